Background: an optimization exercise with open tools, aiming at small area, a short achievable clock period and few clock cycles. Do not read the settings as production practice. Only simulation tests tie the RTL to the original design; equivalence was not proved. The runs stand in the order in which they began. Some may have run side by side, so a run need not build on the results above it, and the first need not be the original design. Some runs may be left out. An edit can pass the tests and still lose a function that they never use.

`run.sh`:
```
#!/bin/bash
# synth_recipe.tcl (not shown) runs the flow's synth.tcl, then flattens the netlist and writes it again
# the make line also repeats each setting of config.mk as NAME=value (left out here)
make -C /OpenROAD-flow-scripts/flow DESIGN_CONFIG=/design/flow/config.mk WORK_HOME=/design/flow/orfs CLKGATE_MAP_FILE= SYNTH_SCRIPT=/design/flow/synth_recipe.tcl finish
```
`design.v`:
```
module milestone1 (
	input logic CLOCK_50_I,                    
	input logic resetn,
	input  logic            M1_en,
	output  logic            M1_end,
	output logic   [17:0]   SRAM_address,
	input  logic   [15:0]   SRAM_read_data,
	output logic   [15:0]   SRAM_write_data,
	output logic            SRAM_we_n
);
typedef enum logic [6:0] {
  S_DELAY1,
	S_IDLE,
	IN_S_0,
	IN_S_1,
	IN_S_2,
	IN_S_3,
	IN_S_4,
	IN_S_5,
	IN_S_6,
	IN_S_7,
	IN_S_8,
	IN_S_9,
	IN_S_10,
	IN_S_11,
	IN_S_12,
	IN_S_13,
	IN_S_14,
	IN_S_15,
	IN_S_16,
	IN_S_17,
	IN_S_18,
	IN_S_19,
	IN_S_20,
	IN_S_21,
	CC_S0_0,
	CC_S0_1,
	CC_S0_2,
	CC_S0_3,
	CC_S0_4,
	CC_S0_5,
	CC_S1_0,
	CC_S1_1,
	CC_S1_2,
	CC_S1_3,
	CC_S1_4,
	CC_S1_5,
	EN_S_0,
	EN_S_1,
	EN_S_2,
	EN_S_3,
	EN_S_4,
	EN_S_5,
	EN_S_6,
	EN_S_7,
	EN_S_8,
	EN_S_9,
	EN_S_10,
	EN_S_11,
	EN_S_12,
	EN_S_13,
	EN_S_14,
	EN_S_15,
	EN_S_16,
	EN_S_17,
	EN_S_18,
	EN_S_19,
	EN_S_20,
	EN_S_21,
	EN_S_22,
	EN_S_23,
	EN_S_24,
	EN_S_25,
	EN_S_26,
	EN_S_27
} M1_state;
M1_state state;
parameter Yaddress = 18'd0,
Uaddress = 18'd38400,
Vaddress = 18'd57600,
RGBaddress = 18'd146944;
logic [17:0] data_counter;
logic [17:0] Y_counter;
logic [17:0] RGB_counter;
logic [17:0] U_counter; 
logic [9:0] Vert_count;
logic [9:0] Hori_count;
logic [15:0] Y;
logic [7:0] U [5:0];
logic [7:0] V [5:0];
logic [7:0] Ytest;
logic [7:0] Utest;
logic [7:0] Vtest;
logic [15:0] UPrime;
logic [15:0] VPrime;
logic [32:0] U_Even;
logic [32:0] U_Odd;
logic [32:0] V_Even;
logic [32:0] V_Odd;
logic [15:0] STORY;
logic [15:0] STORU;
logic [15:0] STORV;
logic [31:0] ans1;
logic [31:0] ans2;
logic [15:0] R;
logic [15:0] G;
logic [15:0] B;
logic [31:0] R0;
logic [31:0] G0;
logic [31:0] B0;
logic [31:0] R1;
logic [31:0] G1;
logic [31:0] B1;
logic [31:0] Mult_op_1, Mult_op_2, Mult_op_3, Mult_op_4, Mult_op_5, Mult_op_6, Mult_op_7, Mult_op_8;
logic [31:0] Mult_result1, Mult_result2, Mult_result3, Mult_result4;
logic [63:0] Mult_result_long1, Mult_result_long2, Mult_result_long3, Mult_result_long4;
assign Mult_result_long1 = Mult_op_1 * Mult_op_2;
assign Mult_result1 = Mult_result_long1[31:0];
assign Mult_result_long2 = Mult_op_3 * Mult_op_4;
assign Mult_result2 = Mult_result_long2[31:0];
assign Mult_result_long3 = Mult_op_5 * Mult_op_6;
assign Mult_result3 = Mult_result_long3[31:0];
assign Mult_result_long4 = Mult_op_7 * Mult_op_8;
assign Mult_result4 = Mult_result_long4[31:0];
always_comb begin
  			Mult_op_1 = 32'd0;
			Mult_op_2 = 32'd0;
			Mult_op_3 = 32'd0;
			Mult_op_4 = 32'd0;
			Mult_op_5 = 32'd0;
			Mult_op_6 = 32'd0;
			Mult_op_7 = 32'd0;
			Mult_op_8 = 32'd0;
	case(state)
		IN_S_5: begin
			Mult_op_1 = {24'd0,U[0]};
			Mult_op_2 = 32'd21;
			Mult_op_3 = {24'd0,V[0]};
			Mult_op_4 = 32'd21;
		end
		IN_S_6: begin
			Mult_op_1 = {24'd0,U[0]};
			Mult_op_2 = 32'd52;
			Mult_op_3 = {24'd0,V[0]};
			Mult_op_4 = 32'd52;
		end
		IN_S_7: begin
			Mult_op_1 = {24'd0,U[0]};
			Mult_op_2 = 32'd159;
			Mult_op_3 = {24'd0,V[0]};
			Mult_op_4 = 32'd159;
		end
		IN_S_8: begin
			Mult_op_1 = {24'd0,U[1]};
			Mult_op_2 = 32'd159;
			Mult_op_3 = {24'd0,V[1]};
			Mult_op_4 = 32'd159;
		end
		IN_S_9: begin
			Mult_op_1 = {24'd0,U[2]};
			Mult_op_2 = 32'd52;
			Mult_op_3 = {24'd0,V[2]};
			Mult_op_4 = 32'd52;
		end
		IN_S_10: begin
			Mult_op_1 = {24'd0,U[3]};
			Mult_op_2 = 32'd21;
			Mult_op_3 = {24'd0,V[3]};
			Mult_op_4 = 32'd21;
			Mult_op_5 = {24'd0,Y[15:8]}-32'd16;
			Mult_op_6 = 32'd76284;
			Mult_op_7 = {24'd0,Y[7:0]}-32'd16;
			Mult_op_8 = 32'd76284;
		end
		IN_S_11: begin
			Mult_op_1 = {24'd0,U[0]};
			Mult_op_2 = 32'd21;
			Mult_op_3 = {24'd0,V[0]};
			Mult_op_4 = 32'd21;
			Mult_op_5 = {24'd0,VPrime[15:8]}-32'd128;
			Mult_op_6 = 32'd104595;
			Mult_op_7 = {24'd0,VPrime[7:0]}-32'd128;
			Mult_op_8 = 32'd104595;
		end
		IN_S_12: begin
			Mult_op_1 = {24'd0,U[0]};
			Mult_op_2 = 32'd52;
			Mult_op_3 = {24'd0,V[0]};
			Mult_op_4 = 32'd52;
			Mult_op_5 = {24'd0,UPrime[15:8]}-32'd128;
			Mult_op_6 = 32'd25624;
			Mult_op_7 = {24'd0,UPrime[7:0]}-32'd128;
			Mult_op_8 = 32'd25624;
		end
		IN_S_13: begin
			Mult_op_1 = {24'd0,U[1]};
			Mult_op_2 = 32'd159;
			Mult_op_3 = {24'd0,V[1]};
			Mult_op_4 = 32'd159;
			Mult_op_5 = {24'd0,VPrime[15:8]}-32'd128;
			Mult_op_6 = 32'd53281;
			Mult_op_7 = {24'd0,VPrime[7:0]}-32'd128;
			Mult_op_8 = 32'd53281;
		end
		IN_S_14: begin
			Mult_op_1 = {24'd0,U[2]};
			Mult_op_2 = 32'd159;
			Mult_op_3 = {24'd0,V[2]};
			Mult_op_4 = 32'd159;
			Mult_op_5 = {24'd0,UPrime[15:8]}-32'd128;
			Mult_op_6 = 32'd132251;
			Mult_op_7 = {24'd0,UPrime[7:0]}-32'd128;
			Mult_op_8 = 32'd132251;;
		end
		IN_S_15: begin
			Mult_op_1 = {24'd0,U[3]};
			Mult_op_2 = 32'd52;
			Mult_op_3 = {24'd0,V[3]};
			Mult_op_4 = 32'd52;
		end
		IN_S_16: begin
			Mult_op_1 = {24'd0,U[4]};
			Mult_op_2 = 32'd21;
			Mult_op_3 = {24'd0,V[4]};
			Mult_op_4 = 32'd21;
			Mult_op_5 = {24'd0,Y[15:8]}-32'd16;
			Mult_op_6 = 32'd76284;
			Mult_op_7 = {24'd0,Y[7:0]}-32'd16;
			Mult_op_8 = 32'd76284;
		end
		IN_S_17: begin
			Mult_op_1 = {24'd0,U[0]};
			Mult_op_2 = 32'd21;
			Mult_op_3 = {24'd0,V[0]};
			Mult_op_4 = 32'd21;
			Mult_op_5 = {24'd0,VPrime[15:8]}-32'd128;
			Mult_op_6 = 32'd104595;
			Mult_op_7 = {24'd0,VPrime[7:0]}-32'd128;
			Mult_op_8 = 32'd104595;
		end
		IN_S_18: begin
			Mult_op_1 = {24'd0,U[1]};
			Mult_op_2 = 32'd52;
			Mult_op_3 = {24'd0,V[1]};
			Mult_op_4 = 32'd52;
			Mult_op_5 = {24'd0,UPrime[15:8]}-32'd128;
			Mult_op_6 = 32'd25624;
			Mult_op_7 = {24'd0,UPrime[7:0]}-32'd128;
			Mult_op_8 = 32'd25624;
		end
		IN_S_19: begin
			Mult_op_1 = {24'd0,U[2]};
			Mult_op_2 = 32'd159;
			Mult_op_3 = {24'd0,V[2]};
			Mult_op_4 = 32'd159;
			Mult_op_5 = {24'd0,VPrime[15:8]}-32'd128;
			Mult_op_6 = 32'd53281;
			Mult_op_7 = {24'd0,VPrime[7:0]}-32'd128;
			Mult_op_8 = 32'd53281;
		end
		IN_S_20: begin
			Mult_op_1 = {24'd0,U[3]};
			Mult_op_2 = 32'd159;
			Mult_op_3 = {24'd0,V[3]};
			Mult_op_4 = 32'd159;
			Mult_op_5 = {24'd0,UPrime[15:8]}-32'd128;
			Mult_op_6 = 32'd132251;
			Mult_op_7 = {24'd0,UPrime[7:0]}-32'd128;
			Mult_op_8 = 32'd132251;
		end
		IN_S_21: begin
			Mult_op_1 = {24'd0,U[4]};
			Mult_op_2 = 32'd52;
			Mult_op_3 = {24'd0,V[4]};
			Mult_op_4 = 32'd52;
		end
		CC_S0_0: begin
			Mult_op_1 = {24'd0,U[5]};
			Mult_op_2 = 32'd21;
			Mult_op_3 = {24'd0,V[5]};
			Mult_op_4 = 32'd21;
			Mult_op_5 = {24'd0,Y[15:8]}-32'd16;
			Mult_op_6 = 32'd76284;
			Mult_op_7 = {24'd0,Y[7:0]}-32'd16;
			Mult_op_8 = 32'd76284;
		end
		CC_S0_1: begin
			Mult_op_1 = {24'd0,U[0]};
			Mult_op_2 = 32'd21;
			Mult_op_3 = {24'd0,V[0]};
			Mult_op_4 = 32'd21;
			Mult_op_5 = {24'd0,VPrime[15:8]}-32'd128;
			Mult_op_6 = 32'd104595;
			Mult_op_7 = {24'd0,VPrime[7:0]}-32'd128;
			Mult_op_8 = 32'd104595;
		end
		CC_S0_2: begin
			Mult_op_1 = {24'd0,U[1]};
			Mult_op_2 = 32'd52;
			Mult_op_3 = {24'd0,V[1]};
			Mult_op_4 = 32'd52;
			Mult_op_5 = {24'd0,UPrime[15:8]}-32'd128;
			Mult_op_6 = 32'd25624;
			Mult_op_7 = {24'd0,UPrime[7:0]}-32'd128;
			Mult_op_8 = 32'd25624;
		end
		CC_S0_3: begin
			Mult_op_1 = {24'd0,U[2]};
			Mult_op_2 = 32'd159;
			Mult_op_3 = {24'd0,V[2]};
			Mult_op_4 = 32'd159;
			Mult_op_5 = {24'd0,VPrime[15:8]}-32'd128;
			Mult_op_6 = 32'd53281;
			Mult_op_7 = {24'd0,VPrime[7:0]}-32'd128;
			Mult_op_8 = 32'd53281;	
		end
		CC_S0_4: begin
			Mult_op_1 = {24'd0,U[3]};
			Mult_op_2 = 32'd159;
			Mult_op_3 = {24'd0,V[3]};
			Mult_op_4 = 32'd159;
			Mult_op_5 = {24'd0,UPrime[15:8]}-32'd128;
			Mult_op_6 = 32'd132251;
			Mult_op_7 = {24'd0,UPrime[7:0]}-32'd128;
			Mult_op_8 = 32'd132251;
		end
		CC_S0_5: begin
			Mult_op_1 = {24'd0,U[4]};
			Mult_op_2 = 32'd52;
			Mult_op_3 = {24'd0,V[4]};
			Mult_op_4 = 32'd52;
		end
		CC_S1_0: begin
			Mult_op_1 = {24'd0,U[5]};
			Mult_op_2 = 32'd21;
			Mult_op_3 = {24'd0,V[5]};
			Mult_op_4 = 32'd21;
			Mult_op_5 = {24'd0,Y[15:8]}-32'd16;
			Mult_op_6 = 32'd76284;
			Mult_op_7 = {24'd0,Y[7:0]}-32'd16;
			Mult_op_8 = 32'd76284;
		end
		CC_S1_1: begin
			Mult_op_1 = {24'd0,U[0]};
			Mult_op_2 = 32'd21;
			Mult_op_3 = {24'd0,V[0]};
			Mult_op_4 = 32'd21;
			Mult_op_5 = {24'd0,VPrime[15:8]}-32'd128;
			Mult_op_6 = 32'd104595;
			Mult_op_7 = {24'd0,VPrime[7:0]}-32'd128;
			Mult_op_8 = 32'd104595;
		end
		CC_S1_2: begin
			Mult_op_1 = {24'd0,U[1]};
			Mult_op_2 = 32'd52;
			Mult_op_3 = {24'd0,V[1]};
			Mult_op_4 = 32'd52;
			Mult_op_5 = {24'd0,UPrime[15:8]}-32'd128;
			Mult_op_6 = 32'd25624;
			Mult_op_7 = {24'd0,UPrime[7:0]}-32'd128;
			Mult_op_8 = 32'd25624;
		end
		CC_S1_3: begin
			Mult_op_1 = {24'd0,U[2]};
			Mult_op_2 = 32'd159;
			Mult_op_3 = {24'd0,V[2]};
			Mult_op_4 = 32'd159;
			Mult_op_5 = {24'd0,VPrime[15:8]}-32'd128;
			Mult_op_6 = 32'd53281;
			Mult_op_7 = {24'd0,VPrime[7:0]}-32'd128;
			Mult_op_8 = 32'd53281;
		end
		CC_S1_4: begin
			Mult_op_1 = {24'd0,U[3]};
			Mult_op_2 = 32'd159;
			Mult_op_3 = {24'd0,V[3]};
			Mult_op_4 = 32'd159;
			Mult_op_5 = {24'd0,UPrime[15:8]}-32'd128;
			Mult_op_6 = 32'd132251;
			Mult_op_7 = {24'd0,UPrime[7:0]}-32'd128;
			Mult_op_8 = 32'd132251;
		end
		CC_S1_5: begin
			Mult_op_1 = {24'd0,U[4]};
			Mult_op_2 = 32'd52;
			Mult_op_3 = {24'd0,V[4]};
			Mult_op_4 = 32'd52;
		end
		EN_S_0: begin
			Mult_op_1 = {24'd0,U[5]};
			Mult_op_2 = 32'd21;
			Mult_op_3 = {24'd0,V[5]};
			Mult_op_4 = 32'd21;
			Mult_op_5 = {24'd0,Y[15:8]}-32'd16;
			Mult_op_6 = 32'd76284;
			Mult_op_7 = {24'd0,Y[7:0]}-32'd16;
			Mult_op_8 = 32'd76284;
		end
		EN_S_1: begin
			Mult_op_1 = {24'd0,U[1]};
			Mult_op_2 = 32'd21;
			Mult_op_3 = {24'd0,V[1]};
			Mult_op_4 = 32'd21;
			Mult_op_5 = {24'd0,VPrime[15:8]}-32'd128;
			Mult_op_6 = 32'd104595;
			Mult_op_7 = {24'd0,VPrime[7:0]}-32'd128;
			Mult_op_8 = 32'd104595;
		end
		EN_S_2: begin
			Mult_op_1 = {24'd0,U[2]};
			Mult_op_2 = 32'd52;
			Mult_op_3 = {24'd0,V[2]};
			Mult_op_4 = 32'd52;
			Mult_op_5 = {24'd0,UPrime[15:8]}-32'd128;
			Mult_op_6 = 32'd25624;
			Mult_op_7 = {24'd0,UPrime[7:0]}-32'd128;
			Mult_op_8 = 32'd25624;
		end
		EN_S_3: begin
			Mult_op_1 = {24'd0,U[3]};
			Mult_op_2 = 32'd159;
			Mult_op_3 = {24'd0,V[3]};
			Mult_op_4 = 32'd159;
			Mult_op_5 = {24'd0,VPrime[15:8]}-32'd128;
			Mult_op_6 = 32'd53281;
			Mult_op_7 = {24'd0,VPrime[7:0]}-32'd128;
			Mult_op_8 = 32'd53281;	
		end
		EN_S_4: begin
			Mult_op_1 = {24'd0,U[4]};
			Mult_op_2 = 32'd159;
			Mult_op_3 = {24'd0,V[4]};
			Mult_op_4 = 32'd159;
			Mult_op_5 = {24'd0,UPrime[15:8]}-32'd128;
			Mult_op_6 = 32'd132251;
			Mult_op_7 = {24'd0,UPrime[7:0]}-32'd128;
			Mult_op_8 = 32'd132251;
		end
		EN_S_5: begin
			Mult_op_1 = {24'd0,U[5]};
			Mult_op_2 = 32'd52;
			Mult_op_3 = {24'd0,V[5]};
			Mult_op_4 = 32'd52;
		end
		EN_S_6: begin
			Mult_op_1 = {24'd0,U[5]};
			Mult_op_2 = 32'd21;
			Mult_op_3 = {24'd0,V[5]};
			Mult_op_4 = 32'd21;
			Mult_op_5 = {24'd0,Y[15:8]}-32'd16;
			Mult_op_6 = 32'd76284;
			Mult_op_7 = {24'd0,Y[7:0]}-32'd16;
			Mult_op_8 = 32'd76284;
		end
		EN_S_7: begin
			Mult_op_1 = {24'd0,U[2]};
			Mult_op_2 = 32'd21;
			Mult_op_3 = {24'd0,V[2]};
			Mult_op_4 = 32'd21;
			Mult_op_5 = {24'd0,VPrime[15:8]}-32'd128;
			Mult_op_6 = 32'd104595;
			Mult_op_7 = {24'd0,VPrime[7:0]}-32'd128;
			Mult_op_8 = 32'd104595;
		end
		EN_S_8: begin
			Mult_op_1 = {24'd0,U[3]};
			Mult_op_2 = 32'd52;
			Mult_op_3 = {24'd0,V[3]};
			Mult_op_4 = 32'd52;
			Mult_op_5 = {24'd0,UPrime[15:8]}-32'd128;
			Mult_op_6 = 32'd25624;
			Mult_op_7 = {24'd0,UPrime[7:0]}-32'd128;
			Mult_op_8 = 32'd25624;
		end
		EN_S_9: begin
			Mult_op_1 = {24'd0,U[4]};
			Mult_op_2 = 32'd159;
			Mult_op_3 = {24'd0,V[4]};
			Mult_op_4 = 32'd159;
			Mult_op_5 = {24'd0,VPrime[15:8]}-32'd128;
			Mult_op_6 = 32'd53281;
			Mult_op_7 = {24'd0,VPrime[7:0]}-32'd128;
			Mult_op_8 = 32'd53281;
		end
		EN_S_10: begin
			Mult_op_1 = {24'd0,U[5]};
			Mult_op_2 = 32'd159;
			Mult_op_3 = {24'd0,V[5]};
			Mult_op_4 = 32'd159;
			Mult_op_5 = {24'd0,UPrime[15:8]}-32'd128;
			Mult_op_6 = 32'd132251;
			Mult_op_7 = {24'd0,UPrime[7:0]}-32'd128;
			Mult_op_8 = 32'd132251;
		end
		EN_S_11: begin
			Mult_op_1 = {24'd0,U[5]};
			Mult_op_2 = 32'd52;
			Mult_op_3 = {24'd0,V[5]};
			Mult_op_4 = 32'd52;
		end
		EN_S_12: begin
			Mult_op_1 = {24'd0,U[5]};
			Mult_op_2 = 32'd21;
			Mult_op_3 = {24'd0,V[5]};
			Mult_op_4 = 32'd21;
			Mult_op_5 = {24'd0,Y[15:8]}-32'd16;
			Mult_op_6 = 32'd76284;
			Mult_op_7 = {24'd0,Y[7:0]}-32'd16;
			Mult_op_8 = 32'd76284;
		end
		EN_S_13: begin
			Mult_op_1 = {24'd0,U[3]};
			Mult_op_2 = 32'd21;
			Mult_op_3 = {24'd0,V[3]};
			Mult_op_4 = 32'd21;
			Mult_op_5 = {24'd0,VPrime[15:8]}-32'd128;
			Mult_op_6 = 32'd104595;
			Mult_op_7 = {24'd0,VPrime[7:0]}-32'd128;
			Mult_op_8 = 32'd104595;
		end
		EN_S_14: begin
			Mult_op_1 = {24'd0,U[4]};
			Mult_op_2 = 32'd52;
			Mult_op_3 = {24'd0,V[4]};
			Mult_op_4 = 32'd52;
			Mult_op_5 = {24'd0,UPrime[15:8]}-32'd128;
			Mult_op_6 = 32'd25624;
			Mult_op_7 = {24'd0,UPrime[7:0]}-32'd128;
			Mult_op_8 = 32'd25624;
		end
		EN_S_15: begin
			Mult_op_1 = {24'd0,U[5]};
			Mult_op_2 = 32'd159;
			Mult_op_3 = {24'd0,V[5]};
			Mult_op_4 = 32'd159;
			Mult_op_5 = {24'd0,VPrime[15:8]}-32'd128;
			Mult_op_6 = 32'd53281;
			Mult_op_7 = {24'd0,VPrime[7:0]}-32'd128;
			Mult_op_8 = 32'd53281;	
			end
		EN_S_16: begin
			Mult_op_1 = {24'd0,U[5]};
			Mult_op_2 = 32'd159;
			Mult_op_3 = {24'd0,V[5]};
			Mult_op_4 = 32'd159;
			Mult_op_5 = {24'd0,UPrime[15:8]}-32'd128;
			Mult_op_6 = 32'd132251;
			Mult_op_7 = {24'd0,UPrime[7:0]}-32'd128;
			Mult_op_8 = 32'd132251;
		end
		EN_S_17: begin
			Mult_op_1 = {24'd0,U[5]};
			Mult_op_2 = 32'd52;
			Mult_op_3 = {24'd0,V[5]};
			Mult_op_4 = 32'd52;
		end
		EN_S_18: begin
			Mult_op_1 = {24'd0,U[5]};
			Mult_op_2 = 32'd21;
			Mult_op_3 = {24'd0,V[5]};
			Mult_op_4 = 32'd21;
			Mult_op_5 = {24'd0,Y[15:8]}-32'd16;
			Mult_op_6 = 32'd76284;
			Mult_op_7 = {24'd0,Y[7:0]}-32'd16;
			Mult_op_8 = 32'd76284;
		end
		EN_S_19: begin
			Mult_op_5 = {24'd0,VPrime[15:8]}-32'd128;
			Mult_op_6 = 32'd104595;
			Mult_op_7 = {24'd0,VPrime[7:0]}-32'd128;
			Mult_op_8 = 32'd104595;
		end
		EN_S_20: begin
			Mult_op_5 = {24'd0,UPrime[15:8]}-32'd128;
			Mult_op_6 = 32'd25624;
			Mult_op_7 = {24'd0,UPrime[7:0]}-32'd128;
			Mult_op_8 = 32'd25624;
		end
		EN_S_21: begin
			Mult_op_5 = {24'd0,VPrime[15:8]}-32'd128;
			Mult_op_6 = 32'd53281;
			Mult_op_7 = {24'd0,VPrime[7:0]}-32'd128;
			Mult_op_8 = 32'd53281;
		end
		EN_S_22: begin
			Mult_op_5 = {24'd0,UPrime[15:8]}-32'd128;
			Mult_op_6 = 32'd132251;
			Mult_op_7 = {24'd0,UPrime[7:0]}-32'd128;
			Mult_op_8 = 32'd132251;
		end
		endcase
	end
	always_ff @ (posedge CLOCK_50_I or negedge resetn) begin
		if (resetn == 1'b0) begin	
			state <= S_IDLE;
			SRAM_we_n <= 1'b1;
			SRAM_write_data <= 16'd0;
			SRAM_address <= 18'd0;
			data_counter <= 18'd0;
			Y_counter <= 18'd0;
			RGB_counter <= 18'd0;
			Vert_count <= 10'd0;
			Hori_count <= 10'd0;
			M1_end <= 1'b0;
			Y <= 16'd0;
			UPrime <= 16'd0; 
			VPrime <= 16'd0;
			STORU <= 16'd0;
			STORV <= 16'd0;
			R <= 16'd0;
			G <= 16'd0;
			B <= 16'd0;
			R0 <= 32'd0;
			G0 <= 32'd0;
			B0 <= 32'd0;
			R1 <= 32'd0;
			G1 <= 32'd0;
			B1 <= 32'd0;
			{U[5], U[4], U[3], U[2], U[1], U[0]} <= 48'd0;
			{V[5], V[4], V[3], V[2], V[1], V[0]} <= 48'd0;
			ans1 <= 32'd0;
			ans2 <= 32'd0;
			end else begin
			case (state)
				S_IDLE: begin		
					if (Hori_count == 10'd319) begin
						Vert_count <= Vert_count + 10'd1;
						Hori_count <= 10'd0;
						data_counter <= data_counter - 18'd1;
					end
					if (Vert_count == 10'd239 && Hori_count == 10'd319) begin
						M1_end <= 1'b1;
					end
					if (M1_en == 1'b1 && M1_end!=1'b1 && !(Vert_count == 10'd239 && Hori_count == 10'd319))
					state <= IN_S_0;	
				end
				S_DELAY1: begin
				  state <= IN_S_0;	
				end
				IN_S_0: begin
				  SRAM_address <= Uaddress + data_counter;
					SRAM_we_n <= 1'b1;
					state <= IN_S_1;
				end
				IN_S_1: begin
				  SRAM_address <= Vaddress + data_counter;
					data_counter <= data_counter +18'd1;
					SRAM_we_n <= 1'b1;
					state <= IN_S_2;
				end
				IN_S_2: begin
				  SRAM_address <= Uaddress + data_counter;
					SRAM_we_n <= 1'b1;
					state <= IN_S_3;
				end
				IN_S_3: begin
				  SRAM_address <= Vaddress + data_counter;
				  data_counter <= data_counter +18'd1;
					SRAM_we_n <= 1'b1;
					U[0] <= SRAM_read_data[15:8];
					U[1] <= SRAM_read_data[7:0];
					state <= IN_S_4;
				end
				IN_S_4: begin
				  SRAM_address <= Yaddress + Y_counter;
					Y_counter <= Y_counter + 18'd1;
					SRAM_we_n <= 1'b1;
					V[0] <= SRAM_read_data[15:8];
					V[1] <= SRAM_read_data[7:0];
					state <= IN_S_5;
				end
				IN_S_5: begin
				  SRAM_address <= Uaddress + data_counter;
					SRAM_we_n <= 1'b1;
					ans1 <= $signed(Mult_result1);
					ans2 <= $signed(Mult_result2);
					U[2] <= SRAM_read_data[15:8];
					U[3] <= SRAM_read_data[7:0];
					state <= IN_S_6;
				end
				IN_S_6: begin
					SRAM_address <= Vaddress + data_counter;
					data_counter <= data_counter +18'd1;
					SRAM_we_n <= 1'b1;
					ans1 <= $signed(ans1-Mult_result1);
					ans2 <= $signed(ans2-Mult_result2);
					V[2] <= SRAM_read_data[15:8];
					V[3] <= SRAM_read_data[7:0];
					state <= IN_S_7;
				end
				IN_S_7: begin
					SRAM_we_n <= 1'b1;
					Y <= SRAM_read_data;
					Ytest <= SRAM_read_data[15:8];
					ans1 <= $signed(ans1+Mult_result1);
					ans2 <= $signed(ans2+Mult_result2);
					state <= IN_S_8;
				end
				IN_S_8: begin
					SRAM_we_n <= 1'b1;
					ans1 <= $signed(ans1+Mult_result1);
					ans2 <= $signed(ans2+Mult_result2);
					U[4] <= SRAM_read_data[15:8];
					U[5] <= SRAM_read_data[7:0];
					state <= IN_S_9;
				end
				IN_S_9: begin
					ans1 <= $signed(ans1-Mult_result1);
					ans2 <= $signed(ans2-Mult_result2);
					V[4] <= SRAM_read_data[15:8];
					V[5] <= SRAM_read_data[7:0];
					state <= IN_S_10;
				end
				IN_S_10: begin
					UPrime[15:8] <= U[0];
					UPrime[7:0] <= $signed(ans1+Mult_result1+8'd128) >>8;
					ans1 <= $signed(ans1+Mult_result1+8'd128) >> 8;
					Utest <= $signed(ans1+Mult_result1+8'd128) >> 8;
					VPrime[15:8] <= V[0];
					VPrime[7:0] <= $signed(ans2+Mult_result2+8'd128) >> 8;			
					ans2 <= $signed(ans2+Mult_result2+8'd128) >> 8;
					Vtest <= $signed(ans2+Mult_result2+8'd128) >> 8;
					R0 <= $signed(Mult_result3);
					G0 <= $signed(Mult_result3);
					B0 <= $signed(Mult_result3);
					R1 <= $signed(Mult_result4);
					G1 <= $signed(Mult_result4);
					B1 <= $signed(Mult_result4);
					state <= IN_S_11;
				end
				IN_S_11: begin
					ans1 <= $signed(Mult_result1);
					ans2 <= $signed(Mult_result2);
					R0 <= $signed(R0 + Mult_result3);
					R1 <= $signed(R1 + Mult_result4);
					state <= IN_S_12;
				end
				IN_S_12: begin
				  SRAM_address <= Yaddress + Y_counter;
					Y_counter <= Y_counter + 18'd1;
					SRAM_we_n <= 1'b1;
					ans1 <= $signed(ans1-Mult_result1);
					ans2 <= $signed(ans2-Mult_result2);
					G0 <= $signed(G0 - Mult_result3);
					G1 <= $signed(G1 - Mult_result4);
					state <= IN_S_13;
				end
				IN_S_13: begin
					SRAM_address <= Yaddress + Y_counter;
					Y_counter <= Y_counter + 18'd1;
					SRAM_we_n <= 1'b1;
					ans1 <= $signed(ans1+Mult_result1);
					ans2 <= $signed(ans2+Mult_result2);
					G0 <= $signed(G0 - Mult_result3);
					G1 <= $signed(G1 - Mult_result4);
					state <= IN_S_14;
				end
				IN_S_14: begin
				  SRAM_address <= Uaddress + data_counter;
					SRAM_we_n <= 1'b1;
					Hori_count <= Hori_count + 10'd1;
					ans1 <= $signed(ans1+Mult_result1);
					ans2 <= $signed(ans2+Mult_result2);
					B0 <= $signed(B0 + Mult_result3);
					B1 <= $signed(B1 + Mult_result4);
					state <= IN_S_15;
				end
				IN_S_15: begin
					SRAM_address <= Vaddress + data_counter;
					data_counter <= data_counter + 18'd1;
					SRAM_we_n <= 1'b1;
					Y <= SRAM_read_data;
					ans1 <= $signed(ans1-Mult_result1);
					ans2 <= $signed(ans2-Mult_result2);
					R[15:8] <= R0[31] ? 8'd0 : |R0[30:24] ? 8'd255 : R0[23:16];
					G[15:8] <= G0[31] ? 8'd0 : |G0[30:24] ? 8'd255 : G0[23:16];
					B[15:8] <= B0[31] ? 8'd0 : |B0[30:24] ? 8'd255 : B0[23:16];
					R[7:0] <= R1[31] ? 8'd0 : |R1[30:24] ? 8'd255 : R1[23:16];
					G[7:0] <= G1[31] ? 8'd0 : |G1[30:24] ? 8'd255 : G1[23:16];
					B[7:0] <= B1[31] ? 8'd0 : |B1[30:24] ? 8'd255 : B1[23:16];
					SRAM_we_n <= 1'b1;
					state <= IN_S_16;
				end
				IN_S_16: begin
					SRAM_address <= RGBaddress + RGB_counter;
					SRAM_write_data <= {R[15:8],G[15:8]};
					RGB_counter <= RGB_counter + 18'd1;
					STORY <= SRAM_read_data;
					UPrime[15:8] <= U[1];
					UPrime[7:0] <= $signed(ans1+Mult_result1+8'd128) >> 8;
					VPrime[15:8] <= V[1];
					VPrime[7:0] <= $signed(ans2+Mult_result2+8'd128) >> 8;			
					R0 <= $signed(Mult_result3);
					G0 <= $signed(Mult_result3);
					B0 <= $signed(Mult_result3);
					R1 <= $signed(Mult_result4);
					G1 <= $signed(Mult_result4);
					B1 <= $signed(Mult_result4);
					SRAM_we_n <= 1'b0;
					state <= IN_S_17;
				end
				IN_S_17: begin
					STORU <= SRAM_read_data;
					SRAM_address <= RGBaddress + RGB_counter;
					SRAM_write_data <= {B[15:8],R[7:0]};
					RGB_counter <= RGB_counter + 18'd1;
					ans1 <= $signed(Mult_result1);
					ans2 <= $signed(Mult_result2);
					R0 <= $signed(R0 + Mult_result3);
					R1 <= $signed(R1 + Mult_result4);
					SRAM_we_n <= 1'b0;
					state <= IN_S_18;
				end
				IN_S_18: begin
					STORV <= SRAM_read_data;
					SRAM_address <= RGBaddress + RGB_counter;
					SRAM_write_data <= {G[7:0],B[7:0]};
					RGB_counter <= RGB_counter + 18'd1;
					ans1 <= $signed(ans1-Mult_result1);
					ans2 <= $signed(ans2-Mult_result2);
					G0 <= $signed(G0 - Mult_result3);
					G1 <= $signed(G1 - Mult_result4);
					SRAM_we_n <= 1'b0;
					state <= IN_S_19;
				end
				IN_S_19: begin
					SRAM_address <= Yaddress + Y_counter;
					Y_counter <= Y_counter + 18'd1;
					SRAM_we_n <= 1'b1;
					Y <= STORY;
					ans1 <= $signed(ans1+Mult_result1);
					ans2 <= $signed(ans2+Mult_result2);
					G0 <= $signed(G0 - Mult_result3);
					G1 <= $signed(G1 - Mult_result4);
					state <= IN_S_20;
				end
				IN_S_20: begin
					SRAM_we_n <= 1'b1;
					ans1 <= $signed(ans1+Mult_result1);
					ans2 <= $signed(ans2+Mult_result2);
					B0 <= $signed(B0 + Mult_result3);
					B1 <= $signed(B1 + Mult_result4);
					state <= IN_S_21;
				end
				IN_S_21: begin
					SRAM_we_n <= 1'b1;
					Hori_count <= Hori_count + 10'd2;
					ans1 <= $signed(ans1-Mult_result1);
					ans2 <= $signed(ans2-Mult_result2);
					R[15:8] <= R0[31] ? 8'd0 : |R0[30:24] ? 8'd255 : R0[23:16];
					G[15:8] <= G0[31] ? 8'd0 : |G0[30:24] ? 8'd255 : G0[23:16];
					B[15:8] <= B0[31] ? 8'd0 : |B0[30:24] ? 8'd255 : B0[23:16];
					R[7:0] <= R1[31] ? 8'd0 : |R1[30:24] ? 8'd255 : R1[23:16];
					G[7:0] <= G1[31] ? 8'd0 : |G1[30:24] ? 8'd255 : G1[23:16];
					B[7:0] <= B1[31] ? 8'd0 : |B1[30:24] ? 8'd255 : B1[23:16];
					Hori_count <= Hori_count + 10'd2;
					state <= CC_S0_0;
					U_counter <= 18'd5;
				end
				CC_S0_0: begin	
					SRAM_address <= RGBaddress + RGB_counter;
					SRAM_write_data <= {R[15:8],G[15:8]};
					RGB_counter <= RGB_counter + 18'd1;
					STORY <= SRAM_read_data;
					UPrime[15:8] <= U[2];
					UPrime[7:0] <= $signed(ans1+Mult_result1+8'd128) >> 8;
					VPrime[15:8] <= V[2];
					VPrime[7:0] <= $signed(ans2+Mult_result2+8'd128) >> 8;			
					R0 <= Mult_result3;
					G0 <= Mult_result3;
					B0 <= Mult_result3;
					R1 <= Mult_result4;
					G1 <= Mult_result4;
					B1 <= Mult_result4;
					U[0] <= U[1];
					U[1] <= U[2];
					U[2] <= U[3];
					U[3] <= U[4];
					U[4] <= U[5];	
					U[5] <= STORU[15:8];
					V[0] <= V[1];
					V[1] <= V[2];
					V[2] <= V[3];
					V[3] <= V[4];
					V[4] <= V[5];	
					V[5] <= STORV[15:8];
					SRAM_we_n <= 1'b0;
					state <= CC_S0_1;	
				end
				CC_S0_1: begin
					Hori_count <= Hori_count + 10'd2;
					SRAM_address <= RGBaddress + RGB_counter;
					SRAM_write_data <= {B[15:8],R[7:0]};
					RGB_counter <= RGB_counter + 18'd1;
					ans1 <= $signed(Mult_result1);
					ans2 <= $signed(Mult_result2);
					R0 <= $signed(R0 + Mult_result3);
					R1 <= $signed(R1 + Mult_result4);
					SRAM_we_n <= 1'b0;
					state <= CC_S0_2;	
				end
				CC_S0_2: begin
					SRAM_address <= RGBaddress + RGB_counter;
					SRAM_write_data <= {G[7:0],B[7:0]};
					RGB_counter <= RGB_counter + 18'd1;
					ans1 <= $signed(ans1-Mult_result1);
					ans2 <= $signed(ans2-Mult_result2);
					G0 <= $signed(G0 - Mult_result3);
					G1 <= $signed(G1 - Mult_result4);
					SRAM_we_n <= 1'b0;
					state <= CC_S0_3;	
				end
				CC_S0_3: begin
					SRAM_address <= Yaddress + Y_counter;
					Y_counter <= Y_counter + 18'd1;
					Y <= STORY;
					SRAM_we_n <= 1'b1;
					ans1 <= $signed(ans1+Mult_result1);
					ans2 <= $signed(ans2+Mult_result2);
					G0 <= $signed(G0 - Mult_result3);
					G1 <= $signed(G1 - Mult_result4);
					state <= CC_S0_4;	
				end
				CC_S0_4: begin
					SRAM_address <= Uaddress + data_counter;
					SRAM_we_n <= 1'b1;
					ans1 <= $signed(ans1+Mult_result1);
					ans2 <= $signed(ans2+Mult_result2);
					B0 <= $signed(B0 + Mult_result3);
					B1 <= $signed(B1 + Mult_result4);
					state <= CC_S0_5;	
				end
				CC_S0_5: begin
					SRAM_address <= Vaddress + data_counter;
					data_counter <= data_counter + 18'd1;
					U_counter <= U_counter + 18'd1;
					SRAM_we_n <= 1'b1;
					ans1 <= $signed(ans1-Mult_result1);
					ans2 <= $signed(ans2-Mult_result2);
					R[15:8] <= R0[31] ? 8'd0 : |R0[30:24] ? 8'd255 : R0[23:16];
					G[15:8] <= G0[31] ? 8'd0 : |G0[30:24] ? 8'd255 : G0[23:16];
					B[15:8] <= B0[31] ? 8'd0 : |B0[30:24] ? 8'd255 : B0[23:16];
					R[7:0] <= R1[31] ? 8'd0 : |R1[30:24] ? 8'd255 : R1[23:16];
					G[7:0] <= G1[31] ? 8'd0 : |G1[30:24] ? 8'd255 : G1[23:16];
					B[7:0] <= B1[31] ? 8'd0 : |B1[30:24] ? 8'd255 : B1[23:16];
					state <= CC_S1_0;	
				end
				CC_S1_0: begin	
					Hori_count <= Hori_count + 10'd2;
					SRAM_address <= RGBaddress + RGB_counter;
					SRAM_write_data <= {R[15:8],G[15:8]};
					RGB_counter <= RGB_counter + 18'd1;
					STORY <= SRAM_read_data;
					UPrime[15:8] <= U[2];
					UPrime[7:0] <= $signed(ans1+Mult_result1+8'd128) >> 8;
					VPrime[15:8] <= V[2];
					VPrime[7:0] <= $signed(ans2+Mult_result2+8'd128) >> 8;			
					R0 <= $signed(Mult_result3);
					G0 <= $signed(Mult_result3);
					B0 <= $signed(Mult_result3);
					R1 <= $signed(Mult_result4);
					G1 <= $signed(Mult_result4);
					B1 <= $signed(Mult_result4);
					U[0] <= U[1];
					U[1] <= U[2];
					U[2] <= U[3];
					U[3] <= U[4];
					U[4] <= U[5];	
					U[5] <= STORU[7:0];
					V[0] <= V[1];
					V[1] <= V[2];
					V[2] <= V[3];
					V[3] <= V[4];
					V[4] <= V[5];	
					V[5] <= STORV[7:0];
					SRAM_we_n <= 1'b0;
					state <= CC_S1_1;	
				end
				CC_S1_1: begin
					STORU <= SRAM_read_data;
					SRAM_address <= RGBaddress + RGB_counter;
					SRAM_write_data <= {B[15:8],R[7:0]};
					RGB_counter <= RGB_counter + 18'd1;
					ans1 <= $signed(Mult_result1);
					ans2 <= $signed(Mult_result2);
					R0 <= $signed(R0 + Mult_result3);
					R1 <= $signed(R1 + Mult_result4);
					SRAM_we_n <= 1'b0;
					state <= CC_S1_2;	
				end
				CC_S1_2: begin
					STORV <= SRAM_read_data;
					SRAM_address <= RGBaddress + RGB_counter;
					SRAM_write_data <= {G[7:0],B[7:0]};
					RGB_counter <= RGB_counter + 18'd1;
					ans1 <= $signed(ans1-Mult_result1);
					ans2 <= $signed(ans2-Mult_result2);
					G0 <= $signed(G0 - Mult_result3);
					G1 <= $signed(G1 - Mult_result4);
					SRAM_we_n <= 1'b0;
					state <= CC_S1_3;	
				end
				CC_S1_3: begin
					SRAM_address <= Yaddress + Y_counter;
					Y_counter <= Y_counter + 18'd1;
					Y <= STORY;
					SRAM_we_n <= 1'b1;
					ans1 <= $signed(ans1+Mult_result1);
					ans2 <= $signed(ans2+Mult_result2);
					G0 <= $signed(G0 - Mult_result3);
					G1 <= $signed(G1 - Mult_result4);
					state <= CC_S1_4;	
				end
				CC_S1_4: begin
					SRAM_we_n <= 1'b1;
					ans1 <= $signed(ans1+Mult_result1);
					ans2 <= $signed(ans2+Mult_result2);
					B0 <= $signed(B0 + Mult_result3);
					B1 <= $signed(B1 + Mult_result4);
					state <= CC_S1_5;	
				end
				CC_S1_5: begin
					ans1 <= $signed(ans1-Mult_result1);
					ans2 <= $signed(ans2-Mult_result2);
					R[15:8] <= R0[31] ? 8'd0 : |R0[30:24] ? 8'd255 : R0[23:16];
					G[15:8] <= G0[31] ? 8'd0 : |G0[30:24] ? 8'd255 : G0[23:16];
					B[15:8] <= B0[31] ? 8'd0 : |B0[30:24] ? 8'd255 : B0[23:16];
					R[7:0] <= R1[31] ? 8'd0 : |R1[30:24] ? 8'd255 : R1[23:16];
					G[7:0] <= G1[31] ? 8'd0 : |G1[30:24] ? 8'd255 : G1[23:16];
					B[7:0] <= B1[31] ? 8'd0 : |B1[30:24] ? 8'd255 : B1[23:16];
					SRAM_we_n <= 1'b1;
					if (Hori_count == 10'd311) 
					   state <= EN_S_0;
					else 
					   state <= CC_S0_0;	
				end
				EN_S_0: begin	
					SRAM_address <= RGBaddress + RGB_counter;
					SRAM_write_data <= {R[15:8],G[15:8]};
					RGB_counter <= RGB_counter + 18'd1;
					STORY <= SRAM_read_data;
					UPrime[15:8] <= U[2];
					UPrime[7:0] <= $signed(ans1+Mult_result1+8'd128) >> 8;
					VPrime[15:8] <= V[2];
					VPrime[7:0] <= $signed(ans2+Mult_result2+8'd128) >> 8;			
					R0 <= $signed(Mult_result3);
					G0 <= $signed(Mult_result3);
					B0 <= $signed(Mult_result3);
					R1 <= $signed(Mult_result4);
					G1 <= $signed(Mult_result4);
					B1 <= $signed(Mult_result4);
					SRAM_we_n <= 1'b0;
					state <= EN_S_1;	
				end
				EN_S_1: begin
					SRAM_address <= RGBaddress + RGB_counter;
					SRAM_write_data <= {B[15:8],R[7:0]};
					RGB_counter <= RGB_counter + 18'd1;
					ans1 <= $signed(Mult_result1);
					ans2 <= $signed(Mult_result2);
					R0 <= $signed(R0 + Mult_result3);
					R1 <= $signed(R1 + Mult_result4);
					SRAM_we_n <= 1'b0;
					state <= EN_S_2;	
				end
				EN_S_2: begin
					SRAM_address <= RGBaddress + RGB_counter;
					SRAM_write_data <= {G[7:0],B[7:0]};
					RGB_counter <= RGB_counter + 18'd1;
					ans1 <= $signed(ans1-Mult_result1);
					ans2 <= $signed(ans2-Mult_result2);
					G0 <= $signed(G0 - Mult_result3);
					G1 <= $signed(G1 - Mult_result4);
					SRAM_we_n <= 1'b0;
					state <= EN_S_3;	
				end
				EN_S_3: begin
					SRAM_address <= Yaddress + Y_counter;
					Y_counter <= Y_counter + 18'd1;
					SRAM_we_n <= 1'b1;
					Y <= STORY;
					ans1 <= $signed(ans1+Mult_result1);
					ans2 <= $signed(ans2+Mult_result2);
					G0 <= $signed(G0 - Mult_result3);
					G1 <= $signed(G1 - Mult_result4);
					state <= EN_S_4;	
				end
				EN_S_4: begin
					SRAM_we_n <= 1'b1;
					ans1 <= $signed(ans1+Mult_result1);
					ans2 <= $signed(ans2+Mult_result2);
					B0 <= $signed(B0 + Mult_result3);
					B1 <= $signed(B1 + Mult_result4);
					state <= EN_S_5;	
				end
				EN_S_5: begin
					Hori_count <= Hori_count + 10'd2;
					SRAM_we_n <= 1'b1;
					ans1 <= $signed(ans1-Mult_result1);
					ans2 <= $signed(ans2-Mult_result2);
					R[15:8] <= R0[31] ? 8'd0 : |R0[30:24] ? 8'd255 : R0[23:16];
					G[15:8] <= G0[31] ? 8'd0 : |G0[30:24] ? 8'd255 : G0[23:16];
					B[15:8] <= B0[31] ? 8'd0 : |B0[30:24] ? 8'd255 : B0[23:16];
					R[7:0] <= R1[31] ? 8'd0 : |R1[30:24] ? 8'd255 : R1[23:16];
					G[7:0] <= G1[31] ? 8'd0 : |G1[30:24] ? 8'd255 : G1[23:16];
					B[7:0] <= B1[31] ? 8'd0 : |B1[30:24] ? 8'd255 : B1[23:16];
					SRAM_we_n <= 1'b1;
					state <= EN_S_6;	
				end
				EN_S_6: begin
					SRAM_address <= RGBaddress + RGB_counter;
					SRAM_write_data <= {R[15:8],G[15:8]};
					RGB_counter <= RGB_counter + 18'd1;
					STORY <= SRAM_read_data;
					UPrime[15:8] <= U[3];
					UPrime[7:0] <= $signed(ans1+Mult_result1+8'd128) >> 8;
					VPrime[15:8] <= V[3];
					VPrime[7:0] <= $signed(ans2+Mult_result2+8'd128) >> 8;			
					R0 <= $signed(Mult_result3);
					G0 <= $signed(Mult_result3);
					B0 <= $signed(Mult_result3);
					R1 <= $signed(Mult_result4);
					G1 <= $signed(Mult_result4);
					B1 <= $signed(Mult_result4);
					SRAM_we_n <= 1'b0;
					state <= EN_S_7;
				end
				EN_S_7: begin
					SRAM_address <= RGBaddress + RGB_counter;
					SRAM_write_data <= {B[15:8],R[7:0]};
					RGB_counter <= RGB_counter + 18'd1;
					ans1 <= $signed(Mult_result1);
					ans2 <= $signed(Mult_result2);
					R0 <= $signed(R0 + Mult_result3);
					R1 <= $signed(R1 + Mult_result4);
					SRAM_we_n <= 1'b0;	
					state <= EN_S_8;
				end
				EN_S_8: begin
					SRAM_address <= RGBaddress + RGB_counter;
					SRAM_write_data <= {G[7:0],B[7:0]};
					RGB_counter <= RGB_counter + 18'd1;
					ans1 <= $signed(ans1-Mult_result1);
					ans2 <= $signed(ans2-Mult_result2);
					G0 <= $signed(G0 - Mult_result3);
					G1 <= $signed(G1 - Mult_result4);
					SRAM_we_n <= 1'b0;	
					state <= EN_S_9;
				end
				EN_S_9: begin
					SRAM_address <= Yaddress + Y_counter;
					Y_counter <= Y_counter + 18'd1;
					SRAM_we_n <= 1'b1;
					Y <= STORY;
					ans1 <= $signed(ans1+Mult_result1);
					ans2 <= $signed(ans2+Mult_result2);
					G0 <= $signed(G0 - Mult_result3);
					G1 <= $signed(G1 - Mult_result4);
					state <= EN_S_10;
				end
				EN_S_10: begin
					SRAM_we_n <= 1'b1;
					ans1 <= $signed(ans1+Mult_result1);
					ans2 <= $signed(ans2+Mult_result2);
					B0 <= $signed(B0 + Mult_result3);
					B1 <= $signed(B1 + Mult_result4);
					state <= EN_S_11;
				end
				EN_S_11: begin
					SRAM_we_n <= 1'b1;
					Hori_count <= Hori_count + 10'd2;
					ans1 <= $signed(ans1-Mult_result1);
					ans2 <= $signed(ans2-Mult_result2);
					R[15:8] <= R0[31] ? 8'd0 : |R0[30:24] ? 8'd255 : R0[23:16];
					G[15:8] <= G0[31] ? 8'd0 : |G0[30:24] ? 8'd255 : G0[23:16];
					B[15:8] <= B0[31] ? 8'd0 : |B0[30:24] ? 8'd255 : B0[23:16];
					R[7:0] <= R1[31] ? 8'd0 : |R1[30:24] ? 8'd255 : R1[23:16];
					G[7:0] <= G1[31] ? 8'd0 : |G1[30:24] ? 8'd255 : G1[23:16];
					B[7:0] <= B1[31] ? 8'd0 : |B1[30:24] ? 8'd255 : B1[23:16];
					state <= EN_S_12;
				end
				EN_S_12: begin
					SRAM_address <= RGBaddress + RGB_counter;
					SRAM_write_data <= {R[15:8],G[15:8]};
					RGB_counter <= RGB_counter + 18'd1;
					STORY <= SRAM_read_data;
					UPrime[15:8] <= U[4];
					UPrime[7:0] <= $signed(ans1+Mult_result1+8'd128) >> 8;
					VPrime[15:8] <= V[4];
					VPrime[7:0] <= $signed(ans2+Mult_result2+8'd128) >> 8;			
					R0 <= $signed(Mult_result3);
					G0 <= $signed(Mult_result3);
					B0 <= $signed(Mult_result3);
					R1 <= $signed(Mult_result4);
					G1 <= $signed(Mult_result4);
					B1 <= $signed(Mult_result4);
					SRAM_we_n <= 1'b0;
					state <= EN_S_13;
				end
				EN_S_13: begin
					SRAM_address <= RGBaddress + RGB_counter;
					SRAM_write_data <= {B[15:8],R[7:0]};
					RGB_counter <= RGB_counter + 18'd1;
					ans1 <= $signed(Mult_result1);
					ans2 <= $signed(Mult_result2);
					R0 <= $signed(R0 + Mult_result3);
					R1 <= $signed(R1 + Mult_result4);
					SRAM_we_n <= 1'b0;
					state <= EN_S_14;
				end
				EN_S_14: begin
					SRAM_address <= RGBaddress + RGB_counter;
					SRAM_write_data <= {G[7:0],B[7:0]};
					RGB_counter <= RGB_counter + 18'd1;
					ans1 <= $signed(ans1-Mult_result1);
					ans2 <= $signed(ans2-Mult_result2);
					G0 <= $signed(G0 - Mult_result3);
					G1 <= $signed(G1 - Mult_result4);
					SRAM_we_n <= 1'b0;
					state <= EN_S_15;
				end
				EN_S_15: begin
					SRAM_we_n <= 1'b1;
					Y <= STORY;
					ans1 <= $signed(ans1+Mult_result1);
					ans2 <= $signed(ans2+Mult_result2);
					G0 <= $signed(G0 - Mult_result3);
					G1 <= $signed(G1 - Mult_result4);
					state <= EN_S_16;
				end
				EN_S_16: begin
					SRAM_we_n <= 1'b1;
					ans1 <= $signed(ans1+Mult_result1);
					ans2 <= $signed(ans2+Mult_result2);
					B0 <= $signed(B0 + Mult_result3);
					B1 <= $signed(B1 + Mult_result4);
					state <= EN_S_17;
				end
				EN_S_17: begin
					SRAM_we_n <= 1'b1;
					ans1 <= $signed(ans1-Mult_result1);
					ans2 <= $signed(ans2-Mult_result2);
					R[15:8] <= R0[31] ? 8'd0 : |R0[30:24] ? 8'd255 : R0[23:16];
					G[15:8] <= G0[31] ? 8'd0 : |G0[30:24] ? 8'd255 : G0[23:16];
					B[15:8] <= B0[31] ? 8'd0 : |B0[30:24] ? 8'd255 : B0[23:16];
					R[7:0] <= R1[31] ? 8'd0 : |R1[30:24] ? 8'd255 : R1[23:16];
					G[7:0] <= G1[31] ? 8'd0 : |G1[30:24] ? 8'd255 : G1[23:16];
					B[7:0] <= B1[31] ? 8'd0 : |B1[30:24] ? 8'd255 : B1[23:16];
					SRAM_we_n <= 1'b1;
					state <= EN_S_18;
				end
				EN_S_18: begin
					SRAM_address <= RGBaddress + RGB_counter;
					SRAM_write_data <= {R[15:8],G[15:8]};
					RGB_counter <= RGB_counter + 18'd1;
					Hori_count <= Hori_count + 10'd2;
					UPrime[15:8] <= U[5];
					UPrime[7:0] <= $signed(ans1+Mult_result1+8'd128) >> 8;
					VPrime[15:8] <= V[5];
					VPrime[7:0] <= $signed(ans2+Mult_result2+8'd128) >> 8;			
					R0 <= $signed(Mult_result3);
					G0 <= $signed(Mult_result3);
					B0 <= $signed(Mult_result3);
					R1 <= $signed(Mult_result4);
					G1 <= $signed(Mult_result4);
					B1 <= $signed(Mult_result4);
					SRAM_we_n <= 1'b0;
					state <= EN_S_19;
				end
				EN_S_19: begin
					SRAM_address <= RGBaddress + RGB_counter;
					SRAM_write_data <= {B[15:8],R[7:0]};
					RGB_counter <= RGB_counter + 18'd1;
					R0 <= $signed(R0 + Mult_result3);
					R1 <= $signed(R1 + Mult_result4);
					SRAM_we_n <= 1'b0;
					state <= EN_S_20;
				end
				EN_S_20: begin
					SRAM_address <= RGBaddress + RGB_counter;
					SRAM_write_data <= {G[7:0],B[7:0]};
					RGB_counter <= RGB_counter + 18'd1;
					G0 <= $signed(G0 - Mult_result3);
					G1 <= $signed(G1 - Mult_result4);
					SRAM_we_n <= 1'b0;
					state <= EN_S_21;
				end
				EN_S_21: begin
					SRAM_we_n <= 1'b1;
					G0 <= $signed(G0 - Mult_result3);
					G1 <= $signed(G1 - Mult_result4);
					state <= EN_S_22;
				end
				EN_S_22: begin
					SRAM_we_n <= 1'b1;
					B0 <= $signed(B0 + Mult_result3);
					B1 <= $signed(B1 + Mult_result4);
					state <= EN_S_23;
				end
				EN_S_23: begin
					Hori_count <= Hori_count + 10'd2;
					SRAM_we_n <= 1'b1;
					R[15:8] <= R0[31] ? 8'd0 : |R0[30:24] ? 8'd255 : R0[23:16];
					G[15:8] <= G0[31] ? 8'd0 : |G0[30:24] ? 8'd255 : G0[23:16];
					B[15:8] <= B0[31] ? 8'd0 : |B0[30:24] ? 8'd255 : B0[23:16];
					R[7:0] <= R1[31] ? 8'd0 : |R1[30:24] ? 8'd255 : R1[23:16];
					G[7:0] <= G1[31] ? 8'd0 : |G1[30:24] ? 8'd255 : G1[23:16];
					B[7:0] <= B1[31] ? 8'd0 : |B1[30:24] ? 8'd255 : B1[23:16];
					SRAM_we_n <= 1'b1;
					state <= EN_S_24;
				end
				EN_S_24: begin
					SRAM_address <= RGBaddress + RGB_counter;
					SRAM_write_data <= {R[15:8],G[15:8]};
					RGB_counter <= RGB_counter + 18'd1;
					SRAM_we_n <= 1'b0;
					state <= EN_S_25;
				end
				EN_S_25: begin
					SRAM_address <= RGBaddress + RGB_counter;
					SRAM_write_data <= {B[15:8],R[7:0]};
					RGB_counter <= RGB_counter + 18'd1;
					SRAM_we_n <= 1'b0;
					state <= EN_S_26;
				end
				EN_S_26: begin
					SRAM_address <= RGBaddress + RGB_counter;
					SRAM_write_data <= {G[7:0],B[7:0]};
					RGB_counter <= RGB_counter + 18'd1;
					SRAM_we_n <= 1'b0;
					state <= EN_S_27;
				end
				EN_S_27: begin
				  SRAM_we_n <= 1'b1;
				  state <= S_IDLE;
				end
				default: state <= S_IDLE;
			endcase
		end
	end
	endmodule
```
`constraint.sdc`:
```
create_clock -name core_clock -period 13.0 [get_ports {CLOCK_50_I}]
set_input_delay 2.6000 -clock core_clock [delete_from_list [all_inputs] [get_ports {CLOCK_50_I}]]
set_output_delay 2.6000 -clock core_clock [all_outputs]
set_load 0.01 [all_outputs]
```
`config.mk`:
```
export PLATFORM = sky130hd
export DESIGN_NAME = milestone1
export DESIGN_NICKNAME = milestone1
export VERILOG_FILES = /design/flow/design.v
export SDC_FILE = /design/flow/constraint.sdc
export NUM_CORES = 4
export LEC_CHECK = 0
export CAP_MARGIN = 20
export CORE_MARGIN = 2
export CORE_UTILIZATION = 40
export SLEW_MARGIN = 20
```
==> results of run 1 <==
## layer usage
metal	up-vias	global-route usage, %
met5	-	0
met4	0	6.48
met3	277	2.61
met2	1631	37.3
met1	26100	33.6
li1	25500	-
## through the flow
step,hold WS (ps),worst slack (ps),cells,cell area [um2],util (%)
floorplan,437,2040,7467,62800,-
global placement,451,977,9347,65700,42.1
detailed placement,457,762,9347,65700,42.1
CTS,469,681,9484,68400,43.9
global route,480,158,9485,68500,43.9
finish,471,829,9485,68500,43.9
## synth_stat cells (104+ instances only)
library cell  count
nor3_1          108
clkbuf_1        293
xor2_1          113
nand2_1         654
mux2i_1         104
xnor2_1         273
a21oi_1         626
ha_1            526
a22oi_1         106
nand3_1         130
nor2_1          755
o21ai_0         412
fa_1            442
a21o_1          144
inv_1           897
dfrtp_1         594
## worst min path at each step
stage	to	start	slack, ps
2_1_floorplan	VPrime[0]	VPrime[0]	440
5_1_grt	RGB_counter[2]	RGB_counter[2]	480
3_5_place_dp	RGB_counter[2]	RGB_counter[2]	460
6_report	RGB_counter[2]	RGB_counter[2]	470
3_3_place_gp	UPrime[0]	UPrime[0]	450
4_1_cts	RGB_counter[2]	RGB_counter[2]	470
## sequential cells by signal, summed over array words and instances, names as in the netlist, 32 cells and up
| signal | count |
|---|---|
| ans2 | 32 |
| V | 48 |
| U | 48 |
| R0 | 32 |
| G0 | 32 |
| ans1 | 32 |
| B0 | 32 |
| G1 | 32 |
| R1 | 32 |
| B1 | 32 |
## kinds of logic after synthesis
family	after synthesis	share of synthesized area, %
AOI/OAI and AO/OA	2040	20.8
xor gates and xnor gates	387	5.41
adders and majority gates	986	24.9
buffers and inverters	1245	7.45
DFF	612	24.5
muxes	144	2.37
other	1	0.00597
and+or+nand+nor	2051	14.5
## worst max-delay path, delay by kind of cell, from the launching register on
family / cells / cell delay, ps
xor+xnor: 1 / 470
fa+ha+maj: 11 / 4850
buf+inv: 7 / 710
compound gates: 15 / 3780
flops: 1 / 450
simple gates: 8 / 1810
## final cells by class
type / count / share of cell area (%)
Sequential cell: 612 / 22.5
Timing Repair Buffer: 168 / 2.11
Tap cell: 2058 / 3.76
Multi-Input combinational cell: 5610 / 62.7
Inverter: 900 / 4.95
Clock buffer: 103 / 3.25
Clock inverter: 34 / 0.709
## repair_timing
item | in CTS | in global routing
resized for setup | 0 | 5
endpoints found under the setup margin | 0 | 7
hold buffers | 0 | 0
setup buffers | 0 | 0
==> summary.md, run 1 <==
| Metric | Value |
|---|---|
| Clk_skew | 57.3 ps |
| FF-to-FF path depth | 42 |
| Post-route ant nets | 0 |
| Post-Syn Instances | about 7500 |
| DR top layer | met4 |
| Fin. Hold Viols | 0 |
| Clock buffer depth | 3 |
| Syn Area/Cell | about 8.4 um2 |
| WL met3 | around 11000 um |
| Vias per cell | 5.64 |
| Initial core utilization | 40.3% |
| RSZ-0062 raised after global routing | false |
| Slew at the pin closest to its max-slew limit | between 1000 and 1500 ps |
| Setup Viol. Count Final | 0 |
| Layout cells sized above 1 | ~5.4% |
| GPL Wtd Cong | 0.939 |
| Drt wl/cell | roughly 20 um |
| WP data arrival | 12790 ps |
| Metal1 wirelength | 88100 um |
| CTS tree | done |
| Yosys warns | 3 |
| CP Capture Type | flip-flop |
| Max-slew violation count | 0 |
| Max stage delay on crit path | 610 ps |
| Cell taking the most area after synthesis | dfrtp_1 |
| Top cell type's share of synthesized area | between 20% and 30% |
| Die ar. | 160000 um2 |
| Number of flops mapped to enable cells by yosys | 16 |
| Htree depth | 3 |
| Root Buffer | clkbuf_16 |
| Post-Route WL | about 190000 um |
| Total Neg Setup Slack | 0 ps |
| Core area | 156000 um2 |
| # port buffers | between 50 and 60 |
| Min-Delay Path Class | reg2reg |
| Run status | finished clean |
| Syn-to-layout area delta | 9.02% |
| Overall routing resource usage | a little under a quarter |
| Synth unique cells | between 100 and 150 |
| Vias | roughly 53000 |
| Sequential fraction of the synthesis area | around 25% |
| DRC errors left | 0 |
| Setup crit end | G1[31] |
| Most used DFF post-synth | dfrtp_1 |
| Reg2Reg Setup Slack | 830 ps |
| Total of max-cap violations | 0 |
| Synth Register Bits | 612 |
| CP Launch Type | flip-flop |
| Filler cells | 15500 |
| # rows | ~150 |
| Antenna violations before repair | 1 |
| Commonest non-fill, non-tap cell in the layout | inv_1 |
| R2r startpoint | state[4] |
| CTS buffer count | 77 |
| Final nets | about 8400 |
| Post-synthesis async set-or-reset flop share | a little over nine tenths |
| I/O pins | between 50 and 60 |
| Clock sinks | between 600 and 700 |
| Worst-path maximum fanout | 31 |
| Worst slew margin | between 20% and 30% |
| WHS Path Cells | 1 |
| Placed wire-length estimate | roughly 140000 um |
| F_max | 82.2 MHz |
| Clock-pin slew on the worst setup and hold paths | around 70 ps |
| Final Critical Period | 12170 ps |
| Grt total ovfl | 0 |
| Die Height | roughly 400 um |
| First-pass GRT wire length | ~300000 um |
| Critical path required time | ~14000 ps |
| Synth top area cells | dfrtp_1 24%, fa_1 14%, ha_1 10% |
| Final period util | 93.6% |
| Area of the multi-input gates | 42900 um2 |
| R2R Path End | G1[31] |
| Vias in the first global route | roughly 53000 |
| Die width | around 400 um |
| WS Path Type | reg2reg |
| Skew-Pair Late Insertion Delay | slightly above 700 ps |
| Slowest-stage cell, CP | fa_1 |
| Largest net degree at the start of global routing | approximately 180 |
| Crit path launch | state[4] |
| Register area | approximately 15000 um2 |
| Mapped Area | between 60000 and 70000 um2 |
| N_diodes | 0 |
| Met2 Routed Length | ~86000 um |
| Number of DRC markers in iteration 0 | between 4000 and 5000 |
| Most frequent cells in the layout | 895 x inv_1, 748 x nor2_1, 651 x nand2_1, 624 x a21oi_1, 592 x dfrtp_1 |
| 1st-pass router iterations | 8 |
Testbench counts, summed over its fixed seeds: cycles 1,404,006.
Power of run 1 is not shown: default switching activity piles up to over one toggle a cycle in this logic, so the estimate is an artifact.
==> inputs of run 2 (changes only) <==
==> design.v (replaced) <==
module milestone1 (
	input  logic        CLOCK_50_I,
	input  logic        resetn,
	input  logic        M1_en,
	output logic        M1_end,
	output logic [17:0] SRAM_address,
	input  logic [15:0] SRAM_read_data,
	output logic [15:0] SRAM_write_data,
	output logic        SRAM_we_n
);
localparam logic [17:0] UBASE = 18'd38400;
localparam logic [17:0] VOFS  = 18'd19200;
localparam logic [17:0] RGBBASE = 18'd146944;
logic [3:0]  ph;
logic        run;
logic [6:0]  gcnt;      
logic [15:0] ya;        
logic [17:0] ca;        
logic [17:0] ra;        
logic [7:0] UW [0:5];
logic [7:0] VW [0:5];
logic [7:0] SU, SV;
logic [7:0] PY, PU, PV;     
logic [7:0] YL;             
logic [7:0] INT;            
logic [7:0] EB;             
wire [7:0] rh = SRAM_read_data[15:8];
wire [7:0] rl = SRAM_read_data[7:0];
wire active = run | M1_en;
wire clamp  = (gcnt >= 7'd78);
wire last_g = (gcnt == 7'd79);
wire isel_v = (ph == 4'd0) || (ph == 4'd3);
wire [7:0] t0 = isel_v ? VW[0] : UW[0];
wire [7:0] t1 = isel_v ? VW[1] : UW[1];
wire [7:0] t2 = isel_v ? VW[2] : UW[2];
wire [7:0] t3 = isel_v ? VW[3] : UW[3];
wire [7:0] t4 = isel_v ? VW[4] : UW[4];
wire [7:0] t5 = isel_v ? VW[5] : UW[5];
wire [8:0] s1 = t0 + t5;
wire [8:0] s2 = t1 + t4;
wire [8:0] s3 = t2 + t3;
wire [15:0] S1 = {7'd0,s1}, S2 = {7'd0,s2}, S3 = {7'd0,s3};
wire [15:0] isum = (S1<<4) + (S1<<2) + S1 - (S2<<6) + (S2<<4) - (S2<<2) + (S3<<7) + (S3<<5) - S3 + 16'd128;
wire [7:0] ip = isum[15:8];
wire [27:0] Y28 = {20'd0, PY};
wire [27:0] U28 = {20'd0, PU};
wire [27:0] V28 = {20'd0, PV};
wire [27:0] Rs = (Y28<<16) + (Y28<<13) + (Y28<<11) + (Y28<<9) - (Y28<<2)
               + (V28<<17) - (V28<<15) + (V28<<13) - (V28<<11) + (V28<<7) + (V28<<4) + (V28<<2) - V28
               - 28'd14608704;
wire [27:0] Gs = (Y28<<16) + (Y28<<13) + (Y28<<11) + (Y28<<9) - (Y28<<2)
               - (U28<<15) + (U28<<13) - (U28<<10) - (U28<<5) + (U28<<3)
               - (V28<<16) + (V28<<14) - (V28<<12) - (V28<<5) - V28
               + 28'd8879296;
wire [27:0] Bs = (Y28<<16) + (Y28<<13) + (Y28<<11) + (Y28<<9) - (Y28<<2)
               + (U28<<17) + (U28<<10) + (U28<<7) + (U28<<5) - (U28<<2) - U28
               - 28'd18148672;
function automatic [7:0] clip(input logic [27:0] x);
	clip = x[27] ? 8'd0 : (|x[26:24]) ? 8'd255 : x[23:16];
endfunction
wire [7:0] Ro = clip(Rs);
wire [7:0] Go = clip(Gs);
wire [7:0] Bo = clip(Bs);
logic [3:0] nph;
always_comb begin
	case (ph)
		4'd6:  nph = last_g ? 4'd10 : 4'd7;
		4'd9:  nph = 4'd0;
		4'd13: nph = 4'd14;
		4'd15: nph = 4'd9;
		default: nph = ph + 4'd1;
	endcase
end
wire frame_done = (ph == 4'd6) && last_g && (&SRAM_address);
always_ff @(posedge CLOCK_50_I or negedge resetn) begin
	if (!resetn) begin
		ph <= 4'd10;
		run <= 1'b0;
		M1_end <= 1'b0;
		gcnt <= 7'd0;
		ya <= 16'd0;
		ca <= UBASE;
		ra <= RGBBASE;
		SRAM_address <= UBASE;
		SRAM_we_n <= 1'b1;
	end else if (active && !M1_end) begin
		run <= 1'b1;
		if (frame_done) begin
			M1_end <= 1'b1;
			SRAM_we_n <= 1'b1;
		end else begin
			ph <= nph;
			if (ph == 4'd6) gcnt <= last_g ? 7'd0 : gcnt + 7'd1;
			SRAM_we_n <= 1'b1;
			case (nph)
				4'd0, 4'd7, 4'd14: begin
					SRAM_address <= {2'b0, ya};
					ya <= ya + 16'd1;
				end
				4'd1, 4'd2, 4'd3, 4'd4, 4'd5, 4'd6: begin
					SRAM_address <= ra;
					ra <= ra + 18'd1;
					SRAM_we_n <= 1'b0;
				end
				4'd8, 4'd10, 4'd12, 4'd15: begin
					SRAM_address <= ca;
				end
				default: begin  
					SRAM_address <= ca + VOFS;
					if (nph != 4'd9 || !clamp) ca <= ca + 18'd1;
				end
			endcase
		end
	end
end
always_ff @(posedge CLOCK_50_I) begin
	case (ph)
		4'd0, 4'd3: SRAM_write_data <= {Ro, Go};
		4'd1, 4'd4: SRAM_write_data <= {EB, Ro};
		default:    SRAM_write_data <= {Go, Bo};
	endcase
	if (ph == 4'd0 || ph == 4'd3) EB <= Bo;
	if (ph == 4'd9 || ph == 4'd2) begin
		PY <= rh; YL <= rl;
		PU <= UW[2]; PV <= VW[2];
		INT <= ip;
	end else if (ph == 4'd0 || ph == 4'd3) begin
		PY <= YL; PU <= INT; PV <= ip;
	end
	if (ph == 4'd0 || ph == 4'd3) begin
		UW[0] <= UW[1]; UW[1] <= UW[2]; UW[2] <= UW[3]; UW[3] <= UW[4]; UW[4] <= UW[5];
		if (!clamp) UW[5] <= (ph == 4'd0) ? rh : SU;
		if (ph == 4'd0) SU <= rl;
	end else if (ph == 4'd12) begin
		UW[0] <= rh; UW[1] <= rh; UW[2] <= rh; UW[3] <= rl;
	end else if (ph == 4'd14) begin
		UW[4] <= rh; UW[5] <= rl;
	end
	if (ph == 4'd1 || ph == 4'd4) begin
		VW[0] <= VW[1]; VW[1] <= VW[2]; VW[2] <= VW[3]; VW[3] <= VW[4]; VW[4] <= VW[5];
		if (!clamp) VW[5] <= (ph == 4'd1) ? rh : SV;
		if (ph == 4'd1) SV <= rl;
	end else if (ph == 4'd13) begin
		VW[0] <= rh; VW[1] <= rh; VW[2] <= rh; VW[3] <= rl;
	end else if (ph == 4'd15) begin
		VW[4] <= rh; VW[5] <= rl;
	end
end
endmodule
==> run 2 against run 1 <==
Against the previous run:
- maximum frequency rose by 40%
- critical path type unchanged
- register-to-register slack improved by 3500 ps
- still clean
- largest cell class unchanged
- highest routed layer unchanged
- hold slack got worse by 11 ps
==> summary.md, run 2 <==
| Metric | Value |
|---|---|
| Skew-Pair Late Insertion Delay | 590 ps (-120 ps) |
| Final period util | 67.1% (-27 points) |
| R2r startpoint | PY[3] |
| 1st-pass router iterations | 8 (unchanged) |
| Antenna violations before repair | 0 (-1) |
| WP data arrival | 9170 ps (-3620 ps) |
| Combinational family with the most area after synthesis | adder cells |
| Number of DRC markers in iteration 0 | 1177 (-74%) |
| Die Height | 253 um (-37%) |
| Vias per cell | 5.23 (-7.2%) |
| Post-CTS resize count | 0 (unchanged) |
| WL met3 | 2360 um (-78%) |
| DR top layer | met4 |
| Yosys warns | 3 (unchanged) |
| Synth Area in Compound Gates | 9.88% (-11 points) |
| Core area | 61500 um2 (-61%) |
| Hold Crit Start | run |
| Post-cts hold buffer count | 0 (unchanged) |
| Post-Synth XOR/XNOR Area | 4.72% (-0.69 points) |
| I/O pins | 55 (unchanged) |
| Area of the multi-input gates | 15800 um2 (-63%) |
| RSZ-0062 raised after global routing | false |
| Setup WS post-layout | 4280 ps (+3450 ps) |
| Cell Count Post-Placement | 3398 (-64%) |
| Htree depth | 1 (-2) |
| Mapped Area | 24800 um2 (-60%) |
| Mux contribution to synthesized area | 1.95% (-0.43 points) |
| Simple-gate share of the synthesized area | 12.7% (-1.8 points) |
| Metal1 wirelength | 29600 um (-66%) |
| Slew at the pin closest to its max-slew limit | 1030 ps (-84.6 ps) |
| Post-Syn Instances | 2584 (-65%) |
| Vias | 18100 (-66%) |
| Most used DFF post-synth | edfxtp_1 |
| Max stage delay on crit path | 510 ps (-100 ps) |
| Die ar. | 64000 um2 (-60%) |
| Slowest-stage cell, CP | fa_1 |
| Fin. Hold Viols | 0 (unchanged) |
| # rows | 91 (-37%) |
| Commonest non-fill, non-tap cell in the layout | inv_1 |
| Initial core utilization | 40.4% (+0.099 points) |
| Filler cells | 5933 (-62%) |
| Clock-pin slew on the worst setup and hold paths | 60 ps (about the same) |
| Run status | finished clean |
| Largest net degree at the start of global routing | 85 (-53%) |
| Post-Route WL | 62900 um (-67%) |
| Synth unique cells | 73 (-32%) |
| Crit path launch | PY[3] |
| Layout cells sized above 1 | 5.11% (-0.31 points) |
| Vias in the first global route | 18600 (-65%) |
| Pre-CTS setup slack | 4390 ps (+3630 ps) |
| Worst slew margin | 31.4% (+5.7 points) |
| Cell taking the most area after synthesis | ha_1 |
| Syn-to-layout area delta | 10.3% |
| CP Capture Type | flip-flop |
| Regs by FF count | UW: 48 flops, VW: 48 flops |
| Syn Area/Cell | 9.60 um2 (+14%) |
| DRC errors left | 0 (unchanged) |
| Critical path required time | 13460 ps (-160 ps) |
| Synth top area cells | ha_1 19%, edfxtp_1 19%, fa_1 15% |
| Most frequent cells in the layout | 446 x inv_1, 430 x nand2_1, 386 x ha_1, 180 x fa_1, 160 x edfxtp_1 |
| Cell Count, Final, Fillers Out | 3454 (-64%) |
| Max-slew violation count | 0 (unchanged) |
| First-pass GRT wire length | 101000 um (-66%) |
| # port buffers | 54 (unchanged) |
| N_diodes | 0 (unchanged) |
| Synth top cells by count | 446 x inv_1, 430 x nand2_1, 386 x ha_1, 180 x fa_1, 160 x edfxtp_1 |
| Worst-path maximum fanout | 7 (-77%) |
| Post-synthesis async set-or-reset flop share | 32.3% (-65 points) |
| Top cell type's share of synthesized area | 19.5% (-4.2 points) |
| Die width | 253 um (-37%) |
| Sequential fraction of the synthesis area | 29.2% (+4.7 points) |
| F_max | 115 MHz (+40%) |
| Clock sinks | 260 (-58%) |
| Grt total ovfl | 0 (unchanged) |
| CTS tree | done |
| Overall routing resource usage | 20.0% (-3.4 points) |
| Drt wl/cell | 18.2 um (-9.1%) |
| Synth Register Bits | 260 (-58%) |
| GPL Wtd Cong | 0.929 (-1.1%) |
| Met2 Routed Length | 30000 um (-65%) |
| Root Buffer | clkbuf_16 |
| Hold slack | 461 ps (-10.5 ps) |
| Min-Delay Path Class | reg2reg |
| Total Neg Setup Slack | 0 ps (unchanged) |
| Final nets | 3225 (-61%) |
| Placed wire-length estimate | 50100 um (-64%) |
| Count leader, synth | inv_1 |
| Clk_skew | 30.7 ps (-26.6 ps) |
| CTS buffer count | 30 (-61%) |
| CP Launch Type | flip-flop |
| Adder-cell share of the synthesized area | 34.0% (+9.1 points) |
| Final Critical Period | 8720 ps (-3450 ps) |
| Register area | 7250 um2 (-53%) |
| Setup Viol. Count Final | 0 (unchanged) |
| Post-route ant nets | 0 (unchanged) |
| Post-CTS Setup Bufs | 0 (unchanged) |
| Number of flops mapped to enable cells by yosys | 160 (+144) |
| Total of max-cap violations | 0 (unchanged) |
| Clock buffer depth | 3 (unchanged) |
| WS Path Type | reg2reg |
-- run 2: cell count changes in the layout (fill, tap and decap cells not counted), moves of 96 or more --
cell and change:
nand3_1 -96, fa_1 -262, nand2_1 -221, dfrtp_1 -525, nor2_1 -637, xnor2_1 -188
edfxtp_1 +144, a21o_1 -111, inv_1 -449, ha_1 -140, a21oi_1 -534, o21ai_0 -339
-- run 2: layout make-up --
class	instances	area share [%]
clock inverters	13	0.544
inverters	447	6.14
well taps	790	3.61
clock buffers	43	3.14
repair buffers	73	2.50
flip-flops and latches	260	26.5
multi-input cells	1828	57.6
-- run 2: final timing paths --
check,slack [ps],depth (start not counted),endpoint
max in group asynchronous,10410,1,SRAM_address[4]
min in group asynchronous,2060,1,SRAM_address[17]
worst min-delay path,460,1,run
worst min register to register,460,1,run
worst max register to register,4280,31,SRAM_write_data[3]
worst max-delay path,4280,31,SRAM_write_data[3]
-- run 2: per-stage QoR --
step / cell area (um2) / util [%]
floorplan: 24800 / -
global placement: 26300 / 42.9
detailed placement: 26300 / 42.9
CTS: 27400 / 44.5
global route: 27400 / 44.5
finish: 27400 / 44.5
-- run 2: critical path: cells and delay by family, from the launching register on --
kind	cells	cell delay [ps]
flip-flops	1	470
adder cells (fa/ha/maj)	9	3640
AO/OA/AOI/OAI	12	2720
AND/OR/NAND/NOR	3	800
buffers and inverters	5	350
XOR/XNOR	2	640
-- run 2: cell families (layout without fill, tap and decap cells) --
group / after synthesis / after routing
compound gates: 369 / 369
fa+ha+maj: 566 / 566
simple gates: 721 / 721
buf+inv: 496 / 576
flops: 260 / 260
xor+xnor: 127 / 127
mux: 45 / 45
-- run 2: per-layer routing --
metal | GRT usage, % | vias up
li1 | - | 8777
met1 | 27.7 | 8877
met2 | 34.1 | 357
met3 | 1.98 | 62
met4 | 3.65 | 0
met5 | 0 | -
Testbench counts for the RTL of run 2, summed over its fixed seeds: cycles 1,157,760.
Power of run 2 is left out for the same reason.
==> inputs of run 3 (changes only) <==
--- a/design.v
+++ b/design.v
@@ -30,5 +30,5 @@
 wire clamp  = (gcnt >= 7'd78);
 wire last_g = (gcnt == 7'd79);
-wire isel_v = (ph == 4'd0) || (ph == 4'd3);
+logic isel_v;    
 wire [7:0] t0 = isel_v ? VW[0] : UW[0];
 wire [7:0] t1 = isel_v ? VW[1] : UW[1];
@@ -37,25 +37,775 @@
 wire [7:0] t4 = isel_v ? VW[4] : UW[4];
 wire [7:0] t5 = isel_v ? VW[5] : UW[5];
-wire [8:0] s1 = t0 + t5;
-wire [8:0] s2 = t1 + t4;
-wire [8:0] s3 = t2 + t3;
-wire [15:0] S1 = {7'd0,s1}, S2 = {7'd0,s2}, S3 = {7'd0,s3};
-wire [15:0] isum = (S1<<4) + (S1<<2) + S1 - (S2<<6) + (S2<<4) - (S2<<2) + (S3<<7) + (S3<<5) - S3 + 16'd128;
+wire q_1 = t0[5] ^ t0[3];
+wire q_2 = t0[5] & t0[3];
+wire q_3 = t0[6] ^ t0[4] ^ t0[2];
+wire q_4 = (t0[6] & t0[4]) | (t0[6] & t0[2]) | (t0[4] & t0[2]);
+wire q_5 = t5[6] ^ t5[4] ^ t5[2];
+wire q_6 = (t5[6] & t5[4]) | (t5[6] & t5[2]) | (t5[4] & t5[2]);
+wire q_7 = t0[7] ^ t0[5] ^ t0[3];
+wire q_8 = (t0[7] & t0[5]) | (t0[7] & t0[3]) | (t0[5] & t0[3]);
+wire q_9 = t5[7] ^ t5[5] ^ t5[3];
+wire q_10 = (t5[7] & t5[5]) | (t5[7] & t5[3]) | (t5[5] & t5[3]);
+wire q_11 = t1[3] ^ t4[3] ^ t2[2];
+wire q_12 = (t1[3] & t4[3]) | (t1[3] & t2[2]) | (t4[3] & t2[2]);
+wire q_13 = t2[0] ^ t3[2];
+wire q_14 = t2[0] & t3[2];
+wire q_15 = t0[6] ^ t0[4] ^ t5[6];
+wire q_16 = (t0[6] & t0[4]) | (t0[6] & t5[6]) | (t0[4] & t5[6]);
+wire q_17 = t5[4] ^ t1[4] ^ t4[4];
+wire q_18 = (t5[4] & t1[4]) | (t5[4] & t4[4]) | (t1[4] & t4[4]);
+wire q_19 = t2[3] ^ t2[1] ^ t3[3];
+wire q_20 = (t2[3] & t2[1]) | (t2[3] & t3[3]) | (t2[1] & t3[3]);
+wire q_21 = t0[7] ^ t0[5] ^ t5[7];
+wire q_22 = (t0[7] & t0[5]) | (t0[7] & t5[7]) | (t0[5] & t5[7]);
+wire q_23 = t5[5] ^ t1[5] ^ t4[5];
+wire q_24 = (t5[5] & t1[5]) | (t5[5] & t4[5]) | (t1[5] & t4[5]);
+wire q_25 = t2[4] ^ t2[2];
+wire q_26 = t2[4] & t2[2];
+wire q_27 = t0[6] ^ t5[6];
+wire q_28 = t0[6] & t5[6];
+wire q_29 = t0[4] ^ t0[2] ^ t0[0];
+wire q_30 = (t0[4] & t0[2]) | (t0[4] & t0[0]) | (t0[2] & t0[0]);
+wire q_31 = t5[4] ^ t5[2];
+wire q_32 = t5[4] & t5[2];
+wire q_33 = q_1 ^ t0[1] ^ t5[5];
+wire q_34 = (q_1 & t0[1]) | (q_1 & t5[5]) | (t0[1] & t5[5]);
+wire q_35 = t5[3] ^ t5[1] ^ t1[1];
+wire q_36 = (t5[3] & t5[1]) | (t5[3] & t1[1]) | (t5[1] & t1[1]);
+wire q_37 = t4[1] ^ t2[0] ^ t3[0];
+wire q_38 = (t4[1] & t2[0]) | (t4[1] & t3[0]) | (t2[0] & t3[0]);
+wire q_39 = q_3 ^ q_5 ^ t1[2];
+wire q_40 = (q_3 & q_5) | (q_3 & t1[2]) | (q_5 & t1[2]);
+wire q_41 = t4[2] ^ t2[1] ^ t3[1];
+wire q_42 = (t4[2] & t2[1]) | (t4[2] & t3[1]) | (t2[1] & t3[1]);
+wire q_43 = q_2 ^ ~t1[4] ^ ~t1[0];
+wire q_44 = (q_2 & ~t1[4]) | (q_2 & ~t1[0]) | (~t1[4] & ~t1[0]);
+wire q_45 = t4[4] ^ t4[0];
+wire q_46 = ~(t4[4] | t4[0]);
+wire q_47 = q_7 ^ q_9 ^ q_11;
+wire q_48 = (q_7 & q_9) | (q_7 & q_11) | (q_9 & q_11);
+wire q_49 = q_13 ^ t3[0] ^ q_4;
+wire q_50 = (q_13 & t3[0]) | (q_13 & q_4) | (t3[0] & q_4);
+wire q_51 = q_6 ^ ~t1[5] ^ ~t1[1];
+wire q_52 = (q_6 & ~t1[5]) | (q_6 & ~t1[1]) | (~t1[5] & ~t1[1]);
+wire q_53 = t4[5] ^ t4[1] ^ t2[7];
+wire q_54 = (t4[5] & t4[1]) | (t4[5] & t2[7]) | (t4[1] & t2[7]);
+wire q_55 = q_15 ^ q_17 ^ q_19;
+wire q_56 = (q_15 & q_17) | (q_15 & q_19) | (q_17 & q_19);
+wire q_57 = t3[1] ^ q_8 ^ q_10;
+wire q_58 = (t3[1] & q_8) | (t3[1] & q_10) | (q_8 & q_10);
+wire q_59 = q_12 ^ q_14 ^ ~t1[6];
+wire q_60 = (q_12 & q_14) | (q_12 & ~t1[6]) | (q_14 & ~t1[6]);
+wire q_61 = t1[2] ^ t4[6] ^ t4[2];
+wire q_62 = (t1[2] & t4[6]) | (t1[2] & t4[2]) | (t4[6] & t4[2]);
+wire q_63 = q_21 ^ q_23 ^ q_25;
+wire q_64 = (q_21 & q_23) | (q_21 & q_25) | (q_23 & q_25);
+wire q_65 = t3[4] ^ t3[2] ^ q_16;
+wire q_66 = (t3[4] & t3[2]) | (t3[4] & q_16) | (t3[2] & q_16);
+wire q_67 = q_18 ^ q_20 ^ ~t1[7];
+wire q_68 = (q_18 & q_20) | (q_18 & ~t1[7]) | (q_20 & ~t1[7]);
+wire q_69 = t1[3] ^ t4[7] ^ t4[3];
+wire q_70 = (t1[3] & t4[7]) | (t1[3] & t4[3]) | (t4[7] & t4[3]);
+wire q_71 = q_27 ^ t1[6] ^ t4[6];
+wire q_72 = (q_27 & t1[6]) | (q_27 & t4[6]) | (t1[6] & t4[6]);
+wire q_73 = t2[5] ^ t2[3] ^ t3[5];
+wire q_74 = (t2[5] & t2[3]) | (t2[5] & t3[5]) | (t2[3] & t3[5]);
+wire q_75 = t3[3] ^ q_22 ^ q_24;
+wire q_76 = (t3[3] & q_22) | (t3[3] & q_24) | (q_22 & q_24);
+wire q_77 = q_26 ^ ~t1[4] ^ ~t4[4];
+wire q_78 = (q_26 & ~t1[4]) | (q_26 & ~t4[4]) | (~t1[4] & ~t4[4]);
+wire q_79 = t0[7] ^ t5[7] ^ t1[7];
+wire q_80 = (t0[7] & t5[7]) | (t0[7] & t1[7]) | (t5[7] & t1[7]);
+wire q_81 = t4[7] ^ t2[6] ^ t2[4];
+wire q_82 = (t4[7] & t2[6]) | (t4[7] & t2[4]) | (t2[6] & t2[4]);
+wire q_83 = t3[6] ^ t3[4] ^ q_28;
+wire q_84 = (t3[6] & t3[4]) | (t3[6] & q_28) | (t3[4] & q_28);
+wire q_85 = t2[7] ^ t2[5];
+wire q_86 = t2[7] & t2[5];
+wire q_87 = t0[2] ^ t0[0] ^ t5[2];
+wire q_88 = (t0[2] & t0[0]) | (t0[2] & t5[2]) | (t0[0] & t5[2]);
+wire q_89 = t0[3] ^ t0[1] ^ t5[3];
+wire q_90 = (t0[3] & t0[1]) | (t0[3] & t5[3]) | (t0[1] & t5[3]);
+wire q_91 = t5[1] ^ ~t1[1] ^ ~t4[1];
+wire q_92 = (t5[1] & ~t1[1]) | (t5[1] & ~t4[1]) | (~t1[1] & ~t4[1]);
+wire q_93 = q_29 ^ q_31 ^ t5[0];
+wire q_94 = (q_29 & q_31) | (q_29 & t5[0]) | (q_31 & t5[0]);
+wire q_95 = t1[0] ^ t4[0] ^ ~t1[2];
+wire q_96 = (t1[0] & t4[0]) | (t1[0] & ~t1[2]) | (t4[0] & ~t1[2]);
+wire q_97 = t4[2] ^ t2[4];
+wire q_98 = ~(t4[2] | t2[4]);
+wire q_99 = q_33 ^ q_35 ^ q_37;
+wire q_100 = (q_33 & q_35) | (q_33 & q_37) | (q_35 & q_37);
+wire q_101 = q_30 ^ q_32 ^ ~t1[3];
+wire q_102 = (q_30 & q_32) | (q_30 & ~t1[3]) | (q_32 & ~t1[3]);
+wire q_103 = t4[3] ^ t2[5] ^ t3[5];
+wire q_104 = (t4[3] & t2[5]) | (t4[3] & t3[5]) | (t2[5] & t3[5]);
+wire q_105 = q_39 ^ q_41 ^ q_43;
+wire q_106 = (q_39 & q_41) | (q_39 & q_43) | (q_41 & q_43);
+wire q_107 = q_45 ^ q_34 ^ q_36;
+wire q_108 = (q_45 & q_34) | (q_45 & q_36) | (q_34 & q_36);
+wire q_109 = q_38 ^ ~t2[6] ^ ~t3[6];
+wire q_110 = (q_38 & ~t2[6]) | (q_38 & ~t3[6]) | (~t2[6] & ~t3[6]);
+wire q_111 = q_47 ^ q_49 ^ q_51;
+wire q_112 = (q_47 & q_49) | (q_47 & q_51) | (q_49 & q_51);
+wire q_113 = q_40 ^ q_42 ^ q_44;
+wire q_114 = (q_40 & q_42) | (q_40 & q_44) | (q_42 & q_44);
+wire q_115 = q_46 ^ ~q_53 ^ ~t3[7];
+wire q_116 = (q_46 & ~q_53) | (q_46 & ~t3[7]) | (~q_53 & ~t3[7]);
+wire q_117 = q_55 ^ q_57 ^ q_59;
+wire q_118 = (q_55 & q_57) | (q_55 & q_59) | (q_57 & q_59);
+wire q_119 = q_48 ^ q_50 ^ q_52;
+wire q_120 = (q_48 & q_50) | (q_48 & q_52) | (q_50 & q_52);
+wire q_121 = ~q_61 ^ ~q_54 ^ 1'b1;
+wire q_122 = (~q_61 & ~q_54) | (~q_61 & 1'b1) | (~q_54 & 1'b1);
+wire q_123 = q_63 ^ q_65 ^ q_67;
+wire q_124 = (q_63 & q_65) | (q_63 & q_67) | (q_65 & q_67);
+wire q_125 = q_56 ^ q_58 ^ q_60;
+wire q_126 = (q_56 & q_58) | (q_56 & q_60) | (q_58 & q_60);
+wire q_127 = ~q_69 ^ ~q_62 ^ 1'b1;
+wire q_128 = (~q_69 & ~q_62) | (~q_69 & 1'b1) | (~q_62 & 1'b1);
+wire q_129 = q_71 ^ q_73 ^ q_75;
+wire q_130 = (q_71 & q_73) | (q_71 & q_75) | (q_73 & q_75);
+wire q_131 = q_77 ^ q_64 ^ q_66;
+wire q_132 = (q_77 & q_64) | (q_77 & q_66) | (q_64 & q_66);
+wire q_133 = q_68 ^ ~q_70 ^ 1'b1;
+wire q_134 = (q_68 & ~q_70) | (q_68 & 1'b1) | (~q_70 & 1'b1);
+wire q_135 = q_79 ^ q_81 ^ q_83;
+wire q_136 = (q_79 & q_81) | (q_79 & q_83) | (q_81 & q_83);
+wire q_137 = q_72 ^ q_74 ^ q_76;
+wire q_138 = (q_72 & q_74) | (q_72 & q_76) | (q_74 & q_76);
+wire q_139 = q_78 ^ ~t1[5] ^ ~t4[5];
+wire q_140 = (q_78 & ~t1[5]) | (q_78 & ~t4[5]) | (~t1[5] & ~t4[5]);
+wire q_141 = q_85 ^ t3[7] ^ t3[5];
+wire q_142 = (q_85 & t3[7]) | (q_85 & t3[5]) | (t3[7] & t3[5]);
+wire q_143 = q_80 ^ q_82 ^ q_84;
+wire q_144 = (q_80 & q_82) | (q_80 & q_84) | (q_82 & q_84);
+wire q_145 = ~t1[6] ^ ~t4[6] ^ 1'b1;
+wire q_146 = (~t1[6] & ~t4[6]) | (~t1[6] & 1'b1) | (~t4[6] & 1'b1);
+wire q_147 = t2[6] ^ t3[6] ^ q_86;
+wire q_148 = (t2[6] & t3[6]) | (t2[6] & q_86) | (t3[6] & q_86);
+wire q_149 = t1[7] ^ t4[7];
+wire q_150 = ~(t1[7] | t4[7]);
+wire q_151 = t0[1] ^ t5[1];
+wire q_152 = t0[1] & t5[1];
+wire q_153 = q_87 ^ t5[0] ^ ~t1[0];
+wire q_154 = (q_87 & t5[0]) | (q_87 & ~t1[0]) | (t5[0] & ~t1[0]);
+wire q_155 = t4[0] ^ t2[2];
+wire q_156 = ~(t4[0] | t2[2]);
+wire q_157 = q_89 ^ q_91 ^ q_88;
+wire q_158 = (q_89 & q_91) | (q_89 & q_88) | (q_91 & q_88);
+wire q_159 = ~t2[3] ^ ~t3[3] ^ 1'b1;
+wire q_160 = (~t2[3] & ~t3[3]) | (~t2[3] & 1'b1) | (~t3[3] & 1'b1);
+wire q_161 = q_93 ^ q_95 ^ q_97;
+wire q_162 = (q_93 & q_95) | (q_93 & q_97) | (q_95 & q_97);
+wire q_163 = q_90 ^ q_92 ^ ~t3[4];
+wire q_164 = (q_90 & q_92) | (q_90 & ~t3[4]) | (q_92 & ~t3[4]);
+wire q_165 = q_99 ^ q_101 ^ q_94;
+wire q_166 = (q_99 & q_101) | (q_99 & q_94) | (q_101 & q_94);
+wire q_167 = q_96 ^ q_98 ^ ~q_103;
+wire q_168 = (q_96 & q_98) | (q_96 & ~q_103) | (q_98 & ~q_103);
+wire q_169 = q_105 ^ q_107 ^ q_109;
+wire q_170 = (q_105 & q_107) | (q_105 & q_109) | (q_107 & q_109);
+wire q_171 = q_100 ^ q_102 ^ ~q_104;
+wire q_172 = (q_100 & q_102) | (q_100 & ~q_104) | (q_102 & ~q_104);
+wire q_173 = q_111 ^ q_113 ^ q_115;
+wire q_174 = (q_111 & q_113) | (q_111 & q_115) | (q_113 & q_115);
+wire q_175 = q_106 ^ q_108 ^ q_110;
+wire q_176 = (q_106 & q_108) | (q_106 & q_110) | (q_108 & q_110);
+wire q_177 = q_117 ^ q_119 ^ q_121;
+wire q_178 = (q_117 & q_119) | (q_117 & q_121) | (q_119 & q_121);
+wire q_179 = q_112 ^ q_114 ^ q_116;
+wire q_180 = (q_112 & q_114) | (q_112 & q_116) | (q_114 & q_116);
+wire q_181 = q_123 ^ q_125 ^ q_127;
+wire q_182 = (q_123 & q_125) | (q_123 & q_127) | (q_125 & q_127);
+wire q_183 = q_118 ^ q_120 ^ q_122;
+wire q_184 = (q_118 & q_120) | (q_118 & q_122) | (q_120 & q_122);
+wire q_185 = q_129 ^ q_131 ^ q_133;
+wire q_186 = (q_129 & q_131) | (q_129 & q_133) | (q_131 & q_133);
+wire q_187 = q_124 ^ q_126 ^ q_128;
+wire q_188 = (q_124 & q_126) | (q_124 & q_128) | (q_126 & q_128);
+wire q_189 = q_135 ^ q_137 ^ q_139;
+wire q_190 = (q_135 & q_137) | (q_135 & q_139) | (q_137 & q_139);
+wire q_191 = q_130 ^ q_132 ^ q_134;
+wire q_192 = (q_130 & q_132) | (q_130 & q_134) | (q_132 & q_134);
+wire q_193 = q_141 ^ q_143 ^ q_145;
+wire q_194 = (q_141 & q_143) | (q_141 & q_145) | (q_143 & q_145);
+wire q_195 = q_136 ^ q_138 ^ q_140;
+wire q_196 = (q_136 & q_138) | (q_136 & q_140) | (q_138 & q_140);
+wire q_197 = q_147 ^ q_149 ^ q_142;
+wire q_198 = (q_147 & q_149) | (q_147 & q_142) | (q_149 & q_142);
+wire q_199 = q_144 ^ q_146 ^ 1'b1;
+wire q_200 = (q_144 & q_146) | (q_144 & 1'b1) | (q_146 & 1'b1);
+wire q_201 = t2[7] ^ t3[7] ^ q_148;
+wire q_202 = (t2[7] & t3[7]) | (t2[7] & q_148) | (t3[7] & q_148);
+wire q_203 = q_150 ^ 1'b1;
+wire q_204 = q_150 & 1'b1;
+wire q_205 = t0[0] ^ t5[0];
+wire q_206 = t0[0] & t5[0];
+wire q_207 = q_151 ^ ~t2[1] ^ ~t3[1];
+wire q_208 = (q_151 & ~t2[1]) | (q_151 & ~t3[1]) | (~t2[1] & ~t3[1]);
+wire q_209 = q_153 ^ q_155 ^ q_152;
+wire q_210 = (q_153 & q_155) | (q_153 & q_152) | (q_155 & q_152);
+wire q_211 = q_157 ^ q_159 ^ q_154;
+wire q_212 = (q_157 & q_159) | (q_157 & q_154) | (q_159 & q_154);
+wire q_213 = q_161 ^ q_163 ^ q_158;
+wire q_214 = (q_161 & q_163) | (q_161 & q_158) | (q_163 & q_158);
+wire q_215 = q_165 ^ q_167 ^ q_162;
+wire q_216 = (q_165 & q_167) | (q_165 & q_162) | (q_167 & q_162);
+wire q_217 = q_169 ^ q_171 ^ q_166;
+wire q_218 = (q_169 & q_171) | (q_169 & q_166) | (q_171 & q_166);
+wire q_219 = q_173 ^ q_175 ^ q_170;
+wire q_220 = (q_173 & q_175) | (q_173 & q_170) | (q_175 & q_170);
+wire q_221 = q_177 ^ q_179 ^ q_174;
+wire q_222 = (q_177 & q_179) | (q_177 & q_174) | (q_179 & q_174);
+wire q_223 = q_181 ^ q_183 ^ q_178;
+wire q_224 = (q_181 & q_183) | (q_181 & q_178) | (q_183 & q_178);
+wire q_225 = q_185 ^ q_187 ^ q_182;
+wire q_226 = (q_185 & q_187) | (q_185 & q_182) | (q_187 & q_182);
+wire q_227 = q_189 ^ q_191 ^ q_186;
+wire q_228 = (q_189 & q_191) | (q_189 & q_186) | (q_191 & q_186);
+wire q_229 = q_193 ^ q_195 ^ q_190;
+wire q_230 = (q_193 & q_195) | (q_193 & q_190) | (q_195 & q_190);
+wire q_231 = q_197 ^ q_199 ^ q_194;
+wire q_232 = (q_197 & q_199) | (q_197 & q_194) | (q_199 & q_194);
+wire q_233 = q_201 ^ q_203 ^ q_198;
+wire q_234 = (q_201 & q_203) | (q_201 & q_198) | (q_203 & q_198);
+wire q_235 = q_205 ^ ~t2[0];
+wire q_236 = q_205 & ~t2[0];
+wire q_237 = q_207 ^ q_206 ^ 1'b1;
+wire q_238 = (q_207 & q_206) | (q_207 & 1'b1) | (q_206 & 1'b1);
+wire q_239 = q_209 ^ q_208 ^ ~t3[2];
+wire q_240 = (q_209 & q_208) | (q_209 & ~t3[2]) | (q_208 & ~t3[2]);
+wire q_241 = q_211 ^ q_156 ^ q_210;
+wire q_242 = (q_211 & q_156) | (q_211 & q_210) | (q_156 & q_210);
+wire q_243 = q_213 ^ q_160 ^ q_212;
+wire q_244 = (q_213 & q_160) | (q_213 & q_212) | (q_160 & q_212);
+wire q_245 = q_215 ^ q_164 ^ q_214;
+wire q_246 = (q_215 & q_164) | (q_215 & q_214) | (q_164 & q_214);
+wire q_247 = q_217 ^ q_168 ^ q_216;
+wire q_248 = (q_217 & q_168) | (q_217 & q_216) | (q_168 & q_216);
+wire q_249 = q_219 ^ q_172 ^ q_218;
+wire q_250 = (q_219 & q_172) | (q_219 & q_218) | (q_172 & q_218);
+wire q_251 = q_221 ^ q_176 ^ q_220;
+wire q_252 = (q_221 & q_176) | (q_221 & q_220) | (q_176 & q_220);
+wire q_253 = q_223 ^ q_180 ^ q_222;
+wire q_254 = (q_223 & q_180) | (q_223 & q_222) | (q_180 & q_222);
+wire q_255 = q_225 ^ q_184 ^ q_224;
+wire q_256 = (q_225 & q_184) | (q_225 & q_224) | (q_184 & q_224);
+wire q_257 = q_227 ^ q_188 ^ q_226;
+wire q_258 = (q_227 & q_188) | (q_227 & q_226) | (q_188 & q_226);
+wire q_259 = q_229 ^ q_192 ^ q_228;
+wire q_260 = (q_229 & q_192) | (q_229 & q_228) | (q_192 & q_228);
+wire q_261 = q_231 ^ q_196 ^ q_230;
+wire q_262 = (q_231 & q_196) | (q_231 & q_230) | (q_196 & q_230);
+wire q_263 = q_233 ^ q_200 ^ q_232;
+wire q_264 = (q_233 & q_200) | (q_233 & q_232) | (q_200 & q_232);
+wire q_265 = q_202 ^ q_204 ^ q_234;
+wire q_266 = (q_202 & q_204) | (q_202 & q_234) | (q_204 & q_234);
+wire [15:0] q_a = {q_265, q_263, q_261, q_259, q_257, q_255, q_253, q_251, q_249, q_247, q_245, q_243, q_241, q_239, q_237, q_235};
+wire [15:0] q_b = {q_264, q_262, q_260, q_258, q_256, q_254, q_252, q_250, q_248, q_246, q_244, q_242, q_240, q_238, q_236, ~t3[0]};
+wire [15:0] isum = q_a + q_b;
 wire [7:0] ip = isum[15:8];
-wire [27:0] Y28 = {20'd0, PY};
-wire [27:0] U28 = {20'd0, PU};
-wire [27:0] V28 = {20'd0, PV};
-wire [27:0] Rs = (Y28<<16) + (Y28<<13) + (Y28<<11) + (Y28<<9) - (Y28<<2)
-               + (V28<<17) - (V28<<15) + (V28<<13) - (V28<<11) + (V28<<7) + (V28<<4) + (V28<<2) - V28
-               - 28'd14608704;
-wire [27:0] Gs = (Y28<<16) + (Y28<<13) + (Y28<<11) + (Y28<<9) - (Y28<<2)
-               - (U28<<15) + (U28<<13) - (U28<<10) - (U28<<5) + (U28<<3)
-               - (V28<<16) + (V28<<14) - (V28<<12) - (V28<<5) - V28
-               + 28'd8879296;
-wire [27:0] Bs = (Y28<<16) + (Y28<<13) + (Y28<<11) + (Y28<<9) - (Y28<<2)
-               + (U28<<17) + (U28<<10) + (U28<<7) + (U28<<5) - (U28<<2) - U28
-               - 28'd18148672;
-function automatic [7:0] clip(input logic [27:0] x);
-	clip = x[27] ? 8'd0 : (|x[26:24]) ? 8'd255 : x[23:16];
+wire r_1 = PY[6] ^ PY[4];
+wire r_2 = PY[6] & PY[4];
+wire r_3 = PY[7] ^ PY[5] ^ PY[3];
+wire r_4 = (PY[7] & PY[5]) | (PY[7] & PY[3]) | (PY[5] & PY[3]);
+wire r_5 = PY[0] ^ PV[3];
+wire r_6 = PY[0] & PV[3];
+wire r_7 = PY[6] ^ PY[4] ^ PY[1];
+wire r_8 = (PY[6] & PY[4]) | (PY[6] & PY[1]) | (PY[4] & PY[1]);
+wire r_9 = PV[4] ^ PV[0];
+wire r_10 = PV[4] & PV[0];
+wire r_11 = PY[7] ^ PY[5] ^ PY[2];
+wire r_12 = (PY[7] & PY[5]) | (PY[7] & PY[2]) | (PY[5] & PY[2]);
+wire r_13 = PV[5] ^ PV[1];
+wire r_14 = PV[5] & PV[1];
+wire r_15 = PY[6] ^ PY[3] ^ PV[6];
+wire r_16 = (PY[6] & PY[3]) | (PY[6] & PV[6]) | (PY[3] & PV[6]);
+wire r_17 = PY[7] ^ PY[4];
+wire r_18 = PY[7] & PY[4];
+wire r_19 = PV[4] ^ PV[2];
+wire r_20 = PV[4] & PV[2];
+wire r_21 = PV[5] ^ PV[3] ^ PV[0];
+wire r_22 = (PV[5] & PV[3]) | (PV[5] & PV[0]) | (PV[3] & PV[0]);
+wire r_23 = PY[5] ^ PV[7];
+wire r_24 = ~(PY[5] | PV[7]);
+wire r_25 = PV[6] ^ PV[4] ^ PV[1];
+wire r_26 = (PV[6] & PV[4]) | (PV[6] & PV[1]) | (PV[4] & PV[1]);
+wire r_27 = ~PY[6] ^ 1'b1;
+wire r_28 = ~PY[6] & 1'b1;
+wire r_29 = PY[0] ^ PV[7] ^ PV[5];
+wire r_30 = (PY[0] & PV[7]) | (PY[0] & PV[5]) | (PV[7] & PV[5]);
+wire r_31 = PV[2] ^ ~PY[7];
+wire r_32 = PV[2] & ~PY[7];
+wire r_33 = PY[1] ^ PV[6];
+wire r_34 = PY[1] & PV[6];
+wire r_35 = PY[2] ^ PY[0] ^ PV[7];
+wire r_36 = (PY[2] & PY[0]) | (PY[2] & PV[7]) | (PY[0] & PV[7]);
+wire r_37 = PV[4] ^ ~PV[0];
+wire r_38 = PV[4] & ~PV[0];
+wire r_39 = PY[3] ^ PY[1] ^ PV[5];
+wire r_40 = (PY[3] & PY[1]) | (PY[3] & PV[5]) | (PY[1] & PV[5]);
+wire r_41 = ~PV[1] ^ 1'b1;
+wire r_42 = ~PV[1] & 1'b1;
+wire r_43 = PY[4] ^ PY[2] ^ PY[0];
+wire r_44 = (PY[4] & PY[2]) | (PY[4] & PY[0]) | (PY[2] & PY[0]);
+wire r_45 = PV[6] ^ PV[0] ^ ~PV[2];
+wire r_46 = (PV[6] & PV[0]) | (PV[6] & ~PV[2]) | (PV[0] & ~PV[2]);
+wire r_47 = PY[5] ^ PY[3] ^ PY[1];
+wire r_48 = (PY[5] & PY[3]) | (PY[5] & PY[1]) | (PY[3] & PY[1]);
+wire r_49 = PV[7] ^ PV[1] ^ ~PV[3];
+wire r_50 = (PV[7] & PV[1]) | (PV[7] & ~PV[3]) | (PV[1] & ~PV[3]);
+wire r_51 = r_1 ^ PY[2] ^ PV[2];
+wire r_52 = (r_1 & PY[2]) | (r_1 & PV[2]) | (PY[2] & PV[2]);
+wire r_53 = ~PV[4] ^ ~PV[0] ^ 1'b1;
+wire r_54 = (~PV[4] & ~PV[0]) | (~PV[4] & 1'b1) | (~PV[0] & 1'b1);
+wire r_55 = r_3 ^ r_5 ^ r_2;
+wire r_56 = (r_3 & r_5) | (r_3 & r_2) | (r_5 & r_2);
+wire r_57 = ~PV[5] ^ ~PV[1] ^ 1'b1;
+wire r_58 = (~PV[5] & ~PV[1]) | (~PV[5] & 1'b1) | (~PV[1] & 1'b1);
+wire r_59 = r_7 ^ r_9 ^ r_4;
+wire r_60 = (r_7 & r_9) | (r_7 & r_4) | (r_9 & r_4);
+wire r_61 = r_6 ^ ~PV[6] ^ ~PV[2];
+wire r_62 = (r_6 & ~PV[6]) | (r_6 & ~PV[2]) | (~PV[6] & ~PV[2]);
+wire r_63 = r_11 ^ r_13 ^ r_8;
+wire r_64 = (r_11 & r_13) | (r_11 & r_8) | (r_13 & r_8);
+wire r_65 = r_10 ^ ~PV[7] ^ ~PV[3];
+wire r_66 = (r_10 & ~PV[7]) | (r_10 & ~PV[3]) | (~PV[7] & ~PV[3]);
+wire r_67 = r_15 ^ PV[2] ^ r_12;
+wire r_68 = (r_15 & PV[2]) | (r_15 & r_12) | (PV[2] & r_12);
+wire r_69 = r_14 ^ ~PV[4] ^ 1'b1;
+wire r_70 = (r_14 & ~PV[4]) | (r_14 & 1'b1) | (~PV[4] & 1'b1);
+wire r_71 = r_17 ^ PV[7] ^ PV[3];
+wire r_72 = (r_17 & PV[7]) | (r_17 & PV[3]) | (PV[7] & PV[3]);
+wire r_73 = r_16 ^ ~PV[5] ^ 1'b1;
+wire r_74 = (r_16 & ~PV[5]) | (r_16 & 1'b1) | (~PV[5] & 1'b1);
+wire r_75 = PY[5] ^ PV[4] ^ r_18;
+wire r_76 = (PY[5] & PV[4]) | (PY[5] & r_18) | (PV[4] & r_18);
+wire r_77 = PV[0] ^ ~PY[0];
+wire r_78 = PV[0] & ~PY[0];
+wire r_79 = PV[1] ^ ~PY[1];
+wire r_80 = PV[1] & ~PY[1];
+wire r_81 = PV[2] ^ PV[0] ^ ~PY[2];
+wire r_82 = (PV[2] & PV[0]) | (PV[2] & ~PY[2]) | (PV[0] & ~PY[2]);
+wire r_83 = PV[3] ^ PV[1] ^ ~PY[3];
+wire r_84 = (PV[3] & PV[1]) | (PV[3] & ~PY[3]) | (PV[1] & ~PY[3]);
+wire r_85 = r_19 ^ ~PY[4] ^ ~PV[6];
+wire r_86 = (r_19 & ~PY[4]) | (r_19 & ~PV[6]) | (~PY[4] & ~PV[6]);
+wire r_87 = r_21 ^ r_23 ^ r_20;
+wire r_88 = (r_21 & r_23) | (r_21 & r_20) | (r_23 & r_20);
+wire r_89 = r_25 ^ r_27 ^ r_22;
+wire r_90 = (r_25 & r_27) | (r_25 & r_22) | (r_27 & r_22);
+wire r_91 = r_29 ^ r_31 ^ r_26;
+wire r_92 = (r_29 & r_31) | (r_29 & r_26) | (r_31 & r_26);
+wire r_93 = r_33 ^ PV[3] ^ r_30;
+wire r_94 = (r_33 & PV[3]) | (r_33 & r_30) | (PV[3] & r_30);
+wire r_95 = r_35 ^ r_37 ^ r_34;
+wire r_96 = (r_35 & r_37) | (r_35 & r_34) | (r_37 & r_34);
+wire r_97 = r_39 ^ r_41 ^ r_36;
+wire r_98 = (r_39 & r_41) | (r_39 & r_36) | (r_41 & r_36);
+wire r_99 = r_43 ^ r_45 ^ r_40;
+wire r_100 = (r_43 & r_45) | (r_43 & r_40) | (r_45 & r_40);
+wire r_101 = r_47 ^ r_49 ^ r_44;
+wire r_102 = (r_47 & r_49) | (r_47 & r_44) | (r_49 & r_44);
+wire r_103 = r_51 ^ r_53 ^ r_48;
+wire r_104 = (r_51 & r_53) | (r_51 & r_48) | (r_53 & r_48);
+wire r_105 = r_55 ^ r_57 ^ r_52;
+wire r_106 = (r_55 & r_57) | (r_55 & r_52) | (r_57 & r_52);
+wire r_107 = r_59 ^ r_61 ^ r_56;
+wire r_108 = (r_59 & r_61) | (r_59 & r_56) | (r_61 & r_56);
+wire r_109 = r_63 ^ r_65 ^ r_60;
+wire r_110 = (r_63 & r_65) | (r_63 & r_60) | (r_65 & r_60);
+wire r_111 = r_67 ^ r_69 ^ r_64;
+wire r_112 = (r_67 & r_69) | (r_67 & r_64) | (r_69 & r_64);
+wire r_113 = r_71 ^ r_73 ^ r_68;
+wire r_114 = (r_71 & r_73) | (r_71 & r_68) | (r_73 & r_68);
+wire r_115 = r_75 ^ r_72 ^ r_74;
+wire r_116 = (r_75 & r_72) | (r_75 & r_74) | (r_72 & r_74);
+wire r_117 = PY[6] ^ PV[5] ^ r_76;
+wire r_118 = (PY[6] & PV[5]) | (PY[6] & r_76) | (PV[5] & r_76);
+wire r_119 = PY[7] ^ PV[6];
+wire r_120 = PY[7] & PV[6];
+wire r_121 = r_77 ^ ~PV[2];
+wire r_122 = r_77 & ~PV[2];
+wire r_123 = r_79 ^ r_78 ^ ~PV[3];
+wire r_124 = (r_79 & r_78) | (r_79 & ~PV[3]) | (r_78 & ~PV[3]);
+wire r_125 = r_81 ^ r_80 ^ ~PV[4];
+wire r_126 = (r_81 & r_80) | (r_81 & ~PV[4]) | (r_80 & ~PV[4]);
+wire r_127 = r_83 ^ r_82 ^ ~PV[5];
+wire r_128 = (r_83 & r_82) | (r_83 & ~PV[5]) | (r_82 & ~PV[5]);
+wire r_129 = r_85 ^ r_84 ^ 1'b1;
+wire r_130 = (r_85 & r_84) | (r_85 & 1'b1) | (r_84 & 1'b1);
+wire r_131 = r_87 ^ r_86 ^ 1'b1;
+wire r_132 = (r_87 & r_86) | (r_87 & 1'b1) | (r_86 & 1'b1);
+wire r_133 = r_89 ^ r_24 ^ r_88;
+wire r_134 = (r_89 & r_24) | (r_89 & r_88) | (r_24 & r_88);
+wire r_135 = r_91 ^ r_28 ^ r_90;
+wire r_136 = (r_91 & r_28) | (r_91 & r_90) | (r_28 & r_90);
+wire r_137 = r_93 ^ r_32 ^ r_92;
+wire r_138 = (r_93 & r_32) | (r_93 & r_92) | (r_32 & r_92);
+wire r_139 = r_95 ^ r_94 ^ 1'b1;
+wire r_140 = (r_95 & r_94) | (r_95 & 1'b1) | (r_94 & 1'b1);
+wire r_141 = r_97 ^ r_38 ^ r_96;
+wire r_142 = (r_97 & r_38) | (r_97 & r_96) | (r_38 & r_96);
+wire r_143 = r_99 ^ r_42 ^ r_98;
+wire r_144 = (r_99 & r_42) | (r_99 & r_98) | (r_42 & r_98);
+wire r_145 = r_101 ^ r_46 ^ r_100;
+wire r_146 = (r_101 & r_46) | (r_101 & r_100) | (r_46 & r_100);
+wire r_147 = r_103 ^ r_50 ^ r_102;
+wire r_148 = (r_103 & r_50) | (r_103 & r_102) | (r_50 & r_102);
+wire r_149 = r_105 ^ r_54 ^ r_104;
+wire r_150 = (r_105 & r_54) | (r_105 & r_104) | (r_54 & r_104);
+wire r_151 = r_107 ^ r_58 ^ r_106;
+wire r_152 = (r_107 & r_58) | (r_107 & r_106) | (r_58 & r_106);
+wire r_153 = r_109 ^ r_62 ^ r_108;
+wire r_154 = (r_109 & r_62) | (r_109 & r_108) | (r_62 & r_108);
+wire r_155 = r_111 ^ r_66 ^ r_110;
+wire r_156 = (r_111 & r_66) | (r_111 & r_110) | (r_66 & r_110);
+wire r_157 = r_113 ^ r_70 ^ r_112;
+wire r_158 = (r_113 & r_70) | (r_113 & r_112) | (r_70 & r_112);
+wire r_159 = r_115 ^ r_114 ^ ~PV[6];
+wire r_160 = (r_115 & r_114) | (r_115 & ~PV[6]) | (r_114 & ~PV[6]);
+wire r_161 = r_117 ^ r_116 ^ ~PV[7];
+wire r_162 = (r_117 & r_116) | (r_117 & ~PV[7]) | (r_116 & ~PV[7]);
+wire r_163 = r_119 ^ r_118 ^ 1'b1;
+wire r_164 = (r_119 & r_118) | (r_119 & 1'b1) | (r_118 & 1'b1);
+wire r_165 = PV[7] ^ r_120;
+wire r_166 = PV[7] & r_120;
+wire [26:0] r_a = {1'b1, 1'b1, r_165, r_163, r_161, r_159, r_157, r_155, r_153, r_151, r_149, r_147, r_145, r_143, r_141, r_139, r_137, r_135, r_133, r_131, r_129, r_127, r_125, r_123, r_121, ~PV[1], ~PV[0]};
+wire [26:0] r_b = {1'b0, r_166, r_164, r_162, r_160, r_158, r_156, r_154, r_152, r_150, r_148, r_146, r_144, r_142, r_140, r_138, r_136, r_134, r_132, r_130, r_128, r_126, r_124, r_122, 1'b1, 1'b0, 1'b1};
+wire [26:0] Rs = r_a + r_b;
+wire g_1 = PY[7] ^ PY[5];
+wire g_2 = PY[7] & PY[5];
+wire g_3 = PY[6] ^ PY[4];
+wire g_4 = PY[6] & PY[4];
+wire g_5 = PY[7] ^ PY[5];
+wire g_6 = PY[7] & PY[5];
+wire g_7 = PY[5] ^ PY[3] ^ PY[1];
+wire g_8 = (PY[5] & PY[3]) | (PY[5] & PY[1]) | (PY[3] & PY[1]);
+wire g_9 = PY[6] ^ PY[4] ^ PY[2];
+wire g_10 = (PY[6] & PY[4]) | (PY[6] & PY[2]) | (PY[4] & PY[2]);
+wire g_11 = PU[2] ^ PV[1] ^ ~PU[5];
+wire g_12 = (PU[2] & PV[1]) | (PU[2] & ~PU[5]) | (PV[1] & ~PU[5]);
+wire g_13 = g_1 ^ PY[3] ^ PY[0];
+wire g_14 = (g_1 & PY[3]) | (g_1 & PY[0]) | (PY[3] & PY[0]);
+wire g_15 = PU[3] ^ PV[2] ^ ~PU[6];
+wire g_16 = (PU[3] & PV[2]) | (PU[3] & ~PU[6]) | (PV[2] & ~PU[6]);
+wire g_17 = PU[1] ^ PV[4];
+wire g_18 = ~(PU[1] | PV[4]);
+wire g_19 = g_3 ^ PY[1] ^ PU[4];
+wire g_20 = (g_3 & PY[1]) | (g_3 & PU[4]) | (PY[1] & PU[4]);
+wire g_21 = PV[3] ^ g_2 ^ ~PU[7];
+wire g_22 = (PV[3] & g_2) | (PV[3] & ~PU[7]) | (g_2 & ~PU[7]);
+wire g_23 = PU[2] ^ PV[5] ^ PV[1];
+wire g_24 = (PU[2] & PV[5]) | (PU[2] & PV[1]) | (PV[5] & PV[1]);
+wire g_25 = g_5 ^ PY[2] ^ PU[5];
+wire g_26 = (g_5 & PY[2]) | (g_5 & PU[5]) | (PY[2] & PU[5]);
+wire g_27 = PV[4] ^ g_4 ^ ~PU[3];
+wire g_28 = (PV[4] & g_4) | (PV[4] & ~PU[3]) | (g_4 & ~PU[3]);
+wire g_29 = ~PV[6] ^ ~PV[2] ^ 1'b1;
+wire g_30 = (~PV[6] & ~PV[2]) | (~PV[6] & 1'b1) | (~PV[2] & 1'b1);
+wire g_31 = PY[6] ^ PY[3] ^ PU[6];
+wire g_32 = (PY[6] & PY[3]) | (PY[6] & PU[6]) | (PY[3] & PU[6]);
+wire g_33 = PV[5] ^ g_6 ^ ~PU[4];
+wire g_34 = (PV[5] & g_6) | (PV[5] & ~PU[4]) | (g_6 & ~PU[4]);
+wire g_35 = PV[7] ^ PV[3];
+wire g_36 = ~(PV[7] | PV[3]);
+wire g_37 = PY[7] ^ PY[4] ^ PU[7];
+wire g_38 = (PY[7] & PY[4]) | (PY[7] & PU[7]) | (PY[4] & PU[7]);
+wire g_39 = PV[6] ^ ~PU[5] ^ ~PV[4];
+wire g_40 = (PV[6] & ~PU[5]) | (PV[6] & ~PV[4]) | (~PU[5] & ~PV[4]);
+wire g_41 = PY[5] ^ PV[7];
+wire g_42 = PY[5] & PV[7];
+wire g_43 = PU[2] ^ ~PY[3];
+wire g_44 = PU[2] & ~PY[3];
+wire g_45 = PU[3] ^ ~PY[4] ^ ~PU[1];
+wire g_46 = (PU[3] & ~PY[4]) | (PU[3] & ~PU[1]) | (~PY[4] & ~PU[1]);
+wire g_47 = PU[4] ^ ~PY[5] ^ ~PU[2];
+wire g_48 = (PU[4] & ~PY[5]) | (PU[4] & ~PU[2]) | (~PY[5] & ~PU[2]);
+wire g_49 = PU[5] ^ ~PY[6];
+wire g_50 = PU[5] & ~PY[6];
+wire g_51 = PY[0] ^ PU[6] ^ ~PY[7];
+wire g_52 = (PY[0] & PU[6]) | (PY[0] & ~PY[7]) | (PU[6] & ~PY[7]);
+wire g_53 = PY[1] ^ PU[7] ^ ~PU[5];
+wire g_54 = (PY[1] & PU[7]) | (PY[1] & ~PU[5]) | (PU[7] & ~PU[5]);
+wire g_55 = PU[0] ^ PV[5];
+wire g_56 = ~(PU[0] | PV[5]);
+wire g_57 = PY[2] ^ PY[0] ^ ~PU[6];
+wire g_58 = (PY[2] & PY[0]) | (PY[2] & ~PU[6]) | (PY[0] & ~PU[6]);
+wire g_59 = ~PU[1] ^ ~PV[6] ^ 1'b1;
+wire g_60 = (~PU[1] & ~PV[6]) | (~PU[1] & 1'b1) | (~PV[6] & 1'b1);
+wire g_61 = PY[3] ^ PY[1] ^ ~PU[7];
+wire g_62 = (PY[3] & PY[1]) | (PY[3] & ~PU[7]) | (PY[1] & ~PU[7]);
+wire g_63 = PU[2] ^ PV[7] ^ PV[0];
+wire g_64 = (PU[2] & PV[7]) | (PU[2] & PV[0]) | (PV[7] & PV[0]);
+wire g_65 = PY[4] ^ PY[2] ^ PY[0];
+wire g_66 = (PY[4] & PY[2]) | (PY[4] & PY[0]) | (PY[2] & PY[0]);
+wire g_67 = PU[0] ^ ~PU[3] ^ ~PV[1];
+wire g_68 = (PU[0] & ~PU[3]) | (PU[0] & ~PV[1]) | (~PU[3] & ~PV[1]);
+wire g_69 = g_7 ^ PU[1] ^ PV[0];
+wire g_70 = (g_7 & PU[1]) | (g_7 & PV[0]) | (PU[1] & PV[0]);
+wire g_71 = ~PU[4] ^ ~PV[2] ^ 1'b1;
+wire g_72 = (~PU[4] & ~PV[2]) | (~PU[4] & 1'b1) | (~PV[2] & 1'b1);
+wire g_73 = g_9 ^ g_11 ^ g_8;
+wire g_74 = (g_9 & g_11) | (g_9 & g_8) | (g_11 & g_8);
+wire g_75 = ~PU[0] ^ ~PV[3] ^ 1'b1;
+wire g_76 = (~PU[0] & ~PV[3]) | (~PU[0] & 1'b1) | (~PV[3] & 1'b1);
+wire g_77 = g_13 ^ g_15 ^ g_17;
+wire g_78 = (g_13 & g_15) | (g_13 & g_17) | (g_15 & g_17);
+wire g_79 = g_10 ^ g_12 ^ ~PV[0];
+wire g_80 = (g_10 & g_12) | (g_10 & ~PV[0]) | (g_12 & ~PV[0]);
+wire g_81 = g_19 ^ g_21 ^ g_14;
+wire g_82 = (g_19 & g_21) | (g_19 & g_14) | (g_21 & g_14);
+wire g_83 = g_16 ^ g_18 ^ ~g_23;
+wire g_84 = (g_16 & g_18) | (g_16 & ~g_23) | (g_18 & ~g_23);
+wire g_85 = g_25 ^ g_27 ^ g_29;
+wire g_86 = (g_25 & g_27) | (g_25 & g_29) | (g_27 & g_29);
+wire g_87 = g_20 ^ g_22 ^ ~g_24;
+wire g_88 = (g_20 & g_22) | (g_20 & ~g_24) | (g_22 & ~g_24);
+wire g_89 = g_31 ^ g_33 ^ g_35;
+wire g_90 = (g_31 & g_33) | (g_31 & g_35) | (g_33 & g_35);
+wire g_91 = g_26 ^ g_28 ^ g_30;
+wire g_92 = (g_26 & g_28) | (g_26 & g_30) | (g_28 & g_30);
+wire g_93 = g_37 ^ g_39 ^ g_32;
+wire g_94 = (g_37 & g_39) | (g_37 & g_32) | (g_39 & g_32);
+wire g_95 = g_34 ^ g_36 ^ 1'b1;
+wire g_96 = (g_34 & g_36) | (g_34 & 1'b1) | (g_36 & 1'b1);
+wire g_97 = g_41 ^ g_38 ^ g_40;
+wire g_98 = (g_41 & g_38) | (g_41 & g_40) | (g_38 & g_40);
+wire g_99 = ~PU[6] ^ ~PV[5] ^ 1'b1;
+wire g_100 = (~PU[6] & ~PV[5]) | (~PU[6] & 1'b1) | (~PV[5] & 1'b1);
+wire g_101 = PY[6] ^ g_42 ^ ~PU[7];
+wire g_102 = (PY[6] & g_42) | (PY[6] & ~PU[7]) | (g_42 & ~PU[7]);
+wire g_103 = ~PV[6] ^ 1'b1;
+wire g_104 = ~PV[6] & 1'b1;
+wire g_105 = PY[7] ^ ~PV[7];
+wire g_106 = PY[7] & ~PV[7];
+wire g_107 = g_43 ^ ~PU[0];
+wire g_108 = g_43 & ~PU[0];
+wire g_109 = g_45 ^ g_44 ^ ~PV[6];
+wire g_110 = (g_45 & g_44) | (g_45 & ~PV[6]) | (g_44 & ~PV[6]);
+wire g_111 = g_47 ^ g_46 ^ ~PV[7];
+wire g_112 = (g_47 & g_46) | (g_47 & ~PV[7]) | (g_46 & ~PV[7]);
+wire g_113 = g_49 ^ g_48 ^ ~PU[3];
+wire g_114 = (g_49 & g_48) | (g_49 & ~PU[3]) | (g_48 & ~PU[3]);
+wire g_115 = g_51 ^ g_50 ^ ~PU[4];
+wire g_116 = (g_51 & g_50) | (g_51 & ~PU[4]) | (g_50 & ~PU[4]);
+wire g_117 = g_53 ^ g_55 ^ g_52;
+wire g_118 = (g_53 & g_55) | (g_53 & g_52) | (g_55 & g_52);
+wire g_119 = g_57 ^ g_59 ^ g_54;
+wire g_120 = (g_57 & g_59) | (g_57 & g_54) | (g_59 & g_54);
+wire g_121 = g_61 ^ g_58 ^ g_60;
+wire g_122 = (g_61 & g_58) | (g_61 & g_60) | (g_58 & g_60);
+wire g_123 = g_65 ^ g_67 ^ g_62;
+wire g_124 = (g_65 & g_67) | (g_65 & g_62) | (g_67 & g_62);
+wire g_125 = g_69 ^ g_71 ^ g_66;
+wire g_126 = (g_69 & g_71) | (g_69 & g_66) | (g_71 & g_66);
+wire g_127 = g_73 ^ g_75 ^ g_70;
+wire g_128 = (g_73 & g_75) | (g_73 & g_70) | (g_75 & g_70);
+wire g_129 = g_77 ^ g_79 ^ g_74;
+wire g_130 = (g_77 & g_79) | (g_77 & g_74) | (g_79 & g_74);
+wire g_131 = g_81 ^ g_83 ^ g_78;
+wire g_132 = (g_81 & g_83) | (g_81 & g_78) | (g_83 & g_78);
+wire g_133 = g_85 ^ g_87 ^ g_82;
+wire g_134 = (g_85 & g_87) | (g_85 & g_82) | (g_87 & g_82);
+wire g_135 = g_89 ^ g_91 ^ g_86;
+wire g_136 = (g_89 & g_91) | (g_89 & g_86) | (g_91 & g_86);
+wire g_137 = g_93 ^ g_95 ^ g_90;
+wire g_138 = (g_93 & g_95) | (g_93 & g_90) | (g_95 & g_90);
+wire g_139 = g_97 ^ g_99 ^ g_94;
+wire g_140 = (g_97 & g_99) | (g_97 & g_94) | (g_99 & g_94);
+wire g_141 = g_101 ^ g_103 ^ g_98;
+wire g_142 = (g_101 & g_103) | (g_101 & g_98) | (g_103 & g_98);
+wire g_143 = g_105 ^ g_102 ^ g_104;
+wire g_144 = (g_105 & g_102) | (g_105 & g_104) | (g_102 & g_104);
+wire g_145 = PY[0] ^ PV[2];
+wire g_146 = ~(PY[0] | PV[2]);
+wire g_147 = PU[0] ^ ~PY[1] ^ ~PV[3];
+wire g_148 = (PU[0] & ~PY[1]) | (PU[0] & ~PV[3]) | (~PY[1] & ~PV[3]);
+wire g_149 = PU[1] ^ ~PY[2] ^ ~PV[4];
+wire g_150 = (PU[1] & ~PY[2]) | (PU[1] & ~PV[4]) | (~PY[2] & ~PV[4]);
+wire g_151 = g_107 ^ ~PV[5] ^ ~PV[0];
+wire g_152 = (g_107 & ~PV[5]) | (g_107 & ~PV[0]) | (~PV[5] & ~PV[0]);
+wire g_153 = g_109 ^ g_108 ^ ~PV[1];
+wire g_154 = (g_109 & g_108) | (g_109 & ~PV[1]) | (g_108 & ~PV[1]);
+wire g_155 = g_111 ^ g_110 ^ ~PV[2];
+wire g_156 = (g_111 & g_110) | (g_111 & ~PV[2]) | (g_110 & ~PV[2]);
+wire g_157 = g_113 ^ g_112 ^ ~PV[3];
+wire g_158 = (g_113 & g_112) | (g_113 & ~PV[3]) | (g_112 & ~PV[3]);
+wire g_159 = g_115 ^ g_114 ^ ~PV[4];
+wire g_160 = (g_115 & g_114) | (g_115 & ~PV[4]) | (g_114 & ~PV[4]);
+wire g_161 = g_117 ^ g_116 ^ 1'b1;
+wire g_162 = (g_117 & g_116) | (g_117 & 1'b1) | (g_116 & 1'b1);
+wire g_163 = g_119 ^ g_56 ^ g_118;
+wire g_164 = (g_119 & g_56) | (g_119 & g_118) | (g_56 & g_118);
+wire g_165 = g_121 ^ g_120 ^ ~g_63;
+wire g_166 = (g_121 & g_120) | (g_121 & ~g_63) | (g_120 & ~g_63);
+wire g_167 = g_123 ^ g_122 ^ ~g_64;
+wire g_168 = (g_123 & g_122) | (g_123 & ~g_64) | (g_122 & ~g_64);
+wire g_169 = g_125 ^ g_68 ^ g_124;
+wire g_170 = (g_125 & g_68) | (g_125 & g_124) | (g_68 & g_124);
+wire g_171 = g_127 ^ g_72 ^ g_126;
+wire g_172 = (g_127 & g_72) | (g_127 & g_126) | (g_72 & g_126);
+wire g_173 = g_129 ^ g_76 ^ g_128;
+wire g_174 = (g_129 & g_76) | (g_129 & g_128) | (g_76 & g_128);
+wire g_175 = g_131 ^ g_80 ^ g_130;
+wire g_176 = (g_131 & g_80) | (g_131 & g_130) | (g_80 & g_130);
+wire g_177 = g_133 ^ g_84 ^ g_132;
+wire g_178 = (g_133 & g_84) | (g_133 & g_132) | (g_84 & g_132);
+wire g_179 = g_135 ^ g_88 ^ g_134;
+wire g_180 = (g_135 & g_88) | (g_135 & g_134) | (g_88 & g_134);
+wire g_181 = g_137 ^ g_92 ^ g_136;
+wire g_182 = (g_137 & g_92) | (g_137 & g_136) | (g_92 & g_136);
+wire g_183 = g_139 ^ g_96 ^ g_138;
+wire g_184 = (g_139 & g_96) | (g_139 & g_138) | (g_96 & g_138);
+wire g_185 = g_141 ^ g_100 ^ g_140;
+wire g_186 = (g_141 & g_100) | (g_141 & g_140) | (g_100 & g_140);
+wire g_187 = g_143 ^ g_142 ^ 1'b1;
+wire g_188 = (g_143 & g_142) | (g_143 & 1'b1) | (g_142 & 1'b1);
+wire g_189 = g_106 ^ g_144;
+wire g_190 = g_106 & g_144;
+wire [26:0] g_a = {1'b1, 1'b1, g_189, g_187, g_185, g_183, g_181, g_179, g_177, g_175, g_173, g_171, g_169, g_167, g_165, g_163, g_161, g_159, g_157, g_155, g_153, g_151, g_149, g_147, g_145, ~PV[1], ~PV[0]};
+wire [26:0] g_b = {1'b0, g_190, g_188, g_186, g_184, g_182, g_180, g_178, g_176, g_174, g_172, g_170, g_168, g_166, g_164, g_162, g_160, g_158, g_156, g_154, g_152, g_150, g_148, g_146, 1'b1, 1'b0, 1'b1};
+wire [26:0] Gs = g_a + g_b;
+wire b_1 = PU[1] ^ ~PY[4];
+wire b_2 = PU[1] & ~PY[4];
+wire b_3 = PU[2] ^ PU[0] ^ ~PY[5];
+wire b_4 = (PU[2] & PU[0]) | (PU[2] & ~PY[5]) | (PU[0] & ~PY[5]);
+wire b_5 = PU[7] ^ PU[5];
+wire b_6 = ~(PU[7] | PU[5]);
+wire b_7 = PU[3] ^ PU[1] ^ ~PY[6];
+wire b_8 = (PU[3] & PU[1]) | (PU[3] & ~PY[6]) | (PU[1] & ~PY[6]);
+wire b_9 = ~PU[6] ^ 1'b1;
+wire b_10 = ~PU[6] & 1'b1;
+wire b_11 = PY[0] ^ PU[4] ^ PU[2];
+wire b_12 = (PY[0] & PU[4]) | (PY[0] & PU[2]) | (PU[4] & PU[2]);
+wire b_13 = PY[7] ^ PU[7];
+wire b_14 = ~(PY[7] | PU[7]);
+wire b_15 = PY[1] ^ PU[5] ^ PU[3];
+wire b_16 = (PY[1] & PU[5]) | (PY[1] & PU[3]) | (PU[5] & PU[3]);
+wire b_17 = PY[2] ^ PY[0] ^ PU[6];
+wire b_18 = (PY[2] & PY[0]) | (PY[2] & PU[6]) | (PY[0] & PU[6]);
+wire b_19 = PU[4] ^ PU[1];
+wire b_20 = PU[4] & PU[1];
+wire b_21 = PY[3] ^ PY[1] ^ PU[7];
+wire b_22 = (PY[3] & PY[1]) | (PY[3] & PU[7]) | (PY[1] & PU[7]);
+wire b_23 = PU[5] ^ PU[2];
+wire b_24 = PU[5] & PU[2];
+wire b_25 = PY[4] ^ PY[2] ^ PY[0];
+wire b_26 = (PY[4] & PY[2]) | (PY[4] & PY[0]) | (PY[2] & PY[0]);
+wire b_27 = PU[6] ^ PU[3];
+wire b_28 = PU[6] & PU[3];
+wire b_29 = PY[5] ^ PY[3] ^ PY[1];
+wire b_30 = (PY[5] & PY[3]) | (PY[5] & PY[1]) | (PY[3] & PY[1]);
+wire b_31 = PU[7] ^ PU[4];
+wire b_32 = PU[7] & PU[4];
+wire b_33 = PY[6] ^ PY[4] ^ PY[2];
+wire b_34 = (PY[6] & PY[4]) | (PY[6] & PY[2]) | (PY[4] & PY[2]);
+wire b_35 = PY[7] ^ PY[5] ^ PY[3];
+wire b_36 = (PY[7] & PY[5]) | (PY[7] & PY[3]) | (PY[5] & PY[3]);
+wire b_37 = PY[0] ^ PU[6];
+wire b_38 = PY[0] & PU[6];
+wire b_39 = PY[6] ^ PY[4] ^ PY[1];
+wire b_40 = (PY[6] & PY[4]) | (PY[6] & PY[1]) | (PY[4] & PY[1]);
+wire b_41 = PU[7] ^ PU[0] ^ 1'b1;
+wire b_42 = (PU[7] & PU[0]) | (PU[7] & 1'b1) | (PU[0] & 1'b1);
+wire b_43 = PY[7] ^ PY[5] ^ PY[2];
+wire b_44 = (PY[7] & PY[5]) | (PY[7] & PY[2]) | (PY[5] & PY[2]);
+wire b_45 = PY[6] ^ PY[3];
+wire b_46 = PY[6] & PY[3];
+wire b_47 = PY[1] ^ PU[3];
+wire b_48 = ~(PY[1] | PU[3]);
+wire b_49 = PY[2] ^ PU[4];
+wire b_50 = ~(PY[2] | PU[4]);
+wire b_51 = PU[0] ^ ~PY[3] ^ ~PU[5];
+wire b_52 = (PU[0] & ~PY[3]) | (PU[0] & ~PU[5]) | (~PY[3] & ~PU[5]);
+wire b_53 = b_1 ^ ~PU[6] ^ ~PU[4];
+wire b_54 = (b_1 & ~PU[6]) | (b_1 & ~PU[4]) | (~PU[6] & ~PU[4]);
+wire b_55 = b_3 ^ b_5 ^ b_2;
+wire b_56 = (b_3 & b_5) | (b_3 & b_2) | (b_5 & b_2);
+wire b_57 = b_7 ^ b_9 ^ b_4;
+wire b_58 = (b_7 & b_9) | (b_7 & b_4) | (b_9 & b_4);
+wire b_59 = b_11 ^ b_13 ^ b_8;
+wire b_60 = (b_11 & b_13) | (b_11 & b_8) | (b_13 & b_8);
+wire b_61 = b_15 ^ PU[0] ^ b_12;
+wire b_62 = (b_15 & PU[0]) | (b_15 & b_12) | (PU[0] & b_12);
+wire b_63 = b_17 ^ b_19 ^ b_16;
+wire b_64 = (b_17 & b_19) | (b_17 & b_16) | (b_19 & b_16);
+wire b_65 = b_21 ^ b_23 ^ b_18;
+wire b_66 = (b_21 & b_23) | (b_21 & b_18) | (b_23 & b_18);
+wire b_67 = b_25 ^ b_27 ^ b_22;
+wire b_68 = (b_25 & b_27) | (b_25 & b_22) | (b_27 & b_22);
+wire b_69 = b_29 ^ b_31 ^ b_26;
+wire b_70 = (b_29 & b_31) | (b_29 & b_26) | (b_31 & b_26);
+wire b_71 = b_33 ^ PU[5] ^ b_30;
+wire b_72 = (b_33 & PU[5]) | (b_33 & b_30) | (PU[5] & b_30);
+wire b_73 = b_35 ^ b_37 ^ b_34;
+wire b_74 = (b_35 & b_37) | (b_35 & b_34) | (b_37 & b_34);
+wire b_75 = b_39 ^ b_41 ^ b_36;
+wire b_76 = (b_39 & b_41) | (b_39 & b_36) | (b_41 & b_36);
+wire b_77 = b_43 ^ PU[1] ^ b_40;
+wire b_78 = (b_43 & PU[1]) | (b_43 & b_40) | (PU[1] & b_40);
+wire b_79 = b_45 ^ PU[2] ^ b_44;
+wire b_80 = (b_45 & PU[2]) | (b_45 & b_44) | (PU[2] & b_44);
+wire b_81 = PY[7] ^ PY[4] ^ PU[3];
+wire b_82 = (PY[7] & PY[4]) | (PY[7] & PU[3]) | (PY[4] & PU[3]);
+wire b_83 = PY[5] ^ PU[4];
+wire b_84 = PY[5] & PU[4];
+wire b_85 = PY[6] ^ PU[5];
+wire b_86 = PY[6] & PU[5];
+wire b_87 = PY[7] ^ PU[6];
+wire b_88 = PY[7] & PU[6];
+wire b_89 = PY[0] ^ PU[2];
+wire b_90 = ~(PY[0] | PU[2]);
+wire b_91 = b_47 ^ ~PU[1] ^ 1'b1;
+wire b_92 = (b_47 & ~PU[1]) | (b_47 & 1'b1) | (~PU[1] & 1'b1);
+wire b_93 = b_49 ^ b_48 ^ ~PU[2];
+wire b_94 = (b_49 & b_48) | (b_49 & ~PU[2]) | (b_48 & ~PU[2]);
+wire b_95 = b_51 ^ b_50 ^ ~PU[3];
+wire b_96 = (b_51 & b_50) | (b_51 & ~PU[3]) | (b_50 & ~PU[3]);
+wire b_97 = b_53 ^ b_52 ^ 1'b1;
+wire b_98 = (b_53 & b_52) | (b_53 & 1'b1) | (b_52 & 1'b1);
+wire b_99 = b_55 ^ b_54 ^ 1'b1;
+wire b_100 = (b_55 & b_54) | (b_55 & 1'b1) | (b_54 & 1'b1);
+wire b_101 = b_57 ^ b_6 ^ b_56;
+wire b_102 = (b_57 & b_6) | (b_57 & b_56) | (b_6 & b_56);
+wire b_103 = b_59 ^ b_10 ^ b_58;
+wire b_104 = (b_59 & b_10) | (b_59 & b_58) | (b_10 & b_58);
+wire b_105 = b_61 ^ b_14 ^ b_60;
+wire b_106 = (b_61 & b_14) | (b_61 & b_60) | (b_14 & b_60);
+wire b_107 = b_63 ^ b_62 ^ 1'b1;
+wire b_108 = (b_63 & b_62) | (b_63 & 1'b1) | (b_62 & 1'b1);
+wire b_109 = b_65 ^ b_20 ^ b_64;
+wire b_110 = (b_65 & b_20) | (b_65 & b_64) | (b_20 & b_64);
+wire b_111 = b_67 ^ b_24 ^ b_66;
+wire b_112 = (b_67 & b_24) | (b_67 & b_66) | (b_24 & b_66);
+wire b_113 = b_69 ^ b_28 ^ b_68;
+wire b_114 = (b_69 & b_28) | (b_69 & b_68) | (b_28 & b_68);
+wire b_115 = b_71 ^ b_32 ^ b_70;
+wire b_116 = (b_71 & b_32) | (b_71 & b_70) | (b_32 & b_70);
+wire b_117 = b_73 ^ b_72 ^ 1'b1;
+wire b_118 = (b_73 & b_72) | (b_73 & 1'b1) | (b_72 & 1'b1);
+wire b_119 = b_75 ^ b_38 ^ b_74;
+wire b_120 = (b_75 & b_38) | (b_75 & b_74) | (b_38 & b_74);
+wire b_121 = b_77 ^ b_42 ^ b_76;
+wire b_122 = (b_77 & b_42) | (b_77 & b_76) | (b_42 & b_76);
+wire b_123 = b_79 ^ b_78 ^ 1'b1;
+wire b_124 = (b_79 & b_78) | (b_79 & 1'b1) | (b_78 & 1'b1);
+wire b_125 = b_81 ^ b_46 ^ b_80;
+wire b_126 = (b_81 & b_46) | (b_81 & b_80) | (b_46 & b_80);
+wire b_127 = b_83 ^ b_82 ^ 1'b1;
+wire b_128 = (b_83 & b_82) | (b_83 & 1'b1) | (b_82 & 1'b1);
+wire b_129 = b_85 ^ b_84 ^ 1'b1;
+wire b_130 = (b_85 & b_84) | (b_85 & 1'b1) | (b_84 & 1'b1);
+wire b_131 = b_87 ^ b_86 ^ 1'b1;
+wire b_132 = (b_87 & b_86) | (b_87 & 1'b1) | (b_86 & 1'b1);
+wire b_133 = PU[7] ^ b_88;
+wire b_134 = PU[7] & b_88;
+wire [26:0] b_a = {1'b1, 1'b1, b_133, b_131, b_129, b_127, b_125, b_123, b_121, b_119, b_117, b_115, b_113, b_111, b_109, b_107, b_105, b_103, b_101, b_99, b_97, b_95, b_93, b_91, b_89, ~PU[1], ~PU[0]};
+wire [26:0] b_b = {1'b0, b_134, b_132, b_130, b_128, b_126, b_124, b_122, b_120, b_118, b_116, b_114, b_112, b_110, b_108, b_106, b_104, b_102, b_100, b_98, b_96, b_94, b_92, b_90, ~PU[0], 1'b0, 1'b1};
+wire [26:0] Bs = b_a + b_b;
+function automatic [7:0] clip(input logic [26:0] x);
+	clip = x[26] ? 8'd0 : (|x[25:24]) ? 8'd255 : x[23:16];
 endfunction
 wire [7:0] Ro = clip(Rs);
@@ -84,6 +834,8 @@
 		SRAM_address <= UBASE;
 		SRAM_we_n <= 1'b1;
+		isel_v <= 1'b0;
 	end else if (active && !M1_end) begin
 		run <= 1'b1;
+		isel_v <= (nph == 4'd0) || (nph == 4'd3);
 		if (frame_done) begin
 			M1_end <= 1'b1;
==> run 3 against run 2 <==
Against the previous run:
- core utilization increased by 0.22 points
- maximum frequency increased by 30%
- synthesized cell count down 14%
- non-clock buffer count shrank 4
- die area fell by 7.0%
- design area fell by 7.3%
- area after synthesis fell by 7.1%
- cell count decreased by 12%
- sequential cell count increased by 1
- via count is 14% lower
- sequential share of layout area increased by 2.2 points
- global-route usage increased by 0.052 points
==> summary.md, run 3 <==
| Metric | Value |
|---|---|
| CP top delay family | adder cells |
| Post-Route WL | 58500 um (-7.0%) |
| Total Neg Setup Slack | 0 ps (unchanged) |
| Synth unique cells | 81 (+11%) |
| RSZ-0062 raised after global routing | false |
| Drt wl/cell | 19.3 um (+5.7%) |
| DRC errors left | 0 (unchanged) |
| CTS buffer count | 29 (-3.3%) |
| Die ar. | 59600 um2 (-7.0%) |
| Register area | 7270 um2 (+0.36%) |
| CTS tree | done |
| 1st-pass router iterations | 5 (-3) |
| GPL Wtd Cong | 0.918 (-1.2%) |
| Count leader, synth | inv_1 |
| Post-CTS resize count | 0 (unchanged) |
| # port buffers | 54 (unchanged) |
| Synth top area cells | fa_1 24%, edfxtp_1 21%, ha_1 10% |
| Sequential fraction of the synthesis area | 31.6% (+2.3 points) |
| Commonest non-fill, non-tap cell in the layout | inv_1 |
| Final Critical Period | 6710 ps (-2010 ps) |
| Top cell type's share of synthesized area | 23.5% (+4.1 points) |
| N_diodes | 0 (unchanged) |
| Clk_skew | 37.8 ps (+7.13 ps) |
| Antenna violations before repair | 3 (+3) |
| WS Path Type | reg2reg |
| Final nets | 2739 (-15%) |
| Post-route ant nets | 0 (unchanged) |
| Placed wire-length estimate | 46700 um (-6.9%) |
| Skew-Pair Late Insertion Delay | 580 ps (about the same) |
| Vias in the first global route | 16300 (-12%) |
| Clock buffer depth | 3 (unchanged) |
| Post-Syn Instances | 2210 (-14%) |
| Buf/Inv on CP | 5 (unchanged) |
| Cell Count Post-Placement | 2984 (-12%) |
| Worst-path maximum fanout | 49 (+42) |
| Post-CTS Setup Bufs | 0 (unchanged) |
| Min-Delay Path Class | reg2reg |
| Critical path required time | 13330 ps (-130 ps) |
| Cell Count, Final, Fillers Out | 3038 (-12%) |
| Max stage delay on crit path | 630 ps (+120 ps) |
| Final Core Density | 44.7% (+0.22 points) |
| Syn-to-layout area delta | 10.0% |
| First-pass GRT wire length | 93500 um (-7.6%) |
| Grt total ovfl | 0 (unchanged) |
| Worst path most repeated cell | fa_1 |
| Max-slew violation count | 0 (unchanged) |
| Clock-pin slew on the worst setup and hold paths | 70 ps (about the same) |
| I/O pins | 55 (unchanged) |
| Layout cells sized above 1 | 6.18% (+1.1 points) |
| Largest net degree at the start of global routing | 86 (+1.2%) |
| Fin. Hold Viols | 0 (unchanged) |
| Most frequent cells in the layout | 416 x inv_1, 285 x nand2_1, 271 x fa_1, 190 x ha_1, 160 x edfxtp_1 |
| Die Height | 244 um (-3.6%) |
| Vias per cell | 5.12 (-2.1%) |
| Slew at the pin closest to its max-slew limit | 1050 ps (+26.8 ps) |
| Slowest-stage cell, CP | buf_4 |
| Post-cts hold buffer count | 0 (unchanged) |
| Regs by FF count | UW: 48 flops, VW: 48 flops |
| Initial core utilization | 40.6% (+0.29 points) |
| Worst slew margin | 29.8% (-1.6 points) |
| Most used DFF post-synth | edfxtp_1 |
| F_max | 149 MHz (+30%) |
| Total of max-cap violations | 0 (unchanged) |
| Synth top cells by count | 417 x inv_1, 285 x nand2_1, 271 x fa_1, 190 x ha_1, 160 x edfxtp_1 |
| Syn Area/Cell | 10.4 um2 (+8.6%) |
| Run status | finished clean |
| CP Capture Type | flip-flop |
| WP data arrival | 7040 ps (-2130 ps) |
| Core area | 56700 um2 (-7.8%) |
| # rows | 87 (-4.4%) |
| Vias | 15600 (-14%) |
| Setup Viol. Count Final | 0 (unchanged) |
| Number of DRC markers in iteration 0 | 1044 (-11%) |
| Mapped Area | 23000 um2 (-7.1%) |
| Cell taking the most area after synthesis | fa_1 |
| Clock sinks | 261 (+0.38%) |
| CP Launch Type | flip-flop |
| Area of the multi-input gates | 14000 um2 (-11%) |
| Overall routing resource usage | 20.1% (+0.052 points) |
| Synth Register Bits | 261 (+0.38%) |
| Htree depth | 1 (unchanged) |
| Yosys warns | 3 (unchanged) |
| Final period util | 51.6% (-15 points) |
| Number of flops mapped to enable cells by yosys | 160 (unchanged) |
| Reg2Reg Setup Slack | 6290 ps (+2010 ps) |
| Die width | 244 um (-3.6%) |
| Post-synthesis async set-or-reset flop share | 32.6% (+0.26 points) |
| Critical path cell sequence | buf_4 > mux2_2 > fa_1 > inv_1 > fa_1 > inv_1 > fa_1 > fa_1 > inv_1 > fa_1 > inv_1 > fa_1 > ha_1 > a21o_1 > a21oi_1 > o211ai_1 > nand2_1 > o21ai_1 > o41ai_1 > xnor2_1 > mux2_2 |
| Root Buffer | clkbuf_16 |
| Filler cells | 5315 (-10%) |
==> run 3: cell types whose count changed after synthesis, sizes merged, moves of 19 or more <==
cell	change
a21oi	-34
fa	+91
ha	-196
inv	-30
mux2i	+40
nand2	-145
nor2	-21
o21bai	-19
==> run 3: through the flow <==
step                      hold slack [ps]  setup WS, ps  cell area [um2]
after CTS                             444          6310            25400
after detailed placement              433          6270            24500
after global routing                  466          5920            25400
final                                 440          6290            25400
after global placement                429          6380            24500
after floorplan                       418          6530            23000
==> run 3: worst paths after layout <==
check	from	endpoint	cells past startpoint
hold / removal	EB[0]	SRAM_write_data[8]	2
max in group asynchronous	resetn	ca[5]	1
setup reg to reg	isel_v	PV[7]	21
setup / recovery	isel_v	PV[7]	21
min in group asynchronous	resetn	ca[16]	1
hold reg to reg	EB[0]	SRAM_write_data[8]	2
==> run 3: area by class of cell <==
type,count,area share (%)
multi-input cells,1481,55.3
repair buffers,69,2.58
flip-flops and latches,261,28.7
clock inverters,12,0.360
inverters,417,6.17
well taps,756,3.73
clock buffers,42,3.13
==> run 3: routing by layer <==
metal / track usage, % / routed length [um]
met2: 33.0 / 27400
met5: 0 / 0
met3: 2.00 / 2450
met1: 28.3 / 27000
met4: 5.38 / 1590
==> run 3: worst register-to-register path, cell delays in order (launching register included) <==
cell,delay [ps]
dfrtp_2,340
buf_4,630
mux2_2,530
fa_1,550
inv_1,50
fa_1,530
inv_1,50
fa_1,450
fa_1,490
inv_1,60
fa_1,470
inv_1,50
fa_1,430
ha_1,300
a21o_1,170
a21oi_1,160
o211ai_1,160
nand2_1,170
o21ai_1,130
o41ai_1,360
xnor2_1,130
mux2_2,270
==> run 3: kinds of logic (layout without fill, tap and decap cells) <==
family                     Yosys count  in the layout  synth area share (%)
muxes                               95             95                  4.32
AOI/OAI and AO/OA                  287            287                  8.28
and+or+nand+nor                    533            533                  10.3
buffers and inverters              468            540                  7.66
xor gates and xnor gates           102            102                  3.88
DFF                                261            261                  31.6
adders and majority gates          464            464                  34.0
Testbench counts for the RTL of run 3, summed over its fixed seeds: cycles 1,157,760.
Power of run 3 is left out for the same reason.
==> inputs of run 4 (changes only) <==
==> design.v (replaced) <==
module milestone1 (
	input  logic        CLOCK_50_I,
	input  logic        resetn,
	input  logic        M1_en,
	output logic        M1_end,
	output logic [17:0] SRAM_address,
	input  logic [15:0] SRAM_read_data,
	output logic [15:0] SRAM_write_data,
	output logic        SRAM_we_n
);
localparam logic [17:0] UBASE = 18'd38400;
localparam logic [17:0] VOFS  = 18'd19200;
localparam logic [17:0] RGBBASE = 18'd146944;
logic [3:0]  ph;
logic        run, first, rs;
logic        isel_v, selR;
logic [6:0]  gcnt;      
logic [15:0] ya;        
logic [17:0] ca;        
logic [17:0] ra;        
logic [7:0] UW [0:5];
logic [7:0] VW [0:5];
logic [7:0] SU, SV;
logic [7:0] YH, YL;         
logic [7:0] PY, PX;         
logic [7:0] PGU, PGV;       
logic [7:0] EB;             
wire [7:0] rh = SRAM_read_data[15:8];
wire [7:0] rl = SRAM_read_data[7:0];
wire active = run | M1_en;
wire clamp  = (gcnt >= 7'd78);
wire last_g = (gcnt == 7'd79);
wire [7:0] t0 = isel_v ? VW[0] : UW[0];
wire [7:0] t1 = isel_v ? VW[1] : UW[1];
wire [7:0] t2 = isel_v ? VW[2] : UW[2];
wire [7:0] t3 = isel_v ? VW[3] : UW[3];
wire [7:0] t4 = isel_v ? VW[4] : UW[4];
wire [7:0] t5 = isel_v ? VW[5] : UW[5];
logic [8:0] S1, S2, S3;
always_ff @(posedge CLOCK_50_I) begin
	S1 <= t0 + t5;
	S2 <= t1 + t4;
	S3 <= t2 + t3;
end
wire q_1 = S1[7] ^ S1[5];
wire q_2 = S1[7] & S1[5];
wire q_3 = S1[8] ^ S1[6];
wire q_4 = S1[8] & S1[6];
wire q_5 = S1[5] ^ S1[3];
wire q_6 = S1[5] & S1[3];
wire q_7 = S1[6] ^ S1[4] ^ S1[2];
wire q_8 = (S1[6] & S1[4]) | (S1[6] & S1[2]) | (S1[4] & S1[2]);
wire q_9 = S2[2] ^ S3[1] ^ ~S2[4];
wire q_10 = (S2[2] & S3[1]) | (S2[2] & ~S2[4]) | (S3[1] & ~S2[4]);
wire q_11 = q_1 ^ S1[3] ^ S2[3];
wire q_12 = (q_1 & S1[3]) | (q_1 & S2[3]) | (S1[3] & S2[3]);
wire q_13 = S3[2] ^ S3[0] ^ ~S2[5];
wire q_14 = (S3[2] & S3[0]) | (S3[2] & ~S2[5]) | (S3[0] & ~S2[5]);
wire q_15 = S2[1] ^ S3[7];
wire q_16 = ~(S2[1] | S3[7]);
wire q_17 = q_3 ^ S1[4] ^ S2[4];
wire q_18 = (q_3 & S1[4]) | (q_3 & S2[4]) | (S1[4] & S2[4]);
wire q_19 = S3[3] ^ S3[1] ^ q_2;
wire q_20 = (S3[3] & S3[1]) | (S3[3] & q_2) | (S3[1] & q_2);
wire q_21 = S2[6] ^ S2[2] ^ S3[8];
wire q_22 = (S2[6] & S2[2]) | (S2[6] & S3[8]) | (S2[2] & S3[8]);
wire q_23 = S1[7] ^ S1[5] ^ S2[5];
wire q_24 = (S1[7] & S1[5]) | (S1[7] & S2[5]) | (S1[5] & S2[5]);
wire q_25 = S3[4] ^ S3[2] ^ q_4;
wire q_26 = (S3[4] & S3[2]) | (S3[4] & q_4) | (S3[2] & q_4);
wire q_27 = ~S2[7] ^ ~S2[3] ^ 1'b1;
wire q_28 = (~S2[7] & ~S2[3]) | (~S2[7] & 1'b1) | (~S2[3] & 1'b1);
wire q_29 = S1[8] ^ S1[6] ^ S2[6];
wire q_30 = (S1[8] & S1[6]) | (S1[8] & S2[6]) | (S1[6] & S2[6]);
wire q_31 = S3[5] ^ S3[3] ^ ~S2[8];
wire q_32 = (S3[5] & S3[3]) | (S3[5] & ~S2[8]) | (S3[3] & ~S2[8]);
wire q_33 = ~S2[4] ^ 1'b1;
wire q_34 = ~S2[4] & 1'b1;
wire q_35 = S1[7] ^ S2[7] ^ S3[6];
wire q_36 = (S1[7] & S2[7]) | (S1[7] & S3[6]) | (S2[7] & S3[6]);
wire q_37 = S1[8] ^ S2[8];
wire q_38 = S1[8] & S2[8];
wire q_39 = S1[2] ^ S1[0];
wire q_40 = S1[2] & S1[0];
wire q_41 = S1[3] ^ S1[1];
wire q_42 = S1[3] & S1[1];
wire q_43 = S1[4] ^ S1[2] ^ S1[0];
wire q_44 = (S1[4] & S1[2]) | (S1[4] & S1[0]) | (S1[2] & S1[0]);
wire q_45 = S2[0] ^ ~S2[2];
wire q_46 = S2[0] & ~S2[2];
wire q_47 = q_5 ^ S1[1] ^ S2[1];
wire q_48 = (q_5 & S1[1]) | (q_5 & S2[1]) | (S1[1] & S2[1]);
wire q_49 = S3[0] ^ ~S2[3] ^ ~S3[5];
wire q_50 = (S3[0] & ~S2[3]) | (S3[0] & ~S3[5]) | (~S2[3] & ~S3[5]);
wire q_51 = q_7 ^ q_9 ^ q_6;
wire q_52 = (q_7 & q_9) | (q_7 & q_6) | (q_9 & q_6);
wire q_53 = ~S2[0] ^ ~S3[6] ^ 1'b1;
wire q_54 = (~S2[0] & ~S3[6]) | (~S2[0] & 1'b1) | (~S3[6] & 1'b1);
wire q_55 = q_11 ^ q_13 ^ q_15;
wire q_56 = (q_11 & q_13) | (q_11 & q_15) | (q_13 & q_15);
wire q_57 = q_8 ^ q_10 ^ 1'b1;
wire q_58 = (q_8 & q_10) | (q_8 & 1'b1) | (q_10 & 1'b1);
wire q_59 = q_17 ^ q_19 ^ q_12;
wire q_60 = (q_17 & q_19) | (q_17 & q_12) | (q_19 & q_12);
wire q_61 = q_14 ^ q_16 ^ ~q_21;
wire q_62 = (q_14 & q_16) | (q_14 & ~q_21) | (q_16 & ~q_21);
wire q_63 = q_23 ^ q_25 ^ q_27;
wire q_64 = (q_23 & q_25) | (q_23 & q_27) | (q_25 & q_27);
wire q_65 = q_18 ^ q_20 ^ ~q_22;
wire q_66 = (q_18 & q_20) | (q_18 & ~q_22) | (q_20 & ~q_22);
wire q_67 = q_29 ^ q_31 ^ q_33;
wire q_68 = (q_29 & q_31) | (q_29 & q_33) | (q_31 & q_33);
wire q_69 = q_24 ^ q_26 ^ q_28;
wire q_70 = (q_24 & q_26) | (q_24 & q_28) | (q_26 & q_28);
wire q_71 = q_35 ^ S3[4] ^ q_30;
wire q_72 = (q_35 & S3[4]) | (q_35 & q_30) | (S3[4] & q_30);
wire q_73 = q_32 ^ q_34 ^ ~S2[5];
wire q_74 = (q_32 & q_34) | (q_32 & ~S2[5]) | (q_34 & ~S2[5]);
wire q_75 = q_37 ^ S3[7] ^ S3[5];
wire q_76 = (q_37 & S3[7]) | (q_37 & S3[5]) | (S3[7] & S3[5]);
wire q_77 = q_36 ^ ~S2[6] ^ 1'b1;
wire q_78 = (q_36 & ~S2[6]) | (q_36 & 1'b1) | (~S2[6] & 1'b1);
wire q_79 = S3[8] ^ S3[6] ^ q_38;
wire q_80 = (S3[8] & S3[6]) | (S3[8] & q_38) | (S3[6] & q_38);
wire q_81 = ~S2[7] ^ 1'b1;
wire q_82 = ~S2[7] & 1'b1;
wire q_83 = S3[7] ^ ~S2[8];
wire q_84 = S3[7] & ~S2[8];
wire q_85 = q_39 ^ ~S2[0];
wire q_86 = q_39 & ~S2[0];
wire q_87 = q_41 ^ q_40 ^ ~S2[1];
wire q_88 = (q_41 & q_40) | (q_41 & ~S2[1]) | (q_40 & ~S2[1]);
wire q_89 = q_43 ^ q_45 ^ q_42;
wire q_90 = (q_43 & q_45) | (q_43 & q_42) | (q_45 & q_42);
wire q_91 = q_47 ^ q_49 ^ q_44;
wire q_92 = (q_47 & q_49) | (q_47 & q_44) | (q_49 & q_44);
wire q_93 = q_51 ^ q_53 ^ q_48;
wire q_94 = (q_51 & q_53) | (q_51 & q_48) | (q_53 & q_48);
wire q_95 = q_55 ^ q_57 ^ q_52;
wire q_96 = (q_55 & q_57) | (q_55 & q_52) | (q_57 & q_52);
wire q_97 = q_59 ^ q_61 ^ q_56;
wire q_98 = (q_59 & q_61) | (q_59 & q_56) | (q_61 & q_56);
wire q_99 = q_63 ^ q_65 ^ q_60;
wire q_100 = (q_63 & q_65) | (q_63 & q_60) | (q_65 & q_60);
wire q_101 = q_67 ^ q_69 ^ q_64;
wire q_102 = (q_67 & q_69) | (q_67 & q_64) | (q_69 & q_64);
wire q_103 = q_71 ^ q_73 ^ q_68;
wire q_104 = (q_71 & q_73) | (q_71 & q_68) | (q_73 & q_68);
wire q_105 = q_75 ^ q_77 ^ q_72;
wire q_106 = (q_75 & q_77) | (q_75 & q_72) | (q_77 & q_72);
wire q_107 = q_79 ^ q_81 ^ q_76;
wire q_108 = (q_79 & q_81) | (q_79 & q_76) | (q_81 & q_76);
wire q_109 = q_83 ^ q_80 ^ q_82;
wire q_110 = (q_83 & q_80) | (q_83 & q_82) | (q_80 & q_82);
wire q_111 = S1[0] ^ ~S3[0];
wire q_112 = S1[0] & ~S3[0];
wire q_113 = S1[1] ^ ~S3[1];
wire q_114 = S1[1] & ~S3[1];
wire q_115 = q_85 ^ ~S3[2] ^ 1'b1;
wire q_116 = (q_85 & ~S3[2]) | (q_85 & 1'b1) | (~S3[2] & 1'b1);
wire q_117 = q_87 ^ q_86 ^ ~S3[3];
wire q_118 = (q_87 & q_86) | (q_87 & ~S3[3]) | (q_86 & ~S3[3]);
wire q_119 = q_89 ^ q_88 ^ ~S3[4];
wire q_120 = (q_89 & q_88) | (q_89 & ~S3[4]) | (q_88 & ~S3[4]);
wire q_121 = q_91 ^ q_46 ^ q_90;
wire q_122 = (q_91 & q_46) | (q_91 & q_90) | (q_46 & q_90);
wire q_123 = q_93 ^ q_50 ^ q_92;
wire q_124 = (q_93 & q_50) | (q_93 & q_92) | (q_50 & q_92);
wire q_125 = q_95 ^ q_54 ^ q_94;
wire q_126 = (q_95 & q_54) | (q_95 & q_94) | (q_54 & q_94);
wire q_127 = q_97 ^ q_58 ^ q_96;
wire q_128 = (q_97 & q_58) | (q_97 & q_96) | (q_58 & q_96);
wire q_129 = q_99 ^ q_62 ^ q_98;
wire q_130 = (q_99 & q_62) | (q_99 & q_98) | (q_62 & q_98);
wire q_131 = q_101 ^ q_66 ^ q_100;
wire q_132 = (q_101 & q_66) | (q_101 & q_100) | (q_66 & q_100);
wire q_133 = q_103 ^ q_70 ^ q_102;
wire q_134 = (q_103 & q_70) | (q_103 & q_102) | (q_70 & q_102);
wire q_135 = q_105 ^ q_74 ^ q_104;
wire q_136 = (q_105 & q_74) | (q_105 & q_104) | (q_74 & q_104);
wire q_137 = q_107 ^ q_78 ^ q_106;
wire q_138 = (q_107 & q_78) | (q_107 & q_106) | (q_78 & q_106);
wire q_139 = q_109 ^ q_108 ^ 1'b1;
wire q_140 = (q_109 & q_108) | (q_109 & 1'b1) | (q_108 & 1'b1);
wire q_141 = S3[8] ^ q_84 ^ q_110;
wire q_142 = (S3[8] & q_84) | (S3[8] & q_110) | (q_84 & q_110);
wire [15:0] q_a = {q_141, q_139, q_137, q_135, q_133, q_131, q_129, q_127, q_125, q_123, q_121, q_119, q_117, q_115, q_113, q_111};
wire [15:0] q_b = {q_140, q_138, q_136, q_134, q_132, q_130, q_128, q_126, q_124, q_122, q_120, q_118, q_116, q_114, q_112, 1'b1};
wire [15:0] isum = q_a + q_b;
wire [7:0] ip = isum[15:8];
wire [7:0] XR = PX & {8{selR}};
wire [7:0] XB = PX & {8{~selR}};
wire rb_1 = PX[7] ^ PX[6];
wire rb_2 = PX[7] & PX[6];
wire rb_3 = PY[2] ^ PY[0];
wire rb_4 = PY[2] & PY[0];
wire rb_5 = PY[3] ^ PY[1] ^ PX[5];
wire rb_6 = (PY[3] & PY[1]) | (PY[3] & PX[5]) | (PY[1] & PX[5]);
wire rb_7 = PY[4] ^ PY[2] ^ PY[0];
wire rb_8 = (PY[4] & PY[2]) | (PY[4] & PY[0]) | (PY[2] & PY[0]);
wire rb_9 = PY[5] ^ PY[3] ^ PY[1];
wire rb_10 = (PY[5] & PY[3]) | (PY[5] & PY[1]) | (PY[3] & PY[1]);
wire rb_11 = PY[6] ^ PY[4] ^ PY[2];
wire rb_12 = (PY[6] & PY[4]) | (PY[6] & PY[2]) | (PY[4] & PY[2]);
wire rb_13 = XR[4] ^ XR[3];
wire rb_14 = XR[4] & XR[3];
wire rb_15 = PY[7] ^ PY[5] ^ PY[3];
wire rb_16 = (PY[7] & PY[5]) | (PY[7] & PY[3]) | (PY[5] & PY[3]);
wire rb_17 = PY[0] ^ XR[5] ^ XR[4];
wire rb_18 = (PY[0] & XR[5]) | (PY[0] & XR[4]) | (XR[5] & XR[4]);
wire rb_19 = XB[6] ^ ~XR[1];
wire rb_20 = XB[6] & ~XR[1];
wire rb_21 = PY[6] ^ PY[4] ^ PY[1];
wire rb_22 = (PY[6] & PY[4]) | (PY[6] & PY[1]) | (PY[4] & PY[1]);
wire rb_23 = PX[0] ^ XR[6] ^ XR[5];
wire rb_24 = (PX[0] & XR[6]) | (PX[0] & XR[5]) | (XR[6] & XR[5]);
wire rb_25 = XB[7] ^ ~XR[2] ^ ~selR;
wire rb_26 = (XB[7] & ~XR[2]) | (XB[7] & ~selR) | (~XR[2] & ~selR);
wire rb_27 = PY[7] ^ PY[5] ^ PY[2];
wire rb_28 = (PY[7] & PY[5]) | (PY[7] & PY[2]) | (PY[5] & PY[2]);
wire rb_29 = PX[1] ^ XR[7] ^ XR[6];
wire rb_30 = (PX[1] & XR[7]) | (PX[1] & XR[6]) | (XR[7] & XR[6]);
wire rb_31 = PY[6] ^ PY[3] ^ PX[2];
wire rb_32 = (PY[6] & PY[3]) | (PY[6] & PX[2]) | (PY[3] & PX[2]);
wire rb_33 = PX[4] ^ PX[3];
wire rb_34 = PX[4] & PX[3];
wire rb_35 = PX[5] ^ PX[4] ^ PX[1];
wire rb_36 = (PX[5] & PX[4]) | (PX[5] & PX[1]) | (PX[4] & PX[1]);
wire rb_37 = PX[6] ^ PX[5] ^ PX[2];
wire rb_38 = (PX[6] & PX[5]) | (PX[6] & PX[2]) | (PX[5] & PX[2]);
wire rb_39 = XB[3] ^ ~PY[4];
wire rb_40 = XB[3] & ~PY[4];
wire rb_41 = rb_1 ^ PX[3] ^ PX[0];
wire rb_42 = (rb_1 & PX[3]) | (rb_1 & PX[0]) | (PX[3] & PX[0]);
wire rb_43 = XB[4] ^ ~PY[5] ^ 1'b1;
wire rb_44 = (XB[4] & ~PY[5]) | (XB[4] & 1'b1) | (~PY[5] & 1'b1);
wire rb_45 = PX[7] ^ PX[4] ^ PX[1];
wire rb_46 = (PX[7] & PX[4]) | (PX[7] & PX[1]) | (PX[4] & PX[1]);
wire rb_47 = XB[5] ^ rb_2 ^ ~PY[6];
wire rb_48 = (XB[5] & rb_2) | (XB[5] & ~PY[6]) | (rb_2 & ~PY[6]);
wire rb_49 = PY[0] ^ PX[5] ^ PX[2];
wire rb_50 = (PY[0] & PX[5]) | (PY[0] & PX[2]) | (PX[5] & PX[2]);
wire rb_51 = XB[6] ^ ~PY[7] ^ 1'b1;
wire rb_52 = (XB[6] & ~PY[7]) | (XB[6] & 1'b1) | (~PY[7] & 1'b1);
wire rb_53 = PY[1] ^ PX[6] ^ PX[3];
wire rb_54 = (PY[1] & PX[6]) | (PY[1] & PX[3]) | (PX[6] & PX[3]);
wire rb_55 = XB[7] ^ XB[0] ^ ~selR;
wire rb_56 = (XB[7] & XB[0]) | (XB[7] & ~selR) | (XB[0] & ~selR);
wire rb_57 = rb_3 ^ PX[7] ^ PX[4];
wire rb_58 = (rb_3 & PX[7]) | (rb_3 & PX[4]) | (PX[7] & PX[4]);
wire rb_59 = XR[0] ^ XB[1] ^ ~selR;
wire rb_60 = (XR[0] & XB[1]) | (XR[0] & ~selR) | (XB[1] & ~selR);
wire rb_61 = rb_5 ^ XR[1] ^ XR[0];
wire rb_62 = (rb_5 & XR[1]) | (rb_5 & XR[0]) | (XR[1] & XR[0]);
wire rb_63 = XB[2] ^ selR ^ rb_4;
wire rb_64 = (XB[2] & selR) | (XB[2] & rb_4) | (selR & rb_4);
wire rb_65 = rb_7 ^ PX[6] ^ XR[2];
wire rb_66 = (rb_7 & PX[6]) | (rb_7 & XR[2]) | (PX[6] & XR[2]);
wire rb_67 = XR[1] ^ XB[3] ^ rb_6;
wire rb_68 = (XR[1] & XB[3]) | (XR[1] & rb_6) | (XB[3] & rb_6);
wire rb_69 = rb_9 ^ PX[7] ^ XR[3];
wire rb_70 = (rb_9 & PX[7]) | (rb_9 & XR[3]) | (PX[7] & XR[3]);
wire rb_71 = XR[2] ^ XB[4] ^ rb_8;
wire rb_72 = (XR[2] & XB[4]) | (XR[2] & rb_8) | (XB[4] & rb_8);
wire rb_73 = rb_11 ^ rb_13 ^ XB[5];
wire rb_74 = (rb_11 & rb_13) | (rb_11 & XB[5]) | (rb_13 & XB[5]);
wire rb_75 = rb_10 ^ ~XR[0] ^ 1'b1;
wire rb_76 = (rb_10 & ~XR[0]) | (rb_10 & 1'b1) | (~XR[0] & 1'b1);
wire rb_77 = rb_15 ^ rb_17 ^ rb_19;
wire rb_78 = (rb_15 & rb_17) | (rb_15 & rb_19) | (rb_17 & rb_19);
wire rb_79 = rb_12 ^ rb_14 ^ 1'b1;
wire rb_80 = (rb_12 & rb_14) | (rb_12 & 1'b1) | (rb_14 & 1'b1);
wire rb_81 = rb_21 ^ rb_23 ^ rb_25;
wire rb_82 = (rb_21 & rb_23) | (rb_21 & rb_25) | (rb_23 & rb_25);
wire rb_83 = rb_16 ^ rb_18 ^ rb_20;
wire rb_84 = (rb_16 & rb_18) | (rb_16 & rb_20) | (rb_18 & rb_20);
wire rb_85 = rb_27 ^ rb_29 ^ rb_22;
wire rb_86 = (rb_27 & rb_29) | (rb_27 & rb_22) | (rb_29 & rb_22);
wire rb_87 = rb_24 ^ rb_26 ^ ~XR[3];
wire rb_88 = (rb_24 & rb_26) | (rb_24 & ~XR[3]) | (rb_26 & ~XR[3]);
wire rb_89 = rb_31 ^ XR[7] ^ rb_28;
wire rb_90 = (rb_31 & XR[7]) | (rb_31 & rb_28) | (XR[7] & rb_28);
wire rb_91 = rb_30 ^ ~XR[4] ^ ~selR;
wire rb_92 = (rb_30 & ~XR[4]) | (rb_30 & ~selR) | (~XR[4] & ~selR);
wire rb_93 = PY[7] ^ PY[4] ^ PX[3];
wire rb_94 = (PY[7] & PY[4]) | (PY[7] & PX[3]) | (PY[4] & PX[3]);
wire rb_95 = rb_32 ^ ~XR[5];
wire rb_96 = rb_32 & ~XR[5];
wire rb_97 = PY[5] ^ PX[4] ^ ~XR[6];
wire rb_98 = (PY[5] & PX[4]) | (PY[5] & ~XR[6]) | (PX[4] & ~XR[6]);
wire rb_99 = PY[6] ^ PX[5];
wire rb_100 = PY[6] & PX[5];
wire rb_101 = PX[2] ^ PX[1];
wire rb_102 = PX[2] & PX[1];
wire rb_103 = PX[3] ^ PX[2] ^ XB[0];
wire rb_104 = (PX[3] & PX[2]) | (PX[3] & XB[0]) | (PX[2] & XB[0]);
wire rb_105 = rb_33 ^ PX[0] ^ XB[1];
wire rb_106 = (rb_33 & PX[0]) | (rb_33 & XB[1]) | (PX[0] & XB[1]);
wire rb_107 = rb_35 ^ XB[2] ^ rb_34;
wire rb_108 = (rb_35 & XB[2]) | (rb_35 & rb_34) | (XB[2] & rb_34);
wire rb_109 = rb_37 ^ rb_39 ^ rb_36;
wire rb_110 = (rb_37 & rb_39) | (rb_37 & rb_36) | (rb_39 & rb_36);
wire rb_111 = rb_41 ^ rb_43 ^ rb_38;
wire rb_112 = (rb_41 & rb_43) | (rb_41 & rb_38) | (rb_43 & rb_38);
wire rb_113 = rb_45 ^ rb_47 ^ rb_42;
wire rb_114 = (rb_45 & rb_47) | (rb_45 & rb_42) | (rb_47 & rb_42);
wire rb_115 = rb_49 ^ rb_51 ^ rb_46;
wire rb_116 = (rb_49 & rb_51) | (rb_49 & rb_46) | (rb_51 & rb_46);
wire rb_117 = rb_53 ^ rb_55 ^ rb_50;
wire rb_118 = (rb_53 & rb_55) | (rb_53 & rb_50) | (rb_55 & rb_50);
wire rb_119 = rb_57 ^ rb_59 ^ rb_54;
wire rb_120 = (rb_57 & rb_59) | (rb_57 & rb_54) | (rb_59 & rb_54);
wire rb_121 = rb_61 ^ rb_63 ^ rb_58;
wire rb_122 = (rb_61 & rb_63) | (rb_61 & rb_58) | (rb_63 & rb_58);
wire rb_123 = rb_65 ^ rb_67 ^ rb_62;
wire rb_124 = (rb_65 & rb_67) | (rb_65 & rb_62) | (rb_67 & rb_62);
wire rb_125 = rb_69 ^ rb_71 ^ rb_66;
wire rb_126 = (rb_69 & rb_71) | (rb_69 & rb_66) | (rb_71 & rb_66);
wire rb_127 = rb_73 ^ rb_75 ^ rb_70;
wire rb_128 = (rb_73 & rb_75) | (rb_73 & rb_70) | (rb_75 & rb_70);
wire rb_129 = rb_77 ^ rb_79 ^ rb_74;
wire rb_130 = (rb_77 & rb_79) | (rb_77 & rb_74) | (rb_79 & rb_74);
wire rb_131 = rb_81 ^ rb_83 ^ rb_78;
wire rb_132 = (rb_81 & rb_83) | (rb_81 & rb_78) | (rb_83 & rb_78);
wire rb_133 = rb_85 ^ rb_87 ^ rb_82;
wire rb_134 = (rb_85 & rb_87) | (rb_85 & rb_82) | (rb_87 & rb_82);
wire rb_135 = rb_89 ^ rb_91 ^ rb_86;
wire rb_136 = (rb_89 & rb_91) | (rb_89 & rb_86) | (rb_91 & rb_86);
wire rb_137 = rb_93 ^ rb_95 ^ rb_90;
wire rb_138 = (rb_93 & rb_95) | (rb_93 & rb_90) | (rb_95 & rb_90);
wire rb_139 = rb_97 ^ rb_94 ^ rb_96;
wire rb_140 = (rb_97 & rb_94) | (rb_97 & rb_96) | (rb_94 & rb_96);
wire rb_141 = rb_99 ^ rb_98 ^ ~XR[7];
wire rb_142 = (rb_99 & rb_98) | (rb_99 & ~XR[7]) | (rb_98 & ~XR[7]);
wire rb_143 = PY[7] ^ PX[6] ^ selR;
wire rb_144 = (PY[7] & PX[6]) | (PY[7] & selR) | (PX[6] & selR);
wire rb_145 = rb_101 ^ ~PY[0];
wire rb_146 = rb_101 & ~PY[0];
wire rb_147 = rb_103 ^ rb_102 ^ ~PY[1];
wire rb_148 = (rb_103 & rb_102) | (rb_103 & ~PY[1]) | (rb_102 & ~PY[1]);
wire rb_149 = rb_105 ^ rb_104 ^ ~PY[2];
wire rb_150 = (rb_105 & rb_104) | (rb_105 & ~PY[2]) | (rb_104 & ~PY[2]);
wire rb_151 = rb_107 ^ rb_106 ^ ~PY[3];
wire rb_152 = (rb_107 & rb_106) | (rb_107 & ~PY[3]) | (rb_106 & ~PY[3]);
wire rb_153 = rb_109 ^ rb_108 ^ 1'b1;
wire rb_154 = (rb_109 & rb_108) | (rb_109 & 1'b1) | (rb_108 & 1'b1);
wire rb_155 = rb_111 ^ rb_40 ^ rb_110;
wire rb_156 = (rb_111 & rb_40) | (rb_111 & rb_110) | (rb_40 & rb_110);
wire rb_157 = rb_113 ^ rb_44 ^ rb_112;
wire rb_158 = (rb_113 & rb_44) | (rb_113 & rb_112) | (rb_44 & rb_112);
wire rb_159 = rb_115 ^ rb_48 ^ rb_114;
wire rb_160 = (rb_115 & rb_48) | (rb_115 & rb_114) | (rb_48 & rb_114);
wire rb_161 = rb_117 ^ rb_52 ^ rb_116;
wire rb_162 = (rb_117 & rb_52) | (rb_117 & rb_116) | (rb_52 & rb_116);
wire rb_163 = rb_119 ^ rb_56 ^ rb_118;
wire rb_164 = (rb_119 & rb_56) | (rb_119 & rb_118) | (rb_56 & rb_118);
wire rb_165 = rb_121 ^ rb_60 ^ rb_120;
wire rb_166 = (rb_121 & rb_60) | (rb_121 & rb_120) | (rb_60 & rb_120);
wire rb_167 = rb_123 ^ rb_64 ^ rb_122;
wire rb_168 = (rb_123 & rb_64) | (rb_123 & rb_122) | (rb_64 & rb_122);
wire rb_169 = rb_125 ^ rb_68 ^ rb_124;
wire rb_170 = (rb_125 & rb_68) | (rb_125 & rb_124) | (rb_68 & rb_124);
wire rb_171 = rb_127 ^ rb_72 ^ rb_126;
wire rb_172 = (rb_127 & rb_72) | (rb_127 & rb_126) | (rb_72 & rb_126);
wire rb_173 = rb_129 ^ rb_76 ^ rb_128;
wire rb_174 = (rb_129 & rb_76) | (rb_129 & rb_128) | (rb_76 & rb_128);
wire rb_175 = rb_131 ^ rb_80 ^ rb_130;
wire rb_176 = (rb_131 & rb_80) | (rb_131 & rb_130) | (rb_80 & rb_130);
wire rb_177 = rb_133 ^ rb_84 ^ rb_132;
wire rb_178 = (rb_133 & rb_84) | (rb_133 & rb_132) | (rb_84 & rb_132);
wire rb_179 = rb_135 ^ rb_88 ^ rb_134;
wire rb_180 = (rb_135 & rb_88) | (rb_135 & rb_134) | (rb_88 & rb_134);
wire rb_181 = rb_137 ^ rb_92 ^ rb_136;
wire rb_182 = (rb_137 & rb_92) | (rb_137 & rb_136) | (rb_92 & rb_136);
wire rb_183 = rb_139 ^ rb_138 ^ 1'b1;
wire rb_184 = (rb_139 & rb_138) | (rb_139 & 1'b1) | (rb_138 & 1'b1);
wire rb_185 = rb_141 ^ rb_140 ^ ~selR;
wire rb_186 = (rb_141 & rb_140) | (rb_141 & ~selR) | (rb_140 & ~selR);
wire rb_187 = rb_143 ^ rb_100 ^ rb_142;
wire rb_188 = (rb_143 & rb_100) | (rb_143 & rb_142) | (rb_100 & rb_142);
wire rb_189 = PX[7] ^ rb_144;
wire rb_190 = PX[7] & rb_144;
wire [26:0] rb_a = {1'b1, 1'b1, rb_189, rb_187, rb_185, rb_183, rb_181, rb_179, rb_177, rb_175, rb_173, rb_171, rb_169, rb_167, rb_165, rb_163, rb_161, rb_159, rb_157, rb_155, rb_153, rb_151, rb_149, rb_147, rb_145, PX[1], PX[0]};
wire [26:0] rb_b = {1'b0, rb_190, rb_188, rb_186, rb_184, rb_182, rb_180, rb_178, rb_176, rb_174, rb_172, rb_170, rb_168, rb_166, rb_164, rb_162, rb_160, rb_158, rb_156, rb_154, rb_152, rb_150, rb_148, rb_146, 1'b1, PX[0], 1'b0};
wire [26:0] RBs = rb_a + rb_b;
wire g_1 = PY[7] ^ PY[5];
wire g_2 = PY[7] & PY[5];
wire g_3 = PY[6] ^ PY[4];
wire g_4 = PY[6] & PY[4];
wire g_5 = PY[7] ^ PY[5];
wire g_6 = PY[7] & PY[5];
wire g_7 = PY[5] ^ PY[3] ^ PY[1];
wire g_8 = (PY[5] & PY[3]) | (PY[5] & PY[1]) | (PY[3] & PY[1]);
wire g_9 = PY[6] ^ PY[4] ^ PY[2];
wire g_10 = (PY[6] & PY[4]) | (PY[6] & PY[2]) | (PY[4] & PY[2]);
wire g_11 = PGU[2] ^ PGV[1] ^ ~PGU[5];
wire g_12 = (PGU[2] & PGV[1]) | (PGU[2] & ~PGU[5]) | (PGV[1] & ~PGU[5]);
wire g_13 = g_1 ^ PY[3] ^ PY[0];
wire g_14 = (g_1 & PY[3]) | (g_1 & PY[0]) | (PY[3] & PY[0]);
wire g_15 = PGU[3] ^ PGV[2] ^ ~PGU[6];
wire g_16 = (PGU[3] & PGV[2]) | (PGU[3] & ~PGU[6]) | (PGV[2] & ~PGU[6]);
wire g_17 = PGU[1] ^ PGV[4];
wire g_18 = ~(PGU[1] | PGV[4]);
wire g_19 = g_3 ^ PY[1] ^ PGU[4];
wire g_20 = (g_3 & PY[1]) | (g_3 & PGU[4]) | (PY[1] & PGU[4]);
wire g_21 = PGV[3] ^ g_2 ^ ~PGU[7];
wire g_22 = (PGV[3] & g_2) | (PGV[3] & ~PGU[7]) | (g_2 & ~PGU[7]);
wire g_23 = PGU[2] ^ PGV[5] ^ PGV[1];
wire g_24 = (PGU[2] & PGV[5]) | (PGU[2] & PGV[1]) | (PGV[5] & PGV[1]);
wire g_25 = g_5 ^ PY[2] ^ PGU[5];
wire g_26 = (g_5 & PY[2]) | (g_5 & PGU[5]) | (PY[2] & PGU[5]);
wire g_27 = PGV[4] ^ g_4 ^ ~PGU[3];
wire g_28 = (PGV[4] & g_4) | (PGV[4] & ~PGU[3]) | (g_4 & ~PGU[3]);
wire g_29 = ~PGV[6] ^ ~PGV[2] ^ 1'b1;
wire g_30 = (~PGV[6] & ~PGV[2]) | (~PGV[6] & 1'b1) | (~PGV[2] & 1'b1);
wire g_31 = PY[6] ^ PY[3] ^ PGU[6];
wire g_32 = (PY[6] & PY[3]) | (PY[6] & PGU[6]) | (PY[3] & PGU[6]);
wire g_33 = PGV[5] ^ g_6 ^ ~PGU[4];
wire g_34 = (PGV[5] & g_6) | (PGV[5] & ~PGU[4]) | (g_6 & ~PGU[4]);
wire g_35 = PGV[7] ^ PGV[3];
wire g_36 = ~(PGV[7] | PGV[3]);
wire g_37 = PY[7] ^ PY[4] ^ PGU[7];
wire g_38 = (PY[7] & PY[4]) | (PY[7] & PGU[7]) | (PY[4] & PGU[7]);
wire g_39 = PGV[6] ^ ~PGU[5] ^ ~PGV[4];
wire g_40 = (PGV[6] & ~PGU[5]) | (PGV[6] & ~PGV[4]) | (~PGU[5] & ~PGV[4]);
wire g_41 = PY[5] ^ PGV[7];
wire g_42 = PY[5] & PGV[7];
wire g_43 = PGU[2] ^ ~PY[3];
wire g_44 = PGU[2] & ~PY[3];
wire g_45 = PGU[3] ^ ~PY[4] ^ ~PGU[1];
wire g_46 = (PGU[3] & ~PY[4]) | (PGU[3] & ~PGU[1]) | (~PY[4] & ~PGU[1]);
wire g_47 = PGU[4] ^ ~PY[5] ^ ~PGU[2];
wire g_48 = (PGU[4] & ~PY[5]) | (PGU[4] & ~PGU[2]) | (~PY[5] & ~PGU[2]);
wire g_49 = PGU[5] ^ ~PY[6];
wire g_50 = PGU[5] & ~PY[6];
wire g_51 = PY[0] ^ PGU[6] ^ ~PY[7];
wire g_52 = (PY[0] & PGU[6]) | (PY[0] & ~PY[7]) | (PGU[6] & ~PY[7]);
wire g_53 = PY[1] ^ PGU[7] ^ ~PGU[5];
wire g_54 = (PY[1] & PGU[7]) | (PY[1] & ~PGU[5]) | (PGU[7] & ~PGU[5]);
wire g_55 = PGU[0] ^ PGV[5];
wire g_56 = ~(PGU[0] | PGV[5]);
wire g_57 = PY[2] ^ PY[0] ^ ~PGU[6];
wire g_58 = (PY[2] & PY[0]) | (PY[2] & ~PGU[6]) | (PY[0] & ~PGU[6]);
wire g_59 = ~PGU[1] ^ ~PGV[6] ^ 1'b1;
wire g_60 = (~PGU[1] & ~PGV[6]) | (~PGU[1] & 1'b1) | (~PGV[6] & 1'b1);
wire g_61 = PY[3] ^ PY[1] ^ ~PGU[7];
wire g_62 = (PY[3] & PY[1]) | (PY[3] & ~PGU[7]) | (PY[1] & ~PGU[7]);
wire g_63 = PGU[2] ^ PGV[7] ^ PGV[0];
wire g_64 = (PGU[2] & PGV[7]) | (PGU[2] & PGV[0]) | (PGV[7] & PGV[0]);
wire g_65 = PY[4] ^ PY[2] ^ PY[0];
wire g_66 = (PY[4] & PY[2]) | (PY[4] & PY[0]) | (PY[2] & PY[0]);
wire g_67 = PGU[0] ^ ~PGU[3] ^ ~PGV[1];
wire g_68 = (PGU[0] & ~PGU[3]) | (PGU[0] & ~PGV[1]) | (~PGU[3] & ~PGV[1]);
wire g_69 = g_7 ^ PGU[1] ^ PGV[0];
wire g_70 = (g_7 & PGU[1]) | (g_7 & PGV[0]) | (PGU[1] & PGV[0]);
wire g_71 = ~PGU[4] ^ ~PGV[2] ^ 1'b1;
wire g_72 = (~PGU[4] & ~PGV[2]) | (~PGU[4] & 1'b1) | (~PGV[2] & 1'b1);
wire g_73 = g_9 ^ g_11 ^ g_8;
wire g_74 = (g_9 & g_11) | (g_9 & g_8) | (g_11 & g_8);
wire g_75 = ~PGU[0] ^ ~PGV[3] ^ 1'b1;
wire g_76 = (~PGU[0] & ~PGV[3]) | (~PGU[0] & 1'b1) | (~PGV[3] & 1'b1);
wire g_77 = g_13 ^ g_15 ^ g_17;
wire g_78 = (g_13 & g_15) | (g_13 & g_17) | (g_15 & g_17);
wire g_79 = g_10 ^ g_12 ^ ~PGV[0];
wire g_80 = (g_10 & g_12) | (g_10 & ~PGV[0]) | (g_12 & ~PGV[0]);
wire g_81 = g_19 ^ g_21 ^ g_14;
wire g_82 = (g_19 & g_21) | (g_19 & g_14) | (g_21 & g_14);
wire g_83 = g_16 ^ g_18 ^ ~g_23;
wire g_84 = (g_16 & g_18) | (g_16 & ~g_23) | (g_18 & ~g_23);
wire g_85 = g_25 ^ g_27 ^ g_29;
wire g_86 = (g_25 & g_27) | (g_25 & g_29) | (g_27 & g_29);
wire g_87 = g_20 ^ g_22 ^ ~g_24;
wire g_88 = (g_20 & g_22) | (g_20 & ~g_24) | (g_22 & ~g_24);
wire g_89 = g_31 ^ g_33 ^ g_35;
wire g_90 = (g_31 & g_33) | (g_31 & g_35) | (g_33 & g_35);
wire g_91 = g_26 ^ g_28 ^ g_30;
wire g_92 = (g_26 & g_28) | (g_26 & g_30) | (g_28 & g_30);
wire g_93 = g_37 ^ g_39 ^ g_32;
wire g_94 = (g_37 & g_39) | (g_37 & g_32) | (g_39 & g_32);
wire g_95 = g_34 ^ g_36 ^ 1'b1;
wire g_96 = (g_34 & g_36) | (g_34 & 1'b1) | (g_36 & 1'b1);
wire g_97 = g_41 ^ g_38 ^ g_40;
wire g_98 = (g_41 & g_38) | (g_41 & g_40) | (g_38 & g_40);
wire g_99 = ~PGU[6] ^ ~PGV[5] ^ 1'b1;
wire g_100 = (~PGU[6] & ~PGV[5]) | (~PGU[6] & 1'b1) | (~PGV[5] & 1'b1);
wire g_101 = PY[6] ^ g_42 ^ ~PGU[7];
wire g_102 = (PY[6] & g_42) | (PY[6] & ~PGU[7]) | (g_42 & ~PGU[7]);
wire g_103 = ~PGV[6] ^ 1'b1;
wire g_104 = ~PGV[6] & 1'b1;
wire g_105 = PY[7] ^ ~PGV[7];
wire g_106 = PY[7] & ~PGV[7];
wire g_107 = g_43 ^ ~PGU[0];
wire g_108 = g_43 & ~PGU[0];
wire g_109 = g_45 ^ g_44 ^ ~PGV[6];
wire g_110 = (g_45 & g_44) | (g_45 & ~PGV[6]) | (g_44 & ~PGV[6]);
wire g_111 = g_47 ^ g_46 ^ ~PGV[7];
wire g_112 = (g_47 & g_46) | (g_47 & ~PGV[7]) | (g_46 & ~PGV[7]);
wire g_113 = g_49 ^ g_48 ^ ~PGU[3];
wire g_114 = (g_49 & g_48) | (g_49 & ~PGU[3]) | (g_48 & ~PGU[3]);
wire g_115 = g_51 ^ g_50 ^ ~PGU[4];
wire g_116 = (g_51 & g_50) | (g_51 & ~PGU[4]) | (g_50 & ~PGU[4]);
wire g_117 = g_53 ^ g_55 ^ g_52;
wire g_118 = (g_53 & g_55) | (g_53 & g_52) | (g_55 & g_52);
wire g_119 = g_57 ^ g_59 ^ g_54;
wire g_120 = (g_57 & g_59) | (g_57 & g_54) | (g_59 & g_54);
wire g_121 = g_61 ^ g_58 ^ g_60;
wire g_122 = (g_61 & g_58) | (g_61 & g_60) | (g_58 & g_60);
wire g_123 = g_65 ^ g_67 ^ g_62;
wire g_124 = (g_65 & g_67) | (g_65 & g_62) | (g_67 & g_62);
wire g_125 = g_69 ^ g_71 ^ g_66;
wire g_126 = (g_69 & g_71) | (g_69 & g_66) | (g_71 & g_66);
wire g_127 = g_73 ^ g_75 ^ g_70;
wire g_128 = (g_73 & g_75) | (g_73 & g_70) | (g_75 & g_70);
wire g_129 = g_77 ^ g_79 ^ g_74;
wire g_130 = (g_77 & g_79) | (g_77 & g_74) | (g_79 & g_74);
wire g_131 = g_81 ^ g_83 ^ g_78;
wire g_132 = (g_81 & g_83) | (g_81 & g_78) | (g_83 & g_78);
wire g_133 = g_85 ^ g_87 ^ g_82;
wire g_134 = (g_85 & g_87) | (g_85 & g_82) | (g_87 & g_82);
wire g_135 = g_89 ^ g_91 ^ g_86;
wire g_136 = (g_89 & g_91) | (g_89 & g_86) | (g_91 & g_86);
wire g_137 = g_93 ^ g_95 ^ g_90;
wire g_138 = (g_93 & g_95) | (g_93 & g_90) | (g_95 & g_90);
wire g_139 = g_97 ^ g_99 ^ g_94;
wire g_140 = (g_97 & g_99) | (g_97 & g_94) | (g_99 & g_94);
wire g_141 = g_101 ^ g_103 ^ g_98;
wire g_142 = (g_101 & g_103) | (g_101 & g_98) | (g_103 & g_98);
wire g_143 = g_105 ^ g_102 ^ g_104;
wire g_144 = (g_105 & g_102) | (g_105 & g_104) | (g_102 & g_104);
wire g_145 = PY[0] ^ PGV[2];
wire g_146 = ~(PY[0] | PGV[2]);
wire g_147 = PGU[0] ^ ~PY[1] ^ ~PGV[3];
wire g_148 = (PGU[0] & ~PY[1]) | (PGU[0] & ~PGV[3]) | (~PY[1] & ~PGV[3]);
wire g_149 = PGU[1] ^ ~PY[2] ^ ~PGV[4];
wire g_150 = (PGU[1] & ~PY[2]) | (PGU[1] & ~PGV[4]) | (~PY[2] & ~PGV[4]);
wire g_151 = g_107 ^ ~PGV[5] ^ ~PGV[0];
wire g_152 = (g_107 & ~PGV[5]) | (g_107 & ~PGV[0]) | (~PGV[5] & ~PGV[0]);
wire g_153 = g_109 ^ g_108 ^ ~PGV[1];
wire g_154 = (g_109 & g_108) | (g_109 & ~PGV[1]) | (g_108 & ~PGV[1]);
wire g_155 = g_111 ^ g_110 ^ ~PGV[2];
wire g_156 = (g_111 & g_110) | (g_111 & ~PGV[2]) | (g_110 & ~PGV[2]);
wire g_157 = g_113 ^ g_112 ^ ~PGV[3];
wire g_158 = (g_113 & g_112) | (g_113 & ~PGV[3]) | (g_112 & ~PGV[3]);
wire g_159 = g_115 ^ g_114 ^ ~PGV[4];
wire g_160 = (g_115 & g_114) | (g_115 & ~PGV[4]) | (g_114 & ~PGV[4]);
wire g_161 = g_117 ^ g_116 ^ 1'b1;
wire g_162 = (g_117 & g_116) | (g_117 & 1'b1) | (g_116 & 1'b1);
wire g_163 = g_119 ^ g_56 ^ g_118;
wire g_164 = (g_119 & g_56) | (g_119 & g_118) | (g_56 & g_118);
wire g_165 = g_121 ^ g_120 ^ ~g_63;
wire g_166 = (g_121 & g_120) | (g_121 & ~g_63) | (g_120 & ~g_63);
wire g_167 = g_123 ^ g_122 ^ ~g_64;
wire g_168 = (g_123 & g_122) | (g_123 & ~g_64) | (g_122 & ~g_64);
wire g_169 = g_125 ^ g_68 ^ g_124;
wire g_170 = (g_125 & g_68) | (g_125 & g_124) | (g_68 & g_124);
wire g_171 = g_127 ^ g_72 ^ g_126;
wire g_172 = (g_127 & g_72) | (g_127 & g_126) | (g_72 & g_126);
wire g_173 = g_129 ^ g_76 ^ g_128;
wire g_174 = (g_129 & g_76) | (g_129 & g_128) | (g_76 & g_128);
wire g_175 = g_131 ^ g_80 ^ g_130;
wire g_176 = (g_131 & g_80) | (g_131 & g_130) | (g_80 & g_130);
wire g_177 = g_133 ^ g_84 ^ g_132;
wire g_178 = (g_133 & g_84) | (g_133 & g_132) | (g_84 & g_132);
wire g_179 = g_135 ^ g_88 ^ g_134;
wire g_180 = (g_135 & g_88) | (g_135 & g_134) | (g_88 & g_134);
wire g_181 = g_137 ^ g_92 ^ g_136;
wire g_182 = (g_137 & g_92) | (g_137 & g_136) | (g_92 & g_136);
wire g_183 = g_139 ^ g_96 ^ g_138;
wire g_184 = (g_139 & g_96) | (g_139 & g_138) | (g_96 & g_138);
wire g_185 = g_141 ^ g_100 ^ g_140;
wire g_186 = (g_141 & g_100) | (g_141 & g_140) | (g_100 & g_140);
wire g_187 = g_143 ^ g_142 ^ 1'b1;
wire g_188 = (g_143 & g_142) | (g_143 & 1'b1) | (g_142 & 1'b1);
wire g_189 = g_106 ^ g_144;
wire g_190 = g_106 & g_144;
wire [26:0] g_a = {1'b1, 1'b1, g_189, g_187, g_185, g_183, g_181, g_179, g_177, g_175, g_173, g_171, g_169, g_167, g_165, g_163, g_161, g_159, g_157, g_155, g_153, g_151, g_149, g_147, g_145, ~PGV[1], ~PGV[0]};
wire [26:0] g_b = {1'b0, g_190, g_188, g_186, g_184, g_182, g_180, g_178, g_176, g_174, g_172, g_170, g_168, g_166, g_164, g_162, g_160, g_158, g_156, g_154, g_152, g_150, g_148, g_146, 1'b1, 1'b0, 1'b1};
wire [26:0] Gs = g_a + g_b;
function automatic [7:0] clip(input logic [26:0] x);
	clip = x[26] ? 8'd0 : (|x[25:24]) ? 8'd255 : x[23:16];
endfunction
wire [7:0] cRB = clip(RBs);
wire [7:0] cG  = clip(Gs);
logic [3:0] nph;
always_comb begin
	case (ph)
		4'd8:  nph = last_g ? 4'd10 : 4'd9;
		4'd9:  nph = 4'd0;
		4'd13: nph = 4'd9;
		4'd14: nph = 4'd10;
		default: nph = ph + 4'd1;
	endcase
end
wire frame_done = (ph == 4'd8) && last_g && (&SRAM_address);
always_ff @(posedge CLOCK_50_I or negedge resetn) begin
	if (!resetn) begin
		ph <= 4'd14;
		run <= 1'b0;
		first <= 1'b1;
		rs <= 1'b0;
		isel_v <= 1'b0;
		selR <= 1'b0;
		M1_end <= 1'b0;
		gcnt <= 7'd0;
		ya <= 16'd1;
		ca <= UBASE;
		ra <= RGBBASE;
		SRAM_address <= 18'd0;
		SRAM_we_n <= 1'b1;
	end else if (active && !M1_end) begin
		run <= 1'b1;
		isel_v <= (nph == 4'd0) || (nph == 4'd4);
		selR <= (nph == 4'd1) || (nph == 4'd2) || (nph == 4'd5) || (nph == 4'd6);
		if (ph == 4'd11) first <= 1'b0;
		if (ph == 4'd13) rs <= 1'b1;
		else if (ph == 4'd0) rs <= 1'b0;
		if (frame_done) begin
			M1_end <= 1'b1;
			SRAM_we_n <= 1'b1;
		end else begin
			ph <= nph;
			if (ph == 4'd8) gcnt <= last_g ? 7'd0 : gcnt + 7'd1;
			SRAM_we_n <= 1'b1;
			case (nph)
				4'd5, 4'd9: begin
					SRAM_address <= {2'b0, ya};
					ya <= ya + 16'd1;
				end
				4'd2, 4'd3, 4'd4, 4'd6, 4'd7, 4'd8: begin
					SRAM_address <= ra;
					ra <= ra + 18'd1;
					SRAM_we_n <= 1'b0;
				end
				4'd0: begin
					SRAM_address <= ca;
				end
				4'd11, 4'd13: begin
					SRAM_address <= ca;
					ca <= ca + 18'd1;
				end
				default: begin  
					SRAM_address <= ca + VOFS;
					if (nph == 4'd1 && !clamp) ca <= ca + 18'd1;
				end
			endcase
		end
	end
end
always_ff @(posedge CLOCK_50_I) begin
	if (ph == 4'd1 || ph == 4'd7 || (ph == 4'd11 && first)) begin
		YH <= rh; YL <= rl;
	end
	case (ph)
		4'd1, 4'd5: SRAM_write_data <= {cRB, cG};
		4'd2, 4'd6: SRAM_write_data <= {EB, cRB};
		default:    SRAM_write_data <= {cG, cRB};
	endcase
	if (ph == 4'd0 || ph == 4'd4) EB <= cRB;
	case (ph)
		4'd9, 4'd3: begin PY <= YH; PX <= UW[2]; end
		4'd0, 4'd4: begin PX <= VW[2]; PGU <= UW[2]; PGV <= VW[2]; end
		4'd1, 4'd5: begin PY <= YL; PX <= ip; PGV <= ip; end
		4'd2, 4'd6: begin PX <= ip; PGU <= ip; end
		default: ;
	endcase
	if (ph == 4'd2 || ph == 4'd6) begin
		UW[0] <= UW[1]; UW[1] <= UW[2]; UW[2] <= UW[3]; UW[3] <= UW[4]; UW[4] <= UW[5];
		if (!clamp) UW[5] <= (ph == 4'd2) ? rh : SU;
		if (ph == 4'd2) SU <= rl;
	end else if (ph == 4'd13) begin
		UW[0] <= rh; UW[1] <= rh; UW[2] <= rh; UW[3] <= rl;
	end else if (ph == 4'd0 && rs) begin
		UW[4] <= rh; UW[5] <= rl;
	end
	if (ph == 4'd3 || ph == 4'd7) begin
		VW[0] <= VW[1]; VW[1] <= VW[2]; VW[2] <= VW[3]; VW[3] <= VW[4]; VW[4] <= VW[5];
		if (!clamp) VW[5] <= (ph == 4'd3) ? rh : SV;
		if (ph == 4'd3) SV <= rl;
	end else if (ph == 4'd12) begin
		VW[0] <= rh; VW[1] <= rh; VW[2] <= rh; VW[3] <= rl;
	end else if (ph == 4'd9 && rs) begin
		VW[4] <= rh; VW[5] <= rl;
	end
end
endmodule
==> run 4 against run 3 <==
Against the previous run:
- still clean on timing, DRC and antenna
- first-iteration DRC count up 15%
- non-clock buffer count down 2
- global-route usage fell by 0.73 points
- die area fell by 5.9%
- largest cell class unchanged
- highest routed layer unchanged
==> summary.md, run 4 <==
| Metric | Value |
|---|---|
| Run status | finished clean |
| Final Core Density | 45.1% (+0.38 points) |
| DRC errors left | 0 (unchanged) |
| # port buffers | 54 (unchanged) |
| Post-route ant nets | 0 (unchanged) |
| FF-to-FF path depth | 16 (-24%) |
| Syn-to-layout area delta | 11.8% |
| Core area | 53700 um2 (-5.3%) |
| Reg2Reg Setup Slack | 6960 ps (+670 ps) |
| Die width | 237 um (-3.0%) |
| Clock-pin slew on the worst setup and hold paths | 60 ps (about the same) |
| Cell Count, Final, Fillers Out | 2866 (-5.7%) |
| Cell Count Post-Placement | 2799 (-6.2%) |
| 1st-pass router iterations | 7 (+2) |
| Synth unique cells | 82 (+1.2%) |
| Vias in the first global route | 15400 (-5.2%) |
| Placed wire-length estimate | 41500 um (-11%) |
| Layout cells sized above 1 | 7.79% (+1.6 points) |
| Most frequent cells in the layout | 325 x nand2_1, 311 x inv_1, 187 x fa_1, 168 x edfxtp_1, 150 x ha_1 |
| Skew-Pair Late Insertion Delay | 550 ps (-30 ps) |
| Largest net degree at the start of global routing | 63 (-27%) |
| Area of the multi-input gates | 12200 um2 (-13%) |
| First-pass GRT wire length | 85300 um (-8.9%) |
| Post-CTS Setup Bufs | 0 (unchanged) |
| Worst-path maximum fanout | 23 (-53%) |
| Number of DRC markers in iteration 0 | 1202 (+15%) |
| Final nets | 2498 (-8.8%) |
| Max-slew violation count | 0 (unchanged) |
| Final Critical Period | 6040 ps (-666 ps) |
| RSZ-0062 raised after global routing | false |
| Mux contribution to synthesized area | 3.64% (-0.68 points) |
| Die Height | 237 um (-3.0%) |
| Critical path required time | 13440 ps (+110 ps) |
| Buf/Inv on CP | 3 (-2) |
| Post-synthesis async set-or-reset flop share | 29.4% (-3.1 points) |
| Cell taking the most area after synthesis | edfxtp_1 |
| WHS Path Cells | 2 (unchanged) |
| Fin. Hold Viols | 0 (unchanged) |
| CP top delay family | compound AO/OA/AOI/OAI gates |
| R2r startpoint | selR |
| Post-Syn Instances | 2095 (-5.2%) |
| Post-Synth XOR/XNOR Area | 4.64% (+0.77 points) |
| Antenna violations before repair | 1 (-2) |
| CTS tree | done |
| Post-Route WL | 53100 um (-9.2%) |
| Drt wl/cell | 18.5 um (-3.7%) |
| Critical path cell sequence | inv_1 > nand2_1 > ha_1 > inv_1 > fa_1 > fa_1 > ha_1 > a2111oi_0 > o21ai_1 > a41oi_1 > nand3b_1 > a31oi_1 > a31oi_1 > o21bai_1 > inv_1 > a32o_1 |
| Root Buffer | clkbuf_16 |
| Hold Path End | first |
| Number of flops mapped to enable cells by yosys | 168 (+5.0%) |
| Simple-gate share of the synthesized area | 12.3% (+2.0 points) |
| Post-CTS resize count | 0 (unchanged) |
| Commonest non-fill, non-tap cell in the layout | nand2_1 |
| Synth Area in Compound Gates | 9.36% (+1.1 points) |
| CP Capture Type | flip-flop |
| CTS buffer count | 37 (+28%) |
| Post-cts hold buffer count | 0 (unchanged) |
| Overall routing resource usage | 19.3% (-0.73 points) |
| Slew at the pin closest to its max-slew limit | 1070 ps (+13.2 ps) |
| I/O pins | 55 (unchanged) |
| Synth top area cells | edfxtp_1 23%, fa_1 17%, ha_1 8.7% |
| WP data arrival | 6480 ps (-560 ps) |
| Total Neg Setup Slack | 0 ps (unchanged) |
| Initial core utilization | 40.3% (-0.29 points) |
| Regs by FF count | UW: 48 flops, VW: 48 flops |
| Most used DFF post-synth | edfxtp_1 |
| Clock sinks | 299 (+15%) |
| Synth top cells by count | 325 x nand2_1, 311 x inv_1, 187 x fa_1, 168 x edfxtp_1, 150 x ha_1 |
| # rows | 85 (-2.3%) |
| Clock buffer depth | 3 (unchanged) |
| F_max | 165 MHz (+11%) |
| Slowest-stage cell, CP | a31oi_1 |
| Combinational family with the most area after synthesis | adder cells |
| CP Launch Type | flip-flop |
| Register area | 8130 um2 (+12%) |
| Max stage delay on crit path | 700 ps (+70 ps) |
| Total of max-cap violations | 0 (unchanged) |
| Htree depth | 2 (+1) |
| Grt total ovfl | 0 (unchanged) |
| GPL Wtd Cong | 0.948 (+3.3%) |
| Crit path launch | selR |
| Yosys warns | 3 (unchanged) |
| Top cell type's share of synthesized area | 23.3% (-0.26 points) |
| Setup Viol. Count Final | 0 (unchanged) |
| Filler cells | 4972 (-6.5%) |
| Clk_skew | 20.9 ps (-16.9 ps) |
| Hold Crit Start | first |
| Die ar. | 56100 um2 (-5.9%) |
| Worst path most repeated cell | inv_1 |
| Sequential fraction of the synthesis area | 37.5% (+6.0 points) |
| Mapped Area | 21700 um2 (-6.0%) |
| Vias per cell | 5.19 (+1.3%) |
| Syn Area/Cell | 10.3 um2 (-0.82%) |
| Final period util | 46.5% (-5.1 points) |
| WS Path Type | reg2reg |
| Vias | 14900 (-4.4%) |
| Count leader, synth | nand2_1 |
| Adder-cell share of the synthesized area | 26.1% (-7.9 points) |
| R2R Path End | SRAM_write_data[0] |
| Min-Delay Path Class | reg2reg |
| Worst slew margin | 28.9% (-0.88 points) |
| Synth Register Bits | 299 (+15%) |
| N_diodes | 0 (unchanged) |
## run 4: per-layer routing
metal | track usage [%] | vias to the layer above | wire (um)
met1 | 26.9 | 7381 | 24700
met4 | 5.18 | 0 | 1120
met3 | 2.83 | 69 | 2500
met5 | 0 | - | 0
met2 | 31.6 | 337 | 24800
li1 | - | 7093 | -
## run 4: how the worst max path moves through the flow
stage	depth (start not counted)	end	slack, ps
6_report	16	SRAM_write_data[0]	6960
5_1_grt	16	SRAM_write_data[0]	6540
4_1_cts	16	SRAM_write_data[0]	7030
3_5_place_dp	16	SRAM_write_data[0]	7070
3_3_place_gp	17	SRAM_write_data[0]	7220
2_1_floorplan	19	SRAM_write_data[8]	7900
## run 4: through the flow
step | area, um2 | hold WS (ps) | setup WS [ps]
after floorplan | 21700 | 421 | 7900
after CTS | 24200 | 444 | 7030
after detailed placement | 23000 | 434 | 7070
after global routing | 24200 | 456 | 6540
final | 24200 | 444 | 6960
after global placement | 23000 | 433 | 7220
## run 4: tightest hold or removal path, stage by stage, from the launching register on
cell and delay (ps):
dfstp_2 370, inv_1 50, a31oi_1 30
## run 4: cell type report
cell class / count / area share, %
Timing Repair Buffer: 67 / 2.62
Inverter: 312 / 4.83
Multi-Input combinational cell: 1425 / 50.2
Clock buffer: 50 / 4.45
Clock inverter: 17 / 0.759
Sequential cell: 299 / 33.6
Tap cell: 696 / 3.60
## run 4: kinds of logic after synthesis
logic type      count (synthesis)
flops                         299
compound gates                307
mux                            73
simple gates                  591
fa+ha+maj                     340
xor+xnor                      114
buf+inv                       371
Testbench counts for the RTL of run 4, summed over its fixed seeds: cycles 1,157,766.
Power of run 4 is left out for the same reason.
==> inputs of run 5 (changes only) <==
==> design.v (replaced) <==
module milestone1 (
	input  logic        CLOCK_50_I,
	input  logic        resetn,
	input  logic        M1_en,
	output logic        M1_end,
	output logic [17:0] SRAM_address,
	input  logic [15:0] SRAM_read_data,
	output logic [15:0] SRAM_write_data,
	output logic        SRAM_we_n
);
localparam logic [17:0] UBASE = 18'd38400;
localparam logic [17:0] VOFS  = 18'd19200;
localparam logic [17:0] RGBBASE = 18'd146944;
logic [3:0]  ph;
logic        run, first, rs;
logic        isel_v, selR;
logic [6:0]  gcnt;      
logic [15:0] ya;        
logic [17:0] ca;        
logic [17:0] ra;        
logic [7:0] UW [0:5];
logic [7:0] VW [0:5];
logic [7:0] SU, SV;
logic [7:0] YH, YL;         
logic [22:0] T;             
logic [7:0] PX;             
logic [7:0] PGU, PGV;       
logic [7:0] EB;             
wire [7:0] rh = SRAM_read_data[15:8];
wire [7:0] rl = SRAM_read_data[7:0];
wire active = run | M1_en;
wire clamp  = (gcnt >= 7'd78);
wire last_g = (gcnt == 7'd79);
wire [7:0] t0 = isel_v ? VW[0] : UW[0];
wire [7:0] t1 = isel_v ? VW[1] : UW[1];
wire [7:0] t2 = isel_v ? VW[2] : UW[2];
wire [7:0] t3 = isel_v ? VW[3] : UW[3];
wire [7:0] t4 = isel_v ? VW[4] : UW[4];
wire [7:0] t5 = isel_v ? VW[5] : UW[5];
logic [8:0] S1, S2, S3;
always_ff @(posedge CLOCK_50_I) begin
	S1 <= t0 + t5;
	S2 <= t1 + t4;
	S3 <= t2 + t3;
end
wire q_1 = S1[7] ^ S1[5];
wire q_2 = S1[7] & S1[5];
wire q_3 = S1[8] ^ S1[6];
wire q_4 = S1[8] & S1[6];
wire q_5 = S1[5] ^ S1[3];
wire q_6 = S1[5] & S1[3];
wire q_7 = S1[6] ^ S1[4] ^ S1[2];
wire q_8 = (S1[6] & S1[4]) | (S1[6] & S1[2]) | (S1[4] & S1[2]);
wire q_9 = S2[2] ^ S3[1] ^ ~S2[4];
wire q_10 = (S2[2] & S3[1]) | (S2[2] & ~S2[4]) | (S3[1] & ~S2[4]);
wire q_11 = q_1 ^ S1[3] ^ S2[3];
wire q_12 = (q_1 & S1[3]) | (q_1 & S2[3]) | (S1[3] & S2[3]);
wire q_13 = S3[2] ^ S3[0] ^ ~S2[5];
wire q_14 = (S3[2] & S3[0]) | (S3[2] & ~S2[5]) | (S3[0] & ~S2[5]);
wire q_15 = S2[1] ^ S3[7];
wire q_16 = ~(S2[1] | S3[7]);
wire q_17 = q_3 ^ S1[4] ^ S2[4];
wire q_18 = (q_3 & S1[4]) | (q_3 & S2[4]) | (S1[4] & S2[4]);
wire q_19 = S3[3] ^ S3[1] ^ q_2;
wire q_20 = (S3[3] & S3[1]) | (S3[3] & q_2) | (S3[1] & q_2);
wire q_21 = S2[6] ^ S2[2] ^ S3[8];
wire q_22 = (S2[6] & S2[2]) | (S2[6] & S3[8]) | (S2[2] & S3[8]);
wire q_23 = S1[7] ^ S1[5] ^ S2[5];
wire q_24 = (S1[7] & S1[5]) | (S1[7] & S2[5]) | (S1[5] & S2[5]);
wire q_25 = S3[4] ^ S3[2] ^ q_4;
wire q_26 = (S3[4] & S3[2]) | (S3[4] & q_4) | (S3[2] & q_4);
wire q_27 = ~S2[7] ^ ~S2[3] ^ 1'b1;
wire q_28 = (~S2[7] & ~S2[3]) | (~S2[7] & 1'b1) | (~S2[3] & 1'b1);
wire q_29 = S1[8] ^ S1[6] ^ S2[6];
wire q_30 = (S1[8] & S1[6]) | (S1[8] & S2[6]) | (S1[6] & S2[6]);
wire q_31 = S3[5] ^ S3[3] ^ ~S2[8];
wire q_32 = (S3[5] & S3[3]) | (S3[5] & ~S2[8]) | (S3[3] & ~S2[8]);
wire q_33 = ~S2[4] ^ 1'b1;
wire q_34 = ~S2[4] & 1'b1;
wire q_35 = S1[7] ^ S2[7] ^ S3[6];
wire q_36 = (S1[7] & S2[7]) | (S1[7] & S3[6]) | (S2[7] & S3[6]);
wire q_37 = S1[8] ^ S2[8];
wire q_38 = S1[8] & S2[8];
wire q_39 = S1[2] ^ S1[0];
wire q_40 = S1[2] & S1[0];
wire q_41 = S1[3] ^ S1[1];
wire q_42 = S1[3] & S1[1];
wire q_43 = S1[4] ^ S1[2] ^ S1[0];
wire q_44 = (S1[4] & S1[2]) | (S1[4] & S1[0]) | (S1[2] & S1[0]);
wire q_45 = S2[0] ^ ~S2[2];
wire q_46 = S2[0] & ~S2[2];
wire q_47 = q_5 ^ S1[1] ^ S2[1];
wire q_48 = (q_5 & S1[1]) | (q_5 & S2[1]) | (S1[1] & S2[1]);
wire q_49 = S3[0] ^ ~S2[3] ^ ~S3[5];
wire q_50 = (S3[0] & ~S2[3]) | (S3[0] & ~S3[5]) | (~S2[3] & ~S3[5]);
wire q_51 = q_7 ^ q_9 ^ q_6;
wire q_52 = (q_7 & q_9) | (q_7 & q_6) | (q_9 & q_6);
wire q_53 = ~S2[0] ^ ~S3[6] ^ 1'b1;
wire q_54 = (~S2[0] & ~S3[6]) | (~S2[0] & 1'b1) | (~S3[6] & 1'b1);
wire q_55 = q_11 ^ q_13 ^ q_15;
wire q_56 = (q_11 & q_13) | (q_11 & q_15) | (q_13 & q_15);
wire q_57 = q_8 ^ q_10 ^ 1'b1;
wire q_58 = (q_8 & q_10) | (q_8 & 1'b1) | (q_10 & 1'b1);
wire q_59 = q_17 ^ q_19 ^ q_12;
wire q_60 = (q_17 & q_19) | (q_17 & q_12) | (q_19 & q_12);
wire q_61 = q_14 ^ q_16 ^ ~q_21;
wire q_62 = (q_14 & q_16) | (q_14 & ~q_21) | (q_16 & ~q_21);
wire q_63 = q_23 ^ q_25 ^ q_27;
wire q_64 = (q_23 & q_25) | (q_23 & q_27) | (q_25 & q_27);
wire q_65 = q_18 ^ q_20 ^ ~q_22;
wire q_66 = (q_18 & q_20) | (q_18 & ~q_22) | (q_20 & ~q_22);
wire q_67 = q_29 ^ q_31 ^ q_33;
wire q_68 = (q_29 & q_31) | (q_29 & q_33) | (q_31 & q_33);
wire q_69 = q_24 ^ q_26 ^ q_28;
wire q_70 = (q_24 & q_26) | (q_24 & q_28) | (q_26 & q_28);
wire q_71 = q_35 ^ S3[4] ^ q_30;
wire q_72 = (q_35 & S3[4]) | (q_35 & q_30) | (S3[4] & q_30);
wire q_73 = q_32 ^ q_34 ^ ~S2[5];
wire q_74 = (q_32 & q_34) | (q_32 & ~S2[5]) | (q_34 & ~S2[5]);
wire q_75 = q_37 ^ S3[7] ^ S3[5];
wire q_76 = (q_37 & S3[7]) | (q_37 & S3[5]) | (S3[7] & S3[5]);
wire q_77 = q_36 ^ ~S2[6] ^ 1'b1;
wire q_78 = (q_36 & ~S2[6]) | (q_36 & 1'b1) | (~S2[6] & 1'b1);
wire q_79 = S3[8] ^ S3[6] ^ q_38;
wire q_80 = (S3[8] & S3[6]) | (S3[8] & q_38) | (S3[6] & q_38);
wire q_81 = ~S2[7] ^ 1'b1;
wire q_82 = ~S2[7] & 1'b1;
wire q_83 = S3[7] ^ ~S2[8];
wire q_84 = S3[7] & ~S2[8];
wire q_85 = q_39 ^ ~S2[0];
wire q_86 = q_39 & ~S2[0];
wire q_87 = q_41 ^ q_40 ^ ~S2[1];
wire q_88 = (q_41 & q_40) | (q_41 & ~S2[1]) | (q_40 & ~S2[1]);
wire q_89 = q_43 ^ q_45 ^ q_42;
wire q_90 = (q_43 & q_45) | (q_43 & q_42) | (q_45 & q_42);
wire q_91 = q_47 ^ q_49 ^ q_44;
wire q_92 = (q_47 & q_49) | (q_47 & q_44) | (q_49 & q_44);
wire q_93 = q_51 ^ q_53 ^ q_48;
wire q_94 = (q_51 & q_53) | (q_51 & q_48) | (q_53 & q_48);
wire q_95 = q_55 ^ q_57 ^ q_52;
wire q_96 = (q_55 & q_57) | (q_55 & q_52) | (q_57 & q_52);
wire q_97 = q_59 ^ q_61 ^ q_56;
wire q_98 = (q_59 & q_61) | (q_59 & q_56) | (q_61 & q_56);
wire q_99 = q_63 ^ q_65 ^ q_60;
wire q_100 = (q_63 & q_65) | (q_63 & q_60) | (q_65 & q_60);
wire q_101 = q_67 ^ q_69 ^ q_64;
wire q_102 = (q_67 & q_69) | (q_67 & q_64) | (q_69 & q_64);
wire q_103 = q_71 ^ q_73 ^ q_68;
wire q_104 = (q_71 & q_73) | (q_71 & q_68) | (q_73 & q_68);
wire q_105 = q_75 ^ q_77 ^ q_72;
wire q_106 = (q_75 & q_77) | (q_75 & q_72) | (q_77 & q_72);
wire q_107 = q_79 ^ q_81 ^ q_76;
wire q_108 = (q_79 & q_81) | (q_79 & q_76) | (q_81 & q_76);
wire q_109 = q_83 ^ q_80 ^ q_82;
wire q_110 = (q_83 & q_80) | (q_83 & q_82) | (q_80 & q_82);
wire q_111 = S1[0] ^ ~S3[0];
wire q_112 = S1[0] & ~S3[0];
wire q_113 = S1[1] ^ ~S3[1];
wire q_114 = S1[1] & ~S3[1];
wire q_115 = q_85 ^ ~S3[2] ^ 1'b1;
wire q_116 = (q_85 & ~S3[2]) | (q_85 & 1'b1) | (~S3[2] & 1'b1);
wire q_117 = q_87 ^ q_86 ^ ~S3[3];
wire q_118 = (q_87 & q_86) | (q_87 & ~S3[3]) | (q_86 & ~S3[3]);
wire q_119 = q_89 ^ q_88 ^ ~S3[4];
wire q_120 = (q_89 & q_88) | (q_89 & ~S3[4]) | (q_88 & ~S3[4]);
wire q_121 = q_91 ^ q_46 ^ q_90;
wire q_122 = (q_91 & q_46) | (q_91 & q_90) | (q_46 & q_90);
wire q_123 = q_93 ^ q_50 ^ q_92;
wire q_124 = (q_93 & q_50) | (q_93 & q_92) | (q_50 & q_92);
wire q_125 = q_95 ^ q_54 ^ q_94;
wire q_126 = (q_95 & q_54) | (q_95 & q_94) | (q_54 & q_94);
wire q_127 = q_97 ^ q_58 ^ q_96;
wire q_128 = (q_97 & q_58) | (q_97 & q_96) | (q_58 & q_96);
wire q_129 = q_99 ^ q_62 ^ q_98;
wire q_130 = (q_99 & q_62) | (q_99 & q_98) | (q_62 & q_98);
wire q_131 = q_101 ^ q_66 ^ q_100;
wire q_132 = (q_101 & q_66) | (q_101 & q_100) | (q_66 & q_100);
wire q_133 = q_103 ^ q_70 ^ q_102;
wire q_134 = (q_103 & q_70) | (q_103 & q_102) | (q_70 & q_102);
wire q_135 = q_105 ^ q_74 ^ q_104;
wire q_136 = (q_105 & q_74) | (q_105 & q_104) | (q_74 & q_104);
wire q_137 = q_107 ^ q_78 ^ q_106;
wire q_138 = (q_107 & q_78) | (q_107 & q_106) | (q_78 & q_106);
wire q_139 = q_109 ^ q_108 ^ 1'b1;
wire q_140 = (q_109 & q_108) | (q_109 & 1'b1) | (q_108 & 1'b1);
wire q_141 = S3[8] ^ q_84 ^ q_110;
wire q_142 = (S3[8] & q_84) | (S3[8] & q_110) | (q_84 & q_110);
wire [15:0] q_a = {q_141, q_139, q_137, q_135, q_133, q_131, q_129, q_127, q_125, q_123, q_121, q_119, q_117, q_115, q_113, q_111};
wire [15:0] q_b = {q_140, q_138, q_136, q_134, q_132, q_130, q_128, q_126, q_124, q_122, q_120, q_118, q_116, q_114, q_112, 1'b1};
wire [15:0] isum = q_a + q_b;
wire [7:0] ip = isum[15:8];
wire [7:0] TY = (ph == 4'd9 || ph == 4'd3) ? YH : YL;
wire ty_1 = TY[7] ^ TY[5];
wire ty_2 = TY[7] & TY[5];
wire ty_3 = TY[6] ^ TY[4];
wire ty_4 = TY[6] & TY[4];
wire ty_5 = TY[7] ^ TY[5];
wire ty_6 = TY[7] & TY[5];
wire ty_7 = TY[4] ^ TY[2];
wire ty_8 = TY[4] & TY[2];
wire ty_9 = TY[5] ^ TY[3] ^ TY[1];
wire ty_10 = (TY[5] & TY[3]) | (TY[5] & TY[1]) | (TY[3] & TY[1]);
wire ty_11 = TY[6] ^ TY[4] ^ TY[2];
wire ty_12 = (TY[6] & TY[4]) | (TY[6] & TY[2]) | (TY[4] & TY[2]);
wire ty_13 = ty_1 ^ TY[3] ^ TY[0];
wire ty_14 = (ty_1 & TY[3]) | (ty_1 & TY[0]) | (TY[3] & TY[0]);
wire ty_15 = ty_3 ^ TY[1] ^ ty_2;
wire ty_16 = (ty_3 & TY[1]) | (ty_3 & ty_2) | (TY[1] & ty_2);
wire ty_17 = ty_5 ^ TY[2] ^ ty_4;
wire ty_18 = (ty_5 & TY[2]) | (ty_5 & ty_4) | (TY[2] & ty_4);
wire ty_19 = TY[6] ^ TY[3] ^ ty_6;
wire ty_20 = (TY[6] & TY[3]) | (TY[6] & ty_6) | (TY[3] & ty_6);
wire ty_21 = TY[7] ^ TY[4];
wire ty_22 = TY[7] & TY[4];
wire ty_23 = TY[2] ^ TY[0];
wire ty_24 = TY[2] & TY[0];
wire ty_25 = TY[3] ^ TY[1] ^ 1'b1;
wire ty_26 = (TY[3] & TY[1]) | (TY[3] & 1'b1) | (TY[1] & 1'b1);
wire ty_27 = ty_7 ^ TY[0] ^ 1'b1;
wire ty_28 = (ty_7 & TY[0]) | (ty_7 & 1'b1) | (TY[0] & 1'b1);
wire ty_29 = ty_9 ^ ty_8 ^ 1'b1;
wire ty_30 = (ty_9 & ty_8) | (ty_9 & 1'b1) | (ty_8 & 1'b1);
wire ty_31 = ty_11 ^ ty_10 ^ 1'b1;
wire ty_32 = (ty_11 & ty_10) | (ty_11 & 1'b1) | (ty_10 & 1'b1);
wire ty_33 = ty_13 ^ ty_12 ^ 1'b1;
wire ty_34 = (ty_13 & ty_12) | (ty_13 & 1'b1) | (ty_12 & 1'b1);
wire ty_35 = ty_15 ^ ty_14 ^ 1'b1;
wire ty_36 = (ty_15 & ty_14) | (ty_15 & 1'b1) | (ty_14 & 1'b1);
wire ty_37 = ty_17 ^ ty_16 ^ 1'b1;
wire ty_38 = (ty_17 & ty_16) | (ty_17 & 1'b1) | (ty_16 & 1'b1);
wire ty_39 = ty_19 ^ ty_18 ^ 1'b1;
wire ty_40 = (ty_19 & ty_18) | (ty_19 & 1'b1) | (ty_18 & 1'b1);
wire ty_41 = ty_21 ^ ty_20 ^ 1'b1;
wire ty_42 = (ty_21 & ty_20) | (ty_21 & 1'b1) | (ty_20 & 1'b1);
wire ty_43 = TY[5] ^ ty_22 ^ 1'b1;
wire ty_44 = (TY[5] & ty_22) | (TY[5] & 1'b1) | (ty_22 & 1'b1);
wire ty_45 = TY[6] ^ 1'b1;
wire ty_46 = TY[6] & 1'b1;
wire ty_47 = TY[7] ^ 1'b1;
wire ty_48 = TY[7] & 1'b1;
wire [22:0] ty_a = {1'b1, ty_47, ty_45, ty_43, ty_41, ty_39, ty_37, ty_35, ty_33, ty_31, ty_29, ty_27, ty_25, ty_23, TY[1], TY[0], ~TY[6], ~TY[5], ~TY[4], ~TY[3], ~TY[2], ~TY[1], ~TY[0]};
wire [22:0] ty_b = {ty_48, ty_46, ty_44, ty_42, ty_40, ty_38, ty_36, ty_34, ty_32, ty_30, ty_28, ty_26, ty_24, 1'b1, 1'b1, ~TY[7], 1'b0, 1'b0, 1'b0, 1'b0, 1'b0, 1'b0, 1'b1};
wire [22:0] Tn = ty_a + ty_b;
wire [7:0] XR = PX & {8{selR}};
wire [7:0] XB = PX & {8{~selR}};
wire rb_1 = T[5] ^ PX[7];
wire rb_2 = T[5] & PX[7];
wire rb_3 = T[15] ^ PX[0];
wire rb_4 = T[15] & PX[0];
wire rb_5 = T[2] ^ PX[4];
wire rb_6 = T[2] & PX[4];
wire rb_7 = T[3] ^ PX[5] ^ PX[4];
wire rb_8 = (T[3] & PX[5]) | (T[3] & PX[4]) | (PX[5] & PX[4]);
wire rb_9 = T[4] ^ PX[6] ^ PX[5];
wire rb_10 = (T[4] & PX[6]) | (T[4] & PX[5]) | (PX[6] & PX[5]);
wire rb_11 = PX[2] ^ XB[3];
wire rb_12 = PX[2] & XB[3];
wire rb_13 = rb_1 ^ PX[6] ^ PX[3];
wire rb_14 = (rb_1 & PX[6]) | (rb_1 & PX[3]) | (PX[6] & PX[3]);
wire rb_15 = PX[0] ^ XB[4] ^ 1'b1;
wire rb_16 = (PX[0] & XB[4]) | (PX[0] & 1'b1) | (XB[4] & 1'b1);
wire rb_17 = T[6] ^ PX[7] ^ PX[4];
wire rb_18 = (T[6] & PX[7]) | (T[6] & PX[4]) | (PX[7] & PX[4]);
wire rb_19 = PX[1] ^ XB[5] ^ rb_2;
wire rb_20 = (PX[1] & XB[5]) | (PX[1] & rb_2) | (XB[5] & rb_2);
wire rb_21 = T[7] ^ PX[5] ^ PX[2];
wire rb_22 = (T[7] & PX[5]) | (T[7] & PX[2]) | (PX[5] & PX[2]);
wire rb_23 = XB[6] ^ 1'b1;
wire rb_24 = XB[6] & 1'b1;
wire rb_25 = T[8] ^ PX[6] ^ PX[3];
wire rb_26 = (T[8] & PX[6]) | (T[8] & PX[3]) | (PX[6] & PX[3]);
wire rb_27 = XB[7] ^ XB[0] ^ selR;
wire rb_28 = (XB[7] & XB[0]) | (XB[7] & selR) | (XB[0] & selR);
wire rb_29 = T[9] ^ PX[7] ^ PX[4];
wire rb_30 = (T[9] & PX[7]) | (T[9] & PX[4]) | (PX[7] & PX[4]);
wire rb_31 = XR[0] ^ XB[1];
wire rb_32 = XR[0] & XB[1];
wire rb_33 = T[10] ^ PX[5] ^ XR[1];
wire rb_34 = (T[10] & PX[5]) | (T[10] & XR[1]) | (PX[5] & XR[1]);
wire rb_35 = XR[0] ^ XB[2] ^ 1'b1;
wire rb_36 = (XR[0] & XB[2]) | (XR[0] & 1'b1) | (XB[2] & 1'b1);
wire rb_37 = T[11] ^ PX[6] ^ XR[2];
wire rb_38 = (T[11] & PX[6]) | (T[11] & XR[2]) | (PX[6] & XR[2]);
wire rb_39 = XR[1] ^ XB[3];
wire rb_40 = XR[1] & XB[3];
wire rb_41 = T[12] ^ PX[7] ^ XR[3];
wire rb_42 = (T[12] & PX[7]) | (T[12] & XR[3]) | (PX[7] & XR[3]);
wire rb_43 = XR[2] ^ XB[4];
wire rb_44 = XR[2] & XB[4];
wire rb_45 = T[13] ^ XR[4] ^ XR[3];
wire rb_46 = (T[13] & XR[4]) | (T[13] & XR[3]) | (XR[4] & XR[3]);
wire rb_47 = XB[5] ^ ~XR[0] ^ 1'b1;
wire rb_48 = (XB[5] & ~XR[0]) | (XB[5] & 1'b1) | (~XR[0] & 1'b1);
wire rb_49 = T[14] ^ XR[5] ^ XR[4];
wire rb_50 = (T[14] & XR[5]) | (T[14] & XR[4]) | (XR[5] & XR[4]);
wire rb_51 = XB[6] ^ ~XR[1] ^ 1'b1;
wire rb_52 = (XB[6] & ~XR[1]) | (XB[6] & 1'b1) | (~XR[1] & 1'b1);
wire rb_53 = rb_3 ^ XR[6] ^ XR[5];
wire rb_54 = (rb_3 & XR[6]) | (rb_3 & XR[5]) | (XR[6] & XR[5]);
wire rb_55 = XB[7] ^ ~XR[2] ^ ~selR;
wire rb_56 = (XB[7] & ~XR[2]) | (XB[7] & ~selR) | (~XR[2] & ~selR);
wire rb_57 = T[16] ^ PX[1] ^ XR[7];
wire rb_58 = (T[16] & PX[1]) | (T[16] & XR[7]) | (PX[1] & XR[7]);
wire rb_59 = XR[6] ^ rb_4 ^ ~XR[3];
wire rb_60 = (XR[6] & rb_4) | (XR[6] & ~XR[3]) | (rb_4 & ~XR[3]);
wire rb_61 = T[17] ^ PX[2] ^ XR[7];
wire rb_62 = (T[17] & PX[2]) | (T[17] & XR[7]) | (PX[2] & XR[7]);
wire rb_63 = XR[4] ^ selR;
wire rb_64 = ~(XR[4] | selR);
wire rb_65 = T[18] ^ PX[3];
wire rb_66 = T[18] & PX[3];
wire rb_67 = T[19] ^ PX[4];
wire rb_68 = T[19] & PX[4];
wire rb_69 = T[20] ^ PX[5];
wire rb_70 = T[20] & PX[5];
wire rb_71 = T[1] ^ PX[3];
wire rb_72 = T[1] & PX[3];
wire rb_73 = rb_5 ^ PX[3] ^ PX[0];
wire rb_74 = (rb_5 & PX[3]) | (rb_5 & PX[0]) | (PX[3] & PX[0]);
wire rb_75 = rb_7 ^ PX[1] ^ XB[2];
wire rb_76 = (rb_7 & PX[1]) | (rb_7 & XB[2]) | (PX[1] & XB[2]);
wire rb_77 = rb_9 ^ rb_11 ^ rb_8;
wire rb_78 = (rb_9 & rb_11) | (rb_9 & rb_8) | (rb_11 & rb_8);
wire rb_79 = rb_13 ^ rb_15 ^ rb_10;
wire rb_80 = (rb_13 & rb_15) | (rb_13 & rb_10) | (rb_15 & rb_10);
wire rb_81 = rb_17 ^ rb_19 ^ rb_14;
wire rb_82 = (rb_17 & rb_19) | (rb_17 & rb_14) | (rb_19 & rb_14);
wire rb_83 = rb_21 ^ rb_23 ^ rb_18;
wire rb_84 = (rb_21 & rb_23) | (rb_21 & rb_18) | (rb_23 & rb_18);
wire rb_85 = rb_25 ^ rb_27 ^ rb_22;
wire rb_86 = (rb_25 & rb_27) | (rb_25 & rb_22) | (rb_27 & rb_22);
wire rb_87 = rb_29 ^ rb_31 ^ rb_26;
wire rb_88 = (rb_29 & rb_31) | (rb_29 & rb_26) | (rb_31 & rb_26);
wire rb_89 = rb_33 ^ rb_35 ^ rb_30;
wire rb_90 = (rb_33 & rb_35) | (rb_33 & rb_30) | (rb_35 & rb_30);
wire rb_91 = rb_37 ^ rb_39 ^ rb_34;
wire rb_92 = (rb_37 & rb_39) | (rb_37 & rb_34) | (rb_39 & rb_34);
wire rb_93 = rb_41 ^ rb_43 ^ rb_38;
wire rb_94 = (rb_41 & rb_43) | (rb_41 & rb_38) | (rb_43 & rb_38);
wire rb_95 = rb_45 ^ rb_47 ^ rb_42;
wire rb_96 = (rb_45 & rb_47) | (rb_45 & rb_42) | (rb_47 & rb_42);
wire rb_97 = rb_49 ^ rb_51 ^ rb_46;
wire rb_98 = (rb_49 & rb_51) | (rb_49 & rb_46) | (rb_51 & rb_46);
wire rb_99 = rb_53 ^ rb_55 ^ rb_50;
wire rb_100 = (rb_53 & rb_55) | (rb_53 & rb_50) | (rb_55 & rb_50);
wire rb_101 = rb_57 ^ rb_59 ^ rb_54;
wire rb_102 = (rb_57 & rb_59) | (rb_57 & rb_54) | (rb_59 & rb_54);
wire rb_103 = rb_61 ^ rb_63 ^ rb_58;
wire rb_104 = (rb_61 & rb_63) | (rb_61 & rb_58) | (rb_63 & rb_58);
wire rb_105 = rb_65 ^ rb_62 ^ rb_64;
wire rb_106 = (rb_65 & rb_62) | (rb_65 & rb_64) | (rb_62 & rb_64);
wire rb_107 = rb_67 ^ rb_66 ^ ~XR[6];
wire rb_108 = (rb_67 & rb_66) | (rb_67 & ~XR[6]) | (rb_66 & ~XR[6]);
wire rb_109 = rb_69 ^ rb_68 ^ ~XR[7];
wire rb_110 = (rb_69 & rb_68) | (rb_69 & ~XR[7]) | (rb_68 & ~XR[7]);
wire rb_111 = T[21] ^ PX[6] ^ selR;
wire rb_112 = (T[21] & PX[6]) | (T[21] & selR) | (PX[6] & selR);
wire rb_113 = T[0] ^ PX[2];
wire rb_114 = T[0] & PX[2];
wire rb_115 = rb_71 ^ PX[2] ^ XB[0];
wire rb_116 = (rb_71 & PX[2]) | (rb_71 & XB[0]) | (PX[2] & XB[0]);
wire rb_117 = rb_73 ^ XB[1] ^ rb_72;
wire rb_118 = (rb_73 & XB[1]) | (rb_73 & rb_72) | (XB[1] & rb_72);
wire rb_119 = rb_75 ^ rb_6 ^ rb_74;
wire rb_120 = (rb_75 & rb_6) | (rb_75 & rb_74) | (rb_6 & rb_74);
wire rb_121 = rb_77 ^ rb_76 ^ 1'b1;
wire rb_122 = (rb_77 & rb_76) | (rb_77 & 1'b1) | (rb_76 & 1'b1);
wire rb_123 = rb_79 ^ rb_12 ^ rb_78;
wire rb_124 = (rb_79 & rb_12) | (rb_79 & rb_78) | (rb_12 & rb_78);
wire rb_125 = rb_81 ^ rb_16 ^ rb_80;
wire rb_126 = (rb_81 & rb_16) | (rb_81 & rb_80) | (rb_16 & rb_80);
wire rb_127 = rb_83 ^ rb_20 ^ rb_82;
wire rb_128 = (rb_83 & rb_20) | (rb_83 & rb_82) | (rb_20 & rb_82);
wire rb_129 = rb_85 ^ rb_24 ^ rb_84;
wire rb_130 = (rb_85 & rb_24) | (rb_85 & rb_84) | (rb_24 & rb_84);
wire rb_131 = rb_87 ^ rb_28 ^ rb_86;
wire rb_132 = (rb_87 & rb_28) | (rb_87 & rb_86) | (rb_28 & rb_86);
wire rb_133 = rb_89 ^ rb_32 ^ rb_88;
wire rb_134 = (rb_89 & rb_32) | (rb_89 & rb_88) | (rb_32 & rb_88);
wire rb_135 = rb_91 ^ rb_36 ^ rb_90;
wire rb_136 = (rb_91 & rb_36) | (rb_91 & rb_90) | (rb_36 & rb_90);
wire rb_137 = rb_93 ^ rb_40 ^ rb_92;
wire rb_138 = (rb_93 & rb_40) | (rb_93 & rb_92) | (rb_40 & rb_92);
wire rb_139 = rb_95 ^ rb_44 ^ rb_94;
wire rb_140 = (rb_95 & rb_44) | (rb_95 & rb_94) | (rb_44 & rb_94);
wire rb_141 = rb_97 ^ rb_48 ^ rb_96;
wire rb_142 = (rb_97 & rb_48) | (rb_97 & rb_96) | (rb_48 & rb_96);
wire rb_143 = rb_99 ^ rb_52 ^ rb_98;
wire rb_144 = (rb_99 & rb_52) | (rb_99 & rb_98) | (rb_52 & rb_98);
wire rb_145 = rb_101 ^ rb_56 ^ rb_100;
wire rb_146 = (rb_101 & rb_56) | (rb_101 & rb_100) | (rb_56 & rb_100);
wire rb_147 = rb_103 ^ rb_60 ^ rb_102;
wire rb_148 = (rb_103 & rb_60) | (rb_103 & rb_102) | (rb_60 & rb_102);
wire rb_149 = rb_105 ^ rb_104 ^ ~XR[5];
wire rb_150 = (rb_105 & rb_104) | (rb_105 & ~XR[5]) | (rb_104 & ~XR[5]);
wire rb_151 = rb_107 ^ rb_106 ^ 1'b1;
wire rb_152 = (rb_107 & rb_106) | (rb_107 & 1'b1) | (rb_106 & 1'b1);
wire rb_153 = rb_109 ^ rb_108 ^ ~selR;
wire rb_154 = (rb_109 & rb_108) | (rb_109 & ~selR) | (rb_108 & ~selR);
wire rb_155 = rb_111 ^ rb_70 ^ rb_110;
wire rb_156 = (rb_111 & rb_70) | (rb_111 & rb_110) | (rb_70 & rb_110);
wire rb_157 = T[22] ^ PX[7] ^ rb_112;
wire rb_158 = (T[22] & PX[7]) | (T[22] & rb_112) | (PX[7] & rb_112);
wire [26:0] rb_a = {1'b1, 1'b1, rb_157, rb_155, rb_153, rb_151, rb_149, rb_147, rb_145, rb_143, rb_141, rb_139, rb_137, rb_135, rb_133, rb_131, rb_129, rb_127, rb_125, rb_123, rb_121, rb_119, rb_117, rb_115, rb_113, PX[1], PX[0]};
wire [26:0] rb_b = {1'b0, rb_158, rb_156, rb_154, rb_152, rb_150, rb_148, rb_146, rb_144, rb_142, rb_140, rb_138, rb_136, rb_134, rb_132, rb_130, rb_128, rb_126, rb_124, rb_122, rb_120, rb_118, rb_116, rb_114, PX[1], PX[0], 1'b0};
wire [26:0] RBs = rb_a + rb_b;
wire g_1 = T[13] ^ PGU[2];
wire g_2 = T[13] & PGU[2];
wire g_3 = T[14] ^ PGU[3] ^ PGV[2];
wire g_4 = (T[14] & PGU[3]) | (T[14] & PGV[2]) | (PGU[3] & PGV[2]);
wire g_5 = T[15] ^ PGU[4] ^ PGV[3];
wire g_6 = (T[15] & PGU[4]) | (T[15] & PGV[3]) | (PGU[4] & PGV[3]);
wire g_7 = T[16] ^ PGU[5] ^ PGV[4];
wire g_8 = (T[16] & PGU[5]) | (T[16] & PGV[4]) | (PGU[5] & PGV[4]);
wire g_9 = T[17] ^ PGU[6];
wire g_10 = T[17] & PGU[6];
wire g_11 = T[18] ^ PGU[7];
wire g_12 = T[18] & PGU[7];
wire g_13 = T[3] ^ PGU[2];
wire g_14 = T[3] & PGU[2];
wire g_15 = T[4] ^ PGU[3] ^ ~PGU[1];
wire g_16 = (T[4] & PGU[3]) | (T[4] & ~PGU[1]) | (PGU[3] & ~PGU[1]);
wire g_17 = T[5] ^ PGU[4] ^ ~PGU[2];
wire g_18 = (T[5] & PGU[4]) | (T[5] & ~PGU[2]) | (PGU[4] & ~PGU[2]);
wire g_19 = T[6] ^ PGU[5];
wire g_20 = T[6] & PGU[5];
wire g_21 = T[7] ^ PGU[6];
wire g_22 = T[7] & PGU[6];
wire g_23 = T[8] ^ PGU[7] ^ ~PGU[5];
wire g_24 = (T[8] & PGU[7]) | (T[8] & ~PGU[5]) | (PGU[7] & ~PGU[5]);
wire g_25 = T[9] ^ ~PGU[6];
wire g_26 = T[9] & ~PGU[6];
wire g_27 = T[10] ^ ~PGU[7] ^ ~PGU[2];
wire g_28 = (T[10] & ~PGU[7]) | (T[10] & ~PGU[2]) | (~PGU[7] & ~PGU[2]);
wire g_29 = PGV[7] ^ PGV[0];
wire g_30 = ~(PGV[7] | PGV[0]);
wire g_31 = T[11] ^ PGU[0] ^ ~PGU[3];
wire g_32 = (T[11] & PGU[0]) | (T[11] & ~PGU[3]) | (PGU[0] & ~PGU[3]);
wire g_33 = T[12] ^ PGU[1] ^ PGV[0];
wire g_34 = (T[12] & PGU[1]) | (T[12] & PGV[0]) | (PGU[1] & PGV[0]);
wire g_35 = PGU[4] ^ PGV[2];
wire g_36 = ~(PGU[4] | PGV[2]);
wire g_37 = g_1 ^ PGV[1] ^ ~PGU[5];
wire g_38 = (g_1 & PGV[1]) | (g_1 & ~PGU[5]) | (PGV[1] & ~PGU[5]);
wire g_39 = ~PGU[0] ^ ~PGV[3] ^ 1'b1;
wire g_40 = (~PGU[0] & ~PGV[3]) | (~PGU[0] & 1'b1) | (~PGV[3] & 1'b1);
wire g_41 = g_3 ^ g_2 ^ ~PGU[6];
wire g_42 = (g_3 & g_2) | (g_3 & ~PGU[6]) | (g_2 & ~PGU[6]);
wire g_43 = PGU[1] ^ PGV[4] ^ PGV[0];
wire g_44 = (PGU[1] & PGV[4]) | (PGU[1] & PGV[0]) | (PGV[4] & PGV[0]);
wire g_45 = g_5 ^ g_4 ^ ~PGU[7];
wire g_46 = (g_5 & g_4) | (g_5 & ~PGU[7]) | (g_4 & ~PGU[7]);
wire g_47 = PGU[2] ^ PGV[5] ^ PGV[1];
wire g_48 = (PGU[2] & PGV[5]) | (PGU[2] & PGV[1]) | (PGV[5] & PGV[1]);
wire g_49 = g_7 ^ g_6 ^ ~PGU[3];
wire g_50 = (g_7 & g_6) | (g_7 & ~PGU[3]) | (g_6 & ~PGU[3]);
wire g_51 = ~PGV[6] ^ ~PGV[2] ^ 1'b1;
wire g_52 = (~PGV[6] & ~PGV[2]) | (~PGV[6] & 1'b1) | (~PGV[2] & 1'b1);
wire g_53 = g_9 ^ PGV[5] ^ g_8;
wire g_54 = (g_9 & PGV[5]) | (g_9 & g_8) | (PGV[5] & g_8);
wire g_55 = PGU[4] ^ PGV[7] ^ PGV[3];
wire g_56 = (PGU[4] & PGV[7]) | (PGU[4] & PGV[3]) | (PGV[7] & PGV[3]);
wire g_57 = g_11 ^ PGV[6] ^ g_10;
wire g_58 = (g_11 & PGV[6]) | (g_11 & g_10) | (PGV[6] & g_10);
wire g_59 = ~PGU[5] ^ ~PGV[4] ^ 1'b1;
wire g_60 = (~PGU[5] & ~PGV[4]) | (~PGU[5] & 1'b1) | (~PGV[4] & 1'b1);
wire g_61 = T[19] ^ PGV[7] ^ g_12;
wire g_62 = (T[19] & PGV[7]) | (T[19] & g_12) | (PGV[7] & g_12);
wire g_63 = ~PGU[6] ^ ~PGV[5] ^ 1'b1;
wire g_64 = (~PGU[6] & ~PGV[5]) | (~PGU[6] & 1'b1) | (~PGV[5] & 1'b1);
wire g_65 = T[20] ^ ~PGU[7] ^ ~PGV[6];
wire g_66 = (T[20] & ~PGU[7]) | (T[20] & ~PGV[6]) | (~PGU[7] & ~PGV[6]);
wire g_67 = g_13 ^ ~PGU[0];
wire g_68 = g_13 & ~PGU[0];
wire g_69 = g_15 ^ g_14 ^ ~PGV[6];
wire g_70 = (g_15 & g_14) | (g_15 & ~PGV[6]) | (g_14 & ~PGV[6]);
wire g_71 = g_17 ^ g_16 ^ ~PGV[7];
wire g_72 = (g_17 & g_16) | (g_17 & ~PGV[7]) | (g_16 & ~PGV[7]);
wire g_73 = g_19 ^ g_18 ^ ~PGU[3];
wire g_74 = (g_19 & g_18) | (g_19 & ~PGU[3]) | (g_18 & ~PGU[3]);
wire g_75 = g_21 ^ g_20 ^ ~PGU[4];
wire g_76 = (g_21 & g_20) | (g_21 & ~PGU[4]) | (g_20 & ~PGU[4]);
wire g_77 = g_23 ^ g_22 ^ ~PGU[0];
wire g_78 = (g_23 & g_22) | (g_23 & ~PGU[0]) | (g_22 & ~PGU[0]);
wire g_79 = g_25 ^ g_24 ^ ~PGU[1];
wire g_80 = (g_25 & g_24) | (g_25 & ~PGU[1]) | (g_24 & ~PGU[1]);
wire g_81 = g_27 ^ g_29 ^ g_26;
wire g_82 = (g_27 & g_29) | (g_27 & g_26) | (g_29 & g_26);
wire g_83 = g_31 ^ g_28 ^ g_30;
wire g_84 = (g_31 & g_28) | (g_31 & g_30) | (g_28 & g_30);
wire g_85 = g_33 ^ g_35 ^ g_32;
wire g_86 = (g_33 & g_35) | (g_33 & g_32) | (g_35 & g_32);
wire g_87 = g_37 ^ g_39 ^ g_34;
wire g_88 = (g_37 & g_39) | (g_37 & g_34) | (g_39 & g_34);
wire g_89 = g_41 ^ g_38 ^ g_40;
wire g_90 = (g_41 & g_38) | (g_41 & g_40) | (g_38 & g_40);
wire g_91 = g_45 ^ g_42 ^ ~g_47;
wire g_92 = (g_45 & g_42) | (g_45 & ~g_47) | (g_42 & ~g_47);
wire g_93 = g_49 ^ g_51 ^ g_46;
wire g_94 = (g_49 & g_51) | (g_49 & g_46) | (g_51 & g_46);
wire g_95 = g_53 ^ g_50 ^ g_52;
wire g_96 = (g_53 & g_50) | (g_53 & g_52) | (g_50 & g_52);
wire g_97 = g_57 ^ g_59 ^ g_54;
wire g_98 = (g_57 & g_59) | (g_57 & g_54) | (g_59 & g_54);
wire g_99 = g_61 ^ g_63 ^ g_58;
wire g_100 = (g_61 & g_63) | (g_61 & g_58) | (g_63 & g_58);
wire g_101 = g_65 ^ g_62 ^ g_64;
wire g_102 = (g_65 & g_62) | (g_65 & g_64) | (g_62 & g_64);
wire g_103 = T[21] ^ g_66 ^ ~PGV[7];
wire g_104 = (T[21] & g_66) | (T[21] & ~PGV[7]) | (g_66 & ~PGV[7]);
wire g_105 = T[1] ^ PGU[0];
wire g_106 = T[1] & PGU[0];
wire g_107 = T[2] ^ PGU[1] ^ ~PGV[4];
wire g_108 = (T[2] & PGU[1]) | (T[2] & ~PGV[4]) | (PGU[1] & ~PGV[4]);
wire g_109 = g_67 ^ ~PGV[5] ^ ~PGV[0];
wire g_110 = (g_67 & ~PGV[5]) | (g_67 & ~PGV[0]) | (~PGV[5] & ~PGV[0]);
wire g_111 = g_69 ^ g_68 ^ ~PGV[1];
wire g_112 = (g_69 & g_68) | (g_69 & ~PGV[1]) | (g_68 & ~PGV[1]);
wire g_113 = g_71 ^ g_70 ^ ~PGV[2];
wire g_114 = (g_71 & g_70) | (g_71 & ~PGV[2]) | (g_70 & ~PGV[2]);
wire g_115 = g_73 ^ g_72 ^ ~PGV[3];
wire g_116 = (g_73 & g_72) | (g_73 & ~PGV[3]) | (g_72 & ~PGV[3]);
wire g_117 = g_75 ^ g_74 ^ ~PGV[4];
wire g_118 = (g_75 & g_74) | (g_75 & ~PGV[4]) | (g_74 & ~PGV[4]);
wire g_119 = g_77 ^ g_76 ^ ~PGV[5];
wire g_120 = (g_77 & g_76) | (g_77 & ~PGV[5]) | (g_76 & ~PGV[5]);
wire g_121 = g_79 ^ g_78 ^ ~PGV[6];
wire g_122 = (g_79 & g_78) | (g_79 & ~PGV[6]) | (g_78 & ~PGV[6]);
wire g_123 = g_81 ^ g_80 ^ 1'b1;
wire g_124 = (g_81 & g_80) | (g_81 & 1'b1) | (g_80 & 1'b1);
wire g_125 = g_83 ^ g_82 ^ ~PGV[1];
wire g_126 = (g_83 & g_82) | (g_83 & ~PGV[1]) | (g_82 & ~PGV[1]);
wire g_127 = g_85 ^ g_84 ^ 1'b1;
wire g_128 = (g_85 & g_84) | (g_85 & 1'b1) | (g_84 & 1'b1);
wire g_129 = g_87 ^ g_36 ^ g_86;
wire g_130 = (g_87 & g_36) | (g_87 & g_86) | (g_36 & g_86);
wire g_131 = g_89 ^ g_88 ^ ~g_43;
wire g_132 = (g_89 & g_88) | (g_89 & ~g_43) | (g_88 & ~g_43);
wire g_133 = g_91 ^ g_90 ^ ~g_44;
wire g_134 = (g_91 & g_90) | (g_91 & ~g_44) | (g_90 & ~g_44);
wire g_135 = g_93 ^ g_92 ^ ~g_48;
wire g_136 = (g_93 & g_92) | (g_93 & ~g_48) | (g_92 & ~g_48);
wire g_137 = g_95 ^ g_94 ^ ~g_55;
wire g_138 = (g_95 & g_94) | (g_95 & ~g_55) | (g_94 & ~g_55);
wire g_139 = g_97 ^ g_96 ^ ~g_56;
wire g_140 = (g_97 & g_96) | (g_97 & ~g_56) | (g_96 & ~g_56);
wire g_141 = g_99 ^ g_60 ^ g_98;
wire g_142 = (g_99 & g_60) | (g_99 & g_98) | (g_60 & g_98);
wire g_143 = g_101 ^ g_100 ^ 1'b1;
wire g_144 = (g_101 & g_100) | (g_101 & 1'b1) | (g_100 & 1'b1);
wire g_145 = g_103 ^ g_102 ^ 1'b1;
wire g_146 = (g_103 & g_102) | (g_103 & 1'b1) | (g_102 & 1'b1);
wire g_147 = T[22] ^ g_104;
wire g_148 = T[22] & g_104;
wire [26:0] g_a = {1'b1, 1'b1, g_147, g_145, g_143, g_141, g_139, g_137, g_135, g_133, g_131, g_129, g_127, g_125, g_123, g_121, g_119, g_117, g_115, g_113, g_111, g_109, g_107, g_105, T[0], ~PGV[1], ~PGV[0]};
wire [26:0] g_b = {1'b0, g_148, g_146, g_144, g_142, g_140, g_138, g_136, g_134, g_132, g_130, g_128, g_126, g_124, g_122, g_120, g_118, g_116, g_114, g_112, g_110, g_108, g_106, ~PGV[3], ~PGV[2], 1'b0, 1'b1};
wire [26:0] Gs = g_a + g_b;
function automatic [7:0] clip(input logic [26:0] x);
	clip = x[26] ? 8'd0 : (|x[25:24]) ? 8'd255 : x[23:16];
endfunction
wire [7:0] cRB = clip(RBs);
wire [7:0] cG  = clip(Gs);
logic [3:0] nph;
always_comb begin
	case (ph)
		4'd8:  nph = last_g ? 4'd10 : 4'd9;
		4'd9:  nph = 4'd0;
		4'd13: nph = 4'd9;
		4'd14: nph = 4'd10;
		default: nph = ph + 4'd1;
	endcase
end
wire frame_done = (ph == 4'd8) && last_g && (&SRAM_address);
always_ff @(posedge CLOCK_50_I or negedge resetn) begin
	if (!resetn) begin
		ph <= 4'd14;
		run <= 1'b0;
		first <= 1'b1;
		rs <= 1'b0;
		isel_v <= 1'b0;
		selR <= 1'b0;
		M1_end <= 1'b0;
		gcnt <= 7'd0;
		ya <= 16'd1;
		ca <= UBASE;
		ra <= RGBBASE;
		SRAM_address <= 18'd0;
		SRAM_we_n <= 1'b1;
	end else if (active && !M1_end) begin
		run <= 1'b1;
		isel_v <= (nph == 4'd0) || (nph == 4'd4);
		selR <= (nph == 4'd1) || (nph == 4'd2) || (nph == 4'd5) || (nph == 4'd6);
		if (ph == 4'd11) first <= 1'b0;
		if (ph == 4'd13) rs <= 1'b1;
		else if (ph == 4'd0) rs <= 1'b0;
		if (frame_done) begin
			M1_end <= 1'b1;
			SRAM_we_n <= 1'b1;
		end else begin
			ph <= nph;
			if (ph == 4'd8) gcnt <= last_g ? 7'd0 : gcnt + 7'd1;
			SRAM_we_n <= 1'b1;
			case (nph)
				4'd5, 4'd9: begin
					SRAM_address <= {2'b0, ya};
					ya <= ya + 16'd1;
				end
				4'd2, 4'd3, 4'd4, 4'd6, 4'd7, 4'd8: begin
					SRAM_address <= ra;
					ra <= ra + 18'd1;
					SRAM_we_n <= 1'b0;
				end
				4'd0: begin
					SRAM_address <= ca;
				end
				4'd11, 4'd13: begin
					SRAM_address <= ca;
					ca <= ca + 18'd1;
				end
				default: begin  
					SRAM_address <= ca + VOFS;
					if (nph == 4'd1 && !clamp) ca <= ca + 18'd1;
				end
			endcase
		end
	end
end
always_ff @(posedge CLOCK_50_I) begin
	if (ph == 4'd1 || ph == 4'd7 || (ph == 4'd11 && first)) begin
		YH <= rh; YL <= rl;
	end
	case (ph)
		4'd1, 4'd5: SRAM_write_data <= {cRB, cG};
		4'd2, 4'd6: SRAM_write_data <= {EB, cRB};
		default:    SRAM_write_data <= {cG, cRB};
	endcase
	if (ph == 4'd0 || ph == 4'd4) EB <= cRB;
	case (ph)
		4'd9, 4'd3: begin T <= Tn; PX <= UW[2]; end
		4'd0, 4'd4: begin PX <= VW[2]; PGU <= UW[2]; PGV <= VW[2]; end
		4'd1, 4'd5: begin T <= Tn; PX <= ip; PGV <= ip; end
		4'd2, 4'd6: begin PX <= ip; PGU <= ip; end
		default: ;
	endcase
	if (ph == 4'd2 || ph == 4'd6) begin
		UW[0] <= UW[1]; UW[1] <= UW[2]; UW[2] <= UW[3]; UW[3] <= UW[4]; UW[4] <= UW[5];
		if (!clamp) UW[5] <= (ph == 4'd2) ? rh : SU;
		if (ph == 4'd2) SU <= rl;
	end else if (ph == 4'd13) begin
		UW[0] <= rh; UW[1] <= rh; UW[2] <= rh; UW[3] <= rl;
	end else if (ph == 4'd0 && rs) begin
		UW[4] <= rh; UW[5] <= rl;
	end
	if (ph == 4'd3 || ph == 4'd7) begin
		VW[0] <= VW[1]; VW[1] <= VW[2]; VW[2] <= VW[3]; VW[3] <= VW[4]; VW[4] <= VW[5];
		if (!clamp) VW[5] <= (ph == 4'd3) ? rh : SV;
		if (ph == 4'd3) SV <= rl;
	end else if (ph == 4'd12) begin
		VW[0] <= rh; VW[1] <= rh; VW[2] <= rh; VW[3] <= rl;
	end else if (ph == 4'd9 && rs) begin
		VW[4] <= rh; VW[5] <= rl;
	end
end
endmodule
==> run 5 against run 4 <==
Against the previous run:
- worst setup slack gained 350 ps
- synthesized cell count grew 6.4%
- wire length grew 5.2%
- sequential cell count grew 15
- still clean on timing, DRC and antenna
- clock-buffer cell count grew 5
- cell count grew 6.8%
- core utilization is essentially flat
==> summary.md, run 5 <==
| Metric | Value |
|---|---|
| Clock-pin slew on the worst setup and hold paths | 60 ps (about the same) |
| Post-Syn Instances | 2230 (+6.4%) |
| CTS buffer count | 37 (unchanged) |
| RSZ-0062 raised after global routing | false |
| Layout cells sized above 1 | 7.98% (+0.19 points) |
| Sequential fraction of the synthesis area | 37.6% (+0.065 points) |
| Htree depth | 2 (unchanged) |
| F_max | 176 MHz (+6.1%) |
| Slew at the pin closest to its max-slew limit | 1090 ps (+23.6 ps) |
| CTS tree | done |
| WP data arrival | 5990 ps (-490 ps) |
| Mapped Area | 22800 um2 (+5.4%) |
| DRC errors left | 0 (unchanged) |
| Vias in the first global route | 16300 (+5.5%) |
| Regs by FF count | UW: 48 flops, VW: 48 flops, T: 23 flops |
| Max-slew violation count | 0 (unchanged) |
| Post-Route WL | 55900 um (+5.2%) |
| Worst slew margin | 27.4% (-1.6 points) |
| Clock buffer depth | 3 (unchanged) |
| Final Core Density | 45.1% (-0.048 points) |
| Core area | 56400 um2 (+5.0%) |
| Synth top cells by count | 346 x inv_1, 329 x nand2_1, 183 x edfxtp_1, 174 x ha_1, 172 x fa_1 |
| Reg2Reg Setup Slack | 7310 ps (+350 ps) |
| CP Launch Type | flip-flop |
| # port buffers | 54 (unchanged) |
| Drt wl/cell | 18.3 um (-1.5%) |
| Overall routing resource usage | 19.2% (-0.093 points) |
| Number of DRC markers in iteration 0 | 1120 (-6.8%) |
| FF-to-FF path depth | 16 (unchanged) |
| Total of max-cap violations | 0 (unchanged) |
| Yosys warns | 3 (unchanged) |
| N_diodes | 0 (unchanged) |
| Syn-to-layout area delta | 11.3% |
| Vias | 15900 (+6.9%) |
| Syn Area/Cell | 10.2 um2 (-1.0%) |
| Synth Register Bits | 314 (+5.0%) |
| WHS Path Cells | 2 (unchanged) |
| Initial core utilization | 40.5% (+0.14 points) |
| Placed wire-length estimate | 43800 um (+5.4%) |
| Number of flops mapped to enable cells by yosys | 183 (+8.9%) |
| Root Buffer | clkbuf_16 |
| WS Path Type | reg2reg |
| Post-CTS resize count | 0 (unchanged) |
| Run status | finished clean |
| Setup Viol. Count Final | 0 (unchanged) |
| Post-synthesis async set-or-reset flop share | 28.0% (-1.4 points) |
| Largest net degree at the start of global routing | 64 (+1.6%) |
| First-pass GRT wire length | 89600 um (+5.1%) |
| CP Capture Type | flip-flop |
| Most frequent cells in the layout | 346 x inv_1, 329 x nand2_1, 183 x edfxtp_1, 174 x ha_1, 172 x fa_1 |
| Final Critical Period | 5690 ps (-350 ps) |
| Total Neg Setup Slack | 0 ps (unchanged) |
| Most used DFF post-synth | edfxtp_1 |
| Hold Path End | first |
| Worst-path maximum fanout | 14 (-39%) |
| Grt total ovfl | 0 (unchanged) |
| Final nets | 2641 (+5.7%) |
| I/O pins | 55 (unchanged) |
| Die Height | 243 um (+2.6%) |
| 1st-pass router iterations | 5 (-2) |
| Min-Delay Path Class | reg2reg |
| Hold Crit Start | first |
| Clk_skew | 33.2 ps (+12.3 ps) |
| Fin. Hold Viols | 0 (unchanged) |
| Post-CTS Setup Bufs | 0 (unchanged) |
| Synth unique cells | 93 (+13%) |
| Die ar. | 59000 um2 (+5.3%) |
| Crit path launch | ph[0] |
| Commonest non-fill, non-tap cell in the layout | inv_1 |
| Final period util | 43.8% (-2.7 points) |
| Synth top area cells | edfxtp_1 24%, fa_1 15%, ha_1 9.5% |
| Skew-Pair Late Insertion Delay | 570 ps (+20 ps) |
| Antenna violations before repair | 0 (-1) |
| Top cell type's share of synthesized area | 24.1% (+0.79 points) |
| Vias per cell | 5.20 (+0.11%) |
| R2R Path End | T[20] |
| Filler cells | 5347 (+7.5%) |
| R2r startpoint | ph[0] |
| Critical path required time | 13290 ps (-150 ps) |
| Die width | 243 um (+2.6%) |
| GPL Wtd Cong | 0.894 (-5.7%) |
| Post-route ant nets | 0 (unchanged) |
| Count leader, synth | inv_1 |
| Clock sinks | 314 (+5.0%) |
| # rows | 87 (+2.4%) |
| Post-cts hold buffer count | 0 (unchanged) |
| Cell taking the most area after synthesis | edfxtp_1 |
-- run 5: changes by cell type after synthesis, moves of 6 or more --
| cell | change |
|---|---|
| a21oi_1 | +12 |
| xor2_1 | +9 |
| inv_1 | +35 |
| nor2_1 | -8 |
| fa_1 | -15 |
| ha_1 | +24 |
| nand3_1 | +15 |
| clkbuf_1 | -7 |
| nor3_1 | +20 |
| xnor2_1 | -12 |
| edfxtp_1 | +15 |
| nand2b_1 | -10 |
| a41oi_1 | +7 |
| o21ai_0 | +6 |
-- run 5: cells by family (layout without fill, tap and decap cells) --
| group | after synthesis | count (layout) | share of synthesized area, % |
|---|---|---|---|
| simple gates | 624 | 624 | 12.5 |
| buf+inv | 404 | 477 | 6.84 |
| compound gates | 350 | 350 | 10.4 |
| fa+ha+maj | 346 | 346 | 24.6 |
| flops | 314 | 314 | 37.6 |
| xor+xnor | 110 | 110 | 4.22 |
| mux | 81 | 81 | 3.86 |
| other cells | 1 | 3 | 0.0164 |
-- run 5: critical path, stage by stage (launching register included) --
cell and delay, ps:
dfrtp_1 550, ha_1 580, mux2i_2 280, nor2_1 820, mux2i_1 540, inv_1 190
ha_1 320, inv_1 40, ha_1 260, inv_1 40, ha_1 350, a21o_1 230
o41a_1 470, a211o_1 310, a31o_1 220, a21oi_2 140, xnor2_1 70
-- run 5: worst max-delay path by stage --
stage,end,depth (start not counted),slack [ps]
2_1_floorplan,T[20],19,8360
3_3_place_gp,T[20],16,7620
3_5_place_dp,T[20],16,7400
4_1_cts,T[20],16,7340
5_1_grt,T[20],16,6870
6_report,T[20],16,7310
-- run 5: layout make-up --
cell class	count	area, um2	share of cell area, %
clock buffer	55	1100	4.33
clock inverter	13	125	0.493
inverter	346	1300	5.11
multi-input combinational	1514	12700	50.2
sequential	314	8580	33.8
tap	756	946	3.72
timing repair buffer	63	606	2.38
-- run 5: metrics by stage --
| stage | hold WS (ps) | setup slack, ps | instances | cell area (um2) |
|---|---|---|---|---|
| final | 441 | 7310 | 3061 | 25400 |
| after CTS | 441 | 7340 | 3061 | 25400 |
| after global placement | 433 | 7620 | 2993 | 24200 |
| after floorplan | 421 | 8360 | 2232 | 22800 |
| after detailed placement | 432 | 7400 | 2993 | 24200 |
| after global routing | 457 | 6870 | 3061 | 25400 |
-- run 5: routing by layer --
layer  wire [um]  track usage (%)  vias to the layer above
met1       26100             27.1                     7767
met5           0                0                        -
met4        1500             5.30                        0
met2       25300             30.7                      451
li1            -                -                     7612
met3        3040             3.04                       80
Testbench counts for the RTL of run 5, summed over its fixed seeds: cycles 1,157,766.
Power of run 5 is left out for the same reason.
==> inputs of run 6 (changes only) <==
--- a/design.v
+++ b/design.v
@@ -12,7 +12,7 @@
 localparam logic [17:0] VOFS  = 18'd19200;
 localparam logic [17:0] RGBBASE = 18'd146944;
-logic [3:0]  ph;
+logic [4:0]  ph;
 logic        run, first, rs;
-logic        isel_v, selR;
+logic        isel_v, selR, selB;
 logic [6:0]  gcnt;      
 logic [15:0] ya;        
@@ -29,5 +29,4 @@
 wire [7:0] rh = SRAM_read_data[15:8];
 wire [7:0] rl = SRAM_read_data[7:0];
-wire active = run | M1_en;
 wire clamp  = (gcnt >= 7'd78);
 wire last_g = (gcnt == 7'd79);
@@ -190,5 +189,5 @@
 wire [15:0] isum = q_a + q_b;
 wire [7:0] ip = isum[15:8];
-wire [7:0] TY = (ph == 4'd9 || ph == 4'd3) ? YH : YL;
+wire [7:0] TY = (ph == 5'd9 || ph == 5'd3) ? YH : YL;
 wire ty_1 = TY[7] ^ TY[5];
 wire ty_2 = TY[7] & TY[5];
@@ -243,5 +242,5 @@
 wire [22:0] Tn = ty_a + ty_b;
 wire [7:0] XR = PX & {8{selR}};
-wire [7:0] XB = PX & {8{~selR}};
+wire [7:0] XB = PX & {8{selB}};
 wire rb_1 = T[5] ^ PX[7];
 wire rb_2 = T[5] & PX[7];
@@ -298,6 +297,6 @@
 wire rb_53 = rb_3 ^ XR[6] ^ XR[5];
 wire rb_54 = (rb_3 & XR[6]) | (rb_3 & XR[5]) | (XR[6] & XR[5]);
-wire rb_55 = XB[7] ^ ~XR[2] ^ ~selR;
-wire rb_56 = (XB[7] & ~XR[2]) | (XB[7] & ~selR) | (~XR[2] & ~selR);
+wire rb_55 = XB[7] ^ selB ^ ~XR[2];
+wire rb_56 = (XB[7] & selB) | (XB[7] & ~XR[2]) | (selB & ~XR[2]);
 wire rb_57 = T[16] ^ PX[1] ^ XR[7];
 wire rb_58 = (T[16] & PX[1]) | (T[16] & XR[7]) | (PX[1] & XR[7]);
@@ -306,6 +305,6 @@
 wire rb_61 = T[17] ^ PX[2] ^ XR[7];
 wire rb_62 = (T[17] & PX[2]) | (T[17] & XR[7]) | (PX[2] & XR[7]);
-wire rb_63 = XR[4] ^ selR;
-wire rb_64 = ~(XR[4] | selR);
+wire rb_63 = selB ^ ~XR[4];
+wire rb_64 = selB & ~XR[4];
 wire rb_65 = T[18] ^ PX[3];
 wire rb_66 = T[18] & PX[3];
@@ -352,6 +351,6 @@
 wire rb_107 = rb_67 ^ rb_66 ^ ~XR[6];
 wire rb_108 = (rb_67 & rb_66) | (rb_67 & ~XR[6]) | (rb_66 & ~XR[6]);
-wire rb_109 = rb_69 ^ rb_68 ^ ~XR[7];
-wire rb_110 = (rb_69 & rb_68) | (rb_69 & ~XR[7]) | (rb_68 & ~XR[7]);
+wire rb_109 = rb_69 ^ selB ^ rb_68;
+wire rb_110 = (rb_69 & selB) | (rb_69 & rb_68) | (selB & rb_68);
 wire rb_111 = T[21] ^ PX[6] ^ selR;
 wire rb_112 = (T[21] & PX[6]) | (T[21] & selR) | (PX[6] & selR);
@@ -396,6 +395,6 @@
 wire rb_151 = rb_107 ^ rb_106 ^ 1'b1;
 wire rb_152 = (rb_107 & rb_106) | (rb_107 & 1'b1) | (rb_106 & 1'b1);
-wire rb_153 = rb_109 ^ rb_108 ^ ~selR;
-wire rb_154 = (rb_109 & rb_108) | (rb_109 & ~selR) | (rb_108 & ~selR);
+wire rb_153 = rb_109 ^ rb_108 ^ ~XR[7];
+wire rb_154 = (rb_109 & rb_108) | (rb_109 & ~XR[7]) | (rb_108 & ~XR[7]);
 wire rb_155 = rb_111 ^ rb_70 ^ rb_110;
 wire rb_156 = (rb_111 & rb_70) | (rb_111 & rb_110) | (rb_70 & rb_110);
@@ -561,18 +560,17 @@
 wire [7:0] cRB = clip(RBs);
 wire [7:0] cG  = clip(Gs);
-logic [3:0] nph;
+logic [4:0] nph;
 always_comb begin
 	case (ph)
-		4'd8:  nph = last_g ? 4'd10 : 4'd9;
-		4'd9:  nph = 4'd0;
-		4'd13: nph = 4'd9;
-		4'd14: nph = 4'd10;
-		default: nph = ph + 4'd1;
+		5'd8:  nph = last_g ? 5'd10 : 5'd9;
+		5'd9:  nph = 5'd0;
+		5'd16: nph = 5'd9;
+		default: nph = ph + 5'd1;
 	endcase
 end
-wire frame_done = (ph == 4'd8) && last_g && (&SRAM_address);
+wire frame_done = (ph == 5'd8) && last_g && (&SRAM_address);
 always_ff @(posedge CLOCK_50_I or negedge resetn) begin
 	if (!resetn) begin
-		ph <= 4'd14;
+		ph <= 5'd10;
 		run <= 1'b0;
 		first <= 1'b1;
@@ -580,18 +578,21 @@
 		isel_v <= 1'b0;
 		selR <= 1'b0;
+		selB <= 1'b0;
 		M1_end <= 1'b0;
 		gcnt <= 7'd0;
-		ya <= 16'd1;
+		ya <= 16'd0;
 		ca <= UBASE;
 		ra <= RGBBASE;
-		SRAM_address <= 18'd0;
+		SRAM_address <= UBASE + VOFS;
 		SRAM_we_n <= 1'b1;
-	end else if (active && !M1_end) begin
-		run <= 1'b1;
-		isel_v <= (nph == 4'd0) || (nph == 4'd4);
-		selR <= (nph == 4'd1) || (nph == 4'd2) || (nph == 4'd5) || (nph == 4'd6);
-		if (ph == 4'd11) first <= 1'b0;
-		if (ph == 4'd13) rs <= 1'b1;
-		else if (ph == 4'd0) rs <= 1'b0;
+	end else begin
+		if (M1_en) run <= 1'b1;
+		if (run && !M1_end) begin
+		isel_v <= (nph == 5'd0) || (nph == 5'd4);
+		selR <= (nph == 5'd1) || (nph == 5'd2) || (nph == 5'd5) || (nph == 5'd6);
+		selB <= !((nph == 5'd1) || (nph == 5'd2) || (nph == 5'd5) || (nph == 5'd6));
+		if (ph == 5'd14) first <= 1'b0;
+		if (ph == 5'd16) rs <= 1'b1;
+		else if (ph == 5'd0) rs <= 1'b0;
 		if (frame_done) begin
 			M1_end <= 1'b1;
@@ -599,20 +600,20 @@
 		end else begin
 			ph <= nph;
-			if (ph == 4'd8) gcnt <= last_g ? 7'd0 : gcnt + 7'd1;
+			if (ph == 5'd8) gcnt <= last_g ? 7'd0 : gcnt + 7'd1;
 			SRAM_we_n <= 1'b1;
 			case (nph)
-				4'd5, 4'd9: begin
+				5'd5, 5'd9, 5'd12: begin
 					SRAM_address <= {2'b0, ya};
-					ya <= ya + 16'd1;
+					if (nph != 5'd12 || first) ya <= ya + 16'd1;
 				end
-				4'd2, 4'd3, 4'd4, 4'd6, 4'd7, 4'd8: begin
+				5'd2, 5'd3, 5'd4, 5'd6, 5'd7, 5'd8: begin
 					SRAM_address <= ra;
 					ra <= ra + 18'd1;
 					SRAM_we_n <= 1'b0;
 				end
-				4'd0: begin
+				5'd0: begin
 					SRAM_address <= ca;
 				end
-				4'd11, 4'd13: begin
+				5'd11, 5'd15: begin
 					SRAM_address <= ca;
 					ca <= ca + 18'd1;
@@ -620,45 +621,48 @@
 				default: begin  
 					SRAM_address <= ca + VOFS;
-					if (nph == 4'd1 && !clamp) ca <= ca + 18'd1;
+					if (nph == 5'd1 && !clamp) ca <= ca + 18'd1;
 				end
 			endcase
 		end
+		end
 	end
 end
+wire u_sh = (ph == 5'd2) || (ph == 5'd6) || (ph == 5'd13) || (ph == 5'd14) || (ph == 5'd15) || (ph == 5'd16) ||
+            ((ph == 5'd9 || ph == 5'd0) && rs);
+wire u_rh = ((ph == 5'd2) && !clamp) || (ph == 5'd13) || (ph == 5'd9);
+wire u_su = ((ph == 5'd6) && !clamp) || (ph == 5'd16) || (ph == 5'd0);
+wire v_sh = (ph == 5'd3) || (ph == 5'd7) || (ph == 5'd12) || (ph == 5'd13) || (ph == 5'd14) || (ph == 5'd15) ||
+            (ph == 5'd16) || ((ph == 5'd9) && rs);
+wire v_rh = ((ph == 5'd3) && !clamp) || (ph == 5'd12) || (ph == 5'd16);
+wire v_sv = ((ph == 5'd7) && !clamp) || (ph == 5'd15) || (ph == 5'd9);
 always_ff @(posedge CLOCK_50_I) begin
-	if (ph == 4'd1 || ph == 4'd7 || (ph == 4'd11 && first)) begin
+	if (ph == 5'd1 || ph == 5'd7 || (ph == 5'd14 && first)) begin
 		YH <= rh; YL <= rl;
 	end
 	case (ph)
-		4'd1, 4'd5: SRAM_write_data <= {cRB, cG};
-		4'd2, 4'd6: SRAM_write_data <= {EB, cRB};
+		5'd1, 5'd5: SRAM_write_data <= {cRB, cG};
+		5'd2, 5'd6: SRAM_write_data <= {EB, cRB};
 		default:    SRAM_write_data <= {cG, cRB};
 	endcase
-	if (ph == 4'd0 || ph == 4'd4) EB <= cRB;
+	if (ph == 5'd0 || ph == 5'd4) EB <= cRB;
 	case (ph)
-		4'd9, 4'd3: begin T <= Tn; PX <= UW[2]; end
-		4'd0, 4'd4: begin PX <= VW[2]; PGU <= UW[2]; PGV <= VW[2]; end
-		4'd1, 4'd5: begin T <= Tn; PX <= ip; PGV <= ip; end
-		4'd2, 4'd6: begin PX <= ip; PGU <= ip; end
+		5'd9, 5'd3: begin T <= Tn; PX <= UW[2]; end
+		5'd0, 5'd4: begin PX <= VW[2]; PGU <= UW[2]; PGV <= VW[2]; end
+		5'd1, 5'd5: begin T <= Tn; PX <= ip; PGV <= ip; end
+		5'd2, 5'd6: begin PX <= ip; PGU <= ip; end
 		default: ;
 	endcase
-	if (ph == 4'd2 || ph == 4'd6) begin
+	if (u_sh) begin
 		UW[0] <= UW[1]; UW[1] <= UW[2]; UW[2] <= UW[3]; UW[3] <= UW[4]; UW[4] <= UW[5];
-		if (!clamp) UW[5] <= (ph == 4'd2) ? rh : SU;
-		if (ph == 4'd2) SU <= rl;
-	end else if (ph == 4'd13) begin
-		UW[0] <= rh; UW[1] <= rh; UW[2] <= rh; UW[3] <= rl;
-	end else if (ph == 4'd0 && rs) begin
-		UW[4] <= rh; UW[5] <= rl;
+		if (u_rh) UW[5] <= rh;
+		else if (u_su) UW[5] <= SU;
 	end
-	if (ph == 4'd3 || ph == 4'd7) begin
+	if (u_rh) SU <= rl;
+	if (v_sh) begin
 		VW[0] <= VW[1]; VW[1] <= VW[2]; VW[2] <= VW[3]; VW[3] <= VW[4]; VW[4] <= VW[5];
-		if (!clamp) VW[5] <= (ph == 4'd3) ? rh : SV;
-		if (ph == 4'd3) SV <= rl;
-	end else if (ph == 4'd12) begin
-		VW[0] <= rh; VW[1] <= rh; VW[2] <= rh; VW[3] <= rl;
-	end else if (ph == 4'd9 && rs) begin
-		VW[4] <= rh; VW[5] <= rl;
+		if (v_rh) VW[5] <= rh;
+		else if (v_sv) VW[5] <= SV;
 	end
+	if (v_rh) SV <= rl;
 end
 endmodule
==> run 6 against run 5 <==
Against the previous run:
- clock-buffer cell count down 6
- die area is 4.4% lower
- hold slack about the same
- critical path type unchanged
- largest cell class unchanged
- highest routed layer unchanged
==> summary.md, run 6 <==
| Metric | Value |
|---|---|
| Cell taking the most area after synthesis | edfxtp_1 |
| Yosys warns | 3 (unchanged) |
| Overall routing resource usage | 18.2% (-1.1 points) |
| WP data arrival | 6130 ps (+140 ps) |
| Largest net degree at the start of global routing | 87 (+36%) |
| Synth top area cells | edfxtp_1 25%, fa_1 16%, ha_1 10% |
| Total of max-cap violations | 0 (unchanged) |
| Most used DFF post-synth | edfxtp_1 |
| CP Capture Type | flip-flop |
| Final period util | 43.6% (-0.17 points) |
| Setup crit end | SRAM_write_data[8] |
| Post-CTS Setup Bufs | 0 (unchanged) |
| Clock buffer depth | 3 (unchanged) |
| Die ar. | 56400 um2 (-4.4%) |
| # rows | 85 (-2.3%) |
| Post-Route WL | 50700 um (-9.3%) |
| Commonest non-fill, non-tap cell in the layout | inv_1 |
| Grt total ovfl | 0 (unchanged) |
| Clock-pin slew on the worst setup and hold paths | 60 ps (about the same) |
| Synth top cells by count | 346 x inv_1, 183 x edfxtp_1, 182 x ha_1, 172 x fa_1, 123 x nand2_1 |
| Layout cells sized above 1 | 8.48% (+0.50 points) |
| Clk_skew | 18.8 ps (-14.4 ps) |
| Final nets | 2409 (-8.8%) |
| Htree depth | 2 (unchanged) |
| Regs by FF count | UW: 48 flops, VW: 48 flops, T: 23 flops |
| Min-Delay Path Class | reg2reg |
| Syn-to-layout area delta | 11.3% (about the same) |
| CP Launch Type | flip-flop |
| Post-cts hold buffer count | 0 (unchanged) |
| Max-slew violation count | 0 (unchanged) |
| Number of flops mapped to enable cells by yosys | 183 (unchanged) |
| Post-CTS resize count | 0 (unchanged) |
| RSZ-0062 raised after global routing | false |
| Sequential fraction of the synthesis area | 39.6% (+2.0 points) |
| Slew at the pin closest to its max-slew limit | 948 ps (-141 ps) |
| Post-Syn Instances | 1975 (-11%) |
| DRC errors left | 0 (unchanged) |
| Mapped Area | 21800 um2 (-4.5%) |
| Vias | 14300 (-9.8%) |
| Count leader, synth | inv_1 |
| Final Critical Period | 5670 ps (-22.4 ps) |
| Vias per cell | 5.20 (about the same) |
| F_max | 176 MHz (+0.39%) |
| N_diodes | 0 (unchanged) |
| Synth Register Bits | 316 (+0.64%) |
| Worst slew margin | 36.6% (+9.2 points) |
| Critical path required time | 13450 ps (+160 ps) |
| Number of DRC markers in iteration 0 | 987 (-12%) |
| Clock sinks | 316 (+0.64%) |
| Fin. Hold Viols | 0 (unchanged) |
| Setup Viol. Count Final | 0 (unchanged) |
| Crit path launch | PGU[5] |
| Worst-path maximum fanout | 12 (-2) |
| 1st-pass router iterations | 6 (+1) |
| Die Height | 238 um (-2.2%) |
| Initial core utilization | 40.5% (about the same) |
| Antenna violations before repair | 0 (unchanged) |
| WS Path Type | reg2reg |
| Skew-Pair Late Insertion Delay | 540 ps (-30 ps) |
| Post-route ant nets | 0 (unchanged) |
| CTS tree | done |
| GPL Wtd Cong | 0.911 (+1.9%) |
| Drt wl/cell | 18.4 um (+0.64%) |
| Core area | 53900 um2 (-4.4%) |
| # port buffers | 54 (unchanged) |
| Die width | 238 um (-2.2%) |
| Run status | finished clean |
| Top cell type's share of synthesized area | 25.2% (+1.1 points) |
| Synth unique cells | 86 (-7.5%) |
| I/O pins | 55 (unchanged) |
| Reg2Reg Setup Slack | 7330 ps (+20 ps) |
| R2R Path End | SRAM_write_data[8] |
| Post-synthesis async set-or-reset flop share | 28.5% (+0.46 points) |
| Total Neg Setup Slack | 0 ps (unchanged) |
| CTS buffer count | 36 (-2.7%) |
| Root Buffer | clkbuf_16 |
| FF-to-FF path depth | 16 (unchanged) |
| Syn Area/Cell | 11.0 um2 (+7.9%) |
| Vias in the first global route | 14600 (-10%) |
| R2r startpoint | PGU[5] |
| Placed wire-length estimate | 40500 um (-7.4%) |
| Most frequent cells in the layout | 346 x inv_1, 183 x edfxtp_1, 182 x ha_1, 172 x fa_1, 123 x nand2_1 |
| First-pass GRT wire length | 80300 um (-10%) |
==> run 6: how the worst min path moves through the flow <==
| stage | slack (ps) | end | start | cells past startpoint |
|---|---|---|---|---|
| 3_3_place_gp | 420 | VW[0][3] | VW[1][3] | 0 |
| 6_report | 440 | UW[2][3] | UW[3][3] | 0 |
| 5_1_grt | 450 | UW[4][4] | UW[5][4] | 0 |
| 2_1_floorplan | 420 | VW[0][0] | VW[1][0] | 0 |
| 3_5_place_dp | 430 | UW[2][0] | UW[3][0] | 0 |
| 4_1_cts | 440 | UW[3][3] | UW[4][3] | 0 |
==> run 6: area by class of cell <==
type / count / area, um2
fill: 4941 / 29600
multi-input combinational: 1270 / 11700
tap: 696 / 871
clock buffer: 49 / 992
clock inverter: 16 / 138
sequential: 316 / 8630
timing repair buffer: 65 / 624
inverter: 347 / 1300
==> run 6: kinds of logic (layout without fill, tap and decap cells) <==
kind of cell | after synthesis | in the layout | share of synthesized area (%)
compound gates | 311 | 311 | 9.43
xor+xnor | 122 | 122 | 4.90
fa+ha+maj | 354 | 354 | 26.2
buf+inv | 389 | 477 | 6.77
flops | 316 | 316 | 39.6
mux | 78 | 78 | 3.98
simple gates | 405 | 405 | 9.14
==> run 6: layer usage <==
metal  track usage, %  vias up  wire, um  part of all wire (%)
met4             4.17        0       968                   1.9
met3             2.46       71      1810                   3.6
met5                0        -         0                     0
li1                 -     6823         -                     -
met1             25.3     7144     23700                    47
met2             30.2      310     24200                    48
==> run 6: critical path, stage by stage, from the launching register on <==
cell	delay (ps)
edfxtp_1	500
fa_1	540
fa_1	550
inv_1	60
fa_1	500
fa_1	540
inv_1	40
ha_1	310
a21o_1	180
a2111oi_0	390
o21ai_0	200
o2111ai_1	290
a21oi_1	190
a21o_1	210
a21oi_1	690
nor2_1	160
o221ai_1	230
==> run 6: per-stage QoR <==
| stage | instances | setup WS, ps | hold slack (ps) | cell area [um2] | util (%) |
|---|---|---|---|---|---|
| after floorplan | 1975 | 8090 | 420 | 21800 | - |
| after global placement | 2694 | 7500 | 424 | 23100 | 42.9 |
| after detailed placement | 2694 | 7380 | 430 | 23100 | 42.9 |
| after CTS | 2759 | 7360 | 444 | 24300 | 45.0 |
| after global routing | 2759 | 7060 | 449 | 24300 | 45.0 |
| final | 2759 | 7330 | 442 | 24300 | 45.0 |
Testbench counts for the RTL of run 6, summed over its fixed seeds: cycles 1,162,086.
Power of run 6 is left out for the same reason.
==> inputs of run 7 (changes only) <==
==> flow/run.sh (new file) <==
#!/bin/bash
# The standard layout (standard.sh, unchanged synthesis and steps), with the
# timing repair after CTS and global routing asked to reach 9 ns of setup slack
# at the design's clock period, using only gate sizing, pin swaps and buffering
# (no gate cloning, no buffer removal). The full make output, which holds every
# tool's output, goes to layout.log here; ORFS keeps each step's log under orfs/logs.
set -euo pipefail
bash standard.sh SETUP_SLACK_MARGIN=9 SKIP_GATE_CLONING=1 SETUP_MOVE_SEQUENCE=sizeup,swap,buffer finish > layout.log 2>&1
==> standard.sh (new file) <==
#!/bin/bash
# synth_recipe.tcl (not shown) runs the flow's synth.tcl, then flattens the netlist and writes it again
# the make line also repeats each setting of config.mk as NAME=value (left out here)
make -C /OpenROAD-flow-scripts/flow DESIGN_CONFIG=/design/flow/config.mk WORK_HOME=/design/flow/orfs CLKGATE_MAP_FILE= SYNTH_SCRIPT=/design/flow/synth_recipe.tcl "${@:-finish}"
removed: run.sh
==> run 7 against run 6 <==
Against the previous run:
- global-route usage is 0.91 points higher
- hold slack barely moved
- first-iteration DRC count decreased by 6.2%
- sequential share of layout area down 2.5 points
- cell count is 3.2% higher
- critical path type unchanged
- highest routed layer unchanged
==> summary.md, run 7 <==
| Metric | Value |
|---|---|
| Run status | finished clean |
| # port buffers | 54 (unchanged) |
| Vias | 14700 (+2.3%) |
| Met1 Use GR | 25.6% (+0.27 points) |
| 1st-pass router iterations | 5 (-1) |
| Top cell type's share of synthesized area | 25.2% (unchanged) |
| Sequential fraction of the synthesis area | 39.6% (unchanged) |
| Antenna violations before repair | 0 (unchanged) |
| Final nets | 2493 (+3.5%) |
| DRC errors left | 0 (unchanged) |
| Initial core utilization | 40.5% (unchanged) |
| Final period util | 35.0% (-8.6 points) |
| Yosys warns | 3 (unchanged) |
| Worst slew margin | 30.8% (-5.8 points) |
| Most used DFF post-synth | edfxtp_1 |
| CTS buffer count | 38 (+5.6%) |
| Layout cells sized above 1 | 20.0% (+12 points) |
| Worst-path maximum fanout | 4 (-8) |
| Area of the multi-input gates | 12700 um2 (+8.6%) |
| Number of flops mapped to enable cells by yosys | 183 (unchanged) |
| Synth unique cells | 86 (unchanged) |
| Critical path cell sequence | buf_4 > nand2_1 > inv_1 > fa_1 > inv_1 > fa_1 > fa_1 > inv_1 > ha_1 > a21o_1 > a21oi_1 > nor2b_1 > o21ai_0 > a21oi_1 > o21ai_0 > nand2_1 > a31oi_4 > nor2_1 |
| Synth top cells by count | 346 x inv_1, 183 x edfxtp_1, 182 x ha_1, 172 x fa_1, 123 x nand2_1 |
| Min-Delay Path Class | reg2reg |
| # rows | 85 (unchanged) |
| Met3 Use GR | 2.88% (+0.42 points) |
| Htree depth | 2 (unchanged) |
| Placed wire-length estimate | 40900 um (+0.80%) |
| CP top delay family | adder cells |
| Syn Area/Cell | 11.0 um2 (unchanged) |
| Total Neg Setup Slack | 0 ps (unchanged) |
| Slew at the pin closest to its max-slew limit | 1040 ps (+87.0 ps) |
| Clock-pin slew on the worst setup and hold paths | 60 ps (about the same) |
| Buf/Inv on CP | 4 (+2) |
| WS Path Type | reg2reg |
| Max stage delay on crit path | 520 ps (-170 ps) |
| Clock buffer depth | 3 (unchanged) |
| N_diodes | 0 (unchanged) |
| CP Capture Type | flip-flop |
| Filler cells | 4773 (-3.4%) |
| Setup Viol. Count Final | 0 (unchanged) |
| Synth Register Bits | 316 (unchanged) |
| Post-synthesis async set-or-reset flop share | 28.5% (unchanged) |
| Die width | 238 um (unchanged) |
| Post-Route WL | 53100 um (+4.7%) |
| Skew-Pair Late Insertion Delay | 570 ps (+30 ps) |
| Post-route ant nets | 0 (unchanged) |
| I/O pins | 55 (unchanged) |
| Largest net degree at the start of global routing | 62 (-29%) |
| Gr busiest metal | met2 |
| Critical path required time | 13320 ps (-130 ps) |
| CTS tree | done |
| CP Launch Type | flip-flop |
| First-pass GRT wire length | 84200 um (+4.8%) |
| Mapped Area | 21800 um2 (unchanged) |
| Die Height | 238 um (unchanged) |
| Core area | 53900 um2 (unchanged) |
| Commonest non-fill, non-tap cell in the layout | inv_1 |
| Drt wl/cell | 18.7 um (+1.5%) |
| Clk_skew | 32.4 ps (+13.6 ps) |
| Cell Count, Final, Fillers Out | 2846 (+3.2%) |
| Clock sinks | 316 (unchanged) |
| Number of DRC markers in iteration 0 | 926 (-6.2%) |
| Register area | 8650 um2 (+0.17%) |
| Syn-to-layout area delta | 19.8% |
| Post-Syn Instances | 1975 (unchanged) |
| Slowest-stage cell, CP | fa_1 |
| Cell taking the most area after synthesis | edfxtp_1 |
| RSZ-0062 raised after global routing | true |
| Setup crit end | EB[2] |
| Final Critical Period | 4550 ps (-1120 ps) |
| Die ar. | 56400 um2 (unchanged) |
| F_max | 220 MHz (+25%) |
| CP Depth | 18 (+2) |
| Count leader, synth | inv_1 |
| R2r startpoint | PX[0] |
| Crit path launch | PX[0] |
| Overall routing resource usage | 19.1% (+0.91 points) |
| Most frequent cells in the layout | 319 x inv_1, 183 x edfxtp_1, 169 x fa_1, 162 x ha_1, 117 x nand2_1 |
| R2R Path End | EB[2] |
| Synth top area cells | edfxtp_1 25%, fa_1 16%, ha_1 10% |
| Fin. Hold Viols | 0 (unchanged) |
| FF-to-FF path depth | 18 (+2) |
| Cell Count Post-Placement | 2693 (-0.037%) |
| Vias per cell | 5.16 (-0.83%) |
| Root Buffer | clkbuf_16 |
| Reg2Reg Setup Slack | 8450 ps (+1120 ps) |
| GPL Wtd Cong | 0.908 (-0.43%) |
| WP data arrival | 4870 ps (-1260 ps) |
| Post-cts hold buffer count | 0 (unchanged) |
| Regs by FF count | UW: 48 flops, VW: 48 flops, T: 23 flops |
| Grt met2 use | 32.3% (+2.1 points) |
| Vias in the first global route | 15400 (+5.3%) |
| Max-slew violation count | 0 (unchanged) |
| Grt total ovfl | 0 (unchanged) |
| Total of max-cap violations | 0 (unchanged) |
[run 7: cell counts after synthesis]
No cell type changed its count.
[run 7: timing repair]
action                                 CTS  global route
gates cloned                             0             0
resized for setup                      173            36
setup endpoints to repair               94            61
pin swaps                               73            42
endpoints found under the hold margin    0             0
setup buffers                           59            24
[run 7: cell families (layout without fill, tap and decap cells)]
| kind of cell | count (synthesis) | in the layout | synth area share, % |
|---|---|---|---|
| compound gates | 311 | 311 | 9.43 |
| flops | 316 | 316 | 39.6 |
| fa+ha+maj | 354 | 354 | 26.2 |
| xor+xnor | 122 | 122 | 4.90 |
| simple gates | 405 | 405 | 9.14 |
| buf+inv | 389 | 564 | 6.77 |
| mux | 78 | 78 | 3.98 |
[run 7: area by class of cell]
cell class	instances	share of cell area, %
multi-input cells	1270	48.7
clock buffers	51	4.02
repair buffers	147	4.83
inverters	347	5.01
flip-flops and latches	316	33.1
well taps	696	3.33
clock inverters	19	1.03
[run 7: metrics by stage]
| stage | util (%) | instance area (um2) | hold slack [ps] | worst slack, ps |
|---|---|---|---|---|
| global placement | 43.5 | 23400 | 423 | 8040 |
| detailed placement | 43.5 | 23400 | 427 | 7970 |
| floorplan | - | 22200 | 420 | 8560 |
| finish | 48.5 | 26100 | 442 | 8450 |
| CTS | 47.8 | 25800 | 442 | 8510 |
| global route | 48.5 | 26100 | 450 | 8280 |
[run 7: worst min-delay path by stage]
stage / start / slack, ps / to / cells past startpoint
after floorplan: VW[1][0] / 420 / VW[0][0] / 0
after global placement: VW[3][0] / 420 / VW[2][0] / 0
after detailed placement: VW[4][5] / 430 / VW[3][5] / 0
after CTS: VW[4][5] / 440 / VW[3][5] / 0
after global routing: VW[4][5] / 450 / VW[3][5] / 0
final: UW[4][0] / 440 / UW[3][0] / 0
[run 7: per-layer routing]
metal	vias to the layer above	share of wire (%)
li1	7008	-
met1	7315	46
met2	277	48
met3	77	3.8
met4	0	2.1
met5	-	0
Power of run 7 is left out for the same reason.
==> inputs of run 8 (changes only) <==
--- a/design.v
+++ b/design.v
@@ -13,6 +13,6 @@
 localparam logic [17:0] RGBBASE = 18'd146944;
 logic [4:0]  ph;
-logic        run, first, rs;
-logic        isel_v, selR, selB;
+logic        run, first, fs, nob;
+logic        isel_v, selR, selB, tyh;
 logic [6:0]  gcnt;      
 logic [15:0] ya;        
@@ -21,9 +21,11 @@
 logic [7:0] UW [0:5];
 logic [7:0] VW [0:5];
-logic [7:0] SU, SV;
+logic [7:0] SU, SV, NV;
 logic [7:0] YH, YL;         
 logic [22:0] T;             
 logic [7:0] PX;             
 logic [7:0] PGU, PGV;       
+logic [10:0] PRB, PG;       
+logic [7:0] IP;             
 logic [7:0] EB;             
 wire [7:0] rh = SRAM_read_data[15:8];
@@ -31,4 +33,5 @@
 wire clamp  = (gcnt >= 7'd78);
 wire last_g = (gcnt == 7'd79);
+wire rowend9;    
 wire [7:0] t0 = isel_v ? VW[0] : UW[0];
 wire [7:0] t1 = isel_v ? VW[1] : UW[1];
@@ -38,9 +41,4 @@
 wire [7:0] t5 = isel_v ? VW[5] : UW[5];
 logic [8:0] S1, S2, S3;
-always_ff @(posedge CLOCK_50_I) begin
-	S1 <= t0 + t5;
-	S2 <= t1 + t4;
-	S3 <= t2 + t3;
-end
 wire q_1 = S1[7] ^ S1[5];
 wire q_2 = S1[7] & S1[5];
@@ -188,6 +186,11 @@
 wire [15:0] q_b = {q_140, q_138, q_136, q_134, q_132, q_130, q_128, q_126, q_124, q_122, q_120, q_118, q_116, q_114, q_112, 1'b1};
 wire [15:0] isum = q_a + q_b;
-wire [7:0] ip = isum[15:8];
-wire [7:0] TY = (ph == 5'd9 || ph == 5'd3) ? YH : YL;
+always_ff @(posedge CLOCK_50_I) begin
+	S1 <= t0 + t5;
+	S2 <= t1 + t4;
+	S3 <= t2 + t3;
+	IP <= isum[15:8];
+end
+wire [7:0] TY = tyh ? YH : YL;
 wire ty_1 = TY[7] ^ TY[5];
 wire ty_2 = TY[7] & TY[5];
@@ -555,28 +558,36 @@
 wire [26:0] g_b = {1'b0, g_148, g_146, g_144, g_142, g_140, g_138, g_136, g_134, g_132, g_130, g_128, g_126, g_124, g_122, g_120, g_118, g_116, g_114, g_112, g_110, g_108, g_106, ~PGV[3], ~PGV[2], 1'b0, 1'b1};
 wire [26:0] Gs = g_a + g_b;
-function automatic [7:0] clip(input logic [26:0] x);
-	clip = x[26] ? 8'd0 : (|x[25:24]) ? 8'd255 : x[23:16];
+always_ff @(posedge CLOCK_50_I) begin
+	PRB <= RBs[26:16];
+	PG  <= Gs[26:16];
+end
+function automatic [7:0] clip(input logic [10:0] x);
+	clip = x[10] ? 8'd0 : (|x[9:8]) ? 8'd255 : x[7:0];
 endfunction
-wire [7:0] cRB = clip(RBs);
-wire [7:0] cG  = clip(Gs);
+wire [7:0] cRB = clip(PRB);
+wire [7:0] cG  = clip(PG);
 logic [4:0] nph;
 always_comb begin
 	case (ph)
-		5'd8:  nph = last_g ? 5'd10 : 5'd9;
-		5'd9:  nph = 5'd0;
-		5'd16: nph = 5'd9;
+		5'd9:  nph = ((last_g && !nob) || fs) ? 5'd10 : 5'd0;
+		5'd15: nph = 5'd7;
 		default: nph = ph + 5'd1;
 	endcase
 end
-wire frame_done = (ph == 5'd8) && last_g && (&SRAM_address);
+assign rowend9 = (ph == 5'd9) && (nph == 5'd10);
+wire wr_ph = (nph == 5'd3) || (nph == 5'd4) || (nph == 5'd5) ||
+             (!nob && ((nph == 5'd9) || (nph == 5'd0) || (nph == 5'd1) || (nph == 5'd10) || (nph == 5'd11)));
+wire frame_done = (ph == 5'd11) && !nob && (&SRAM_address);
 always_ff @(posedge CLOCK_50_I or negedge resetn) begin
 	if (!resetn) begin
-		ph <= 5'd10;
+		ph <= 5'd7;
 		run <= 1'b0;
 		first <= 1'b1;
-		rs <= 1'b0;
+		fs <= 1'b1;
+		nob <= 1'b1;
 		isel_v <= 1'b0;
 		selR <= 1'b0;
 		selB <= 1'b0;
+		tyh <= 1'b0;
 		M1_end <= 1'b0;
 		gcnt <= 7'd0;
@@ -589,10 +600,12 @@
 		if (M1_en) run <= 1'b1;
 		if (run && !M1_end) begin
-		isel_v <= (nph == 5'd0) || (nph == 5'd4);
-		selR <= (nph == 5'd1) || (nph == 5'd2) || (nph == 5'd5) || (nph == 5'd6);
-		selB <= !((nph == 5'd1) || (nph == 5'd2) || (nph == 5'd5) || (nph == 5'd6));
-		if (ph == 5'd14) first <= 1'b0;
-		if (ph == 5'd16) rs <= 1'b1;
-		else if (ph == 5'd0) rs <= 1'b0;
+		isel_v <= (nph == 5'd9) || (nph == 5'd5);
+		tyh <= (nph == 5'd9) || (nph == 5'd5);
+		selR <= (nph == 5'd1) || (nph == 5'd2) || (nph == 5'd7) || (nph == 5'd8);
+		selB <= !((nph == 5'd1) || (nph == 5'd2) || (nph == 5'd7) || (nph == 5'd8));
+		if (ph == 5'd9) fs <= 1'b0;
+		if (ph == 5'd7 && !fs) first <= 1'b0;
+		if (ph == 5'd12) nob <= 1'b1;
+		else if (ph == 5'd1) nob <= 1'b0;
 		if (frame_done) begin
 			M1_end <= 1'b1;
@@ -600,55 +613,51 @@
 		end else begin
 			ph <= nph;
-			if (ph == 5'd8) gcnt <= last_g ? 7'd0 : gcnt + 7'd1;
-			SRAM_we_n <= 1'b1;
-			case (nph)
-				5'd5, 5'd9, 5'd12: begin
-					SRAM_address <= {2'b0, ya};
-					if (nph != 5'd12 || first) ya <= ya + 16'd1;
-				end
-				5'd2, 5'd3, 5'd4, 5'd6, 5'd7, 5'd8: begin
-					SRAM_address <= ra;
-					ra <= ra + 18'd1;
-					SRAM_we_n <= 1'b0;
-				end
-				5'd0: begin
-					SRAM_address <= ca;
-				end
-				5'd11, 5'd15: begin
-					SRAM_address <= ca;
-					ca <= ca + 18'd1;
-				end
-				default: begin  
-					SRAM_address <= ca + VOFS;
-					if (nph == 5'd1 && !clamp) ca <= ca + 18'd1;
-				end
-			endcase
+			if (ph == 5'd9 && !nob) gcnt <= last_g ? 7'd0 : gcnt + 7'd1;
+			SRAM_we_n <= !wr_ph;
+			if (wr_ph) begin
+				SRAM_address <= ra;
+				ra <= ra + 18'd1;
+			end else begin
+				case (nph)
+					5'd2, 5'd6, 5'd14: begin
+						SRAM_address <= {2'b0, ya};
+						if (nph != 5'd14 || first) ya <= ya + 16'd1;
+					end
+					5'd7, 5'd12: SRAM_address <= ca + VOFS;
+					5'd8, 5'd13: begin
+						SRAM_address <= ca;
+						if (nph == 5'd13 || gcnt < 7'd77 || last_g) ca <= ca + 18'd1;
+					end
+					default: ;
+				endcase
+			end
 		end
 		end
 	end
 end
-wire u_sh = (ph == 5'd2) || (ph == 5'd6) || (ph == 5'd13) || (ph == 5'd14) || (ph == 5'd15) || (ph == 5'd16) ||
-            ((ph == 5'd9 || ph == 5'd0) && rs);
-wire u_rh = ((ph == 5'd2) && !clamp) || (ph == 5'd13) || (ph == 5'd9);
-wire u_su = ((ph == 5'd6) && !clamp) || (ph == 5'd16) || (ph == 5'd0);
-wire v_sh = (ph == 5'd3) || (ph == 5'd7) || (ph == 5'd12) || (ph == 5'd13) || (ph == 5'd14) || (ph == 5'd15) ||
-            (ph == 5'd16) || ((ph == 5'd9) && rs);
-wire v_rh = ((ph == 5'd3) && !clamp) || (ph == 5'd12) || (ph == 5'd16);
-wire v_sv = ((ph == 5'd7) && !clamp) || (ph == 5'd15) || (ph == 5'd9);
+wire u_sh  = (ph == 5'd0) || (ph == 5'd7) || (ph == 5'd10) || (ph == 5'd11) || (ph == 5'd12) ||
+             (ph == 5'd13) || (ph == 5'd15);
+wire u_rh  = ((ph == 5'd0) && !clamp) || (ph == 5'd10) || (ph == 5'd15);
+wire u_su  = ((ph == 5'd7) && !clamp) || (ph == 5'd13);
+wire v_sh  = (ph == 5'd1) || ((ph == 5'd7) && !nob) || rowend9 || (ph == 5'd10) ||
+             (ph == 5'd11) || (ph == 5'd12) || (ph == 5'd14) || (ph == 5'd15);
+wire v_rh  = rowend9 || (ph == 5'd14);
+wire v_nv  = (ph == 5'd1) && !clamp;
+wire v_sv  = ((ph == 5'd7) && !clamp) || (ph == 5'd12) || (ph == 5'd15);
 always_ff @(posedge CLOCK_50_I) begin
-	if (ph == 5'd1 || ph == 5'd7 || (ph == 5'd14 && first)) begin
+	if (((ph == 5'd4 || ph == 5'd8) && !nob) || (ph == 5'd7 && first)) begin
 		YH <= rh; YL <= rl;
 	end
 	case (ph)
-		5'd1, 5'd5: SRAM_write_data <= {cRB, cG};
-		5'd2, 5'd6: SRAM_write_data <= {EB, cRB};
+		5'd2, 5'd8: SRAM_write_data <= {cRB, cG};
+		5'd3, 5'd9: SRAM_write_data <= {EB, cRB};
 		default:    SRAM_write_data <= {cG, cRB};
 	endcase
-	if (ph == 5'd0 || ph == 5'd4) EB <= cRB;
+	if (ph == 5'd1 || ph == 5'd7) EB <= cRB;
 	case (ph)
-		5'd9, 5'd3: begin T <= Tn; PX <= UW[2]; end
-		5'd0, 5'd4: begin PX <= VW[2]; PGU <= UW[2]; PGV <= VW[2]; end
-		5'd1, 5'd5: begin T <= Tn; PX <= ip; PGV <= ip; end
-		5'd2, 5'd6: begin PX <= ip; PGU <= ip; end
+		5'd9, 5'd5: begin T <= Tn; PX <= UW[2]; end
+		5'd0, 5'd6: begin PX <= VW[2]; PGU <= UW[2]; PGV <= VW[2]; end
+		5'd1, 5'd7: begin T <= Tn; PX <= IP; PGV <= IP; end
+		5'd2, 5'd8: begin PX <= IP; PGU <= IP; end
 		default: ;
 	endcase
@@ -662,7 +671,9 @@
 		VW[0] <= VW[1]; VW[1] <= VW[2]; VW[2] <= VW[3]; VW[3] <= VW[4]; VW[4] <= VW[5];
 		if (v_rh) VW[5] <= rh;
+		else if (v_nv) VW[5] <= NV;
 		else if (v_sv) VW[5] <= SV;
 	end
-	if (v_rh) SV <= rl;
+	if (ph == 5'd9 || ph == 5'd14) SV <= rl;
+	if (ph == 5'd9) NV <= rh;
 end
 endmodule
==> run 8 against run 7 <==
Against the previous run:
- sequential share of layout area is 2.4 points higher
- clock-buffer cell count is 1 higher
- hold slack hardly changed
- sequential cell count is 39 higher
- first-iteration DRC count is 4.2% lower
- via count is 1.8% higher
- register-to-register slack better by 300 ps
- highest routed layer unchanged
- critical path depth is 4 lower
==> summary.md, run 8 <==
| Metric | Value |
|---|---|
| GPL Wtd Cong | 0.878 (-3.2%) |
| Most frequent cells in the layout | 349 x inv_1, 191 x edfxtp_1, 172 x fa_1, 165 x ha_1, 109 x nor2_1 |
| # port buffers | 54 (unchanged) |
| Count leader, synth | inv_1 |
| Grt total ovfl | 0 (unchanged) |
| Skew-Pair Late Insertion Delay | 570 ps (about the same) |
| Cell Count Post-Placement | 2804 (+4.1%) |
| Synth top area cells | edfxtp_1 25%, fa_1 15%, ha_1 9.9% |
| Sequential fraction of the synthesis area | 41.1% (+1.5 points) |
| Antenna violations before repair | 0 (unchanged) |
| CP Launch Type | flip-flop |
| Syn-to-layout area delta | 16.0% |
| CTS tree | done |
| Vias per cell | 5.11 (-0.96%) |
| Die ar. | 59700 um2 (+5.8%) |
| Clock sinks | 355 (+12%) |
| 1st-pass router iterations | 8 (+3) |
| Final Critical Period | 4260 ps (-296 ps) |
| Final nets | 2502 (+0.36%) |
| Root Buffer | clkbuf_16 |
| # rows | 88 (+3.5%) |
| Cell Count, Final, Fillers Out | 2926 (+2.8%) |
| Largest net degree at the start of global routing | 78 (+26%) |
| Min-Delay Path Class | reg2reg |
| Htree depth | 2 (unchanged) |
| I/O pins | 55 (unchanged) |
| Top cell type's share of synthesized area | 24.8% (-0.37 points) |
| Overall routing resource usage | 18.5% (-0.58 points) |
| Worst slew margin | 25.9% (-4.9 points) |
| Clk_skew | 27.2 ps (-5.23 ps) |
| Syn Area/Cell | 11.4 um2 (+3.1%) |
| Total of max-cap violations | 0 (unchanged) |
| Regs by FF count | UW: 48 flops, VW: 48 flops, T: 23 flops |
| Placed wire-length estimate | 41800 um (+2.2%) |
| Vias | 14900 (+1.8%) |
| Final period util | 32.7% (-2.3 points) |
| CTS buffer count | 40 (+5.3%) |
| Post-route ant nets | 0 (unchanged) |
| First-pass GRT wire length | 86000 um (+2.1%) |
| F_max | 235 MHz (+7.0%) |
| Vias in the first global route | 15300 (-0.65%) |
| N_diodes | 0 (unchanged) |
| Run status | finished clean |
| Number of flops mapped to enable cells by yosys | 191 (+4.4%) |
| WP data arrival | 4710 ps (-160 ps) |
| Setup Viol. Count Final | 0 (unchanged) |
| Post-Syn Instances | 2030 (+2.8%) |
| CP Capture Type | flip-flop |
| Clock-pin slew on the worst setup and hold paths | 60 ps (about the same) |
| Max-slew violation count | 0 (unchanged) |
| Yosys warns | 3 (unchanged) |
| Slew at the pin closest to its max-slew limit | 1110 ps (+76.1 ps) |
| Drt wl/cell | 18.6 um (-0.11%) |
| Die width | 244 um (+2.9%) |
| Number of DRC markers in iteration 0 | 887 (-4.2%) |
| Initial core utilization | 40.3% (-0.17 points) |
| WS Path Type | reg2reg |
| DRC errors left | 0 (unchanged) |
| Clock buffer depth | 3 (unchanged) |
| Critical path required time | 13450 ps (+130 ps) |
| Layout cells sized above 1 | 16.6% (-3.4 points) |
| Mapped Area | 23100 um2 (+5.9%) |
| Worst-path maximum fanout | 4 (unchanged) |
| Total Neg Setup Slack | 0 ps (unchanged) |
| Most used DFF post-synth | edfxtp_1 |
| Post-Route WL | 54500 um (+2.7%) |
| Fin. Hold Viols | 0 (unchanged) |
| Synth unique cells | 96 (+12%) |
| Core area | 57400 um2 (+6.4%) |
| Synth Register Bits | 355 (+12%) |
| RSZ-0062 raised after global routing | true |
| Commonest non-fill, non-tap cell in the layout | inv_1 |
| Synth top cells by count | 365 x inv_1, 191 x edfxtp_1, 182 x ha_1, 172 x fa_1, 118 x nor2_1 |
| Post-synthesis async set-or-reset flop share | 25.6% (-2.8 points) |
| Cell taking the most area after synthesis | edfxtp_1 |
| Die Height | 244 um (+2.9%) |
run 8: cells by family (layout without fill, tap and decap cells):
kind of cell / count (synthesis) / in the layout / share of synthesized area (%)
XOR/XNOR: 127 / 127 / 4.85
buffers and inverters: 421 / 552 / 7.18
AND/OR/NAND/NOR: 380 / 380 / 8.21
multiplexers: 96 / 96 / 4.57
flip-flops: 355 / 355 / 41.1
adder cells (fa/ha/maj): 354 / 354 / 24.8
AO/OA/AOI/OAI: 297 / 297 / 9.34
run 8: layout make-up:
type | count | area, um2
Clock buffer | 52 | 1100
Clock inverter | 22 | 249
Fill cell | 5133 | 30600
Inverter | 366 | 1380
Multi-Input combinational cell | 1254 | 12600
Sequential cell | 355 | 9520
Tap cell | 765 | 957
Timing Repair Buffer | 112 | 987
run 8: timing repair:
action,in CTS,in global routing
endpoints found under the hold margin,0,0
gates cloned,0,0
hold buffers,0,0
gates resized for setup,114,63
setup endpoints to repair,77,56
pin swaps,45,46
setup buffers,37,11
run 8: metrics by stage:
step / instance area (um2) / hold slack (ps) / worst slack, ps / utilization, %
floorplan: 23200 / 420 / 8830 / -
global placement: 24500 / 423 / 8480 / 42.8
detailed placement: 24500 / 430 / 8370 / 42.8
CTS: 26500 / 441 / 8720 / 46.1
global route: 26800 / 451 / 8580 / 46.7
finish: 26800 / 442 / 8740 / 46.7
run 8: critical path: stages (launching register included):
cell	delay (ps)
edfxtp_1	430
fa_1	530
fa_1	530
inv_2	50
fa_1	470
fa_1	540
inv_2	50
ha_4	230
a21oi_2	150
o221ai_2	110
o41a_1	490
buf_4	170
a211oi_4	200
nor3_2	60
xnor2_1	120
run 8: path summary, 6_finish.rpt:
check,startpoint,end,slack [ps],cells after the start
setup / recovery,PGV[3],PG[9],8740,14
hold / removal,VW[1][6],VW[0][6],440,0
setup reg to reg,PGV[3],PG[9],8740,14
hold reg to reg,VW[1][6],VW[0][6],440,0
max in group asynchronous,resetn,ra[3],9880,2
min in group asynchronous,resetn,ph[4],1890,1
run 8: routing by layer:
metal / up-vias / track usage, % / wire length [um]
met5: - / 0 / 0
met4: 0 / 6.29 / 1580
met3: 85 / 2.18 / 2070
met2: 349 / 29.9 / 25800
met1: 7411 / 25.8 / 25100
li1: 7099 / - / -
Testbench counts for the RTL of run 8, summed over its fixed seeds: cycles 1,164,996.
Power of run 8 is left out for the same reason.
==> inputs of run 9 (changes only) <==
--- a/design.v
+++ b/design.v
@@ -17,5 +17,4 @@
 logic [6:0]  gcnt;      
 logic [15:0] ya;        
-logic [17:0] ca;        
 logic [17:0] ra;        
 logic [7:0] UW [0:5];
@@ -41,153 +40,139 @@
 wire [7:0] t5 = isel_v ? VW[5] : UW[5];
 logic [8:0] S1, S2, S3;
-wire q_1 = S1[7] ^ S1[5];
-wire q_2 = S1[7] & S1[5];
-wire q_3 = S1[8] ^ S1[6];
-wire q_4 = S1[8] & S1[6];
-wire q_5 = S1[5] ^ S1[3];
-wire q_6 = S1[5] & S1[3];
-wire q_7 = S1[6] ^ S1[4] ^ S1[2];
-wire q_8 = (S1[6] & S1[4]) | (S1[6] & S1[2]) | (S1[4] & S1[2]);
-wire q_9 = S2[2] ^ S3[1] ^ ~S2[4];
-wire q_10 = (S2[2] & S3[1]) | (S2[2] & ~S2[4]) | (S3[1] & ~S2[4]);
-wire q_11 = q_1 ^ S1[3] ^ S2[3];
-wire q_12 = (q_1 & S1[3]) | (q_1 & S2[3]) | (S1[3] & S2[3]);
-wire q_13 = S3[2] ^ S3[0] ^ ~S2[5];
-wire q_14 = (S3[2] & S3[0]) | (S3[2] & ~S2[5]) | (S3[0] & ~S2[5]);
-wire q_15 = S2[1] ^ S3[7];
-wire q_16 = ~(S2[1] | S3[7]);
-wire q_17 = q_3 ^ S1[4] ^ S2[4];
-wire q_18 = (q_3 & S1[4]) | (q_3 & S2[4]) | (S1[4] & S2[4]);
-wire q_19 = S3[3] ^ S3[1] ^ q_2;
-wire q_20 = (S3[3] & S3[1]) | (S3[3] & q_2) | (S3[1] & q_2);
-wire q_21 = S2[6] ^ S2[2] ^ S3[8];
-wire q_22 = (S2[6] & S2[2]) | (S2[6] & S3[8]) | (S2[2] & S3[8]);
-wire q_23 = S1[7] ^ S1[5] ^ S2[5];
-wire q_24 = (S1[7] & S1[5]) | (S1[7] & S2[5]) | (S1[5] & S2[5]);
-wire q_25 = S3[4] ^ S3[2] ^ q_4;
-wire q_26 = (S3[4] & S3[2]) | (S3[4] & q_4) | (S3[2] & q_4);
-wire q_27 = ~S2[7] ^ ~S2[3] ^ 1'b1;
-wire q_28 = (~S2[7] & ~S2[3]) | (~S2[7] & 1'b1) | (~S2[3] & 1'b1);
-wire q_29 = S1[8] ^ S1[6] ^ S2[6];
-wire q_30 = (S1[8] & S1[6]) | (S1[8] & S2[6]) | (S1[6] & S2[6]);
-wire q_31 = S3[5] ^ S3[3] ^ ~S2[8];
-wire q_32 = (S3[5] & S3[3]) | (S3[5] & ~S2[8]) | (S3[3] & ~S2[8]);
-wire q_33 = ~S2[4] ^ 1'b1;
-wire q_34 = ~S2[4] & 1'b1;
-wire q_35 = S1[7] ^ S2[7] ^ S3[6];
-wire q_36 = (S1[7] & S2[7]) | (S1[7] & S3[6]) | (S2[7] & S3[6]);
-wire q_37 = S1[8] ^ S2[8];
-wire q_38 = S1[8] & S2[8];
-wire q_39 = S1[2] ^ S1[0];
-wire q_40 = S1[2] & S1[0];
-wire q_41 = S1[3] ^ S1[1];
-wire q_42 = S1[3] & S1[1];
-wire q_43 = S1[4] ^ S1[2] ^ S1[0];
-wire q_44 = (S1[4] & S1[2]) | (S1[4] & S1[0]) | (S1[2] & S1[0]);
-wire q_45 = S2[0] ^ ~S2[2];
-wire q_46 = S2[0] & ~S2[2];
-wire q_47 = q_5 ^ S1[1] ^ S2[1];
-wire q_48 = (q_5 & S1[1]) | (q_5 & S2[1]) | (S1[1] & S2[1]);
-wire q_49 = S3[0] ^ ~S2[3] ^ ~S3[5];
-wire q_50 = (S3[0] & ~S2[3]) | (S3[0] & ~S3[5]) | (~S2[3] & ~S3[5]);
-wire q_51 = q_7 ^ q_9 ^ q_6;
-wire q_52 = (q_7 & q_9) | (q_7 & q_6) | (q_9 & q_6);
-wire q_53 = ~S2[0] ^ ~S3[6] ^ 1'b1;
-wire q_54 = (~S2[0] & ~S3[6]) | (~S2[0] & 1'b1) | (~S3[6] & 1'b1);
-wire q_55 = q_11 ^ q_13 ^ q_15;
-wire q_56 = (q_11 & q_13) | (q_11 & q_15) | (q_13 & q_15);
-wire q_57 = q_8 ^ q_10 ^ 1'b1;
-wire q_58 = (q_8 & q_10) | (q_8 & 1'b1) | (q_10 & 1'b1);
-wire q_59 = q_17 ^ q_19 ^ q_12;
-wire q_60 = (q_17 & q_19) | (q_17 & q_12) | (q_19 & q_12);
-wire q_61 = q_14 ^ q_16 ^ ~q_21;
-wire q_62 = (q_14 & q_16) | (q_14 & ~q_21) | (q_16 & ~q_21);
-wire q_63 = q_23 ^ q_25 ^ q_27;
-wire q_64 = (q_23 & q_25) | (q_23 & q_27) | (q_25 & q_27);
-wire q_65 = q_18 ^ q_20 ^ ~q_22;
-wire q_66 = (q_18 & q_20) | (q_18 & ~q_22) | (q_20 & ~q_22);
-wire q_67 = q_29 ^ q_31 ^ q_33;
-wire q_68 = (q_29 & q_31) | (q_29 & q_33) | (q_31 & q_33);
-wire q_69 = q_24 ^ q_26 ^ q_28;
-wire q_70 = (q_24 & q_26) | (q_24 & q_28) | (q_26 & q_28);
-wire q_71 = q_35 ^ S3[4] ^ q_30;
-wire q_72 = (q_35 & S3[4]) | (q_35 & q_30) | (S3[4] & q_30);
-wire q_73 = q_32 ^ q_34 ^ ~S2[5];
-wire q_74 = (q_32 & q_34) | (q_32 & ~S2[5]) | (q_34 & ~S2[5]);
-wire q_75 = q_37 ^ S3[7] ^ S3[5];
-wire q_76 = (q_37 & S3[7]) | (q_37 & S3[5]) | (S3[7] & S3[5]);
-wire q_77 = q_36 ^ ~S2[6] ^ 1'b1;
-wire q_78 = (q_36 & ~S2[6]) | (q_36 & 1'b1) | (~S2[6] & 1'b1);
-wire q_79 = S3[8] ^ S3[6] ^ q_38;
-wire q_80 = (S3[8] & S3[6]) | (S3[8] & q_38) | (S3[6] & q_38);
-wire q_81 = ~S2[7] ^ 1'b1;
-wire q_82 = ~S2[7] & 1'b1;
-wire q_83 = S3[7] ^ ~S2[8];
-wire q_84 = S3[7] & ~S2[8];
-wire q_85 = q_39 ^ ~S2[0];
-wire q_86 = q_39 & ~S2[0];
-wire q_87 = q_41 ^ q_40 ^ ~S2[1];
-wire q_88 = (q_41 & q_40) | (q_41 & ~S2[1]) | (q_40 & ~S2[1]);
-wire q_89 = q_43 ^ q_45 ^ q_42;
-wire q_90 = (q_43 & q_45) | (q_43 & q_42) | (q_45 & q_42);
-wire q_91 = q_47 ^ q_49 ^ q_44;
-wire q_92 = (q_47 & q_49) | (q_47 & q_44) | (q_49 & q_44);
-wire q_93 = q_51 ^ q_53 ^ q_48;
-wire q_94 = (q_51 & q_53) | (q_51 & q_48) | (q_53 & q_48);
-wire q_95 = q_55 ^ q_57 ^ q_52;
-wire q_96 = (q_55 & q_57) | (q_55 & q_52) | (q_57 & q_52);
-wire q_97 = q_59 ^ q_61 ^ q_56;
-wire q_98 = (q_59 & q_61) | (q_59 & q_56) | (q_61 & q_56);
-wire q_99 = q_63 ^ q_65 ^ q_60;
-wire q_100 = (q_63 & q_65) | (q_63 & q_60) | (q_65 & q_60);
-wire q_101 = q_67 ^ q_69 ^ q_64;
-wire q_102 = (q_67 & q_69) | (q_67 & q_64) | (q_69 & q_64);
-wire q_103 = q_71 ^ q_73 ^ q_68;
-wire q_104 = (q_71 & q_73) | (q_71 & q_68) | (q_73 & q_68);
-wire q_105 = q_75 ^ q_77 ^ q_72;
-wire q_106 = (q_75 & q_77) | (q_75 & q_72) | (q_77 & q_72);
-wire q_107 = q_79 ^ q_81 ^ q_76;
-wire q_108 = (q_79 & q_81) | (q_79 & q_76) | (q_81 & q_76);
-wire q_109 = q_83 ^ q_80 ^ q_82;
-wire q_110 = (q_83 & q_80) | (q_83 & q_82) | (q_80 & q_82);
-wire q_111 = S1[0] ^ ~S3[0];
-wire q_112 = S1[0] & ~S3[0];
-wire q_113 = S1[1] ^ ~S3[1];
-wire q_114 = S1[1] & ~S3[1];
-wire q_115 = q_85 ^ ~S3[2] ^ 1'b1;
-wire q_116 = (q_85 & ~S3[2]) | (q_85 & 1'b1) | (~S3[2] & 1'b1);
-wire q_117 = q_87 ^ q_86 ^ ~S3[3];
-wire q_118 = (q_87 & q_86) | (q_87 & ~S3[3]) | (q_86 & ~S3[3]);
-wire q_119 = q_89 ^ q_88 ^ ~S3[4];
-wire q_120 = (q_89 & q_88) | (q_89 & ~S3[4]) | (q_88 & ~S3[4]);
-wire q_121 = q_91 ^ q_46 ^ q_90;
-wire q_122 = (q_91 & q_46) | (q_91 & q_90) | (q_46 & q_90);
-wire q_123 = q_93 ^ q_50 ^ q_92;
-wire q_124 = (q_93 & q_50) | (q_93 & q_92) | (q_50 & q_92);
-wire q_125 = q_95 ^ q_54 ^ q_94;
-wire q_126 = (q_95 & q_54) | (q_95 & q_94) | (q_54 & q_94);
-wire q_127 = q_97 ^ q_58 ^ q_96;
-wire q_128 = (q_97 & q_58) | (q_97 & q_96) | (q_58 & q_96);
-wire q_129 = q_99 ^ q_62 ^ q_98;
-wire q_130 = (q_99 & q_62) | (q_99 & q_98) | (q_62 & q_98);
-wire q_131 = q_101 ^ q_66 ^ q_100;
-wire q_132 = (q_101 & q_66) | (q_101 & q_100) | (q_66 & q_100);
-wire q_133 = q_103 ^ q_70 ^ q_102;
-wire q_134 = (q_103 & q_70) | (q_103 & q_102) | (q_70 & q_102);
-wire q_135 = q_105 ^ q_74 ^ q_104;
-wire q_136 = (q_105 & q_74) | (q_105 & q_104) | (q_74 & q_104);
-wire q_137 = q_107 ^ q_78 ^ q_106;
-wire q_138 = (q_107 & q_78) | (q_107 & q_106) | (q_78 & q_106);
-wire q_139 = q_109 ^ q_108 ^ 1'b1;
-wire q_140 = (q_109 & q_108) | (q_109 & 1'b1) | (q_108 & 1'b1);
-wire q_141 = S3[8] ^ q_84 ^ q_110;
-wire q_142 = (S3[8] & q_84) | (S3[8] & q_110) | (q_84 & q_110);
-wire [15:0] q_a = {q_141, q_139, q_137, q_135, q_133, q_131, q_129, q_127, q_125, q_123, q_121, q_119, q_117, q_115, q_113, q_111};
-wire [15:0] q_b = {q_140, q_138, q_136, q_134, q_132, q_130, q_128, q_126, q_124, q_122, q_120, q_118, q_116, q_114, q_112, 1'b1};
+wire [9:0] s1c = {1'b0, t0, 1'b1} + {1'b0, t5, 1'b1};    
+wire [9:0] s3c = {1'b0, t2, 1'b1} + {1'b0, t3, 1'b1};    
+wire q_1 = S1[5] ^ S1[3] ^ S1[1];
+wire q_2 = (S1[5] & S1[3]) | (S1[5] & S1[1]) | (S1[3] & S1[1]);
+wire q_3 = S1[6] ^ S1[4] ^ S1[2];
+wire q_4 = (S1[6] & S1[4]) | (S1[6] & S1[2]) | (S1[4] & S1[2]);
+wire q_5 = S3[1] ^ ~S2[4];
+wire q_6 = S3[1] & ~S2[4];
+wire q_7 = S1[7] ^ S1[5] ^ S1[3];
+wire q_8 = (S1[7] & S1[5]) | (S1[7] & S1[3]) | (S1[5] & S1[3]);
+wire q_9 = S3[2] ^ S3[0] ^ ~S2[5];
+wire q_10 = (S3[2] & S3[0]) | (S3[2] & ~S2[5]) | (S3[0] & ~S2[5]);
+wire q_11 = S2[3] ^ S2[2];
+wire q_12 = ~(S2[3] | S2[2]);
+wire q_13 = S1[8] ^ S1[6] ^ S1[4];
+wire q_14 = (S1[8] & S1[6]) | (S1[8] & S1[4]) | (S1[6] & S1[4]);
+wire q_15 = S3[3] ^ S3[1] ^ ~S2[6];
+wire q_16 = (S3[3] & S3[1]) | (S3[3] & ~S2[6]) | (S3[1] & ~S2[6]);
+wire q_17 = S2[4] ^ S2[3] ^ S3[8];
+wire q_18 = (S2[4] & S2[3]) | (S2[4] & S3[8]) | (S2[3] & S3[8]);
+wire q_19 = S1[7] ^ S1[5] ^ S3[4];
+wire q_20 = (S1[7] & S1[5]) | (S1[7] & S3[4]) | (S1[5] & S3[4]);
+wire q_21 = S3[2] ^ ~S2[7] ^ ~S2[5];
+wire q_22 = (S3[2] & ~S2[7]) | (S3[2] & ~S2[5]) | (~S2[7] & ~S2[5]);
+wire q_23 = ~S2[4] ^ 1'b1;
+wire q_24 = ~S2[4] & 1'b1;
+wire q_25 = S1[8] ^ S1[6] ^ S3[5];
+wire q_26 = (S1[8] & S1[6]) | (S1[8] & S3[5]) | (S1[6] & S3[5]);
+wire q_27 = S3[3] ^ ~S2[8] ^ ~S2[6];
+wire q_28 = (S3[3] & ~S2[8]) | (S3[3] & ~S2[6]) | (~S2[8] & ~S2[6]);
+wire q_29 = ~S2[5] ^ 1'b1;
+wire q_30 = ~S2[5] & 1'b1;
+wire q_31 = S1[7] ^ S3[6] ^ S3[4];
+wire q_32 = (S1[7] & S3[6]) | (S1[7] & S3[4]) | (S3[6] & S3[4]);
+wire q_33 = S1[8] ^ S3[7];
+wire q_34 = S1[8] & S3[7];
+wire q_35 = S1[4] ^ S1[2] ^ S1[0];
+wire q_36 = (S1[4] & S1[2]) | (S1[4] & S1[0]) | (S1[2] & S1[0]);
+wire q_37 = q_1 ^ S3[0] ^ ~S2[3];
+wire q_38 = (q_1 & S3[0]) | (q_1 & ~S2[3]) | (S3[0] & ~S2[3]);
+wire q_39 = S2[1] ^ S2[0];
+wire q_40 = ~(S2[1] | S2[0]);
+wire q_41 = q_3 ^ q_5 ^ q_2;
+wire q_42 = (q_3 & q_5) | (q_3 & q_2) | (q_5 & q_2);
+wire q_43 = S2[2] ^ S2[1] ^ S3[6];
+wire q_44 = (S2[2] & S2[1]) | (S2[2] & S3[6]) | (S2[1] & S3[6]);
+wire q_45 = q_7 ^ q_9 ^ q_11;
+wire q_46 = (q_7 & q_9) | (q_7 & q_11) | (q_9 & q_11);
+wire q_47 = q_4 ^ q_6 ^ ~S3[7];
+wire q_48 = (q_4 & q_6) | (q_4 & ~S3[7]) | (q_6 & ~S3[7]);
+wire q_49 = q_13 ^ q_15 ^ q_8;
+wire q_50 = (q_13 & q_15) | (q_13 & q_8) | (q_15 & q_8);
+wire q_51 = q_10 ^ q_12 ^ ~q_17;
+wire q_52 = (q_10 & q_12) | (q_10 & ~q_17) | (q_12 & ~q_17);
+wire q_53 = q_19 ^ q_21 ^ q_23;
+wire q_54 = (q_19 & q_21) | (q_19 & q_23) | (q_21 & q_23);
+wire q_55 = q_14 ^ q_16 ^ ~q_18;
+wire q_56 = (q_14 & q_16) | (q_14 & ~q_18) | (q_16 & ~q_18);
+wire q_57 = q_25 ^ q_27 ^ q_29;
+wire q_58 = (q_25 & q_27) | (q_25 & q_29) | (q_27 & q_29);
+wire q_59 = q_20 ^ q_22 ^ q_24;
+wire q_60 = (q_20 & q_22) | (q_20 & q_24) | (q_22 & q_24);
+wire q_61 = q_31 ^ q_26 ^ q_28;
+wire q_62 = (q_31 & q_26) | (q_31 & q_28) | (q_26 & q_28);
+wire q_63 = q_30 ^ ~S2[7] ^ ~S2[6];
+wire q_64 = (q_30 & ~S2[7]) | (q_30 & ~S2[6]) | (~S2[7] & ~S2[6]);
+wire q_65 = q_33 ^ S3[5] ^ q_32;
+wire q_66 = (q_33 & S3[5]) | (q_33 & q_32) | (S3[5] & q_32);
+wire q_67 = ~S2[8] ^ ~S2[7] ^ 1'b1;
+wire q_68 = (~S2[8] & ~S2[7]) | (~S2[8] & 1'b1) | (~S2[7] & 1'b1);
+wire q_69 = S3[8] ^ S3[6] ^ q_34;
+wire q_70 = (S3[8] & S3[6]) | (S3[8] & q_34) | (S3[6] & q_34);
+wire q_71 = S1[2] ^ S1[0];
+wire q_72 = S1[2] & S1[0];
+wire q_73 = S1[3] ^ S1[1] ^ ~S2[1];
+wire q_74 = (S1[3] & S1[1]) | (S1[3] & ~S2[1]) | (S1[1] & ~S2[1]);
+wire q_75 = q_35 ^ ~S2[2] ^ ~S2[0];
+wire q_76 = (q_35 & ~S2[2]) | (q_35 & ~S2[0]) | (~S2[2] & ~S2[0]);
+wire q_77 = q_37 ^ q_39 ^ q_36;
+wire q_78 = (q_37 & q_39) | (q_37 & q_36) | (q_39 & q_36);
+wire q_79 = q_41 ^ q_38 ^ q_40;
+wire q_80 = (q_41 & q_38) | (q_41 & q_40) | (q_38 & q_40);
+wire q_81 = q_45 ^ q_47 ^ q_42;
+wire q_82 = (q_45 & q_47) | (q_45 & q_42) | (q_47 & q_42);
+wire q_83 = q_49 ^ q_51 ^ q_46;
+wire q_84 = (q_49 & q_51) | (q_49 & q_46) | (q_51 & q_46);
+wire q_85 = q_53 ^ q_55 ^ q_50;
+wire q_86 = (q_53 & q_55) | (q_53 & q_50) | (q_55 & q_50);
+wire q_87 = q_57 ^ q_59 ^ q_54;
+wire q_88 = (q_57 & q_59) | (q_57 & q_54) | (q_59 & q_54);
+wire q_89 = q_61 ^ q_63 ^ q_58;
+wire q_90 = (q_61 & q_63) | (q_61 & q_58) | (q_63 & q_58);
+wire q_91 = q_65 ^ q_67 ^ q_62;
+wire q_92 = (q_65 & q_67) | (q_65 & q_62) | (q_67 & q_62);
+wire q_93 = q_69 ^ q_66 ^ q_68;
+wire q_94 = (q_69 & q_66) | (q_69 & q_68) | (q_66 & q_68);
+wire q_95 = S1[0] ^ ~S3[0];
+wire q_96 = S1[0] & ~S3[0];
+wire q_97 = S1[1] ^ ~S3[1];
+wire q_98 = S1[1] & ~S3[1];
+wire q_99 = q_71 ^ ~S2[0] ^ ~S3[2];
+wire q_100 = (q_71 & ~S2[0]) | (q_71 & ~S3[2]) | (~S2[0] & ~S3[2]);
+wire q_101 = q_73 ^ q_72 ^ ~S3[3];
+wire q_102 = (q_73 & q_72) | (q_73 & ~S3[3]) | (q_72 & ~S3[3]);
+wire q_103 = q_75 ^ q_74 ^ ~S3[4];
+wire q_104 = (q_75 & q_74) | (q_75 & ~S3[4]) | (q_74 & ~S3[4]);
+wire q_105 = q_77 ^ q_76 ^ ~S3[5];
+wire q_106 = (q_77 & q_76) | (q_77 & ~S3[5]) | (q_76 & ~S3[5]);
+wire q_107 = q_79 ^ q_78 ^ ~q_43;
+wire q_108 = (q_79 & q_78) | (q_79 & ~q_43) | (q_78 & ~q_43);
+wire q_109 = q_81 ^ q_80 ^ ~q_44;
+wire q_110 = (q_81 & q_80) | (q_81 & ~q_44) | (q_80 & ~q_44);
+wire q_111 = q_83 ^ q_48 ^ q_82;
+wire q_112 = (q_83 & q_48) | (q_83 & q_82) | (q_48 & q_82);
+wire q_113 = q_85 ^ q_52 ^ q_84;
+wire q_114 = (q_85 & q_52) | (q_85 & q_84) | (q_52 & q_84);
+wire q_115 = q_87 ^ q_56 ^ q_86;
+wire q_116 = (q_87 & q_56) | (q_87 & q_86) | (q_56 & q_86);
+wire q_117 = q_89 ^ q_60 ^ q_88;
+wire q_118 = (q_89 & q_60) | (q_89 & q_88) | (q_60 & q_88);
+wire q_119 = q_91 ^ q_64 ^ q_90;
+wire q_120 = (q_91 & q_64) | (q_91 & q_90) | (q_64 & q_90);
+wire q_121 = q_93 ^ q_92 ^ ~S2[8];
+wire q_122 = (q_93 & q_92) | (q_93 & ~S2[8]) | (q_92 & ~S2[8]);
+wire q_123 = S3[7] ^ q_70 ^ q_94;
+wire q_124 = (S3[7] & q_70) | (S3[7] & q_94) | (q_70 & q_94);
+wire q_125 = S3[8] ^ 1'b1;
+wire q_126 = S3[8] & 1'b1;
+wire [15:0] q_a = {q_125, q_123, q_121, q_119, q_117, q_115, q_113, q_111, q_109, q_107, q_105, q_103, q_101, q_99, q_97, q_95};
+wire [15:0] q_b = {q_124, q_122, q_120, q_118, q_116, q_114, q_112, q_110, q_108, q_106, q_104, q_102, q_100, q_98, q_96, 1'b1};
 wire [15:0] isum = q_a + q_b;
 always_ff @(posedge CLOCK_50_I) begin
-	S1 <= t0 + t5;
+	S1 <= s1c[9:1];
 	S2 <= t1 + t4;
-	S3 <= t2 + t3;
+	S3 <= s3c[9:1];
 	IP <= isum[15:8];
 end
@@ -578,4 +563,5 @@
 wire wr_ph = (nph == 5'd3) || (nph == 5'd4) || (nph == 5'd5) ||
              (!nob && ((nph == 5'd9) || (nph == 5'd0) || (nph == 5'd1) || (nph == 5'd10) || (nph == 5'd11)));
+wire [1:0]  cinc = (nph == 5'd12 || nph == 5'd13) ? 2'd1 : (last_g || fs) ? 2'd0 : {ya[0], ~ya[0]};
 wire frame_done = (ph == 5'd11) && !nob && (&SRAM_address);
 always_ff @(posedge CLOCK_50_I or negedge resetn) begin
@@ -593,5 +579,4 @@
 		gcnt <= 7'd0;
 		ya <= 16'd0;
-		ca <= UBASE;
 		ra <= RGBBASE;
 		SRAM_address <= UBASE + VOFS;
@@ -624,9 +609,6 @@
 						if (nph != 5'd14 || first) ya <= ya + 16'd1;
 					end
-					5'd7, 5'd12: SRAM_address <= ca + VOFS;
-					5'd8, 5'd13: begin
-						SRAM_address <= ca;
-						if (nph == 5'd13 || gcnt < 7'd77 || last_g) ca <= ca + 18'd1;
-					end
+					5'd7, 5'd12: SRAM_address <= UBASE + VOFS + {3'd0, ya[15:1]} + {16'd0, cinc};
+					5'd8, 5'd13: SRAM_address <= UBASE + {3'd0, ya[15:1]} + {16'd0, cinc};
 					default: ;
 				endcase
==> run 9 against run 8 <==
Against the previous run:
- highest routed layer unchanged
- still clean
- critical path type unchanged
- design area decreased by 0.56%
- area after synthesis decreased by 3.1%
- cell count grew 0.62%
- worst setup slack improved by 62 ps
- sequential share of layout area down 1.4 points
- largest cell class unchanged
- synthesized cell count shrank 0.49%
- first-iteration DRC count increased by 5.7%
- sequential cell count decreased by 18
==> summary.md, run 9 <==
| Metric | Value |
|---|---|
| Filler cells | 4964 (-3.3%) |
| Commonest non-fill, non-tap cell in the layout | inv_1 |
| Largest net degree at the start of global routing | 74 (-5.1%) |
| Layout cells sized above 1 | 19.9% (+3.3 points) |
| Synth top area cells | edfxtp_1 26%, fa_1 16%, ha_1 9.5% |
| I/O pins | 55 (unchanged) |
| CP Capture Type | flip-flop |
| Slew at the pin closest to its max-slew limit | 1030 ps (-86.1 ps) |
| Clock-pin slew on the worst setup and hold paths | 60 ps (about the same) |
| Area of the multi-input gates | 12600 um2 (-0.18%) |
| Final nets | 2531 (+1.2%) |
| Vias per cell | 5.02 (-1.8%) |
| Overall routing resource usage | 17.9% (-0.55 points) |
| Clk_skew | 19.7 ps (-7.50 ps) |
| Root Buffer | clkbuf_16 |
| Post-Syn Instances | 2020 (-0.49%) |
| Antenna violations before repair | 0 (unchanged) |
| WS Path Type | reg2reg |
| Critical path required time | 13480 ps (+30 ps) |
| Cell taking the most area after synthesis | edfxtp_1 |
| Worst slew margin | 31.3% (+5.4 points) |
| N_diodes | 0 (unchanged) |
| Final Critical Period | 4190 ps (-61.8 ps) |
| Post-route ant nets | 0 (unchanged) |
| Skew-Pair Late Insertion Delay | 560 ps (about the same) |
| Count leader, synth | inv_1 |
| Number of flops mapped to enable cells by yosys | 191 (unchanged) |
| Regs by FF count | UW: 48 flops, VW: 48 flops, T: 23 flops |
| Setup Viol. Count Final | 0 (unchanged) |
| Sequential fraction of the synthesis area | 40.4% (-0.74 points) |
| Mapped Area | 22400 um2 (-3.1%) |
| Post-Route WL | 51300 um (-5.9%) |
| Critical path cell sequence | fa_1 > fa_1 > fa_1 > inv_2 > fa_1 > inv_2 > ha_4 > a21oi_4 > o21ai_2 > nor4_4 > a21oi_4 > o211ai_1 > a31oi_1 > nor2_1 > xnor2_1 |
| Drt wl/cell | 17.4 um (-6.5%) |
| Total Neg Setup Slack | 0 ps (unchanged) |
| # rows | 86 (-2.3%) |
| Slowest-stage cell, CP | fa_1 |
| Post-synthesis async set-or-reset flop share | 21.7% (-4.0 points) |
| Run status | finished clean |
| Core area | 55200 um2 (-3.8%) |
| Die ar. | 57900 um2 (-3.0%) |
| Worst path most repeated cell | fa_1 |
| CTS tree | done |
| Clock buffer depth | 3 (unchanged) |
| Vias | 14800 (-1.2%) |
| Register area | 9080 um2 (-4.6%) |
| Worst-path maximum fanout | 4 (unchanged) |
| Syn Area/Cell | 11.1 um2 (-2.6%) |
| Max-slew violation count | 0 (unchanged) |
| GPL Wtd Cong | 0.891 (+1.4%) |
| First-pass GRT wire length | 81500 um (-5.2%) |
| Most frequent cells in the layout | 317 x inv_1, 191 x edfxtp_1, 169 x fa_1, 150 x ha_1, 126 x nand2_1 |
| Min-Delay Path Class | reg2reg |
| Final period util | 32.3% (-0.48 points) |
| Post-cts hold buffer count | 0 (unchanged) |
| Die width | 241 um (-1.5%) |
| Placed wire-length estimate | 38600 um (-7.5%) |
| RSZ-0062 raised after global routing | true |
| 1st-pass router iterations | 5 (-3) |
| CP Launch Type | flip-flop |
| Yosys warns | 3 (unchanged) |
| F_max | 238 MHz (+1.5%) |
| Syn-to-layout area delta | 19.0% |
| Vias in the first global route | 14900 (-2.4%) |
| Total of max-cap violations | 0 (unchanged) |
| # port buffers | 54 (unchanged) |
| CTS buffer count | 39 (-2.5%) |
| Top cell type's share of synthesized area | 25.6% (+0.78 points) |
| Initial core utilization | 40.6% (+0.30 points) |
| Number of DRC markers in iteration 0 | 938 (+5.7%) |
| Fin. Hold Viols | 0 (unchanged) |
| Most used DFF post-synth | edfxtp_1 |
| Synth top cells by count | 347 x inv_1, 191 x edfxtp_1, 175 x fa_1, 171 x ha_1, 131 x nand2_1 |
| Synth unique cells | 92 (-4.2%) |
| DRC errors left | 0 (unchanged) |
| Max stage delay on crit path | 610 ps (+70 ps) |
| Synth Register Bits | 337 (-5.1%) |
| Die Height | 241 um (-1.5%) |
| Grt total ovfl | 0 (unchanged) |
| Htree depth | 2 (unchanged) |
| WP data arrival | 4670 ps (-40 ps) |
| Clock sinks | 337 (-5.1%) |
run 9: cell count changes after synthesis, sizes merged, moves of 11 or more:
cell / change
dfrtp: -14
ha: -11
inv: -19
nand2: +48
nand3: +17
xnor2: -20
run 9: stage by stage:
step / cell area [um2] / hold WS [ps] / worst slack (ps) / util [%] / instances
detailed placement: 23900 / 429 / 8050 / 43.3 / 2781
global placement: 23900 / 424 / 8190 / 43.3 / 2781
global route: 26700 / 450 / 8660 / 48.3 / 2944
floorplan: 22500 / 420 / 8980 / - / 2020
CTS: 26100 / 441 / 8810 / 47.2 / 2913
finish: 26700 / 437 / 8810 / 48.3 / 2944
run 9: worst paths after layout:
path | depth (start not counted) | slack [ps] | to | start
worst max-delay path | 15 | 8810 | PG[9] | PGV[3]
worst min-delay path | 0 | 440 | UW[3][5] | UW[4][5]
worst min register to register | 0 | 440 | UW[3][5] | UW[4][5]
min in group asynchronous | 1 | 2170 | run | resetn
worst max register to register | 15 | 8810 | PG[9] | PGV[3]
max in group asynchronous | 1 | 10130 | ph[3] | resetn
run 9: final cells by class:
class,instances,share of cell area [%]
flip-flops and latches,337,34.1
multi-input cells,1280,47.2
inverters,349,5.00
clock buffers,50,4.07
well taps,748,3.51
repair buffers,159,5.04
clock inverters,21,1.07
run 9: kinds of logic after synthesis:
kind of cell / count (synthesis) / share of synthesized area [%]
multiplexers: 94 / 4.55
AND/OR/NAND/NOR: 432 / 9.47
buffers and inverters: 403 / 7.03
flip-flops: 337 / 40.4
adder cells (fa/ha/maj): 346 / 25.2
XOR/XNOR: 105 / 4.21
AO/OA/AOI/OAI: 303 / 9.19
run 9: repair_timing:
item                       in CTS  in global routing
pin swaps                      63                 52
gates resized for setup       153                 68
cloned                          0                  0
setup endpoints to repair      89                 37
setup buffers                  61                 31
run 9: routing by layer:
metal | part of all wire, % | vias to the layer above | GRT usage (%) | wire length, um
met5 | 0 | - | 0 | 0
met4 | 2.1 | 0 | 4.46 | 1080
met3 | 4.6 | 68 | 2.87 | 2380
met2 | 48 | 337 | 29.2 | 24400
met1 | 46 | 7222 | 25.1 | 23500
li1 | - | 7141 | - | -
run 9: worst max-delay path: cells and delay by family, from the launching register on:
| family | cells | cell delay (ps) |
|---|---|---|
| and+or+nand+nor | 2 | 320 |
| DFF | 1 | 460 |
| xor gates and xnor gates | 1 | 130 |
| adders and majority gates | 5 | 2380 |
| buffers and inverters | 2 | 100 |
| AOI/OAI and AO/OA | 5 | 740 |
Testbench counts for the RTL of run 9, summed over its fixed seeds: cycles 1,164,996.
Power of run 9 is left out for the same reason.
==> inputs of run 10 (changes only) <==
--- a/design.v
+++ b/design.v
@@ -25,5 +25,6 @@
 logic [7:0] PX;             
 logic [7:0] PGU, PGV;       
-logic [10:0] PRB, PG;       
+logic [10:0] PRBa, PRBb, PGa, PGb;    
+logic        PRBc, PGc;             
 logic [7:0] IP;             
 logic [7:0] EB;             
@@ -391,5 +392,5 @@
 wire [26:0] rb_a = {1'b1, 1'b1, rb_157, rb_155, rb_153, rb_151, rb_149, rb_147, rb_145, rb_143, rb_141, rb_139, rb_137, rb_135, rb_133, rb_131, rb_129, rb_127, rb_125, rb_123, rb_121, rb_119, rb_117, rb_115, rb_113, PX[1], PX[0]};
 wire [26:0] rb_b = {1'b0, rb_158, rb_156, rb_154, rb_152, rb_150, rb_148, rb_146, rb_144, rb_142, rb_140, rb_138, rb_136, rb_134, rb_132, rb_130, rb_128, rb_126, rb_124, rb_122, rb_120, rb_118, rb_116, rb_114, PX[1], PX[0], 1'b0};
-wire [26:0] RBs = rb_a + rb_b;
+wire [16:0] rb_lo = {1'b0, rb_a[15:0]} + {1'b0, rb_b[15:0]};
 wire g_1 = T[13] ^ PGU[2];
 wire g_2 = T[13] & PGU[2];
@@ -542,12 +543,14 @@
 wire [26:0] g_a = {1'b1, 1'b1, g_147, g_145, g_143, g_141, g_139, g_137, g_135, g_133, g_131, g_129, g_127, g_125, g_123, g_121, g_119, g_117, g_115, g_113, g_111, g_109, g_107, g_105, T[0], ~PGV[1], ~PGV[0]};
 wire [26:0] g_b = {1'b0, g_148, g_146, g_144, g_142, g_140, g_138, g_136, g_134, g_132, g_130, g_128, g_126, g_124, g_122, g_120, g_118, g_116, g_114, g_112, g_110, g_108, g_106, ~PGV[3], ~PGV[2], 1'b0, 1'b1};
-wire [26:0] Gs = g_a + g_b;
+wire [16:0] g_lo = {1'b0, g_a[15:0]} + {1'b0, g_b[15:0]};
 always_ff @(posedge CLOCK_50_I) begin
-	PRB <= RBs[26:16];
-	PG  <= Gs[26:16];
+	PRBa <= rb_a[26:16]; PRBb <= rb_b[26:16]; PRBc <= rb_lo[16];
+	PGa  <= g_a[26:16];  PGb  <= g_b[26:16];  PGc  <= g_lo[16];
 end
 function automatic [7:0] clip(input logic [10:0] x);
 	clip = x[10] ? 8'd0 : (|x[9:8]) ? 8'd255 : x[7:0];
 endfunction
+wire [10:0] PRB = PRBa + PRBb + {10'd0, PRBc};
+wire [10:0] PG  = PGa + PGb + {10'd0, PGc};
 wire [7:0] cRB = clip(PRB);
 wire [7:0] cG  = clip(PG);
--- a/config.mk
+++ b/config.mk
@@ -9,3 +9,5 @@
 export CORE_MARGIN = 2
 export CORE_UTILIZATION = 40
+export CTS_CLUSTER_DIAMETER = 100
+export CTS_CLUSTER_SIZE = 25
 export SLEW_MARGIN = 20
==> run 10 against run 9 <==
Against the previous run:
- still clean
- wire length shrank 0.95%
- maximum frequency grew 3.5%
- first-iteration DRC count grew 35%
- design area shrank 5.8%
- clock skew grew 16 ps
- clock-buffer cell count shrank 22
- non-clock buffer count shrank 62
- global-route usage shrank 0.12 points
- worst setup slack gained 140 ps
- hold slack gained 7.4 ps
==> summary.md, run 10 <==
| Metric | Value |
|---|---|
| Reg2Reg Setup Slack | 8950 ps (+140 ps) |
| Clock buffer depth | 3 (unchanged) |
| Run status | finished clean |
| Clock sinks | 355 (+5.3%) |
| Synth unique cells | 78 (-15%) |
| I/O pins | 55 (unchanged) |
| Commonest non-fill, non-tap cell in the layout | inv_1 |
| Register area | 9430 um2 (+3.9%) |
| Setup WS post-layout | 8950 ps (+140 ps) |
| # port buffers | 54 (unchanged) |
| CP Capture Type | flip-flop |
| Cell Count, Final, Fillers Out | 2839 (-3.6%) |
| # rows | 86 (unchanged) |
| Post-synthesis async set-or-reset flop share | 20.6% (-1.1 points) |
| Antenna violations before repair | 1 (+1) |
| Max-slew violation count | 0 (unchanged) |
| CTS buffer count | 20 (-49%) |
| Cell Count Post-Placement | 2772 (-0.32%) |
| Number of DRC markers in iteration 0 | 1263 (+35%) |
| Yosys warns | 3 (unchanged) |
| Htree depth | 1 (-1) |
| Count leader, synth | inv_1 |
| Grt total ovfl | 0 (unchanged) |
| FF-to-FF path depth | 17 (+2) |
| Root Buffer | clkbuf_16 |
| Total of max-cap violations | 0 (unchanged) |
| Total Neg Setup Slack | 0 ps (unchanged) |
| Drt wl/cell | 17.9 um (+2.7%) |
| Clk_skew | 35.8 ps (+16.1 ps) |
| 1st-pass router iterations | 6 (+1) |
| Overall routing resource usage | 17.8% (-0.12 points) |
| Worst slew margin | 28.6% (-2.7 points) |
| Top cell type's share of synthesized area | 25.5% (-0.085 points) |
| WHS Path Cells | 0 (unchanged) |
| Die ar. | 58100 um2 (+0.33%) |
| Core area | 55300 um2 (+0.19%) |
| Pre-CTS setup slack | 8270 ps (+218 ps) |
| Regs by FF count | UW: 48 flops, VW: 48 flops, T: 23 flops |
| Die width | 241 um (+0.16%) |
| Layout cells sized above 1 | 12.0% (-7.8 points) |
| Syn-to-layout area delta | 11.6% |
| DRC errors left | 0 (unchanged) |
| Slew at the pin closest to its max-slew limit | 1070 ps (+45.5 ps) |
| Largest net degree at the start of global routing | 74 (unchanged) |
| Crit path launch | S3[0] |
| Sequential fraction of the synthesis area | 41.8% (+1.5 points) |
| Mapped Area | 22500 um2 (+0.34%) |
| Skew-Pair Late Insertion Delay | 570 ps (about the same) |
| Synth top cells by count | 349 x inv_1, 191 x edfxtp_1, 178 x fa_1, 169 x ha_1, 132 x nand2_1 |
| CTS tree | done |
| Most used DFF post-synth | edfxtp_1 |
| WS Path Type | reg2reg |
| Filler cells | 5117 (+3.1%) |
| Setup Viol. Count Final | 0 (unchanged) |
| RSZ-0062 raised after global routing | true |
| Syn Area/Cell | 11.2 um2 (+1.2%) |
| GPL Wtd Cong | 0.866 (-2.7%) |
| Hold Path End | VW[4][3] |
| Hold Crit Start | VW[5][3] |
| Post-route ant nets | 0 (unchanged) |
| CP Launch Type | flip-flop |
| Final period util | 31.2% (-1.1 points) |
| Post-Syn Instances | 2003 (-0.84%) |
| R2r startpoint | S3[0] |
| Post-Route WL | 50800 um (-0.95%) |
| Fin. Hold Viols | 0 (unchanged) |
| Vias | 14300 (-2.9%) |
| Number of flops mapped to enable cells by yosys | 191 (unchanged) |
| Final nets | 2442 (-3.5%) |
| Area of the multi-input gates | 11900 um2 (-5.3%) |
| R2R Path End | IP[7] |
| WP data arrival | 4560 ps (-110 ps) |
| Initial core utilization | 40.6% (+0.057 points) |
| First-pass GRT wire length | 80600 um (-1.1%) |
| Min-Delay Path Class | reg2reg |
| Cell taking the most area after synthesis | edfxtp_1 |
| Synth top area cells | edfxtp_1 26%, fa_1 16%, ha_1 9.4% |
| Clock-pin slew on the worst setup and hold paths | 100 ps (+40 ps) |
| Synth Register Bits | 355 (+5.3%) |
| Worst-path maximum fanout | 3 (-1) |
| Placed wire-length estimate | 39700 um (+2.8%) |
| Final Critical Period | 4050 ps (-140 ps) |
| Die Height | 241 um (+0.16%) |
| F_max | 247 MHz (+3.5%) |
| Critical path required time | 13510 ps (+30 ps) |
| Vias per cell | 5.05 (+0.68%) |
| Most frequent cells in the layout | 340 x inv_1, 191 x edfxtp_1, 177 x fa_1, 162 x ha_1, 132 x nand2_1 |
| Vias in the first global route | 14600 (-1.9%) |
[run 10: cell types whose count changed in the layout (fill, tap and decap cells not counted), sizes merged, moves of 8 or more]
cell and delta:
o22ai +15, a21oi -11, dfxtp +18, buf -60
clkbuf -22, nand3 -15, o21ai -8, xnor2 -16
[run 10: kinds of logic after synthesis]
kind of cell	after synthesis	synth area share (%)
flops	355	41.8
xor+xnor	93	3.62
buf+inv	397	6.70
compound gates	298	8.89
fa+ha+maj	347	25.3
mux	92	4.44
simple gates	421	9.25
[run 10: what timing repair did]
action                                 in CTS  in global routing
resized for setup                          76                 51
hold buffers                                0                  0
pin swaps                                  11                 20
setup endpoints to repair                  67                 29
setup buffers                              15                 15
endpoints found under the hold margin       0                  0
[run 10: cell type report]
| type | count | share of cell area (%) |
|---|---|---|
| flip-flops and latches | 355 | 37.6 |
| well taps | 748 | 3.73 |
| clock inverters | 8 | 0.414 |
| inverters | 351 | 5.28 |
| diodes | 1 | 0.00997 |
| multi-input cells | 1251 | 47.5 |
| repair buffers | 97 | 3.33 |
| clock buffers | 28 | 2.11 |
[run 10: stage by stage]
stage / utilization [%] / cell area [um2] / hold WS [ps]
floorplan: - / 22500 / 420
global placement: 43.3 / 24000 / 424
detailed placement: 43.3 / 24000 / 428
CTS: 44.8 / 24800 / 449
global route: 45.4 / 25100 / 458
finish: 45.4 / 25100 / 445
[run 10: worst max-delay path: stages, from the launching register on]
cell	delay (ps)
dfxtp_2	350
inv_2	50
fa_1	530
inv_1	50
fa_1	450
fa_1	500
inv_2	40
fa_1	540
inv_2	50
ha_4	260
o21ai_2	50
a21oi_2	140
o21ai_4	100
a2111oi_4	290
a211o_1	190
o22ai_2	90
o21bai_1	180
xnor2_1	130
[run 10: worst max path at each step]
stage                       endpoint  slack [ps]  depth (start not counted)
CTS                            T[22]        8870                         15
finish                         IP[7]        8950                         17
global placement               T[22]        8300                         17
floorplan           SRAM_address[14]        9000                         20
detailed placement             T[22]        8270                         17
global route                   T[22]        8790                         16
[run 10: layer usage]
layer	wire, um	track usage [%]	vias to the layer above
li1	-	-	6911
met1	23600	25.2	7061
met2	24100	29.5	306
met3	2130	1.98	60
met4	916	4.19	0
met5	0	0	-
Testbench counts for the RTL of run 10, summed over its fixed seeds: cycles 1,164,996.
Power of run 10 is left out for the same reason.
--- run 11: outline of the changes from run 10 ---
design.v: 664 -> 686 lines; modules unchanged: 0
  milestone1: edited, 664 -> 686 lines, shown in part
==> module milestone1 as of run 11, first 52 of 686 lines <==
module milestone1 (
	input  logic        CLOCK_50_I,
	input  logic        resetn,
	input  logic        M1_en,
	output logic        M1_end,
	output logic [17:0] SRAM_address,
	input  logic [15:0] SRAM_read_data,
	output logic [15:0] SRAM_write_data,
	output logic        SRAM_we_n
);
localparam logic [17:0] UBASE = 18'd38400;
localparam logic [17:0] VOFS  = 18'd19200;
localparam logic [17:0] RGBBASE = 18'd146944;
logic [4:0]  ph;
logic        run, first, fs, nob;
logic        isel_v, selR, selB, tyh;
logic [6:0]  gcnt;      
logic [15:0] ya;        
logic [17:0] ra;        
logic [7:0] UW [0:5];
logic [7:0] VW [0:5];
logic [7:0] SU, SV, NV;
logic [7:0] YH, YL;         
logic [7:0] PY;             
logic [7:0] PX;             
logic [7:0] PGU, PGV;       
logic [10:0] PRBa, PRBb, PGa, PGb;    
logic        PRBc, PGc;             
logic [7:0] IP;             
logic [7:0] EB;             
wire [7:0] rh = SRAM_read_data[15:8];
wire [7:0] rl = SRAM_read_data[7:0];
wire clamp  = (gcnt >= 7'd78);
wire last_g = (gcnt == 7'd79);
wire rowend9;    
wire [7:0] t0 = isel_v ? VW[0] : UW[0];
wire [7:0] t1 = isel_v ? VW[1] : UW[1];
wire [7:0] t2 = isel_v ? VW[2] : UW[2];
wire [7:0] t3 = isel_v ? VW[3] : UW[3];
wire [7:0] t4 = isel_v ? VW[4] : UW[4];
wire [7:0] t5 = isel_v ? VW[5] : UW[5];
logic [8:0] S1, S2, S3;
wire [9:0] s1c = {1'b0, t0, 1'b1} + {1'b0, t5, 1'b1};    
wire [9:0] s3c = {1'b0, t2, 1'b1} + {1'b0, t3, 1'b1};    
wire q_1 = S1[5] ^ S1[3] ^ S1[1];
wire q_2 = (S1[5] & S1[3]) | (S1[5] & S1[1]) | (S1[3] & S1[1]);
wire q_3 = S1[6] ^ S1[4] ^ S1[2];
wire q_4 = (S1[6] & S1[4]) | (S1[6] & S1[2]) | (S1[4] & S1[2]);
wire q_5 = S3[1] ^ ~S2[4];
wire q_6 = S3[1] & ~S2[4];
wire q_7 = S1[7] ^ S1[5] ^ S1[3];
wire q_8 = (S1[7] & S1[5]) | (S1[7] & S1[3]) | (S1[5] & S1[3]);
==> run 11 against run 10 <==
Against the previous run:
- still clean on timing, DRC and antenna
- clock-buffer cell count unchanged
- critical path depth rose by 1
- sequential share of layout area down 1.0 points
- cell count decreased by 4.1%
- wire length down 2.7%
- sequential cell count is 15 lower
- register-to-register slack improved by 90 ps
- core utilization is 0.10 points higher
- clock skew is 5.5 ps lower
- hold slack better by 2.2 ps
- global-route usage hardly changed
- non-clock buffer count rose by 22
- highest routed layer unchanged
==> summary.md, run 11 <==
| Metric | Value |
|---|---|
| Final Critical Period | 3960 ps (-92.0 ps) |
| CP Capture Type | flip-flop |
| Gr busiest metal | met2 |
| Setup Viol. Count Final | 0 (unchanged) |
| Number of DRC markers in iteration 0 | 1050 (-17%) |
| Drt wl/cell | 18.2 um (+1.4%) |
| Root Buffer | clkbuf_16 |
| Post-route ant nets | 0 (unchanged) |
| Synth unique cells | 91 (+17%) |
| Commonest non-fill, non-tap cell in the layout | inv_1 |
| Skew-Pair Late Insertion Delay | 550 ps (-20 ps) |
| Overall routing resource usage | 17.9% (+0.036 points) |
| Most frequent cells in the layout | 320 x inv_1, 204 x fa_1, 176 x edfxtp_1, 149 x nand2_1, 132 x ha_1 |
| CTS tree | done |
| Slew at the pin closest to its max-slew limit | 934 ps (-137 ps) |
| Top cell type's share of synthesized area | 24.1% (-1.4 points) |
| Total Neg Setup Slack | 0 ps (unchanged) |
| RSZ-0062 raised after global routing | true |
| Vias in the first global route | 15000 (+2.2%) |
| Grt met2 use | 31.3% (+1.9 points) |
| R2R Path End | IP[7] |
| Met3 Use GR | 1.98% (about the same) |
| Post-synthesis async set-or-reset flop share | 21.5% (+0.91 points) |
| # port buffers | 54 (unchanged) |
| Filler cells | 5000 (-2.3%) |
| Largest net degree at the start of global routing | 74 (unchanged) |
| Htree depth | 1 (unchanged) |
| Count leader, synth | inv_1 |
| Clock sinks | 340 (-4.2%) |
| Run status | finished clean |
| Die Height | 238 um (-1.2%) |
| Mapped Area | 22000 um2 (-2.3%) |
| Crit path launch | S1[4] |
| Hold Path End | VW[0][7] |
| CTS buffer count | 18 (-10%) |
| Total of max-cap violations | 0 (unchanged) |
| Post-Syn Instances | 1926 (-3.8%) |
| Placed wire-length estimate | 37300 um (-6.2%) |
| GPL Wtd Cong | 0.898 (+3.7%) |
| F_max | 252 MHz (+2.3%) |
| Fin. Hold Viols | 0 (unchanged) |
| DRC errors left | 0 (unchanged) |
| Core area | 54000 um2 (-2.3%) |
| First-pass GRT wire length | 80300 um (-0.36%) |
| Clk_skew | 30.3 ps (-5.51 ps) |
| Final period util | 30.5% (-0.71 points) |
| Critical path required time | 13470 ps (-40 ps) |
| WHS Path Cells | 0 (unchanged) |
| Worst slew margin | 37.5% (+8.9 points) |
| Syn-to-layout area delta | 11.9% |
| N_diodes | 0 (-1) |
| Min-Delay Path Class | reg2reg |
| WS Path Type | reg2reg |
| I/O pins | 55 (unchanged) |
| Clock buffer depth | 3 (unchanged) |
| Initial core utilization | 40.6% (about the same) |
| Clock-pin slew on the worst setup and hold paths | 100 ps (about the same) |
| Regs by FF count | UW: 48 flops, VW: 48 flops |
| Die width | 238 um (-1.2%) |
| 1st-pass router iterations | 6 (unchanged) |
| Number of flops mapped to enable cells by yosys | 176 (-7.9%) |
| FF-to-FF path depth | 18 (+1) |
| Layout cells sized above 1 | 14.5% (+2.4 points) |
| WP data arrival | 4430 ps (-130 ps) |
| Reg2Reg Setup Slack | 9040 ps (+90 ps) |
| Worst-path maximum fanout | 4 (+1) |
| Hold slack | 447 ps (+2.19 ps) |
| Yosys warns | 3 (unchanged) |
| Sequential fraction of the synthesis area | 40.8% (-1.1 points) |
| Max-slew violation count | 0 (unchanged) |
| Cell taking the most area after synthesis | edfxtp_1 |
| Synth top area cells | edfxtp_1 24%, fa_1 19%, dfxtp_1 8.3% |
| Syn Area/Cell | 11.4 um2 (+1.6%) |
| Met1 Use GR | 23.6% (-1.6 points) |
| Final nets | 2378 (-2.6%) |
| Vias | 14100 (-1.4%) |
| Synth Register Bits | 340 (-4.2%) |
| Vias per cell | 5.19 (+2.8%) |
| Synth top cells by count | 326 x inv_1, 205 x fa_1, 176 x edfxtp_1, 150 x nand2_1, 139 x ha_1 |
| Hold Crit Start | VW[1][7] |
| Most used DFF post-synth | edfxtp_1 |
| R2r startpoint | S1[4] |
| Antenna violations before repair | 0 (-1) |
| # rows | 85 (-1.2%) |
| Grt total ovfl | 0 (unchanged) |
| Post-Route WL | 49400 um (-2.7%) |
| CP Launch Type | flip-flop |
| Die ar. | 56800 um2 (-2.3%) |
run 11: cell count changes after synthesis, moves of 9 or more:
cell / change
a221oi_1: +12
edfxtp_1: -15
fa_1: +27
ha_1: -30
inv_1: -23
mux2_2: +15
mux2i_1: -9
nand2_1: +18
nor2_1: -16
nor3_1: -10
o22ai_1: -26
o31ai_1: +10
xor2_1: -11
run 11: worst max-delay path by stage:
| stage | end | slack (ps) |
|---|---|---|
| 2_1_floorplan | IP[7] | 9000 |
| 3_3_place_gp | SRAM_address[14] | 8400 |
| 3_5_place_dp | SRAM_address[14] | 8180 |
| 4_1_cts | IP[7] | 8950 |
| 5_1_grt | IP[7] | 8870 |
| 6_report | IP[7] | 9040 |
run 11: worst max-delay path, stage by stage (launching register included):
cell	delay, ps
dfxtp_4	370
fa_1	540
inv_2	40
fa_1	480
inv_2	40
fa_1	480
inv_1	50
fa_1	450
inv_2	80
ha_4	140
buf_4	110
nor2_1	40
a21oi_2	190
nand4_1	140
and2_4	180
a21oi_4	190
nor3_4	60
o21bai_1	170
xnor2_1	140
run 11: layer usage:
metal,vias to the layer above,wire length (um)
li1,6641,-
met1,7170,21700
met2,266,24700
met3,66,1780
met4,0,1210
met5,-,0
run 11: repair_timing:
action,CTS,global route
pin swaps,19,14
gates resized for setup,88,37
hold buffers,0,0
buffers inserted,30,25
endpoints found under the setup margin,77,23
run 11: kinds of logic after synthesis:
logic type	Yosys count	synth area share, %
DFF	340	40.8
and+or+nand+nor	399	8.79
adders and majority gates	345	26.7
xor gates and xnor gates	79	3.15
buffers and inverters	377	6.66
AOI/OAI and AO/OA	287	8.97
muxes	99	4.97
run 11: area by class of cell:
cell class	instances	area [um2]	share of cell area (%)
Clock buffer	28	519	2.11
Clock inverter	4	81.3	0.331
Inverter	327	1240	5.03
Multi-Input combinational cell	1209	11900	48.3
Sequential cell	340	8990	36.6
Tap cell	696	871	3.54
Timing Repair Buffer	119	995	4.05
run 11: per-stage QoR:
| step | instance area [um2] | util, % | instances | setup WS (ps) |
|---|---|---|---|---|
| after detailed placement | 23300 | 43.1 | 2636 | 8180 |
| after global routing | 24600 | 45.5 | 2723 | 8870 |
| final | 24600 | 45.5 | 2723 | 9040 |
| after global placement | 23200 | 43.0 | 2636 | 8400 |
| after floorplan | 22000 | - | 1926 | 9000 |
| after CTS | 24200 | 44.9 | 2698 | 8950 |
Testbench counts for the RTL of run 11, summed over its fixed seeds: cycles 1,164,996.
Power of run 11 is left out for the same reason.
==> inputs of run 12 (changes only) <==
--- a/design.v
+++ b/design.v
@@ -23,6 +23,5 @@
 logic [7:0] YH, YL;         
 logic [7:0] PY;             
-logic [7:0] PX;             
-logic [7:0] PGU, PGV;       
+logic [7:0] PU, PV;         
 logic [10:0] PRBa, PRBb, PGa, PGb;    
 logic        PRBc, PGc;             
@@ -178,12 +177,13 @@
 	IP <= isum[15:8];
 end
-wire [7:0] XR = PX & {8{selR}};
-wire [7:0] XB = PX & {8{selB}};
-wire rb_1 = PX[7] ^ PX[6];
-wire rb_2 = PX[7] & PX[6];
+wire [7:0] XR = PV & {8{selR}};              
+wire [7:0] XB = PU & {8{selB}};              
+wire [7:0] XC = XR | XB;                     
+wire rb_1 = XC[7] ^ XC[6];
+wire rb_2 = XC[7] & XC[6];
 wire rb_3 = PY[2] ^ PY[0];
 wire rb_4 = PY[2] & PY[0];
-wire rb_5 = PY[3] ^ PY[1] ^ PX[5];
-wire rb_6 = (PY[3] & PY[1]) | (PY[3] & PX[5]) | (PY[1] & PX[5]);
+wire rb_5 = PY[3] ^ PY[1] ^ XC[5];
+wire rb_6 = (PY[3] & PY[1]) | (PY[3] & XC[5]) | (PY[1] & XC[5]);
 wire rb_7 = PY[4] ^ PY[2] ^ PY[0];
 wire rb_8 = (PY[4] & PY[2]) | (PY[4] & PY[0]) | (PY[2] & PY[0]);
@@ -202,40 +202,40 @@
 wire rb_21 = PY[6] ^ PY[4] ^ PY[1];
 wire rb_22 = (PY[6] & PY[4]) | (PY[6] & PY[1]) | (PY[4] & PY[1]);
-wire rb_23 = PX[0] ^ XR[6] ^ XR[5];
-wire rb_24 = (PX[0] & XR[6]) | (PX[0] & XR[5]) | (XR[6] & XR[5]);
+wire rb_23 = XC[0] ^ XR[6] ^ XR[5];
+wire rb_24 = (XC[0] & XR[6]) | (XC[0] & XR[5]) | (XR[6] & XR[5]);
 wire rb_25 = XB[7] ^ selB ^ ~XR[2];
 wire rb_26 = (XB[7] & selB) | (XB[7] & ~XR[2]) | (selB & ~XR[2]);
 wire rb_27 = PY[7] ^ PY[5] ^ PY[2];
 wire rb_28 = (PY[7] & PY[5]) | (PY[7] & PY[2]) | (PY[5] & PY[2]);
-wire rb_29 = PX[1] ^ XR[7] ^ XR[6];
-wire rb_30 = (PX[1] & XR[7]) | (PX[1] & XR[6]) | (XR[7] & XR[6]);
-wire rb_31 = PY[6] ^ PY[3] ^ PX[2];
-wire rb_32 = (PY[6] & PY[3]) | (PY[6] & PX[2]) | (PY[3] & PX[2]);
-wire rb_33 = PX[4] ^ PX[3];
-wire rb_34 = PX[4] & PX[3];
-wire rb_35 = PX[5] ^ PX[4] ^ PX[1];
-wire rb_36 = (PX[5] & PX[4]) | (PX[5] & PX[1]) | (PX[4] & PX[1]);
-wire rb_37 = PX[6] ^ PX[5] ^ PX[2];
-wire rb_38 = (PX[6] & PX[5]) | (PX[6] & PX[2]) | (PX[5] & PX[2]);
+wire rb_29 = XC[1] ^ XR[7] ^ XR[6];
+wire rb_30 = (XC[1] & XR[7]) | (XC[1] & XR[6]) | (XR[7] & XR[6]);
+wire rb_31 = PY[6] ^ PY[3] ^ XC[2];
+wire rb_32 = (PY[6] & PY[3]) | (PY[6] & XC[2]) | (PY[3] & XC[2]);
+wire rb_33 = XC[4] ^ XC[3];
+wire rb_34 = XC[4] & XC[3];
+wire rb_35 = XC[5] ^ XC[4] ^ XC[1];
+wire rb_36 = (XC[5] & XC[4]) | (XC[5] & XC[1]) | (XC[4] & XC[1]);
+wire rb_37 = XC[6] ^ XC[5] ^ XC[2];
+wire rb_38 = (XC[6] & XC[5]) | (XC[6] & XC[2]) | (XC[5] & XC[2]);
 wire rb_39 = XB[3] ^ ~PY[4];
 wire rb_40 = XB[3] & ~PY[4];
-wire rb_41 = rb_1 ^ PX[3] ^ PX[0];
-wire rb_42 = (rb_1 & PX[3]) | (rb_1 & PX[0]) | (PX[3] & PX[0]);
+wire rb_41 = rb_1 ^ XC[3] ^ XC[0];
+wire rb_42 = (rb_1 & XC[3]) | (rb_1 & XC[0]) | (XC[3] & XC[0]);
 wire rb_43 = XB[4] ^ ~PY[5] ^ 1'b1;
 wire rb_44 = (XB[4] & ~PY[5]) | (XB[4] & 1'b1) | (~PY[5] & 1'b1);
-wire rb_45 = PX[7] ^ PX[4] ^ PX[1];
-wire rb_46 = (PX[7] & PX[4]) | (PX[7] & PX[1]) | (PX[4] & PX[1]);
+wire rb_45 = XC[7] ^ XC[4] ^ XC[1];
+wire rb_46 = (XC[7] & XC[4]) | (XC[7] & XC[1]) | (XC[4] & XC[1]);
 wire rb_47 = XB[5] ^ rb_2 ^ ~PY[6];
 wire rb_48 = (XB[5] & rb_2) | (XB[5] & ~PY[6]) | (rb_2 & ~PY[6]);
-wire rb_49 = PY[0] ^ PX[5] ^ PX[2];
-wire rb_50 = (PY[0] & PX[5]) | (PY[0] & PX[2]) | (PX[5] & PX[2]);
+wire rb_49 = PY[0] ^ XC[5] ^ XC[2];
+wire rb_50 = (PY[0] & XC[5]) | (PY[0] & XC[2]) | (XC[5] & XC[2]);
 wire rb_51 = XB[6] ^ ~PY[7] ^ 1'b1;
 wire rb_52 = (XB[6] & ~PY[7]) | (XB[6] & 1'b1) | (~PY[7] & 1'b1);
-wire rb_53 = PY[1] ^ PX[6] ^ PX[3];
-wire rb_54 = (PY[1] & PX[6]) | (PY[1] & PX[3]) | (PX[6] & PX[3]);
+wire rb_53 = PY[1] ^ XC[6] ^ XC[3];
+wire rb_54 = (PY[1] & XC[6]) | (PY[1] & XC[3]) | (XC[6] & XC[3]);
 wire rb_55 = XB[7] ^ XB[0] ^ selB;
 wire rb_56 = (XB[7] & XB[0]) | (XB[7] & selB) | (XB[0] & selB);
-wire rb_57 = rb_3 ^ PX[7] ^ PX[4];
-wire rb_58 = (rb_3 & PX[7]) | (rb_3 & PX[4]) | (PX[7] & PX[4]);
+wire rb_57 = rb_3 ^ XC[7] ^ XC[4];
+wire rb_58 = (rb_3 & XC[7]) | (rb_3 & XC[4]) | (XC[7] & XC[4]);
 wire rb_59 = XR[0] ^ XB[1] ^ selB;
 wire rb_60 = (XR[0] & XB[1]) | (XR[0] & selB) | (XB[1] & selB);
@@ -244,10 +244,10 @@
 wire rb_63 = XB[2] ^ selR ^ rb_4;
 wire rb_64 = (XB[2] & selR) | (XB[2] & rb_4) | (selR & rb_4);
-wire rb_65 = rb_7 ^ PX[6] ^ XR[2];
-wire rb_66 = (rb_7 & PX[6]) | (rb_7 & XR[2]) | (PX[6] & XR[2]);
+wire rb_65 = rb_7 ^ XC[6] ^ XR[2];
+wire rb_66 = (rb_7 & XC[6]) | (rb_7 & XR[2]) | (XC[6] & XR[2]);
 wire rb_67 = XR[1] ^ XB[3] ^ rb_6;
 wire rb_68 = (XR[1] & XB[3]) | (XR[1] & rb_6) | (XB[3] & rb_6);
-wire rb_69 = rb_9 ^ PX[7] ^ XR[3];
-wire rb_70 = (rb_9 & PX[7]) | (rb_9 & XR[3]) | (PX[7] & XR[3]);
+wire rb_69 = rb_9 ^ XC[7] ^ XR[3];
+wire rb_70 = (rb_9 & XC[7]) | (rb_9 & XR[3]) | (XC[7] & XR[3]);
 wire rb_71 = XR[2] ^ XB[4] ^ rb_8;
 wire rb_72 = (XR[2] & XB[4]) | (XR[2] & rb_8) | (XB[4] & rb_8);
@@ -272,18 +272,18 @@
 wire rb_91 = rb_28 ^ rb_30 ^ ~XR[4];
 wire rb_92 = (rb_28 & rb_30) | (rb_28 & ~XR[4]) | (rb_30 & ~XR[4]);
-wire rb_93 = PY[7] ^ PY[4] ^ PX[3];
-wire rb_94 = (PY[7] & PY[4]) | (PY[7] & PX[3]) | (PY[4] & PX[3]);
+wire rb_93 = PY[7] ^ PY[4] ^ XC[3];
+wire rb_94 = (PY[7] & PY[4]) | (PY[7] & XC[3]) | (PY[4] & XC[3]);
 wire rb_95 = rb_32 ^ ~XR[5];
 wire rb_96 = rb_32 & ~XR[5];
-wire rb_97 = PY[5] ^ PX[4] ^ ~XR[6];
-wire rb_98 = (PY[5] & PX[4]) | (PY[5] & ~XR[6]) | (PX[4] & ~XR[6]);
-wire rb_99 = PY[6] ^ PX[5];
-wire rb_100 = PY[6] & PX[5];
-wire rb_101 = PX[2] ^ PX[1];
-wire rb_102 = PX[2] & PX[1];
-wire rb_103 = PX[3] ^ PX[2] ^ XB[0];
-wire rb_104 = (PX[3] & PX[2]) | (PX[3] & XB[0]) | (PX[2] & XB[0]);
-wire rb_105 = rb_33 ^ PX[0] ^ XB[1];
-wire rb_106 = (rb_33 & PX[0]) | (rb_33 & XB[1]) | (PX[0] & XB[1]);
+wire rb_97 = PY[5] ^ XC[4] ^ ~XR[6];
+wire rb_98 = (PY[5] & XC[4]) | (PY[5] & ~XR[6]) | (XC[4] & ~XR[6]);
+wire rb_99 = PY[6] ^ XC[5];
+wire rb_100 = PY[6] & XC[5];
+wire rb_101 = XC[2] ^ XC[1];
+wire rb_102 = XC[2] & XC[1];
+wire rb_103 = XC[3] ^ XC[2] ^ XB[0];
+wire rb_104 = (XC[3] & XC[2]) | (XC[3] & XB[0]) | (XC[2] & XB[0]);
+wire rb_105 = rb_33 ^ XC[0] ^ XB[1];
+wire rb_106 = (rb_33 & XC[0]) | (rb_33 & XB[1]) | (XC[0] & XB[1]);
 wire rb_107 = rb_35 ^ XB[2] ^ rb_34;
 wire rb_108 = (rb_35 & XB[2]) | (rb_35 & rb_34) | (XB[2] & rb_34);
@@ -322,6 +322,6 @@
 wire rb_141 = rb_99 ^ selB ^ rb_98;
 wire rb_142 = (rb_99 & selB) | (rb_99 & rb_98) | (selB & rb_98);
-wire rb_143 = PY[7] ^ PX[6] ^ selR;
-wire rb_144 = (PY[7] & PX[6]) | (PY[7] & selR) | (PX[6] & selR);
+wire rb_143 = PY[7] ^ XC[6] ^ selR;
+wire rb_144 = (PY[7] & XC[6]) | (PY[7] & selR) | (XC[6] & selR);
 wire rb_145 = rb_101 ^ ~PY[0];
 wire rb_146 = rb_101 & ~PY[0];
@@ -368,8 +368,8 @@
 wire rb_187 = rb_143 ^ rb_100 ^ rb_142;
 wire rb_188 = (rb_143 & rb_100) | (rb_143 & rb_142) | (rb_100 & rb_142);
-wire rb_189 = PX[7] ^ rb_144;
-wire rb_190 = PX[7] & rb_144;
-wire [26:0] rb_a = {1'b1, 1'b1, rb_189, rb_187, rb_185, rb_183, rb_181, rb_179, rb_177, rb_175, rb_173, rb_171, rb_169, rb_167, rb_165, rb_163, rb_161, rb_159, rb_157, rb_155, rb_153, rb_151, rb_149, rb_147, rb_145, PX[1], PX[0]};
-wire [26:0] rb_b = {1'b0, rb_190, rb_188, rb_186, rb_184, rb_182, rb_180, rb_178, rb_176, rb_174, rb_172, rb_170, rb_168, rb_166, rb_164, rb_162, rb_160, rb_158, rb_156, rb_154, rb_152, rb_150, rb_148, rb_146, 1'b1, PX[0], 1'b0};
+wire rb_189 = XC[7] ^ rb_144;
+wire rb_190 = XC[7] & rb_144;
+wire [26:0] rb_a = {1'b1, 1'b1, rb_189, rb_187, rb_185, rb_183, rb_181, rb_179, rb_177, rb_175, rb_173, rb_171, rb_169, rb_167, rb_165, rb_163, rb_161, rb_159, rb_157, rb_155, rb_153, rb_151, rb_149, rb_147, rb_145, XC[1], XC[0]};
+wire [26:0] rb_b = {1'b0, rb_190, rb_188, rb_186, rb_184, rb_182, rb_180, rb_178, rb_176, rb_174, rb_172, rb_170, rb_168, rb_166, rb_164, rb_162, rb_160, rb_158, rb_156, rb_154, rb_152, rb_150, rb_148, rb_146, 1'b1, XC[0], 1'b0};
 wire [16:0] rb_lo = {1'b0, rb_a[15:0]} + {1'b0, rb_b[15:0]};
 wire g_1 = PY[7] ^ PY[5];
@@ -383,74 +383,74 @@
 wire g_9 = PY[6] ^ PY[4] ^ PY[2];
 wire g_10 = (PY[6] & PY[4]) | (PY[6] & PY[2]) | (PY[4] & PY[2]);
-wire g_11 = PGU[2] ^ PGV[1] ^ ~PGU[5];
-wire g_12 = (PGU[2] & PGV[1]) | (PGU[2] & ~PGU[5]) | (PGV[1] & ~PGU[5]);
+wire g_11 = PU[2] ^ PV[1] ^ ~PU[5];
+wire g_12 = (PU[2] & PV[1]) | (PU[2] & ~PU[5]) | (PV[1] & ~PU[5]);
 wire g_13 = g_1 ^ PY[3] ^ PY[0];
 wire g_14 = (g_1 & PY[3]) | (g_1 & PY[0]) | (PY[3] & PY[0]);
-wire g_15 = PGU[3] ^ PGV[2] ^ ~PGU[6];
-wire g_16 = (PGU[3] & PGV[2]) | (PGU[3] & ~PGU[6]) | (PGV[2] & ~PGU[6]);
-wire g_17 = PGU[1] ^ PGV[4];
-wire g_18 = ~(PGU[1] | PGV[4]);
-wire g_19 = g_3 ^ PY[1] ^ PGU[4];
-wire g_20 = (g_3 & PY[1]) | (g_3 & PGU[4]) | (PY[1] & PGU[4]);
-wire g_21 = PGV[3] ^ g_2 ^ ~PGU[7];
-wire g_22 = (PGV[3] & g_2) | (PGV[3] & ~PGU[7]) | (g_2 & ~PGU[7]);
-wire g_23 = PGU[2] ^ PGV[5] ^ PGV[1];
-wire g_24 = (PGU[2] & PGV[5]) | (PGU[2] & PGV[1]) | (PGV[5] & PGV[1]);
-wire g_25 = g_5 ^ PY[2] ^ PGU[5];
-wire g_26 = (g_5 & PY[2]) | (g_5 & PGU[5]) | (PY[2] & PGU[5]);
-wire g_27 = PGV[4] ^ g_4 ^ ~PGU[3];
-wire g_28 = (PGV[4] & g_4) | (PGV[4] & ~PGU[3]) | (g_4 & ~PGU[3]);
-wire g_29 = ~PGV[6] ^ ~PGV[2] ^ 1'b1;
-wire g_30 = (~PGV[6] & ~PGV[2]) | (~PGV[6] & 1'b1) | (~PGV[2] & 1'b1);
-wire g_31 = PY[6] ^ PY[3] ^ PGU[6];
-wire g_32 = (PY[6] & PY[3]) | (PY[6] & PGU[6]) | (PY[3] & PGU[6]);
-wire g_33 = PGV[5] ^ g_6 ^ ~PGU[4];
-wire g_34 = (PGV[5] & g_6) | (PGV[5] & ~PGU[4]) | (g_6 & ~PGU[4]);
-wire g_35 = PGV[7] ^ PGV[3];
-wire g_36 = ~(PGV[7] | PGV[3]);
-wire g_37 = PY[7] ^ PY[4] ^ PGU[7];
-wire g_38 = (PY[7] & PY[4]) | (PY[7] & PGU[7]) | (PY[4] & PGU[7]);
-wire g_39 = PGV[6] ^ ~PGU[5] ^ ~PGV[4];
-wire g_40 = (PGV[6] & ~PGU[5]) | (PGV[6] & ~PGV[4]) | (~PGU[5] & ~PGV[4]);
-wire g_41 = PY[5] ^ PGV[7];
-wire g_42 = PY[5] & PGV[7];
-wire g_43 = PGU[2] ^ ~PY[3];
-wire g_44 = PGU[2] & ~PY[3];
-wire g_45 = PGU[3] ^ ~PY[4] ^ ~PGU[1];
-wire g_46 = (PGU[3] & ~PY[4]) | (PGU[3] & ~PGU[1]) | (~PY[4] & ~PGU[1]);
-wire g_47 = PGU[4] ^ ~PY[5] ^ ~PGU[2];
-wire g_48 = (PGU[4] & ~PY[5]) | (PGU[4] & ~PGU[2]) | (~PY[5] & ~PGU[2]);
-wire g_49 = PGU[5] ^ ~PY[6];
-wire g_50 = PGU[5] & ~PY[6];
-wire g_51 = PY[0] ^ PGU[6] ^ ~PY[7];
-wire g_52 = (PY[0] & PGU[6]) | (PY[0] & ~PY[7]) | (PGU[6] & ~PY[7]);
-wire g_53 = PY[1] ^ PGU[7] ^ ~PGU[5];
-wire g_54 = (PY[1] & PGU[7]) | (PY[1] & ~PGU[5]) | (PGU[7] & ~PGU[5]);
-wire g_55 = PGU[0] ^ PGV[5];
-wire g_56 = ~(PGU[0] | PGV[5]);
-wire g_57 = PY[2] ^ PY[0] ^ ~PGU[6];
-wire g_58 = (PY[2] & PY[0]) | (PY[2] & ~PGU[6]) | (PY[0] & ~PGU[6]);
-wire g_59 = ~PGU[1] ^ ~PGV[6] ^ 1'b1;
-wire g_60 = (~PGU[1] & ~PGV[6]) | (~PGU[1] & 1'b1) | (~PGV[6] & 1'b1);
-wire g_61 = PY[3] ^ PY[1] ^ ~PGU[7];
-wire g_62 = (PY[3] & PY[1]) | (PY[3] & ~PGU[7]) | (PY[1] & ~PGU[7]);
-wire g_63 = PGU[2] ^ PGV[7] ^ PGV[0];
-wire g_64 = (PGU[2] & PGV[7]) | (PGU[2] & PGV[0]) | (PGV[7] & PGV[0]);
+wire g_15 = PU[3] ^ PV[2] ^ ~PU[6];
+wire g_16 = (PU[3] & PV[2]) | (PU[3] & ~PU[6]) | (PV[2] & ~PU[6]);
+wire g_17 = PU[1] ^ PV[4];
+wire g_18 = ~(PU[1] | PV[4]);
+wire g_19 = g_3 ^ PY[1] ^ PU[4];
+wire g_20 = (g_3 & PY[1]) | (g_3 & PU[4]) | (PY[1] & PU[4]);
+wire g_21 = PV[3] ^ g_2 ^ ~PU[7];
+wire g_22 = (PV[3] & g_2) | (PV[3] & ~PU[7]) | (g_2 & ~PU[7]);
+wire g_23 = PU[2] ^ PV[5] ^ PV[1];
+wire g_24 = (PU[2] & PV[5]) | (PU[2] & PV[1]) | (PV[5] & PV[1]);
+wire g_25 = g_5 ^ PY[2] ^ PU[5];
+wire g_26 = (g_5 & PY[2]) | (g_5 & PU[5]) | (PY[2] & PU[5]);
+wire g_27 = PV[4] ^ g_4 ^ ~PU[3];
+wire g_28 = (PV[4] & g_4) | (PV[4] & ~PU[3]) | (g_4 & ~PU[3]);
+wire g_29 = ~PV[6] ^ ~PV[2] ^ 1'b1;
+wire g_30 = (~PV[6] & ~PV[2]) | (~PV[6] & 1'b1) | (~PV[2] & 1'b1);
+wire g_31 = PY[6] ^ PY[3] ^ PU[6];
+wire g_32 = (PY[6] & PY[3]) | (PY[6] & PU[6]) | (PY[3] & PU[6]);
+wire g_33 = PV[5] ^ g_6 ^ ~PU[4];
+wire g_34 = (PV[5] & g_6) | (PV[5] & ~PU[4]) | (g_6 & ~PU[4]);
+wire g_35 = PV[7] ^ PV[3];
+wire g_36 = ~(PV[7] | PV[3]);
+wire g_37 = PY[7] ^ PY[4] ^ PU[7];
+wire g_38 = (PY[7] & PY[4]) | (PY[7] & PU[7]) | (PY[4] & PU[7]);
+wire g_39 = PV[6] ^ ~PU[5] ^ ~PV[4];
+wire g_40 = (PV[6] & ~PU[5]) | (PV[6] & ~PV[4]) | (~PU[5] & ~PV[4]);
+wire g_41 = PY[5] ^ PV[7];
+wire g_42 = PY[5] & PV[7];
+wire g_43 = PU[2] ^ ~PY[3];
+wire g_44 = PU[2] & ~PY[3];
+wire g_45 = PU[3] ^ ~PY[4] ^ ~PU[1];
+wire g_46 = (PU[3] & ~PY[4]) | (PU[3] & ~PU[1]) | (~PY[4] & ~PU[1]);
+wire g_47 = PU[4] ^ ~PY[5] ^ ~PU[2];
+wire g_48 = (PU[4] & ~PY[5]) | (PU[4] & ~PU[2]) | (~PY[5] & ~PU[2]);
+wire g_49 = PU[5] ^ ~PY[6];
+wire g_50 = PU[5] & ~PY[6];
+wire g_51 = PY[0] ^ PU[6] ^ ~PY[7];
+wire g_52 = (PY[0] & PU[6]) | (PY[0] & ~PY[7]) | (PU[6] & ~PY[7]);
+wire g_53 = PY[1] ^ PU[7] ^ ~PU[5];
+wire g_54 = (PY[1] & PU[7]) | (PY[1] & ~PU[5]) | (PU[7] & ~PU[5]);
+wire g_55 = PU[0] ^ PV[5];
+wire g_56 = ~(PU[0] | PV[5]);
+wire g_57 = PY[2] ^ PY[0] ^ ~PU[6];
+wire g_58 = (PY[2] & PY[0]) | (PY[2] & ~PU[6]) | (PY[0] & ~PU[6]);
+wire g_59 = ~PU[1] ^ ~PV[6] ^ 1'b1;
+wire g_60 = (~PU[1] & ~PV[6]) | (~PU[1] & 1'b1) | (~PV[6] & 1'b1);
+wire g_61 = PY[3] ^ PY[1] ^ ~PU[7];
+wire g_62 = (PY[3] & PY[1]) | (PY[3] & ~PU[7]) | (PY[1] & ~PU[7]);
+wire g_63 = PU[2] ^ PV[7] ^ PV[0];
+wire g_64 = (PU[2] & PV[7]) | (PU[2] & PV[0]) | (PV[7] & PV[0]);
 wire g_65 = PY[4] ^ PY[2] ^ PY[0];
 wire g_66 = (PY[4] & PY[2]) | (PY[4] & PY[0]) | (PY[2] & PY[0]);
-wire g_67 = PGU[0] ^ ~PGU[3] ^ ~PGV[1];
-wire g_68 = (PGU[0] & ~PGU[3]) | (PGU[0] & ~PGV[1]) | (~PGU[3] & ~PGV[1]);
-wire g_69 = g_7 ^ PGU[1] ^ PGV[0];
-wire g_70 = (g_7 & PGU[1]) | (g_7 & PGV[0]) | (PGU[1] & PGV[0]);
-wire g_71 = ~PGU[4] ^ ~PGV[2] ^ 1'b1;
-wire g_72 = (~PGU[4] & ~PGV[2]) | (~PGU[4] & 1'b1) | (~PGV[2] & 1'b1);
+wire g_67 = PU[0] ^ ~PU[3] ^ ~PV[1];
+wire g_68 = (PU[0] & ~PU[3]) | (PU[0] & ~PV[1]) | (~PU[3] & ~PV[1]);
+wire g_69 = g_7 ^ PU[1] ^ PV[0];
+wire g_70 = (g_7 & PU[1]) | (g_7 & PV[0]) | (PU[1] & PV[0]);
+wire g_71 = ~PU[4] ^ ~PV[2] ^ 1'b1;
+wire g_72 = (~PU[4] & ~PV[2]) | (~PU[4] & 1'b1) | (~PV[2] & 1'b1);
 wire g_73 = g_9 ^ g_11 ^ g_8;
 wire g_74 = (g_9 & g_11) | (g_9 & g_8) | (g_11 & g_8);
-wire g_75 = ~PGU[0] ^ ~PGV[3] ^ 1'b1;
-wire g_76 = (~PGU[0] & ~PGV[3]) | (~PGU[0] & 1'b1) | (~PGV[3] & 1'b1);
+wire g_75 = ~PU[0] ^ ~PV[3] ^ 1'b1;
+wire g_76 = (~PU[0] & ~PV[3]) | (~PU[0] & 1'b1) | (~PV[3] & 1'b1);
 wire g_77 = g_13 ^ g_15 ^ g_17;
 wire g_78 = (g_13 & g_15) | (g_13 & g_17) | (g_15 & g_17);
-wire g_79 = g_10 ^ g_12 ^ ~PGV[0];
-wire g_80 = (g_10 & g_12) | (g_10 & ~PGV[0]) | (g_12 & ~PGV[0]);
+wire g_79 = g_10 ^ g_12 ^ ~PV[0];
+wire g_80 = (g_10 & g_12) | (g_10 & ~PV[0]) | (g_12 & ~PV[0]);
 wire g_81 = g_19 ^ g_21 ^ g_14;
 wire g_82 = (g_19 & g_21) | (g_19 & g_14) | (g_21 & g_14);
@@ -471,22 +471,22 @@
 wire g_97 = g_41 ^ g_38 ^ g_40;
 wire g_98 = (g_41 & g_38) | (g_41 & g_40) | (g_38 & g_40);
-wire g_99 = ~PGU[6] ^ ~PGV[5] ^ 1'b1;
-wire g_100 = (~PGU[6] & ~PGV[5]) | (~PGU[6] & 1'b1) | (~PGV[5] & 1'b1);
-wire g_101 = PY[6] ^ g_42 ^ ~PGU[7];
-wire g_102 = (PY[6] & g_42) | (PY[6] & ~PGU[7]) | (g_42 & ~PGU[7]);
-wire g_103 = ~PGV[6] ^ 1'b1;
-wire g_104 = ~PGV[6] & 1'b1;
-wire g_105 = PY[7] ^ ~PGV[7];
-wire g_106 = PY[7] & ~PGV[7];
-wire g_107 = g_43 ^ ~PGU[0];
-wire g_108 = g_43 & ~PGU[0];
-wire g_109 = g_45 ^ g_44 ^ ~PGV[6];
-wire g_110 = (g_45 & g_44) | (g_45 & ~PGV[6]) | (g_44 & ~PGV[6]);
-wire g_111 = g_47 ^ g_46 ^ ~PGV[7];
-wire g_112 = (g_47 & g_46) | (g_47 & ~PGV[7]) | (g_46 & ~PGV[7]);
-wire g_113 = g_49 ^ g_48 ^ ~PGU[3];
-wire g_114 = (g_49 & g_48) | (g_49 & ~PGU[3]) | (g_48 & ~PGU[3]);
-wire g_115 = g_51 ^ g_50 ^ ~PGU[4];
-wire g_116 = (g_51 & g_50) | (g_51 & ~PGU[4]) | (g_50 & ~PGU[4]);
+wire g_99 = ~PU[6] ^ ~PV[5] ^ 1'b1;
+wire g_100 = (~PU[6] & ~PV[5]) | (~PU[6] & 1'b1) | (~PV[5] & 1'b1);
+wire g_101 = PY[6] ^ g_42 ^ ~PU[7];
+wire g_102 = (PY[6] & g_42) | (PY[6] & ~PU[7]) | (g_42 & ~PU[7]);
+wire g_103 = ~PV[6] ^ 1'b1;
+wire g_104 = ~PV[6] & 1'b1;
+wire g_105 = PY[7] ^ ~PV[7];
+wire g_106 = PY[7] & ~PV[7];
+wire g_107 = g_43 ^ ~PU[0];
+wire g_108 = g_43 & ~PU[0];
+wire g_109 = g_45 ^ g_44 ^ ~PV[6];
+wire g_110 = (g_45 & g_44) | (g_45 & ~PV[6]) | (g_44 & ~PV[6]);
+wire g_111 = g_47 ^ g_46 ^ ~PV[7];
+wire g_112 = (g_47 & g_46) | (g_47 & ~PV[7]) | (g_46 & ~PV[7]);
+wire g_113 = g_49 ^ g_48 ^ ~PU[3];
+wire g_114 = (g_49 & g_48) | (g_49 & ~PU[3]) | (g_48 & ~PU[3]);
+wire g_115 = g_51 ^ g_50 ^ ~PU[4];
+wire g_116 = (g_51 & g_50) | (g_51 & ~PU[4]) | (g_50 & ~PU[4]);
 wire g_117 = g_53 ^ g_55 ^ g_52;
 wire g_118 = (g_53 & g_55) | (g_53 & g_52) | (g_55 & g_52);
@@ -517,20 +517,20 @@
 wire g_143 = g_105 ^ g_102 ^ g_104;
 wire g_144 = (g_105 & g_102) | (g_105 & g_104) | (g_102 & g_104);
-wire g_145 = PY[0] ^ PGV[2];
-wire g_146 = ~(PY[0] | PGV[2]);
-wire g_147 = PGU[0] ^ ~PY[1] ^ ~PGV[3];
-wire g_148 = (PGU[0] & ~PY[1]) | (PGU[0] & ~PGV[3]) | (~PY[1] & ~PGV[3]);
-wire g_149 = PGU[1] ^ ~PY[2] ^ ~PGV[4];
-wire g_150 = (PGU[1] & ~PY[2]) | (PGU[1] & ~PGV[4]) | (~PY[2] & ~PGV[4]);
-wire g_151 = g_107 ^ ~PGV[5] ^ ~PGV[0];
-wire g_152 = (g_107 & ~PGV[5]) | (g_107 & ~PGV[0]) | (~PGV[5] & ~PGV[0]);
-wire g_153 = g_109 ^ g_108 ^ ~PGV[1];
-wire g_154 = (g_109 & g_108) | (g_109 & ~PGV[1]) | (g_108 & ~PGV[1]);
-wire g_155 = g_111 ^ g_110 ^ ~PGV[2];
-wire g_156 = (g_111 & g_110) | (g_111 & ~PGV[2]) | (g_110 & ~PGV[2]);
-wire g_157 = g_113 ^ g_112 ^ ~PGV[3];
-wire g_158 = (g_113 & g_112) | (g_113 & ~PGV[3]) | (g_112 & ~PGV[3]);
-wire g_159 = g_115 ^ g_114 ^ ~PGV[4];
-wire g_160 = (g_115 & g_114) | (g_115 & ~PGV[4]) | (g_114 & ~PGV[4]);
+wire g_145 = PY[0] ^ PV[2];
+wire g_146 = ~(PY[0] | PV[2]);
+wire g_147 = PU[0] ^ ~PY[1] ^ ~PV[3];
+wire g_148 = (PU[0] & ~PY[1]) | (PU[0] & ~PV[3]) | (~PY[1] & ~PV[3]);
+wire g_149 = PU[1] ^ ~PY[2] ^ ~PV[4];
+wire g_150 = (PU[1] & ~PY[2]) | (PU[1] & ~PV[4]) | (~PY[2] & ~PV[4]);
+wire g_151 = g_107 ^ ~PV[5] ^ ~PV[0];
+wire g_152 = (g_107 & ~PV[5]) | (g_107 & ~PV[0]) | (~PV[5] & ~PV[0]);
+wire g_153 = g_109 ^ g_108 ^ ~PV[1];
+wire g_154 = (g_109 & g_108) | (g_109 & ~PV[1]) | (g_108 & ~PV[1]);
+wire g_155 = g_111 ^ g_110 ^ ~PV[2];
+wire g_156 = (g_111 & g_110) | (g_111 & ~PV[2]) | (g_110 & ~PV[2]);
+wire g_157 = g_113 ^ g_112 ^ ~PV[3];
+wire g_158 = (g_113 & g_112) | (g_113 & ~PV[3]) | (g_112 & ~PV[3]);
+wire g_159 = g_115 ^ g_114 ^ ~PV[4];
+wire g_160 = (g_115 & g_114) | (g_115 & ~PV[4]) | (g_114 & ~PV[4]);
 wire g_161 = g_117 ^ g_116 ^ 1'b1;
 wire g_162 = (g_117 & g_116) | (g_117 & 1'b1) | (g_116 & 1'b1);
@@ -563,5 +563,5 @@
 wire g_189 = g_106 ^ g_144;
 wire g_190 = g_106 & g_144;
-wire [26:0] g_a = {1'b1, 1'b1, g_189, g_187, g_185, g_183, g_181, g_179, g_177, g_175, g_173, g_171, g_169, g_167, g_165, g_163, g_161, g_159, g_157, g_155, g_153, g_151, g_149, g_147, g_145, ~PGV[1], ~PGV[0]};
+wire [26:0] g_a = {1'b1, 1'b1, g_189, g_187, g_185, g_183, g_181, g_179, g_177, g_175, g_173, g_171, g_169, g_167, g_165, g_163, g_161, g_159, g_157, g_155, g_153, g_151, g_149, g_147, g_145, ~PV[1], ~PV[0]};
 wire [26:0] g_b = {1'b0, g_190, g_188, g_186, g_184, g_182, g_180, g_178, g_176, g_174, g_172, g_170, g_168, g_166, g_164, g_162, g_160, g_158, g_156, g_154, g_152, g_150, g_148, g_146, 1'b1, 1'b0, 1'b1};
 wire [16:0] g_lo = {1'b0, g_a[15:0]} + {1'b0, g_b[15:0]};
@@ -663,8 +663,8 @@
 	if (ph == 5'd1 || ph == 5'd7) EB <= cRB;
 	case (ph)
-		5'd9, 5'd5: begin PY <= YH; PX <= UW[2]; end
-		5'd0, 5'd6: begin PX <= VW[2]; PGU <= UW[2]; PGV <= VW[2]; end
-		5'd1, 5'd7: begin PY <= YL; PX <= IP; PGV <= IP; end
-		5'd2, 5'd8: begin PX <= IP; PGU <= IP; end
+		5'd9, 5'd5: begin PY <= YH; PU <= UW[2]; end
+		5'd0, 5'd6: PV <= VW[2];
+		5'd1, 5'd7: begin PY <= YL; PV <= IP; end
+		5'd2, 5'd8: PU <= IP;
 		default: ;
 	endcase
==> run 12 against run 11 <==
Against the previous run:
- wire length increased by 2.1%
- via count decreased by 1.2%
- global-route usage grew 0.38 points
- non-clock buffer count increased by 37
- first-iteration DRC count increased by 8.3%
- sequential share of layout area fell by 0.89 points
- design area decreased by 0.16%
- worst setup slack lost 74 ps
- largest cell class unchanged
==> summary.md, run 12 <==
| Metric | Value |
|---|---|
| Sequential fraction of the synthesis area | 40.7% (-0.057 points) |
| Syn Area/Cell | 11.4 um2 (+0.16%) |
| Critical path required time | 13480 ps (about the same) |
| # port buffers | 54 (unchanged) |
| Htree depth | 1 (unchanged) |
| Largest net degree at the start of global routing | 74 (unchanged) |
| Die Height | 235 um (-1.3%) |
| Grt total ovfl | 0 (unchanged) |
| Max stage delay on crit path | 800 ps (+260 ps) |
| Buf/Inv on CP | 1 (-4) |
| Overall routing resource usage | 18.2% (+0.38 points) |
| CTS tree | done |
| Count leader, synth | inv_1 |
| Mapped Area | 21400 um2 (-2.5%) |
| Number of flops mapped to enable cells by yosys | 168 (-4.5%) |
| WS Path Type | reg2reg |
| # rows | 84 (-1.2%) |
| Initial core utilization | 40.5% (-0.085 points) |
| Max-slew violation count | 0 (unchanged) |
| CP Launch Type | flip-flop |
| Vias in the first global route | 14100 (-5.6%) |
| Syn-to-layout area delta | 14.6% |
| Regs by FF count | UW: 48 flops, VW: 48 flops |
| RSZ-0062 raised after global routing | true |
| Run status | finished clean |
| Hold slack | 446 ps (-0.936 ps) |
| Final nets | 2364 (-0.59%) |
| Top cell type's share of synthesized area | 23.6% (-0.49 points) |
| WL met3 | 2640 um (+49%) |
| Die width | 235 um (-1.3%) |
| CP Capture Type | flip-flop |
| Antenna violations before repair | 0 (unchanged) |
| WP data arrival | 4520 ps (+90 ps) |
| Die ar. | 55400 um2 (-2.5%) |
| Cell taking the most area after synthesis | edfxtp_1 |
| I/O pins | 55 (unchanged) |
| Core area | 52800 um2 (-2.3%) |
| GPL Wtd Cong | 0.871 (-3.1%) |
| Final Cell Area | 24500 um2 (-0.16%) |
| Vias per cell | 5.17 (-0.42%) |
| Worst path most repeated cell | or3_4 |
| Worst slew margin | 28.1% (-9.4 points) |
| Worst-path maximum fanout | 30 (+26) |
| Most frequent cells in the layout | 311 x inv_1, 201 x fa_1, 168 x edfxtp_1, 129 x ha_1, 109 x nand2_1 |
| CP top delay family | simple AND/OR/NAND/NOR gates |
| F_max | 248 MHz (-1.8%) |
| Placement Cell Area | 22700 um2 (-2.2%) |
| Clock-pin slew on the worst setup and hold paths | 100 ps (about the same) |
| Total of max-cap violations | 0 (unchanged) |
| CTS buffer count | 18 (unchanged) |
| First-pass GRT wire length | 79500 um (-1.0%) |
| Clock sinks | 332 (-2.4%) |
| 1st-pass router iterations | 8 (+2) |
| Post-Syn Instances | 1874 (-2.7%) |
| Final Critical Period | 4040 ps (+73.7 ps) |
| Slew at the pin closest to its max-slew limit | 1070 ps (+140 ps) |
| DR top layer | met4 |
| Synth top cells by count | 327 x inv_1, 205 x fa_1, 168 x edfxtp_1, 138 x ha_1, 127 x nand2_1 |
| Setup Viol. Count Final | 0 (unchanged) |
| Most used DFF post-synth | edfxtp_1 |
| Layout cells sized above 1 | 17.3% (+2.9 points) |
| Total Neg Setup Slack | 0 ps (unchanged) |
| Number of DRC markers in iteration 0 | 1137 (+8.3%) |
| Fin. Hold Viols | 0 (unchanged) |
| Met2 Routed Length | 23200 um (-6.2%) |
| Synth top area cells | edfxtp_1 24%, fa_1 19%, dfxtp_1 8.5% |
| DRC errors left | 0 (unchanged) |
| Vias | 14000 (-1.2%) |
| Post-synthesis async set-or-reset flop share | 22.0% (+0.52 points) |
| Placed wire-length estimate | 37700 um (+1.2%) |
| Clk_skew | 39.7 ps (+9.44 ps) |
| Synth unique cells | 84 (-7.7%) |
| Min-Delay Path Class | reg2reg |
| N_diodes | 0 (unchanged) |
| Yosys warns | 3 (unchanged) |
| Synth Register Bits | 332 (-2.4%) |
| Clock buffer depth | 3 (unchanged) |
| Slowest-stage cell, CP | dfstp_4 |
| Skew-Pair Late Insertion Delay | 550 ps (about the same) |
| Commonest non-fill, non-tap cell in the layout | inv_1 |
| Drt wl/cell | 18.7 um (+2.9%) |
| Critical path cell sequence | nand4bb_4 > inv_8 > or3_4 > or3_4 > o32ai_1 > ha_2 > fa_2 > nand3_4 > o31ai_4 > a21oi_2 > or4_1 > nand3_1 > a221oi_1 > nor3_2 |
| Final period util | 31.0% (+0.57 points) |
| Metal1 wirelength | 23400 um (+7.8%) |
| Post-route ant nets | 0 (unchanged) |
| Root Buffer | clkbuf_16 |
| Post-Route WL | 50500 um (+2.1%) |
run 12: cell count changes after synthesis, sizes merged, moves of 8 or more:
cell    delta
a21oi     +16
a221oi    -10
edfxtp     -8
nand2     -22
o21ai     -11
o31ai     -11
xnor2      +8
xor2       -8
run 12: repair_timing:
item | 4_1_cts | 5_1_grt
setup buffers | 55 | 38
setup endpoints to repair | 92 | 70
cloned | 0 | 0
hold buffers | 0 | 0
gates resized for setup | 110 | 68
pin swaps | 26 | 33
run 12: cell families (layout without fill, tap and decap cells):
logic type / count (synthesis) / count (layout) / synth area share, %
buffers and inverters: 378 / 518 / 6.81
AND/OR/NAND/NOR: 372 / 372 / 8.27
adder cells (fa/ha/maj): 343 / 343 / 27.3
flip-flops: 332 / 332 / 40.7
AO/OA/AOI/OAI: 276 / 276 / 8.88
multiplexers: 94 / 94 / 4.81
XOR/XNOR: 79 / 79 / 3.23
run 12: final cells by class:
type	count	area (um2)
Clock buffer	26	502
Timing Repair Buffer	156	1330
Clock inverter	6	68.8
Fill cell	4840	28200
Multi-Input combinational cell	1164	11700
Tap cell	688	861
Sequential cell	332	8750
Inverter	330	1270
run 12: final timing paths:
kind	cells after the start	slack (ps)	endpoint	from
setup / recovery	14	8960	SRAM_address[14]	ph[2]
hold / removal	0	450	VW[4][2]	VW[5][2]
setup reg to reg	14	8960	SRAM_address[14]	ph[2]
hold reg to reg	0	450	VW[4][2]	VW[5][2]
max in group asynchronous	1	10150	isel_v	resetn
min in group asynchronous	1	2170	M1_end	resetn
run 12: per-stage QoR:
| stage | std cells | util, % | setup slack (ps) |
|---|---|---|---|
| detailed placement | 2577 | 43.1 | 8290 |
| finish | 2702 | 46.5 | 8960 |
| global route | 2702 | 46.5 | 8810 |
| CTS | 2664 | 45.5 | 8890 |
| global placement | 2576 | 43.1 | 8380 |
| floorplan | 1874 | - | 8790 |
run 12: per-layer routing:
metal  global-route usage (%)  up-vias
li1                         -     6540
met5                        0        -
met2                     29.3      391
met4                     4.34        0
met3                     2.49       65
met1                     26.2     6979
Testbench counts for the RTL of run 12, summed over its fixed seeds: cycles 1,164,996.
Power of run 12 is left out for the same reason.
==> inputs of run 13 (changes only) <==
--- a/design.v
+++ b/design.v
@@ -588,5 +588,5 @@
 wire wr_ph = (nph == 5'd3) || (nph == 5'd4) || (nph == 5'd5) ||
              (!nob && ((nph == 5'd9) || (nph == 5'd0) || (nph == 5'd1) || (nph == 5'd10) || (nph == 5'd11)));
-wire [1:0]  cinc = (nph == 5'd12 || nph == 5'd13) ? 2'd1 : (last_g || fs) ? 2'd0 : {ya[0], ~ya[0]};
+logic [1:0] cinc;
 wire frame_done = (ph == 5'd11) && !nob && (&SRAM_address);
 always_ff @(posedge CLOCK_50_I or negedge resetn) begin
@@ -601,4 +601,5 @@
 		selB <= 1'b0;
 		tyh <= 1'b0;
+		cinc <= 2'd0;
 		M1_end <= 1'b0;
 		gcnt <= 7'd0;
@@ -612,4 +613,5 @@
 		isel_v <= (nph == 5'd9) || (nph == 5'd5);
 		tyh <= (nph == 5'd9) || (nph == 5'd5);
+		cinc <= (nph == 5'd11 || nph == 5'd12) ? 2'd1 : (last_g || fs) ? 2'd0 : 2'd2;
 		selR <= (nph == 5'd1) || (nph == 5'd2) || (nph == 5'd7) || (nph == 5'd8);
 		selB <= !((nph == 5'd1) || (nph == 5'd2) || (nph == 5'd7) || (nph == 5'd8));
==> run 13 against run 12 <==
Against the previous run:
- largest cell class unchanged
- wire length down 4.7%
- die area about the same
- clock skew down 10 ps
- sequential share of layout area up 1.2 points
- non-clock buffer count down 40
- critical path type unchanged
- core utilization down 1.4 points
- critical endpoint is now PRBc
- design area down 2.9%
- hold slack better by 4.4 ps
==> summary.md, run 13 <==
| Metric | Value |
|---|---|
| R2r startpoint | PY[3] |
| Slew at the pin closest to its max-slew limit | 1080 ps (+9.20 ps) |
| Area of the multi-input gates | 11300 um2 (-3.7%) |
| Worst slew margin | 27.5% (-0.64 points) |
| CP Launch Type | flip-flop |
| Final nets | 2315 (-2.1%) |
| Synth Register Bits | 334 (+0.60%) |
| RSZ-0062 raised after global routing | true |
| Critical path required time | 13450 ps (-30 ps) |
| F_max | 246 MHz (-0.73%) |
| Max-slew violation count | 0 (unchanged) |
| Met1 Use GR | 25.8% (-0.39 points) |
| First-pass GRT wire length | 77400 um (-2.6%) |
| Sequential fraction of the synthesis area | 41.0% (+0.24 points) |
| Initial core utilization | 40.5% (about the same) |
| Top cell type's share of synthesized area | 23.6% (about the same) |
| Post-route ant nets | 0 (unchanged) |
| WP data arrival | 4520 ps (about the same) |
| Die Height | 235 um (about the same) |
| Clk_skew | 29.8 ps (-9.97 ps) |
| N_diodes | 0 (unchanged) |
| Grt met2 use | 27.9% (-1.4 points) |
| Vias per cell | 5.12 (-0.95%) |
| Fin. Hold Viols | 0 (unchanged) |
| WS Path Type | reg2reg |
| Worst-path maximum fanout | 7 (-77%) |
| CTS tree | done |
| 1st-pass router iterations | 9 (+1) |
| Post-synthesis async set-or-reset flop share | 22.5% (+0.47 points) |
| Antenna violations before repair | 0 (unchanged) |
| Root Buffer | clkbuf_16 |
| Setup crit end | PRBc |
| CP Capture Type | flip-flop |
| Register area | 8780 um2 (+0.27%) |
| Post-Route WL | 48100 um (-4.7%) |
| # port buffers | 54 (unchanged) |
| Most used DFF post-synth | edfxtp_1 |
| Drt wl/cell | 18.1 um (-3.0%) |
| Final period util | 31.3% (+0.23 points) |
| Number of DRC markers in iteration 0 | 921 (-19%) |
| Placed wire-length estimate | 37100 um (-1.7%) |
| I/O pins | 55 (unchanged) |
| Min-Delay Path Class | reg2reg |
| Syn Area/Cell | 11.5 um2 (+0.41%) |
| Regs by FF count | UW: 48 flops, VW: 48 flops |
| R2R Path End | PRBc |
| Critical path cell sequence | inv_1 > fa_1 > fa_1 > fa_1 > inv_1 > fa_1 > ha_1 > a21o_1 > a21oi_1 > o21ai_0 > a21o_1 |
| Die ar. | 55300 um2 (about the same) |
| Crit path launch | PY[3] |
| Worst path most repeated cell | fa_1 |
| Total of max-cap violations | 0 (unchanged) |
| Synth unique cells | 84 (unchanged) |
| Syn-to-layout area delta | 11.3% |
| Cell taking the most area after synthesis | edfxtp_1 |
| Run status | finished clean |
| Die width | 235 um (about the same) |
| Layout cells sized above 1 | 11.9% (-5.4 points) |
| Met3 Use GR | 2.23% (-0.26 points) |
| Most frequent cells in the layout | 326 x inv_1, 205 x fa_1, 168 x edfxtp_1, 136 x ha_1, 123 x nand2_1 |
| Mapped Area | 21400 um2 (about the same) |
| Largest net degree at the start of global routing | 76 (+2.7%) |
| Number of flops mapped to enable cells by yosys | 168 (unchanged) |
| Vias in the first global route | 13900 (-1.9%) |
| Skew-Pair Late Insertion Delay | 550 ps (about the same) |
| Setup Viol. Count Final | 0 (unchanged) |
| DRC errors left | 0 (unchanged) |
| Synth top area cells | edfxtp_1 24%, fa_1 19%, dfxtp_1 8.5% |
| GPL Wtd Cong | 0.898 (+3.1%) |
| Yosys warns | 3 (unchanged) |
| Count leader, synth | inv_1 |
| Htree depth | 1 (unchanged) |
| Clock buffer depth | 3 (unchanged) |
| Total Neg Setup Slack | 0 ps (unchanged) |
| Gr busiest metal | met2 |
| Commonest non-fill, non-tap cell in the layout | inv_1 |
| Clock-pin slew on the worst setup and hold paths | 100 ps (about the same) |
| FF-to-FF path depth | 11 (-3) |
| Overall routing resource usage | 17.5% (-0.73 points) |
| Synth top cells by count | 333 x inv_1, 205 x fa_1, 168 x edfxtp_1, 138 x ha_1, 129 x nand2_1 |
| Slowest-stage cell, CP | fa_1 |
| Filler cells | 4924 (+1.7%) |
| # rows | 84 (unchanged) |
| Vias | 13600 (-2.7%) |
| Max stage delay on crit path | 550 ps (-250 ps) |
| Post-Syn Instances | 1866 (-0.43%) |
| CTS buffer count | 19 (+1) |
| Grt total ovfl | 0 (unchanged) |
| Final Critical Period | 4060 ps (+29.6 ps) |
| Clock sinks | 334 (+0.60%) |
| Core area | 52800 um2 (unchanged) |
| Reg2Reg Setup Slack | 8940 ps (-30 ps) |
==> run 13: cell types whose count changed after synthesis, moves of 6 or more <==
cell | before | now
nand3_1 | 24 | 34
nor2_1 | 95 | 75
o22ai_1 | 4 | 12
xor2_1 | 19 | 26
inv_1 | 327 | 333
o221ai_1 | 0 | 10
xnor2_1 | 60 | 54
a21oi_1 | 77 | 61
nand2b_1 | 9 | 16
==> run 13: metrics by stage <==
stage / cells / hold WS (ps) / cell area (um2) / utilization [%] / setup WS, ps
4_1_cts: 2612 / 450 / 23400 / 44.4 / 8750
5_1_grt: 2654 / 465 / 23800 / 45.1 / 8700
3_5_place_dp: 2565 / 429 / 22700 / 43.0 / 8540
3_3_place_gp: 2564 / 423 / 22700 / 42.9 / 8660
6_report: 2654 / 450 / 23800 / 45.1 / 8940
2_1_floorplan: 1866 / 420 / 21400 / - / 9010
==> run 13: area by class of cell <==
type / count / area share, %
inverters: 335 / 5.34
clock inverters: 6 / 0.378
repair buffers: 116 / 4.12
flip-flops and latches: 334 / 36.9
clock buffers: 28 / 2.18
well taps: 688 / 3.62
multi-input cells: 1147 / 47.5
==> run 13: repair_timing <==
action	in CTS	in global routing
pin swaps	10	1
gates resized for setup	56	22
endpoints found under the setup margin	96	49
buffers inserted	13	42
hold buffers	0	0
==> run 13: worst max-delay path, delay by kind of cell (launching register included) <==
| family | cells | cell delay (ps) |
|---|---|---|
| flops | 1 | 540 |
| buf+inv | 2 | 530 |
| fa+ha+maj | 5 | 2320 |
| compound gates | 4 | 600 |
==> run 13: worst min path at each step <==
stage / startpoint / to / slack [ps] / cells after the start
after floorplan: VW[1][0] / VW[0][0] / 420 / 0
after CTS: VW[5][3] / VW[4][3] / 450 / 0
final: VW[4][0] / VW[3][0] / 450 / 0
after detailed placement: VW[5][4] / VW[4][4] / 430 / 0
after global placement: VW[4][0] / VW[3][0] / 420 / 0
after global routing: VW[3][1] / VW[2][1] / 460 / 0
==> run 13: cells by family after synthesis <==
group	after synthesis	share of synthesized area, %
DFF	334	41.0
adders and majority gates	343	27.3
xor gates and xnor gates	80	3.28
muxes	87	4.46
and+or+nand+nor	362	8.17
buffers and inverters	385	6.90
AOI/OAI and AO/OA	275	8.96
==> run 13: layer usage <==
metal,vias up,wire (um)
li1,6442,-
met1,6739,22700
met2,371,22200
met3,45,2340
met4,0,852
met5,-,0
Testbench counts for the RTL of run 13, summed over its fixed seeds: cycles 1,164,996.
Power of run 13 is left out for the same reason.
==> inputs of run 14 (changes only) <==
==> flow/run.sh (replaced) <==
#!/bin/bash
# The standard layout (standard.sh, unchanged synthesis and steps), with the
# timing repair after CTS and global routing asked to reach 9.2 ns of setup slack
# at the design's clock period, using only gate sizing, pin swaps and buffering
# (no gate cloning, no buffer removal). The full make output, which holds every
# tool's output, goes to layout.log here; ORFS keeps each step's log under orfs/logs.
set -euo pipefail
bash standard.sh SETUP_SLACK_MARGIN=9.2 SKIP_GATE_CLONING=1 SETUP_MOVE_SEQUENCE=sizeup,swap,buffer finish > layout.log 2>&1
==> run 14 against run 13 <==
Against the previous run:
- clock skew down 5.0 ps
- hold slack worse by 5.1 ps
- wire length grew 0.80%
- core utilization rose by 0.49 points
- clock-buffer cell count is 1 lower
- first-iteration DRC count is 0.98% higher
- highest routed layer unchanged
- non-clock buffer count is 19 higher
- critical path depth increased by 4
- die area stayed put
==> summary.md, run 14 <==
| Metric | Value |
|---|---|
| CTS buffer count | 19 (unchanged) |
| Number of flops mapped to enable cells by yosys | 168 (unchanged) |
| Mux contribution to synthesized area | 4.46% (unchanged) |
| R2R Path End | IP[7] |
| FF-to-FF path depth | 15 (+4) |
| Root Buffer | clkbuf_16 |
| Hold Path End | UW[4][2] |
| Clock-pin slew on the worst setup and hold paths | 100 ps (about the same) |
| Max stage delay on crit path | 530 ps (-20 ps) |
| N_diodes | 0 (unchanged) |
| DRC errors left | 0 (unchanged) |
| Total Neg Setup Slack | 0 ps (unchanged) |
| Worst-path maximum fanout | 3 (-4) |
| Sequential fraction of the synthesis area | 41.0% (unchanged) |
| I/O pins | 55 (unchanged) |
| 1st-pass router iterations | 6 (-3) |
| Total of max-cap violations | 0 (unchanged) |
| Post-Syn Instances | 1866 (unchanged) |
| F_max | 252 MHz (+2.4%) |
| Placed wire-length estimate | 36900 um (-0.49%) |
| Post-route ant nets | 0 (unchanged) |
| GPL Wtd Cong | 0.909 (+1.2%) |
| Layout cells sized above 1 | 15.2% (+3.3 points) |
| Clk_skew | 24.7 ps (-5.03 ps) |
| Commonest non-fill, non-tap cell in the layout | inv_1 |
| # rows | 84 (unchanged) |
| Die Height | 235 um (unchanged) |
| Critical path required time | 13470 ps (+20 ps) |
| Max-slew violation count | 0 (unchanged) |
| Largest net degree at the start of global routing | 76 (unchanged) |
| WHS Path Cells | 0 (unchanged) |
| Slew at the pin closest to its max-slew limit | 1060 ps (-24.8 ps) |
| Clock sinks | 334 (unchanged) |
| Most frequent cells in the layout | 318 x inv_1, 203 x fa_1, 168 x edfxtp_1, 134 x ha_1, 114 x nand2_1 |
| Most used DFF post-synth | edfxtp_1 |
| Final nets | 2334 (+0.82%) |
| Cell taking the most area after synthesis | edfxtp_1 |
| Min-Delay Path Class | reg2reg |
| Worst path most repeated cell | fa_1 |
| WS Path Type | reg2reg |
| Syn-to-layout area delta | 12.5% |
| CTS tree | done |
| Grt total ovfl | 0 (unchanged) |
| Mapped Area | 21400 um2 (unchanged) |
| Drt wl/cell | 18.1 um (about the same) |
| Final Critical Period | 3970 ps (-94.7 ps) |
| Number of DRC markers in iteration 0 | 930 (+0.98%) |
| # port buffers | 54 (unchanged) |
| First-pass GRT wire length | 78600 um (+1.5%) |
| Cell Count, Final, Fillers Out | 2673 (+0.72%) |
| Worst slew margin | 29.1% (+1.6 points) |
| Die ar. | 55300 um2 (unchanged) |
| Synth unique cells | 84 (unchanged) |
| Setup Viol. Count Final | 0 (unchanged) |
| Buf/Inv on CP | 2 (unchanged) |
| Regs by FF count | UW: 48 flops, VW: 48 flops |
| Combinational family with the most area after synthesis | adder cells |
| Initial core utilization | 40.5% (unchanged) |
| Post-Synth XOR/XNOR Area | 3.28% (unchanged) |
| Synth Area in Compound Gates | 8.96% (unchanged) |
| Yosys warns | 3 (unchanged) |
| WP data arrival | 4440 ps (-80 ps) |
| Top cell type's share of synthesized area | 23.6% (unchanged) |
| CP Capture Type | flip-flop |
| Reg2Reg Setup Slack | 9030 ps (+90 ps) |
| Run status | finished clean |
| Fin. Hold Viols | 0 (unchanged) |
| Antenna violations before repair | 0 (unchanged) |
| Vias | 13600 (+0.38%) |
| Overall routing resource usage | 17.8% (+0.27 points) |
| Vias in the first global route | 14100 (+1.5%) |
| Syn Area/Cell | 11.5 um2 (unchanged) |
| Synth Register Bits | 334 (unchanged) |
| Hold Crit Start | UW[5][2] |
| Slowest-stage cell, CP | fa_1 |
| Clock buffer depth | 3 (unchanged) |
| Htree depth | 1 (unchanged) |
| CP top delay family | adder cells |
| Adder-cell share of the synthesized area | 27.3% (unchanged) |
| Die width | 235 um (unchanged) |
| CP Launch Type | flip-flop |
| Simple-gate share of the synthesized area | 8.17% (unchanged) |
| Final period util | 30.5% (-0.73 points) |
| Vias per cell | 5.11 (-0.34%) |
| Post-Route WL | 48500 um (+0.80%) |
| Critical path cell sequence | fa_1 > inv_1 > fa_1 > inv_1 > fa_1 > fa_1 > ha_4 > a2111oi_4 > o21ai_1 > o211ai_1 > a21oi_2 > o41ai_4 > o2111ai_2 > a21oi_2 > xnor2_1 |
| Post-synthesis async set-or-reset flop share | 22.5% (unchanged) |
| Hold slack | 445 ps (-5.10 ps) |
| RSZ-0062 raised after global routing | true |
| Core area | 52800 um2 (unchanged) |
| R2r startpoint | S1[3] |
| Count leader, synth | inv_1 |
| Cell Count Post-Placement | 2564 (-0.039%) |
| Synth top cells by count | 333 x inv_1, 205 x fa_1, 168 x edfxtp_1, 138 x ha_1, 129 x nand2_1 |
| Skew-Pair Late Insertion Delay | 550 ps (about the same) |
| Synth top area cells | edfxtp_1 24%, fa_1 19%, dfxtp_1 8.5% |
run 14: cell types whose count changed in the layout (fill, tap and decap cells not counted), sizes merged:
cell and delta:
dlymetal6s2s -5, buf +37, dlygate4sd2 -10, clkinv +2, clkinvlp -1, bufinv +1
clkdlybuf4s15 -5, inv -1, clkbuf +1
run 14: kinds of logic (layout without fill, tap and decap cells):
| kind of cell | after synthesis | after routing |
|---|---|---|
| AO/OA/AOI/OAI | 275 | 275 |
| XOR/XNOR | 80 | 80 |
| adder cells (fa/ha/maj) | 343 | 343 |
| buffers and inverters | 385 | 504 |
| flip-flops | 334 | 334 |
| multiplexers | 87 | 87 |
| AND/OR/NAND/NOR | 362 | 362 |
run 14: timing repair:
item | in CTS | in global routing
endpoints found under the setup margin | 130 | 52
gates resized for setup | 142 | 42
buffers inserted | 55 | 20
hold buffers | 0 | 0
cloned | 0 | 0
pin swaps | 15 | 22
run 14: worst max-delay path by stage:
stage	endpoint	start	slack (ps)	depth (start not counted)
after CTS	IP[7]	S1[3]	8980	14
after detailed placement	VW[0][6]	ph[0]	8520	6
after floorplan	IP[7]	S1[3]	9070	14
final	IP[7]	S1[3]	9030	15
after global routing	IP[5]	S1[3]	8860	14
after global placement	PRBc	selB	8650	15
run 14: layout make-up:
class                   instances  area [um2]
multi-input cells            1147       11400
flip-flops and latches        334        8780
fillers                      4860       28700
clock buffers                  27         505
inverters                     335        1270
well taps                     688         861
clock inverters                 7         118
repair buffers                135        1090
run 14: metal layers:
layer	track usage, %	routed length, um	up-vias	share of wire, %
li1	-	-	6489	-
met3	1.96	1990	58	4.1
met1	25.9	23000	6812	48
met4	3.71	1060	0	2.2
met5	0	0	-	0
met2	28.8	22400	289	46
run 14: stage by stage:
stage                     instance area [um2]  setup WS, ps  utilization [%]
after detailed placement                22700          8520             43.0
after global placement                  22700          8650             43.0
after CTS                               23800          8980             45.1
final                                   24100          9030             45.6
after floorplan                         21400          9070                -
after global routing                    24100          8860             45.6
Power of run 14 is left out for the same reason.
==> inputs of run 15 (changes only) <==
==> run.sh (new file) <==
#!/bin/bash
# synth_recipe.tcl (not shown) runs the flow's synth.tcl, then flattens the netlist and writes it again
# the make line also repeats each setting of config.mk as NAME=value (left out here)
make -C /OpenROAD-flow-scripts/flow DESIGN_CONFIG=/design/flow/config.mk WORK_HOME=/design/flow/orfs CLKGATE_MAP_FILE= SYNTH_SCRIPT=/design/flow/synth_recipe.tcl finish
removed: flow/run.sh
removed: standard.sh
==> run 15 against run 14 <==
Against the previous run:
- via count shrank 3.4%
- clock skew grew 13 ps
- die area is the same
- synthesized cell count is the same
- first-iteration DRC count grew 25%
- critical path depth is the same
- wire length shrank 3.2%
- largest cell class unchanged
- sequential share of layout area grew 1.4 points
- maximum frequency shrank 17%
- still clean on timing, DRC and antenna
==> summary.md, run 15 <==
| Metric | Value |
|---|---|
| Run status | finished clean |
| Die Height | 235 um (unchanged) |
| Post-Syn Instances | 1866 (unchanged) |
| Vias per cell | 5.08 (-0.53%) |
| Met3 Use GR | 1.89% (-0.070 points) |
| Mapped Area | 21400 um2 (unchanged) |
| Top cell type's share of synthesized area | 23.6% (unchanged) |
| # port buffers | 54 (unchanged) |
| Post-CTS Setup Bufs | 0 (-100%) |
| Yosys warns | 3 (unchanged) |
| Overall routing resource usage | 17.2% (-0.58 points) |
| Clk_skew | 38.0 ps (+13.2 ps) |
| Number of DRC markers in iteration 0 | 1166 (+25%) |
| Synth Register Bits | 334 (unchanged) |
| Synth unique cells | 84 (unchanged) |
| Critical path required time | 13470 ps (about the same) |
| # rows | 84 (unchanged) |
| Final nets | 2259 (-3.2%) |
| Final period util | 36.7% (+6.2 points) |
| Post-route ant nets | 0 (unchanged) |
| GPL Wtd Cong | 0.885 (-2.6%) |
| Regs by FF count | UW: 48 flops, VW: 48 flops |
| Clock sinks | 334 (unchanged) |
| Filler cells | 4913 (+1.1%) |
| Fin. Hold Viols | 0 (unchanged) |
| Worst-path maximum fanout | 4 (+1) |
| Count leader, synth | inv_1 |
| Synth top cells by count | 333 x inv_1, 205 x fa_1, 168 x edfxtp_1, 138 x ha_1, 129 x nand2_1 |
| 1st-pass router iterations | 7 (+1) |
| RSZ-0062 raised after global routing | false |
| Number of flops mapped to enable cells by yosys | 168 (unchanged) |
| Post-CTS resize count | 0 (-100%) |
| Die ar. | 55300 um2 (unchanged) |
| Initial core utilization | 40.5% (unchanged) |
| Post-Route WL | 47000 um (-3.2%) |
| Reg2Reg Setup Slack | 8230 ps (-800 ps) |
| Vias | 13200 (-3.4%) |
| Placed wire-length estimate | 36600 um (-0.69%) |
| F_max | 210 MHz (-17%) |
| Grt met2 use | 27.3% (-1.5 points) |
| Syn Area/Cell | 11.5 um2 (unchanged) |
| Worst slew margin | 32.7% (+3.6 points) |
| Die width | 235 um (unchanged) |
| Clock buffer depth | 3 (unchanged) |
| Antenna violations before repair | 0 (unchanged) |
| Synth top area cells | edfxtp_1 24%, fa_1 19%, dfxtp_1 8.5% |
| Grt total ovfl | 0 (unchanged) |
| Core area | 52800 um2 (unchanged) |
| Most used DFF post-synth | edfxtp_1 |
| Total Neg Setup Slack | 0 ps (unchanged) |
| Final Critical Period | 4770 ps (+801 ps) |
| Max-slew violation count | 0 (unchanged) |
| Most frequent cells in the layout | 333 x inv_1, 205 x fa_1, 168 x edfxtp_1, 138 x ha_1, 129 x nand2_1 |
| Total of max-cap violations | 0 (unchanged) |
| Layout cells sized above 1 | 7.08% (-8.1 points) |
| Slew at the pin closest to its max-slew limit | 1000 ps (-53.3 ps) |
| CTS tree | done |
| Syn-to-layout area delta | 8.24% |
| Register area | 8770 um2 (-0.19%) |
| WP data arrival | 5240 ps (+800 ps) |
| Htree depth | 1 (unchanged) |
| DRC errors left | 0 (unchanged) |
| Clock-pin slew on the worst setup and hold paths | 100 ps (about the same) |
| CP Capture Type | flip-flop |
| Sequential fraction of the synthesis area | 41.0% (unchanged) |
| Gr busiest metal | met2 |
| CP Launch Type | flip-flop |
| Drt wl/cell | 18.1 um (-0.30%) |
| Met1 Use GR | 25.8% (-0.099 points) |
| Area of the multi-input gates | 11200 um2 (-2.2%) |
| Setup Viol. Count Final | 0 (unchanged) |
| Post-synthesis async set-or-reset flop share | 22.5% (unchanged) |
| WS Path Type | reg2reg |
| Cell taking the most area after synthesis | edfxtp_1 |
| Largest net degree at the start of global routing | 76 (unchanged) |
| N_diodes | 0 (unchanged) |
| Skew-Pair Late Insertion Delay | 550 ps (about the same) |
| Vias in the first global route | 13700 (-2.9%) |
| First-pass GRT wire length | 76400 um (-2.8%) |
| Min-Delay Path Class | reg2reg |
| I/O pins | 55 (unchanged) |
| Root Buffer | clkbuf_16 |
| Commonest non-fill, non-tap cell in the layout | inv_1 |
| Post-cts hold buffer count | 0 (unchanged) |
| CTS buffer count | 17 (-2) |
## run 15: cell families (layout without fill, tap and decap cells)
logic type,Yosys count,in the layout,share of synthesized area [%]
flops,334,334,41.0
buf+inv,385,427,6.90
fa+ha+maj,343,343,27.3
mux,87,87,4.46
compound gates,275,275,8.96
xor+xnor,80,80,3.28
simple gates,362,362,8.17
## run 15: per-layer routing
metal / vias to the layer above / routed length [um]
met5: - / 0
li1: 6322 / -
met3: 41 / 2130
met2: 294 / 21500
met4: 0 / 707
met1: 6528 / 22600
## run 15: final timing paths
check / startpoint / end / cells past startpoint
max in group asynchronous: resetn / isel_v / 1
hold reg to reg: UW[3][2] / UW[2][2] / 0
min in group asynchronous: resetn / gcnt[1] / 1
setup / recovery: S1[1] / IP[7] / 15
setup reg to reg: S1[1] / IP[7] / 15
hold / removal: UW[3][2] / UW[2][2] / 0
## run 15: cell type report
cell class	count	area share, %
inverter	335	5.43
clock buffer	26	1.98
tap	688	3.72
clock inverter	4	0.135
sequential	334	37.9
timing repair buffer	62	2.58
multi-input combinational	1147	48.3
## run 15: stage by stage
stage | hold slack, ps | std cells | area (um2) | util (%) | worst slack, ps
after floorplan | 420 | 1866 | 21400 | - | 8390
after global placement | 422 | 2566 | 22600 | 42.9 | 8370
after global routing | 463 | 2596 | 23200 | 43.9 | 7920
after detailed placement | 430 | 2566 | 22600 | 42.9 | 8180
final | 430 | 2596 | 23200 | 43.9 | 8230
after CTS | 425 | 2596 | 23100 | 43.9 | 8180
## run 15: worst max-delay path: stages, from the launching register on
cell       delay (ps)
dfxtp_1           350
fa_1              540
inv_1              50
fa_1              470
inv_1              50
fa_1              500
fa_1              490
ha_1              210
a2111oi_0         310
o21ai_0           150
o211ai_1          140
a21oi_1           200
o41ai_1           610
o2111ai_1         270
a21oi_1           230
xnor2_1           130
Power of run 15 is left out for the same reason.
==> inputs of run 16 (changes only) <==
--- a/design.v
+++ b/design.v
@@ -26,5 +26,6 @@
 logic [10:0] PRBa, PRBb, PGa, PGb;    
 logic        PRBc, PGc;             
-logic [7:0] IP;             
+logic [7:0] IPa, IPb;       
+logic       IPc;            
 logic [7:0] EB;             
 wire [7:0] rh = SRAM_read_data[15:8];
@@ -170,11 +171,12 @@
 wire [15:0] q_a = {q_125, q_123, q_121, q_119, q_117, q_115, q_113, q_111, q_109, q_107, q_105, q_103, q_101, q_99, q_97, q_95};
 wire [15:0] q_b = {q_124, q_122, q_120, q_118, q_116, q_114, q_112, q_110, q_108, q_106, q_104, q_102, q_100, q_98, q_96, 1'b1};
-wire [15:0] isum = q_a + q_b;
+wire [8:0] q_lo = {1'b0, q_a[7:0]} + {1'b0, q_b[7:0]};
 always_ff @(posedge CLOCK_50_I) begin
 	S1 <= s1c[9:1];
 	S2 <= t1 + t4;
 	S3 <= s3c[9:1];
-	IP <= isum[15:8];
+	IPa <= q_a[15:8]; IPb <= q_b[15:8]; IPc <= q_lo[8];
 end
+wire [7:0] IP = IPa + IPb + {7'd0, IPc};
 wire [7:0] XR = PV & {8{selR}};              
 wire [7:0] XB = PU & {8{selB}};              
==> flow/run.sh (new file) <==
#!/bin/bash
# The standard layout (standard.sh, unchanged synthesis and steps), with the
# timing repair after CTS and global routing asked to reach 9.2 ns of setup slack
# at the design's clock period, using only gate sizing, pin swaps and buffering
# (no gate cloning, no buffer removal). The full make output, which holds every
# tool's output, goes to layout.log here; ORFS keeps each step's log under orfs/logs.
set -euo pipefail
bash standard.sh SETUP_SLACK_MARGIN=9.2 SKIP_GATE_CLONING=1 SETUP_MOVE_SEQUENCE=sizeup,swap,buffer finish > layout.log 2>&1
==> standard.sh (new file) <==
#!/bin/bash
# synth_recipe.tcl (not shown) runs the flow's synth.tcl, then flattens the netlist and writes it again
# the make line also repeats each setting of config.mk as NAME=value (left out here)
make -C /OpenROAD-flow-scripts/flow DESIGN_CONFIG=/design/flow/config.mk WORK_HOME=/design/flow/orfs CLKGATE_MAP_FILE= SYNTH_SCRIPT=/design/flow/synth_recipe.tcl "${@:-finish}"
removed: run.sh
==> run 16 against run 15 <==
Against the previous run:
- area after synthesis grew 1.6%
- sequential cell count is 9 higher
- wire length up 7.8%
- critical endpoint is now PGc
- clock skew fell by 13 ps
- hold slack improved by 15 ps
- critical path depth fell by 2
- first-iteration DRC count decreased by 35%
- via count up 3.8%
- worst setup slack better by 900 ps
==> summary.md, run 16 <==
| Metric | Value |
|---|---|
| Setup WS post-layout | 9130 ps (+898 ps) |
| Die ar. | 56200 um2 (+1.6%) |
| Placed wire-length estimate | 38900 um (+6.3%) |
| Drt wl/cell | 18.7 um (+3.6%) |
| Cell taking the most area after synthesis | edfxtp_1 |
| Total Neg Setup Slack | 0 ps (unchanged) |
| Core area | 53800 um2 (+2.0%) |
| R2r startpoint | PY[1] |
| Run status | finished clean |
| Vias in the first global route | 14300 (+4.6%) |
| Regs by FF count | UW: 48 flops, VW: 48 flops |
| Post-Syn Instances | 1902 (+1.9%) |
| Reg2Reg Setup Slack | 9130 ps (+900 ps) |
| Filler cells | 4969 (+1.1%) |
| Clock-pin slew on the worst setup and hold paths | 100 ps (about the same) |
| # port buffers | 54 (unchanged) |
| GPL Wtd Cong | 0.908 (+2.6%) |
| Sequential fraction of the synthesis area | 41.2% (+0.18 points) |
| Antenna violations before repair | 0 (unchanged) |
| Initial core utilization | 40.4% (-0.15 points) |
| Slew at the pin closest to its max-slew limit | 942 ps (-62.3 ps) |
| RSZ-0062 raised after global routing | true |
| Synth top cells by count | 322 x inv_1, 207 x fa_1, 168 x edfxtp_1, 144 x nand2_1, 136 x ha_1 |
| Syn Area/Cell | 11.4 um2 (-0.31%) |
| I/O pins | 55 (unchanged) |
| R2R Path End | PGc |
| CP Launch Type | flip-flop |
| Count leader, synth | inv_1 |
| Worst-path maximum fanout | 4 (unchanged) |
| Number of DRC markers in iteration 0 | 756 (-35%) |
| Root Buffer | clkbuf_16 |
| Vias | 13700 (+3.8%) |
| Post-Route WL | 50600 um (+7.8%) |
| Cell Count Post-Placement | 2610 (+1.7%) |
| Min-Delay Path Class | reg2reg |
| Skew-Pair Late Insertion Delay | 570 ps (+20 ps) |
| Mapped Area | 21700 um2 (+1.6%) |
| Clock sinks | 343 (+2.7%) |
| Clock buffer depth | 3 (unchanged) |
| Max-slew violation count | 0 (unchanged) |
| F_max | 258 MHz (+23%) |
| First-pass GRT wire length | 80400 um (+5.2%) |
| Synth top area cells | edfxtp_1 23%, fa_1 19%, dfxtp_1 9.2% |
| Final Core Density | 45.2% (+1.4 points) |
| Final nets | 2351 (+4.1%) |
| Setup crit end | PGc |
| Post-synthesis async set-or-reset flop share | 21.9% (-0.59 points) |
| FF-to-FF path depth | 13 (-2) |
| Critical path required time | 13460 ps (about the same) |
| Die width | 237 um (+0.79%) |
| Number of flops mapped to enable cells by yosys | 168 (unchanged) |
| Final period util | 29.8% (-6.9 points) |
| Worst slew margin | 37.2% (+4.5 points) |
| Cell Count, Final, Fillers Out | 2701 (+4.0%) |
| Commonest non-fill, non-tap cell in the layout | inv_1 |
| CTS tree | done |
| Syn-to-layout area delta | 12.0% |
| Clk_skew | 25.0 ps (-13.0 ps) |
| 1st-pass router iterations | 5 (-2) |
| Total of max-cap violations | 0 (unchanged) |
| Post-cts hold buffer count | 0 (unchanged) |
| WP data arrival | 4330 ps (-910 ps) |
| Pre-CTS setup slack | 8660 ps (+485 ps) |
| CTS buffer count | 21 (+4) |
| Post-route ant nets | 0 (unchanged) |
| Htree depth | 1 (unchanged) |
| DRC errors left | 0 (unchanged) |
| WS Path Type | reg2reg |
| Crit path launch | PY[1] |
| Top cell type's share of synthesized area | 23.2% (-0.37 points) |
| Setup Viol. Count Final | 0 (unchanged) |
| Fin. Hold Viols | 0 (unchanged) |
| Final Critical Period | 3870 ps (-898 ps) |
| Most frequent cells in the layout | 313 x inv_1, 203 x fa_1, 168 x edfxtp_1, 131 x nand2_1, 129 x ha_1 |
| Most used DFF post-synth | edfxtp_1 |
| Synth unique cells | 89 (+6.0%) |
| Die Height | 237 um (+0.79%) |
| Synth Register Bits | 343 (+2.7%) |
| Overall routing resource usage | 18.2% (+1.0 points) |
| Layout cells sized above 1 | 13.5% (+6.4 points) |
| CP Capture Type | flip-flop |
| Largest net degree at the start of global routing | 76 (unchanged) |
| Vias per cell | 5.07 (-0.24%) |
| Grt total ovfl | 0 (unchanged) |
| Yosys warns | 3 (unchanged) |
| # rows | 85 (+1.2%) |
run 16: worst max-delay path, stage by stage, from the launching register on:
cell and delay, ps:
edfxtp_1 530, buf_6 180, fa_2 580, inv_2 50, fa_1 470, inv_1 50
fa_1 520, inv_1 50, fa_1 490, inv_2 50, ha_4 210, a211o_1 330
nor3_1 180, nor3_1 80
run 16: how the worst min path moves through the flow:
stage,start,end,slack [ps],cells after the start
after floorplan,S3[8],IPa[7],400,1
after CTS,VW[3][2],VW[2][2],450,0
after global placement,VW[3][4],VW[2][4],420,0
final,UW[3][3],UW[2][3],440,0
after global routing,VW[4][5],VW[3][5],460,0
after detailed placement,VW[4][6],VW[3][6],430,0
run 16: cells by family after synthesis:
kind of cell | after synthesis | synth area share (%)
AO/OA/AOI/OAI | 300 | 9.73
AND/OR/NAND/NOR | 397 | 8.88
flip-flops | 343 | 41.2
XOR/XNOR | 72 | 2.90
multiplexers | 75 | 3.79
buffers and inverters | 372 | 6.65
adder cells (fa/ha/maj) | 343 | 26.9
run 16: metrics by stage:
stage | cell area (um2) | hold slack (ps)
after floorplan | 21800 | 398
after CTS | 24000 | 453
final | 24400 | 445
after global routing | 24300 | 458
after detailed placement | 23000 | 429
after global placement | 23000 | 422
run 16: final cells by class:
cell class | instances | area (um2) | share of cell area [%]
Multi-Input combinational cell | 1187 | 11700 | 47.9
Clock buffer | 28 | 552 | 2.27
Sequential cell | 343 | 8960 | 36.8
Antenna cell | 1 | 2.50 | 0.0103
Clock inverter | 10 | 141 | 0.581
Inverter | 324 | 1230 | 5.07
Tap cell | 696 | 871 | 3.58
Timing Repair Buffer | 112 | 927 | 3.81
run 16: repair_timing:
| action | 4_1_cts | 5_1_grt |
|---|---|---|
| pin swaps | 19 | 28 |
| setup buffers | 43 | 8 |
| resized for setup | 121 | 45 |
| endpoints found under the setup margin | 44 | 34 |
run 16: layer usage:
metal  GRT usage, %  up-vias  wire (um)
met3           2.97       49       2380
met2           29.0      290      23300
li1               -     6563          -
met4           4.75        0       1070
met1           26.0     6783      23900
met5              0        -          0
Testbench counts for the RTL of run 16, summed over its fixed seeds: cycles 1,164,996.
Power of run 16 is left out for the same reason.

[afterwards: timing with drivers on the ports]
The flow's constraints put no driver on any port. The routed layouts listed below were extracted and timed again, unchanged, in two steps.
Step 1: set_driving_cell puts a clkbuf_16 on CLOCK_50_I and a buf_2 on each other input, an assumption about the parent block.
Step 2 also shifts input and output timing later by t, the mid clock arrival at the registers, as if the neighbouring blocks saw the same clock.
Slacks: ideal ports / drivers / drivers and shift; pairs: ideal ports / drivers.
run | shift t [ns] | setup WS [ns] | hold WS [ns]
run 1 | 0.764 | 0.829 / 0.829 / 0.829 | 0.471 / 0.471 / 0.471
run 2 | 0.634 | 4.284 / 4.284 / 4.284 | 0.461 / 0.461 / 0.461
run 3 | 0.617 | 6.290 / 6.290 / 6.290 | 0.440 / 0.440 / 0.440
run 4 | 0.609 | 6.956 / 6.956 / 6.956 | 0.444 / 0.444 / 0.444
run 5 | 0.612 | 7.306 / 7.306 / 7.306 | 0.441 / 0.441 / 0.441
run 6 | 0.585 | 7.328 / 7.328 / 7.328 | 0.442 / 0.442 / 0.442
run 7 | 0.607 | 8.448 / 8.448 / 8.448 | 0.442 / 0.442 / 0.442
run 8 | 0.617 | 8.744 / 8.744 / 8.744 | 0.442 / 0.442 / 0.442
run 9 | 0.607 | 8.806 / 8.806 / 8.806 | 0.437 / 0.437 / 0.437
run 10 | 0.615 | 8.946 / 8.946 / 8.946 | 0.445 / 0.445 / 0.445
run 11 | 0.585 | 9.038 / 8.991 / 9.038 | 0.447 / 0.447 / 0.447
run 12 | 0.585 | 8.965 / 8.965 / 8.965 | 0.446 / 0.446 / 0.446
run 13 | 0.596 | 8.935 / 8.935 / 8.935 | 0.450 / 0.450 / 0.450
run 14 | 0.593 | 9.030 / 9.030 / 9.030 | 0.445 / 0.445 / 0.445
run 15 | 0.591 | 8.229 / 8.229 / 8.229 | 0.430 / 0.430 / 0.430
run 16 | 0.618 | 9.127 / 9.091 / 9.127 | 0.445 / 0.445 / 0.445
After both steps setup and hold are still met in every run listed.
